This design comes from an exercise in tuning for small area and a short achievable clock period on the open sky130 flow, not from production work. RTL that was checked went through simulation tests only; none was proved equivalent to the original. Order is by start time. A run may have started before the one above it ended, and the first run may already hold edits. Not every run is shown, and edits may drop behaviour that the tests do not exercise. No functional check of the RTL was part of runs 5 to 9, 16, 19, 24, 26 to 28 and 42. Power figures rest on the tool's default switching activity, not on a simulated workload.

**run.sh**
```bash
#!/bin/bash
# synth_recipe.tcl (not shown) runs the flow's synth.tcl, then flattens the netlist and writes it again
# the make line also repeats each setting of config.mk as NAME=value (left out here)
make -C /OpenROAD-flow-scripts/flow DESIGN_CONFIG=/design/flow/config.mk WORK_HOME=/design/flow/orfs CLKGATE_MAP_FILE= SYNTH_SCRIPT=/design/flow/synth_recipe.tcl finish
```
**config.mk**
```make
export PLATFORM = sky130hd
export DESIGN_NAME = sigmoid
export DESIGN_NICKNAME = sigmoid
export VERILOG_FILES = /design/flow/design.v
export SDC_FILE = /design/flow/constraint.sdc
export NUM_CORES = 4
export LEC_CHECK = 0
export CAP_MARGIN = 20
export CORE_MARGIN = 2
export CORE_UTILIZATION = 40
export SLEW_MARGIN = 20
```
**constraint.sdc**
```tcl
create_clock -name core_clock -period 14.0 [get_ports {clk}]
set_input_delay 2.8000 -clock core_clock [delete_from_list [all_inputs] [get_ports {clk}]]
set_output_delay 2.8000 -clock core_clock [all_outputs]
set_load 0.01 [all_outputs]
```
**design.v**
```verilog
module sigmoid_ROM(
    input [2:0] addr,
    output reg [17:0]  dout1,
    output reg [17:0]  dout2
    );
	always @* begin
		case(addr)
		4'h0: begin 
				dout1<=18'b0_0000_0100000000000; 
				dout2<=18'b0_0000_1000000000000; 
				end
		4'h1: begin 
				dout1<=18'b0_0000_0010000010101; 
				dout2<=18'b0_0000_1001100101011; 
				end
		4'h2: begin 
				dout1<=18'b0_0000_0000100010111; 
				dout2<=18'b0_0000_1101100001100; 
				end
		4'h3: begin 
				dout1<=18'b0_0000_0000000101000; 
				dout2<=18'b0_0000_1111011001101; 
				end
		4'h4: begin 
				dout1<=18'b0_0000_0000000000000; 
				dout2<=18'b0_0001_0000000000000; 
				end
		default:begin
				dout1<=18'd0;
				dout2<=18'd0;
				end
		endcase
	end
endmodule
module sigmoid_combinational(
    input wire [17:0] x1,
    output reg signed [15:0] fixed_op
    );
	wire [17:0]  dout1,dout2;
	reg [17:0] n1,n2,n3,n4,n5;
	reg [2:0] addr;
	reg pos,sign;
	reg signed [47:0] temp1;
	reg [17:0] x_abs;
	reg signed [47:0] temp2;
	sigmoid_ROM my_rom(
		.addr(addr),
		.dout1(dout1),
		.dout2(dout2)	
	);
	always @* begin
		x_abs={1'b0,x1[16:0]}; 
		n1=18'b0_0000_1100010110111;   	 
		n2=18'b0_0010_1010010100011;   	 
		n3=18'b0_0100_0000000000000;   	 
		n4=18'b0_1000_0000000000000;	 
		if(x1[17]==0) begin
			pos=1; 
		end else begin
			pos=0;
		end
		if(x_abs[16:0]< n1[16:0]) begin
			addr=3'b000;
		end
		else if((x_abs[16:0]>=n1[16:0]) && (x_abs[16:0]<n2[16:0])) begin
			addr=3'b001;
		end
		else if((x_abs[16:0]>=n2[16:0]) && (x_abs[16:0]<n3[16:0])) begin
			addr=3'b010;
		end
		else if((x_abs[16:0]>=n3[16:0]) && (x_abs[16:0]<n4[16:0])) begin
			addr=3'b011;
		end 
		else if(x_abs[16:0]>=n4[16:0]) begin
			addr=3'b100;
		end
		else begin
			addr=3'b100;
		end
		temp1=(x_abs*dout1)>>13; 
		temp2=(temp1+dout2);	
		if(temp2 >8192) begin
			temp2=8192;
		end
		if(pos==1) begin
			fixed_op=temp2;
		end else begin
			fixed_op=18'b0_0001_0000000000000-temp2;
		end	
	end 
endmodule
module sigmoid(
	input wire clk,
	input wire reset,
	input wire enable,
	input wire [17:0] x1,
	output reg [15:0] fixed_op
	);
	wire [15:0] fixed_op_next;
	sigmoid_combinational sigmoid_combinational_instance1(
		.x1(x1),
		.fixed_op(fixed_op_next)
	);
	always @(posedge(clk),posedge(reset)) begin
		if(reset) begin
			fixed_op <= 567;
		end else begin
			if(enable) begin
				fixed_op <= fixed_op_next;
			end else begin
				fixed_op <= fixed_op;
			end
		end
	end
endmodule
```
==> metrics.md, run 1 <==
| Metric | Value |
|---|---|
| Result of the run | timing/DRC/antenna clean |
| Final Net Count | 1119 |
| TritonCTS clock tree | done |
| Data arrival time of the critical path | 13.50 ns |
| Non-Filler Instances | approximately 1100 |
| Summed negative setup slack over all endpoints | 0 ns |
| Post-synth EDFFs | 0 |
| Initial antenna violation count | 0 |
| Diode count | 0 |
| Peak per-stage delay on the critical path | 0.67 ns |
| Final critical delay including setup and external delays | 13.33 ns |
| Latest clock arrival within the worst-skew pair | 0.24 ns |
| Port-buffer cells | 36 |
| Height of the die | 137 um |
| Clock slew seen by the registers of the worst setup and hold paths | 0.05 ns |
| Fraction of synthesized cell area taken by the top area cell type | 0.274 |
| Top Ports | 37 |
| Top cell types by occurrence after synthesis | sky130_fd_sc_hd__inv_1 (184), sky130_fd_sc_hd__ha_1 (109), sky130_fd_sc_hd__fa_1 (97), sky130_fd_sc_hd__nand2_1 (59), sky130_fd_sc_hd__and2_1 (47) |
| Core Rows | 48 |
| Overall Global Routing Usage | 0.196 |
| Root buffer selected by CTS | sky130_fd_sc_hd__clkbuf_16 |
| Number of vias in the routed layout | 5859 |
| TritonCTS buffer count | 3 |
| Die X-Extent | 137 um |
| Final setup margin | 0.668 ns |
| Via count of the first global-routing pass | 5809 |
| Standard cell with the maximum stage delay on the critical path | sky130_fd_sc_hd__or4b_2 |
| Number of distinct library cells after synthesis | 76 |
| Residual antenna-violating net count after detailed routing | 0 |
| Area enclosed by the die boundary | 18800 um^2 |
| Number of DRC markers in iteration 0 | 300 |
| Maximum ir drop on the vdd rail | 0.000110 V |
| Syn_area_per_cell | 8.45 um^2 |
| Global-route wire length before repair | 29300 um |
| Worst flop-to-flop path startpoint | fixed_op[12]$_DFFE_PP0P_ |
| Post-synthesis cell area | ~7100 um^2 |
| Sink count of the clock tree | 16 |
| Worst min path class | reg -> reg |
| Average wire per standard cell | 15.6 um |
| Layout Skew | 0 ns |
| Register bit count reported by yosys | 16 |
| Worst slew margin relative to its limit | 0.480 |
| Largest net degree at the start of global routing | 23 |
| Final wirelength | 17400 um |
| Reg-to-reg critical path endpoint | fixed_op[12]$_DFFE_PP0P_ |
| Top cells by area, synth | sky130_fd_sc_hd__fa_1 (27%), sky130_fd_sc_hd__ha_1 (19%), sky130_fd_sc_hd__inv_1 (9.7%), sky130_fd_sc_hd__and2_1 (4.1%), sky130_fd_sc_hd__dfrtp_1 (3.5%) |
| Placed insts | 1110 |
| Worst Hold End | fixed_op[5]$_DFFE_PP1P_ |
| Final Wtd Congestion | 0.896 |
| Data required time at the worst endpoint | 14.16 ns |
| Core ar. | 17300 um^2 |
| CTS HTree Levels | 1 |
| Max-slew violation count | 0 |
| Reg2reg setup slack | 12.95 ns |
| Share of synthesized registers carrying an async set or reset | 1.00 |
| Max Clock Freq | 75.0 MHz |
| Pre-CTS worst setup slack | 0.223 ns |
| Worst-Margin Slew | 0.760 ns |
| Share of the yosys chip area belonging to registers | 0.0575 |
| Drc violations | 0 |
| Worst Hold Path Cells | 1 |
| Synth warn | 3 |
| Critical setup path kind | in -> reg |
| Cells on worst reg2reg path | 2 |
| Final Setup Violations | 0 |
| Vias per Instance | around 5.3 |
| Post-Syn Instances | about 840 |
| Max reg flops | 16 |
| Largest registers ranked by flip-flop count | fixed_op (16) |
| Biggest register | fixed_op |
| Cell type with the highest aggregate area in the netlist | sky130_fd_sc_hd__fa_1 |
| Type of origin of the critical path | input port |
| Highest net fanout along the worst path | 21 |
| Synthesis-to-finish area growth | 11.9% |
| Leakage power summed over all cells | 4.16 nW |
| Hold Path Origin | fixed_op[5]$_DFFE_PP1P_ |
| Number of detailed-routing iterations run before antenna repair | 5 |
| Areal power density over the cells | 160 nW/um^2 |
| Post-detail-place hpwl | 15200 um |
| Remaining Overflow, GRT | 0 |
| Final hold viol count | 0 |
| Number of violations of the max-capacitance limit | 0 |
| Element type at the critical path end | flop |
| Number of filler cells placed in the layout | 1782 |
| Most frequent cell on the critical path | sky130_fd_sc_hd__a21oi_1 |
| Share of cells above drive strength 1 | 0.0561 |
| Period utilisation layout | 0.952 |
| Setup repair after global routing missed its margin | false |
| Starting Density | 0.410 |
| Number of buffers between clock root and the deepest sink | 2 |
| Ys flop type | sky130_fd_sc_hd__dfrtp_1 |
| Dominant cell by count in the synthesized netlist | sky130_fd_sc_hd__inv_1 |
==> logic make-up (layout without fill, tap and decap cells) <==
kind of cell / count (synthesis) / count (layout) / synth area share
adder cells (fa/ha/maj): 206 / 206 / 0.466
flip-flops: 16 / 16 / 0.0575
AO/OA/AOI/OAI: 159 / 159 / 0.158
AND/OR/NAND/NOR: 219 / 219 / 0.164
buffers and inverters: 204 / 240 / 0.110
multiplexers: 2 / 2 / 0.00335
XOR/XNOR: 31 / 31 / 0.0394
other: 2 / 18 / 0.00106
==> through the flow <==
stage	area, um^2	utilization	power (mW)	hold WS, ns
final	7940	0.459	1.27	0.474
after global routing	7940	0.459	1.41	0.497
after CTS	7900	0.457	1.25	0.477
after detailed placement	7810	0.452	1.17	0.469
after global placement	7810	0.452	1.18	0.466
after floorplan	7150	-	0.920	0.474
==> per-layer routing <==
metal | share of wire | track usage | vias to the layer above
met5 | 0 | 0 | -
met1 | 0.48 | 0.282 | 2810
met2 | 0.46 | 0.328 | 148
met4 | 0.015 | 0.0321 | 0
li1 | - | - | 2875
met3 | 0.043 | 0.0137 | 26
==> worst max-delay path by stage <==
stage,from,slack [ns],endpoint,cells past startpoint
floorplan,x1[11],1.60,fixed_op[10]$_DFFE_PP0P_,43
global placement,x1[9],0.33,fixed_op[10]$_DFFE_PP0P_,43
detailed placement,x1[9],0.22,fixed_op[10]$_DFFE_PP0P_,43
CTS,x1[9],0.44,fixed_op[10]$_DFFE_PP0P_,43
global route,x1[16],0.02,fixed_op[10]$_DFFE_PP0P_,45
finish,x1[9],0.67,fixed_op[10]$_DFFE_PP0P_,44
==> worst max-delay path, delay by kind of cell <==
family	cells	cell delay, ns
buf+inv	7	1.35
compound gates	18	3.51
fa+ha+maj	8	3.35
xor+xnor	1	0.13
simple gates	10	2.32
==> what timing repair did <==
item / CTS / global route
resized for setup: 0 / 6
setup endpoints to repair: 0 / 6
hold buffers: 0 / 0
setup buffers: 0 / 2
==> area by class of cell <==
type / count / area, um^2 / share of cell area
Clock buffer: 4 / 88.8 / 0.0112
Inverter: 184 / 691 / 0.0870
Multi-Input combinational cell: 635 / 5990 / 0.754
Sequential cell: 16 / 408 / 0.0514
Tap cell: 225 / 282 / 0.0355
Timing Repair Buffer: 52 / 480 / 0.0605
==> layout by cell type (no fill, tap or decap), types with 3 or more instances in the layout <==
cell type	instances
sky130_fd_sc_hd__nand2b_1	5
sky130_fd_sc_hd__conb_1	18
sky130_fd_sc_hd__o21bai_1	3
sky130_fd_sc_hd__nor2b_1	8
sky130_fd_sc_hd__nand2_1	58
sky130_fd_sc_hd__o21ai_1	3
sky130_fd_sc_hd__a211oi_1	7
sky130_fd_sc_hd__o2111ai_1	3
sky130_fd_sc_hd__a21oi_1	40
sky130_fd_sc_hd__and2_1	47
sky130_fd_sc_hd__clkbuf_16	3
sky130_fd_sc_hd__ha_1	109
sky130_fd_sc_hd__nand4_1	11
sky130_fd_sc_hd__a21o_1	12
sky130_fd_sc_hd__nor2_1	33
sky130_fd_sc_hd__nor3_1	9
sky130_fd_sc_hd__nand3_1	14
sky130_fd_sc_hd__inv_1	184
sky130_fd_sc_hd__dfstp_2	6
sky130_fd_sc_hd__dfrtp_1	10
sky130_fd_sc_hd__xor2_1	11
sky130_fd_sc_hd__fa_1	97
sky130_fd_sc_hd__o211ai_1	6
sky130_fd_sc_hd__o21a_1	7
sky130_fd_sc_hd__buf_4	16
sky130_fd_sc_hd__o21ai_0	19
sky130_fd_sc_hd__clkdlybuf4s50_1	36
sky130_fd_sc_hd__o211a_1	4
sky130_fd_sc_hd__or3_1	3
sky130_fd_sc_hd__xnor2_1	19
sky130_fd_sc_hd__nand2_2	3
sky130_fd_sc_hd__o31ai_1	6
sky130_fd_sc_hd__a211o_1	4
sky130_fd_sc_hd__and4_1	4
sky130_fd_sc_hd__and3_1	11
sky130_fd_sc_hd__a31oi_1	12
==> where the power goes <==
part / switching (mW) / internal, mW / total [mW]
sequential: 0.00828 / 0.0678 / 0.0761
clock: 0.0170 / 0.0433 / 0.0604
combinational: 0.679 / 0.455 / 1.13
==> run 2, diff against run 1 <==
==> design.v (replaced) <==
module sigmoid_combinational(
    input  wire [17:0] x1,
    output wire [15:0] fixed_op
    );
	wire [16:0] m   = x1[16:0];
	wire        neg = x1[17];
	wire r0  = m < 17'h018B7;
	wire r1  = m < 17'h054A3;
	wire r2  = ~m[16] & ~m[15];
	wire sat = m >= 17'd62874;	 
	wire [25:0] p1 = m[14:0] * 11'd1045;
	wire [24:0] p2 = m[14:0] * 9'd279;
	wire [19:0] p3 = m[15:0] * 3'd5;
	wire [11:0] q = r0 ? {1'b0, m[12:2]} :
	                r1 ? p1[24:13] :
	                r2 ? p2[24:13] :
	                     {2'b0, p3[19:10]};
	wire [12:0] k = r0 ? (neg ? 13'd1    : 13'd4096) :
	                r1 ? (neg ? 13'd7382 : 13'd4907) :
	                r2 ? (neg ? 13'd5365 : 13'd6924) :
	                     (neg ? 13'd4404 : 13'd7885);
	wire [12:0] g = k + {1'b0, q ^ {12{neg}}};
	assign fixed_op = sat ? {2'b00, ~neg, 13'd0} : {3'b000, g};
endmodule
module sigmoid(
	input wire clk,
	input wire reset,
	input wire enable,
	input wire [17:0] x1,
	output reg [15:0] fixed_op
	);
	wire [15:0] fixed_op_next;
	sigmoid_combinational sigmoid_combinational_instance1(
		.x1(x1),
		.fixed_op(fixed_op_next)
	);
	always @(posedge clk, posedge reset) begin
		if (reset)
			fixed_op <= 567;
		else if (enable)
			fixed_op <= fixed_op_next;
	end
endmodule
==> run 2 against run 1 <==
- largest power group unchanged
- synthesized cell count decreased by 13%
- total power decreased by 34%
- sequential cell count decreased by 2
- count of clock-buffer cells in the layout unchanged
- final cell count decreased by 13%
- critical path type unchanged
- utilization decreased by 0.93 points
- wire length decreased by 17%
==> metrics.md, run 2 <==
| Metric | Value |
|---|---|
| Result of the run | timing/DRC/antenna clean |
| Area enclosed by the die boundary | 17300 um^2 (-8.1%) |
| Buffering stage count on the worst path with inverters included | 3 (-4) |
| Worst-Margin Slew | 0.858 ns (+0.0978 ns) |
| Die X-Extent | 131 um (-4.2%) |
| Non-Filler Instances | 975 (-13%) |
| Global-route wire length before repair | 24700 um (-16%) |
| Max reg flops | 14 (-2) |
| Number of vias in the routed layout | 4909 (-16%) |
| Placed cell areas | 7050 um^2 (-9.8%) |
| Final critical delay including setup and external delays | 9.74 ns (-3.59 ns) |
| # Post-CTS Setup Buffers | 0 (unchanged) |
| Post-synthesis cell area | 6500 um^2 (-8.4%) |
| Areal power density over the cells | 117 nW/um^2 (-27%) |
| Post-Syn Instances | 729 (-13%) |
| Diode count | 0 (unchanged) |
| TritonCTS buffer count | 3 (unchanged) |
| Share of cells above drive strength 1 | 0.0540 (-0.00210) |
| Sink count of the clock tree | 14 (-2) |
| Area occupied by multi-input gates | 5440 um^2 (-9.2%) |
| Fraction of synthesized cell area taken by the top area cell type | 0.347 (+0.0728) |
| Final hold viol count | 0 (unchanged) |
| Top Ports | 37 (unchanged) |
| Part of the total power dissipated in the clock network | 0.071 (+0.023) |
| Post-detail-place hpwl | 11900 um (-22%) |
| Max-slew violation count | 0 (unchanged) |
| Number of filler cells placed in the layout | 1637 (-8.1%) |
| Dominant cell by count in the synthesized netlist | sky130_fd_sc_hd__ha_1 |
| Initial antenna violation count | 0 (unchanged) |
| Leakage power summed over all cells | 3.74 nW (-10%) |
| Type of origin of the critical path | input port |
| TritonCTS clock tree | done |
| Share of the yosys chip area belonging to registers | 0.0551 (-0.00244) |
| Vias per Instance | 5.03 (-4.1%) |
| Overall Global Routing Usage | 0.173 (-0.0228) |
| Worst slew margin relative to its limit | 0.426 (-0.0539) |
| Maximum ir drop on the vdd rail | 0.0000750 V (-32%) |
| Final Wtd Congestion | 0.840 (-6.2%) |
| Element type at the critical path end | flop |
| Switching power of the nets | 0.410 mW (-42%) |
| Residual antenna-violating net count after detailed routing | 0 (unchanged) |
| Critical setup path kind | in -> reg |
| Placed insts | 971 (-13%) |
| Highest net fanout along the worst path | 11 (-48%) |
| Largest registers ranked by flip-flop count | fixed_op (14) |
| Number of distinct library cells after synthesis | 75 (-1.3%) |
| Cells resized by post-CTS repair | 0 (unchanged) |
| Drc violations | 0 (unchanged) |
| Hold buffer count at cts | 0 (unchanged) |
| Port-buffer cells | 34 (-5.6%) |
| Post-synth EDFFs | 0 (unchanged) |
| Commonest non-fill, non-tap cells in the layout | sky130_fd_sc_hd__ha_1 (180), sky130_fd_sc_hd__inv_1 (157), sky130_fd_sc_hd__fa_1 (53) |
| Biggest register | fixed_op |
| Register bit count reported by yosys | 14 (-2) |
| Kind of cell adding the most delay to the critical path | adder cells |
| Portion of total power attributed to combinational logic | 0.846 (-0.047) |
| Peak per-stage delay on the critical path | 0.91 ns (+0.24 ns) |
| Core ar. | 15900 um^2 (-8.2%) |
| Most frequent standard cell in the layout excluding fill and tap cells | sky130_fd_sc_hd__ha_1 |
| Cell type with the highest aggregate area in the netlist | sky130_fd_sc_hd__ha_1 |
| Height of the die | 131 um (-4.2%) |
| Average wire per standard cell | 14.8 um (-5.4%) |
| Layout Skew | 0 ns (unchanged) |
| Number of buffers between clock root and the deepest sink | 2 (unchanged) |
| CTS HTree Levels | 1 (unchanged) |
| Max Clock Freq | 103 MHz (+37%) |
| Top cells by area, synth | sky130_fd_sc_hd__ha_1 (35%), sky130_fd_sc_hd__fa_1 (16%), sky130_fd_sc_hd__inv_1 (9.1%), sky130_fd_sc_hd__xnor2_1 (4.7%), sky130_fd_sc_hd__dfrtp_1 (3.1%) |
| Data required time at the worst endpoint | 14.15 ns (about the same) |
| Final Setup Violations | 0 (unchanged) |
| Largest net degree at the start of global routing | 24 (+4.3%) |
| Standard cell with the maximum stage delay on the critical path | sky130_fd_sc_hd__clkdlybuf4s50_1 |
| Data arrival time of the critical path | 9.89 ns (-3.61 ns) |
| Synthesis-to-finish area growth | 9.92% |
| Summed negative setup slack over all endpoints | 0 ns (unchanged) |
| Number of detailed-routing iterations run before antenna repair | 4 (-1) |
| Remaining Overflow, GRT | 0 (unchanged) |
| Setup repair after global routing missed its margin | false |
| Area occupied by registers | 358 um^2 (-12%) |
| Share of total power in sequential cells | 0.084 (+0.024) |
| Ys flop type | sky130_fd_sc_hd__dfrtp_1 |
| Starting Density | 0.409 (-0.000992) |
| Via count of the first global-routing pass | 5012 (-14%) |
| Root buffer selected by CTS | sky130_fd_sc_hd__clkbuf_16 |
| Top cell types by occurrence after synthesis | sky130_fd_sc_hd__ha_1 (180), sky130_fd_sc_hd__inv_1 (157), sky130_fd_sc_hd__fa_1 (53), sky130_fd_sc_hd__xnor2_1 (35), sky130_fd_sc_hd__nand2_1 (30) |
| Number of violations of the max-capacitance limit | 0 (unchanged) |
| Number of DRC markers in iteration 0 | 218 (-27%) |
| Latest clock arrival within the worst-skew pair | 0.24 ns (about the same) |
| Share of synthesized registers carrying an async set or reset | 1.00 (unchanged) |
| Final wirelength | 14400 um (-17%) |
| Non-Filler Cell Area, Final | 7140 um^2 (-10%) |
| Final Net Count | 1014 (-9.4%) |
| Clock slew seen by the registers of the worst setup and hold paths | 0.05 ns (about the same) |
| Syn_area_per_cell | 8.91 um^2 (+5.4%) |
| Internal power | 0.422 mW (-25%) |
| Core Rows | 46 (-4.2%) |
| Synth warn | 1 (-2) |
| Worst min path class | reg -> reg |
| Share of total power consumed by net switching | 0.493 (-0.0615) |
| Period utilisation layout | 0.696 (-0.256) |
run 2: worst paths after layout:
check / start / to / slack, ns / cells past startpoint
max in group asynchronous: reset / fixed_op[2]$_DFFE_PP1P_ / 10.76 / 2
worst min register to register: fixed_op[1]$_DFFE_PP1P_ / fixed_op[1]$_DFFE_PP1P_ / 0.47 / 2
worst min-delay path: fixed_op[1]$_DFFE_PP1P_ / fixed_op[1]$_DFFE_PP1P_ / 0.47 / 2
worst max register to register: fixed_op[8]$_DFFE_PP0P_ / fixed_op[8]$_DFFE_PP0P_ / 13.17 / 2
worst max-delay path: x1[9] / fixed_op[12]$_DFFE_PP0P_ / 4.26 / 28
min in group asynchronous: reset / fixed_op[8]$_DFFE_PP0P_ / 2.89 / 2
run 2: area by class of cell:
cell class / instances / share of cell area
inverter: 159 / 0.0860
sequential: 14 / 0.0501
timing repair buffer: 38 / 0.0519
multi-input combinational: 544 / 0.762
tap: 216 / 0.0378
clock buffer: 4 / 0.0124
run 2: power groups by stage:
stage / logic (mW) / clock network, mW / registers [mW]
after floorplan: 0.524 / 0 / 0.0778
after global placement: 0.699 / 0 / 0.0698
after detailed placement: 0.705 / 0 / 0.0704
after CTS: 0.710 / 0.0600 / 0.0702
after global routing: 0.806 / 0.0612 / 0.0725
final: 0.704 / 0.0588 / 0.0697
run 2: per-stage QoR:
stage | hold slack [ns] | util | setup slack [ns] | power (mW)
CTS | 0.470 | 0.450 | 4.22 | 0.841
detailed placement | 0.462 | 0.444 | 4.00 | 0.775
global placement | 0.464 | 0.444 | 4.09 | 0.769
floorplan | 0.474 | - | 5.56 | 0.602
finish | 0.466 | 0.450 | 4.26 | 0.832
global route | 0.489 | 0.450 | 3.75 | 0.940
run 2: cells by family (layout without fill, tap and decap cells):
kind of cell | Yosys count | count (layout) | synth area share
adders and majority gates | 233 | 233 | 0.510
other | 1 | 2 | 0.000577
DFF | 14 | 14 | 0.0551
xor gates and xnor gates | 46 | 46 | 0.0620
muxes | 3 | 3 | 0.00558
and+or+nand+nor | 115 | 115 | 0.0886
buffers and inverters | 172 | 201 | 0.108
AOI/OAI and AO/OA | 145 | 145 | 0.170
run 2: metal layers:
metal,vias up,share of wire,track usage
met3,10,0.021,0.00424
met4,0,0.0099,0.0236
met1,2321,0.47,0.237
met2,55,0.49,0.312
li1,2523,-,-
met5,-,0,0
run 2: tightest hold or removal path: stages, from the launching register on:
cell and delay, ns:
sky130_fd_sc_hd__dfstp_2 0.36, sky130_fd_sc_hd__inv_1 0.04, sky130_fd_sc_hd__o21ai_0 0.06
==> run 3, diff against run 2 <==
==> design.v (replaced) <==
module sigmoid_combinational(
    input  wire [17:0] x1,
    output wire [15:0] fixed_op
    );
	wire [16:0] m   = x1[16:0];
	wire        neg = x1[17];
	wire r0  = m < 17'h018B7;
	wire r1  = ~r0 & (m < 17'h054A3);
	wire r2  = ~r0 & ~r1 & ~m[16] & ~m[15];
	wire r3  = ~r0 & ~r1 & ~r2;
	wire sat = m >= 17'd62874;	 
	wire [12:0] n13 = m[12:0] ^ {13{neg}};
	wire [14:0] n15 = m[14:0] ^ {15{neg}};
	wire [15:0] n16 = m[15:0] ^ {16{neg}};
	wire [25:0] a = ({26{r0}} & ({13'd0, n13} << 11))
	              | ({26{r1}} & ({11'd0, n15} << 10))
	              | ({26{r2}} & ({11'd0, n15} << 8))
	              | ({26{r3}} & ({10'd0, n16} << 5));
	wire [25:0] b = ({26{r1 | r2}} & ({11'd0, n15} << 4))
	              | ({26{r3}}      & ({10'd0, n16} << 3));
	wire [25:0] c = ({26{r1 | r2}} & ({11'd0, n15} << 2));
	wire [25:0] d = ({26{r1}} & {11'd0, n15})
	              | ({26{r2}} & ({11'd0, n15} << 1));
	wire [25:0] e = ({26{r2}} & {11'd0, n15});
	wire [25:0] k = r0 ? (neg ? 26'h10027ff : 26'h2000000) :
	                r1 ? (neg ? 26'h3904414 : 26'h2656000) :
	                r2 ? (neg ? 26'h0132116 : 26'h3618000) :
	                     (neg ? 26'h3fe8027 : 26'h3d9a000);
	wire [25:0] g = k + a + b + c + d + e;
	assign fixed_op = sat ? {2'b00, ~neg, 13'd0} : {3'b000, g[25:13]};
endmodule
module sigmoid(
	input wire clk,
	input wire reset,
	input wire enable,
	input wire [17:0] x1,
	output reg [15:0] fixed_op
	);
	wire [15:0] fixed_op_next;
	sigmoid_combinational sigmoid_combinational_instance1(
		.x1(x1),
		.fixed_op(fixed_op_next)
	);
	always @(posedge clk, posedge reset) begin
		if (reset)
			fixed_op <= 567;
		else if (enable)
			fixed_op <= fixed_op_next;
	end
endmodule
==> run 3 against run 2 <==
- sequential cell count unchanged
- fmax is 11% lower
- cell area shrank 21%
- utilization shrank 0.45 points
- via count down 1.2%
- first-iteration DRC count up 130%
- combinational power down 4.5%
- count of clock-buffer cells in the layout stayed put
- critical path depth shrank 5
- sequential share of layout area grew 1.3 points
==> metrics.md, run 3 <==
| Metric | Value |
|---|---|
| Summed negative setup slack over all endpoints | 0 ns (unchanged) |
| Final hold viol count | 0 (unchanged) |
| Fraction of synthesized cell area taken by the top area cell type | 0.208 (-0.139) |
| Share of cells above drive strength 1 | 0.0559 (+0.00189) |
| Worst-Margin Slew | 1.12 ns (+0.260 ns) |
| Sink count of the clock tree | 14 (unchanged) |
| Hold buffer count at cts | 0 (unchanged) |
| Data required time at the worst endpoint | 14.13 ns (-0.02 ns) |
| Number of vias in the routed layout | 4848 (-1.2%) |
| Result of the run | timing/DRC/antenna clean |
| Port-buffer cells | 34 (unchanged) |
| Biggest register | fixed_op |
| Final critical delay including setup and external delays | 10.92 ns (+1.18 ns) |
| Data arrival time of the critical path | 11.05 ns (+1.16 ns) |
| Share of synthesized registers carrying an async set or reset | 1.00 (unchanged) |
| Core Rows | 41 (-11%) |
| Area share of and/or/nand/nor cells after synthesis | 0.121 (+0.0325) |
| Starting Density | 0.410 (+0.00124) |
| Layout Skew | 0 ns (unchanged) |
| Core ar. | 12700 um^2 (-20%) |
| Non-Filler Cell Area, Final | 5640 um^2 (-21%) |
| Placed cell areas | 5560 um^2 (-21%) |
| Top cells by area, synth | sky130_fd_sc_hd__fa_1 (21%), sky130_fd_sc_hd__ha_1 (13%), sky130_fd_sc_hd__inv_1 (6.9%), sky130_fd_sc_hd__a221oi_1 (6.1%), sky130_fd_sc_hd__xnor2_1 (4.2%) |
| Critical Path Sink | fixed_op[6]$_DFFE_PP0P_ |
| Area share of xor/xnor cells in the synthesized design | 0.0506 (-0.0115) |
| Element type at the critical path end | flop |
| Worst slew margin relative to its limit | 0.254 (-0.172) |
| Die X-Extent | 118 um (-10%) |
| Vias per Instance | 6.08 (+21%) |
| Worst min path class | reg -> reg |
| Area occupied by multi-input gates | 4240 um^2 (-22%) |
| Highest net fanout along the worst path | 32 (+21) |
| Number of violations of the max-capacitance limit | 0 (unchanged) |
| Share of the synthesized area in compound gates (AO/OA/AOI/OAI) | 0.302 (+0.132) |
| Leakage power summed over all cells | 2.54 nW (-32%) |
| Final setup margin | 3.08 ns (-1.18 ns) |
| Via count of the first global-routing pass | 4828 (-3.7%) |
| Worst flop-to-flop path startpoint | fixed_op[9]$_DFFE_PP1P_ |
| Ys flop type | sky130_fd_sc_hd__dfrtp_1 |
| Dominant combinational cell family by area after synthesis | adder cells |
| Number of DRC markers in iteration 0 | 499 (+130%) |
| Root buffer selected by CTS | sky130_fd_sc_hd__clkbuf_16 |
| Height of the die | 118 um (-10%) |
| CTS HTree Levels | 1 (unchanged) |
| Dominant cell by count in the synthesized netlist | sky130_fd_sc_hd__inv_1 |
| Post-synth EDFFs | 0 (unchanged) |
| Register bit count reported by yosys | 14 (unchanged) |
| Number of distinct library cells after synthesis | 72 (-4.0%) |
| Share of cell area taken by muxes after synthesis | 0 (-0.00559) |
| Maximum ir drop on the vdd rail | 0.000108 V (+44%) |
| Most frequent standard cell in the layout excluding fill and tap cells | sky130_fd_sc_hd__inv_1 |
| Worst hold-check slack | 0.479 ns (+0.0137 ns) |
| Largest net degree at the start of global routing | 88 (+270%) |
| Syn_area_per_cell | 8.21 um^2 (-7.9%) |
| Reg-to-reg critical path endpoint | fixed_op[9]$_DFFE_PP1P_ |
| Number of buffers between clock root and the deepest sink | 2 (unchanged) |
| Top Ports | 37 (unchanged) |
| Post-detail-place hpwl | 11000 um (-8.1%) |
| Post-Syn Instances | 633 (-13%) |
| Final wirelength | 14300 um (-0.59%) |
| Final Wtd Congestion | 0.879 (+4.6%) |
| Drc violations | 0 (unchanged) |
| Average wire per standard cell | 17.9 um (+21%) |
| Residual antenna-violating net count after detailed routing | 0 (unchanged) |
| Share of the yosys chip area belonging to registers | 0.0688 (+0.0138) |
| Cells on worst reg2reg path | 2 (unchanged) |
| Critical setup path kind | in -> reg |
| Reg2reg setup slack | 13.09 ns (-0.08 ns) |
| Area enclosed by the die boundary | 13900 um^2 (-19%) |
| Latest clock arrival within the worst-skew pair | 0.24 ns (about the same) |
| Max Clock Freq | 91.5 MHz (-11%) |
| Cells resized by post-CTS repair | 0 (unchanged) |
| Setup repair after global routing missed its margin | false |
| Number of filler cells placed in the layout | 1325 (-19%) |
| Clock slew seen by the registers of the worst setup and hold paths | 0.05 ns (about the same) |
| TritonCTS buffer count | 3 (unchanged) |
| Final Setup Violations | 0 (unchanged) |
| Global-route wire length before repair | 24300 um (-1.9%) |
| Synthesis-to-finish area growth | 8.50% |
| Diode count | 0 (unchanged) |
| Top cell types by occurrence after synthesis | sky130_fd_sc_hd__inv_1 (95), sky130_fd_sc_hd__ha_1 (55), sky130_fd_sc_hd__fa_1 (54), sky130_fd_sc_hd__a21oi_1 (43), sky130_fd_sc_hd__nor2_1 (42) |
| Pre-CTS worst setup slack | 2.97 ns (-1.03 ns) |
| Post-synthesis cell area | 5200 um^2 (-20%) |
| First element of the critical path | x1[11] |
| # Post-CTS Setup Buffers | 0 (unchanged) |
| Synth warn | 1 (unchanged) |
| Remaining Overflow, GRT | 0 (unchanged) |
| Largest registers ranked by flip-flop count | fixed_op (14) |
| Area occupied by registers | 358 um^2 (unchanged) |
| Max-slew violation count | 0 (unchanged) |
| Final Net Count | 757 (-25%) |
| Areal power density over the cells | 141 nW/um^2 (+21%) |
| Cell type with the highest aggregate area in the netlist | sky130_fd_sc_hd__fa_1 |
| Number of detailed-routing iterations run before antenna repair | 6 (+2) |
| Period utilisation layout | 0.780 (+0.0842) |
| Commonest non-fill, non-tap cells in the layout | sky130_fd_sc_hd__inv_1 (95), sky130_fd_sc_hd__ha_1 (55), sky130_fd_sc_hd__fa_1 (54) |
| Overall Global Routing Usage | 0.210 (+0.0368) |
| Max reg flops | 14 (unchanged) |
| Arithmetic-cell share of the synthesized area counting full adders, half adders and majority gates | 0.340 (-0.170) |
| Initial antenna violation count | 0 (unchanged) |
| Type of origin of the critical path | input port |
| TritonCTS clock tree | done |
-- run 3: changes by cell type in the layout (fill, tap and decap cells not counted), sizes merged, moves of 6 or more --
cell and delta:
a221o +6, inv -61, a221oi +33, nand3 -7, o22a +18, ha -125, nor2 +19, xnor2 -10
o21ai -17, xor2 -6, a21oi +13, a22o +11
-- run 3: logic make-up after synthesis --
kind of cell | after synthesis
compound gates | 203
xor+xnor | 30
fa+ha+maj | 109
buf+inv | 149
flops | 14
other cells | 1
simple gates | 127
-- run 3: per-layer routing --
metal,up-vias,share of wire,routed length [um],GRT usage
li1,2251,-,-,-
met1,2411,0.43,6230,0.280
met2,170,0.51,7290,0.376
met3,16,0.040,578,0.0131
met4,0,0.015,218,0.0392
met5,-,0,0,0
-- run 3: worst min path at each step --
stage,startpoint,end,slack [ns],cells past startpoint
global placement,fixed_op[4]$_DFFE_PP1P_,fixed_op[4]$_DFFE_PP1P_,0.47,2
global route,fixed_op[4]$_DFFE_PP1P_,fixed_op[4]$_DFFE_PP1P_,0.49,2
detailed placement,fixed_op[4]$_DFFE_PP1P_,fixed_op[4]$_DFFE_PP1P_,0.47,2
floorplan,fixed_op[4]$_DFFE_PP1P_,fixed_op[4]$_DFFE_PP1P_,0.47,2
finish,fixed_op[4]$_DFFE_PP1P_,fixed_op[4]$_DFFE_PP1P_,0.48,2
CTS,fixed_op[4]$_DFFE_PP1P_,fixed_op[4]$_DFFE_PP1P_,0.48,2
-- run 3: final cells by class --
class                           instances  share of cell area
Clock buffer                            4              0.0140
Inverter                               97              0.0646
Multi-Input combinational cell        471               0.752
Sequential cell                        14              0.0635
Tap cell                              172              0.0382
Timing Repair Buffer                   40              0.0679
-- run 3: per-stage QoR --
stage	power, mW	cells	util
global route	0.895	798	0.445
finish	0.795	798	0.445
detailed placement	0.739	794	0.439
CTS	0.798	798	0.445
floorplan	0.562	634	-
global placement	0.724	794	0.439
-- run 3: power by group --
| group | switching [mW] | total [mW] | internal [mW] |
|---|---|---|---|
| registers | 0.00854 | 0.0689 | 0.0603 |
| logic | 0.395 | 0.672 | 0.277 |
| clock network | 0.0163 | 0.0548 | 0.0385 |
-- run 3: critical path: stages --
cell	delay (ns)
sky130_fd_sc_hd__clkdlybuf4s50_1	0.80
sky130_fd_sc_hd__a21oi_1	0.37
sky130_fd_sc_hd__o211ai_1	0.16
sky130_fd_sc_hd__a21o_2	0.31
sky130_fd_sc_hd__nand2_1	0.10
sky130_fd_sc_hd__buf_4	0.34
sky130_fd_sc_hd__inv_1	0.45
sky130_fd_sc_hd__nor2_2	0.99
sky130_fd_sc_hd__o22a_1	0.27
sky130_fd_sc_hd__a21oi_1	0.08
sky130_fd_sc_hd__fa_1	0.52
sky130_fd_sc_hd__fa_1	0.49
sky130_fd_sc_hd__inv_1	0.05
sky130_fd_sc_hd__fa_1	0.52
sky130_fd_sc_hd__inv_1	0.04
sky130_fd_sc_hd__ha_1	0.35
sky130_fd_sc_hd__and2_1	0.19
sky130_fd_sc_hd__a221o_1	0.32
sky130_fd_sc_hd__a31oi_1	0.45
sky130_fd_sc_hd__a21boi_0	0.62
sky130_fd_sc_hd__a211o_1	0.34
sky130_fd_sc_hd__o21ai_0	0.14
sky130_fd_sc_hd__a221o_1	0.30
==> run 4, diff against run 3 <==
--- a/config.mk
+++ b/config.mk
@@ -6,6 +6,8 @@
 export NUM_CORES = 4
 export LEC_CHECK = 0
+export ABC_CLOCK_PERIOD_IN_PS = 3000
 export CAP_MARGIN = 20
 export CORE_MARGIN = 2
 export CORE_UTILIZATION = 40
+export SETUP_SLACK_MARGIN = 5
 export SLEW_MARGIN = 20
==> run 4 against run 3 <==
- largest power group unchanged
- still clean
- non-clock buffer count up 20
- clock skew unchanged
- setup slack better by 2.1 ns
- hold slack about the same
- global-route usage up 1.3 points
- critical path depth up 1
- die area unchanged
- critical endpoint is now fixed_op[11]$_DFFE_PP0P_
- utilization up 3.3 points
- synthesized cell count unchanged
==> metrics.md, run 4 <==
| Metric | Value |
|---|---|
| TritonCTS clock tree | done |
| Share of the yosys chip area belonging to registers | 0.0688 (unchanged) |
| Setup repair after global routing missed its margin | false |
| Cell type with the highest aggregate area in the netlist | sky130_fd_sc_hd__fa_1 |
| Post-synthesis cell area | 5200 um^2 (unchanged) |
| Height of the die | 118 um (unchanged) |
| Type of origin of the critical path | input port |
| Remaining Overflow, GRT | 0 (unchanged) |
| Commonest non-fill, non-tap cells in the layout | sky130_fd_sc_hd__inv_1 (93), sky130_fd_sc_hd__fa_1 (54), sky130_fd_sc_hd__ha_1 (54) |
| Most frequent cell on the critical path | sky130_fd_sc_hd__fa_1 |
| Post-Syn Instances | 633 (unchanged) |
| Final wirelength | 15600 um (+8.9%) |
| Average wire per standard cell | 18.9 um (+5.6%) |
| Areal power density over the cells | 148 nW/um^2 (+4.7%) |
| Share of cells above drive strength 1 | 0.149 (+0.0931) |
| Post-synth EDFFs | 0 (unchanged) |
| Drc violations | 0 (unchanged) |
| Most frequent standard cell in the layout excluding fill and tap cells | sky130_fd_sc_hd__inv_1 |
| Fraction of synthesized cell area taken by the top area cell type | 0.208 (unchanged) |
| Data arrival time of the critical path | 8.97 ns (-2.08 ns) |
| Maximum ir drop on the vdd rail | 0.000116 V (+7.1%) |
| Result of the run | timing/DRC/antenna clean |
| Worst slew margin relative to its limit | 0.331 (+0.0767) |
| Root buffer selected by CTS | sky130_fd_sc_hd__clkbuf_16 |
| Dominant cell by count in the synthesized netlist | sky130_fd_sc_hd__inv_1 |
| Largest registers ranked by flip-flop count | fixed_op (14) |
| Summed negative setup slack over all endpoints | 0 ns (unchanged) |
| Sink count of the clock tree | 14 (unchanged) |
| Syn_area_per_cell | 8.21 um^2 (unchanged) |
| Biggest register | fixed_op |
| Residual antenna-violating net count after detailed routing | 0 (unchanged) |
| Number of filler cells placed in the layout | 1299 (-2.0%) |
| Number of buffers between clock root and the deepest sink | 2 (unchanged) |
| Number of violations of the max-capacitance limit | 0 (unchanged) |
| Peak per-stage delay on the critical path | 0.53 ns (-0.46 ns) |
| Final critical delay including setup and external delays | 8.80 ns (-2.13 ns) |
| Standard cell with the maximum stage delay on the critical path | sky130_fd_sc_hd__fa_1 |
| Leakage power summed over all cells | 2.72 nW (+7.2%) |
| CTS HTree Levels | 1 (unchanged) |
| CP Cell Sequence | dlygate4sd2_1 -> or3_4 -> nor4_4 -> a21o_2 -> nand2_2 -> buf_12 -> clkinvlp_4 -> buf_4 -> nor2_4 -> buf_4 -> o221a_2 -> a31oi_2 -> fa_1 -> fa_1 -> inv_1 -> fa_1 -> inv_1 -> ha_1 -> nand4_1 -> a211oi_4 -> a21boi_4 -> a211o_4 -> or4_1 -> nand4_1 |
| Overall Global Routing Usage | 0.222 (+0.0126) |
| Clock slew seen by the registers of the worst setup and hold paths | 0.05 ns (about the same) |
| Initial antenna violation count | 0 (unchanged) |
| Global-route wire length before repair | 25500 um (+5.2%) |
| Via count of the first global-routing pass | 5018 (+3.9%) |
| Top cell types by occurrence after synthesis | sky130_fd_sc_hd__inv_1 (95), sky130_fd_sc_hd__ha_1 (55), sky130_fd_sc_hd__fa_1 (54), sky130_fd_sc_hd__a21oi_1 (43), sky130_fd_sc_hd__nor2_1 (42) |
| Period utilisation layout | 0.628 (-0.152) |
| Worst-Margin Slew | 1.00 ns (-0.114 ns) |
| Latest clock arrival within the worst-skew pair | 0.24 ns (about the same) |
| TritonCTS buffer count | 3 (unchanged) |
| Highest net fanout along the worst path | 17 (-47%) |
| Final Net Count | 782 (+3.3%) |
| Worst min path class | reg -> reg |
| Synth warn | 1 (unchanged) |
| Port-buffer cells | 34 (unchanged) |
| Number of distinct library cells after synthesis | 72 (unchanged) |
| Final Wtd Congestion | 0.879 (unchanged) |
| Element type at the critical path end | flop |
| Area enclosed by the die boundary | 13900 um^2 (unchanged) |
| Diode count | 0 (unchanged) |
| Core ar. | 12700 um^2 (unchanged) |
| Layout Skew | 0 ns (unchanged) |
| Final hold viol count | 0 (unchanged) |
| Ys flop type | sky130_fd_sc_hd__dfrtp_1 |
| Area occupied by registers | 358 um^2 (unchanged) |
| Max Clock Freq | 114 MHz (+24%) |
| Starting Density | 0.410 (unchanged) |
| Core Rows | 41 (unchanged) |
| Number of detailed-routing iterations run before antenna repair | 6 (unchanged) |
| Max reg flops | 14 (unchanged) |
| Top cells by area, synth | sky130_fd_sc_hd__fa_1 (21%), sky130_fd_sc_hd__ha_1 (13%), sky130_fd_sc_hd__inv_1 (6.9%), sky130_fd_sc_hd__a221oi_1 (6.1%), sky130_fd_sc_hd__xnor2_1 (4.2%) |
| Synthesis-to-finish area growth | 16.5% |
| Number of vias in the routed layout | 5082 (+4.8%) |
| Post-detail-place hpwl | 11000 um (unchanged) |
| Die X-Extent | 118 um (unchanged) |
| Kind of cell adding the most delay to the critical path | adder cells |
| Critical setup path kind | in -> reg |
| Final Setup Violations | 0 (unchanged) |
| Data required time at the worst endpoint | 14.18 ns (+0.05 ns) |
| Register bit count reported by yosys | 14 (unchanged) |
| Vias per Instance | 6.17 (+1.6%) |
| Buffering stage count on the worst path with inverters included | 7 (+2) |
| Number of DRC markers in iteration 0 | 405 (-19%) |
| Share of synthesized registers carrying an async set or reset | 1.00 (unchanged) |
| Power consumption | 0.894 mW (+12%) |
| Area occupied by multi-input gates | 4460 um^2 (+5.1%) |
| Max-slew violation count | 0 (unchanged) |
| Top Ports | 37 (unchanged) |
| Largest net degree at the start of global routing | 88 (unchanged) |
-- run 4: changes by cell type in the layout (fill, tap and decap cells not counted), sizes merged --
cell and change:
clkbuf +8, clkdlybuf4s15 +2, nor2 +1, clkinvlp +6
dlymetal6s2s +2, inv -2, buf +19, dlygate4sd2 +6
clkdlybuf4s50 -17
-- run 4: final cells by class --
class                      count  area share
multi-input combinational    472       0.736
tap                          172      0.0355
clock buffer                   4      0.0130
inverter                      97      0.0614
timing repair inverter         4     0.00454
timing repair buffer          60      0.0907
sequential                    14      0.0591
-- run 4: final timing paths --
kind | endpoint | cells past startpoint | start | slack, ns
max | fixed_op[11]$_DFFE_PP0P_ | 24 | x1[13] | 5.20
min | fixed_op[4]$_DFFE_PP1P_ | 2 | fixed_op[4]$_DFFE_PP1P_ | 0.48
max reg2reg | fixed_op[9]$_DFFE_PP1P_ | 2 | fixed_op[9]$_DFFE_PP1P_ | 13.08
min reg2reg | fixed_op[4]$_DFFE_PP1P_ | 2 | fixed_op[4]$_DFFE_PP1P_ | 0.48
max in group asynchronous | fixed_op[4]$_DFFE_PP1P_ | 2 | reset | 10.72
min in group asynchronous | fixed_op[6]$_DFFE_PP0P_ | 2 | reset | 2.91
-- run 4: routing by layer --
| metal | global-route usage | up-vias | part of all wire |
|---|---|---|---|
| met3 | 0.0237 | 35 | 0.055 |
| li1 | - | 2301 | - |
| met1 | 0.289 | 2550 | 0.42 |
| met5 | 0 | - | 0 |
| met2 | 0.401 | 196 | 0.50 |
| met4 | 0.0407 | 0 | 0.027 |
-- run 4: timing repair --
item                                    CTS  global route
gates cloned                              6             1
pin swaps                                 3             7
setup buffers                            12             6
hold buffers                              0             0
resized for setup                        55            33
endpoints found under the setup margin   13            13
-- run 4: where the power goes --
part / switching [mW] / leakage, nW / internal, mW
clock network: 0.0162 / 0.0382 / 0.0385
logic: 0.446 / 2.52 / 0.324
registers: 0.00871 / 0.165 / 0.0604
-- run 4: cell families (layout without fill, tap and decap cells) --
logic type                 after synthesis  after routing  share of synthesized area
AOI/OAI and AO/OA                      203            203                      0.302
buffers and inverters                  149            165                      0.116
and+or+nand+nor                        127            128                      0.121
adders and majority gates              109            109                      0.340
xor gates and xnor gates                30             30                     0.0506
DFF                                     14             14                     0.0688
other                                    1              2                   0.000722
-- run 4: through the flow --
stage          cell area, um^2   util  worst slack (ns)  hold WS, ns  std cells
6_report                  6060  0.478              5.20        0.479        823
5_1_grt                   6060  0.478              5.01        0.491        823
4_1_cts                   5920  0.467              5.02        0.480        816
3_5_place_dp              5560  0.439              2.97        0.470        794
3_3_place_gp              5560  0.439              3.27        0.470        794
2_1_floorplan             5200      -              5.09        0.473        634
-- run 4: tightest hold or removal path, delay by kind of cell (launching register included) --
| kind | cells | cell delay, ns |
|---|---|---|
| buffers and inverters | 1 | 0.05 |
| DFF | 1 | 0.36 |
| AOI/OAI and AO/OA | 1 | 0.06 |
==> run 5, diff against run 4 <==
==> design.v (replaced) <==
module sigmoid_combinational(
    input  wire [17:0] x1,
    output wire [15:0] fixed_op
    );
	wire [16:0] m   = x1[16:0];
	wire        neg = x1[17];
	wire lt0 = m < 17'h018B7;
	wire lt1 = m < 17'h054A3;
	wire r0  = lt0;
	wire r1  = ~lt0 & lt1;
	wire r2  = ~lt1 & ~m[16] & ~m[15];
	wire r3  = ~m[16] & m[15];
	wire sat = m >= 17'd62874;	 
	wire [14:0] n  = m[14:0] ^ {15{neg}};
	wire [14:0] ni = ~n;
	wire p0_5 = (r3 & n[0]);
	wire p0_6 = (r3 & n[1]);
	wire p0_7 = (r3 & n[2]);
	wire p0_8 = (r2 & n[0]) | (r3 & n[3]);
	wire p0_9 = (r2 & n[1]) | (r3 & n[4]);
	wire p0_10 = (r1 & n[0]) | (r2 & n[2]) | (r3 & n[5]);
	wire p0_11 = (r0 & n[0]) | (r1 & n[1]) | (r2 & n[3]) | (r3 & n[6]);
	wire p0_12 = (r0 & n[1]) | (r1 & n[2]) | (r2 & n[4]) | (r3 & n[7]);
	wire p0_13 = (r0 & n[2]) | (r1 & n[3]) | (r2 & n[5]) | (r3 & n[8]);
	wire p0_14 = (r0 & n[3]) | (r1 & n[4]) | (r2 & n[6]) | (r3 & n[9]);
	wire p0_15 = (r0 & n[4]) | (r1 & n[5]) | (r2 & n[7]) | (r3 & n[10]);
	wire p0_16 = (r0 & n[5]) | (r1 & n[6]) | (r2 & n[8]) | (r3 & n[11]);
	wire p0_17 = (r0 & n[6]) | (r1 & n[7]) | (r2 & n[9]) | (r3 & n[12]);
	wire p0_18 = (r0 & n[7]) | (r1 & n[8]) | (r2 & n[10]) | (r3 & n[13]);
	wire p0_19 = (r0 & n[8]) | (r1 & n[9]) | (r2 & n[11]) | (r3 & n[14]);
	wire p0_20 = (r0 & n[9]) | (r1 & n[10]) | (r2 & n[12]);
	wire p0_21 = (r0 & n[10]) | (r1 & n[11]) | (r2 & n[13]);
	wire p0_22 = (r0 & n[11]) | (r1 & n[12]) | (r2 & n[14]);
	wire p0_23 = (r0 & n[12]) | (r1 & n[13]);
	wire p0_24 = (r0 & n[13]) | (r1 & n[14]);
	wire p0_25 = (r0 & n[14]);
	wire p1_3 = (r3 & n[0]);
	wire p1_4 = (r1 & n[0]) | (r3 & n[1]);
	wire p1_5 = (r1 & n[1]) | (r2 & n[0]) | (r3 & n[2]);
	wire p1_6 = (r1 & n[2]) | (r2 & n[1]) | (r3 & n[3]);
	wire p1_7 = (r1 & n[3]) | (r2 & n[2]) | (r3 & n[4]);
	wire p1_8 = (r1 & n[4]) | (r2 & n[3]) | (r3 & n[5]);
	wire p1_9 = (r1 & n[5]) | (r2 & n[4]) | (r3 & n[6]);
	wire p1_10 = (r1 & n[6]) | (r2 & n[5]) | (r3 & n[7]);
	wire p1_11 = (r1 & n[7]) | (r2 & n[6]) | (r3 & n[8]);
	wire p1_12 = (r1 & n[8]) | (r2 & n[7]) | (r3 & n[9]);
	wire p1_13 = (r1 & n[9]) | (r2 & n[8]) | (r3 & n[10]);
	wire p1_14 = (r1 & n[10]) | (r2 & n[9]) | (r3 & n[11]);
	wire p1_15 = (r1 & n[11]) | (r2 & n[10]) | (r3 & n[12]);
	wire p1_16 = (r1 & n[12]) | (r2 & n[11]) | (r3 & n[13]);
	wire p1_17 = (r1 & n[13]) | (r2 & n[12]) | (r3 & n[14]);
	wire p1_18 = (r1 & n[14]) | (r2 & n[13]);
	wire p1_19 = (r2 & n[14]);
	wire p2_2 = (r1 & n[0]);
	wire p2_3 = (r1 & n[1]) | (r2 & ni[0]);
	wire p2_4 = (r1 & n[2]) | (r2 & ni[1]);
	wire p2_5 = (r1 & n[3]) | (r2 & ni[2]);
	wire p2_6 = (r1 & n[4]) | (r2 & ni[3]);
	wire p2_7 = (r1 & n[5]) | (r2 & ni[4]);
	wire p2_8 = (r1 & n[6]) | (r2 & ni[5]);
	wire p2_9 = (r1 & n[7]) | (r2 & ni[6]);
	wire p2_10 = (r1 & n[8]) | (r2 & ni[7]);
	wire p2_11 = (r1 & n[9]) | (r2 & ni[8]);
	wire p2_12 = (r1 & n[10]) | (r2 & ni[9]);
	wire p2_13 = (r1 & n[11]) | (r2 & ni[10]);
	wire p2_14 = (r1 & n[12]) | (r2 & ni[11]);
	wire p2_15 = (r1 & n[13]) | (r2 & ni[12]);
	wire p2_16 = (r1 & n[14]) | (r2 & ni[13]);
	wire p2_17 = (r2 & ni[14]);
	wire p3_0 = (r1 & n[0]) | (r2 & ni[0]);
	wire p3_1 = (r1 & n[1]) | (r2 & ni[1]);
	wire p3_2 = (r1 & n[2]) | (r2 & ni[2]);
	wire p3_3 = (r1 & n[3]) | (r2 & ni[3]);
	wire p3_4 = (r1 & n[4]) | (r2 & ni[4]);
	wire p3_5 = (r1 & n[5]) | (r2 & ni[5]);
	wire p3_6 = (r1 & n[6]) | (r2 & ni[6]);
	wire p3_7 = (r1 & n[7]) | (r2 & ni[7]);
	wire p3_8 = (r1 & n[8]) | (r2 & ni[8]);
	wire p3_9 = (r1 & n[9]) | (r2 & ni[9]);
	wire p3_10 = (r1 & n[10]) | (r2 & ni[10]);
	wire p3_11 = (r1 & n[11]) | (r2 & ni[11]);
	wire p3_12 = (r1 & n[12]) | (r2 & ni[12]);
	wire p3_13 = (r1 & n[13]) | (r2 & ni[13]);
	wire p3_14 = (r1 & n[14]) | (r2 & ni[14]);
	wire k_0 = (r0 & neg) | r2 | (r3 & neg);
	wire k_1 = (r0 & neg) | (r2 & neg) | (r3 & neg);
	wire k_2 = (r0 & neg) | (r1 & neg) | (r2 & neg) | (r3 & neg);
	wire k_3 = (r0 & neg) | r2;
	wire k_4 = (r0 & neg) | (r1 & neg) | (r2 & neg);
	wire k_5 = (r0 & neg) | (r3 & neg);
	wire k_6 = (r0 & neg);
	wire k_7 = (r0 & neg);
	wire k_8 = (r0 & neg) | (r2 & neg);
	wire k_9 = (r0 & neg);
	wire k_10 = (r0 & neg) | (r1 & neg);
	wire k_13 = (r0 & neg) | (r1 & ~neg) | (r2 & neg) | (r3 & ~neg);
	wire k_14 = r1;
	wire k_15 = (r2 & neg) | r3;
	wire k_16 = (r1 & ~neg) | (r2 & ~neg) | (r3 & ~neg);
	wire k_17 = (r2 & neg) | (r3 & neg);
	wire k_18 = (r1 & ~neg) | r2 | r3;
	wire k_19 = r2 | r3;
	wire k_20 = (r1 & neg) | (r2 & ~neg) | (r3 & neg);
	wire k_21 = (r1 & ~neg) | r3;
	wire k_22 = (r1 & ~neg) | (r2 & ~neg) | r3;
	wire k_23 = (r1 & neg) | r3;
	wire k_24 = (r1 & neg) | (r2 & ~neg) | r3;
	wire k_25 = r0 | r1 | (r2 & ~neg) | r3;
	wire s0 = p0_5 ^ p1_5;
	wire c0 = p0_5 & p1_5;
	wire s1 = p0_6 ^ p1_6 ^ p2_6;
	wire c1 = (p0_6 & p1_6) | (p0_6 & p2_6) | (p1_6 & p2_6);
	wire s2 = p0_7 ^ p1_7 ^ p2_7;
	wire c2 = (p0_7 & p1_7) | (p0_7 & p2_7) | (p1_7 & p2_7);
	wire s3 = p0_8 ^ p1_8 ^ p2_8;
	wire c3 = (p0_8 & p1_8) | (p0_8 & p2_8) | (p1_8 & p2_8);
	wire s4 = p0_9 ^ p1_9 ^ p2_9;
	wire c4 = (p0_9 & p1_9) | (p0_9 & p2_9) | (p1_9 & p2_9);
	wire s5 = p0_10 ^ p1_10 ^ p2_10;
	wire c5 = (p0_10 & p1_10) | (p0_10 & p2_10) | (p1_10 & p2_10);
	wire s6 = p0_11 ^ p1_11;
	wire c6 = p0_11 & p1_11;
	wire s7 = p0_12 ^ p1_12;
	wire c7 = p0_12 & p1_12;
	wire s8 = p0_13 ^ p1_13 ^ p2_13;
	wire c8 = (p0_13 & p1_13) | (p0_13 & p2_13) | (p1_13 & p2_13);
	wire s9 = p0_14 ^ p1_14 ^ p2_14;
	wire c9 = (p0_14 & p1_14) | (p0_14 & p2_14) | (p1_14 & p2_14);
	wire s10 = p0_15 ^ p1_15;
	wire c10 = p0_15 & p1_15;
	wire s11 = p0_16 ^ p1_16;
	wire c11 = p0_16 & p1_16;
	wire s12 = p0_17 ^ p1_17;
	wire c12 = p0_17 & p1_17;
	wire s13 = p1_3 ^ p2_3;
	wire c13 = p1_3 & p2_3;
	wire s14 = p1_4 ^ p2_4 ^ p3_4;
	wire c14 = (p1_4 & p2_4) | (p1_4 & p3_4) | (p2_4 & p3_4);
	wire s15 = p2_5 ^ p3_5 ^ k_5;
	wire c15 = (p2_5 & p3_5) | (p2_5 & k_5) | (p3_5 & k_5);
	wire s16 = p3_6 ^ k_6 ^ c0;
	wire c16 = (p3_6 & k_6) | (p3_6 & c0) | (k_6 & c0);
	wire s17 = p3_7 ^ k_7 ^ c1;
	wire c17 = (p3_7 & k_7) | (p3_7 & c1) | (k_7 & c1);
	wire s18 = p3_8 ^ k_8 ^ c2;
	wire c18 = (p3_8 & k_8) | (p3_8 & c2) | (k_8 & c2);
	wire s19 = p3_9 ^ k_9 ^ c3;
	wire c19 = (p3_9 & k_9) | (p3_9 & c3) | (k_9 & c3);
	wire s20 = p3_10 ^ k_10 ^ c4;
	wire c20 = (p3_10 & k_10) | (p3_10 & c4) | (k_10 & c4);
	wire s21 = p2_11 ^ p3_11 ^ c5;
	wire c21 = (p2_11 & p3_11) | (p2_11 & c5) | (p3_11 & c5);
	wire s22 = p2_12 ^ p3_12 ^ c6;
	wire c22 = (p2_12 & p3_12) | (p2_12 & c6) | (p3_12 & c6);
	wire s23 = p3_13 ^ k_13 ^ c7;
	wire c23 = (p3_13 & k_13) | (p3_13 & c7) | (k_13 & c7);
	wire s24 = p3_14 ^ k_14 ^ c8;
	wire c24 = (p3_14 & k_14) | (p3_14 & c8) | (k_14 & c8);
	wire s25 = p2_15 ^ k_15 ^ c9;
	wire c25 = (p2_15 & k_15) | (p2_15 & c9) | (k_15 & c9);
	wire s26 = p2_16 ^ k_16 ^ c10;
	wire c26 = (p2_16 & k_16) | (p2_16 & c10) | (k_16 & c10);
	wire s27 = p2_17 ^ k_17 ^ c11;
	wire c27 = (p2_17 & k_17) | (p2_17 & c11) | (k_17 & c11);
	wire s28 = p0_18 ^ p1_18 ^ k_18;
	wire c28 = (p0_18 & p1_18) | (p0_18 & k_18) | (p1_18 & k_18);
	wire s29 = p0_19 ^ p1_19;
	wire c29 = p0_19 & p1_19;
	wire s30 = p2_2 ^ p3_2;
	wire c30 = p2_2 & p3_2;
	wire s31 = p3_3 ^ k_3 ^ s13;
	wire c31 = (p3_3 & k_3) | (p3_3 & s13) | (k_3 & s13);
	wire s32 = k_4 ^ c13 ^ s14;
	wire c32 = (k_4 & c13) | (k_4 & s14) | (c13 & s14);
	wire s33 = s0 ^ c14 ^ s15;
	wire c33 = (s0 & c14) | (s0 & s15) | (c14 & s15);
	wire s34 = s1 ^ c15 ^ s16;
	wire c34 = (s1 & c15) | (s1 & s16) | (c15 & s16);
	wire s35 = s2 ^ c16 ^ s17;
	wire c35 = (s2 & c16) | (s2 & s17) | (c16 & s17);
	wire s36 = s3 ^ c17 ^ s18;
	wire c36 = (s3 & c17) | (s3 & s18) | (c17 & s18);
	wire s37 = s4 ^ c18 ^ s19;
	wire c37 = (s4 & c18) | (s4 & s19) | (c18 & s19);
	wire s38 = s5 ^ c19 ^ s20;
	wire c38 = (s5 & c19) | (s5 & s20) | (c19 & s20);
	wire s39 = s6 ^ c20 ^ s21;
	wire c39 = (s6 & c20) | (s6 & s21) | (c20 & s21);
	wire s40 = s7 ^ c21 ^ s22;
	wire c40 = (s7 & c21) | (s7 & s22) | (c21 & s22);
	wire s41 = s8 ^ c22 ^ s23;
	wire c41 = (s8 & c22) | (s8 & s23) | (c22 & s23);
	wire s42 = s9 ^ c23 ^ s24;
	wire c42 = (s9 & c23) | (s9 & s24) | (c23 & s24);
	wire s43 = s10 ^ c24 ^ s25;
	wire c43 = (s10 & c24) | (s10 & s25) | (c24 & s25);
	wire s44 = s11 ^ c25 ^ s26;
	wire c44 = (s11 & c25) | (s11 & s26) | (c25 & s26);
	wire s45 = s12 ^ c26 ^ s27;
	wire c45 = (s12 & c26) | (s12 & s27) | (c26 & s27);
	wire s46 = c12 ^ c27 ^ s28;
	wire c46 = (c12 & c27) | (c12 & s28) | (c27 & s28);
	wire s47 = k_19 ^ c28 ^ s29;
	wire c47 = (k_19 & c28) | (k_19 & s29) | (c28 & s29);
	wire s48 = p0_20 ^ k_20 ^ c29;
	wire c48 = (p0_20 & k_20) | (p0_20 & c29) | (k_20 & c29);
	wire s49 = p0_21 ^ k_21;
	wire c49 = p0_21 & k_21;
	wire s50 = p0_22 ^ k_22;
	wire c50 = p0_22 & k_22;
	wire s51 = p0_23 ^ k_23;
	wire c51 = p0_23 & k_23;
	wire s52 = p0_24 ^ k_24;
	wire c52 = p0_24 & k_24;
	wire s53 = p0_25 ^ k_25;
	wire c53 = p0_25 & k_25;
	wire [25:0] ra = {c52, c51, c50, c49, c48, c47, c46, c45, c44, c43, c42, c41, c40, c39, c38, c37, c36, c35, c34, c33, c32, c31, c30, k_2, p3_1, p3_0};
	wire [25:0] rb = {s53, s52, s51, s50, s49, s48, s47, s46, s45, s44, s43, s42, s41, s40, s39, s38, s37, s36, s35, s34, s33, s32, s31, s30, k_1, k_0};
	wire [25:0] pg = ra ^ rb;
	wire [25:0] gg = ra & rb;
	wire G1_0 = gg[1] | (pg[1] & gg[0]);
	wire G3_2 = gg[3] | (pg[3] & gg[2]);
	wire P3_2 = pg[3] & pg[2];
	wire G5_4 = gg[5] | (pg[5] & gg[4]);
	wire P5_4 = pg[5] & pg[4];
	wire G7_6 = gg[7] | (pg[7] & gg[6]);
	wire P7_6 = pg[7] & pg[6];
	wire G9_8 = gg[9] | (pg[9] & gg[8]);
	wire P9_8 = pg[9] & pg[8];
	wire G11_10 = gg[11] | (pg[11] & gg[10]);
	wire P11_10 = pg[11] & pg[10];
	wire G13_12 = gg[13] | (pg[13] & gg[12]);
	wire P13_12 = pg[13] & pg[12];
	wire G15_14 = gg[15] | (pg[15] & gg[14]);
	wire P15_14 = pg[15] & pg[14];
	wire G17_16 = gg[17] | (pg[17] & gg[16]);
	wire P17_16 = pg[17] & pg[16];
	wire G19_18 = gg[19] | (pg[19] & gg[18]);
	wire P19_18 = pg[19] & pg[18];
	wire G21_20 = gg[21] | (pg[21] & gg[20]);
	wire P21_20 = pg[21] & pg[20];
	wire G23_22 = gg[23] | (pg[23] & gg[22]);
	wire P23_22 = pg[23] & pg[22];
	wire G25_24 = gg[25] | (pg[25] & gg[24]);
	wire P25_24 = pg[25] & pg[24];
	wire G3_0 = G3_2 | (P3_2 & G1_0);
	wire G7_4 = G7_6 | (P7_6 & G5_4);
	wire P7_4 = P7_6 & P5_4;
	wire G11_8 = G11_10 | (P11_10 & G9_8);
	wire P11_8 = P11_10 & P9_8;
	wire G15_12 = G15_14 | (P15_14 & G13_12);
	wire P15_12 = P15_14 & P13_12;
	wire G19_16 = G19_18 | (P19_18 & G17_16);
	wire P19_16 = P19_18 & P17_16;
	wire G23_20 = G23_22 | (P23_22 & G21_20);
	wire P23_20 = P23_22 & P21_20;
	wire G7_0 = G7_4 | (P7_4 & G3_0);
	wire G15_8 = G15_12 | (P15_12 & G11_8);
	wire P15_8 = P15_12 & P11_8;
	wire G23_16 = G23_20 | (P23_20 & G19_16);
	wire P23_16 = P23_20 & P19_16;
	wire G15_0 = G15_8 | (P15_8 & G7_0);
	wire G23_0 = G23_16 | (P23_16 & G15_0);
	wire G11_0 = G11_8 | (P11_8 & G7_0);
	wire G19_0 = G19_16 | (P19_16 & G15_0);
	wire G5_0 = G5_4 | (P5_4 & G3_0);
	wire G9_0 = G9_8 | (P9_8 & G7_0);
	wire G13_0 = G13_12 | (P13_12 & G11_0);
	wire G17_0 = G17_16 | (P17_16 & G15_0);
	wire G21_0 = G21_20 | (P21_20 & G19_0);
	wire G25_0 = G25_24 | (P25_24 & G23_0);
	wire G2_0 = gg[2] | (pg[2] & G1_0);
	wire G4_0 = gg[4] | (pg[4] & G3_0);
	wire G6_0 = gg[6] | (pg[6] & G5_0);
	wire G8_0 = gg[8] | (pg[8] & G7_0);
	wire G10_0 = gg[10] | (pg[10] & G9_0);
	wire G12_0 = gg[12] | (pg[12] & G11_0);
	wire G14_0 = gg[14] | (pg[14] & G13_0);
	wire G16_0 = gg[16] | (pg[16] & G15_0);
	wire G18_0 = gg[18] | (pg[18] & G17_0);
	wire G20_0 = gg[20] | (pg[20] & G19_0);
	wire G22_0 = gg[22] | (pg[22] & G21_0);
	wire G24_0 = gg[24] | (pg[24] & G23_0);
	wire G0_0 = gg[0];
	wire [25:0] g = pg ^ {G24_0, G23_0, G22_0, G21_0, G20_0, G19_0, G18_0, G17_0, G16_0, G15_0, G14_0, G13_0, G12_0, G11_0, G10_0, G9_0, G8_0, G7_0, G6_0, G5_0, G4_0, G3_0, G2_0, G1_0, G0_0, 1'b0};
	assign fixed_op = sat ? {2'b00, ~neg, 13'd0} : {3'b000, g[25:13]};
endmodule
module sigmoid(
	input wire clk,
	input wire reset,
	input wire enable,
	input wire [17:0] x1,
	output reg [15:0] fixed_op
	);
	wire [15:0] fixed_op_next;
	sigmoid_combinational sigmoid_combinational_instance1(
		.x1(x1),
		.fixed_op(fixed_op_next)
	);
	always @(posedge clk, posedge reset) begin
		if (reset)
			fixed_op <= 567;
		else if (enable)
			fixed_op <= fixed_op_next;
	end
endmodule
--- a/config.mk
+++ b/config.mk
@@ -6,8 +6,7 @@
 export NUM_CORES = 4
 export LEC_CHECK = 0
-export ABC_CLOCK_PERIOD_IN_PS = 3000
+export ABC_AREA = 1
 export CAP_MARGIN = 20
 export CORE_MARGIN = 2
 export CORE_UTILIZATION = 40
-export SETUP_SLACK_MARGIN = 5
 export SLEW_MARGIN = 20
==> run 5 against run 4 <==
- still clean
- clock power shrank 29%
- fmax grew 7.6%
- cell area shrank 32%
- clock skew is the same
- critical path depth shrank 3
- utilization shrank 0.74 points
- die area shrank 28%
- sequential share of layout area grew 2.7 points
- synthesized cell count shrank 19%
- sequential power shrank 8.7%
- largest cell class unchanged
==> metrics.md, run 5 <==
| Metric | Value |
|---|---|
| Cell type with the highest aggregate area in the netlist | sky130_fd_sc_hd__fa_1 |
| CP Cell Sequence | clkdlybuf4s50_1 -> xnor2_1 -> nor2_1 -> nor3_1 -> fa_1 -> inv_1 -> fa_1 -> fa_1 -> ha_1 -> nand2_1 -> inv_1 -> a221oi_1 -> o211a_1 -> nand2_1 -> nand2_1 -> nand2_1 -> a21oi_1 -> fa_1 -> xor2_1 -> xor2_1 -> a22o_1 |
| Port-buffer cells | 34 (unchanged) |
| Areal power density over the cells | 95.5 nW/um^2 (-35%) |
| Standard cell with the maximum stage delay on the critical path | sky130_fd_sc_hd__clkdlybuf4s50_1 |
| Die X-Extent | 99.9 um (-15%) |
| Share of synthesized registers carrying an async set or reset | 1.00 (unchanged) |
| Clock slew seen by the registers of the worst setup and hold paths | 0.06 ns (about the same) |
| Dominant cell by count in the synthesized netlist | sky130_fd_sc_hd__nand2_1 |
| Summed negative setup slack over all endpoints | 0 ns (unchanged) |
| Global-route wire length before repair | 16300 um (-36%) |
| Number of buffers between clock root and the deepest sink | 2 (unchanged) |
| Top cell types by occurrence after synthesis | sky130_fd_sc_hd__nand2_1 (127), sky130_fd_sc_hd__inv_1 (92), sky130_fd_sc_hd__fa_1 (46), sky130_fd_sc_hd__nor2_1 (40), sky130_fd_sc_hd__ha_1 (36) |
| Critical setup path kind | in -> reg |
| Final Net Count | 643 (-18%) |
| Initial antenna violation count | 0 (unchanged) |
| Drc violations | 0 (unchanged) |
| Pre-CTS worst setup slack | 5.57 ns (+2.60 ns) |
| Remaining Overflow, GRT | 0 (unchanged) |
| Result of the run | timing/DRC/antenna clean |
| Latest clock arrival within the worst-skew pair | 0.24 ns (about the same) |
| Leakage power summed over all cells | 2.28 nW (-16%) |
| Largest net degree at the start of global routing | 25 (-72%) |
| Placed insts | 643 (-19%) |
| Max Clock Freq | 122 MHz (+7.6%) |
| Non-Filler Instances | 647 (-21%) |
| Maximum ir drop on the vdd rail | 0.0000630 V (-46%) |
| Via count of the first global-routing pass | 3539 (-29%) |
| Post-layout util | 0.471 (-0.00744) |
| Core ar. | 8810 um^2 (-31%) |
| Starting Density | 0.418 (+0.00754) |
| Number of DRC markers in iteration 0 | 281 (-31%) |
| TritonCTS clock tree | done |
| Largest registers ranked by flip-flop count | fixed_op (14) |
| Worst hold-check slack | 0.469 ns (-0.0106 ns) |
| Sink count of the clock tree | 14 (unchanged) |
| Number of detailed-routing iterations run before antenna repair | 5 (-1) |
| Max reg flops | 14 (unchanged) |
| # Post-CTS Setup Buffers | 0 (-12) |
| Post-detail-place hpwl | 8090 um (-26%) |
| Overall Global Routing Usage | 0.202 (-0.0208) |
| Data arrival time of the critical path | 8.31 ns (-0.66 ns) |
| Top cells by area, synth | sky130_fd_sc_hd__fa_1 (25%), sky130_fd_sc_hd__nand2_1 (13%), sky130_fd_sc_hd__ha_1 (12%), sky130_fd_sc_hd__inv_1 (9.4%), sky130_fd_sc_hd__dfrtp_1 (5.4%) |
| Post-Syn Instances | 511 (-19%) |
| Number of vias in the routed layout | 3365 (-34%) |
| Power consumption | 0.396 mW (-56%) |
| Worst min path class | reg -> reg |
| Share of cells above drive strength 1 | 0.0668 (-0.0822) |
| Placed cell areas | 4090 um^2 (-26%) |
| CTS HTree Levels | 1 (unchanged) |
| Post-synthesis cell area | 3680 um^2 (-29%) |
| Layout Skew | 0 ns (unchanged) |
| Core Rows | 34 (-17%) |
| Element type at the critical path end | flop |
| Share of the yosys chip area belonging to registers | 0.0973 (+0.0284) |
| Height of the die | 99.9 um (-15%) |
| Diode count | 0 (unchanged) |
| TritonCTS buffer count | 3 (unchanged) |
| Average wire per standard cell | 14.8 um (-22%) |
| Setup repair after global routing missed its margin | false |
| Worst-Margin Slew | 0.967 ns (-0.0375 ns) |
| Worst slew margin relative to its limit | 0.354 (+0.0230) |
| Period utilisation layout | 0.584 (-0.0446) |
| Final Setup Violations | 0 (unchanged) |
| Non-Filler Cell Area, Final | 4140 um^2 (-32%) |
| Top Ports | 37 (unchanged) |
| Highest net fanout along the worst path | 20 (+3) |
| Syn_area_per_cell | 7.20 um^2 (-12%) |
| Most frequent standard cell in the layout excluding fill and tap cells | sky130_fd_sc_hd__nand2_1 |
| Data required time at the worst endpoint | 14.14 ns (-0.04 ns) |
| Cells resized by post-CTS repair | 0 (-100%) |
| Vias per Instance | 5.20 (-16%) |
| Fraction of synthesized cell area taken by the top area cell type | 0.250 (+0.0423) |
| Biggest register | fixed_op |
| Final wirelength | 9600 um (-38%) |
| Residual antenna-violating net count after detailed routing | 0 (unchanged) |
| Peak per-stage delay on the critical path | 0.91 ns (+0.38 ns) |
| Number of distinct library cells after synthesis | 45 (-38%) |
| Final Wtd Congestion | 0.979 (+11%) |
| Hold buffer count at cts | 0 (unchanged) |
| Commonest non-fill, non-tap cells in the layout | sky130_fd_sc_hd__nand2_1 (127), sky130_fd_sc_hd__inv_1 (92), sky130_fd_sc_hd__fa_1 (46) |
| Final critical delay including setup and external delays | 8.17 ns (-0.624 ns) |
| Max-slew violation count | 0 (unchanged) |
| Synthesis-to-finish area growth | 12.7% |
| Root buffer selected by CTS | sky130_fd_sc_hd__clkbuf_8 |
| Final setup margin | 5.83 ns (+0.624 ns) |
| Final hold viol count | 0 (unchanged) |
| Register bit count reported by yosys | 14 (unchanged) |
| Type of origin of the critical path | input port |
| Number of violations of the max-capacitance limit | 0 (unchanged) |
| Area enclosed by the die boundary | 9980 um^2 (-28%) |
| Ys flop type | sky130_fd_sc_hd__dfrtp_1 |
| Synth warn | 1 (unchanged) |
| Post-synth EDFFs | 0 (unchanged) |
## run 5: cell families (layout without fill, tap and decap cells)
logic type | after synthesis | in the layout | synth area share
xor+xnor | 22 | 22 | 0.0524
fa+ha+maj | 82 | 82 | 0.373
buf+inv | 117 | 144 | 0.129
simple gates | 223 | 223 | 0.259
flops | 14 | 14 | 0.0973
compound gates | 52 | 52 | 0.0884
other cells | 1 | 2 | 0.00102
## run 5: path summary, 6_finish.rpt
kind                       cells after the start  slack (ns)                     from                       end
max in group asynchronous                      2       10.75                    reset   fixed_op[5]$_DFFE_PP1P_
hold reg to reg                                2        0.47  fixed_op[0]$_DFFE_PP1P_   fixed_op[0]$_DFFE_PP1P_
setup reg to reg                               2       13.25  fixed_op[4]$_DFFE_PP1P_   fixed_op[4]$_DFFE_PP1P_
setup / recovery                              21        5.83                   x1[17]  fixed_op[12]$_DFFE_PP0P_
hold / removal                                 2        0.47  fixed_op[0]$_DFFE_PP1P_   fixed_op[0]$_DFFE_PP1P_
min in group asynchronous                      2        2.89                    reset  fixed_op[11]$_DFFE_PP0P_
## run 5: area by class of cell
type	count	area (um^2)
fillers	906	4660
multi-input cells	381	2850
inverters	105	399
flip-flops and latches	14	358
repair buffers	35	348
well taps	108	135
clock buffers	4	55.1
## run 5: power breakdown
| group | internal, mW | total, mW | switching (mW) |
|---|---|---|---|
| registers | 0.0568 | 0.0631 | 0.00635 |
| logic | 0.126 | 0.294 | 0.168 |
| clock network | 0.0249 | 0.0391 | 0.0142 |
## run 5: per-layer routing
metal / vias up / GRT usage / part of all wire
li1: 1641 / - / -
met1: 1616 / 0.274 / 0.45
met2: 102 / 0.356 / 0.50
met3: 6 / 0.0237 / 0.049
met4: 0 / 0.0285 / 0.0058
met5: - / 0 / 0
## run 5: critical path: cells and delay by family
kind	cells	cell delay, ns
compound gates	4	0.90
xor+xnor	3	1.07
fa+ha+maj	5	1.69
buf+inv	3	1.00
simple gates	6	0.84
==> run 6, diff against run 5 <==
--- a/config.mk
+++ b/config.mk
@@ -10,3 +10,4 @@
 export CORE_MARGIN = 2
 export CORE_UTILIZATION = 40
+export SETUP_SLACK_MARGIN = 5
 export SLEW_MARGIN = 20
==> run 6 against run 5 <==
- still clean
- synthesized cell count unchanged
- critical endpoint unchanged
- total power unchanged
- via count unchanged
- clock skew unchanged
- global-route usage unchanged
- hold slack unchanged
- first-iteration DRC count unchanged
- combinational power about the same
- non-clock buffer count unchanged
- critical path depth unchanged
- clock power about the same
- sequential share of layout area unchanged
- highest routed layer unchanged
==> metrics.md, run 6 <==
| Metric | Value |
|---|---|
| Worst min path class | reg -> reg |
| Biggest register | fixed_op |
| Data required time at the worst endpoint | 14.14 ns (about the same) |
| Most frequent standard cell in the layout excluding fill and tap cells | sky130_fd_sc_hd__nand2_1 |
| Synthesis-to-finish area growth | 12.7% (unchanged) |
| Max Clock Freq | 122 MHz (unchanged) |
| Worst-Margin Slew | 0.967 ns (unchanged) |
| Setup repair after global routing missed its margin | false |
| Share of cell area taken by muxes after synthesis | 0 (unchanged) |
| Number of filler cells placed in the layout | 906 (unchanged) |
| Max reg flops | 14 (unchanged) |
| Most heavily used metal layer in global routing | met2 |
| Data arrival time of the critical path | 8.31 ns (about the same) |
| Number of detailed-routing iterations run before antenna repair | 5 (unchanged) |
| Fraction of synthesized cell area taken by the top area cell type | 0.250 (unchanged) |
| Element type at the critical path end | flop |
| Share of synthesized registers carrying an async set or reset | 1.00 (unchanged) |
| Final Net Count | 643 (unchanged) |
| Max-slew violation count | 0 (unchanged) |
| Final Setup Violations | 0 (unchanged) |
| Pre-CTS worst setup slack | 5.57 ns (unchanged) |
| Power consumption | 0.396 mW (unchanged) |
| Number of vias in the routed layout | 3365 (unchanged) |
| Cells resized by post-CTS repair | 0 (unchanged) |
| Cell type with the highest aggregate area in the netlist | sky130_fd_sc_hd__fa_1 |
| Post-synthesis cell area | 3680 um^2 (unchanged) |
| Leakage power summed over all cells | 2.28 nW (unchanged) |
| Latest clock arrival within the worst-skew pair | 0.24 ns (about the same) |
| Share of the synthesized area in compound gates (AO/OA/AOI/OAI) | 0.0884 (unchanged) |
| Number of distinct library cells after synthesis | 45 (unchanged) |
| Type of origin of the critical path | input port |
| Starting Density | 0.418 (unchanged) |
| Die X-Extent | 99.9 um (unchanged) |
| Final setup margin | 5.83 ns (unchanged) |
| Area occupied by registers | 358 um^2 (unchanged) |
| Period utilisation layout | 0.584 (unchanged) |
| Post-detail-place hpwl | 8090 um (unchanged) |
| GRT met1 Usage | 0.274 (unchanged) |
| Root buffer selected by CTS | sky130_fd_sc_hd__clkbuf_8 |
| Initial antenna violation count | 0 (unchanged) |
| Maximum ir drop on the vdd rail | 0.0000630 V (unchanged) |
| Commonest non-fill, non-tap cells in the layout | sky130_fd_sc_hd__nand2_1 (127), sky130_fd_sc_hd__inv_1 (92), sky130_fd_sc_hd__fa_1 (46) |
| Number of DRC markers in iteration 0 | 281 (unchanged) |
| Vias per Instance | 5.20 (unchanged) |
| Final wirelength | 9600 um (unchanged) |
| Overall Global Routing Usage | 0.202 (unchanged) |
| Dominant combinational cell family by area after synthesis | adder cells |
| Area share of and/or/nand/nor cells after synthesis | 0.259 (unchanged) |
| Summed negative setup slack over all endpoints | 0 ns (unchanged) |
| Global-route wire length before repair | 16300 um (unchanged) |
| Final hold viol count | 0 (unchanged) |
| Drc violations | 0 (unchanged) |
| Via count of the first global-routing pass | 3539 (unchanged) |
| CP Cell Sequence | clkdlybuf4s50_1 -> xnor2_1 -> nor2_1 -> nor3_1 -> fa_1 -> inv_1 -> fa_1 -> fa_1 -> ha_1 -> nand2_1 -> inv_1 -> a221oi_1 -> o211a_1 -> nand2_1 -> nand2_1 -> nand2_1 -> a21oi_1 -> fa_1 -> xor2_1 -> xor2_1 -> a22o_1 |
| Top Ports | 37 (unchanged) |
| Area occupied by multi-input gates | 2850 um^2 (unchanged) |
| Core Rows | 34 (unchanged) |
| Top cell types by occurrence after synthesis | sky130_fd_sc_hd__nand2_1 (127), sky130_fd_sc_hd__inv_1 (92), sky130_fd_sc_hd__fa_1 (46), sky130_fd_sc_hd__nor2_1 (40), sky130_fd_sc_hd__ha_1 (36) |
| Final critical delay including setup and external delays | 8.17 ns (unchanged) |
| Ys flop type | sky130_fd_sc_hd__dfrtp_1 |
| Remaining Overflow, GRT | 0 (unchanged) |
| Share of cells above drive strength 1 | 0.0668 (unchanged) |
| Height of the die | 99.9 um (unchanged) |
| Port-buffer cells | 34 (unchanged) |
| Synth warn | 1 (unchanged) |
| CTS HTree Levels | 1 (unchanged) |
| Clock slew seen by the registers of the worst setup and hold paths | 0.06 ns (about the same) |
| Register bit count reported by yosys | 14 (unchanged) |
| Largest net degree at the start of global routing | 25 (unchanged) |
| Final Wtd Congestion | 0.979 (unchanged) |
| Routing usage on met3 | 0.0237 (unchanged) |
| Residual antenna-violating net count after detailed routing | 0 (unchanged) |
| Post-synth EDFFs | 0 (unchanged) |
| Syn_area_per_cell | 7.20 um^2 (unchanged) |
| Highest net fanout along the worst path | 20 (unchanged) |
| Standard cell with the maximum stage delay on the critical path | sky130_fd_sc_hd__clkdlybuf4s50_1 |
| Sink count of the clock tree | 14 (unchanged) |
| Core ar. | 8810 um^2 (unchanged) |
| TritonCTS clock tree | done |
| Met2 track demand over resource | 0.356 (unchanged) |
| Number of buffers between clock root and the deepest sink | 2 (unchanged) |
| Top cells by area, synth | sky130_fd_sc_hd__fa_1 (25%), sky130_fd_sc_hd__nand2_1 (13%), sky130_fd_sc_hd__ha_1 (12%), sky130_fd_sc_hd__inv_1 (9.4%), sky130_fd_sc_hd__dfrtp_1 (5.4%) |
| Hold buffer count at cts | 0 (unchanged) |
| Average wire per standard cell | 14.8 um (unchanged) |
| Worst slew margin relative to its limit | 0.354 (unchanged) |
| Peak per-stage delay on the critical path | 0.91 ns (about the same) |
| Dominant cell by count in the synthesized netlist | sky130_fd_sc_hd__nand2_1 |
| Share of the yosys chip area belonging to registers | 0.0973 (unchanged) |
| Diode count | 0 (unchanged) |
| Area enclosed by the die boundary | 9980 um^2 (unchanged) |
| Areal power density over the cells | 95.5 nW/um^2 (unchanged) |
| Buffering stage count on the worst path with inverters included | 3 (unchanged) |
| Layout Skew | 0 ns (unchanged) |
| Number of violations of the max-capacitance limit | 0 (unchanged) |
| Post-Syn Instances | 511 (unchanged) |
| Result of the run | timing/DRC/antenna clean |
| Area share of xor/xnor cells in the synthesized design | 0.0524 (unchanged) |
| Kind of cell adding the most delay to the critical path | adder cells |
| # Post-CTS Setup Buffers | 0 (unchanged) |
| TritonCTS buffer count | 3 (unchanged) |
| Largest registers ranked by flip-flop count | fixed_op (14) |
| Critical setup path kind | in -> reg |
| Arithmetic-cell share of the synthesized area counting full adders, half adders and majority gates | 0.373 (unchanged) |
run 6: path summary, 6_finish.rpt:
| path | depth (start not counted) | endpoint | slack [ns] | start |
|---|---|---|---|---|
| worst max-delay path | 21 | fixed_op[12]$_DFFE_PP0P_ | 5.83 | x1[17] |
| max in group asynchronous | 2 | fixed_op[5]$_DFFE_PP1P_ | 10.75 | reset |
| worst max register to register | 2 | fixed_op[4]$_DFFE_PP1P_ | 13.25 | fixed_op[4]$_DFFE_PP1P_ |
| worst min register to register | 2 | fixed_op[0]$_DFFE_PP1P_ | 0.47 | fixed_op[0]$_DFFE_PP1P_ |
| worst min-delay path | 2 | fixed_op[0]$_DFFE_PP1P_ | 0.47 | fixed_op[0]$_DFFE_PP1P_ |
| min in group asynchronous | 2 | fixed_op[11]$_DFFE_PP0P_ | 2.89 | reset |
run 6: cell families (layout without fill, tap and decap cells):
logic type               Yosys count  after routing
AO/OA/AOI/OAI                     52             52
AND/OR/NAND/NOR                  223            223
buffers and inverters            117            144
XOR/XNOR                          22             22
adder cells (fa/ha/maj)           82             82
flip-flops                        14             14
other                              1              2
run 6: final cells by class:
type                            instances  area share
Clock buffer                            4      0.0133
Inverter                              105      0.0963
Sequential cell                        14      0.0864
Timing Repair Buffer                   35      0.0839
Multi-Input combinational cell        381       0.688
Tap cell                              108      0.0326
run 6: worst reg2reg max path, stage by stage, from the launching register on:
cell	delay, ns
sky130_fd_sc_hd__dfstp_2	0.53
sky130_fd_sc_hd__nand2_1	0.05
sky130_fd_sc_hd__o21ai_0	0.09
run 6: stage by stage:
step                area (um^2)  utilization  instances  hold WS [ns]
floorplan                  3680            -        512         0.474
global placement           4090        0.464        643         0.463
detailed placement         4090        0.464        643         0.463
CTS                        4140        0.471        647         0.472
global route               4140        0.471        647         0.512
finish                     4140        0.471        647         0.469
run 6: metal layers:
layer  up-vias  routed length [um]  share of wire
met5         -                   0              0
met4         0                  56         0.0058
met3         6                 466          0.049
met2       102                4760           0.50
met1      1616                4320           0.45
li1       1641                   -              -
run 6: power by group:
part	internal (mW)	leakage [nW]	switching (mW)
clock network	0.0249	0.0288	0.0142
registers	0.0568	0.168	0.00635
logic	0.126	2.08	0.168
==> run 7, diff against run 6 <==
==> flow/run.sh (new file) <==
#!/bin/bash
# The standard layout, with timing repair aiming for extra setup slack.
set -euo pipefail
bash standard.sh SETUP_SLACK_MARGIN=8 finish > standard.log 2>&1
==> standard.sh (new file) <==
#!/bin/bash
# synth_recipe.tcl (not shown) runs the flow's synth.tcl, then flattens the netlist and writes it again
# the make line also repeats each setting of config.mk as NAME=value (left out here)
make -C /OpenROAD-flow-scripts/flow DESIGN_CONFIG=/design/flow/config.mk WORK_HOME=/design/flow/orfs CLKGATE_MAP_FILE= SYNTH_SCRIPT=/design/flow/synth_recipe.tcl "${@:-finish}"
--- a/config.mk
+++ b/config.mk
@@ -10,4 +10,3 @@
 export CORE_MARGIN = 2
 export CORE_UTILIZATION = 40
-export SETUP_SLACK_MARGIN = 5
 export SLEW_MARGIN = 20
removed: run.sh
==> run 7 against run 6 <==
- hold slack improved by 0.0029 ns
- critical path type unchanged
- clock skew unchanged
- total power rose by 30%
- clock power shrank 13%
- sequential cell count is the same
- setup slack improved by 0.82 ns
- final cell count rose by 12%
- wire length rose by 29%
- die area unchanged
- critical path depth grew 6
- combinational power rose by 43%
- still clean on timing, DRC and antenna
- global-route usage up 3.8 points
==> metrics.md, run 7 <==
| Metric | Value |
|---|---|
| Dominant combinational cell family by area after synthesis | adder cells |
| Post-synth EDFFs | 0 (unchanged) |
| Top cells by area, synth | sky130_fd_sc_hd__fa_1 (25%), sky130_fd_sc_hd__nand2_1 (13%), sky130_fd_sc_hd__ha_1 (12%), sky130_fd_sc_hd__inv_1 (9.4%), sky130_fd_sc_hd__dfrtp_1 (5.4%) |
| Number of vias in the routed layout | 3814 (+13%) |
| Remaining Overflow, GRT | 0 (unchanged) |
| Max reg flops | 14 (unchanged) |
| Port-buffer cells | 34 (unchanged) |
| Number of detailed-routing iterations run before antenna repair | 5 (unchanged) |
| Non-Filler Instances | 724 (+12%) |
| Worst slew margin relative to its limit | 0.537 (+0.184) |
| Max Clock Freq | 136 MHz (+11%) |
| Max-slew violation count | 0 (unchanged) |
| Period utilisation layout | 0.525 (-0.0589) |
| Final hold viol count | 0 (unchanged) |
| Post-Syn Instances | 511 (unchanged) |
| Share of total power consumed by net switching | 0.472 (-0.00379) |
| Height of the die | 99.9 um (unchanged) |
| Worst Hold Path Cells | 2 (unchanged) |
| Area share of xor/xnor cells in the synthesized design | 0.0524 (unchanged) |
| Top Ports | 37 (unchanged) |
| Number of violations of the max-capacitance limit | 0 (unchanged) |
| Ys flop type | sky130_fd_sc_hd__dfrtp_1 |
| Metal3 WL | 544 um (+17%) |
| Worst-Margin Slew | 0.689 ns (-0.278 ns) |
| Fraction of synthesized cell area taken by the top area cell type | 0.250 (unchanged) |
| Portion of total power attributed to combinational logic | 0.812 (+0.070) |
| Switching power of the nets | 0.243 mW (+29%) |
| Data required time at the worst endpoint | 14.14 ns (about the same) |
| Largest net degree at the start of global routing | 25 (unchanged) |
| Overall Global Routing Usage | 0.240 (+0.0381) |
| Areal power density over the cells | 94.3 nW/um^2 (-1.3%) |
| Wire length on met1 | 5360 um (+24%) |
| Highest Signal Layer | met4 |
| Global-route wire length before repair | 19200 um (+17%) |
| Post-detail-place hpwl | 8500 um (+5.0%) |
| Standard cell with the maximum stage delay on the critical path | sky130_fd_sc_hd__fa_1 |
| Number of DRC markers in iteration 0 | 339 (+21%) |
| Core ar. | 8810 um^2 (unchanged) |
| CTS HTree Levels | 1 (unchanged) |
| Final critical delay including setup and external delays | 7.35 ns (-0.824 ns) |
| Worst min path class | reg -> reg |
| Residual antenna-violating net count after detailed routing | 0 (unchanged) |
| TritonCTS buffer count | 3 (unchanged) |
| Element type at the critical path end | flop |
| Final Setup Violations | 0 (unchanged) |
| Synth warn | 1 (unchanged) |
| Most frequent standard cell in the layout excluding fill and tap cells | sky130_fd_sc_hd__nand2_1 |
| Core Rows | 34 (unchanged) |
| Hold buffer count at cts | 0 (unchanged) |
| Peak per-stage delay on the critical path | 0.55 ns (-0.36 ns) |
| Register bit count reported by yosys | 14 (unchanged) |
| Largest registers ranked by flip-flop count | fixed_op (14) |
| Top cell types by occurrence after synthesis | sky130_fd_sc_hd__nand2_1 (127), sky130_fd_sc_hd__inv_1 (92), sky130_fd_sc_hd__fa_1 (46), sky130_fd_sc_hd__nor2_1 (40), sky130_fd_sc_hd__ha_1 (36) |
| Initial antenna violation count | 0 (unchanged) |
| Commonest non-fill, non-tap cells in the layout | sky130_fd_sc_hd__nand2_1 (101), sky130_fd_sc_hd__inv_1 (75), sky130_fd_sc_hd__buf_4 (42) |
| Share of synthesized registers carrying an async set or reset | 1.00 (unchanged) |
| First element of the critical path | x1[15] |
| Worst flop-to-flop path startpoint | fixed_op[4]$_DFFE_PP1P_ |
| Area enclosed by the die boundary | 9980 um^2 (unchanged) |
| Final Net Count | 720 (+12%) |
| Diode count | 0 (unchanged) |
| Kind of cell adding the most delay to the critical path | adder cells |
| Number of distinct library cells after synthesis | 45 (unchanged) |
| Layout Skew | 0 ns (unchanged) |
| Synthesis-to-finish area growth | 48.7% |
| Cell type with the highest aggregate area in the netlist | sky130_fd_sc_hd__fa_1 |
| Vias per Instance | 5.27 (+1.3%) |
| Share of cells above drive strength 1 | 0.407 (+0.341) |
| Share of the synthesized area in compound gates (AO/OA/AOI/OAI) | 0.0884 (unchanged) |
| Reg2reg setup slack | 13.26 ns (about the same) |
| Critical Path Sink | fixed_op[12]$_DFFE_PP0P_ |
| Setup repair after global routing missed its margin | true |
| Via count of the first global-routing pass | 3877 (+9.6%) |
| Final setup margin | 6.65 ns (+0.824 ns) |
| Summed negative setup slack over all endpoints | 0 ns (unchanged) |
| Maximum ir drop on the vdd rail | 0.0000569 V (-9.7%) |
| Critical setup path kind | in -> reg |
| Syn_area_per_cell | 7.20 um^2 (unchanged) |
| Final wirelength | 12400 um (+29%) |
| Starting Density | 0.418 (unchanged) |
| Leakage power summed over all cells | 2.81 nW (+24%) |
| Share of total power in sequential cells | 0.122 (-0.037) |
| TritonCTS clock tree | done |
| Buffering stage count on the worst path with inverters included | 5 (+2) |
| Die X-Extent | 99.9 um (unchanged) |
| Final Wtd Congestion | 0.930 (-5.1%) |
| Share of the yosys chip area belonging to registers | 0.0973 (unchanged) |
| Root buffer selected by CTS | sky130_fd_sc_hd__clkbuf_8 |
| Levels on crit path | 27 (+29%) |
| Internal power | 0.272 mW (+31%) |
| Area share of and/or/nand/nor cells after synthesis | 0.259 (unchanged) |
| Data arrival time of the critical path | 7.48 ns (-0.83 ns) |
| Sink count of the clock tree | 14 (unchanged) |
| Average wire per standard cell | 17.1 um (+15%) |
| Biggest register | fixed_op |
| Post-synthesis cell area | 3680 um^2 (unchanged) |
| Sum of met2 wire segment lengths after detailed routing | 6160 um (+29%) |
| Highest net fanout along the worst path | 7 (-65%) |
| Dominant cell by count in the synthesized netlist | sky130_fd_sc_hd__nand2_1 |
| Clock slew seen by the registers of the worst setup and hold paths | 0.06 ns (about the same) |
| Drc violations | 0 (unchanged) |
| Pre-CTS worst setup slack | 5.26 ns (-0.312 ns) |
| Post-layout util | 0.621 (+0.150) |
| Most frequent cell on the critical path | sky130_fd_sc_hd__nand2_4 |
| Power consumption | 0.516 mW (+30%) |
| Placed insts | 642 (-0.16%) |
| Part of the total power dissipated in the clock network | 0.066 (-0.033) |
| Arithmetic-cell share of the synthesized area counting full adders, half adders and majority gates | 0.373 (unchanged) |
| Result of the run | timing/DRC/antenna clean |
| Number of buffers between clock root and the deepest sink | 2 (unchanged) |
| Reg-to-reg critical path endpoint | fixed_op[4]$_DFFE_PP1P_ |
| Latest clock arrival within the worst-skew pair | 0.24 ns (about the same) |
| Cells on worst reg2reg path | 2 (unchanged) |
| Type of origin of the critical path | input port |
| Share of cell area taken by muxes after synthesis | 0 (unchanged) |
[run 7: cell types whose count changed in the layout (fill, tap and decap cells not counted), sizes merged]
cell / delta
nand2: +1
nor2: +1
clkdlybuf4s50: -18
clkinv: +1
clkinvlp: +1
inv: -1
buf: +92
[run 7: how the worst min path moves through the flow]
stage,from,to,slack (ns)
final,fixed_op[0]$_DFFE_PP1P_,fixed_op[0]$_DFFE_PP1P_,0.47
after global routing,fixed_op[0]$_DFFE_PP1P_,fixed_op[0]$_DFFE_PP1P_,0.50
after CTS,fixed_op[0]$_DFFE_PP1P_,fixed_op[0]$_DFFE_PP1P_,0.48
after detailed placement,fixed_op[0]$_DFFE_PP1P_,fixed_op[0]$_DFFE_PP1P_,0.47
after global placement,fixed_op[0]$_DFFE_PP1P_,fixed_op[0]$_DFFE_PP1P_,0.46
after floorplan,fixed_op[0]$_DFFE_PP1P_,fixed_op[0]$_DFFE_PP1P_,0.47
[run 7: metal layers]
metal | up-vias | GRT usage
li1 | 1806 | -
met1 | 1856 | 0.337
met2 | 124 | 0.402
met3 | 28 | 0.0230
met4 | 0 | 0.0558
met5 | - | 0
[run 7: stage by stage]
step | hold slack (ns) | area (um^2)
after global routing | 0.495 | 5470
after CTS | 0.477 | 5050
final | 0.472 | 5470
after detailed placement | 0.468 | 4200
after floorplan | 0.474 | 3820
after global placement | 0.463 | 4200
[run 7: power by group through the flow]
stage | Sequential, mW | Combinational [mW] | Clock [mW]
finish | 0.0629 | 0.419 | 0.0342
global route | 0.0645 | 0.469 | 0.0380
CTS | 0.0630 | 0.368 | 0.0344
detailed placement | 0.0634 | 0.314 | 0
global placement | 0.0634 | 0.307 | 0
floorplan | 0.0692 | 0.219 | 0
[run 7: logic make-up (layout without fill, tap and decap cells)]
group / Yosys count / count (layout)
and+or+nand+nor: 223 / 225
buffers and inverters: 117 / 219
adders and majority gates: 82 / 82
AOI/OAI and AO/OA: 52 / 52
xor gates and xnor gates: 22 / 22
DFF: 14 / 14
other: 1 / 2
[run 7: cell type report]
class	instances	area (um^2)
multi-input cells	383	3460
fillers	776	3340
repair buffers	109	1030
inverters	105	430
flip-flops and latches	14	358
well taps	108	135
clock buffers	4	45.0
repair inverters	1	7.51
[run 7: worst register-to-register path, cell delays in order (launching register included)]
cell                      delay [ns]
sky130_fd_sc_hd__dfstp_2        0.53
sky130_fd_sc_hd__nand2_1        0.05
sky130_fd_sc_hd__o21ai_1        0.10
[run 7: what timing repair did]
| item | CTS | global route |
|---|---|---|
| cloned | 3 | 0 |
| setup endpoints to repair | 13 | 14 |
| gates resized for setup | 172 | 94 |
| buffers inserted | 64 | 11 |
| pin swaps | 56 | 65 |
==> run 8, diff against run 7 <==
==> design.v (replaced) <==
module sigmoid_combinational(
    input  wire [17:0] x1,
    output wire [15:0] fixed_op
    );
	wire [16:0] m   = x1[16:0];
	wire        neg = x1[17];
	wire lt0 = m < 17'h018B7;
	wire lt1 = m < 17'h054A3;
	wire r0  = lt0;
	wire r1  = ~lt0 & lt1;
	wire r2  = ~lt1 & ~m[16] & ~m[15];
	wire r3  = ~m[16] & m[15];
	wire sat = m >= 17'd62874;	 
	wire [14:0] n  = m[14:0] ^ {15{neg}};
	wire [14:0] ni = ~n;
	wire p0_0 = r2 | (r3 & neg);
	wire p0_1 = (r2 & neg) | (r3 & neg);
	wire p0_2 = (r1 & neg) | (r2 & neg) | (r3 & neg);
	wire p0_4 = (r1 & neg) | (r2 & neg);
	wire p0_5 = (r0 & neg) | (r3 & n[0]);
	wire p0_6 = (r0 & neg) | (r3 & n[1]);
	wire p0_7 = (r0 & neg) | (r3 & n[2]);
	wire p0_8 = (r0 & neg) | (r2 & n[0]) | (r3 & n[3]);
	wire p0_9 = (r0 & neg) | (r2 & n[1]) | (r3 & n[4]);
	wire p0_10 = (r0 & neg) | (r1 & n[0]) | (r2 & n[2]) | (r3 & n[5]);
	wire p0_11 = (r0 & n[0]) | (r1 & n[1]) | (r2 & n[3]) | (r3 & n[6]);
	wire p0_12 = (r0 & n[1]) | (r1 & n[2]) | (r2 & n[4]) | (r3 & n[7]);
	wire p0_13 = (r0 & n[2]) | (r1 & n[3]) | (r2 & n[5]) | (r3 & n[8]);
	wire p0_14 = (r0 & n[3]) | (r1 & n[4]) | (r2 & n[6]) | (r3 & n[9]);
	wire p0_15 = (r0 & n[4]) | (r1 & n[5]) | (r2 & n[7]) | (r3 & n[10]);
	wire p0_16 = (r0 & n[5]) | (r1 & n[6]) | (r2 & n[8]) | (r3 & n[11]);
	wire p0_17 = (r0 & n[6]) | (r1 & n[7]) | (r2 & n[9]) | (r3 & n[12]);
	wire p0_18 = (r0 & n[7]) | (r1 & n[8]) | (r2 & n[10]) | (r3 & n[13]);
	wire p0_19 = (r0 & n[8]) | (r1 & n[9]) | (r2 & n[11]) | (r3 & n[14]);
	wire p0_20 = (r0 & n[9]) | (r1 & n[10]) | (r2 & n[12]) | (r3 & neg);
	wire p0_21 = (r0 & n[10]) | (r1 & n[11]) | (r2 & n[13]) | r3;
	wire p0_22 = (r0 & n[11]) | (r1 & n[12]) | r3;
	wire p0_23 = (r0 & n[12]) | (r1 & n[13]) | (r2 & ~neg) | r3;
	wire p0_24 = (r0 & neg) | (r1 & n[14]) | (r2 & ~neg) | r3;
	wire p0_25 = (r0 & ~neg) | r1 | (r2 & ~neg) | r3;
	wire p1_3 = (r0 & neg) | r2 | (r3 & n[0]);
	wire p1_4 = (r0 & neg) | (r1 & n[0]) | (r3 & n[1]);
	wire p1_5 = (r1 & n[1]) | (r2 & n[0]) | (r3 & n[2]);
	wire p1_6 = (r1 & n[2]) | (r2 & n[1]) | (r3 & n[3]);
	wire p1_7 = (r1 & n[3]) | (r2 & n[2]) | (r3 & n[4]);
	wire p1_8 = (r1 & n[4]) | (r2 & n[3]) | (r3 & n[5]);
	wire p1_9 = (r1 & n[5]) | (r2 & n[4]) | (r3 & n[6]);
	wire p1_10 = (r1 & n[6]) | (r2 & n[5]) | (r3 & n[7]);
	wire p1_11 = (r1 & n[7]) | (r2 & n[6]) | (r3 & n[8]);
	wire p1_12 = (r1 & n[8]) | (r2 & n[7]) | (r3 & n[9]);
	wire p1_13 = (r0 & neg) | (r1 & n[9]) | (r2 & n[8]) | (r3 & n[10]);
	wire p1_14 = (r1 & n[10]) | (r2 & n[9]) | (r3 & n[11]);
	wire p1_15 = (r1 & n[11]) | (r2 & n[10]) | (r3 & n[12]);
	wire p1_16 = (r1 & n[12]) | (r2 & n[11]) | (r3 & n[13]);
	wire p1_17 = (r1 & n[13]) | (r2 & n[12]) | (r3 & n[14]);
	wire p1_18 = (r1 & n[14]) | (r2 & n[13]) | r3;
	wire p1_19 = r3;
	wire p1_20 = (r1 & neg) | (r2 & neg);
	wire p1_21 = (r1 & ~neg) | (r2 & ~neg);
	wire p1_22 = (r1 & ~neg);
	wire p1_23 = (r1 & neg);
	wire p1_24 = (r1 & neg);
	wire p2_2 = (r0 & neg) | (r1 & n[0]);
	wire p2_3 = (r1 & n[1]) | (r2 & ni[0]);
	wire p2_4 = (r1 & n[2]) | (r2 & ni[1]);
	wire p2_5 = (r1 & n[3]) | (r2 & ni[2]) | (r3 & neg);
	wire p2_6 = (r1 & n[4]) | (r2 & ni[3]);
	wire p2_7 = (r1 & n[5]) | (r2 & ni[4]);
	wire p2_8 = (r1 & n[6]) | (r2 & ni[5]);
	wire p2_9 = (r1 & n[7]) | (r2 & ni[6]);
	wire p2_10 = (r1 & n[8]) | (r2 & ni[7]);
	wire p2_11 = (r1 & n[9]) | (r2 & ni[8]);
	wire p2_12 = (r1 & n[10]) | (r2 & ni[9]);
	wire p2_13 = (r1 & n[11]) | (r2 & ni[10]) | (r3 & ~neg);
	wire p2_14 = (r1 & n[12]) | (r2 & ni[11]);
	wire p2_15 = (r1 & n[13]) | (r2 & ni[12]) | r3;
	wire p2_16 = (r1 & n[14]) | (r2 & ni[13]) | (r3 & ~neg);
	wire p2_17 = (r3 & neg);
	wire p2_18 = (r1 & ~neg) | (r2 & ~neg);
	wire p3_0 = (r0 & neg) | (r1 & n[0]) | (r2 & ni[0]);
	wire p3_1 = (r0 & neg) | (r1 & n[1]) | (r2 & ni[1]);
	wire p3_2 = (r1 & n[2]) | (r2 & ni[2]);
	wire p3_3 = (r1 & n[3]) | (r2 & ni[3]);
	wire p3_4 = (r1 & n[4]) | (r2 & ni[4]);
	wire p3_5 = (r1 & n[5]) | (r2 & ni[5]);
	wire p3_6 = (r1 & n[6]) | (r2 & ni[6]);
	wire p3_7 = (r1 & n[7]) | (r2 & ni[7]);
	wire p3_8 = (r1 & n[8]) | (r2 & ni[8]);
	wire p3_9 = (r1 & n[9]) | (r2 & ni[9]);
	wire p3_10 = (r1 & n[10]) | (r2 & ni[10]);
	wire p3_11 = (r1 & n[11]) | (r2 & ni[11]);
	wire p3_12 = (r1 & n[12]) | (r2 & ni[12]);
	wire p3_13 = (r1 & n[13]) | (r2 & ni[13]);
	wire p3_14 = (r1 & n[14]) | (r2 & neg);
	wire p3_15 = (r2 & neg);
	wire p3_16 = (r1 & ~neg) | (r2 & ~neg);
	wire p4_8 = (r2 & neg);
	wire p4_10 = (r1 & neg);
	wire p4_13 = (r1 & ~neg) | (r2 & neg);
	wire p4_14 = r1;
	wire s0 = p0_8 ^ p1_8;
	wire c0 = p0_8 & p1_8;
	wire s1 = p0_9 ^ p1_9;
	wire c1 = p0_9 & p1_9;
	wire s2 = p0_10 ^ p1_10 ^ p2_10;
	wire c2 = (p0_10 & p1_10) | (p0_10 & p2_10) | (p1_10 & p2_10);
	wire s3 = p0_11 ^ p1_11;
	wire c3 = p0_11 & p1_11;
	wire s4 = p0_12 ^ p1_12;
	wire c4 = p0_12 & p1_12;
	wire s5 = p0_13 ^ p1_13 ^ p2_13;
	wire c5 = (p0_13 & p1_13) | (p0_13 & p2_13) | (p1_13 & p2_13);
	wire s6 = p0_14 ^ p1_14 ^ p2_14;
	wire c6 = (p0_14 & p1_14) | (p0_14 & p2_14) | (p1_14 & p2_14);
	wire s7 = p0_15 ^ p1_15;
	wire c7 = p0_15 & p1_15;
	wire s8 = p0_16 ^ p1_16;
	wire c8 = p0_16 & p1_16;
	wire s9 = p0_4 ^ p1_4;
	wire c9 = p0_4 & p1_4;
	wire s10 = p0_5 ^ p1_5 ^ p2_5;
	wire c10 = (p0_5 & p1_5) | (p0_5 & p2_5) | (p1_5 & p2_5);
	wire s11 = p0_6 ^ p1_6 ^ p2_6;
	wire c11 = (p0_6 & p1_6) | (p0_6 & p2_6) | (p1_6 & p2_6);
	wire s12 = p0_7 ^ p1_7 ^ p2_7;
	wire c12 = (p0_7 & p1_7) | (p0_7 & p2_7) | (p1_7 & p2_7);
	wire s13 = p2_8 ^ p3_8 ^ p4_8;
	wire c13 = (p2_8 & p3_8) | (p2_8 & p4_8) | (p3_8 & p4_8);
	wire s14 = p2_9 ^ p3_9 ^ c0;
	wire c14 = (p2_9 & p3_9) | (p2_9 & c0) | (p3_9 & c0);
	wire s15 = p3_10 ^ p4_10 ^ c1;
	wire c15 = (p3_10 & p4_10) | (p3_10 & c1) | (p4_10 & c1);
	wire s16 = p2_11 ^ p3_11 ^ c2;
	wire c16 = (p2_11 & p3_11) | (p2_11 & c2) | (p3_11 & c2);
	wire s17 = p2_12 ^ p3_12 ^ c3;
	wire c17 = (p2_12 & p3_12) | (p2_12 & c3) | (p3_12 & c3);
	wire s18 = p3_13 ^ p4_13 ^ c4;
	wire c18 = (p3_13 & p4_13) | (p3_13 & c4) | (p4_13 & c4);
	wire s19 = p3_14 ^ p4_14 ^ c5;
	wire c19 = (p3_14 & p4_14) | (p3_14 & c5) | (p4_14 & c5);
	wire s20 = p2_15 ^ p3_15 ^ c6;
	wire c20 = (p2_15 & p3_15) | (p2_15 & c6) | (p3_15 & c6);
	wire s21 = p2_16 ^ p3_16 ^ c7;
	wire c21 = (p2_16 & p3_16) | (p2_16 & c7) | (p3_16 & c7);
	wire s22 = p0_17 ^ p1_17 ^ p2_17;
	wire c22 = (p0_17 & p1_17) | (p0_17 & p2_17) | (p1_17 & p2_17);
	wire s23 = p0_18 ^ p1_18;
	wire c23 = p0_18 & p1_18;
	wire s24 = p0_2 ^ p2_2;
	wire c24 = p0_2 & p2_2;
	wire s25 = p1_3 ^ p2_3 ^ p3_3;
	wire c25 = (p1_3 & p2_3) | (p1_3 & p3_3) | (p2_3 & p3_3);
	wire s26 = p2_4 ^ p3_4 ^ s9;
	wire c26 = (p2_4 & p3_4) | (p2_4 & s9) | (p3_4 & s9);
	wire s27 = p3_5 ^ c9 ^ s10;
	wire c27 = (p3_5 & c9) | (p3_5 & s10) | (c9 & s10);
	wire s28 = p3_6 ^ c10 ^ s11;
	wire c28 = (p3_6 & c10) | (p3_6 & s11) | (c10 & s11);
	wire s29 = p3_7 ^ c11 ^ s12;
	wire c29 = (p3_7 & c11) | (p3_7 & s12) | (c11 & s12);
	wire s30 = s0 ^ c12 ^ s13;
	wire c30 = (s0 & c12) | (s0 & s13) | (c12 & s13);
	wire s31 = s1 ^ c13 ^ s14;
	wire c31 = (s1 & c13) | (s1 & s14) | (c13 & s14);
	wire s32 = s2 ^ c14 ^ s15;
	wire c32 = (s2 & c14) | (s2 & s15) | (c14 & s15);
	wire s33 = s3 ^ c15 ^ s16;
	wire c33 = (s3 & c15) | (s3 & s16) | (c15 & s16);
	wire s34 = s4 ^ c16 ^ s17;
	wire c34 = (s4 & c16) | (s4 & s17) | (c16 & s17);
	wire s35 = s5 ^ c17 ^ s18;
	wire c35 = (s5 & c17) | (s5 & s18) | (c17 & s18);
	wire s36 = s6 ^ c18 ^ s19;
	wire c36 = (s6 & c18) | (s6 & s19) | (c18 & s19);
	wire s37 = s7 ^ c19 ^ s20;
	wire c37 = (s7 & c19) | (s7 & s20) | (c19 & s20);
	wire s38 = s8 ^ c20 ^ s21;
	wire c38 = (s8 & c20) | (s8 & s21) | (c20 & s21);
	wire s39 = c8 ^ c21 ^ s22;
	wire c39 = (c8 & c21) | (c8 & s22) | (c21 & s22);
	wire s40 = p2_18 ^ c22 ^ s23;
	wire c40 = (p2_18 & c22) | (p2_18 & s23) | (c22 & s23);
	wire s41 = p0_19 ^ p1_19 ^ c23;
	wire c41 = (p0_19 & p1_19) | (p0_19 & c23) | (p1_19 & c23);
	wire s42 = p0_20 ^ p1_20;
	wire c42 = p0_20 & p1_20;
	wire s43 = p0_21 ^ p1_21;
	wire c43 = p0_21 & p1_21;
	wire s44 = p0_22 ^ p1_22;
	wire c44 = p0_22 & p1_22;
	wire s45 = p0_23 ^ p1_23;
	wire c45 = p0_23 & p1_23;
	wire s46 = p0_24 ^ p1_24;
	wire c46 = p0_24 & p1_24;
	wire [25:0] ra = {p0_25, c45, c44, c43, c42, c41, c40, c39, c38, c37, c36, c35, c34, c33, c32, c31, c30, c29, c28, c27, c26, c25, c24, p3_2, p0_1, p0_0};
	wire [25:0] rb = {c46, s46, s45, s44, s43, s42, s41, s40, s39, s38, s37, s36, s35, s34, s33, s32, s31, s30, s29, s28, s27, s26, s25, s24, p3_1, p3_0};
	wire [25:0] pg = ra ^ rb;
	wire [25:0] gg = ra & rb;
	wire G1_0 = gg[1] | (pg[1] & gg[0]);
	wire G3_2 = gg[3] | (pg[3] & gg[2]);
	wire P3_2 = pg[3] & pg[2];
	wire G5_4 = gg[5] | (pg[5] & gg[4]);
	wire P5_4 = pg[5] & pg[4];
	wire G7_6 = gg[7] | (pg[7] & gg[6]);
	wire P7_6 = pg[7] & pg[6];
	wire G9_8 = gg[9] | (pg[9] & gg[8]);
	wire P9_8 = pg[9] & pg[8];
	wire G11_10 = gg[11] | (pg[11] & gg[10]);
	wire P11_10 = pg[11] & pg[10];
	wire G13_12 = gg[13] | (pg[13] & gg[12]);
	wire P13_12 = pg[13] & pg[12];
	wire G15_14 = gg[15] | (pg[15] & gg[14]);
	wire P15_14 = pg[15] & pg[14];
	wire G17_16 = gg[17] | (pg[17] & gg[16]);
	wire P17_16 = pg[17] & pg[16];
	wire G19_18 = gg[19] | (pg[19] & gg[18]);
	wire P19_18 = pg[19] & pg[18];
	wire G21_20 = gg[21] | (pg[21] & gg[20]);
	wire P21_20 = pg[21] & pg[20];
	wire G23_22 = gg[23] | (pg[23] & gg[22]);
	wire P23_22 = pg[23] & pg[22];
	wire G25_24 = gg[25] | (pg[25] & gg[24]);
	wire P25_24 = pg[25] & pg[24];
	wire G3_0 = G3_2 | (P3_2 & G1_0);
	wire G7_4 = G7_6 | (P7_6 & G5_4);
	wire P7_4 = P7_6 & P5_4;
	wire G11_8 = G11_10 | (P11_10 & G9_8);
	wire P11_8 = P11_10 & P9_8;
	wire G15_12 = G15_14 | (P15_14 & G13_12);
	wire P15_12 = P15_14 & P13_12;
	wire G19_16 = G19_18 | (P19_18 & G17_16);
	wire P19_16 = P19_18 & P17_16;
	wire G23_20 = G23_22 | (P23_22 & G21_20);
	wire P23_20 = P23_22 & P21_20;
	wire G7_0 = G7_4 | (P7_4 & G3_0);
	wire G15_8 = G15_12 | (P15_12 & G11_8);
	wire P15_8 = P15_12 & P11_8;
	wire G23_16 = G23_20 | (P23_20 & G19_16);
	wire P23_16 = P23_20 & P19_16;
	wire G15_0 = G15_8 | (P15_8 & G7_0);
	wire G23_0 = G23_16 | (P23_16 & G15_0);
	wire G11_0 = G11_8 | (P11_8 & G7_0);
	wire G19_0 = G19_16 | (P19_16 & G15_0);
	wire G5_0 = G5_4 | (P5_4 & G3_0);
	wire G9_0 = G9_8 | (P9_8 & G7_0);
	wire G13_0 = G13_12 | (P13_12 & G11_0);
	wire G17_0 = G17_16 | (P17_16 & G15_0);
	wire G21_0 = G21_20 | (P21_20 & G19_0);
	wire G25_0 = G25_24 | (P25_24 & G23_0);
	wire G2_0 = gg[2] | (pg[2] & G1_0);
	wire G4_0 = gg[4] | (pg[4] & G3_0);
	wire G6_0 = gg[6] | (pg[6] & G5_0);
	wire G8_0 = gg[8] | (pg[8] & G7_0);
	wire G10_0 = gg[10] | (pg[10] & G9_0);
	wire G12_0 = gg[12] | (pg[12] & G11_0);
	wire G14_0 = gg[14] | (pg[14] & G13_0);
	wire G16_0 = gg[16] | (pg[16] & G15_0);
	wire G18_0 = gg[18] | (pg[18] & G17_0);
	wire G20_0 = gg[20] | (pg[20] & G19_0);
	wire G22_0 = gg[22] | (pg[22] & G21_0);
	wire G24_0 = gg[24] | (pg[24] & G23_0);
	wire G0_0 = gg[0];
	wire [25:0] g = pg ^ {G24_0, G23_0, G22_0, G21_0, G20_0, G19_0, G18_0, G17_0, G16_0, G15_0, G14_0, G13_0, G12_0, G11_0, G10_0, G9_0, G8_0, G7_0, G6_0, G5_0, G4_0, G3_0, G2_0, G1_0, G0_0, 1'b0};
	assign fixed_op = sat ? {2'b00, ~neg, 13'd0} : {3'b000, g[25:13]};
endmodule
module sigmoid(
	input wire clk,
	input wire reset,
	input wire enable,
	input wire [17:0] x1,
	output reg [15:0] fixed_op
	);
	wire [15:0] fixed_op_next;
	sigmoid_combinational sigmoid_combinational_instance1(
		.x1(x1),
		.fixed_op(fixed_op_next)
	);
	always @(posedge clk, posedge reset) begin
		if (reset)
			fixed_op <= 567;
		else if (enable)
			fixed_op <= fixed_op_next;
	end
endmodule
==> flow/run.sh (replaced) <==
#!/bin/bash
# The standard layout, with plain buffers on the ports and timing repair
# aiming for extra setup slack.
set -euo pipefail
bash standard.sh BUFFER_PORTS_ARGS="-buffer_cell sky130_fd_sc_hd__buf_1" SETUP_SLACK_MARGIN=0 finish > standard.log 2>&1
==> run 8 against run 7 <==
- count of clock-buffer cells in the layout stayed put
- synthesized cell count is 3.1% lower
- register-to-register slack hardly changed
- critical path depth is 2 higher
- setup slack worse by 0.83 ns
- clock skew stayed put
- final cell count is 13% lower
- hold slack hardly changed
- highest routed layer unchanged
- non-clock buffer count is 74 lower
- die area is 3.1% lower
- critical path type unchanged
==> metrics.md, run 8 <==
| Metric | Value |
|---|---|
| Result of the run | timing/DRC/antenna clean |
| Standard cell with the maximum stage delay on the critical path | sky130_fd_sc_hd__inv_1 |
| Final critical delay including setup and external delays | 8.18 ns (+0.828 ns) |
| Kind of cell adding the most delay to the critical path | adder cells |
| Post-Syn Instances | 495 (-3.1%) |
| Via count of the first global-routing pass | 3310 (-15%) |
| Post-synth EDFFs | 0 (unchanged) |
| Maximum ir drop on the vdd rail | 0.0000355 V (-38%) |
| Post-detail-place hpwl | 8050 um (-5.3%) |
| Core ar. | 8680 um^2 (-1.4%) |
| Area enclosed by the die boundary | 9670 um^2 (-3.1%) |
| Worst flop-to-flop path startpoint | fixed_op[1]$_DFFE_PP1P_ |
| Reg2reg setup slack | 13.25 ns (about the same) |
| Summed negative setup slack over all endpoints | 0 ns (unchanged) |
| Most frequent cell on the critical path | sky130_fd_sc_hd__nand2_1 |
| Remaining Overflow, GRT | 0 (unchanged) |
| Port-buffer cells | 34 (unchanged) |
| Synthesis-to-finish area growth | 7.34% |
| Vias per Instance | 5.20 (-1.3%) |
| Period utilisation layout | 0.584 (+0.0592) |
| Hold buffer count at cts | 0 (unchanged) |
| Root buffer selected by CTS | sky130_fd_sc_hd__clkbuf_8 |
| Diode count | 0 (unchanged) |
| Drc violations | 0 (unchanged) |
| Max-slew violation count | 0 (unchanged) |
| Most heavily used metal layer in global routing | met2 |
| Hold Path Origin | fixed_op[5]$_DFFE_PP1P_ |
| Top cell types by occurrence after synthesis | sky130_fd_sc_hd__nand2_1 (125), sky130_fd_sc_hd__inv_1 (94), sky130_fd_sc_hd__fa_1 (39), sky130_fd_sc_hd__ha_1 (37), sky130_fd_sc_hd__nor2_1 (36) |
| Most frequent standard cell in the layout excluding fill and tap cells | sky130_fd_sc_hd__nand2_1 |
| TritonCTS buffer count | 3 (unchanged) |
| Synth warn | 1 (unchanged) |
| Ys flop type | sky130_fd_sc_hd__dfrtp_1 |
| Cells resized by post-CTS repair | 0 (-100%) |
| Starting Density | 0.410 (-0.00741) |
| Top Ports | 37 (unchanged) |
| Final Wtd Congestion | 0.968 (+4.1%) |
| Routing usage on met3 | 0.0143 (-0.00866) |
| Met2 track demand over resource | 0.320 (-0.0826) |
| Initial antenna violation count | 0 (unchanged) |
| Final Net Count | 621 (-14%) |
| Largest net degree at the start of global routing | 25 (unchanged) |
| Die X-Extent | 98.4 um (-1.5%) |
| First element of the critical path | x1[7] |
| Max Clock Freq | 122 MHz (-10%) |
| Top cells by area, synth | sky130_fd_sc_hd__fa_1 (22%), sky130_fd_sc_hd__nand2_1 (13%), sky130_fd_sc_hd__ha_1 (13%), sky130_fd_sc_hd__inv_1 (9.9%), sky130_fd_sc_hd__dfrtp_1 (5.6%) |
| Worst slew margin relative to its limit | 0.382 (-0.155) |
| Layout Skew | 0 ns (unchanged) |
| Final hold viol count | 0 (unchanged) |
| Syn_area_per_cell | 7.19 um^2 (about the same) |
| Number of detailed-routing iterations run before antenna repair | 5 (unchanged) |
| Final Setup Violations | 0 (unchanged) |
| Worst min path class | reg -> reg |
| Number of distinct library cells after synthesis | 43 (-4.4%) |
| Global-route wire length before repair | 15600 um (-19%) |
| Sink count of the clock tree | 14 (unchanged) |
| Max reg flops | 14 (unchanged) |
| Buffering stage count on the worst path with inverters included | 3 (-2) |
| Share of cells above drive strength 1 | 0.0707 (-0.337) |
| Data arrival time of the critical path | 8.31 ns (+0.83 ns) |
| Average wire per standard cell | 14.7 um (-14%) |
| Core Rows | 34 (unchanged) |
| CTS HTree Levels | 1 (unchanged) |
| Highest net fanout along the worst path | 14 (+7) |
| Critical setup path kind | in -> reg |
| Leakage power summed over all cells | 2.07 nW (-26%) |
| Share of synthesized registers carrying an async set or reset | 1.00 (unchanged) |
| Worst-Margin Slew | 0.915 ns (+0.226 ns) |
| Areal power density over the cells | 92.1 nW/um^2 (-2.3%) |
| Latest clock arrival within the worst-skew pair | 0.24 ns (about the same) |
| Number of DRC markers in iteration 0 | 209 (-38%) |
| # Post-CTS Setup Buffers | 0 (-100%) |
| Largest registers ranked by flip-flop count | fixed_op (14) |
| Number of filler cells placed in the layout | 930 (+20%) |
| Element type at the critical path end | flop |
| Register bit count reported by yosys | 14 (unchanged) |
| Overall Global Routing Usage | 0.195 (-0.0450) |
| Type of origin of the critical path | input port |
| Fraction of synthesized cell area taken by the top area cell type | 0.219 (-0.0311) |
| Cell type with the highest aggregate area in the netlist | sky130_fd_sc_hd__fa_1 |
| Dominant cell by count in the synthesized netlist | sky130_fd_sc_hd__nand2_1 |
| Peak per-stage delay on the critical path | 0.46 ns (-0.09 ns) |
| Setup repair after global routing missed its margin | false |
| Data required time at the worst endpoint | 14.13 ns (about the same) |
| Number of vias in the routed layout | 3281 (-14%) |
| Biggest register | fixed_op |
| Post-synthesis cell area | 3560 um^2 (-3.2%) |
| Number of violations of the max-capacitance limit | 0 (unchanged) |
| TritonCTS clock tree | done |
| Final wirelength | 9310 um (-25%) |
| Share of the yosys chip area belonging to registers | 0.100 (+0.00321) |
| Commonest non-fill, non-tap cells in the layout | sky130_fd_sc_hd__nand2_1 (125), sky130_fd_sc_hd__inv_1 (94), sky130_fd_sc_hd__fa_1 (39) |
| GRT met1 Usage | 0.275 (-0.0620) |
| Number of buffers between clock root and the deepest sink | 2 (unchanged) |
| Worst hold-check slack | 0.472 ns (+0.000489 ns) |
| Clock slew seen by the registers of the worst setup and hold paths | 0.06 ns (about the same) |
| Height of the die | 98.4 um (-1.5%) |
| Residual antenna-violating net count after detailed routing | 0 (unchanged) |
==> run 8: worst paths after layout <==
check | depth (start not counted) | endpoint
setup / recovery | 29 | fixed_op[12]$_DFFE_PP0P_
setup reg to reg | 2 | fixed_op[1]$_DFFE_PP1P_
hold reg to reg | 2 | fixed_op[5]$_DFFE_PP1P_
min in group asynchronous | 2 | fixed_op[11]$_DFFE_PP0P_
max in group asynchronous | 2 | fixed_op[4]$_DFFE_PP1P_
hold / removal | 2 | fixed_op[5]$_DFFE_PP1P_
==> run 8: worst register-to-register path, stage by stage (launching register included) <==
cell and delay, ns:
sky130_fd_sc_hd__dfstp_2 0.53, sky130_fd_sc_hd__nand2_1 0.05, sky130_fd_sc_hd__o21ai_1 0.10
==> run 8: cell families (layout without fill, tap and decap cells) <==
kind of cell	Yosys count	in the layout	synth area share
and+or+nand+nor	219	219	0.274
buffers and inverters	110	137	0.122
other	1	2	0.00105
adders and majority gates	76	76	0.349
DFF	14	14	0.100
AOI/OAI and AO/OA	53	53	0.0987
xor gates and xnor gates	22	22	0.0541
==> run 8: routing by layer <==
layer / up-vias / share of wire
li1: 1610 / -
met4: 0 / 0.022
met5: - / 0
met1: 1530 / 0.46
met3: 18 / 0.060
met2: 123 / 0.46
==> run 8: area by class of cell <==
| cell class | count | area [um^2] | area share |
|---|---|---|---|
| clock buffers | 4 | 55.1 | 0.0144 |
| inverters | 98 | 368 | 0.0962 |
| multi-input cells | 372 | 2770 | 0.725 |
| flip-flops and latches | 14 | 358 | 0.0936 |
| well taps | 108 | 135 | 0.0354 |
| repair buffers | 35 | 135 | 0.0354 |
==> run 8: metrics by stage <==
step	cell area, um^2	setup WS [ns]	cells	total power, mW	utilization
2_1_floorplan	3560	7.00	496	0.250	-
3_3_place_gp	3770	5.88	627	0.307	0.434
3_5_place_dp	3770	5.67	627	0.314	0.434
4_1_cts	3820	5.92	631	0.354	0.440
5_1_grt	3820	5.47	631	0.395	0.440
6_report	3820	5.82	631	0.352	0.440
==> run 8: power breakdown <==
group	switching [mW]	internal [mW]
Sequential	0.00598	0.0571
Combinational	0.154	0.0973
Clock	0.0134	0.0249
==> run 9, diff against run 8 <==
==> flow/run.sh (replaced) <==
#!/bin/bash
# The standard layout, with plain buffers on the ports and timing repair
# aiming for extra setup slack.
set -euo pipefail
bash standard.sh BUFFER_PORTS_ARGS="-buffer_cell sky130_fd_sc_hd__buf_1" SETUP_SLACK_MARGIN=7 finish > standard.log 2>&1
==> run 9 against run 8 <==
- sequential share of layout area fell by 1.7 points
- largest power group unchanged
- clock skew did not move
- final cell count rose by 5.2%
- total power rose by 25%
- sequential cell count did not move
- synthesized cell count did not move
==> metrics.md, run 9 <==
| Metric | Value |
|---|---|
| Post-Syn Instances | 495 (unchanged) |
| Max-slew violation count | 0 (unchanged) |
| Global-route wire length before repair | 16900 um (+8.4%) |
| Port-buffer cells | 34 (unchanged) |
| Data arrival time of the critical path | 7.35 ns (-0.96 ns) |
| Biggest register | fixed_op |
| Core ar. | 8680 um^2 (unchanged) |
| Power consumption | 0.442 mW (+25%) |
| Share of the yosys chip area belonging to registers | 0.100 (unchanged) |
| Hold buffer count at cts | 0 (unchanged) |
| Vias per Instance | 5.28 (+1.5%) |
| Layout Skew | 0 ns (unchanged) |
| Number of detailed-routing iterations run before antenna repair | 4 (-1) |
| Share of total power consumed by net switching | 0.484 (-0.00685) |
| Largest registers ranked by flip-flop count | fixed_op (14) |
| Synth warn | 1 (unchanged) |
| Standard cell with the maximum stage delay on the critical path | sky130_fd_sc_hd__fa_1 |
| TritonCTS clock tree | done |
| Share of cells above drive strength 1 | 0.308 (+0.237) |
| Area enclosed by the die boundary | 9670 um^2 (unchanged) |
| Portion of total power attributed to combinational logic | 0.771 (+0.059) |
| Number of distinct library cells after synthesis | 43 (unchanged) |
| Type of origin of the critical path | input port |
| Leakage power summed over all cells | 2.44 nW (+17%) |
| Residual antenna-violating net count after detailed routing | 0 (unchanged) |
| Highest net fanout along the worst path | 3 (-11) |
| TritonCTS buffer count | 3 (unchanged) |
| Element type at the critical path end | flop |
| Final hold viol count | 0 (unchanged) |
| Post-detail-place hpwl | 8050 um (unchanged) |
| Buffering stage count on the worst path with inverters included | 6 (+3) |
| Peak per-stage delay on the critical path | 0.55 ns (+0.09 ns) |
| Kind of cell adding the most delay to the critical path | adder cells |
| Die X-Extent | 98.4 um (unchanged) |
| Cell type with the highest aggregate area in the netlist | sky130_fd_sc_hd__fa_1 |
| Diode count | 0 (unchanged) |
| Worst min path class | reg -> reg |
| Number of buffers between clock root and the deepest sink | 2 (unchanged) |
| Final Wtd Congestion | 0.968 (unchanged) |
| Internal power | 0.228 mW (+27%) |
| Remaining Overflow, GRT | 0 (unchanged) |
| Data required time at the worst endpoint | 14.13 ns (about the same) |
| Summed negative setup slack over all endpoints | 0 ns (unchanged) |
| CTS HTree Levels | 1 (unchanged) |
| Ys flop type | sky130_fd_sc_hd__dfrtp_1 |
| Part of the total power dissipated in the clock network | 0.087 (-0.022) |
| Register bit count reported by yosys | 14 (unchanged) |
| Number of vias in the routed layout | 3504 (+6.8%) |
| Worst slew margin relative to its limit | 0.380 (-0.00180) |
| Final critical delay including setup and external delays | 7.22 ns (-0.956 ns) |
| Setup repair after global routing missed its margin | true |
| Number of DRC markers in iteration 0 | 249 (+19%) |
| Overall Global Routing Usage | 0.211 (+0.0161) |
| Height of the die | 98.4 um (unchanged) |
| Drc violations | 0 (unchanged) |
| Root buffer selected by CTS | sky130_fd_sc_hd__clkbuf_8 |
| Fraction of synthesized cell area taken by the top area cell type | 0.219 (unchanged) |
| Areal power density over the cells | 94.7 nW/um^2 (+2.8%) |
| Result of the run | timing/DRC/antenna clean |
| Top Ports | 37 (unchanged) |
| Largest net degree at the start of global routing | 25 (unchanged) |
| Share of synthesized registers carrying an async set or reset | 1.00 (unchanged) |
| Worst-Margin Slew | 0.918 ns (+0.00267 ns) |
| Post-synthesis cell area | 3560 um^2 (unchanged) |
| Final Net Count | 654 (+5.3%) |
| Maximum ir drop on the vdd rail | 0.0000415 V (+17%) |
| Most frequent standard cell in the layout excluding fill and tap cells | sky130_fd_sc_hd__nand2_1 |
| Syn_area_per_cell | 7.19 um^2 (unchanged) |
| Core Rows | 34 (unchanged) |
| Most frequent cell on the critical path | sky130_fd_sc_hd__nand2_2 |
| Max reg flops | 14 (unchanged) |
| Number of filler cells placed in the layout | 820 (-12%) |
| Share of total power in sequential cells | 0.143 (-0.036) |
| Average wire per standard cell | 16.0 um (+8.5%) |
| Number of violations of the max-capacitance limit | 0 (unchanged) |
| Final Setup Violations | 0 (unchanged) |
| Synthesis-to-finish area growth | 31.1% |
| Period utilisation layout | 0.516 (-0.0683) |
| Dominant cell by count in the synthesized netlist | sky130_fd_sc_hd__nand2_1 |
| Commonest non-fill, non-tap cells in the layout | sky130_fd_sc_hd__nand2_1 (103), sky130_fd_sc_hd__inv_1 (83), sky130_fd_sc_hd__ha_1 (31) |
| Clock slew seen by the registers of the worst setup and hold paths | 0.06 ns (about the same) |
| Final wirelength | 10600 um (+14%) |
| Max Clock Freq | 138 MHz (+13%) |
| Sink count of the clock tree | 14 (unchanged) |
| Initial antenna violation count | 0 (unchanged) |
| Via count of the first global-routing pass | 3555 (+7.4%) |
| Latest clock arrival within the worst-skew pair | 0.24 ns (about the same) |
| Top cells by area, synth | sky130_fd_sc_hd__fa_1 (22%), sky130_fd_sc_hd__nand2_1 (13%), sky130_fd_sc_hd__ha_1 (13%), sky130_fd_sc_hd__inv_1 (9.9%), sky130_fd_sc_hd__dfrtp_1 (5.6%) |
| Starting Density | 0.410 (unchanged) |
| Critical setup path kind | in -> reg |
| Switching power of the nets | 0.214 mW (+24%) |
| Post-synth EDFFs | 0 (unchanged) |
| Top cell types by occurrence after synthesis | sky130_fd_sc_hd__nand2_1 (125), sky130_fd_sc_hd__inv_1 (94), sky130_fd_sc_hd__fa_1 (39), sky130_fd_sc_hd__ha_1 (37), sky130_fd_sc_hd__nor2_1 (36) |
[run 9: cell counts after synthesis]
No cell type changed its count.
[run 9: per-layer routing]
| metal | track usage | vias to the layer above | wire length (um) |
|---|---|---|---|
| met3 | 0.0179 | 28 | 477 |
| met4 | 0.0706 | 0 | 289 |
| met5 | 0 | - | 0 |
| li1 | - | 1677 | - |
| met1 | 0.287 | 1665 | 4640 |
| met2 | 0.355 | 134 | 5230 |
[run 9: final timing paths]
check	start	endpoint	slack, ns	depth (start not counted)
min in group asynchronous	reset	fixed_op[11]$_DFFE_PP0P_	2.56	2
worst max register to register	fixed_op[2]$_DFFE_PP1P_	fixed_op[2]$_DFFE_PP1P_	13.25	2
worst min register to register	fixed_op[5]$_DFFE_PP1P_	fixed_op[5]$_DFFE_PP1P_	0.47	2
worst min-delay path	fixed_op[5]$_DFFE_PP1P_	fixed_op[5]$_DFFE_PP1P_	0.47	2
max in group asynchronous	reset	fixed_op[4]$_DFFE_PP1P_	11.08	2
worst max-delay path	x1[1]	fixed_op[12]$_DFFE_PP0P_	6.78	28
[run 9: cell type report]
class	instances	area (um^2)	area share
multi-input cells	372	3210	0.689
repair buffers	68	495	0.106
inverters	98	410	0.0879
flip-flops and latches	14	358	0.0767
well taps	108	135	0.0289
clock buffers	4	55.1	0.0118
[run 9: per-stage QoR]
step | cell area (um^2) | cells | setup slack [ns] | util | hold slack, ns
floorplan | 3560 | 496 | 7.00 | - | 0.473
global placement | 3770 | 627 | 5.88 | 0.434 | 0.463
detailed placement | 3770 | 627 | 5.67 | 0.434 | 0.463
CTS | 4210 | 652 | 6.89 | 0.485 | 0.473
global route | 4670 | 664 | 6.65 | 0.538 | 0.488
finish | 4670 | 664 | 6.78 | 0.538 | 0.471
[run 9: tightest hold or removal path: stages, from the launching register on]
cell	delay, ns
sky130_fd_sc_hd__dfstp_2	0.36
sky130_fd_sc_hd__nand2_1	0.05
sky130_fd_sc_hd__o21ai_1	0.05
[run 9: cells by family after synthesis]
| logic type | after synthesis | share of synthesized area |
|---|---|---|
| AND/OR/NAND/NOR | 219 | 0.274 |
| XOR/XNOR | 22 | 0.0541 |
| adder cells (fa/ha/maj) | 76 | 0.349 |
| flip-flops | 14 | 0.100 |
| other | 1 | 0.00105 |
| buffers and inverters | 110 | 0.122 |
| AO/OA/AOI/OAI | 53 | 0.0987 |
[run 9: timing repair]
action,CTS,global route
buffers inserted,21,12
pin swaps,29,63
resized for setup,73,96
setup endpoints to repair,13,12
[run 9: power groups by stage]
stage	registers [mW]	logic (mW)	clock network, mW
2_1_floorplan	0.0696	0.181	0
3_3_place_gp	0.0633	0.244	0
3_5_place_dp	0.0637	0.250	0
4_1_cts	0.0632	0.283	0.0390
5_1_grt	0.0649	0.380	0.0415
6_report	0.0630	0.341	0.0383
==> run 10, diff against run 9 <==
--- a/design.v
+++ b/design.v
@@ -99,98 +99,98 @@
 	wire p4_13 = (r1 & ~neg) | (r2 & neg);
 	wire p4_14 = r1;
-	wire s0 = p0_8 ^ p1_8;
-	wire c0 = p0_8 & p1_8;
-	wire s1 = p0_9 ^ p1_9;
-	wire c1 = p0_9 & p1_9;
-	wire s2 = p0_10 ^ p1_10 ^ p2_10;
-	wire c2 = (p0_10 & p1_10) | (p0_10 & p2_10) | (p1_10 & p2_10);
-	wire s3 = p0_11 ^ p1_11;
-	wire c3 = p0_11 & p1_11;
-	wire s4 = p0_12 ^ p1_12;
-	wire c4 = p0_12 & p1_12;
-	wire s5 = p0_13 ^ p1_13 ^ p2_13;
-	wire c5 = (p0_13 & p1_13) | (p0_13 & p2_13) | (p1_13 & p2_13);
-	wire s6 = p0_14 ^ p1_14 ^ p2_14;
-	wire c6 = (p0_14 & p1_14) | (p0_14 & p2_14) | (p1_14 & p2_14);
-	wire s7 = p0_15 ^ p1_15;
-	wire c7 = p0_15 & p1_15;
-	wire s8 = p0_16 ^ p1_16;
-	wire c8 = p0_16 & p1_16;
-	wire s9 = p0_4 ^ p1_4;
-	wire c9 = p0_4 & p1_4;
-	wire s10 = p0_5 ^ p1_5 ^ p2_5;
-	wire c10 = (p0_5 & p1_5) | (p0_5 & p2_5) | (p1_5 & p2_5);
-	wire s11 = p0_6 ^ p1_6 ^ p2_6;
-	wire c11 = (p0_6 & p1_6) | (p0_6 & p2_6) | (p1_6 & p2_6);
-	wire s12 = p0_7 ^ p1_7 ^ p2_7;
-	wire c12 = (p0_7 & p1_7) | (p0_7 & p2_7) | (p1_7 & p2_7);
-	wire s13 = p2_8 ^ p3_8 ^ p4_8;
-	wire c13 = (p2_8 & p3_8) | (p2_8 & p4_8) | (p3_8 & p4_8);
-	wire s14 = p2_9 ^ p3_9 ^ c0;
-	wire c14 = (p2_9 & p3_9) | (p2_9 & c0) | (p3_9 & c0);
-	wire s15 = p3_10 ^ p4_10 ^ c1;
-	wire c15 = (p3_10 & p4_10) | (p3_10 & c1) | (p4_10 & c1);
-	wire s16 = p2_11 ^ p3_11 ^ c2;
-	wire c16 = (p2_11 & p3_11) | (p2_11 & c2) | (p3_11 & c2);
-	wire s17 = p2_12 ^ p3_12 ^ c3;
-	wire c17 = (p2_12 & p3_12) | (p2_12 & c3) | (p3_12 & c3);
-	wire s18 = p3_13 ^ p4_13 ^ c4;
-	wire c18 = (p3_13 & p4_13) | (p3_13 & c4) | (p4_13 & c4);
-	wire s19 = p3_14 ^ p4_14 ^ c5;
-	wire c19 = (p3_14 & p4_14) | (p3_14 & c5) | (p4_14 & c5);
-	wire s20 = p2_15 ^ p3_15 ^ c6;
-	wire c20 = (p2_15 & p3_15) | (p2_15 & c6) | (p3_15 & c6);
-	wire s21 = p2_16 ^ p3_16 ^ c7;
-	wire c21 = (p2_16 & p3_16) | (p2_16 & c7) | (p3_16 & c7);
-	wire s22 = p0_17 ^ p1_17 ^ p2_17;
-	wire c22 = (p0_17 & p1_17) | (p0_17 & p2_17) | (p1_17 & p2_17);
-	wire s23 = p0_18 ^ p1_18;
-	wire c23 = p0_18 & p1_18;
-	wire s24 = p0_2 ^ p2_2;
-	wire c24 = p0_2 & p2_2;
-	wire s25 = p1_3 ^ p2_3 ^ p3_3;
-	wire c25 = (p1_3 & p2_3) | (p1_3 & p3_3) | (p2_3 & p3_3);
-	wire s26 = p2_4 ^ p3_4 ^ s9;
-	wire c26 = (p2_4 & p3_4) | (p2_4 & s9) | (p3_4 & s9);
-	wire s27 = p3_5 ^ c9 ^ s10;
-	wire c27 = (p3_5 & c9) | (p3_5 & s10) | (c9 & s10);
-	wire s28 = p3_6 ^ c10 ^ s11;
-	wire c28 = (p3_6 & c10) | (p3_6 & s11) | (c10 & s11);
-	wire s29 = p3_7 ^ c11 ^ s12;
-	wire c29 = (p3_7 & c11) | (p3_7 & s12) | (c11 & s12);
-	wire s30 = s0 ^ c12 ^ s13;
-	wire c30 = (s0 & c12) | (s0 & s13) | (c12 & s13);
-	wire s31 = s1 ^ c13 ^ s14;
-	wire c31 = (s1 & c13) | (s1 & s14) | (c13 & s14);
-	wire s32 = s2 ^ c14 ^ s15;
-	wire c32 = (s2 & c14) | (s2 & s15) | (c14 & s15);
-	wire s33 = s3 ^ c15 ^ s16;
-	wire c33 = (s3 & c15) | (s3 & s16) | (c15 & s16);
-	wire s34 = s4 ^ c16 ^ s17;
-	wire c34 = (s4 & c16) | (s4 & s17) | (c16 & s17);
-	wire s35 = s5 ^ c17 ^ s18;
-	wire c35 = (s5 & c17) | (s5 & s18) | (c17 & s18);
-	wire s36 = s6 ^ c18 ^ s19;
-	wire c36 = (s6 & c18) | (s6 & s19) | (c18 & s19);
-	wire s37 = s7 ^ c19 ^ s20;
-	wire c37 = (s7 & c19) | (s7 & s20) | (c19 & s20);
-	wire s38 = s8 ^ c20 ^ s21;
-	wire c38 = (s8 & c20) | (s8 & s21) | (c20 & s21);
-	wire s39 = c8 ^ c21 ^ s22;
-	wire c39 = (c8 & c21) | (c8 & s22) | (c21 & s22);
-	wire s40 = p2_18 ^ c22 ^ s23;
-	wire c40 = (p2_18 & c22) | (p2_18 & s23) | (c22 & s23);
-	wire s41 = p0_19 ^ p1_19 ^ c23;
-	wire c41 = (p0_19 & p1_19) | (p0_19 & c23) | (p1_19 & c23);
-	wire s42 = p0_20 ^ p1_20;
-	wire c42 = p0_20 & p1_20;
-	wire s43 = p0_21 ^ p1_21;
-	wire c43 = p0_21 & p1_21;
-	wire s44 = p0_22 ^ p1_22;
-	wire c44 = p0_22 & p1_22;
-	wire s45 = p0_23 ^ p1_23;
-	wire c45 = p0_23 & p1_23;
-	wire s46 = p0_24 ^ p1_24;
-	wire c46 = p0_24 & p1_24;
+	wire s0, c0;
+	sigmoid_ha ha0 (.a(p0_8), .b(p1_8), .s(s0), .co(c0));
+	wire s1, c1;
+	sigmoid_ha ha1 (.a(p0_9), .b(p1_9), .s(s1), .co(c1));
+	wire s2, c2;
+	sigmoid_fa fa2 (.a(p0_10), .b(p1_10), .c(p2_10), .s(s2), .co(c2));
+	wire s3, c3;
+	sigmoid_ha ha3 (.a(p0_11), .b(p1_11), .s(s3), .co(c3));
+	wire s4, c4;
+	sigmoid_ha ha4 (.a(p0_12), .b(p1_12), .s(s4), .co(c4));
+	wire s5, c5;
+	sigmoid_fa fa5 (.a(p0_13), .b(p1_13), .c(p2_13), .s(s5), .co(c5));
+	wire s6, c6;
+	sigmoid_fa fa6 (.a(p0_14), .b(p1_14), .c(p2_14), .s(s6), .co(c6));
+	wire s7, c7;
+	sigmoid_ha ha7 (.a(p0_15), .b(p1_15), .s(s7), .co(c7));
+	wire s8, c8;
+	sigmoid_ha ha8 (.a(p0_16), .b(p1_16), .s(s8), .co(c8));
+	wire s9, c9;
+	sigmoid_ha ha9 (.a(p0_4), .b(p1_4), .s(s9), .co(c9));
+	wire s10, c10;
+	sigmoid_fa fa10 (.a(p0_5), .b(p1_5), .c(p2_5), .s(s10), .co(c10));
+	wire s11, c11;
+	sigmoid_fa fa11 (.a(p0_6), .b(p1_6), .c(p2_6), .s(s11), .co(c11));
+	wire s12, c12;
+	sigmoid_fa fa12 (.a(p0_7), .b(p1_7), .c(p2_7), .s(s12), .co(c12));
+	wire s13, c13;
+	sigmoid_fa fa13 (.a(p2_8), .b(p3_8), .c(p4_8), .s(s13), .co(c13));
+	wire s14, c14;
+	sigmoid_fa fa14 (.a(p2_9), .b(p3_9), .c(c0), .s(s14), .co(c14));
+	wire s15, c15;
+	sigmoid_fa fa15 (.a(p3_10), .b(p4_10), .c(c1), .s(s15), .co(c15));
+	wire s16, c16;
+	sigmoid_fa fa16 (.a(p2_11), .b(p3_11), .c(c2), .s(s16), .co(c16));
+	wire s17, c17;
+	sigmoid_fa fa17 (.a(p2_12), .b(p3_12), .c(c3), .s(s17), .co(c17));
+	wire s18, c18;
+	sigmoid_fa fa18 (.a(p3_13), .b(p4_13), .c(c4), .s(s18), .co(c18));
+	wire s19, c19;
+	sigmoid_fa fa19 (.a(p3_14), .b(p4_14), .c(c5), .s(s19), .co(c19));
+	wire s20, c20;
+	sigmoid_fa fa20 (.a(p2_15), .b(p3_15), .c(c6), .s(s20), .co(c20));
+	wire s21, c21;
+	sigmoid_fa fa21 (.a(p2_16), .b(p3_16), .c(c7), .s(s21), .co(c21));
+	wire s22, c22;
+	sigmoid_fa fa22 (.a(p0_17), .b(p1_17), .c(p2_17), .s(s22), .co(c22));
+	wire s23, c23;
+	sigmoid_ha ha23 (.a(p0_18), .b(p1_18), .s(s23), .co(c23));
+	wire s24, c24;
+	sigmoid_ha ha24 (.a(p0_2), .b(p2_2), .s(s24), .co(c24));
+	wire s25, c25;
+	sigmoid_fa fa25 (.a(p1_3), .b(p2_3), .c(p3_3), .s(s25), .co(c25));
+	wire s26, c26;
+	sigmoid_fa fa26 (.a(p2_4), .b(p3_4), .c(s9), .s(s26), .co(c26));
+	wire s27, c27;
+	sigmoid_fa fa27 (.a(p3_5), .b(c9), .c(s10), .s(s27), .co(c27));
+	wire s28, c28;
+	sigmoid_fa fa28 (.a(p3_6), .b(c10), .c(s11), .s(s28), .co(c28));
+	wire s29, c29;
+	sigmoid_fa fa29 (.a(p3_7), .b(c11), .c(s12), .s(s29), .co(c29));
+	wire s30, c30;
+	sigmoid_fa fa30 (.a(s0), .b(c12), .c(s13), .s(s30), .co(c30));
+	wire s31, c31;
+	sigmoid_fa fa31 (.a(s1), .b(c13), .c(s14), .s(s31), .co(c31));
+	wire s32, c32;
+	sigmoid_fa fa32 (.a(s2), .b(c14), .c(s15), .s(s32), .co(c32));
+	wire s33, c33;
+	sigmoid_fa fa33 (.a(s3), .b(c15), .c(s16), .s(s33), .co(c33));
+	wire s34, c34;
+	sigmoid_fa fa34 (.a(s4), .b(c16), .c(s17), .s(s34), .co(c34));
+	wire s35, c35;
+	sigmoid_fa fa35 (.a(s5), .b(c17), .c(s18), .s(s35), .co(c35));
+	wire s36, c36;
+	sigmoid_fa fa36 (.a(s6), .b(c18), .c(s19), .s(s36), .co(c36));
+	wire s37, c37;
+	sigmoid_fa fa37 (.a(s7), .b(c19), .c(s20), .s(s37), .co(c37));
+	wire s38, c38;
+	sigmoid_fa fa38 (.a(s8), .b(c20), .c(s21), .s(s38), .co(c38));
+	wire s39, c39;
+	sigmoid_fa fa39 (.a(c8), .b(c21), .c(s22), .s(s39), .co(c39));
+	wire s40, c40;
+	sigmoid_fa fa40 (.a(p2_18), .b(c22), .c(s23), .s(s40), .co(c40));
+	wire s41, c41;
+	sigmoid_fa fa41 (.a(p0_19), .b(p1_19), .c(c23), .s(s41), .co(c41));
+	wire s42, c42;
+	sigmoid_ha ha42 (.a(p0_20), .b(p1_20), .s(s42), .co(c42));
+	wire s43, c43;
+	sigmoid_ha ha43 (.a(p0_21), .b(p1_21), .s(s43), .co(c43));
+	wire s44, c44;
+	sigmoid_ha ha44 (.a(p0_22), .b(p1_22), .s(s44), .co(c44));
+	wire s45, c45;
+	sigmoid_ha ha45 (.a(p0_23), .b(p1_23), .s(s45), .co(c45));
+	wire s46, c46;
+	sigmoid_ha ha46 (.a(p0_24), .b(p1_24), .s(s46), .co(c46));
 	wire [25:0] ra = {p0_25, c45, c44, c43, c42, c41, c40, c39, c38, c37, c36, c35, c34, c33, c32, c31, c30, c29, c28, c27, c26, c25, c24, p3_2, p0_1, p0_0};
 	wire [25:0] rb = {c46, s46, s45, s44, s43, s42, s41, s40, s39, s38, s37, s36, s35, s34, s33, s32, s31, s30, s29, s28, s27, s26, s25, s24, p3_1, p3_0};
@@ -264,4 +264,12 @@
 	assign fixed_op = sat ? {2'b00, ~neg, 13'd0} : {3'b000, g[25:13]};
 endmodule
+module sigmoid_fa(input wire a, input wire b, input wire c, output wire s, output wire co);
+	assign s  = a ^ b ^ c;
+	assign co = (a & b) | (a & c) | (b & c);
+endmodule
+module sigmoid_ha(input wire a, input wire b, output wire s, output wire co);
+	assign s  = a ^ b;
+	assign co = a & b;
+endmodule
 module sigmoid(
 	input wire clk,
==> flow/run.sh (replaced) <==
#!/bin/bash
# The standard layout, with plain buffers on the ports and timing repair
# aiming for extra setup slack.
set -euo pipefail
bash standard.sh BUFFER_PORTS_ARGS="-buffer_cell sky130_fd_sc_hd__buf_1" SETUP_SLACK_MARGIN=0 finish > standard.log 2>&1
--- a/config.mk
+++ b/config.mk
@@ -11,2 +11,3 @@
 export CORE_UTILIZATION = 40
 export SLEW_MARGIN = 20
+export SYNTH_HIERARCHICAL = 1
==> run 10 against run 9 <==
- non-clock buffer count decreased by 28
- synthesized cell count decreased by 3.8%
- fmax decreased by 9.7%
- utilization decreased by 10 points
- area after synthesis decreased by 1.9%
- total power decreased by 15%
- critical path depth increased by 3
- final cell count decreased by 7.4%
- largest power group unchanged
==> metrics.md, run 10 <==
| Metric | Value |
|---|---|
| Result of the run | timing/DRC/antenna clean |
| Port-buffer cells | 36 (+5.9%) |
| Number of vias in the routed layout | 3202 (-8.6%) |
| Residual antenna-violating net count after detailed routing | 0 (unchanged) |
| Maximum ir drop on the vdd rail | 0.0000396 V (-4.7%) |
| Worst-Margin Slew | 0.814 ns (-0.103 ns) |
| Register bit count reported by yosys | 16 (+2) |
| Reg2reg setup slack | 13.30 ns (+0.05 ns) |
| Summed negative setup slack over all endpoints | 0 ns (unchanged) |
| Drc violations | 0 (unchanged) |
| # Post-CTS Setup Buffers | 0 (-100%) |
| Top cells by area, synth | sky130_fd_sc_hd__fa_1 (22%), sky130_fd_sc_hd__nand2_1 (18%), sky130_fd_sc_hd__ha_1 (13%), sky130_fd_sc_hd__dfrtp_1 (7.2%), sky130_fd_sc_hd__inv_1 (5.3%) |
| Non-Filler Instances | 615 (-7.4%) |
| Post-detail-place hpwl | 7460 um (-7.4%) |
| Worst slew margin relative to its limit | 0.457 (+0.0770) |
| Vias per Instance | 5.21 (-1.3%) |
| Post-synth EDFFs | 0 (unchanged) |
| Worst Hold End | fixed_op[2]$_DFFE_PP1P_ |
| Post-layout util | 0.435 (-0.103) |
| Reg-to-reg critical path endpoint | fixed_op[0]$_DFFE_PP1P_ |
| Diode count | 0 (unchanged) |
| Core Rows | 34 (unchanged) |
| Number of DRC markers in iteration 0 | 271 (+8.8%) |
| Height of the die | 97.5 um (-0.89%) |
| TritonCTS clock tree | done |
| Leakage power summed over all cells | 2.06 nW (-15%) |
| Placed cell areas | 3690 um^2 (-1.9%) |
| Final Setup Violations | 0 (unchanged) |
| Type of origin of the critical path | input port |
| CTS HTree Levels | 1 (unchanged) |
| Average wire per standard cell | 14.1 um (-12%) |
| Standard cell with the maximum stage delay on the critical path | sky130_fd_sc_hd__fa_1 |
| Final setup margin | 6.00 ns (-0.776 ns) |
| Worst min path class | reg -> reg |
| Highest net fanout along the worst path | 16 (+13) |
| Final wirelength | 8680 um (-18%) |
| Most frequent cell on the critical path | sky130_fd_sc_hd__nand2_1 |
| Critical setup path kind | in -> reg |
| Areal power density over the cells | 100 nW/um^2 (+6.0%) |
| Root buffer selected by CTS | sky130_fd_sc_hd__clkbuf_8 |
| Clock slew seen by the registers of the worst setup and hold paths | 0.07 ns (about the same) |
| Element type at the critical path end | flop |
| Number of detailed-routing iterations run before antenna repair | 5 (+1) |
| Number of buffers between clock root and the deepest sink | 2 (unchanged) |
| Dominant cell by count in the synthesized netlist | sky130_fd_sc_hd__nand2_1 |
| Setup repair after global routing missed its margin | false |
| Top Ports | 37 (unchanged) |
| Most frequent standard cell in the layout excluding fill and tap cells | sky130_fd_sc_hd__nand2_1 |
| Remaining Overflow, GRT | 0 (unchanged) |
| Starting Density | 0.407 (-0.00365) |
| Share of the yosys chip area belonging to registers | 0.117 (+0.0162) |
| Worst flop-to-flop path startpoint | fixed_op[0]$_DFFE_PP1P_ |
| Data required time at the worst endpoint | 14.19 ns (+0.06 ns) |
| Syn_area_per_cell | 7.34 um^2 (+2.1%) |
| Max reg flops | 16 (+2) |
| Final critical delay including setup and external delays | 8.00 ns (+0.776 ns) |
| Number of distinct library cells after synthesis | 39 (-9.3%) |
| Area enclosed by the die boundary | 9500 um^2 (-1.8%) |
| Period utilisation layout | 0.571 (+0.0554) |
| Final Net Count | 605 (-7.5%) |
| Biggest register | fixed_op |
| Top cell types by occurrence after synthesis | sky130_fd_sc_hd__nand2_1 (163), sky130_fd_sc_hd__inv_1 (49), sky130_fd_sc_hd__fa_1 (39), sky130_fd_sc_hd__ha_1 (37), sky130_fd_sc_hd__nor2_1 (36) |
| Via count of the first global-routing pass | 3190 (-10%) |
| Peak per-stage delay on the critical path | 0.52 ns (-0.03 ns) |
| Cells resized by post-CTS repair | 0 (-100%) |
| Cell type with the highest aggregate area in the netlist | sky130_fd_sc_hd__fa_1 |
| Post-synthesis cell area | 3490 um^2 (-1.9%) |
| Cells on worst reg2reg path | 2 (unchanged) |
| Die X-Extent | 97.5 um (-0.89%) |
| Area occupied by multi-input gates | 2790 um^2 (-13%) |
| Share of cells above drive strength 1 | 0.0671 (-0.240) |
| Layout Skew | 0 ns (unchanged) |
| Core ar. | 8590 um^2 (-0.98%) |
| Number of violations of the max-capacitance limit | 0 (unchanged) |
| Synthesis-to-finish area growth | 7.02% |
| Largest net degree at the start of global routing | 30 (+20%) |
| Max-slew violation count | 0 (unchanged) |
| Largest registers ranked by flip-flop count | fixed_op (16) |
| Data arrival time of the critical path | 8.19 ns (+0.84 ns) |
| Fraction of synthesized cell area taken by the top area cell type | 0.223 (+0.00416) |
| Post-Syn Instances | 476 (-3.8%) |
| Final hold viol count | 0 (unchanged) |
| Commonest non-fill, non-tap cells in the layout | sky130_fd_sc_hd__nand2_1 (163), sky130_fd_sc_hd__inv_1 (49), sky130_fd_sc_hd__fa_1 (39) |
| Power consumption | 0.375 mW (-15%) |
| Hold Path Origin | fixed_op[2]$_DFFE_PP1P_ |
| Worst hold-check slack | 0.461 ns (-0.0109 ns) |
| Synth warn | 7 (+6) |
| Hold buffer count at cts | 0 (unchanged) |
| Placed insts | 611 (-2.6%) |
| Initial antenna violation count | 0 (unchanged) |
| TritonCTS buffer count | 3 (unchanged) |
| Non-Filler Cell Area, Final | 3740 um^2 (-20%) |
| Number of filler cells placed in the layout | 917 (+12%) |
| Worst Hold Path Cells | 2 (unchanged) |
| Global-route wire length before repair | 15000 um (-11%) |
| Latest clock arrival within the worst-skew pair | 0.25 ns (about the same) |
| Share of synthesized registers carrying an async set or reset | 1.00 (unchanged) |
| Area occupied by registers | 408 um^2 (+14%) |
| Overall Global Routing Usage | 0.190 (-0.0212) |
| Pre-CTS worst setup slack | 5.78 ns (+0.100 ns) |
| Ys flop type | sky130_fd_sc_hd__dfrtp_1 |
| Max Clock Freq | 125 MHz (-9.7%) |
| Sink count of the clock tree | 16 (+2) |
| Final Wtd Congestion | 0.952 (-1.7%) |
run 10: cell types whose count changed after synthesis, moves of 3 or more:
cell / before / now
sky130_fd_sc_hd__o21ai_1: 10 / 2
sky130_fd_sc_hd__o21ai_0: 8 / 5
sky130_fd_sc_hd__o2111ai_1: 9 / 13
sky130_fd_sc_hd__nand3b_1: 6 / 0
sky130_fd_sc_hd__nor3_1: 5 / 0
sky130_fd_sc_hd__nand2_1: 125 / 163
sky130_fd_sc_hd__nor2_2: 3 / 0
sky130_fd_sc_hd__nand3_2: 3 / 0
sky130_fd_sc_hd__nand2_2: 8 / 15
sky130_fd_sc_hd__inv_1: 94 / 49
sky130_fd_sc_hd__buf_6: 0 / 3
sky130_fd_sc_hd__nand3_1: 21 / 32
run 10: per-layer routing:
layer | wire length, um | GRT usage | vias to the layer above | share of wire
met1 | 4030 | 0.264 | 1475 | 0.46
met4 | 74 | 0.0214 | 0 | 0.0085
met5 | 0 | 0 | - | 0
met3 | 520 | 0.0353 | 14 | 0.060
met2 | 4050 | 0.319 | 119 | 0.47
li1 | - | - | 1594 | -
run 10: area by class of cell:
class	count	area share
well taps	108	0.0361
inverters	51	0.0525
clock buffers	4	0.0120
flip-flops and latches	16	0.109
multi-input cells	396	0.746
repair buffers	40	0.0442
run 10: worst max path at each step:
stage | start | endpoint | slack, ns | cells past startpoint
6_report | x1[14] | fixed_op[12]$_DFFE_PP0P_ | 6.00 | 31
5_1_grt | x1[16] | fixed_op[12]$_DFFE_PP0P_ | 5.51 | 31
4_1_cts | x1[14] | fixed_op[12]$_DFFE_PP0P_ | 6.03 | 31
3_5_place_dp | x1[16] | fixed_op[12]$_DFFE_PP0P_ | 5.78 | 31
3_3_place_gp | x1[16] | fixed_op[12]$_DFFE_PP0P_ | 5.86 | 31
2_1_floorplan | x1[16] | fixed_op[12]$_DFFE_PP0P_ | 6.64 | 30
run 10: power breakdown:
group	internal (mW)	switching (mW)	leakage [nW]
combinational	0.110	0.159	1.85
sequential	0.0637	0.00684	0.192
clock	0.0202	0.0164	0.0228
run 10: kinds of logic after synthesis:
group                    synth area share
AO/OA/AOI/OAI                      0.0784
AND/OR/NAND/NOR                     0.309
adder cells (fa/ha/maj)             0.356
other                             0.00107
buffers and inverters              0.0859
XOR/XNOR                           0.0526
flip-flops                          0.117
run 10: worst max-delay path: cells and delay by family:
kind                     cells  cell delay [ns]
AO/OA/AOI/OAI                5             0.71
buffers and inverters        4             0.48
XOR/XNOR                     1             0.20
AND/OR/NAND/NOR             16             1.89
adder cells (fa/ha/maj)      5             2.10
run 10: modules after synthesis (local to each module, per instance):
module / area, um^2 / copies in the design / cells inside / flops+latches
sigmoid: 656 / 1 / 69 / 16
sigmoid_ha: 12.5 / 14 / 1 / 0
sigmoid_combinational: 2000 / 1 / 360 / 0
sigmoid_fa: 20.0 / 33 / 1 / 0
==> run 11, diff against run 10 <==
==> flow/run.sh (replaced) <==
#!/bin/bash
# The standard layout, with plain buffers (buf_1) on the ports instead of the
# default delay-cell buffers.  The make output goes to standard.log; ORFS keeps
# each step's log under orfs/logs/.
set -euo pipefail
bash standard.sh BUFFER_PORTS_ARGS="-buffer_cell sky130_fd_sc_hd__buf_1" finish > standard.log 2>&1
==> run 11 against run 10 <==
- die area unchanged
- count of clock-buffer cells in the layout unchanged
- still clean on timing, DRC and antenna
- wire length unchanged
- via count unchanged
- non-clock buffer count unchanged
- final cell count unchanged
- global-route usage unchanged
- cell area unchanged
- synthesized cell count unchanged
- fmax unchanged
- clock skew unchanged
==> metrics.md, run 11 <==
| Metric | Value |
|---|---|
| Result of the run | timing/DRC/antenna clean |
| Biggest register | fixed_op |
| Number of vias in the routed layout | 3202 (unchanged) |
| Port-buffer cells | 36 (unchanged) |
| Core ar. | 8590 um^2 (unchanged) |
| Die X-Extent | 97.5 um (unchanged) |
| Setup repair after global routing missed its margin | false |
| Maximum ir drop on the vdd rail | 0.0000396 V (unchanged) |
| Element type at the critical path end | flop |
| Placed cell areas | 3690 um^2 (unchanged) |
| Starting Density | 0.407 (unchanged) |
| Buffering stage count on the worst path with inverters included | 4 (unchanged) |
| Type of origin of the critical path | input port |
| Number of DRC markers in iteration 0 | 271 (unchanged) |
| Commonest non-fill, non-tap cells in the layout | sky130_fd_sc_hd__nand2_1 (163), sky130_fd_sc_hd__inv_1 (49), sky130_fd_sc_hd__fa_1 (39) |
| Final critical delay including setup and external delays | 8.00 ns (unchanged) |
| Post-Syn Instances | 476 (unchanged) |
| Residual antenna-violating net count after detailed routing | 0 (unchanged) |
| Synth warn | 7 (unchanged) |
| Via count of the first global-routing pass | 3190 (unchanged) |
| TritonCTS clock tree | done |
| Summed negative setup slack over all endpoints | 0 ns (unchanged) |
| Post-detail-place hpwl | 7460 um (unchanged) |
| Worst-Margin Slew | 0.814 ns (unchanged) |
| Synthesis-to-finish area growth | 7.02% (unchanged) |
| Largest registers ranked by flip-flop count | fixed_op (16) |
| Number of distinct library cells after synthesis | 39 (unchanged) |
| TritonCTS buffer count | 3 (unchanged) |
| Data arrival time of the critical path | 8.19 ns (about the same) |
| Cell type with the highest aggregate area in the netlist | sky130_fd_sc_hd__fa_1 |
| Drc violations | 0 (unchanged) |
| Non-Filler Cell Area, Final | 3740 um^2 (unchanged) |
| Top cells by area, synth | sky130_fd_sc_hd__fa_1 (22%), sky130_fd_sc_hd__nand2_1 (18%), sky130_fd_sc_hd__ha_1 (13%), sky130_fd_sc_hd__dfrtp_1 (7.2%), sky130_fd_sc_hd__inv_1 (5.3%) |
| Non-Filler Instances | 615 (unchanged) |
| Worst min path class | reg -> reg |
| Syn_area_per_cell | 7.34 um^2 (unchanged) |
| Share of the yosys chip area belonging to registers | 0.117 (unchanged) |
| Cells resized by post-CTS repair | 0 (unchanged) |
| Most frequent cell on the critical path | sky130_fd_sc_hd__nand2_1 |
| Overall Global Routing Usage | 0.190 (unchanged) |
| Critical setup path kind | in -> reg |
| Post-synthesis cell area | 3490 um^2 (unchanged) |
| Number of detailed-routing iterations run before antenna repair | 5 (unchanged) |
| Power consumption | 0.375 mW (unchanged) |
| Initial antenna violation count | 0 (unchanged) |
| Post-synth EDFFs | 0 (unchanged) |
| Max-slew violation count | 0 (unchanged) |
| Dominant cell by count in the synthesized netlist | sky130_fd_sc_hd__nand2_1 |
| Final wirelength | 8680 um (unchanged) |
| Final hold viol count | 0 (unchanged) |
| Latest clock arrival within the worst-skew pair | 0.25 ns (about the same) |
| Leakage power summed over all cells | 2.06 nW (unchanged) |
| Highest net fanout along the worst path | 16 (unchanged) |
| Max reg flops | 16 (unchanged) |
| Vias per Instance | 5.21 (unchanged) |
| Final Net Count | 605 (unchanged) |
| Placed insts | 611 (unchanged) |
| Top cell types by occurrence after synthesis | sky130_fd_sc_hd__nand2_1 (163), sky130_fd_sc_hd__inv_1 (49), sky130_fd_sc_hd__fa_1 (39), sky130_fd_sc_hd__ha_1 (37), sky130_fd_sc_hd__nor2_1 (36) |
| Kind of cell adding the most delay to the critical path | adder cells |
| Root buffer selected by CTS | sky130_fd_sc_hd__clkbuf_8 |
| Most frequent standard cell in the layout excluding fill and tap cells | sky130_fd_sc_hd__nand2_1 |
| Height of the die | 97.5 um (unchanged) |
| Layout Skew | 0 ns (unchanged) |
| Remaining Overflow, GRT | 0 (unchanged) |
| Sink count of the clock tree | 16 (unchanged) |
| Area enclosed by the die boundary | 9500 um^2 (unchanged) |
| Share of cells above drive strength 1 | 0.0671 (unchanged) |
| Period utilisation layout | 0.571 (unchanged) |
| Number of violations of the max-capacitance limit | 0 (unchanged) |
| Fraction of synthesized cell area taken by the top area cell type | 0.223 (unchanged) |
| Number of filler cells placed in the layout | 917 (unchanged) |
| # Post-CTS Setup Buffers | 0 (unchanged) |
| Hold buffer count at cts | 0 (unchanged) |
| Max Clock Freq | 125 MHz (unchanged) |
| Areal power density over the cells | 100 nW/um^2 (unchanged) |
| Peak per-stage delay on the critical path | 0.52 ns (about the same) |
| Data required time at the worst endpoint | 14.19 ns (about the same) |
| Ys flop type | sky130_fd_sc_hd__dfrtp_1 |
| Global-route wire length before repair | 15000 um (unchanged) |
| Core Rows | 34 (unchanged) |
| Final Wtd Congestion | 0.952 (unchanged) |
| Final Setup Violations | 0 (unchanged) |
| Standard cell with the maximum stage delay on the critical path | sky130_fd_sc_hd__fa_1 |
| Clock slew seen by the registers of the worst setup and hold paths | 0.07 ns (about the same) |
| Register bit count reported by yosys | 16 (unchanged) |
| Share of synthesized registers carrying an async set or reset | 1.00 (unchanged) |
| Worst slew margin relative to its limit | 0.457 (unchanged) |
| Top Ports | 37 (unchanged) |
| Largest net degree at the start of global routing | 30 (unchanged) |
| Average wire per standard cell | 14.1 um (unchanged) |
| Diode count | 0 (unchanged) |
| CTS HTree Levels | 1 (unchanged) |
| Number of buffers between clock root and the deepest sink | 2 (unchanged) |
-- run 11: cell counts after synthesis --
Identical to the previous run, type by type.
-- run 11: stage by stage --
step,setup slack [ns],hold WS [ns],utilization
detailed placement,5.78,0.453,0.430
global placement,5.86,0.454,0.430
finish,6.00,0.461,0.435
global route,5.51,0.483,0.435
CTS,6.03,0.463,0.435
floorplan,6.64,0.466,-
-- run 11: metal layers --
metal / global-route usage / wire length, um
met1: 0.264 / 4030
met5: 0 / 0
met3: 0.0353 / 520
met2: 0.319 / 4050
met4: 0.0214 / 74
-- run 11: modules after synthesis, one instance, submodules excluded --
module	area, um^2	flip-flops and latches	cells
sigmoid_combinational	2000	0	360
sigmoid	656	16	69
sigmoid_fa	20.0	0	1
sigmoid_ha	12.5	0	1
-- run 11: worst reg2reg max path, stage by stage (launching register included) --
cell	delay (ns)
sky130_fd_sc_hd__dfstp_2	0.53
sky130_fd_sc_hd__nand2_1	0.05
sky130_fd_sc_hd__nand2_1	0.06
-- run 11: cell type report --
type / count / area (um^2) / area share
inverter: 51 / 196 / 0.0525
clock buffer: 4 / 45.0 / 0.0120
timing repair buffer: 40 / 165 / 0.0442
multi-input combinational: 396 / 2790 / 0.746
sequential: 16 / 408 / 0.109
tap: 108 / 135 / 0.0361
-- run 11: final timing paths --
kind | startpoint | endpoint | slack (ns) | depth (start not counted)
hold / removal | fixed_op[2]$_DFFE_PP1P_ | fixed_op[2]$_DFFE_PP1P_ | 0.46 | 2
min in group asynchronous | reset | fixed_op[6]$_DFFE_PP0P_ | 2.60 | 2
setup / recovery | x1[14] | fixed_op[12]$_DFFE_PP0P_ | 6.00 | 31
max in group asynchronous | reset | fixed_op[11]$_DFFE_PP0P_ | 11.00 | 2
hold reg to reg | fixed_op[2]$_DFFE_PP1P_ | fixed_op[2]$_DFFE_PP1P_ | 0.46 | 2
setup reg to reg | fixed_op[0]$_DFFE_PP1P_ | fixed_op[0]$_DFFE_PP1P_ | 13.30 | 2
-- run 11: cells by family (layout without fill, tap and decap cells) --
group | after synthesis | count (layout) | synth area share
AND/OR/NAND/NOR | 257 | 257 | 0.309
adder cells (fa/ha/maj) | 76 | 76 | 0.356
buffers and inverters | 65 | 95 | 0.0859
AO/OA/AOI/OAI | 40 | 40 | 0.0784
XOR/XNOR | 21 | 21 | 0.0526
flip-flops | 16 | 16 | 0.117
other | 1 | 2 | 0.00107
-- run 11: power by group --
group	total, mW	internal (mW)	switching [mW]	leakage (nW)
clock network	0.0366	0.0202	0.0164	0.0228
registers	0.0706	0.0637	0.00684	0.192
logic	0.268	0.110	0.159	1.85
total	0.375	0.193	0.182	2.06
==> run 12, diff against run 11 <==
--- a/design.v
+++ b/design.v
@@ -1,6 +1,17 @@
-module sigmoid_combinational(
-    input  wire [17:0] x1,
-    output wire [15:0] fixed_op
-    );
+module sigmoid_fa(input wire a, input wire b, input wire c, output wire s, output wire co);
+	assign s  = a ^ b ^ c;
+	assign co = (a & b) | (a & c) | (b & c);
+endmodule
+module sigmoid_ha(input wire a, input wire b, output wire s, output wire co);
+	assign s  = a ^ b;
+	assign co = a & b;
+endmodule
+module sigmoid(
+	input wire clk,
+	input wire reset,
+	input wire enable,
+	input wire [17:0] x1,
+	output reg [15:0] fixed_op
+	);
 	wire [16:0] m   = x1[16:0];
 	wire        neg = x1[17];
@@ -262,26 +273,5 @@
 	wire G0_0 = gg[0];
 	wire [25:0] g = pg ^ {G24_0, G23_0, G22_0, G21_0, G20_0, G19_0, G18_0, G17_0, G16_0, G15_0, G14_0, G13_0, G12_0, G11_0, G10_0, G9_0, G8_0, G7_0, G6_0, G5_0, G4_0, G3_0, G2_0, G1_0, G0_0, 1'b0};
-	assign fixed_op = sat ? {2'b00, ~neg, 13'd0} : {3'b000, g[25:13]};
-endmodule
-module sigmoid_fa(input wire a, input wire b, input wire c, output wire s, output wire co);
-	assign s  = a ^ b ^ c;
-	assign co = (a & b) | (a & c) | (b & c);
-endmodule
-module sigmoid_ha(input wire a, input wire b, output wire s, output wire co);
-	assign s  = a ^ b;
-	assign co = a & b;
-endmodule
-module sigmoid(
-	input wire clk,
-	input wire reset,
-	input wire enable,
-	input wire [17:0] x1,
-	output reg [15:0] fixed_op
-	);
-	wire [15:0] fixed_op_next;
-	sigmoid_combinational sigmoid_combinational_instance1(
-		.x1(x1),
-		.fixed_op(fixed_op_next)
-	);
+	wire [15:0] fixed_op_next = sat ? {2'b00, ~neg, 13'd0} : {3'b000, g[25:13]};
 	always @(posedge clk, posedge reset) begin
 		if (reset)
==> run 12 against run 11 <==
- hold slack improved by 0.015 ns
- still clean on timing, DRC and antenna
- first-iteration DRC count increased by 13%
- final cell count decreased by 6.0%
- wire length decreased by 0.30%
- setup slack improved by 0.39 ns
- via count decreased by 3.4%
- total power decreased by 10%
- utilization increased by 0.35 points
- sequential cell count decreased by 2
==> metrics.md, run 12 <==
| Metric | Value |
|---|---|
| Number of vias in the routed layout | 3093 (-3.4%) |
| Number of DRC markers in iteration 0 | 305 (+13%) |
| Sink count of the clock tree | 14 (-2) |
| Ys flop type | sky130_fd_sc_hd__dfrtp_1 |
| Remaining Overflow, GRT | 0 (unchanged) |
| Post-Syn Instances | 444 (-6.7%) |
| Largest registers ranked by flip-flop count | fixed_op (14) |
| Average wire per standard cell | 15.0 um (+6.1%) |
| Synth warn | 7 (unchanged) |
| Worst Hold End | fixed_op[0]$_DFFE_PP1P_ |
| Worst min path class | reg -> reg |
| Worst flop-to-flop path startpoint | fixed_op[4]$_DFFE_PP1P_ |
| Dominant cell by count in the synthesized netlist | sky130_fd_sc_hd__nand2_1 |
| Number of distinct library cells after synthesis | 37 (-5.1%) |
| Final Wtd Congestion | 0.965 (+1.3%) |
| Syn_area_per_cell | 7.47 um^2 (+1.7%) |
| Non-Filler Cell Area, Final | 3570 um^2 (-4.6%) |
| Hold buffer count at cts | 0 (unchanged) |
| Element type at the critical path end | flop |
| Final critical delay including setup and external delays | 7.60 ns (-0.392 ns) |
| Final wirelength | 8650 um (-0.30%) |
| Register bit count reported by yosys | 14 (-2) |
| Placed cell areas | 3520 um^2 (-4.6%) |
| Cells resized by post-CTS repair | 0 (unchanged) |
| Vias per Instance | 5.35 (+2.8%) |
| Max reg flops | 14 (-2) |
| Type of origin of the critical path | input port |
| Reg-to-reg critical path endpoint | fixed_op[4]$_DFFE_PP1P_ |
| Area occupied by multi-input gates | 2700 um^2 (-3.1%) |
| Diode count | 0 (unchanged) |
| Top Ports | 37 (unchanged) |
| Die X-Extent | 95.0 um (-2.5%) |
| Cells on worst reg2reg path | 2 (unchanged) |
| Fraction of synthesized cell area taken by the top area cell type | 0.235 (+0.0121) |
| Share of synthesized registers carrying an async set or reset | 1.00 (unchanged) |
| Core ar. | 8130 um^2 (-5.3%) |
| Areal power density over the cells | 94.3 nW/um^2 (-6.1%) |
| Core Rows | 33 (-2.9%) |
| Area enclosed by the die boundary | 9030 um^2 (-4.9%) |
| Pre-CTS worst setup slack | 6.14 ns (+0.364 ns) |
| Biggest register | fixed_op |
| Global-route wire length before repair | 14300 um (-5.0%) |
| Worst slew margin relative to its limit | 0.435 (-0.0219) |
| Final hold viol count | 0 (unchanged) |
| Clock slew seen by the registers of the worst setup and hold paths | 0.06 ns (about the same) |
| Number of violations of the max-capacitance limit | 0 (unchanged) |
| Worst-Margin Slew | 0.846 ns (+0.0320 ns) |
| Latest clock arrival within the worst-skew pair | 0.24 ns (about the same) |
| Cell type with the highest aggregate area in the netlist | sky130_fd_sc_hd__fa_1 |
| Top cells by area, synth | sky130_fd_sc_hd__fa_1 (24%), sky130_fd_sc_hd__nand2_1 (16%), sky130_fd_sc_hd__ha_1 (14%), sky130_fd_sc_hd__dfrtp_1 (6.0%), sky130_fd_sc_hd__inv_1 (5.4%) |
| Share of the yosys chip area belonging to registers | 0.108 (-0.00880) |
| Root buffer selected by CTS | sky130_fd_sc_hd__clkbuf_8 |
| Reg2reg setup slack | 13.22 ns (-0.08 ns) |
| Via count of the first global-routing pass | 3018 (-5.4%) |
| Post-synth EDFFs | 0 (unchanged) |
| Post-synthesis cell area | 3320 um^2 (-5.1%) |
| Starting Density | 0.408 (+0.000961) |
| Setup repair after global routing missed its margin | false |
| Result of the run | timing/DRC/antenna clean |
| Hold Path Origin | fixed_op[0]$_DFFE_PP1P_ |
| Initial antenna violation count | 0 (unchanged) |
| Share of cells above drive strength 1 | 0.0592 (-0.00786) |
| Highest net fanout along the worst path | 18 (+2) |
| Layout Skew | 0 ns (unchanged) |
| Max-slew violation count | 0 (unchanged) |
| Residual antenna-violating net count after detailed routing | 0 (unchanged) |
| Largest net degree at the start of global routing | 28 (-6.7%) |
| Post-layout util | 0.439 (+0.00349) |
| TritonCTS clock tree | done |
| Data required time at the worst endpoint | 14.13 ns (-0.06 ns) |
| # Post-CTS Setup Buffers | 0 (unchanged) |
| Post-detail-place hpwl | 7510 um (+0.67%) |
| Summed negative setup slack over all endpoints | 0 ns (unchanged) |
| Height of the die | 95.0 um (-2.5%) |
| Number of buffers between clock root and the deepest sink | 2 (unchanged) |
| Most frequent standard cell in the layout excluding fill and tap cells | sky130_fd_sc_hd__nand2_1 |
| Area occupied by registers | 358 um^2 (-12%) |
| Drc violations | 0 (unchanged) |
| Final Setup Violations | 0 (unchanged) |
| Final Net Count | 571 (-5.6%) |
| Data arrival time of the critical path | 7.74 ns (-0.45 ns) |
| Port-buffer cells | 34 (-5.6%) |
| Max Clock Freq | 132 MHz (+5.1%) |
| Maximum ir drop on the vdd rail | 0.0000606 V (+53%) |
| Overall Global Routing Usage | 0.200 (+0.0100) |
| Number of detailed-routing iterations run before antenna repair | 8 (+3) |
| Synthesis-to-finish area growth | 7.62% |
| Critical setup path kind | in -> reg |
| Number of filler cells placed in the layout | 815 (-11%) |
| Period utilisation layout | 0.543 (-0.0280) |
| TritonCTS buffer count | 3 (unchanged) |
| CTS HTree Levels | 1 (unchanged) |
| Power consumption | 0.336 mW (-10%) |
| Worst Hold Path Cells | 2 (unchanged) |
| Leakage power summed over all cells | 1.91 nW (-7.3%) |
| Final setup margin | 6.40 ns (+0.392 ns) |
| Top cell types by occurrence after synthesis | sky130_fd_sc_hd__nand2_1 (141), sky130_fd_sc_hd__inv_1 (48), sky130_fd_sc_hd__fa_1 (39), sky130_fd_sc_hd__ha_1 (37), sky130_fd_sc_hd__nand3_1 (30) |
| Commonest non-fill, non-tap cells in the layout | sky130_fd_sc_hd__nand2_1 (141), sky130_fd_sc_hd__inv_1 (48), sky130_fd_sc_hd__fa_1 (39) |
[run 12: cells by family (layout without fill, tap and decap cells)]
logic type,Yosys count,count (layout),synth area share
AND/OR/NAND/NOR,218,218,0.281
AO/OA/AOI/OAI,50,50,0.0989
adder cells (fa/ha/maj),76,76,0.375
XOR/XNOR,22,22,0.0581
other,1,2,0.00113
flip-flops,14,14,0.108
buffers and inverters,63,91,0.0777
[run 12: metal layers]
| layer | wire (um) | share of wire | global-route usage | vias up |
|---|---|---|---|---|
| met5 | 0 | 0 | 0 | - |
| met4 | 177 | 0.020 | 0.0423 | 0 |
| met3 | 577 | 0.067 | 0.0387 | 22 |
| met2 | 4010 | 0.46 | 0.324 | 135 |
| met1 | 3890 | 0.45 | 0.278 | 1428 |
| li1 | - | - | - | 1508 |
[run 12: worst max-delay path: stages]
cell,delay (ns)
sky130_fd_sc_hd__buf_1,0.18
sky130_fd_sc_hd__inv_1,0.06
sky130_fd_sc_hd__nand2_1,0.07
sky130_fd_sc_hd__inv_1,0.04
sky130_fd_sc_hd__nand2_1,0.09
sky130_fd_sc_hd__o211ai_1,0.10
sky130_fd_sc_hd__nand2_1,0.08
sky130_fd_sc_hd__nand3_2,0.27
sky130_fd_sc_hd__inv_1,0.22
sky130_fd_sc_hd__nor2_4,0.12
sky130_fd_sc_hd__nand2_1,0.20
sky130_fd_sc_hd__o2111ai_1,0.19
sky130_fd_sc_hd__fa_1,0.47
sky130_fd_sc_hd__fa_1,0.50
sky130_fd_sc_hd__fa_1,0.41
sky130_fd_sc_hd__ha_1,0.34
sky130_fd_sc_hd__inv_1,0.07
sky130_fd_sc_hd__nor3_1,0.26
sky130_fd_sc_hd__nand3_1,0.13
sky130_fd_sc_hd__nand2_2,0.12
sky130_fd_sc_hd__nand2_2,0.06
sky130_fd_sc_hd__nand2_2,0.09
sky130_fd_sc_hd__a21oi_1,0.09
sky130_fd_sc_hd__fa_1,0.38
sky130_fd_sc_hd__xor2_1,0.16
sky130_fd_sc_hd__xnor2_1,0.15
sky130_fd_sc_hd__o21ai_1,0.07
[run 12: cell type report]
| type | count | share of cell area |
|---|---|---|
| inverter | 52 | 0.0547 |
| timing repair buffer | 35 | 0.0379 |
| clock buffer | 4 | 0.0126 |
| multi-input combinational | 368 | 0.758 |
| sequential | 14 | 0.100 |
| tap | 105 | 0.0368 |
[run 12: metrics by stage]
stage,hold slack (ns),cells
after global placement,0.461,574
after global routing,0.507,578
after CTS,0.477,578
final,0.475,578
after detailed placement,0.468,574
after floorplan,0.474,445
[run 12: per-module statistics from Yosys (local to each module, per instance)]
module	flip-flops and latches	cells
sigmoid_fa	0	1
sigmoid_ha	0	1
sigmoid	14	397
[run 12: how the worst max path moves through the flow]
stage          startpoint                       end  cells past startpoint
6_report            x1[8]  fixed_op[12]$_DFFE_PP0P_                     27
5_1_grt             x1[7]  fixed_op[12]$_DFFE_PP0P_                     23
4_1_cts             x1[7]  fixed_op[12]$_DFFE_PP0P_                     23
3_5_place_dp        x1[7]  fixed_op[12]$_DFFE_PP0P_                     23
3_3_place_gp       x1[16]  fixed_op[12]$_DFFE_PP0P_                     22
2_1_floorplan      x1[15]  fixed_op[12]$_DFFE_PP0P_                     22
[run 12: power by group]
group          switching, mW  total (mW)  leakage (nW)  internal, mW
clock network         0.0145      0.0346        0.0228        0.0201
logic                  0.143       0.239          1.72        0.0959
registers            0.00610      0.0632         0.167        0.0571
total                  0.163       0.336          1.91         0.173
==> run 13, diff against run 12 <==
==> flow/run.sh (replaced) <==
#!/bin/bash
set -euo pipefail
bash standard.sh BUFFER_PORTS_ARGS="-buffer_cell sky130_fd_sc_hd__buf_1" SETUP_SLACK_MARGIN=7 finish > standard.log 2>&1
--- a/config.mk
+++ b/config.mk
@@ -12,2 +12,3 @@
 export SLEW_MARGIN = 20
 export SYNTH_HIERARCHICAL = 1
+export TNS_END_PERCENT = 0
==> run 13 against run 12 <==
- critical endpoint unchanged
- critical path type unchanged
- synthesized cell count stayed put
- hold slack worse by 0.0073 ns
- clock power is 4% lower
- critical path depth is 6 lower
- total power is 22% higher
- largest cell class unchanged
==> metrics.md, run 13 <==
| Metric | Value |
|---|---|
| Height of the die | 95.0 um (unchanged) |
| Max-slew violation count | 0 (unchanged) |
| Core Rows | 33 (unchanged) |
| Commonest non-fill, non-tap cells in the layout | sky130_fd_sc_hd__nand2_1 (117), sky130_fd_sc_hd__inv_1 (37), sky130_fd_sc_hd__fa_1 (31), sky130_fd_sc_hd__ha_1 (31), sky130_fd_sc_hd__buf_4 (25) |
| TritonCTS clock tree | done |
| Most frequent standard cell in the layout excluding fill and tap cells | sky130_fd_sc_hd__nand2_1 |
| Worst flop-to-flop path startpoint | fixed_op[4]$_DFFE_PP1P_ |
| Number of distinct library cells after synthesis | 37 (unchanged) |
| Die X-Extent | 95.0 um (unchanged) |
| Top Ports | 37 (unchanged) |
| Worst slew margin relative to its limit | 0.486 (+0.0505) |
| Largest net degree at the start of global routing | 28 (unchanged) |
| Top cells by area, synth | sky130_fd_sc_hd__fa_1 (24%), sky130_fd_sc_hd__nand2_1 (16%), sky130_fd_sc_hd__ha_1 (14%), sky130_fd_sc_hd__dfrtp_1 (6.0%), sky130_fd_sc_hd__inv_1 (5.4%) |
| Type of origin of the critical path | input port |
| Max reg flops | 14 (unchanged) |
| Final wirelength | 9310 um (+7.7%) |
| Final critical delay including setup and external delays | 6.96 ns (-0.646 ns) |
| Leakage power summed over all cells | 2.18 nW (+14%) |
| Setup repair after global routing missed its margin | true |
| Sink count of the clock tree | 14 (unchanged) |
| Max Clock Freq | 144 MHz (+9.3%) |
| Port-buffer cells | 34 (unchanged) |
| Areal power density over the cells | 96.7 nW/um^2 (+2.6%) |
| Pre-CTS worst setup slack | 6.23 ns (+0.0903 ns) |
| Summed negative setup slack over all endpoints | 0 ns (unchanged) |
| Overall Global Routing Usage | 0.210 (+0.0108) |
| Maximum ir drop on the vdd rail | 0.0000699 V (+15%) |
| Cell type with the highest aggregate area in the netlist | sky130_fd_sc_hd__fa_1 |
| Dominant combinational cell family by area after synthesis | adder cells |
| Clock slew seen by the registers of the worst setup and hold paths | 0.05 ns (about the same) |
| Biggest register | fixed_op |
| Reg2reg setup slack | 13.25 ns (+0.03 ns) |
| Fraction of synthesized cell area taken by the top area cell type | 0.235 (unchanged) |
| Starting Density | 0.408 (unchanged) |
| Final Setup Violations | 0 (unchanged) |
| CTS HTree Levels | 1 (unchanged) |
| Synth warn | 7 (unchanged) |
| Share of cell area taken by muxes after synthesis | 0 (unchanged) |
| Share of the synthesized area in compound gates (AO/OA/AOI/OAI) | 0.0989 (unchanged) |
| Root buffer selected by CTS | sky130_fd_sc_hd__clkbuf_8 |
| Largest registers ranked by flip-flop count | fixed_op (14) |
| Final hold viol count | 0 (unchanged) |
| Worst Hold End | fixed_op[0]$_DFFE_PP1P_ |
| Ys flop type | sky130_fd_sc_hd__dfrtp_1 |
| Average wire per standard cell | 15.5 um (+3.7%) |
| Element type at the critical path end | flop |
| Number of vias in the routed layout | 3237 (+4.7%) |
| Syn_area_per_cell | 7.47 um^2 (unchanged) |
| Final Net Count | 593 (+3.9%) |
| Residual antenna-violating net count after detailed routing | 0 (unchanged) |
| Hold Path Origin | fixed_op[0]$_DFFE_PP1P_ |
| Core ar. | 8130 um^2 (unchanged) |
| Layout Skew | 0 ns (unchanged) |
| Post-synthesis cell area | 3320 um^2 (unchanged) |
| Synthesis-to-finish area growth | 28.3% |
| Global-route wire length before repair | 15100 um (+5.6%) |
| Reg-to-reg critical path endpoint | fixed_op[4]$_DFFE_PP1P_ |
| Share of cells above drive strength 1 | 0.287 (+0.228) |
| Top cell types by occurrence after synthesis | sky130_fd_sc_hd__nand2_1 (141), sky130_fd_sc_hd__inv_1 (48), sky130_fd_sc_hd__fa_1 (39), sky130_fd_sc_hd__ha_1 (37), sky130_fd_sc_hd__nand3_1 (30) |
| Worst-Margin Slew | 0.761 ns (-0.0848 ns) |
| Data arrival time of the critical path | 7.09 ns (-0.65 ns) |
| Diode count | 0 (unchanged) |
| Drc violations | 0 (unchanged) |
| Post-Syn Instances | 444 (unchanged) |
| Period utilisation layout | 0.497 (-0.0461) |
| Dominant cell by count in the synthesized netlist | sky130_fd_sc_hd__nand2_1 |
| Number of detailed-routing iterations run before antenna repair | 6 (-2) |
| Post-layout util | 0.523 (+0.0844) |
| Cells on worst reg2reg path | 2 (unchanged) |
| Vias per Instance | 5.40 (+0.82%) |
| Number of filler cells placed in the layout | 768 (-5.8%) |
| Result of the run | timing/DRC/antenna clean |
| Arithmetic-cell share of the synthesized area counting full adders, half adders and majority gates | 0.375 (unchanged) |
| Critical setup path kind | in -> reg |
| Data required time at the worst endpoint | 14.13 ns (about the same) |
| Initial antenna violation count | 0 (unchanged) |
| Worst min path class | reg -> reg |
| Area enclosed by the die boundary | 9030 um^2 (unchanged) |
| Number of buffers between clock root and the deepest sink | 2 (unchanged) |
| Worst Hold Path Cells | 2 (unchanged) |
| Latest clock arrival within the worst-skew pair | 0.24 ns (about the same) |
| Worst hold-check slack | 0.468 ns (-0.00733 ns) |
| Number of violations of the max-capacitance limit | 0 (unchanged) |
| Area share of xor/xnor cells in the synthesized design | 0.0581 (unchanged) |
| Area share of and/or/nand/nor cells after synthesis | 0.281 (unchanged) |
| Highest net fanout along the worst path | 22 (+4) |
| Final setup margin | 7.04 ns (+0.646 ns) |
| Remaining Overflow, GRT | 0 (unchanged) |
| Share of synthesized registers carrying an async set or reset | 1.00 (unchanged) |
| Share of the yosys chip area belonging to registers | 0.108 (unchanged) |
| Post-synth EDFFs | 0 (unchanged) |
| Number of DRC markers in iteration 0 | 335 (+9.8%) |
| Final Wtd Congestion | 1.01 (+4.3%) |
| Register bit count reported by yosys | 14 (unchanged) |
| TritonCTS buffer count | 3 (unchanged) |
| Via count of the first global-routing pass | 3059 (+1.4%) |
| Post-detail-place hpwl | 7400 um (-1.5%) |
==> run 13: cell counts after synthesis <==
Identical to the previous run, type by type.
==> run 13: how the worst max path moves through the flow <==
stage           start                       end  slack, ns
3_5_place_dp    x1[8]  fixed_op[12]$_DFFE_PP0P_       6.23
5_1_grt        x1[10]  fixed_op[12]$_DFFE_PP0P_       6.89
2_1_floorplan   x1[6]  fixed_op[12]$_DFFE_PP0P_       7.02
3_3_place_gp   x1[16]  fixed_op[12]$_DFFE_PP0P_       6.26
4_1_cts         x1[6]  fixed_op[12]$_DFFE_PP0P_       7.01
6_report       x1[17]  fixed_op[12]$_DFFE_PP0P_       7.04
==> run 13: worst max-delay path: stages <==
cell,delay (ns)
sky130_fd_sc_hd__buf_1,0.07
sky130_fd_sc_hd__buf_4,0.23
sky130_fd_sc_hd__xnor2_1,0.38
sky130_fd_sc_hd__inv_1,0.13
sky130_fd_sc_hd__nand2_1,0.22
sky130_fd_sc_hd__o2111ai_2,0.16
sky130_fd_sc_hd__fa_2,0.37
sky130_fd_sc_hd__fa_1,0.50
sky130_fd_sc_hd__fa_2,0.47
sky130_fd_sc_hd__ha_4,0.30
sky130_fd_sc_hd__inv_2,0.06
sky130_fd_sc_hd__nor3_4,0.21
sky130_fd_sc_hd__nand3_2,0.12
sky130_fd_sc_hd__nand2_4,0.10
sky130_fd_sc_hd__nand2_4,0.05
sky130_fd_sc_hd__nand2_4,0.09
sky130_fd_sc_hd__a21oi_4,0.06
sky130_fd_sc_hd__fa_2,0.35
sky130_fd_sc_hd__xor2_2,0.15
sky130_fd_sc_hd__xnor2_1,0.17
sky130_fd_sc_hd__o21ai_1,0.09
==> run 13: cells by family (layout without fill, tap and decap cells) <==
| group | count (synthesis) | count (layout) |
|---|---|---|
| fa+ha+maj | 76 | 76 |
| simple gates | 218 | 219 |
| xor+xnor | 22 | 22 |
| buf+inv | 63 | 112 |
| flops | 14 | 14 |
| other cells | 1 | 2 |
| compound gates | 50 | 50 |
==> run 13: modules after synthesis, one instance, submodules excluded <==
module      cells  flops+latches  times used
sigmoid_ha      1              0          14
sigmoid       397             14           1
sigmoid_fa      1              0          33
==> run 13: stage by stage <==
step / total power, mW / cells / instance area [um^2]
6_report: 0.412 / 600 / 4260
4_1_cts: 0.369 / 587 / 3890
5_1_grt: 0.458 / 600 / 4260
3_5_place_dp: 0.305 / 574 / 3530
3_3_place_gp: 0.303 / 574 / 3530
2_1_floorplan: 0.249 / 445 / 3330
==> run 13: per-layer routing <==
metal | wire length [um] | vias to the layer above | track usage
met4 | 208 | 0 | 0.0471
met2 | 4450 | 130 | 0.344
met1 | 4160 | 1524 | 0.300
met5 | 0 | - | 0
met3 | 493 | 26 | 0.0253
li1 | - | 1557 | -
==> run 13: timing repair <==
item	in CTS	in global routing
pin swaps	30	44
gates resized for setup	66	83
cloned	1	2
setup endpoints to repair	12	11
hold buffers	0	0
setup buffers	8	11
==> run 13: final cells by class <==
cell class / count / area (um^2) / area share
Sequential cell: 14 / 358 / 0.0841
Timing Repair Buffer: 54 / 369 / 0.0867
Clock buffer: 4 / 45.0 / 0.0106
Tap cell: 105 / 131 / 0.0309
Inverter: 52 / 215 / 0.0506
Multi-Input combinational cell: 369 / 3120 / 0.733
Timing Repair inverter: 2 / 17.5 / 0.00412
==> run 13: power by group <==
group / internal [mW] / switching [mW]
Clock: 0.0201 / 0.0131
Combinational: 0.139 / 0.177
Sequential: 0.0571 / 0.00595
Total: 0.216 / 0.196
==> run 14, diff against run 13 <==
==> flow/run.sh (replaced) <==
#!/bin/bash
# The standard layout, with plain buffers (buf_1) on the ports instead of the
# default delay-cell buffers.  The make output goes to standard.log; ORFS keeps
# each step's log under orfs/logs/.
set -euo pipefail
bash standard.sh BUFFER_PORTS_ARGS="-buffer_cell sky130_fd_sc_hd__buf_1" finish > standard.log 2>&1
--- a/config.mk
+++ b/config.mk
@@ -9,6 +9,5 @@
 export CAP_MARGIN = 20
 export CORE_MARGIN = 2
-export CORE_UTILIZATION = 40
+export CORE_UTILIZATION = 70
 export SLEW_MARGIN = 20
 export SYNTH_HIERARCHICAL = 1
-export TNS_END_PERCENT = 0
==> run 14 against run 13 <==
- still clean on timing, DRC and antenna
- non-clock buffer count is 20 lower
- area after synthesis stayed put
- count of clock-buffer cells in the layout stayed put
- wire length is 5.6% lower
- total power is 15% lower
- sequential power hardly changed
- hold slack better by 0.0022 ns
- die area is 41% lower
- cell area is 18% lower
- critical path type unchanged
- critical endpoint unchanged
- highest routed layer unchanged
==> metrics.md, run 14 <==
| Metric | Value |
|---|---|
| Residual antenna-violating net count after detailed routing | 0 (unchanged) |
| Number of buffers between clock root and the deepest sink | 2 (unchanged) |
| Areal power density over the cells | 99.9 nW/um^2 (+3.3%) |
| Core ar. | 4630 um^2 (-43%) |
| TritonCTS buffer count | 3 (unchanged) |
| Hold Path Origin | fixed_op[0]$_DFFE_PP1P_ |
| Die X-Extent | 72.8 um (-23%) |
| Data arrival time of the critical path | 7.94 ns (+0.85 ns) |
| Worst flop-to-flop path startpoint | fixed_op[9]$_DFFE_PP1P_ |
| Vias per Instance | 6.23 (+15%) |
| Max reg flops | 14 (unchanged) |
| Critical setup path kind | in -> reg |
| Share of total power consumed by net switching | 0.495 (+0.0193) |
| Core Rows | 25 (-24%) |
| Peak per-stage delay on the critical path | 0.53 ns (+0.03 ns) |
| Commonest non-fill, non-tap cells in the layout | sky130_fd_sc_hd__nand2_1 (141), sky130_fd_sc_hd__inv_1 (48), sky130_fd_sc_hd__fa_1 (39) |
| Leakage power summed over all cells | 1.91 nW (-12%) |
| Result of the run | timing/DRC/antenna clean |
| Diode count | 0 (unchanged) |
| Port-buffer cells | 34 (unchanged) |
| Register bit count reported by yosys | 14 (unchanged) |
| Share of cells above drive strength 1 | 0.0593 (-0.228) |
| Share of the yosys chip area belonging to registers | 0.108 (unchanged) |
| Average wire per standard cell | 16.7 um (+7.6%) |
| Number of vias in the routed layout | 3275 (+1.2%) |
| Final Net Count | 570 (-3.9%) |
| Part of the total power dissipated in the clock network | 0.101 (+0.020) |
| Switching power of the nets | 0.173 mW (-12%) |
| TritonCTS clock tree | done |
| Post-Syn Instances | 444 (unchanged) |
| Dominant cell by count in the synthesized netlist | sky130_fd_sc_hd__nand2_1 |
| Metal3 WL | 804 um (+63%) |
| Via count of the first global-routing pass | 3173 (+3.7%) |
| Data required time at the worst endpoint | 14.14 ns (about the same) |
| Final Wtd Congestion | 1.01 (+0.60%) |
| Post-layout util | 0.756 (+0.233) |
| Post-synthesis cell area | 3320 um^2 (unchanged) |
| Worst-Margin Slew | 0.778 ns (+0.0162 ns) |
| Final critical delay including setup and external delays | 7.80 ns (+0.842 ns) |
| Drc violations | 0 (unchanged) |
| Post-detail-place hpwl | 7340 um (-0.77%) |
| Sink count of the clock tree | 14 (unchanged) |
| Maximum ir drop on the vdd rail | 0.0000812 V (+16%) |
| Hold buffer count at cts | 0 (unchanged) |
| Number of detailed-routing iterations run before antenna repair | 6 (unchanged) |
| Worst slew margin relative to its limit | 0.481 (-0.00469) |
| Top Ports | 37 (unchanged) |
| Overall Global Routing Usage | 0.347 (+0.137) |
| Biggest register | fixed_op |
| Share of synthesized registers carrying an async set or reset | 1.00 (unchanged) |
| Largest registers ranked by flip-flop count | fixed_op (14) |
| Final wirelength | 8790 um (-5.6%) |
| # Post-CTS Setup Buffers | 0 (-8) |
| CTS HTree Levels | 1 (unchanged) |
| Ys flop type | sky130_fd_sc_hd__dfrtp_1 |
| Kind of cell adding the most delay to the critical path | adder cells |
| Layout Skew | 0 ns (unchanged) |
| Worst min path class | reg -> reg |
| Number of violations of the max-capacitance limit | 0 (unchanged) |
| First element of the critical path | x1[8] |
| Element type at the critical path end | flop |
| Max Clock Freq | 128 MHz (-11%) |
| Most frequent standard cell in the layout excluding fill and tap cells | sky130_fd_sc_hd__nand2_1 |
| Starting Density | 0.716 (+0.309) |
| Synth warn | 7 (unchanged) |
| Largest net degree at the start of global routing | 28 (unchanged) |
| Latest clock arrival within the worst-skew pair | 0.24 ns (about the same) |
| Share of total power in sequential cells | 0.180 (+0.027) |
| Summed negative setup slack over all endpoints | 0 ns (unchanged) |
| Max-slew violation count | 0 (unchanged) |
| Top cells by area, synth | sky130_fd_sc_hd__fa_1 (24%), sky130_fd_sc_hd__nand2_1 (16%), sky130_fd_sc_hd__ha_1 (14%), sky130_fd_sc_hd__dfrtp_1 (6.0%), sky130_fd_sc_hd__inv_1 (5.4%) |
| Cells resized by post-CTS repair | 0 (-100%) |
| Initial antenna violation count | 0 (unchanged) |
| Top cell types by occurrence after synthesis | sky130_fd_sc_hd__nand2_1 (141), sky130_fd_sc_hd__inv_1 (48), sky130_fd_sc_hd__fa_1 (39), sky130_fd_sc_hd__ha_1 (37), sky130_fd_sc_hd__nand3_1 (30) |
| Synthesis-to-finish area growth | 5.51% |
| Setup repair after global routing missed its margin | false |
| Sum of met2 wire segment lengths after detailed routing | 4160 um (-6.5%) |
| Root buffer selected by CTS | sky130_fd_sc_hd__clkbuf_8 |
| Area enclosed by the die boundary | 5300 um^2 (-41%) |
| Buffering stage count on the worst path with inverters included | 5 (+1) |
| Post-synth EDFFs | 0 (unchanged) |
| Number of DRC markers in iteration 0 | 435 (+30%) |
| Remaining Overflow, GRT | 0 (unchanged) |
| Period utilisation layout | 0.557 (+0.0601) |
| Internal power | 0.177 mW (-18%) |
| Highest net fanout along the worst path | 18 (-18%) |
| Clock slew seen by the registers of the worst setup and hold paths | 0.06 ns (about the same) |
| Global-route wire length before repair | 14300 um (-4.9%) |
| Wire length on met1 | 3550 um (-15%) |
| Height of the die | 72.8 um (-23%) |
| Syn_area_per_cell | 7.47 um^2 (unchanged) |
| Fraction of synthesized cell area taken by the top area cell type | 0.235 (unchanged) |
| Cell type with the highest aggregate area in the netlist | sky130_fd_sc_hd__fa_1 |
| Final Setup Violations | 0 (unchanged) |
| Portion of total power attributed to combinational logic | 0.719 (-0.047) |
| Type of origin of the critical path | input port |
| Number of distinct library cells after synthesis | 37 (unchanged) |
| Standard cell with the maximum stage delay on the critical path | sky130_fd_sc_hd__fa_1 |
| Final hold viol count | 0 (unchanged) |
| Highest Signal Layer | met4 |
==> run 14: cell counts after synthesis <==
No cell type changed its count.
==> run 14: metrics by stage <==
stage / area (um^2) / worst slack, ns / std cells / hold WS (ns) / power [mW]
2_1_floorplan: 3320 / 6.95 / 445 / 0.474 / 0.247
3_3_place_gp: 3450 / 6.07 / 522 / 0.456 / 0.294
3_5_place_dp: 3450 / 6.03 / 522 / 0.458 / 0.309
4_1_cts: 3500 / 6.29 / 526 / 0.468 / 0.348
5_1_grt: 3500 / 5.80 / 526 / 0.494 / 0.384
6_report: 3500 / 6.20 / 526 / 0.470 / 0.350
==> run 14: metal layers <==
layer	GRT usage	up-vias
met1	0.465	1493
met2	0.586	235
li1	-	1505
met3	0.0566	42
met5	0	-
met4	0.0947	0
==> run 14: power groups by stage <==
stage                     clock network [mW]  registers, mW  logic (mW)
after CTS                             0.0345         0.0630       0.251
after global placement                     0         0.0631       0.231
after detailed placement                   0         0.0634       0.246
final                                 0.0354         0.0630       0.251
after global routing                  0.0367         0.0650       0.282
after floorplan                            0         0.0696       0.177
==> run 14: final cells by class <==
type / count / area [um^2]
Inverter: 52 / 195
Tap cell: 54 / 67.6
Fill cell: 367 / 1130
Clock buffer: 4 / 45.0
Sequential cell: 14 / 358
Timing Repair Buffer: 34 / 129
Multi-Input combinational cell: 368 / 2700
==> run 14: modules after synthesis (local to each module, per instance) <==
module      cells  cell area [um^2]  flip-flops and latches
sigmoid       397              2480                      14
sigmoid_fa      1              20.0                       0
sigmoid_ha      1              12.5                       0
==> run 14: path summary, 6_finish.rpt <==
kind | depth (start not counted) | slack, ns | endpoint
worst max-delay path | 27 | 6.20 | fixed_op[12]$_DFFE_PP0P_
worst min-delay path | 2 | 0.47 | fixed_op[0]$_DFFE_PP1P_
worst max register to register | 2 | 13.24 | fixed_op[9]$_DFFE_PP1P_
worst min register to register | 2 | 0.47 | fixed_op[0]$_DFFE_PP1P_
max in group asynchronous | 2 | 11.08 | fixed_op[4]$_DFFE_PP1P_
min in group asynchronous | 2 | 2.55 | fixed_op[7]$_DFFE_PP0P_
==> run 14: cell families after synthesis <==
kind of cell / after synthesis / synth area share
simple gates: 218 / 0.281
fa+ha+maj: 76 / 0.375
buf+inv: 63 / 0.0777
compound gates: 50 / 0.0989
xor+xnor: 22 / 0.0581
flops: 14 / 0.108
other cells: 1 / 0.00113
==> run 14: worst min-delay path, cell delays in order (launching register included) <==
cell and delay [ns]:
sky130_fd_sc_hd__dfstp_2 0.36, sky130_fd_sc_hd__nand2_1 0.05, sky130_fd_sc_hd__nand2_1 0.05
==> run 15, diff against run 14 <==
--- a/config.mk
+++ b/config.mk
@@ -10,4 +10,5 @@
 export CORE_MARGIN = 2
 export CORE_UTILIZATION = 70
+export CTS_BUF_LIST = sky130_fd_sc_hd__clkbuf_2 sky130_fd_sc_hd__clkbuf_4
 export SLEW_MARGIN = 20
 export SYNTH_HIERARCHICAL = 1
==> run 15 against run 14 <==
- sequential cell count unchanged
- cell area decreased by 0.43%
- largest power group unchanged
- utilization decreased by 0.32 points
- still clean
- sequential share of layout area about the same
- final cell count unchanged
- global-route usage decreased by 0.27 points
==> metrics.md, run 15 <==
| Metric | Value |
|---|---|
| Top cells by area, synth | sky130_fd_sc_hd__fa_1 (24%), sky130_fd_sc_hd__nand2_1 (16%), sky130_fd_sc_hd__ha_1 (14%), sky130_fd_sc_hd__dfrtp_1 (6.0%), sky130_fd_sc_hd__inv_1 (5.4%) |
| Number of violations of the max-capacitance limit | 0 (unchanged) |
| Core Rows | 25 (unchanged) |
| Die X-Extent | 72.8 um (unchanged) |
| Result of the run | timing/DRC/antenna clean |
| Data required time at the worst endpoint | 14.18 ns (+0.04 ns) |
| Power consumption | 0.337 mW (-3.6%) |
| Hold Path Origin | fixed_op[0]$_DFFE_PP1P_ |
| Worst hold-check slack | 0.472 ns (+0.00229 ns) |
| Post-synth EDFFs | 0 (unchanged) |
| # Post-CTS Setup Buffers | 0 (unchanged) |
| Post-synthesis cell area | 3320 um^2 (unchanged) |
| Final hold viol count | 0 (unchanged) |
| Overall Global Routing Usage | 0.344 (-0.00273) |
| Element type at the critical path end | flop |
| Kind of cell adding the most delay to the critical path | adder cells |
| Clock slew seen by the registers of the worst setup and hold paths | 0.09 ns (+0.03 ns) |
| Hold buffer count at cts | 0 (unchanged) |
| Residual antenna-violating net count after detailed routing | 0 (unchanged) |
| Final critical delay including setup and external delays | 7.75 ns (-0.0543 ns) |
| Standard cell with the maximum stage delay on the critical path | sky130_fd_sc_hd__fa_1 |
| Latest clock arrival within the worst-skew pair | 0.28 ns (+0.04 ns) |
| Syn_area_per_cell | 7.47 um^2 (unchanged) |
| Final Wtd Congestion | 1.01 (unchanged) |
| Commonest non-fill, non-tap cells in the layout | sky130_fd_sc_hd__nand2_1 (141), sky130_fd_sc_hd__inv_1 (48), sky130_fd_sc_hd__fa_1 (39) |
| Final Net Count | 570 (unchanged) |
| Diode count | 0 (unchanged) |
| Critical setup path kind | in -> reg |
| Summed negative setup slack over all endpoints | 0 ns (unchanged) |
| Worst-Margin Slew | 0.778 ns (+0.000622 ns) |
| Maximum ir drop on the vdd rail | 0.000107 V (+32%) |
| Dominant cell by count in the synthesized netlist | sky130_fd_sc_hd__nand2_1 |
| Highest net fanout along the worst path | 18 (unchanged) |
| Share of cells above drive strength 1 | 0.0614 (+0.00212) |
| CTS HTree Levels | 1 (unchanged) |
| Peak per-stage delay on the critical path | 0.47 ns (-0.06 ns) |
| Synth warn | 7 (unchanged) |
| Area enclosed by the die boundary | 5300 um^2 (unchanged) |
| Max reg flops | 14 (unchanged) |
| Post-Syn Instances | 444 (unchanged) |
| Number of detailed-routing iterations run before antenna repair | 6 (unchanged) |
| Max-slew violation count | 0 (unchanged) |
| Share of the synthesized area in compound gates (AO/OA/AOI/OAI) | 0.0989 (unchanged) |
| Average wire per standard cell | 16.3 um (-2.5%) |
| Leakage power summed over all cells | 1.91 nW (-0.23%) |
| Register bit count reported by yosys | 14 (unchanged) |
| Layout Skew | 0 ns (unchanged) |
| Largest registers ranked by flip-flop count | fixed_op (14) |
| Final Setup Violations | 0 (unchanged) |
| Port-buffer cells | 34 (unchanged) |
| Top Ports | 37 (unchanged) |
| Arithmetic-cell share of the synthesized area counting full adders, half adders and majority gates | 0.375 (unchanged) |
| Final wirelength | 8560 um (-2.5%) |
| First element of the critical path | x1[7] |
| Top cell types by occurrence after synthesis | sky130_fd_sc_hd__nand2_1 (141), sky130_fd_sc_hd__inv_1 (48), sky130_fd_sc_hd__fa_1 (39), sky130_fd_sc_hd__ha_1 (37), sky130_fd_sc_hd__nand3_1 (30) |
| Number of distinct library cells after synthesis | 37 (unchanged) |
| Via count of the first global-routing pass | 3158 (-0.47%) |
| Number of buffers between clock root and the deepest sink | 2 (unchanged) |
| Cell type with the highest aggregate area in the netlist | sky130_fd_sc_hd__fa_1 |
| Initial antenna violation count | 0 (unchanged) |
| Dominant combinational cell family by area after synthesis | adder cells |
| Ys flop type | sky130_fd_sc_hd__dfrtp_1 |
| Synthesis-to-finish area growth | 5.06% |
| Area share of xor/xnor cells in the synthesized design | 0.0581 (unchanged) |
| Core ar. | 4630 um^2 (unchanged) |
| Remaining Overflow, GRT | 0 (unchanged) |
| Worst slew margin relative to its limit | 0.481 (about the same) |
| Setup repair after global routing missed its margin | false |
| TritonCTS clock tree | done |
| Share of synthesized registers carrying an async set or reset | 1.00 (unchanged) |
| Share of the yosys chip area belonging to registers | 0.108 (unchanged) |
| Cells resized by post-CTS repair | 0 (unchanged) |
| Worst flop-to-flop path startpoint | fixed_op[9]$_DFFE_PP1P_ |
| Drc violations | 0 (unchanged) |
| Areal power density over the cells | 96.8 nW/um^2 (-3.1%) |
| Biggest register | fixed_op |
| Starting Density | 0.716 (unchanged) |
| Buffering stage count on the worst path with inverters included | 4 (-1) |
| Global-route wire length before repair | 14100 um (-1.3%) |
| Area share of and/or/nand/nor cells after synthesis | 0.281 (unchanged) |
| Max Clock Freq | 129 MHz (+0.70%) |
| Height of the die | 72.8 um (unchanged) |
| Period utilisation layout | 0.553 (-0.00388) |
| Number of DRC markers in iteration 0 | 400 (-8.0%) |
| Vias per Instance | 6.11 (-1.9%) |
| Type of origin of the critical path | input port |
| Data arrival time of the critical path | 7.93 ns (about the same) |
| Sink count of the clock tree | 14 (unchanged) |
| Post-detail-place hpwl | 7340 um (unchanged) |
| Share of cell area taken by muxes after synthesis | 0 (unchanged) |
| Most frequent standard cell in the layout excluding fill and tap cells | sky130_fd_sc_hd__nand2_1 |
| Fraction of synthesized cell area taken by the top area cell type | 0.235 (unchanged) |
| TritonCTS buffer count | 3 (unchanged) |
| Largest net degree at the start of global routing | 28 (unchanged) |
| Root buffer selected by CTS | sky130_fd_sc_hd__clkbuf_4 |
| Worst min path class | reg -> reg |
| Number of vias in the routed layout | 3212 (-1.9%) |
[run 15: logic make-up after synthesis]
group / count (synthesis)
compound gates: 50
xor+xnor: 22
fa+ha+maj: 76
buf+inv: 63
flops: 14
other cells: 1
simple gates: 218
[run 15: cell type report]
type,count,area [um^2]
multi-input cells,368,2700
well taps,54,67.6
fillers,375,1150
repair buffers,34,129
inverters,52,195
clock buffers,4,30.0
flip-flops and latches,14,358
[run 15: metal layers]
| layer | share of wire | GRT usage | wire length, um |
|---|---|---|---|
| met5 | 0 | 0 | 0 |
| met4 | 0.027 | 0.0988 | 229 |
| met3 | 0.093 | 0.0580 | 799 |
| met2 | 0.47 | 0.570 | 3990 |
| met1 | 0.41 | 0.469 | 3550 |
[run 15: Yosys stat by module, one instance, submodules excluded]
module	flip-flops and latches	copies in the design
sigmoid_ha	0	14
sigmoid_fa	0	33
sigmoid	14	1
[run 15: worst reg2reg max path, cell delays in order (launching register included)]
cell and delay, ns:
sky130_fd_sc_hd__dfstp_2 0.54, sky130_fd_sc_hd__nand2_1 0.05, sky130_fd_sc_hd__o21ai_0 0.09
[run 15: where the power goes]
group          total [mW]  leakage [nW]  switching [mW]  internal [mW]
registers          0.0630         0.167         0.00605         0.0569
logic               0.247          1.72           0.149         0.0983
clock network      0.0271        0.0184          0.0141         0.0130
total               0.337          1.91           0.169          0.168
[run 15: per-stage QoR]
step | cell area (um^2) | utilization | setup WS, ns | instances
after global placement | 3450 | 0.746 | 6.07 | 522
after floorplan | 3320 | - | 6.95 | 445
after CTS | 3480 | 0.752 | 6.35 | 526
final | 3480 | 0.752 | 6.25 | 526
after global routing | 3480 | 0.752 | 5.85 | 526
after detailed placement | 3450 | 0.746 | 6.03 | 522
[run 15: final timing paths]
check                                                 to  slack, ns  depth (start not counted)
worst min register to register   fixed_op[0]$_DFFE_PP1P_       0.47                          2
min in group asynchronous        fixed_op[7]$_DFFE_PP0P_       2.51                          2
worst max-delay path            fixed_op[12]$_DFFE_PP0P_       6.25                         26
worst min-delay path             fixed_op[0]$_DFFE_PP1P_       0.47                          2
worst max register to register   fixed_op[9]$_DFFE_PP1P_      13.24                          2
max in group asynchronous        fixed_op[4]$_DFFE_PP1P_      11.12                          2
==> run 16, diff against run 15 <==
--- a/design.v
+++ b/design.v
@@ -25,4 +25,6 @@
 	wire [14:0] n  = m[14:0] ^ {15{neg}};
 	wire [14:0] ni = ~n;
+	wire [15:0] v1_3 = neg ? ({1'd0, n[14:0]} + 16'd17408) : ({1'd0, n[14:0]} + 16'd24576);
+	wire [16:0] v2_3 = neg ? ({3'd0, ni[13:0]} + 17'd57600) : ({3'd0, ni[13:0]} + 17'd0);
 	wire p0_0 = r2 | (r3 & neg);
 	wire p0_1 = (r2 & neg) | (r3 & neg);
@@ -89,122 +91,104 @@
 	wire p2_17 = (r3 & neg);
 	wire p2_18 = (r1 & ~neg) | (r2 & ~neg);
-	wire p3_0 = (r0 & neg) | (r1 & n[0]) | (r2 & ni[0]);
-	wire p3_1 = (r0 & neg) | (r1 & n[1]) | (r2 & ni[1]);
-	wire p3_2 = (r1 & n[2]) | (r2 & ni[2]);
-	wire p3_3 = (r1 & n[3]) | (r2 & ni[3]);
-	wire p3_4 = (r1 & n[4]) | (r2 & ni[4]);
-	wire p3_5 = (r1 & n[5]) | (r2 & ni[5]);
-	wire p3_6 = (r1 & n[6]) | (r2 & ni[6]);
-	wire p3_7 = (r1 & n[7]) | (r2 & ni[7]);
-	wire p3_8 = (r1 & n[8]) | (r2 & ni[8]);
-	wire p3_9 = (r1 & n[9]) | (r2 & ni[9]);
-	wire p3_10 = (r1 & n[10]) | (r2 & ni[10]);
-	wire p3_11 = (r1 & n[11]) | (r2 & ni[11]);
-	wire p3_12 = (r1 & n[12]) | (r2 & ni[12]);
-	wire p3_13 = (r1 & n[13]) | (r2 & ni[13]);
-	wire p3_14 = (r1 & n[14]) | (r2 & neg);
-	wire p3_15 = (r2 & neg);
-	wire p3_16 = (r1 & ~neg) | (r2 & ~neg);
-	wire p4_8 = (r2 & neg);
-	wire p4_10 = (r1 & neg);
-	wire p4_13 = (r1 & ~neg) | (r2 & neg);
-	wire p4_14 = r1;
+	wire p3_0 = (r0 & neg) | (r1 & v1_3[0]) | (r2 & v2_3[0]);
+	wire p3_1 = (r0 & neg) | (r1 & v1_3[1]) | (r2 & v2_3[1]);
+	wire p3_2 = (r1 & v1_3[2]) | (r2 & v2_3[2]);
+	wire p3_3 = (r1 & v1_3[3]) | (r2 & v2_3[3]);
+	wire p3_4 = (r1 & v1_3[4]) | (r2 & v2_3[4]);
+	wire p3_5 = (r1 & v1_3[5]) | (r2 & v2_3[5]);
+	wire p3_6 = (r1 & v1_3[6]) | (r2 & v2_3[6]);
+	wire p3_7 = (r1 & v1_3[7]) | (r2 & v2_3[7]);
+	wire p3_8 = (r1 & v1_3[8]) | (r2 & v2_3[8]);
+	wire p3_9 = (r1 & v1_3[9]) | (r2 & v2_3[9]);
+	wire p3_10 = (r1 & v1_3[10]) | (r2 & v2_3[10]);
+	wire p3_11 = (r1 & v1_3[11]) | (r2 & v2_3[11]);
+	wire p3_12 = (r1 & v1_3[12]) | (r2 & v2_3[12]);
+	wire p3_13 = (r1 & v1_3[13]) | (r2 & v2_3[13]);
+	wire p3_14 = (r1 & v1_3[14]) | (r2 & v2_3[14]);
+	wire p3_15 = (r1 & v1_3[15]) | (r2 & v2_3[15]);
+	wire p3_16 = (r1 & ~neg) | (r2 & v2_3[16]);
+	wire p4_16 = (r2 & ~neg);
 	wire s0, c0;
-	sigmoid_ha ha0 (.a(p0_8), .b(p1_8), .s(s0), .co(c0));
+	sigmoid_ha ha0 (.a(p0_16), .b(p1_16), .s(s0), .co(c0));
 	wire s1, c1;
-	sigmoid_ha ha1 (.a(p0_9), .b(p1_9), .s(s1), .co(c1));
+	sigmoid_ha ha1 (.a(p0_4), .b(p1_4), .s(s1), .co(c1));
 	wire s2, c2;
-	sigmoid_fa fa2 (.a(p0_10), .b(p1_10), .c(p2_10), .s(s2), .co(c2));
+	sigmoid_fa fa2 (.a(p0_5), .b(p1_5), .c(p2_5), .s(s2), .co(c2));
 	wire s3, c3;
-	sigmoid_ha ha3 (.a(p0_11), .b(p1_11), .s(s3), .co(c3));
+	sigmoid_fa fa3 (.a(p0_6), .b(p1_6), .c(p2_6), .s(s3), .co(c3));
 	wire s4, c4;
-	sigmoid_ha ha4 (.a(p0_12), .b(p1_12), .s(s4), .co(c4));
+	sigmoid_fa fa4 (.a(p0_7), .b(p1_7), .c(p2_7), .s(s4), .co(c4));
 	wire s5, c5;
-	sigmoid_fa fa5 (.a(p0_13), .b(p1_13), .c(p2_13), .s(s5), .co(c5));
+	sigmoid_fa fa5 (.a(p0_8), .b(p1_8), .c(p2_8), .s(s5), .co(c5));
 	wire s6, c6;
-	sigmoid_fa fa6 (.a(p0_14), .b(p1_14), .c(p2_14), .s(s6), .co(c6));
+	sigmoid_fa fa6 (.a(p0_9), .b(p1_9), .c(p2_9), .s(s6), .co(c6));
 	wire s7, c7;
-	sigmoid_ha ha7 (.a(p0_15), .b(p1_15), .s(s7), .co(c7));
+	sigmoid_fa fa7 (.a(p0_10), .b(p1_10), .c(p2_10), .s(s7), .co(c7));
 	wire s8, c8;
-	sigmoid_ha ha8 (.a(p0_16), .b(p1_16), .s(s8), .co(c8));
+	sigmoid_fa fa8 (.a(p0_11), .b(p1_11), .c(p2_11), .s(s8), .co(c8));
 	wire s9, c9;
-	sigmoid_ha ha9 (.a(p0_4), .b(p1_4), .s(s9), .co(c9));
+	sigmoid_fa fa9 (.a(p0_12), .b(p1_12), .c(p2_12), .s(s9), .co(c9));
 	wire s10, c10;
-	sigmoid_fa fa10 (.a(p0_5), .b(p1_5), .c(p2_5), .s(s10), .co(c10));
+	sigmoid_fa fa10 (.a(p0_13), .b(p1_13), .c(p2_13), .s(s10), .co(c10));
 	wire s11, c11;
-	sigmoid_fa fa11 (.a(p0_6), .b(p1_6), .c(p2_6), .s(s11), .co(c11));
+	sigmoid_fa fa11 (.a(p0_14), .b(p1_14), .c(p2_14), .s(s11), .co(c11));
 	wire s12, c12;
-	sigmoid_fa fa12 (.a(p0_7), .b(p1_7), .c(p2_7), .s(s12), .co(c12));
+	sigmoid_fa fa12 (.a(p0_15), .b(p1_15), .c(p2_15), .s(s12), .co(c12));
 	wire s13, c13;
-	sigmoid_fa fa13 (.a(p2_8), .b(p3_8), .c(p4_8), .s(s13), .co(c13));
+	sigmoid_fa fa13 (.a(p2_16), .b(p3_16), .c(p4_16), .s(s13), .co(c13));
 	wire s14, c14;
-	sigmoid_fa fa14 (.a(p2_9), .b(p3_9), .c(c0), .s(s14), .co(c14));
+	sigmoid_fa fa14 (.a(p0_17), .b(p1_17), .c(p2_17), .s(s14), .co(c14));
 	wire s15, c15;
-	sigmoid_fa fa15 (.a(p3_10), .b(p4_10), .c(c1), .s(s15), .co(c15));
+	sigmoid_ha ha15 (.a(p0_18), .b(p1_18), .s(s15), .co(c15));
 	wire s16, c16;
-	sigmoid_fa fa16 (.a(p2_11), .b(p3_11), .c(c2), .s(s16), .co(c16));
+	sigmoid_ha ha16 (.a(p0_2), .b(p2_2), .s(s16), .co(c16));
 	wire s17, c17;
-	sigmoid_fa fa17 (.a(p2_12), .b(p3_12), .c(c3), .s(s17), .co(c17));
+	sigmoid_fa fa17 (.a(p1_3), .b(p2_3), .c(p3_3), .s(s17), .co(c17));
 	wire s18, c18;
-	sigmoid_fa fa18 (.a(p3_13), .b(p4_13), .c(c4), .s(s18), .co(c18));
+	sigmoid_fa fa18 (.a(p2_4), .b(p3_4), .c(s1), .s(s18), .co(c18));
 	wire s19, c19;
-	sigmoid_fa fa19 (.a(p3_14), .b(p4_14), .c(c5), .s(s19), .co(c19));
+	sigmoid_fa fa19 (.a(p3_5), .b(c1), .c(s2), .s(s19), .co(c19));
 	wire s20, c20;
-	sigmoid_fa fa20 (.a(p2_15), .b(p3_15), .c(c6), .s(s20), .co(c20));
+	sigmoid_fa fa20 (.a(p3_6), .b(c2), .c(s3), .s(s20), .co(c20));
 	wire s21, c21;
-	sigmoid_fa fa21 (.a(p2_16), .b(p3_16), .c(c7), .s(s21), .co(c21));
+	sigmoid_fa fa21 (.a(p3_7), .b(c3), .c(s4), .s(s21), .co(c21));
 	wire s22, c22;
-	sigmoid_fa fa22 (.a(p0_17), .b(p1_17), .c(p2_17), .s(s22), .co(c22));
+	sigmoid_fa fa22 (.a(p3_8), .b(c4), .c(s5), .s(s22), .co(c22));
 	wire s23, c23;
-	sigmoid_ha ha23 (.a(p0_18), .b(p1_18), .s(s23), .co(c23));
+	sigmoid_fa fa23 (.a(p3_9), .b(c5), .c(s6), .s(s23), .co(c23));
 	wire s24, c24;
-	sigmoid_ha ha24 (.a(p0_2), .b(p2_2), .s(s24), .co(c24));
+	sigmoid_fa fa24 (.a(p3_10), .b(c6), .c(s7), .s(s24), .co(c24));
 	wire s25, c25;
-	sigmoid_fa fa25 (.a(p1_3), .b(p2_3), .c(p3_3), .s(s25), .co(c25));
+	sigmoid_fa fa25 (.a(p3_11), .b(c7), .c(s8), .s(s25), .co(c25));
 	wire s26, c26;
-	sigmoid_fa fa26 (.a(p2_4), .b(p3_4), .c(s9), .s(s26), .co(c26));
+	sigmoid_fa fa26 (.a(p3_12), .b(c8), .c(s9), .s(s26), .co(c26));
 	wire s27, c27;
-	sigmoid_fa fa27 (.a(p3_5), .b(c9), .c(s10), .s(s27), .co(c27));
+	sigmoid_fa fa27 (.a(p3_13), .b(c9), .c(s10), .s(s27), .co(c27));
 	wire s28, c28;
-	sigmoid_fa fa28 (.a(p3_6), .b(c10), .c(s11), .s(s28), .co(c28));
+	sigmoid_fa fa28 (.a(p3_14), .b(c10), .c(s11), .s(s28), .co(c28));
 	wire s29, c29;
-	sigmoid_fa fa29 (.a(p3_7), .b(c11), .c(s12), .s(s29), .co(c29));
+	sigmoid_fa fa29 (.a(p3_15), .b(c11), .c(s12), .s(s29), .co(c29));
 	wire s30, c30;
 	sigmoid_fa fa30 (.a(s0), .b(c12), .c(s13), .s(s30), .co(c30));
 	wire s31, c31;
-	sigmoid_fa fa31 (.a(s1), .b(c13), .c(s14), .s(s31), .co(c31));
+	sigmoid_fa fa31 (.a(c0), .b(c13), .c(s14), .s(s31), .co(c31));
 	wire s32, c32;
-	sigmoid_fa fa32 (.a(s2), .b(c14), .c(s15), .s(s32), .co(c32));
+	sigmoid_fa fa32 (.a(p2_18), .b(c14), .c(s15), .s(s32), .co(c32));
 	wire s33, c33;
-	sigmoid_fa fa33 (.a(s3), .b(c15), .c(s16), .s(s33), .co(c33));
+	sigmoid_fa fa33 (.a(p0_19), .b(p1_19), .c(c15), .s(s33), .co(c33));
 	wire s34, c34;
-	sigmoid_fa fa34 (.a(s4), .b(c16), .c(s17), .s(s34), .co(c34));
+	sigmoid_ha ha34 (.a(p0_20), .b(p1_20), .s(s34), .co(c34));
 	wire s35, c35;
-	sigmoid_fa fa35 (.a(s5), .b(c17), .c(s18), .s(s35), .co(c35));
+	sigmoid_ha ha35 (.a(p0_21), .b(p1_21), .s(s35), .co(c35));
 	wire s36, c36;
-	sigmoid_fa fa36 (.a(s6), .b(c18), .c(s19), .s(s36), .co(c36));
+	sigmoid_ha ha36 (.a(p0_22), .b(p1_22), .s(s36), .co(c36));
 	wire s37, c37;
-	sigmoid_fa fa37 (.a(s7), .b(c19), .c(s20), .s(s37), .co(c37));
+	sigmoid_ha ha37 (.a(p0_23), .b(p1_23), .s(s37), .co(c37));
 	wire s38, c38;
-	sigmoid_fa fa38 (.a(s8), .b(c20), .c(s21), .s(s38), .co(c38));
-	wire s39, c39;
-	sigmoid_fa fa39 (.a(c8), .b(c21), .c(s22), .s(s39), .co(c39));
-	wire s40, c40;
-	sigmoid_fa fa40 (.a(p2_18), .b(c22), .c(s23), .s(s40), .co(c40));
-	wire s41, c41;
-	sigmoid_fa fa41 (.a(p0_19), .b(p1_19), .c(c23), .s(s41), .co(c41));
-	wire s42, c42;
-	sigmoid_ha ha42 (.a(p0_20), .b(p1_20), .s(s42), .co(c42));
-	wire s43, c43;
-	sigmoid_ha ha43 (.a(p0_21), .b(p1_21), .s(s43), .co(c43));
-	wire s44, c44;
-	sigmoid_ha ha44 (.a(p0_22), .b(p1_22), .s(s44), .co(c44));
-	wire s45, c45;
-	sigmoid_ha ha45 (.a(p0_23), .b(p1_23), .s(s45), .co(c45));
-	wire s46, c46;
-	sigmoid_ha ha46 (.a(p0_24), .b(p1_24), .s(s46), .co(c46));
-	wire [25:0] ra = {p0_25, c45, c44, c43, c42, c41, c40, c39, c38, c37, c36, c35, c34, c33, c32, c31, c30, c29, c28, c27, c26, c25, c24, p3_2, p0_1, p0_0};
-	wire [25:0] rb = {c46, s46, s45, s44, s43, s42, s41, s40, s39, s38, s37, s36, s35, s34, s33, s32, s31, s30, s29, s28, s27, s26, s25, s24, p3_1, p3_0};
+	sigmoid_ha ha38 (.a(p0_24), .b(p1_24), .s(s38), .co(c38));
+	wire [25:0] ra = {p0_25, c37, c36, c35, c34, c33, c32, c31, c30, c29, c28, c27, c26, c25, c24, c23, c22, c21, c20, c19, c18, c17, c16, p3_2, p0_1, p0_0};
+	wire [25:0] rb = {c38, s38, s37, s36, s35, s34, s33, s32, s31, s30, s29, s28, s27, s26, s25, s24, s23, s22, s21, s20, s19, s18, s17, s16, p3_1, p3_0};
 	wire [25:0] pg = ra ^ rb;
+	wire [25:0] tg = ra | rb;
 	wire [25:0] gg = ra & rb;
 	wire G1_0 = gg[1] | (pg[1] & gg[0]);
--- a/config.mk
+++ b/config.mk
@@ -9,6 +9,5 @@
 export CAP_MARGIN = 20
 export CORE_MARGIN = 2
-export CORE_UTILIZATION = 70
-export CTS_BUF_LIST = sky130_fd_sc_hd__clkbuf_2 sky130_fd_sc_hd__clkbuf_4
+export CORE_UTILIZATION = 40
 export SLEW_MARGIN = 20
 export SYNTH_HIERARCHICAL = 1
==> run 16 against run 15 <==
- fmax shrank 5.7%
- count of clock-buffer cells in the layout is the same
- clock power up 24%
- clock skew is the same
- hold slack got worse by 0.0060 ns
- via count rose by 9.3%
- wire length grew 11%
- utilization is 31 points lower
- critical path type unchanged
- largest power group unchanged
==> metrics.md, run 16 <==
| Metric | Value |
|---|---|
| Worst min path class | reg -> reg |
| Leakage power summed over all cells | 1.95 nW (+2.4%) |
| Most frequent standard cell in the layout excluding fill and tap cells | sky130_fd_sc_hd__nand2_1 |
| Clock slew seen by the registers of the worst setup and hold paths | 0.06 ns (-0.03 ns) |
| Layout Skew | 0 ns (unchanged) |
| Setup repair after global routing missed its margin | false |
| Top cells by area, synth | sky130_fd_sc_hd__fa_1 (20%), sky130_fd_sc_hd__nand2_1 (16%), sky130_fd_sc_hd__ha_1 (14%), sky130_fd_sc_hd__dfrtp_1 (5.6%), sky130_fd_sc_hd__inv_1 (5.3%) |
| Fraction of synthesized cell area taken by the top area cell type | 0.203 (-0.0322) |
| Maximum ir drop on the vdd rail | 0.0000325 V (-70%) |
| Latest clock arrival within the worst-skew pair | 0.24 ns (-0.04 ns) |
| Worst slew margin relative to its limit | 0.534 (+0.0530) |
| Max Clock Freq | 122 MHz (-5.7%) |
| Average wire per standard cell | 15.0 um (-8.1%) |
| Final critical delay including setup and external delays | 8.22 ns (+0.470 ns) |
| Reg2reg setup slack | 13.26 ns (+0.02 ns) |
| Post-synthesis cell area | 3540 um^2 (+6.9%) |
| Area enclosed by the die boundary | 9630 um^2 (+82%) |
| Number of buffers between clock root and the deepest sink | 2 (unchanged) |
| Initial antenna violation count | 0 (unchanged) |
| Starting Density | 0.410 (-0.306) |
| Global-route wire length before repair | 16600 um (+18%) |
| Top cell types by occurrence after synthesis | sky130_fd_sc_hd__nand2_1 (150), sky130_fd_sc_hd__inv_1 (50), sky130_fd_sc_hd__ha_1 (39), sky130_fd_sc_hd__nand3_1 (37) |
| Area occupied by multi-input gates | 2900 um^2 (+7.2%) |
| Max-slew violation count | 0 (unchanged) |
| Post-detail-place hpwl | 7870 um (+7.2%) |
| Data arrival time of the critical path | 8.38 ns (+0.45 ns) |
| Critical setup path kind | in -> reg |
| Port-buffer cells | 34 (unchanged) |
| Post-Syn Instances | 502 (+13%) |
| Final hold viol count | 0 (unchanged) |
| Worst flop-to-flop path startpoint | fixed_op[9]$_DFFE_PP1P_ |
| Via count of the first global-routing pass | 3491 (+11%) |
| Vias per Instance | 5.53 (-9.4%) |
| Share of cells above drive strength 1 | 0.0607 (-0.000720) |
| Hold buffer count at cts | 0 (unchanged) |
| Number of filler cells placed in the layout | 900 (+140%) |
| Ys flop type | sky130_fd_sc_hd__dfrtp_1 |
| Diode count | 0 (unchanged) |
| Reg-to-reg critical path endpoint | fixed_op[9]$_DFFE_PP1P_ |
| Drc violations | 0 (unchanged) |
| Number of violations of the max-capacitance limit | 0 (unchanged) |
| Residual antenna-violating net count after detailed routing | 0 (unchanged) |
| Sink count of the clock tree | 14 (unchanged) |
| Syn_area_per_cell | 7.06 um^2 (-5.4%) |
| Share of synthesized registers carrying an async set or reset | 1.00 (unchanged) |
| Dominant cell by count in the synthesized netlist | sky130_fd_sc_hd__nand2_1 |
| Worst Hold Path Cells | 2 (unchanged) |
| Data required time at the worst endpoint | 14.16 ns (-0.02 ns) |
| Period utilisation layout | 0.587 (+0.0336) |
| Number of DRC markers in iteration 0 | 345 (-14%) |
| Worst-Margin Slew | 0.695 ns (-0.0830 ns) |
| Summed negative setup slack over all endpoints | 0 ns (unchanged) |
| Cells resized by post-CTS repair | 0 (unchanged) |
| Height of the die | 98.1 um (+35%) |
| Worst Hold End | fixed_op[0]$_DFFE_PP1P_ |
| Synthesis-to-finish area growth | 6.99% |
| Final Net Count | 624 (+9.5%) |
| Register bit count reported by yosys | 14 (unchanged) |
| Root buffer selected by CTS | sky130_fd_sc_hd__clkbuf_8 |
| Cells on worst reg2reg path | 2 (unchanged) |
| CTS HTree Levels | 1 (unchanged) |
| Largest net degree at the start of global routing | 29 (+3.6%) |
| Post-layout util | 0.439 (-0.313) |
| TritonCTS clock tree | done |
| Areal power density over the cells | 85.5 nW/um^2 (-12%) |
| Final Wtd Congestion | 1.00 (-1.1%) |
| Remaining Overflow, GRT | 0 (unchanged) |
| Type of origin of the critical path | input port |
| Core ar. | 8640 um^2 (+87%) |
| Largest registers ranked by flip-flop count | fixed_op (14) |
| Number of distinct library cells after synthesis | 37 (unchanged) |
| Element type at the critical path end | flop |
| Max reg flops | 14 (unchanged) |
| Cell type with the highest aggregate area in the netlist | sky130_fd_sc_hd__fa_1 |
| TritonCTS buffer count | 3 (unchanged) |
| Final Setup Violations | 0 (unchanged) |
| Result of the run | timing/DRC/antenna clean |
| Top Ports | 37 (unchanged) |
| Overall Global Routing Usage | 0.206 (-0.138) |
| # Post-CTS Setup Buffers | 0 (unchanged) |
| Area occupied by registers | 358 um^2 (unchanged) |
| Die X-Extent | 98.1 um (+35%) |
| Hold Path Origin | fixed_op[0]$_DFFE_PP1P_ |
| Highest net fanout along the worst path | 16 (-2) |
| Share of the yosys chip area belonging to registers | 0.101 (-0.00697) |
| Number of detailed-routing iterations run before antenna repair | 5 (-1) |
| Biggest register | fixed_op |
| Synth warn | 7 (unchanged) |
| Post-synth EDFFs | 0 (unchanged) |
| Number of vias in the routed layout | 3512 (+9.3%) |
| Commonest non-fill, non-tap cells in the layout | sky130_fd_sc_hd__nand2_1 (150), sky130_fd_sc_hd__inv_1 (50), sky130_fd_sc_hd__ha_1 (39) |
| Core Rows | 34 (+36%) |
| Final wirelength | 9500 um (+11%) |
==> run 16: cell count changes in the layout (fill, tap and decap cells not counted), moves of 4 or more <==
cell / delta
sky130_fd_sc_hd__clkbuf_4: -4
sky130_fd_sc_hd__xnor2_1: -6
sky130_fd_sc_hd__nand3_1: +7
sky130_fd_sc_hd__nor2_1: +13
sky130_fd_sc_hd__nand2_1: +9
sky130_fd_sc_hd__o21ai_0: +12
sky130_fd_sc_hd__inv_2: +4
==> run 16: cell families (layout without fill, tap and decap cells) <==
group | Yosys count | count (layout) | share of synthesized area
other cells | 1 | 2 | 0.00106
fa+ha+maj | 75 | 75 | 0.341
flops | 14 | 14 | 0.101
xor+xnor | 18 | 18 | 0.0445
compound gates | 74 | 74 | 0.135
simple gates | 246 | 246 | 0.295
buf+inv | 74 | 98 | 0.0826
==> run 16: metrics by stage <==
step / instance area (um^2) / hold slack [ns] / power (mW) / cells / setup WS, ns
after floorplan: 3550 / 0.474 / 0.234 / 503 / 6.93
after global placement: 3750 / 0.464 / 0.287 / 631 / 5.75
after detailed placement: 3750 / 0.461 / 0.291 / 631 / 5.62
after CTS: 3790 / 0.471 / 0.327 / 635 / 5.85
after global routing: 3790 / 0.511 / 0.369 / 635 / 5.32
final: 3790 / 0.466 / 0.324 / 635 / 5.78
==> run 16: worst max-delay path, cell delays in order <==
cell and delay, ns:
sky130_fd_sc_hd__buf_1 0.13, sky130_fd_sc_hd__clkinv_1 0.27, sky130_fd_sc_hd__ha_1 0.30, sky130_fd_sc_hd__nand3_1 0.10, sky130_fd_sc_hd__nor2_1 0.05, sky130_fd_sc_hd__nor2_1 0.15
sky130_fd_sc_hd__nand3_2 0.34, sky130_fd_sc_hd__nand2_1 0.44, sky130_fd_sc_hd__inv_1 0.36, sky130_fd_sc_hd__nand2_1 0.27, sky130_fd_sc_hd__o2111ai_1 0.19, sky130_fd_sc_hd__fa_1 0.59
sky130_fd_sc_hd__fa_1 0.41, sky130_fd_sc_hd__ha_1 0.36, sky130_fd_sc_hd__nand2_1 0.07, sky130_fd_sc_hd__nor3_1 0.21, sky130_fd_sc_hd__nand3_1 0.15, sky130_fd_sc_hd__nand2_2 0.11
sky130_fd_sc_hd__nand2_1 0.07, sky130_fd_sc_hd__nand2_2 0.11, sky130_fd_sc_hd__a21oi_2 0.07, sky130_fd_sc_hd__fa_1 0.37, sky130_fd_sc_hd__xor2_1 0.16, sky130_fd_sc_hd__xor2_1 0.16
sky130_fd_sc_hd__o21ai_0 0.15
==> run 16: Yosys stat by module (local to each module, per instance) <==
module,cell area [um^2],cells inside,copies in the design
sigmoid,2830,463,1
sigmoid_fa,20.0,1,30
sigmoid_ha,12.5,1,9
==> run 16: worst max path at each step <==
stage / startpoint / end / cells after the start / slack (ns)
after floorplan: x1[13] / fixed_op[12]$_DFFE_PP0P_ / 25 / 6.93
after global placement: x1[13] / fixed_op[12]$_DFFE_PP0P_ / 25 / 5.75
after detailed placement: x1[13] / fixed_op[12]$_DFFE_PP0P_ / 25 / 5.62
after CTS: x1[13] / fixed_op[12]$_DFFE_PP0P_ / 25 / 5.85
after global routing: x1[13] / fixed_op[12]$_DFFE_PP0P_ / 25 / 5.32
final: x1[13] / fixed_op[12]$_DFFE_PP0P_ / 25 / 5.78
==> run 16: report_power, final <==
part,switching [mW],internal (mW),leakage [nW],total [mW]
Sequential,0.00612,0.0578,0.168,0.0639
Clock,0.0134,0.0201,0.0228,0.0335
Combinational,0.139,0.0884,1.76,0.227
Total,0.158,0.166,1.95,0.324
==> run 16: cell type report <==
| type | instances | area share |
|---|---|---|
| Sequential cell | 14 | 0.0944 |
| Multi-Input combinational cell | 415 | 0.764 |
| Timing Repair Buffer | 35 | 0.0356 |
| Clock buffer | 4 | 0.0119 |
| Inverter | 59 | 0.0584 |
| Tap cell | 108 | 0.0356 |
==> run 16: layer usage <==
layer	wire length [um]	part of all wire	track usage	vias to the layer above
met1	4400	0.46	0.294	1651
met2	4350	0.46	0.344	132
met5	0	0	0	-
li1	-	-	-	1706
met4	191	0.020	0.0400	0
met3	558	0.059	0.0200	23
==> run 17, diff against run 16 <==
==> design.v: back to that of run 12 <==
==> flow/run.sh (replaced) <==
#!/bin/bash
set -euo pipefail
bash standard.sh BUFFER_PORTS_ARGS="-buffer_cell sky130_fd_sc_hd__buf_1" ADDER_MAP_FILE= finish > standard.log 2>&1
--- a/config.mk
+++ b/config.mk
@@ -11,3 +11,2 @@
 export CORE_UTILIZATION = 40
 export SLEW_MARGIN = 20
-export SYNTH_HIERARCHICAL = 1
==> run 17 against run 16 <==
- still clean
- global-route usage rose by 0.98 points
- largest power group unchanged
- fmax rose by 21%
- critical path depth rose by 2
- first-iteration DRC count fell by 3.8%
- largest cell class unchanged
==> metrics.md, run 17 <==
| Metric | Value |
|---|---|
| Result of the run | timing/DRC/antenna clean |
| Largest registers ranked by flip-flop count | fixed_op (14) |
| Final hold viol count | 0 (unchanged) |
| Power consumption | 0.348 mW (+7.4%) |
| Share of the yosys chip area belonging to registers | 0.0810 (-0.0200) |
| Height of the die | 109 um (+11%) |
| Number of buffers between clock root and the deepest sink | 2 (unchanged) |
| Worst Hold Path Cells | 2 (unchanged) |
| Final Net Count | 944 (+51%) |
| Most frequent standard cell in the layout excluding fill and tap cells | sky130_fd_sc_hd__nand2_1 |
| Latest clock arrival within the worst-skew pair | 0.23 ns (about the same) |
| Drc violations | 0 (unchanged) |
| Max reg flops | 14 (unchanged) |
| Synth warn | 1 (-6) |
| Post-synth EDFFs | 0 (unchanged) |
| Share of synthesized registers carrying an async set or reset | 1.00 (unchanged) |
| Global-route wire length before repair | 21200 um (+28%) |
| Element type at the critical path end | flop |
| Top cell types by occurrence after synthesis | sky130_fd_sc_hd__nand2_1 (382), sky130_fd_sc_hd__inv_1 (125), sky130_fd_sc_hd__nand3_1 (123), sky130_fd_sc_hd__nor2_1 (78), sky130_fd_sc_hd__nand4_1 (23) |
| Ys flop type | sky130_fd_sc_hd__dfrtp_1 |
| Core Rows | 38 (+12%) |
| Worst-Margin Slew | 0.943 ns (+0.248 ns) |
| Data required time at the worst endpoint | 14.13 ns (-0.03 ns) |
| Residual antenna-violating net count after detailed routing | 0 (unchanged) |
| Standard cell with the maximum stage delay on the critical path | sky130_fd_sc_hd__nor2_4 |
| Post-Syn Instances | 900 (+79%) |
| Internal power | 0.159 mW (-4.2%) |
| Summed negative setup slack over all endpoints | 0 ns (unchanged) |
| Final Setup Violations | 0 (unchanged) |
| Die X-Extent | 109 um (+11%) |
| Levels on crit path | 27 (+8.0%) |
| Dominant cell by count in the synthesized netlist | sky130_fd_sc_hd__nand2_1 |
| Number of detailed-routing iterations run before antenna repair | 5 (unchanged) |
| Via count of the first global-routing pass | 4851 (+39%) |
| Areal power density over the cells | 74.8 nW/um^2 (-13%) |
| Type of origin of the critical path | input port |
| Overall Global Routing Usage | 0.216 (+0.00981) |
| Average wire per standard cell | 11.3 um (-24%) |
| Layout Skew | 0 ns (unchanged) |
| Area enclosed by the die boundary | 11900 um^2 (+24%) |
| Maximum ir drop on the vdd rail | 0.0000513 V (+58%) |
| Fraction of synthesized cell area taken by the top area cell type | 0.324 (+0.121) |
| Share of total power consumed by net switching | 0.543 (+0.0553) |
| Clock slew seen by the registers of the worst setup and hold paths | 0.05 ns (about the same) |
| Root buffer selected by CTS | sky130_fd_sc_hd__clkbuf_8 |
| # Post-CTS Setup Buffers | 0 (unchanged) |
| Final Wtd Congestion | 0.938 (-6.3%) |
| Commonest non-fill, non-tap cells in the layout | sky130_fd_sc_hd__nand2_1 (382), sky130_fd_sc_hd__inv_1 (125), sky130_fd_sc_hd__nand3_1 (123) |
| Top Ports | 37 (unchanged) |
| Final wirelength | 12000 um (+27%) |
| Number of filler cells placed in the layout | 1253 (+39%) |
| Max-slew violation count | 0 (unchanged) |
| Leakage power summed over all cells | 2.91 nW (+49%) |
| Buffering stage count on the worst path with inverters included | 1 (-2) |
| Kind of cell adding the most delay to the critical path | simple AND/OR/NAND/NOR gates |
| Worst slew margin relative to its limit | 0.369 (-0.164) |
| Critical setup path kind | in -> reg |
| Part of the total power dissipated in the clock network | 0.093 (-0.010) |
| Synthesis-to-finish area growth | 5.41% |
| Port-buffer cells | 34 (unchanged) |
| Share of total power in sequential cells | 0.168 (-0.029) |
| Remaining Overflow, GRT | 0 (unchanged) |
| Cell type with the highest aggregate area in the netlist | sky130_fd_sc_hd__nand2_1 |
| Number of DRC markers in iteration 0 | 332 (-3.8%) |
| Most frequent cell on the critical path | sky130_fd_sc_hd__nand2_1 |
| Starting Density | 0.410 (-0.000885) |
| Diode count | 0 (unchanged) |
| Portion of total power attributed to combinational logic | 0.739 (+0.039) |
| Max Clock Freq | 148 MHz (+21%) |
| Syn_area_per_cell | 4.91 um^2 (-30%) |
| Biggest register | fixed_op |
| Register bit count reported by yosys | 14 (unchanged) |
| Share of cells above drive strength 1 | 0.0586 (-0.00215) |
| Core ar. | 10800 um^2 (+25%) |
| Cells resized by post-CTS repair | 0 (unchanged) |
| Worst min path class | reg -> reg |
| Cells on worst reg2reg path | 2 (unchanged) |
| Number of vias in the routed layout | 5223 (+49%) |
| Hold buffer count at cts | 0 (unchanged) |
| CTS HTree Levels | 1 (unchanged) |
| Post-synthesis cell area | 4420 um^2 (+25%) |
| Switching power of the nets | 0.189 mW (+20%) |
| TritonCTS clock tree | done |
| Sink count of the clock tree | 14 (unchanged) |
| Setup repair after global routing missed its margin | false |
| Data arrival time of the critical path | 6.90 ns (-1.48 ns) |
| Vias per Instance | 4.92 (-11%) |
| Largest net degree at the start of global routing | 27 (-6.9%) |
| Initial antenna violation count | 0 (unchanged) |
| Final critical delay including setup and external delays | 6.78 ns (-1.44 ns) |
| Number of distinct library cells after synthesis | 43 (+16%) |
| Number of violations of the max-capacitance limit | 0 (unchanged) |
| Peak per-stage delay on the critical path | 0.54 ns (-0.05 ns) |
| Post-detail-place hpwl | 10100 um (+28%) |
| TritonCTS buffer count | 3 (unchanged) |
| Top cells by area, synth | sky130_fd_sc_hd__nand2_1 (32%), sky130_fd_sc_hd__nand3_1 (14%), sky130_fd_sc_hd__inv_1 (11%), sky130_fd_sc_hd__nor2_1 (6.6%), sky130_fd_sc_hd__dfrtp_1 (4.5%) |
| Highest net fanout along the worst path | 26 (+10) |
| Period utilisation layout | 0.484 (-0.103) |
[run 17: cell types whose count changed after synthesis, sizes merged, moves of 5 or more]
cell / change
nor2: +41
ha: -39
fa: -36
a21oi: -5
nand4: +18
xnor2: +5
inv: +76
buf: +5
nand2: +236
nor3: +5
nand3b: +5
xor2: +6
nand3: +100
o2111ai: -12
[run 17: cells by family after synthesis]
logic type | count (synthesis) | share of synthesized area
other cells | 1 | 0.000848
buf+inv | 151 | 0.140
flops | 14 | 0.0810
xor+xnor | 29 | 0.0575
simple gates | 653 | 0.649
compound gates | 52 | 0.0713
[run 17: per-stage QoR]
step | instance area [um^2] | util | setup slack (ns) | hold slack, ns | std cells
final | 4660 | 0.432 | 7.22 | 0.469 | 1062
after global routing | 4660 | 0.432 | 6.58 | 0.489 | 1062
after detailed placement | 4610 | 0.428 | 7.02 | 0.465 | 1058
after CTS | 4660 | 0.432 | 7.26 | 0.473 | 1062
after floorplan | 4420 | - | 8.51 | 0.477 | 901
after global placement | 4610 | 0.428 | 7.04 | 0.462 | 1058
[run 17: power by group through the flow]
| stage | Clock [mW] | Combinational, mW | Sequential, mW |
|---|---|---|---|
| 6_report | 0.0324 | 0.258 | 0.0584 |
| 5_1_grt | 0.0360 | 0.303 | 0.0599 |
| 4_1_cts | 0.0336 | 0.258 | 0.0586 |
| 3_5_place_dp | 0 | 0.257 | 0.0591 |
| 3_3_place_gp | 0 | 0.256 | 0.0585 |
| 2_1_floorplan | 0 | 0.201 | 0.0639 |
[run 17: cell type report]
class / count / area [um^2] / area share
multi-input combinational: 736 / 3450 / 0.740
inverter: 133 / 499 / 0.107
sequential: 14 / 358 / 0.0768
tap: 140 / 175 / 0.0376
timing repair buffer: 35 / 135 / 0.0290
clock buffer: 4 / 45.0 / 0.00967
[run 17: per-layer routing]
metal / track usage / up-vias / part of all wire
met1: 0.278 / 2212 / 0.48
met3: 0.00717 / 20 / 0.040
li1: - / 2875 / -
met5: 0 / - / 0
met2: 0.391 / 116 / 0.46
met4: 0.0586 / 0 / 0.022
[run 17: path summary, 6_finish.rpt]
check	startpoint	to	slack, ns
setup / recovery	x1[16]	fixed_op[10]$_DFFE_PP0P_	7.22
hold / removal	fixed_op[9]$_DFFE_PP1P_	fixed_op[9]$_DFFE_PP1P_	0.47
setup reg to reg	fixed_op[2]$_DFFE_PP1P_	fixed_op[2]$_DFFE_PP1P_	13.25
hold reg to reg	fixed_op[9]$_DFFE_PP1P_	fixed_op[9]$_DFFE_PP1P_	0.47
max in group asynchronous	reset	fixed_op[1]$_DFFE_PP1P_	11.08
min in group asynchronous	reset	fixed_op[6]$_DFFE_PP0P_	2.55
[run 17: worst reg2reg max path, delay by kind of cell, from the launching register on]
kind,cells,cell delay [ns]
flip-flops,1,0.52
AO/OA/AOI/OAI,1,0.10
AND/OR/NAND/NOR,1,0.05
==> run 18, diff against run 17 <==
--- a/design.v
+++ b/design.v
@@ -50,20 +50,19 @@
 	wire p0_24 = (r0 & neg) | (r1 & n[14]) | (r2 & ~neg) | r3;
 	wire p0_25 = (r0 & ~neg) | r1 | (r2 & ~neg) | r3;
-	wire p1_3 = (r0 & neg) | r2 | (r3 & n[0]);
-	wire p1_4 = (r0 & neg) | (r1 & n[0]) | (r3 & n[1]);
-	wire p1_5 = (r1 & n[1]) | (r2 & n[0]) | (r3 & n[2]);
-	wire p1_6 = (r1 & n[2]) | (r2 & n[1]) | (r3 & n[3]);
-	wire p1_7 = (r1 & n[3]) | (r2 & n[2]) | (r3 & n[4]);
-	wire p1_8 = (r1 & n[4]) | (r2 & n[3]) | (r3 & n[5]);
-	wire p1_9 = (r1 & n[5]) | (r2 & n[4]) | (r3 & n[6]);
-	wire p1_10 = (r1 & n[6]) | (r2 & n[5]) | (r3 & n[7]);
-	wire p1_11 = (r1 & n[7]) | (r2 & n[6]) | (r3 & n[8]);
-	wire p1_12 = (r1 & n[8]) | (r2 & n[7]) | (r3 & n[9]);
-	wire p1_13 = (r0 & neg) | (r1 & n[9]) | (r2 & n[8]) | (r3 & n[10]);
-	wire p1_14 = (r1 & n[10]) | (r2 & n[9]) | (r3 & n[11]);
-	wire p1_15 = (r1 & n[11]) | (r2 & n[10]) | (r3 & n[12]);
-	wire p1_16 = (r1 & n[12]) | (r2 & n[11]) | (r3 & n[13]);
-	wire p1_17 = (r1 & n[13]) | (r2 & n[12]) | (r3 & n[14]);
-	wire p1_18 = (r1 & n[14]) | (r2 & n[13]) | r3;
+	wire p1_4 = (r0 & neg) | (r1 & n[0]) | (r2 & n[0]);
+	wire p1_5 = (r1 & n[1]) | (r2 & n[1]) | (r3 & neg);
+	wire p1_6 = (r1 & n[2]) | (r2 & n[2]);
+	wire p1_7 = (r1 & n[3]) | (r2 & n[3]);
+	wire p1_8 = (r1 & n[4]) | (r2 & n[4]);
+	wire p1_9 = (r1 & n[5]) | (r2 & n[5]);
+	wire p1_10 = (r1 & n[6]) | (r2 & n[6]);
+	wire p1_11 = (r1 & n[7]) | (r2 & n[7]);
+	wire p1_12 = (r1 & n[8]) | (r2 & n[8]);
+	wire p1_13 = (r0 & neg) | (r1 & n[9]) | (r2 & n[9]) | (r3 & ~neg);
+	wire p1_14 = (r1 & n[10]) | (r2 & n[10]);
+	wire p1_15 = (r1 & n[11]) | (r2 & n[11]) | r3;
+	wire p1_16 = (r1 & n[12]) | (r2 & n[12]) | (r3 & ~neg);
+	wire p1_17 = (r1 & n[13]) | (r2 & n[13]) | (r3 & neg);
+	wire p1_18 = (r1 & n[14]) | (r2 & ~neg) | r3;
 	wire p1_19 = r3;
 	wire p1_20 = (r1 & neg) | (r2 & neg);
@@ -73,20 +72,20 @@
 	wire p1_24 = (r1 & neg);
 	wire p2_2 = (r0 & neg) | (r1 & n[0]);
-	wire p2_3 = (r1 & n[1]) | (r2 & ni[0]);
-	wire p2_4 = (r1 & n[2]) | (r2 & ni[1]);
-	wire p2_5 = (r1 & n[3]) | (r2 & ni[2]) | (r3 & neg);
-	wire p2_6 = (r1 & n[4]) | (r2 & ni[3]);
-	wire p2_7 = (r1 & n[5]) | (r2 & ni[4]);
-	wire p2_8 = (r1 & n[6]) | (r2 & ni[5]);
-	wire p2_9 = (r1 & n[7]) | (r2 & ni[6]);
-	wire p2_10 = (r1 & n[8]) | (r2 & ni[7]);
-	wire p2_11 = (r1 & n[9]) | (r2 & ni[8]);
-	wire p2_12 = (r1 & n[10]) | (r2 & ni[9]);
-	wire p2_13 = (r1 & n[11]) | (r2 & ni[10]) | (r3 & ~neg);
-	wire p2_14 = (r1 & n[12]) | (r2 & ni[11]);
-	wire p2_15 = (r1 & n[13]) | (r2 & ni[12]) | r3;
-	wire p2_16 = (r1 & n[14]) | (r2 & ni[13]) | (r3 & ~neg);
-	wire p2_17 = (r3 & neg);
-	wire p2_18 = (r1 & ~neg) | (r2 & ~neg);
+	wire p2_3 = (r0 & neg) | (r1 & n[1]) | (r2 & n[0]) | (r3 & n[0]);
+	wire p2_4 = (r1 & n[2]) | (r2 & n[1]) | (r3 & n[1]);
+	wire p2_5 = (r1 & n[3]) | (r2 & n[2]) | (r3 & n[2]);
+	wire p2_6 = (r1 & n[4]) | (r2 & n[3]) | (r3 & n[3]);
+	wire p2_7 = (r1 & n[5]) | (r2 & n[4]) | (r3 & n[4]);
+	wire p2_8 = (r1 & n[6]) | (r2 & n[5]) | (r3 & n[5]);
+	wire p2_9 = (r1 & n[7]) | (r2 & n[6]) | (r3 & n[6]);
+	wire p2_10 = (r1 & n[8]) | (r2 & n[7]) | (r3 & n[7]);
+	wire p2_11 = (r1 & n[9]) | (r2 & n[8]) | (r3 & n[8]);
+	wire p2_12 = (r1 & n[10]) | (r2 & n[9]) | (r3 & n[9]);
+	wire p2_13 = (r1 & n[11]) | (r2 & n[10]) | (r3 & n[10]);
+	wire p2_14 = (r1 & n[12]) | (r2 & n[11]) | (r3 & n[11]);
+	wire p2_15 = (r1 & n[13]) | (r2 & n[12]) | (r3 & n[12]);
+	wire p2_16 = (r1 & n[14]) | (r2 & n[13]) | (r3 & n[13]);
+	wire p2_17 = r2 | (r3 & n[14]);
+	wire p2_18 = (r1 & ~neg);
 	wire p3_0 = (r0 & neg) | (r1 & n[0]) | (r2 & ni[0]);
 	wire p3_1 = (r0 & neg) | (r1 & n[1]) | (r2 & ni[1]);
@@ -161,5 +160,5 @@
 	sigmoid_ha ha24 (.a(p0_2), .b(p2_2), .s(s24), .co(c24));
 	wire s25, c25;
-	sigmoid_fa fa25 (.a(p1_3), .b(p2_3), .c(p3_3), .s(s25), .co(c25));
+	sigmoid_ha ha25 (.a(p2_3), .b(p3_3), .s(s25), .co(c25));
 	wire s26, c26;
 	sigmoid_fa fa26 (.a(p2_4), .b(p3_4), .c(s9), .s(s26), .co(c26));
@@ -207,4 +206,5 @@
 	wire [25:0] rb = {c46, s46, s45, s44, s43, s42, s41, s40, s39, s38, s37, s36, s35, s34, s33, s32, s31, s30, s29, s28, s27, s26, s25, s24, p3_1, p3_0};
 	wire [25:0] pg = ra ^ rb;
+	wire [25:0] tg = ra | rb;
 	wire [25:0] gg = ra & rb;
 	wire G1_0 = gg[1] | (pg[1] & gg[0]);
==> flow/run.sh (replaced) <==
#!/bin/bash
# The standard layout, with plain buffers (buf_1) on the ports instead of the
# default delay-cell buffers.  The make output goes to standard.log; ORFS keeps
# each step's log under orfs/logs/.
set -euo pipefail
bash standard.sh BUFFER_PORTS_ARGS="-buffer_cell sky130_fd_sc_hd__buf_1" finish > standard.log 2>&1
--- a/config.mk
+++ b/config.mk
@@ -10,3 +10,5 @@
 export CORE_MARGIN = 2
 export CORE_UTILIZATION = 40
+export GPL_TIMING_DRIVEN = 1
 export SLEW_MARGIN = 20
+export SYNTH_HIERARCHICAL = 1
==> run 18 against run 17 <==
- wire length is 31% lower
- clock power is 2% higher
- non-clock buffer count stayed put
- final cell count is 48% lower
- sequential power is 7.7% higher
- area after synthesis is 26% lower
- total power is 4.7% lower
- clock skew stayed put
- register-to-register slack hardly changed
- largest power group unchanged
- highest routed layer unchanged
==> metrics.md, run 18 <==
| Metric | Value |
|---|---|
| Area occupied by registers | 358 um^2 (unchanged) |
| Via count of the first global-routing pass | 3039 (-37%) |
| Max reg flops | 14 (unchanged) |
| Setup repair after global routing missed its margin | false |
| Worst Hold End | fixed_op[0]$_DFFE_PP1P_ |
| Max Clock Freq | 133 MHz (-10%) |
| Hold Path Origin | fixed_op[0]$_DFFE_PP1P_ |
| Number of detailed-routing iterations run before antenna repair | 4 (-1) |
| TritonCTS clock tree | done |
| TritonCTS buffer count | 3 (unchanged) |
| Latest clock arrival within the worst-skew pair | 0.24 ns (about the same) |
| Register bit count reported by yosys | 14 (unchanged) |
| Post-detail-place hpwl | 7230 um (-28%) |
| Post-synth EDFFs | 0 (unchanged) |
| Power consumption | 0.332 mW (-4.7%) |
| Number of violations of the max-capacitance limit | 0 (unchanged) |
| Clock slew seen by the registers of the worst setup and hold paths | 0.06 ns (about the same) |
| Post-synthesis cell area | 3270 um^2 (-26%) |
| Number of DRC markers in iteration 0 | 326 (-1.8%) |
| # Post-CTS Setup Buffers | 0 (unchanged) |
| Diode count | 0 (unchanged) |
| Drc violations | 0 (unchanged) |
| Global-route wire length before repair | 14200 um (-33%) |
| Cells resized by post-CTS repair | 0 (unchanged) |
| Largest registers ranked by flip-flop count | fixed_op (14) |
| Worst flop-to-flop path startpoint | fixed_op[2]$_DFFE_PP1P_ |
| Area enclosed by the die boundary | 8920 um^2 (-25%) |
| Final Net Count | 551 (-42%) |
| Worst slew margin relative to its limit | 0.610 (+0.241) |
| Commonest non-fill, non-tap cells in the layout | sky130_fd_sc_hd__nand2_1 (119), sky130_fd_sc_hd__fa_1 (38), sky130_fd_sc_hd__ha_1 (38) |
| Layout Skew | 0 ns (unchanged) |
| Core Rows | 32 (-16%) |
| Highest Signal Layer | met4 |
| CTS HTree Levels | 1 (unchanged) |
| Area occupied by multi-input gates | 2720 um^2 (-21%) |
| Max-slew violation count | 0 (unchanged) |
| Metal3 WL | 407 um (-16%) |
| Top Ports | 37 (unchanged) |
| Data arrival time of the critical path | 7.66 ns (+0.76 ns) |
| Height of the die | 94.5 um (-13%) |
| Standard cell with the maximum stage delay on the critical path | sky130_fd_sc_hd__fa_1 |
| Most frequent standard cell in the layout excluding fill and tap cells | sky130_fd_sc_hd__nand2_1 |
| Ys flop type | sky130_fd_sc_hd__dfrtp_1 |
| Cell type with the highest aggregate area in the netlist | sky130_fd_sc_hd__fa_1 |
| Summed negative setup slack over all endpoints | 0 ns (unchanged) |
| Root buffer selected by CTS | sky130_fd_sc_hd__clkbuf_8 |
| Initial antenna violation count | 0 (unchanged) |
| Sink count of the clock tree | 14 (unchanged) |
| Average wire per standard cell | 15.0 um (+33%) |
| Leakage power summed over all cells | 1.83 nW (-37%) |
| Synth warn | 7 (+6) |
| Biggest register | fixed_op |
| Number of vias in the routed layout | 2954 (-43%) |
| Share of synthesized registers carrying an async set or reset | 1.00 (unchanged) |
| Most frequent cell on the critical path | sky130_fd_sc_hd__fa_1 |
| Wire length on met1 | 4020 um (-30%) |
| Share of the yosys chip area belonging to registers | 0.109 (+0.0284) |
| Final critical delay including setup and external delays | 7.54 ns (+0.759 ns) |
| Remaining Overflow, GRT | 0 (unchanged) |
| Cells on worst reg2reg path | 2 (unchanged) |
| Synthesis-to-finish area growth | 7.61% |
| Highest net fanout along the worst path | 16 (-38%) |
| Core ar. | 7850 um^2 (-27%) |
| Hold buffer count at cts | 0 (unchanged) |
| Reg-to-reg critical path endpoint | fixed_op[2]$_DFFE_PP1P_ |
| Largest net degree at the start of global routing | 23 (-15%) |
| Worst min path class | reg -> reg |
| Data required time at the worst endpoint | 14.13 ns (about the same) |
| Final Setup Violations | 0 (unchanged) |
| Worst Hold Path Cells | 2 (unchanged) |
| Areal power density over the cells | 94.3 nW/um^2 (+26%) |
| Port-buffer cells | 34 (unchanged) |
| Dominant cell by count in the synthesized netlist | sky130_fd_sc_hd__nand2_1 |
| Period utilisation layout | 0.538 (+0.0542) |
| Kind of cell adding the most delay to the critical path | adder cells |
| Top cells by area, synth | sky130_fd_sc_hd__fa_1 (23%), sky130_fd_sc_hd__ha_1 (15%), sky130_fd_sc_hd__nand2_1 (14%), sky130_fd_sc_hd__dfrtp_1 (6.1%), sky130_fd_sc_hd__dfstp_2 (4.8%) |
| Fraction of synthesized cell area taken by the top area cell type | 0.232 (-0.0920) |
| Overall Global Routing Usage | 0.199 (-0.0173) |
| Result of the run | timing/DRC/antenna clean |
| Worst-Margin Slew | 0.578 ns (-0.365 ns) |
| Type of origin of the critical path | input port |
| Element type at the critical path end | flop |
| Post-layout util | 0.449 (+0.0171) |
| Reg2reg setup slack | 13.26 ns (about the same) |
| Top cell types by occurrence after synthesis | sky130_fd_sc_hd__nand2_1 (119), sky130_fd_sc_hd__fa_1 (38), sky130_fd_sc_hd__ha_1 (38), sky130_fd_sc_hd__inv_1 (32), sky130_fd_sc_hd__nand3_1 (30) |
| Post-Syn Instances | 424 (-53%) |
| Maximum ir drop on the vdd rail | 0.0000675 V (+32%) |
| Number of buffers between clock root and the deepest sink | 2 (unchanged) |
| Critical setup path kind | in -> reg |
| Number of distinct library cells after synthesis | 40 (-7.0%) |
| Starting Density | 0.417 (+0.00752) |
| Syn_area_per_cell | 7.72 um^2 (+57%) |
| Residual antenna-violating net count after detailed routing | 0 (unchanged) |
| Buffering stage count on the worst path with inverters included | 4 (+3) |
| Final wirelength | 8330 um (-31%) |
| Final Wtd Congestion | 0.906 (-3.5%) |
| Peak per-stage delay on the critical path | 0.51 ns (-0.03 ns) |
| Final hold viol count | 0 (unchanged) |
| Vias per Instance | 5.32 (+8.2%) |
| Die X-Extent | 94.5 um (-13%) |
| Sum of met2 wire segment lengths after detailed routing | 3810 um (-31%) |
| Share of cells above drive strength 1 | 0.0905 (+0.0319) |
| Number of filler cells placed in the layout | 842 (-33%) |
-- run 18: changes by cell type after synthesis, sizes merged, moves of 5 or more --
cell,previous run,this run
nand2,390,133
nand3,139,31
inv,133,36
nor2,82,27
fa,0,38
ha,0,38
xnor2,17,5
nand4,23,14
nor3,9,2
buf,14,8
nand3b,5,0
xor2,12,17
-- run 18: logic make-up (layout without fill, tap and decap cells) --
| family | count (synthesis) | count (layout) | synth area share |
|---|---|---|---|
| AO/OA/AOI/OAI | 53 | 53 | 0.0982 |
| XOR/XNOR | 22 | 22 | 0.0589 |
| adder cells (fa/ha/maj) | 76 | 76 | 0.378 |
| buffers and inverters | 48 | 76 | 0.0619 |
| flip-flops | 14 | 14 | 0.109 |
| other | 1 | 2 | 0.00115 |
| AND/OR/NAND/NOR | 210 | 210 | 0.293 |
-- run 18: modules after synthesis (local to each module, per instance) --
| module | times used | flops+latches |
|---|---|---|
| sigmoid_ha | 15 | 0 |
| sigmoid_fa | 32 | 0 |
| sigmoid | 1 | 14 |
-- run 18: through the flow --
stage / area [um^2] / cells / setup slack [ns] / hold WS, ns
after floorplan: 3280 / 425 / 6.92 / 0.474
after CTS: 3520 / 555 / 6.46 / 0.478
after detailed placement: 3480 / 551 / 6.21 / 0.466
after global placement: 3480 / 551 / 6.37 / 0.464
after global routing: 3520 / 555 / 6.01 / 0.499
final: 3520 / 555 / 6.46 / 0.471
-- run 18: final cells by class --
class                   count  share of cell area
repair buffers             35              0.0384
clock buffers               4              0.0128
multi-input cells         363               0.771
inverters                  37              0.0398
well taps                 102              0.0362
flip-flops and latches     14               0.102
-- run 18: metal layers --
| metal | track usage | up-vias |
|---|---|---|
| li1 | - | 1459 |
| met1 | 0.286 | 1399 |
| met2 | 0.335 | 84 |
| met3 | 0.0200 | 12 |
| met4 | 0.0205 | 0 |
| met5 | 0 | - |
-- run 18: worst max path at each step --
stage | startpoint | to | slack, ns | cells past startpoint
6_report | x1[16] | fixed_op[12]$_DFFE_PP0P_ | 6.46 | 25
5_1_grt | x1[14] | fixed_op[12]$_DFFE_PP0P_ | 6.01 | 28
4_1_cts | x1[16] | fixed_op[12]$_DFFE_PP0P_ | 6.46 | 25
3_5_place_dp | x1[16] | fixed_op[12]$_DFFE_PP0P_ | 6.21 | 25
3_3_place_gp | x1[16] | fixed_op[12]$_DFFE_PP0P_ | 6.37 | 25
2_1_floorplan | x1[15] | fixed_op[12]$_DFFE_PP0P_ | 6.92 | 25
-- run 18: report_power, final --
group	leakage [nW]	switching [mW]	internal, mW	total, mW
Sequential	0.167	0.00572	0.0572	0.0629
Clock	0.0228	0.0128	0.0201	0.0329
Combinational	1.64	0.141	0.0952	0.236
-- run 18: worst reg2reg max path: stages (launching register included) --
cell,delay (ns)
sky130_fd_sc_hd__dfstp_2,0.52
sky130_fd_sc_hd__nand2_1,0.04
sky130_fd_sc_hd__o21ai_0,0.10
==> run 19, diff against run 18 <==
--- a/design.v
+++ b/design.v
@@ -16,10 +16,10 @@
 	wire [16:0] m   = x1[16:0];
 	wire        neg = x1[17];
-	wire lt0 = m < 17'h018B7;
-	wire lt1 = m < 17'h054A3;
+	wire lt0 = m[15:0] < 16'h18B7;
+	wire lt1 = m[15:0] < 16'h54A3;
 	wire r0  = lt0;
 	wire r1  = ~lt0 & lt1;
-	wire r2  = ~lt1 & ~m[16] & ~m[15];
-	wire r3  = ~m[16] & m[15];
+	wire r2  = ~lt1 & ~m[15];
+	wire r3  = m[15];
 	wire sat = m >= 17'd62874;	 
 	wire [14:0] n  = m[14:0] ^ {15{neg}};
--- a/config.mk
+++ b/config.mk
@@ -10,5 +10,4 @@
 export CORE_MARGIN = 2
 export CORE_UTILIZATION = 40
-export GPL_TIMING_DRIVEN = 1
 export SLEW_MARGIN = 20
 export SYNTH_HIERARCHICAL = 1
==> run 19 against run 18 <==
- sequential share of layout area is 0.14 points higher
- final cell count shrank 0.54%
- wire length up 0.65%
- synthesized cell count down 0.94%
- combinational power up 57%
- count of clock-buffer cells in the layout unchanged
- first-iteration DRC count decreased by 35%
- global-route usage rose by 0.97 points
- die area shrank 2.2%
- critical path type unchanged
==> metrics.md, run 19 <==
| Metric | Value |
|---|---|
| Result of the run | timing/DRC/antenna clean |
| Final critical delay including setup and external delays | 7.83 ns (+0.290 ns) |
| Syn_area_per_cell | 7.61 um^2 (-1.4%) |
| Max-slew violation count | 0 (unchanged) |
| Height of the die | 93.4 um (-1.1%) |
| Area occupied by multi-input gates | 2650 um^2 (-2.6%) |
| Share of cells above drive strength 1 | 0.0733 (-0.0172) |
| Share of total power in sequential cells | 0.136 (-0.053) |
| Most frequent standard cell in the layout excluding fill and tap cells | sky130_fd_sc_hd__nand2_1 |
| Largest net degree at the start of global routing | 23 (unchanged) |
| Diode count | 0 (unchanged) |
| TritonCTS buffer count | 3 (unchanged) |
| Leakage power summed over all cells | 1.74 nW (-5.2%) |
| Type of origin of the critical path | input port |
| Portion of total power attributed to combinational logic | 0.780 (+0.068) |
| Largest registers ranked by flip-flop count | fixed_op (14) |
| Final wirelength | 8390 um (+0.65%) |
| Synthesis-to-finish area growth | 8.61% |
| Number of distinct library cells after synthesis | 37 (-7.5%) |
| Vias per Instance | 5.39 (+1.3%) |
| Hold buffer count at cts | 0 (unchanged) |
| TritonCTS clock tree | done |
| Biggest register | fixed_op |
| Post-synth EDFFs | 0 (unchanged) |
| Root buffer selected by CTS | sky130_fd_sc_hd__clkbuf_8 |
| Synth warn | 7 (unchanged) |
| Element type at the critical path end | flop |
| Share of cell area taken by muxes after synthesis | 0 (unchanged) |
| Die X-Extent | 93.4 um (-1.1%) |
| Number of vias in the routed layout | 2976 (+0.74%) |
| Area enclosed by the die boundary | 8730 um^2 (-2.2%) |
| Number of detailed-routing iterations run before antenna repair | 4 (unchanged) |
| Max reg flops | 14 (unchanged) |
| Overall Global Routing Usage | 0.208 (+0.00966) |
| Top Ports | 37 (unchanged) |
| Post-Syn Instances | 420 (-0.94%) |
| Share of total power consumed by net switching | 0.501 (+0.0200) |
| Worst slew margin relative to its limit | 0.586 (-0.0247) |
| Final hold viol count | 0 (unchanged) |
| Maximum ir drop on the vdd rail | 0.0000558 V (-17%) |
| Worst-Margin Slew | 0.615 ns (+0.0367 ns) |
| Non-Filler Cell Area, Final | 3470 um^2 (-1.4%) |
| Top cells by area, synth | sky130_fd_sc_hd__fa_1 (24%), sky130_fd_sc_hd__ha_1 (15%), sky130_fd_sc_hd__nand2_1 (14%), sky130_fd_sc_hd__dfrtp_1 (6.3%), sky130_fd_sc_hd__nand3_1 (5.5%) |
| Register bit count reported by yosys | 14 (unchanged) |
| Layout Skew | 0 ns (unchanged) |
| Number of buffers between clock root and the deepest sink | 2 (unchanged) |
| Drc violations | 0 (unchanged) |
| Share of the synthesized area in compound gates (AO/OA/AOI/OAI) | 0.104 (+0.00583) |
| Final Wtd Congestion | 0.967 (+6.8%) |
| Global-route wire length before repair | 14600 um (+3.5%) |
| Arithmetic-cell share of the synthesized area counting full adders, half adders and majority gates | 0.387 (+0.00887) |
| Period utilisation layout | 0.559 (+0.0207) |
| Dominant combinational cell family by area after synthesis | adder cells |
| Ys flop type | sky130_fd_sc_hd__dfrtp_1 |
| Initial antenna violation count | 0 (unchanged) |
| Data required time at the worst endpoint | 14.14 ns (about the same) |
| Max Clock Freq | 128 MHz (-3.7%) |
| Number of filler cells placed in the layout | 812 (-3.6%) |
| Fraction of synthesized cell area taken by the top area cell type | 0.238 (+0.00546) |
| Top cell types by occurrence after synthesis | sky130_fd_sc_hd__nand2_1 (121), sky130_fd_sc_hd__fa_1 (38), sky130_fd_sc_hd__ha_1 (38), sky130_fd_sc_hd__nand3_1 (35), sky130_fd_sc_hd__inv_1 (32) |
| Post-synthesis cell area | 3200 um^2 (-2.3%) |
| Internal power | 0.237 mW (+37%) |
| Post-detail-place hpwl | 7220 um (-0.13%) |
| Starting Density | 0.414 (-0.00323) |
| CTS HTree Levels | 1 (unchanged) |
| Post-layout util | 0.449 (+0.000662) |
| Remaining Overflow, GRT | 0 (unchanged) |
| Cell type with the highest aggregate area in the netlist | sky130_fd_sc_hd__fa_1 |
| Port-buffer cells | 34 (unchanged) |
| Summed negative setup slack over all endpoints | 0 ns (unchanged) |
| Dominant cell by count in the synthesized netlist | sky130_fd_sc_hd__nand2_1 |
| Latest clock arrival within the worst-skew pair | 0.24 ns (about the same) |
| Final Net Count | 548 (-0.54%) |
| Data arrival time of the critical path | 7.96 ns (+0.30 ns) |
| Via count of the first global-routing pass | 2994 (-1.5%) |
| Setup repair after global routing missed its margin | false |
| Core Rows | 32 (unchanged) |
| Sink count of the clock tree | 14 (unchanged) |
| Highest net fanout along the worst path | 22 (+6) |
| Final Setup Violations | 0 (unchanged) |
| # Post-CTS Setup Buffers | 0 (unchanged) |
| Areal power density over the cells | 136 nW/um^2 (+45%) |
| Switching power of the nets | 0.237 mW (+49%) |
| Area occupied by registers | 358 um^2 (unchanged) |
| Commonest non-fill, non-tap cells in the layout | sky130_fd_sc_hd__nand2_1 (121), sky130_fd_sc_hd__fa_1 (38), sky130_fd_sc_hd__ha_1 (38) |
| Worst min path class | reg -> reg |
| Average wire per standard cell | 15.2 um (+1.2%) |
| Part of the total power dissipated in the clock network | 0.084 (-0.015) |
| Clock slew seen by the registers of the worst setup and hold paths | 0.06 ns (about the same) |
| Residual antenna-violating net count after detailed routing | 0 (unchanged) |
| Critical setup path kind | in -> reg |
| Area share of xor/xnor cells in the synthesized design | 0.0603 (+0.00138) |
| Share of synthesized registers carrying an async set or reset | 1.00 (unchanged) |
| Number of DRC markers in iteration 0 | 211 (-35%) |
| Area share of and/or/nand/nor cells after synthesis | 0.274 (-0.0186) |
| Cells resized by post-CTS repair | 0 (unchanged) |
| Share of the yosys chip area belonging to registers | 0.112 (+0.00257) |
| Placed cell areas | 3420 um^2 (-1.7%) |
| Core ar. | 7730 um^2 (-1.5%) |
| Number of violations of the max-capacitance limit | 0 (unchanged) |
run 19: path summary, 6_finish.rpt:
kind,from,endpoint,slack [ns],depth (start not counted)
setup / recovery,x1[15],fixed_op[12]$_DFFE_PP0P_,6.17,26
hold / removal,fixed_op[0]$_DFFE_PP1P_,fixed_op[0]$_DFFE_PP1P_,0.48,2
setup reg to reg,fixed_op[9]$_DFFE_PP1P_,fixed_op[9]$_DFFE_PP1P_,13.26,2
hold reg to reg,fixed_op[0]$_DFFE_PP1P_,fixed_op[0]$_DFFE_PP1P_,0.48,2
max in group asynchronous,reset,fixed_op[5]$_DFFE_PP1P_,11.06,2
min in group asynchronous,reset,fixed_op[13]$_DFFE_PP0P_,2.57,2
run 19: cell families after synthesis:
kind of cell / after synthesis
other: 1
flip-flops: 14
adder cells (fa/ha/maj): 76
AO/OA/AOI/OAI: 56
AND/OR/NAND/NOR: 202
XOR/XNOR: 22
buffers and inverters: 49
run 19: per-layer routing:
metal | up-vias | part of all wire | global-route usage
li1 | 1456 | - | -
met1 | 1409 | 0.48 | 0.298
met2 | 98 | 0.46 | 0.344
met3 | 13 | 0.048 | 0.0274
met4 | 0 | 0.014 | 0.0294
met5 | - | 0 | 0
run 19: layout make-up:
type                            count  share of cell area
Timing Repair Buffer               36              0.0411
Multi-Input combinational cell    358               0.762
Tap cell                          102              0.0367
Inverter                           38              0.0414
Clock buffer                        4              0.0159
Sequential cell                    14               0.103
run 19: through the flow:
step                      std cells  total power, mW  hold WS (ns)  setup WS [ns]
after floorplan                 421            0.356         0.474           6.89
after global placement          548            0.436         0.460           5.91
after detailed placement        548            0.441         0.466           5.95
after CTS                       552            0.482         0.482           6.20
after global routing            552            0.548         0.507           5.90
final                           552            0.474         0.476           6.17
run 19: worst max-delay path, stage by stage:
cell	delay (ns)
sky130_fd_sc_hd__buf_1	0.07
sky130_fd_sc_hd__buf_4	0.27
sky130_fd_sc_hd__inv_2	0.14
sky130_fd_sc_hd__nand4_1	0.11
sky130_fd_sc_hd__nor2_2	0.04
sky130_fd_sc_hd__nand2_1	0.07
sky130_fd_sc_hd__nand2_2	0.09
sky130_fd_sc_hd__nand2_1	0.45
sky130_fd_sc_hd__inv_2	0.25
sky130_fd_sc_hd__nand2_1	0.17
sky130_fd_sc_hd__nand4_1	0.17
sky130_fd_sc_hd__fa_1	0.46
sky130_fd_sc_hd__fa_1	0.50
sky130_fd_sc_hd__fa_1	0.41
sky130_fd_sc_hd__ha_1	0.34
sky130_fd_sc_hd__inv_1	0.07
sky130_fd_sc_hd__nor3_1	0.25
sky130_fd_sc_hd__nand3_1	0.13
sky130_fd_sc_hd__nand2_2	0.11
sky130_fd_sc_hd__nand2_2	0.07
sky130_fd_sc_hd__nand2_4	0.08
sky130_fd_sc_hd__a21oi_2	0.06
sky130_fd_sc_hd__fa_1	0.37
sky130_fd_sc_hd__xnor2_1	0.14
sky130_fd_sc_hd__xor2_1	0.16
sky130_fd_sc_hd__a22o_1	0.18
run 19: modules after synthesis, one instance, submodules excluded:
module | flip-flops and latches | cell area, um^2 | cells | times used
sigmoid | 14 | 2370 | 373 | 1
sigmoid_fa | 0 | 20.0 | 1 | 32
sigmoid_ha | 0 | 12.5 | 1 | 15
run 19: power groups by stage:
stage | combinational, mW | clock [mW] | sequential (mW)
5_1_grt | 0.438 | 0.0428 | 0.0669
4_1_cts | 0.377 | 0.0405 | 0.0649
3_3_place_gp | 0.371 | 0 | 0.0652
6_report | 0.370 | 0.0397 | 0.0646
2_1_floorplan | 0.284 | 0 | 0.0716
3_5_place_dp | 0.375 | 0 | 0.0655
==> run 20, diff against run 19 <==
--- a/design.v
+++ b/design.v
@@ -16,10 +16,10 @@
 	wire [16:0] m   = x1[16:0];
 	wire        neg = x1[17];
-	wire lt0 = m[15:0] < 16'h18B7;
-	wire lt1 = m[15:0] < 16'h54A3;
+	wire lt0 = m < 17'h018B7;
+	wire lt1 = m < 17'h054A3;
 	wire r0  = lt0;
 	wire r1  = ~lt0 & lt1;
-	wire r2  = ~lt1 & ~m[15];
-	wire r3  = m[15];
+	wire r2  = ~lt1 & ~m[16] & ~m[15];
+	wire r3  = ~m[16] & m[15];
 	wire sat = m >= 17'd62874;	 
 	wire [14:0] n  = m[14:0] ^ {15{neg}};
==> run 20 against run 19 <==
- largest power group unchanged
- non-clock buffer count down 1
- cell area up 1.4%
- register-to-register slack about the same
==> metrics.md, run 20 <==
| Metric | Value |
|---|---|
| Result of the run | timing/DRC/antenna clean |
| Share of cells above drive strength 1 | 0.0905 (+0.0172) |
| Post-detail-place hpwl | 7230 um (+0.13%) |
| Synth warn | 7 (unchanged) |
| Worst slew margin relative to its limit | 0.610 (+0.0247) |
| Worst-Margin Slew | 0.578 ns (-0.0367 ns) |
| Peak per-stage delay on the critical path | 0.51 ns (about the same) |
| Post-synthesis cell area | 3270 um^2 (+2.3%) |
| Worst Hold End | fixed_op[0]$_DFFE_PP1P_ |
| Number of distinct library cells after synthesis | 40 (+8.1%) |
| Top cells by area, synth | sky130_fd_sc_hd__fa_1 (23%), sky130_fd_sc_hd__ha_1 (15%), sky130_fd_sc_hd__nand2_1 (14%), sky130_fd_sc_hd__dfrtp_1 (6.1%), sky130_fd_sc_hd__dfstp_2 (4.8%) |
| Setup repair after global routing missed its margin | false |
| TritonCTS clock tree | done |
| Residual antenna-violating net count after detailed routing | 0 (unchanged) |
| Final hold viol count | 0 (unchanged) |
| Highest net fanout along the worst path | 16 (-27%) |
| Number of violations of the max-capacitance limit | 0 (unchanged) |
| Cell type with the highest aggregate area in the netlist | sky130_fd_sc_hd__fa_1 |
| Most frequent cell on the critical path | sky130_fd_sc_hd__fa_1 |
| Final Setup Violations | 0 (unchanged) |
| Synthesis-to-finish area growth | 7.61% |
| Top Ports | 37 (unchanged) |
| Overall Global Routing Usage | 0.199 (-0.00966) |
| Cells resized by post-CTS repair | 0 (unchanged) |
| Initial antenna violation count | 0 (unchanged) |
| Starting Density | 0.417 (+0.00323) |
| Hold buffer count at cts | 0 (unchanged) |
| Drc violations | 0 (unchanged) |
| Sink count of the clock tree | 14 (unchanged) |
| Power consumption | 0.332 mW (-30%) |
| Type of origin of the critical path | input port |
| Worst flop-to-flop path startpoint | fixed_op[2]$_DFFE_PP1P_ |
| Number of DRC markers in iteration 0 | 326 (+55%) |
| Area enclosed by the die boundary | 8920 um^2 (+2.2%) |
| Via count of the first global-routing pass | 3039 (+1.5%) |
| Share of synthesized registers carrying an async set or reset | 1.00 (unchanged) |
| Syn_area_per_cell | 7.72 um^2 (+1.4%) |
| Final Net Count | 551 (+0.55%) |
| Reg-to-reg critical path endpoint | fixed_op[2]$_DFFE_PP1P_ |
| Die X-Extent | 94.5 um (+1.1%) |
| Number of detailed-routing iterations run before antenna repair | 4 (unchanged) |
| CTS HTree Levels | 1 (unchanged) |
| TritonCTS buffer count | 3 (unchanged) |
| Height of the die | 94.5 um (+1.1%) |
| Global-route wire length before repair | 14200 um (-3.3%) |
| Max-slew violation count | 0 (unchanged) |
| Critical setup path kind | in -> reg |
| Number of vias in the routed layout | 2954 (-0.74%) |
| Core ar. | 7850 um^2 (+1.6%) |
| Worst Hold Path Cells | 2 (unchanged) |
| Data required time at the worst endpoint | 14.13 ns (about the same) |
| Summed negative setup slack over all endpoints | 0 ns (unchanged) |
| Worst min path class | reg -> reg |
| Clock slew seen by the registers of the worst setup and hold paths | 0.06 ns (about the same) |
| Reg2reg setup slack | 13.26 ns (about the same) |
| Layout Skew | 0 ns (unchanged) |
| Post-synth EDFFs | 0 (unchanged) |
| Port-buffer cells | 34 (unchanged) |
| Standard cell with the maximum stage delay on the critical path | sky130_fd_sc_hd__fa_1 |
| # Post-CTS Setup Buffers | 0 (unchanged) |
| Top cell types by occurrence after synthesis | sky130_fd_sc_hd__nand2_1 (119), sky130_fd_sc_hd__fa_1 (38), sky130_fd_sc_hd__ha_1 (38), sky130_fd_sc_hd__inv_1 (32), sky130_fd_sc_hd__nand3_1 (30) |
| Areal power density over the cells | 94.3 nW/um^2 (-31%) |
| Max reg flops | 14 (unchanged) |
| Dominant cell by count in the synthesized netlist | sky130_fd_sc_hd__nand2_1 |
| Final wirelength | 8330 um (-0.64%) |
| Most frequent standard cell in the layout excluding fill and tap cells | sky130_fd_sc_hd__nand2_1 |
| Commonest non-fill, non-tap cells in the layout | sky130_fd_sc_hd__nand2_1 (119), sky130_fd_sc_hd__fa_1 (38), sky130_fd_sc_hd__ha_1 (38) |
| Final Wtd Congestion | 0.906 (-6.4%) |
| Maximum ir drop on the vdd rail | 0.0000675 V (+21%) |
| Largest registers ranked by flip-flop count | fixed_op (14) |
| Ys flop type | sky130_fd_sc_hd__dfrtp_1 |
| Average wire per standard cell | 15.0 um (-1.2%) |
| Core Rows | 32 (unchanged) |
| Element type at the critical path end | flop |
| Latest clock arrival within the worst-skew pair | 0.24 ns (about the same) |
| Largest net degree at the start of global routing | 23 (unchanged) |
| Fraction of synthesized cell area taken by the top area cell type | 0.232 (-0.00546) |
| Biggest register | fixed_op |
| Number of buffers between clock root and the deepest sink | 2 (unchanged) |
| Buffering stage count on the worst path with inverters included | 4 (-1) |
| Kind of cell adding the most delay to the critical path | adder cells |
| Post-Syn Instances | 424 (+0.95%) |
| Share of the yosys chip area belonging to registers | 0.109 (-0.00257) |
| Diode count | 0 (unchanged) |
| Remaining Overflow, GRT | 0 (unchanged) |
| Hold Path Origin | fixed_op[0]$_DFFE_PP1P_ |
| Number of filler cells placed in the layout | 842 (+3.7%) |
| Final critical delay including setup and external delays | 7.54 ns (-0.290 ns) |
| Period utilisation layout | 0.538 (-0.0207) |
| Root buffer selected by CTS | sky130_fd_sc_hd__clkbuf_8 |
| Data arrival time of the critical path | 7.66 ns (-0.30 ns) |
| Max Clock Freq | 133 MHz (+3.8%) |
| Leakage power summed over all cells | 1.83 nW (+5.4%) |
| Cells on worst reg2reg path | 2 (unchanged) |
| Register bit count reported by yosys | 14 (unchanged) |
| Vias per Instance | 5.32 (-1.3%) |
[run 20: stage by stage]
stage / instance area (um^2) / utilization / worst slack, ns / std cells / hold WS, ns
after floorplan: 3280 / - / 6.92 / 425 / 0.474
after global placement: 3480 / 0.443 / 6.37 / 551 / 0.464
after detailed placement: 3480 / 0.443 / 6.21 / 551 / 0.466
after CTS: 3520 / 0.449 / 6.46 / 555 / 0.478
after global routing: 3520 / 0.449 / 6.01 / 555 / 0.499
final: 3520 / 0.449 / 6.46 / 555 / 0.471
[run 20: final cells by class]
type                       count  area (um^2)  share of cell area
multi-input combinational    363         2720               0.771
clock buffer                   4         45.0              0.0128
timing repair buffer          35          135              0.0384
inverter                      37          140              0.0398
tap                          102          128              0.0362
sequential                    14          358               0.102
[run 20: how the worst max path moves through the flow]
stage                       from                       end  slack, ns  depth (start not counted)
after floorplan           x1[15]  fixed_op[12]$_DFFE_PP0P_       6.92                         25
after global placement    x1[16]  fixed_op[12]$_DFFE_PP0P_       6.37                         25
after detailed placement  x1[16]  fixed_op[12]$_DFFE_PP0P_       6.21                         25
after CTS                 x1[16]  fixed_op[12]$_DFFE_PP0P_       6.46                         25
after global routing      x1[14]  fixed_op[12]$_DFFE_PP0P_       6.01                         28
final                     x1[16]  fixed_op[12]$_DFFE_PP0P_       6.46                         25
[run 20: worst register-to-register path, cell delays in order (launching register included)]
cell and delay (ns):
sky130_fd_sc_hd__dfstp_2 0.52, sky130_fd_sc_hd__nand2_1 0.04, sky130_fd_sc_hd__o21ai_0 0.10
[run 20: per-module statistics from Yosys (local to each module, per instance)]
module,cell area [um^2],times used
sigmoid,2440,1
sigmoid_ha,12.5,15
sigmoid_fa,20.0,32
[run 20: cells by family (layout without fill, tap and decap cells)]
family          Yosys count  count (layout)  synth area share
compound gates           53              53            0.0982
xor+xnor                 22              22            0.0589
fa+ha+maj                76              76             0.378
buf+inv                  48              76            0.0619
flops                    14              14             0.109
other cells               1               2           0.00115
simple gates            210             210             0.293
[run 20: layer usage]
metal  share of wire  GRT usage
met5               0          0
met4           0.011     0.0205
met3           0.049     0.0200
met2            0.46      0.335
met1            0.48      0.286
[run 20: power by group]
group / internal, mW / leakage [nW] / switching, mW
sequential: 0.0572 / 0.167 / 0.00572
combinational: 0.0952 / 1.64 / 0.141
clock: 0.0201 / 0.0228 / 0.0128
total: 0.173 / 1.83 / 0.160
==> run 21, diff against run 20 <==
==> flow/run.sh (replaced) <==
#!/bin/bash
set -euo pipefail
bash standard.sh BUFFER_PORTS_ARGS="-buffer_cell sky130_fd_sc_hd__buf_1" SETUP_SLACK_MARGIN=6.8 TNS_END_PERCENT=0 finish > standard.log 2>&1
--- a/config.mk
+++ b/config.mk
@@ -9,5 +9,6 @@
 export CAP_MARGIN = 20
 export CORE_MARGIN = 2
-export CORE_UTILIZATION = 40
+export CORE_UTILIZATION = 60
+export CTS_BUF_LIST = sky130_fd_sc_hd__clkbuf_4
 export SLEW_MARGIN = 20
 export SYNTH_HIERARCHICAL = 1
==> run 21 against run 20 <==
- register-to-register slack lost 0.04 ns
- via count up 9.1%
- hold slack gained 0.0040 ns
- highest routed layer unchanged
- sequential cell count did not move
- synthesized cell count is the same
- sequential share of layout area shrank 0.62 points
- still clean
- largest cell class unchanged
- critical path depth is 1 higher
- clock skew unchanged
- largest power group unchanged
- die area down 32%
- count of clock-buffer cells in the layout is 1 lower
- sequential power rose by 0.6%
==> metrics.md, run 21 <==
| Metric | Value |
|---|---|
| Maximum ir drop on the vdd rail | 0.0000675 V (about the same) |
| Worst Hold Path Cells | 2 (unchanged) |
| Post-detail-place hpwl | 7220 um (-0.11%) |
| Number of violations of the max-capacitance limit | 0 (unchanged) |
| Summed negative setup slack over all endpoints | 0 ns (unchanged) |
| Height of the die | 77.9 um (-18%) |
| Area share of xor/xnor cells in the synthesized design | 0.0589 (unchanged) |
| Diode count | 0 (unchanged) |
| Latest clock arrival within the worst-skew pair | 0.30 ns (+0.06 ns) |
| Global-route wire length before repair | 14900 um (+5.5%) |
| Largest net degree at the start of global routing | 23 (unchanged) |
| Data arrival time of the critical path | 7.28 ns (-0.38 ns) |
| Starting Density | 0.633 (+0.216) |
| Type of origin of the critical path | input port |
| Register bit count reported by yosys | 14 (unchanged) |
| Core ar. | 5170 um^2 (-34%) |
| Share of the yosys chip area belonging to registers | 0.109 (unchanged) |
| Number of detailed-routing iterations run before antenna repair | 6 (+2) |
| Critical setup path kind | in -> reg |
| Worst min path class | reg -> reg |
| Final critical delay including setup and external delays | 7.10 ns (-0.433 ns) |
| Post-Syn Instances | 424 (unchanged) |
| Met2 track demand over resource | 0.517 (+0.182) |
| Area enclosed by the die boundary | 6060 um^2 (-32%) |
| Port-buffer cells | 34 (unchanged) |
| Sink count of the clock tree | 14 (unchanged) |
| Number of distinct library cells after synthesis | 40 (unchanged) |
| Via count of the first global-routing pass | 3222 (+6.0%) |
| Worst-Margin Slew | 0.585 ns (+0.00661 ns) |
| Routing usage on met3 | 0.0581 (+0.0382) |
| Non-Filler Instances | 535 (-3.6%) |
| Overall Global Routing Usage | 0.307 (+0.109) |
| Biggest register | fixed_op |
| Share of cells above drive strength 1 | 0.189 (+0.0987) |
| TritonCTS buffer count | 3 (unchanged) |
| Share of the synthesized area in compound gates (AO/OA/AOI/OAI) | 0.0982 (unchanged) |
| Drc violations | 0 (unchanged) |
| Worst Hold End | fixed_op[0]$_DFFE_PP1P_ |
| Most frequent standard cell in the layout excluding fill and tap cells | sky130_fd_sc_hd__nand2_1 |
| Reg-to-reg critical path endpoint | fixed_op[2]$_DFFE_PP1P_ |
| Top cells by area, synth | sky130_fd_sc_hd__fa_1 (23%), sky130_fd_sc_hd__ha_1 (15%), sky130_fd_sc_hd__nand2_1 (14%), sky130_fd_sc_hd__dfrtp_1 (6.1%), sky130_fd_sc_hd__dfstp_2 (4.8%) |
| Core Rows | 26 (-19%) |
| Post-synthesis cell area | 3270 um^2 (unchanged) |
| Syn_area_per_cell | 7.72 um^2 (unchanged) |
| Most heavily used metal layer in global routing | met2 |
| Hold buffer count at cts | 0 (unchanged) |
| TritonCTS clock tree | done |
| Number of vias in the routed layout | 3223 (+9.1%) |
| Worst flop-to-flop path startpoint | fixed_op[2]$_DFFE_PP1P_ |
| Final wirelength | 8980 um (+7.8%) |
| Number of buffers between clock root and the deepest sink | 2 (unchanged) |
| Post-synth EDFFs | 0 (unchanged) |
| Initial antenna violation count | 0 (unchanged) |
| Layout Skew | 0 ns (unchanged) |
| Commonest non-fill, non-tap cells in the layout | sky130_fd_sc_hd__nand2_1 (114), sky130_fd_sc_hd__ha_1 (36), sky130_fd_sc_hd__fa_1 (34) |
| Result of the run | timing/DRC/antenna clean |
| Setup repair after global routing missed its margin | true |
| Root buffer selected by CTS | sky130_fd_sc_hd__clkbuf_4 |
| Dominant combinational cell family by area after synthesis | adder cells |
| Period utilisation layout | 0.507 (-0.0309) |
| Arithmetic-cell share of the synthesized area counting full adders, half adders and majority gates | 0.378 (unchanged) |
| Number of DRC markers in iteration 0 | 400 (+23%) |
| Average wire per standard cell | 16.8 um (+12%) |
| Hold Path Origin | fixed_op[0]$_DFFE_PP1P_ |
| Part of the total power dissipated in the clock network | 0.071 (-0.028) |
| Remaining Overflow, GRT | 0 (unchanged) |
| Cell type with the highest aggregate area in the netlist | sky130_fd_sc_hd__fa_1 |
| GRT met1 Usage | 0.422 (+0.136) |
| Element type at the critical path end | flop |
| Max-slew violation count | 0 (unchanged) |
| Share of synthesized registers carrying an async set or reset | 1.00 (unchanged) |
| Power consumption | 0.361 mW (+8.8%) |
| Number of filler cells placed in the layout | 439 (-48%) |
| Synthesis-to-finish area growth | 14.6% |
| Final Wtd Congestion | 0.954 (+5.3%) |
| Residual antenna-violating net count after detailed routing | 0 (unchanged) |
| Leakage power summed over all cells | 1.94 nW (+6.1%) |
| Placed insts | 518 (-6.0%) |
| Clock slew seen by the registers of the worst setup and hold paths | 0.10 ns (+0.04 ns) |
| Worst slew margin relative to its limit | 0.606 (-0.00445) |
| Portion of total power attributed to combinational logic | 0.754 (+0.042) |
| Vias per Instance | 6.02 (+13%) |
| Share of cell area taken by muxes after synthesis | 0 (unchanged) |
| Area share of and/or/nand/nor cells after synthesis | 0.293 (unchanged) |
| Cells on worst reg2reg path | 2 (unchanged) |
| Data required time at the worst endpoint | 14.18 ns (+0.05 ns) |
| Share of total power in sequential cells | 0.175 (-0.014) |
| Dominant cell by count in the synthesized netlist | sky130_fd_sc_hd__nand2_1 |
| Die X-Extent | 77.9 um (-18%) |
| Areal power density over the cells | 96.4 nW/um^2 (+2.2%) |
| Top Ports | 37 (unchanged) |
| Switching power of the nets | 0.179 mW (+12%) |
| Max reg flops | 14 (unchanged) |
| Share of total power consumed by net switching | 0.496 (+0.0152) |
| Synth warn | 7 (unchanged) |
| Final Net Count | 563 (+2.2%) |
| Final Setup Violations | 0 (unchanged) |
| Highest net fanout along the worst path | 8 (-8) |
| Ys flop type | sky130_fd_sc_hd__dfrtp_1 |
| CTS HTree Levels | 1 (unchanged) |
| Top cell types by occurrence after synthesis | sky130_fd_sc_hd__nand2_1 (119), sky130_fd_sc_hd__fa_1 (38), sky130_fd_sc_hd__ha_1 (38), sky130_fd_sc_hd__inv_1 (32), sky130_fd_sc_hd__nand3_1 (30) |
| Max Clock Freq | 141 MHz (+6.1%) |
| Internal power | 0.182 mW (+5.6%) |
| Largest registers ranked by flip-flop count | fixed_op (14) |
| Final hold viol count | 0 (unchanged) |
| Reg2reg setup slack | 13.22 ns (-0.04 ns) |
| Fraction of synthesized cell area taken by the top area cell type | 0.232 (unchanged) |
run 21: cell counts after synthesis:
No cell type changed its count.
run 21: power groups by stage:
| stage | logic, mW | registers, mW | clock network, mW |
|---|---|---|---|
| finish | 0.273 | 0.0633 | 0.0255 |
| detailed placement | 0.242 | 0.0638 | 0 |
| global route | 0.309 | 0.0651 | 0.0275 |
| floorplan | 0.175 | 0.0698 | 0 |
| CTS | 0.249 | 0.0631 | 0.0262 |
| global placement | 0.231 | 0.0631 | 0 |
run 21: worst max-delay path by stage:
| stage | start | endpoint | slack, ns | cells past startpoint |
|---|---|---|---|---|
| after floorplan | x1[15] | fixed_op[12]$_DFFE_PP0P_ | 6.92 | 25 |
| after global placement | x1[17] | fixed_op[12]$_DFFE_PP0P_ | 6.20 | 18 |
| after detailed placement | x1[17] | fixed_op[12]$_DFFE_PP0P_ | 6.14 | 18 |
| after CTS | x1[8] | fixed_op[12]$_DFFE_PP0P_ | 6.80 | 26 |
| after global routing | x1[7] | fixed_op[12]$_DFFE_PP0P_ | 6.68 | 25 |
| final | x1[6] | fixed_op[12]$_DFFE_PP0P_ | 6.90 | 26 |
run 21: Yosys stat by module (local to each module, per instance):
module      cells  times used  flops+latches  area [um^2]
sigmoid       377           1             14         2440
sigmoid_fa      1          32              0         20.0
sigmoid_ha      1          15              0         12.5
run 21: layout make-up:
type	count	area, um^2	area share
clock inverter	1	3.75	0.00100
tap	70	87.6	0.0234
clock buffer	3	22.5	0.00601
sequential	14	358	0.0954
timing repair buffer	47	268	0.0714
inverter	37	158	0.0420
multi-input combinational	363	2850	0.761
run 21: per-layer routing:
layer | share of wire | routed length [um] | up-vias
met2 | 0.47 | 4180 | 190
met1 | 0.43 | 3890 | 1514
li1 | - | - | 1487
met5 | 0 | 0 | -
met3 | 0.077 | 692 | 32
met4 | 0.024 | 218 | 0
run 21: logic make-up (layout without fill, tap and decap cells):
logic type | count (synthesis) | count (layout)
buffers and inverters | 48 | 88
xor gates and xnor gates | 22 | 22
and+or+nand+nor | 210 | 210
adders and majority gates | 76 | 76
other | 1 | 2
DFF | 14 | 14
AOI/OAI and AO/OA | 53 | 53
run 21: what timing repair did:
action,CTS,global route
setup endpoints to repair,8,8
setup buffers,6,7
resized for setup,8,50
pin swaps,2,22
run 21: worst max-delay path, cell delays in order:
cell                         delay (ns)
sky130_fd_sc_hd__buf_8             0.11
sky130_fd_sc_hd__inv_4             0.05
sky130_fd_sc_hd__nand2_4           0.04
sky130_fd_sc_hd__nor2_4            0.11
sky130_fd_sc_hd__inv_1             0.05
sky130_fd_sc_hd__o211ai_1          0.16
sky130_fd_sc_hd__nand2_1           0.11
sky130_fd_sc_hd__nand3_4           0.13
sky130_fd_sc_hd__clkinvlp_4        0.16
sky130_fd_sc_hd__buf_12            0.16
sky130_fd_sc_hd__nand2_2           0.05
sky130_fd_sc_hd__nand4_1           0.15
sky130_fd_sc_hd__fa_2              0.40
sky130_fd_sc_hd__fa_1              0.53
sky130_fd_sc_hd__fa_1              0.56
sky130_fd_sc_hd__ha_4              0.32
sky130_fd_sc_hd__nand3_2           0.08
sky130_fd_sc_hd__o211a_1           0.22
sky130_fd_sc_hd__nand2_2           0.09
sky130_fd_sc_hd__nand2_2           0.07
sky130_fd_sc_hd__nand2_4           0.09
sky130_fd_sc_hd__a21oi_4           0.07
sky130_fd_sc_hd__fa_2              0.37
sky130_fd_sc_hd__xor2_1            0.16
sky130_fd_sc_hd__xnor2_1           0.14
sky130_fd_sc_hd__o21ai_1           0.09
run 21: stage by stage:
step	utilization	area, um^2	setup WS, ns	hold slack [ns]
floorplan	-	3280	6.92	0.474
global placement	0.663	3430	6.20	0.458
CTS	0.688	3560	6.80	0.477
global route	0.725	3750	6.68	0.507
finish	0.725	3750	6.90	0.475
detailed placement	0.663	3430	6.14	0.462
==> run 22, diff against run 21 <==
==> flow/run.sh (replaced) <==
#!/bin/bash
set -euo pipefail
bash standard.sh BUFFER_PORTS_ARGS="-buffer_cell sky130_fd_sc_hd__buf_1" SETUP_SLACK_MARGIN=7.2 TNS_END_PERCENT=0 finish > standard.log 2>&1
==> run 22 against run 21 <==
- hold slack better by 0.0081 ns
- still clean
- non-clock buffer count increased by 24
- via count rose by 4.5%
- sequential power about the same
- register-to-register slack gained 0.02 ns
- first-iteration DRC count fell by 3.0%
- wire length grew 3.9%
==> metrics.md, run 22 <==
| Metric | Value |
|---|---|
| Worst-Margin Slew | 0.603 ns (+0.0178 ns) |
| Share of cells above drive strength 1 | 0.280 (+0.0903) |
| Hold Path Origin | fixed_op[0]$_DFFE_PP1P_ |
| Final wirelength | 9330 um (+3.9%) |
| Post-detail-place hpwl | 6940 um (-3.9%) |
| Largest registers ranked by flip-flop count | fixed_op (14) |
| Vias per Instance | 6.01 (-0.20%) |
| Max reg flops | 14 (unchanged) |
| Top Ports | 37 (unchanged) |
| Share of synthesized registers carrying an async set or reset | 1.00 (unchanged) |
| Final critical delay including setup and external delays | 7.00 ns (-0.0985 ns) |
| Most heavily used metal layer in global routing | met2 |
| Ys flop type | sky130_fd_sc_hd__dfrtp_1 |
| Leakage power summed over all cells | 2.12 nW (+9.2%) |
| First element of the critical path | x1[5] |
| Overall Global Routing Usage | 0.324 (+0.0172) |
| Diode count | 0 (unchanged) |
| Commonest non-fill, non-tap cells in the layout | sky130_fd_sc_hd__nand2_1 (103), sky130_fd_sc_hd__buf_4 (35), sky130_fd_sc_hd__fa_1 (33) |
| Largest net degree at the start of global routing | 20 (-13%) |
| Final hold viol count | 0 (unchanged) |
| Remaining Overflow, GRT | 0 (unchanged) |
| Top cells by area, synth | sky130_fd_sc_hd__fa_1 (23%), sky130_fd_sc_hd__ha_1 (15%), sky130_fd_sc_hd__nand2_1 (14%), sky130_fd_sc_hd__dfrtp_1 (6.1%), sky130_fd_sc_hd__dfstp_2 (4.8%) |
| Areal power density over the cells | 94.8 nW/um^2 (-1.6%) |
| Element type at the critical path end | flop |
| Summed negative setup slack over all endpoints | 0 ns (unchanged) |
| Worst slew margin relative to its limit | 0.597 (-0.00908) |
| Result of the run | timing/DRC/antenna clean |
| Number of vias in the routed layout | 3367 (+4.5%) |
| Global-route wire length before repair | 15800 um (+5.7%) |
| Data arrival time of the critical path | 7.18 ns (-0.10 ns) |
| Non-Filler Instances | 560 (+4.7%) |
| Average wire per standard cell | 16.7 um (-0.73%) |
| Placed cell areas | 3480 um^2 (+1.5%) |
| Synth warn | 7 (unchanged) |
| Fraction of synthesized cell area taken by the top area cell type | 0.232 (unchanged) |
| Final Setup Violations | 0 (unchanged) |
| Post-synthesis cell area | 3270 um^2 (unchanged) |
| Data required time at the worst endpoint | 14.18 ns (about the same) |
| Core Rows | 26 (unchanged) |
| Final Wtd Congestion | 1.05 (+10%) |
| Worst flop-to-flop path startpoint | fixed_op[4]$_DFFE_PP1P_ |
| Placed insts | 519 (+0.19%) |
| TritonCTS buffer count | 3 (unchanged) |
| Setup repair after global routing missed its margin | true |
| Drc violations | 0 (unchanged) |
| Number of detailed-routing iterations run before antenna repair | 6 (unchanged) |
| Reg2reg setup slack | 13.24 ns (+0.02 ns) |
| Cell type with the highest aggregate area in the netlist | sky130_fd_sc_hd__fa_1 |
| Cells on worst reg2reg path | 2 (unchanged) |
| Syn_area_per_cell | 7.72 um^2 (unchanged) |
| Core ar. | 5170 um^2 (unchanged) |
| Max-slew violation count | 0 (unchanged) |
| Final Net Count | 588 (+4.4%) |
| Maximum ir drop on the vdd rail | 0.0000660 V (-2.2%) |
| Non-Filler Cell Area, Final | 4110 um^2 (+9.7%) |
| Height of the die | 77.9 um (unchanged) |
| Biggest register | fixed_op |
| Dominant cell by count in the synthesized netlist | sky130_fd_sc_hd__nand2_1 |
| Share of the yosys chip area belonging to registers | 0.109 (unchanged) |
| CTS HTree Levels | 1 (unchanged) |
| Pre-CTS worst setup slack | 6.42 ns (+0.285 ns) |
| Post-synth EDFFs | 0 (unchanged) |
| Worst min path class | reg -> reg |
| Die X-Extent | 77.9 um (unchanged) |
| Number of DRC markers in iteration 0 | 388 (-3.0%) |
| Synthesis-to-finish area growth | 25.6% |
| Sink count of the clock tree | 14 (unchanged) |
| Via count of the first global-routing pass | 3421 (+6.2%) |
| Reg-to-reg critical path endpoint | fixed_op[4]$_DFFE_PP1P_ |
| Clock slew seen by the registers of the worst setup and hold paths | 0.10 ns (about the same) |
| Number of buffers between clock root and the deepest sink | 2 (unchanged) |
| Most frequent standard cell in the layout excluding fill and tap cells | sky130_fd_sc_hd__nand2_1 |
| Hold buffer count at cts | 0 (unchanged) |
| Max Clock Freq | 143 MHz (+1.4%) |
| Residual antenna-violating net count after detailed routing | 0 (unchanged) |
| Register bit count reported by yosys | 14 (unchanged) |
| Number of distinct library cells after synthesis | 40 (unchanged) |
| Routing usage on met3 | 0.0500 (-0.00814) |
| Number of violations of the max-capacitance limit | 0 (unchanged) |
| Initial antenna violation count | 0 (unchanged) |
| Top cell types by occurrence after synthesis | sky130_fd_sc_hd__nand2_1 (119), sky130_fd_sc_hd__fa_1 (38), sky130_fd_sc_hd__ha_1 (38), sky130_fd_sc_hd__inv_1 (32), sky130_fd_sc_hd__nand3_1 (30) |
| Type of origin of the critical path | input port |
| Starting Density | 0.633 (unchanged) |
| Latest clock arrival within the worst-skew pair | 0.29 ns (about the same) |
| Root buffer selected by CTS | sky130_fd_sc_hd__clkbuf_4 |
| TritonCTS clock tree | done |
| Layout Skew | 0 ns (unchanged) |
| Area enclosed by the die boundary | 6060 um^2 (unchanged) |
| Highest net fanout along the worst path | 7 (-1) |
| Period utilisation layout | 0.500 (-0.00703) |
| Port-buffer cells | 34 (unchanged) |
| Final setup margin | 7.00 ns (+0.0985 ns) |
| Critical Path Sink | fixed_op[12]$_DFFE_PP0P_ |
| Met2 track demand over resource | 0.555 (+0.0379) |
| GRT met1 Usage | 0.428 (+0.00549) |
| Critical setup path kind | in -> reg |
| Post-Syn Instances | 424 (unchanged) |
==> run 22: repair_timing <==
action / CTS / global route
resized for setup: 72 / 19
setup endpoints to repair: 12 / 12
pin swaps: 36 / 30
cloned: 1 / 0
setup buffers: 29 / 7
==> run 22: cell type report <==
class	count	area, um^2
Inverter	37	166
Timing Repair inverter	1	8.76
Fill cell	372	1060
Multi-Input combinational cell	363	2990
Sequential cell	14	358
Timing Repair Buffer	71	479
Tap cell	70	87.6
Clock buffer	3	22.5
Clock inverter	1	3.75
==> run 22: cell families after synthesis <==
| kind of cell | synth area share |
|---|---|
| AOI/OAI and AO/OA | 0.0982 |
| xor gates and xnor gates | 0.0589 |
| adders and majority gates | 0.378 |
| buffers and inverters | 0.0619 |
| DFF | 0.109 |
| other | 0.00115 |
| and+or+nand+nor | 0.293 |
==> run 22: Yosys stat by module (local to each module, per instance) <==
module	copies in the design	area [um^2]
sigmoid_ha	15	12.5
sigmoid_fa	32	20.0
sigmoid	1	2440
==> run 22: per-stage QoR <==
stage,power [mW],hold WS [ns],util
floorplan,0.251,0.474,-
global placement,0.298,0.458,0.670
detailed placement,0.310,0.471,0.673
CTS,0.367,0.488,0.771
global route,0.431,0.524,0.795
finish,0.390,0.483,0.795
==> run 22: metal layers <==
metal	up-vias	wire, um
li1	1539	-
met2	202	4430
met3	46	802
met5	-	0
met4	0	322
met1	1580	3780
==> run 22: worst min-delay path by stage <==
stage | depth (start not counted) | end
CTS | 2 | fixed_op[0]$_DFFE_PP1P_
floorplan | 2 | fixed_op[0]$_DFFE_PP1P_
finish | 2 | fixed_op[0]$_DFFE_PP1P_
detailed placement | 2 | fixed_op[0]$_DFFE_PP1P_
global route | 2 | fixed_op[13]$_DFFE_PP0P_
global placement | 2 | fixed_op[0]$_DFFE_PP1P_
==> run 22: critical path, stage by stage <==
cell and delay, ns:
sky130_fd_sc_hd__buf_2 0.13, sky130_fd_sc_hd__nand2_2 0.07, sky130_fd_sc_hd__nor2_4 0.12, sky130_fd_sc_hd__inv_1 0.05
sky130_fd_sc_hd__o211ai_1 0.18, sky130_fd_sc_hd__nand2_1 0.13, sky130_fd_sc_hd__nand3_4 0.18, sky130_fd_sc_hd__inv_8 0.06
sky130_fd_sc_hd__nand2_8 0.07, sky130_fd_sc_hd__nand4_1 0.16, sky130_fd_sc_hd__fa_2 0.41, sky130_fd_sc_hd__fa_1 0.48
sky130_fd_sc_hd__fa_1 0.54, sky130_fd_sc_hd__ha_4 0.31, sky130_fd_sc_hd__nand2_4 0.05, sky130_fd_sc_hd__o21ai_2 0.14
sky130_fd_sc_hd__inv_2 0.06, sky130_fd_sc_hd__o211a_1 0.21, sky130_fd_sc_hd__nand2_2 0.08, sky130_fd_sc_hd__nand2_2 0.06
sky130_fd_sc_hd__nand2_4 0.08, sky130_fd_sc_hd__a21oi_4 0.06, sky130_fd_sc_hd__fa_2 0.36, sky130_fd_sc_hd__xor2_2 0.16
sky130_fd_sc_hd__xnor2_1 0.14, sky130_fd_sc_hd__o21ai_1 0.07
==> run 22: report_power, final <==
part / switching, mW / internal (mW)
clock network: 0.0148 / 0.0104
logic: 0.169 / 0.133
registers: 0.00594 / 0.0571
total: 0.189 / 0.201
==> run 23, diff against run 22 <==
==> flow/run.sh (replaced) <==
#!/bin/bash
# The standard layout, with plain buffers (buf_1) on the ports instead of the
# default delay-cell buffers.  The make output goes to standard.log; ORFS keeps
# each step's log under orfs/logs/.
set -euo pipefail
bash standard.sh BUFFER_PORTS_ARGS="-buffer_cell sky130_fd_sc_hd__buf_1" finish > standard.log 2>&1
--- a/config.mk
+++ b/config.mk
@@ -9,5 +9,5 @@
 export CAP_MARGIN = 20
 export CORE_MARGIN = 2
-export CORE_UTILIZATION = 60
+export CORE_UTILIZATION = 80
 export CTS_BUF_LIST = sky130_fd_sc_hd__clkbuf_4
 export SLEW_MARGIN = 20
==> run 23 against run 22 <==
- still clean on timing, DRC and antenna
- sequential cell count stayed put
- cell area is 17% lower
- clock skew stayed put
- sequential share of layout area is 1.7 points higher
- area after synthesis stayed put
- global-route usage is 15 points higher
- wire length is 0.60% higher
- critical path depth stayed put
- combinational power is 12% lower
- largest power group unchanged
==> metrics.md, run 23 <==
| Metric | Value |
|---|---|
| Maximum ir drop on the vdd rail | 0.0000565 V (-14%) |
| Placed insts | 498 (-4.0%) |
| Remaining Overflow, GRT | 0 (unchanged) |
| Syn_area_per_cell | 7.72 um^2 (unchanged) |
| Power consumption | 0.356 mW (-8.6%) |
| Area enclosed by the die boundary | 4620 um^2 (-24%) |
| Layout Skew | 0 ns (unchanged) |
| Area occupied by registers | 358 um^2 (unchanged) |
| Commonest non-fill, non-tap cells in the layout | sky130_fd_sc_hd__nand2_1 (119), sky130_fd_sc_hd__fa_1 (38), sky130_fd_sc_hd__ha_1 (38) |
| Average wire per standard cell | 18.7 um (+12%) |
| Worst hold-check slack | 0.481 ns (-0.00279 ns) |
| Root buffer selected by CTS | sky130_fd_sc_hd__clkbuf_4 |
| Post-synthesis cell area | 3270 um^2 (unchanged) |
| Data required time at the worst endpoint | 14.18 ns (about the same) |
| Final Net Count | 550 (-6.5%) |
| Core ar. | 3970 um^2 (-23%) |
| Hold buffer count at cts | 0 (unchanged) |
| Data arrival time of the critical path | 7.76 ns (+0.58 ns) |
| Register bit count reported by yosys | 14 (unchanged) |
| Area occupied by multi-input gates | 2720 um^2 (-9.0%) |
| Dominant cell by count in the synthesized netlist | sky130_fd_sc_hd__nand2_1 |
| Areal power density over the cells | 104 nW/um^2 (+9.5%) |
| Critical setup path kind | in -> reg |
| Cells resized by post-CTS repair | 0 (-100%) |
| Type of origin of the critical path | input port |
| Period utilisation layout | 0.541 (+0.0410) |
| Final hold viol count | 0 (unchanged) |
| Worst min path class | reg -> reg |
| Post-Syn Instances | 424 (unchanged) |
| Switching power of the nets | 0.186 mW (-1.5%) |
| Biggest register | fixed_op |
| Placed cell areas | 3400 um^2 (-2.2%) |
| Number of detailed-routing iterations run before antenna repair | 8 (+2) |
| Latest clock arrival within the worst-skew pair | 0.30 ns (about the same) |
| Diode count | 0 (unchanged) |
| Number of buffers between clock root and the deepest sink | 2 (unchanged) |
| Via count of the first global-routing pass | 3472 (+1.5%) |
| Part of the total power dissipated in the clock network | 0.073 (+0.009) |
| Residual antenna-violating net count after detailed routing | 0 (unchanged) |
| Top cells by area, synth | sky130_fd_sc_hd__fa_1 (23%), sky130_fd_sc_hd__ha_1 (15%), sky130_fd_sc_hd__nand2_1 (14%), sky130_fd_sc_hd__dfrtp_1 (6.1%), sky130_fd_sc_hd__dfstp_2 (4.8%) |
| Share of the yosys chip area belonging to registers | 0.109 (unchanged) |
| Standard cell with the maximum stage delay on the critical path | sky130_fd_sc_hd__fa_1 |
| Max-slew violation count | 0 (unchanged) |
| Final critical delay including setup and external delays | 7.58 ns (+0.574 ns) |
| Max Clock Freq | 132 MHz (-7.6%) |
| Share of cells above drive strength 1 | 0.0907 (-0.189) |
| Synthesis-to-finish area growth | 4.85% |
| Cell type with the highest aggregate area in the netlist | sky130_fd_sc_hd__fa_1 |
| Non-Filler Cell Area, Final | 3430 um^2 (-17%) |
| Most frequent cell on the critical path | sky130_fd_sc_hd__fa_1 |
| Element type at the critical path end | flop |
| Vias per Instance | 6.54 (+8.7%) |
| Setup repair after global routing missed its margin | false |
| Final Setup Violations | 0 (unchanged) |
| Highest net fanout along the worst path | 13 (+6) |
| Worst-Margin Slew | 0.590 ns (-0.0128 ns) |
| Peak per-stage delay on the critical path | 0.51 ns (-0.03 ns) |
| Number of vias in the routed layout | 3282 (-2.5%) |
| Worst slew margin relative to its limit | 0.606 (+0.00946) |
| Post-synth EDFFs | 0 (unchanged) |
| Global-route wire length before repair | 16000 um (+1.5%) |
| Fraction of synthesized cell area taken by the top area cell type | 0.232 (unchanged) |
| Result of the run | timing/DRC/antenna clean |
| Largest registers ranked by flip-flop count | fixed_op (14) |
| Starting Density | 0.824 (+0.191) |
| Die X-Extent | 68.0 um (-13%) |
| Post-detail-place hpwl | 7670 um (+11%) |
| Number of DRC markers in iteration 0 | 427 (+10%) |
| Ys flop type | sky130_fd_sc_hd__dfrtp_1 |
| Top Ports | 37 (unchanged) |
| Largest net degree at the start of global routing | 23 (+15%) |
| Sink count of the clock tree | 14 (unchanged) |
| # Post-CTS Setup Buffers | 0 (-100%) |
| Final wirelength | 9390 um (+0.60%) |
| TritonCTS clock tree | done |
| Summed negative setup slack over all endpoints | 0 ns (unchanged) |
| Internal power | 0.170 mW (-15%) |
| Number of filler cells placed in the layout | 237 (-36%) |
| Clock slew seen by the registers of the worst setup and hold paths | 0.10 ns (about the same) |
| Portion of total power attributed to combinational logic | 0.749 (-0.025) |
| Share of total power in sequential cells | 0.178 (+0.016) |
| Initial antenna violation count | 0 (unchanged) |
| Synth warn | 7 (unchanged) |
| Number of distinct library cells after synthesis | 40 (unchanged) |
| Share of synthesized registers carrying an async set or reset | 1.00 (unchanged) |
| Max reg flops | 14 (unchanged) |
| Drc violations | 0 (unchanged) |
| Port-buffer cells | 34 (unchanged) |
| Most frequent standard cell in the layout excluding fill and tap cells | sky130_fd_sc_hd__nand2_1 |
| Non-Filler Instances | 502 (-10%) |
| Leakage power summed over all cells | 1.82 nW (-14%) |
| CTS HTree Levels | 1 (unchanged) |
| Height of the die | 68.0 um (-13%) |
| Overall Global Routing Usage | 0.473 (+0.149) |
| Number of violations of the max-capacitance limit | 0 (unchanged) |
| Final Wtd Congestion | 1.06 (+1.4%) |
| TritonCTS buffer count | 3 (unchanged) |
| Top cell types by occurrence after synthesis | sky130_fd_sc_hd__nand2_1 (119), sky130_fd_sc_hd__fa_1 (38), sky130_fd_sc_hd__ha_1 (38), sky130_fd_sc_hd__inv_1 (32), sky130_fd_sc_hd__nand3_1 (30) |
| Share of total power consumed by net switching | 0.523 (+0.0380) |
| Core Rows | 23 (-12%) |
-- run 23: logic make-up (layout without fill, tap and decap cells) --
| kind of cell | count (synthesis) | after routing | share of synthesized area |
|---|---|---|---|
| buf+inv | 48 | 75 | 0.0619 |
| flops | 14 | 14 | 0.109 |
| simple gates | 210 | 210 | 0.293 |
| other cells | 1 | 2 | 0.00115 |
| fa+ha+maj | 76 | 76 | 0.378 |
| xor+xnor | 22 | 22 | 0.0589 |
| compound gates | 53 | 53 | 0.0982 |
-- run 23: power groups by stage --
stage / Combinational (mW) / Clock (mW) / Sequential (mW)
floorplan: 0.175 / 0 / 0.0698
global placement: 0.226 / 0 / 0.0631
detailed placement: 0.256 / 0 / 0.0641
CTS: 0.258 / 0.0260 / 0.0634
global route: 0.302 / 0.0277 / 0.0657
finish: 0.267 / 0.0261 / 0.0634
-- run 23: metal layers --
metal  up-vias  share of wire  global-route usage
li1       1458              -                   -
met1      1515           0.37               0.543
met2       239           0.48               0.737
met3        70           0.10               0.207
met4         0          0.050               0.263
met5         -              0              0.0125
-- run 23: path summary, 6_finish.rpt --
kind | startpoint | endpoint | slack [ns] | cells past startpoint
min in group asynchronous | reset | fixed_op[3]$_DFFE_PP0P_ | 2.51 | 2
min reg2reg | fixed_op[0]$_DFFE_PP1P_ | fixed_op[0]$_DFFE_PP1P_ | 0.48 | 2
max in group asynchronous | reset | fixed_op[11]$_DFFE_PP0P_ | 11.09 | 2
max reg2reg | fixed_op[4]$_DFFE_PP1P_ | fixed_op[4]$_DFFE_PP1P_ | 13.17 | 2
min | fixed_op[0]$_DFFE_PP1P_ | fixed_op[0]$_DFFE_PP1P_ | 0.48 | 2
max | x1[7] | fixed_op[12]$_DFFE_PP0P_ | 6.42 | 26
-- run 23: metrics by stage --
stage / utilization / setup WS (ns)
2_1_floorplan: - / 6.92
3_3_place_gp: 0.857 / 6.32
3_5_place_dp: 0.857 / 6.13
4_1_cts: 0.864 / 6.45
5_1_grt: 0.864 / 6.04
6_report: 0.864 / 6.42
-- run 23: worst max-delay path: cells and delay by family --
kind	cells	cell delay, ns
AO/OA/AOI/OAI	5	0.70
XOR/XNOR	2	0.36
adder cells (fa/ha/maj)	5	2.10
buffers and inverters	4	0.56
AND/OR/NAND/NOR	10	1.23
-- run 23: area by class of cell --
type | count | area share
multi-input combinational | 363 | 0.791
sequential | 14 | 0.104
inverter | 37 | 0.0408
timing repair buffer | 34 | 0.0376
tap | 50 | 0.0182
clock buffer | 3 | 0.00656
clock inverter | 1 | 0.00109
-- run 23: modules after synthesis, one instance, submodules excluded --
module      flops+latches  cells  times used
sigmoid                14    377           1
sigmoid_fa              0      1          32
sigmoid_ha              0      1          15
==> run 24, diff against run 23 <==
--- a/design.v
+++ b/design.v
@@ -25,14 +25,14 @@
 	wire [14:0] n  = m[14:0] ^ {15{neg}};
 	wire [14:0] ni = ~n;
-	wire p0_0 = r2 | (r3 & neg);
-	wire p0_1 = (r2 & neg) | (r3 & neg);
-	wire p0_2 = (r1 & neg) | (r2 & neg) | (r3 & neg);
+	wire p0_0 = r2;
+	wire p0_1 = (r2 & neg);
+	wire p0_2 = (r1 & neg) | (r2 & neg);
 	wire p0_4 = (r1 & neg) | (r2 & neg);
-	wire p0_5 = (r0 & neg) | (r3 & n[0]);
-	wire p0_6 = (r0 & neg) | (r3 & n[1]);
-	wire p0_7 = (r0 & neg) | (r3 & n[2]);
-	wire p0_8 = (r0 & neg) | (r2 & n[0]) | (r3 & n[3]);
-	wire p0_9 = (r0 & neg) | (r2 & n[1]) | (r3 & n[4]);
-	wire p0_10 = (r0 & neg) | (r1 & n[0]) | (r2 & n[2]) | (r3 & n[5]);
+	wire p0_5 = (r3 & n[0]);
+	wire p0_6 = (r3 & n[1]);
+	wire p0_7 = (r3 & n[2]);
+	wire p0_8 = (r2 & n[0]) | (r3 & n[3]);
+	wire p0_9 = (r2 & n[1]) | (r3 & n[4]);
+	wire p0_10 = (r1 & n[0]) | (r2 & n[2]) | (r3 & n[5]);
 	wire p0_11 = (r0 & n[0]) | (r1 & n[1]) | (r2 & n[3]) | (r3 & n[6]);
 	wire p0_12 = (r0 & n[1]) | (r1 & n[2]) | (r2 & n[4]) | (r3 & n[7]);
@@ -50,5 +50,5 @@
 	wire p0_24 = (r0 & neg) | (r1 & n[14]) | (r2 & ~neg) | r3;
 	wire p0_25 = (r0 & ~neg) | r1 | (r2 & ~neg) | r3;
-	wire p1_4 = (r0 & neg) | (r1 & n[0]) | (r2 & n[0]);
+	wire p1_4 = (r1 & n[0]) | (r2 & n[0]);
 	wire p1_5 = (r1 & n[1]) | (r2 & n[1]) | (r3 & neg);
 	wire p1_6 = (r1 & n[2]) | (r2 & n[2]);
@@ -71,6 +71,6 @@
 	wire p1_23 = (r1 & neg);
 	wire p1_24 = (r1 & neg);
-	wire p2_2 = (r0 & neg) | (r1 & n[0]);
-	wire p2_3 = (r0 & neg) | (r1 & n[1]) | (r2 & n[0]) | (r3 & n[0]);
+	wire p2_2 = (r1 & n[0]);
+	wire p2_3 = (r1 & n[1]) | (r2 & n[0]) | (r3 & n[0]);
 	wire p2_4 = (r1 & n[2]) | (r2 & n[1]) | (r3 & n[1]);
 	wire p2_5 = (r1 & n[3]) | (r2 & n[2]) | (r3 & n[2]);
@@ -88,6 +88,6 @@
 	wire p2_17 = r2 | (r3 & n[14]);
 	wire p2_18 = (r1 & ~neg);
-	wire p3_0 = (r0 & neg) | (r1 & n[0]) | (r2 & ni[0]);
-	wire p3_1 = (r0 & neg) | (r1 & n[1]) | (r2 & ni[1]);
+	wire p3_0 = (r1 & n[0]) | (r2 & ni[0]);
+	wire p3_1 = (r1 & n[1]) | (r2 & ni[1]);
 	wire p3_2 = (r1 & n[2]) | (r2 & ni[2]);
 	wire p3_3 = (r1 & n[3]) | (r2 & ni[3]);
--- a/config.mk
+++ b/config.mk
@@ -9,5 +9,5 @@
 export CAP_MARGIN = 20
 export CORE_MARGIN = 2
-export CORE_UTILIZATION = 80
+export CORE_UTILIZATION = 60
 export CTS_BUF_LIST = sky130_fd_sc_hd__clkbuf_4
 export SLEW_MARGIN = 20
==> run 24 against run 23 <==
- sequential cell count did not move
- largest cell class unchanged
- global-route usage fell by 18 points
- critical path type unchanged
- fmax rose by 1.2%
- highest routed layer unchanged
- sequential share of layout area fell by 0.16 points
==> metrics.md, run 24 <==
| Metric | Value |
|---|---|
| Standard cell with the maximum stage delay on the critical path | sky130_fd_sc_hd__fa_1 |
| Max-slew violation count | 0 (unchanged) |
| Final critical delay including setup and external delays | 7.49 ns (-0.0889 ns) |
| Worst min path class | reg -> reg |
| TritonCTS clock tree | done |
| Number of violations of the max-capacitance limit | 0 (unchanged) |
| Register bit count reported by yosys | 14 (unchanged) |
| Share of total power consumed by net switching | 0.502 (-0.0216) |
| Period utilisation layout | 0.535 (-0.00635) |
| Vias per Instance | 5.79 (-11%) |
| Share of synthesized registers carrying an async set or reset | 1.00 (unchanged) |
| Max reg flops | 14 (unchanged) |
| Maximum ir drop on the vdd rail | 0.0000789 V (+40%) |
| Dominant cell by count in the synthesized netlist | sky130_fd_sc_hd__nand2_1 |
| Element type at the critical path end | flop |
| Number of DRC markers in iteration 0 | 426 (-0.23%) |
| Diode count | 0 (unchanged) |
| Final Wtd Congestion | 1.05 (-1.3%) |
| Number of filler cells placed in the layout | 482 (+100%) |
| Max Clock Freq | 134 MHz (+1.2%) |
| Share of cells above drive strength 1 | 0.0940 (+0.00325) |
| Type of origin of the critical path | input port |
| Area enclosed by the die boundary | 6100 um^2 (+32%) |
| Most frequent cell on the critical path | sky130_fd_sc_hd__nand2_1 |
| Height of the die | 78.1 um (+15%) |
| Hold buffer count at cts | 0 (unchanged) |
| Sink count of the clock tree | 14 (unchanged) |
| Cell type with the highest aggregate area in the netlist | sky130_fd_sc_hd__fa_1 |
| Drc violations | 0 (unchanged) |
| Residual antenna-violating net count after detailed routing | 0 (unchanged) |
| Clock slew seen by the registers of the worst setup and hold paths | 0.09 ns (about the same) |
| Number of distinct library cells after synthesis | 42 (+5.0%) |
| Largest net degree at the start of global routing | 23 (unchanged) |
| Ys flop type | sky130_fd_sc_hd__dfrtp_1 |
| Die X-Extent | 78.1 um (+15%) |
| Average wire per standard cell | 16.2 um (-13%) |
| Remaining Overflow, GRT | 0 (unchanged) |
| Top cell types by occurrence after synthesis | sky130_fd_sc_hd__nand2_1 (110), sky130_fd_sc_hd__fa_1 (38), sky130_fd_sc_hd__ha_1 (38), sky130_fd_sc_hd__inv_1 (33), sky130_fd_sc_hd__nor2_1 (28) |
| Area occupied by multi-input gates | 2730 um^2 (+0.55%) |
| Core Rows | 26 (+13%) |
| Number of buffers between clock root and the deepest sink | 2 (unchanged) |
| Synthesis-to-finish area growth | 5.81% |
| Cells resized by post-CTS repair | 0 (unchanged) |
| Post-synth EDFFs | 0 (unchanged) |
| Root buffer selected by CTS | sky130_fd_sc_hd__clkbuf_4 |
| Post-Syn Instances | 417 (-1.7%) |
| Core ar. | 5200 um^2 (+31%) |
| Number of detailed-routing iterations run before antenna repair | 5 (-3) |
| Non-Filler Cell Area, Final | 3490 um^2 (+1.6%) |
| Final Net Count | 545 (-0.91%) |
| Final Setup Violations | 0 (unchanged) |
| Critical setup path kind | in -> reg |
| Final wirelength | 8390 um (-11%) |
| Final hold viol count | 0 (unchanged) |
| Cells on worst reg2reg path | 2 (unchanged) |
| Highest net fanout along the worst path | 15 (+2) |
| Top cells by area, synth | sky130_fd_sc_hd__fa_1 (23%), sky130_fd_sc_hd__ha_1 (14%), sky130_fd_sc_hd__nand2_1 (13%), sky130_fd_sc_hd__dfrtp_1 (6.1%), sky130_fd_sc_hd__dfstp_2 (4.8%) |
| CTS HTree Levels | 1 (unchanged) |
| Share of total power in sequential cells | 0.190 (+0.012) |
| Part of the total power dissipated in the clock network | 0.073 (about the same) |
| Most frequent standard cell in the layout excluding fill and tap cells | sky130_fd_sc_hd__nand2_1 |
| Starting Density | 0.633 (-0.191) |
| Leakage power summed over all cells | 1.88 nW (+3.1%) |
| Largest registers ranked by flip-flop count | fixed_op (14) |
| TritonCTS buffer count | 3 (unchanged) |
| Switching power of the nets | 0.166 mW (-11%) |
| Data required time at the worst endpoint | 14.17 ns (about the same) |
| Worst slew margin relative to its limit | 0.466 (-0.140) |
| Worst Hold Path Cells | 2 (unchanged) |
| # Post-CTS Setup Buffers | 0 (unchanged) |
| Area occupied by registers | 358 um^2 (unchanged) |
| Fraction of synthesized cell area taken by the top area cell type | 0.231 (-0.00150) |
| Biggest register | fixed_op |
| Placed cell areas | 3460 um^2 (+1.6%) |
| Internal power | 0.165 mW (-3.0%) |
| Commonest non-fill, non-tap cells in the layout | sky130_fd_sc_hd__nand2_1 (110), sky130_fd_sc_hd__fa_1 (38), sky130_fd_sc_hd__ha_1 (38) |
| Top Ports | 37 (unchanged) |
| Port-buffer cells | 34 (unchanged) |
| Layout Skew | 0 ns (unchanged) |
| Result of the run | timing/DRC/antenna clean |
| Syn_area_per_cell | 7.90 um^2 (+2.3%) |
| Number of vias in the routed layout | 2994 (-8.8%) |
| Via count of the first global-routing pass | 3034 (-13%) |
| Initial antenna violation count | 0 (unchanged) |
| Post-detail-place hpwl | 7160 um (-6.6%) |
| Worst-Margin Slew | 0.792 ns (+0.203 ns) |
| Share of the yosys chip area belonging to registers | 0.109 (-0.000706) |
| Setup repair after global routing missed its margin | false |
| Peak per-stage delay on the critical path | 0.44 ns (-0.07 ns) |
| Summed negative setup slack over all endpoints | 0 ns (unchanged) |
| Global-route wire length before repair | 14300 um (-10%) |
| Post-synthesis cell area | 3290 um^2 (+0.65%) |
| Portion of total power attributed to combinational logic | 0.737 (-0.012) |
| Latest clock arrival within the worst-skew pair | 0.29 ns (about the same) |
| Synth warn | 7 (unchanged) |
| Data arrival time of the critical path | 7.66 ns (-0.10 ns) |
| Overall Global Routing Usage | 0.297 (-0.176) |
| Areal power density over the cells | 94.8 nW/um^2 (-8.7%) |
run 24: changes by cell type in the layout (fill, tap and decap cells not counted), sizes merged, moves of 2 or more:
cell,delta
nand2,-7
nand3,-5
nor2,+5
nand3b,+4
nand4,-4
buf,+2
inv,+2
o2111ai,+2
or2,-2
run 24: worst paths after layout:
path	startpoint	end	slack, ns
min in group asynchronous	reset	fixed_op[3]$_DFFE_PP0P_	2.51
max reg2reg	fixed_op[4]$_DFFE_PP1P_	fixed_op[4]$_DFFE_PP1P_	13.25
max in group asynchronous	reset	fixed_op[9]$_DFFE_PP1P_	11.12
min	fixed_op[0]$_DFFE_PP1P_	fixed_op[0]$_DFFE_PP1P_	0.48
min reg2reg	fixed_op[0]$_DFFE_PP1P_	fixed_op[0]$_DFFE_PP1P_	0.48
max	x1[6]	fixed_op[12]$_DFFE_PP0P_	6.51
run 24: cell type report:
| class | instances | share of cell area |
|---|---|---|
| timing repair buffer | 35 | 0.0388 |
| multi-input combinational | 355 | 0.784 |
| sequential | 14 | 0.103 |
| tap | 70 | 0.0251 |
| clock buffer | 3 | 0.00646 |
| clock inverter | 1 | 0.00108 |
| inverter | 39 | 0.0424 |
run 24: cells by family (layout without fill, tap and decap cells):
group,Yosys count,after routing,synth area share
flops,14,14,0.109
other cells,1,2,0.00114
simple gates,200,200,0.289
xor+xnor,21,21,0.0558
fa+ha+maj,76,76,0.375
buf+inv,49,78,0.0634
compound gates,56,56,0.106
run 24: stage by stage:
stage / total power, mW / utilization / cells / setup slack [ns] / hold WS (ns)
3_5_place_dp: 0.306 / 0.665 / 513 / 6.18 / 0.466
5_1_grt: 0.370 / 0.670 / 517 / 6.10 / 0.511
3_3_place_gp: 0.295 / 0.665 / 513 / 6.25 / 0.457
2_1_floorplan: 0.246 / - / 418 / 7.01 / 0.474
4_1_cts: 0.332 / 0.670 / 517 / 6.48 / 0.479
6_report: 0.330 / 0.670 / 517 / 6.51 / 0.483
run 24: critical path: cells and delay by family:
kind,cells,cell delay [ns]
and+or+nand+nor,14,1.36
xor gates and xnor gates,1,0.17
adders and majority gates,5,1.76
buffers and inverters,4,0.75
AOI/OAI and AO/OA,5,0.79
run 24: modules after synthesis, one instance, submodules excluded:
module      flops+latches  times used
sigmoid                14           1
sigmoid_fa              0          32
sigmoid_ha              0          15
run 24: power groups by stage:
stage	sequential (mW)	clock [mW]	combinational [mW]
finish	0.0629	0.0240	0.243
global route	0.0647	0.0270	0.278
CTS	0.0629	0.0245	0.244
detailed placement	0.0635	0	0.243
global placement	0.0632	0	0.231
floorplan	0.0697	0	0.176
run 24: per-layer routing:
metal / GRT usage / vias up / part of all wire
met3: 0.0460 / 13 / 0.074
li1: - / 1444 / -
met5: 0 / - / 0
met1: 0.430 / 1401 / 0.46
met4: 0.0404 / 0 / 0.014
met2: 0.487 / 136 / 0.45
==> run 25, diff against run 24 <==
--- a/design.v
+++ b/design.v
@@ -25,14 +25,14 @@
 	wire [14:0] n  = m[14:0] ^ {15{neg}};
 	wire [14:0] ni = ~n;
-	wire p0_0 = r2;
-	wire p0_1 = (r2 & neg);
-	wire p0_2 = (r1 & neg) | (r2 & neg);
+	wire p0_0 = r2 | (r3 & neg);
+	wire p0_1 = (r2 & neg) | (r3 & neg);
+	wire p0_2 = (r1 & neg) | (r2 & neg) | (r3 & neg);
 	wire p0_4 = (r1 & neg) | (r2 & neg);
-	wire p0_5 = (r3 & n[0]);
-	wire p0_6 = (r3 & n[1]);
-	wire p0_7 = (r3 & n[2]);
-	wire p0_8 = (r2 & n[0]) | (r3 & n[3]);
-	wire p0_9 = (r2 & n[1]) | (r3 & n[4]);
-	wire p0_10 = (r1 & n[0]) | (r2 & n[2]) | (r3 & n[5]);
+	wire p0_5 = (r0 & neg) | (r3 & n[0]);
+	wire p0_6 = (r0 & neg) | (r3 & n[1]);
+	wire p0_7 = (r0 & neg) | (r3 & n[2]);
+	wire p0_8 = (r0 & neg) | (r2 & n[0]) | (r3 & n[3]);
+	wire p0_9 = (r0 & neg) | (r2 & n[1]) | (r3 & n[4]);
+	wire p0_10 = (r0 & neg) | (r1 & n[0]) | (r2 & n[2]) | (r3 & n[5]);
 	wire p0_11 = (r0 & n[0]) | (r1 & n[1]) | (r2 & n[3]) | (r3 & n[6]);
 	wire p0_12 = (r0 & n[1]) | (r1 & n[2]) | (r2 & n[4]) | (r3 & n[7]);
@@ -50,5 +50,5 @@
 	wire p0_24 = (r0 & neg) | (r1 & n[14]) | (r2 & ~neg) | r3;
 	wire p0_25 = (r0 & ~neg) | r1 | (r2 & ~neg) | r3;
-	wire p1_4 = (r1 & n[0]) | (r2 & n[0]);
+	wire p1_4 = (r0 & neg) | (r1 & n[0]) | (r2 & n[0]);
 	wire p1_5 = (r1 & n[1]) | (r2 & n[1]) | (r3 & neg);
 	wire p1_6 = (r1 & n[2]) | (r2 & n[2]);
@@ -71,6 +71,6 @@
 	wire p1_23 = (r1 & neg);
 	wire p1_24 = (r1 & neg);
-	wire p2_2 = (r1 & n[0]);
-	wire p2_3 = (r1 & n[1]) | (r2 & n[0]) | (r3 & n[0]);
+	wire p2_2 = (r0 & neg) | (r1 & n[0]);
+	wire p2_3 = (r0 & neg) | (r1 & n[1]) | (r2 & n[0]) | (r3 & n[0]);
 	wire p2_4 = (r1 & n[2]) | (r2 & n[1]) | (r3 & n[1]);
 	wire p2_5 = (r1 & n[3]) | (r2 & n[2]) | (r3 & n[2]);
@@ -88,6 +88,6 @@
 	wire p2_17 = r2 | (r3 & n[14]);
 	wire p2_18 = (r1 & ~neg);
-	wire p3_0 = (r1 & n[0]) | (r2 & ni[0]);
-	wire p3_1 = (r1 & n[1]) | (r2 & ni[1]);
+	wire p3_0 = (r0 & neg) | (r1 & n[0]) | (r2 & ni[0]);
+	wire p3_1 = (r0 & neg) | (r1 & n[1]) | (r2 & ni[1]);
 	wire p3_2 = (r1 & n[2]) | (r2 & ni[2]);
 	wire p3_3 = (r1 & n[3]) | (r2 & ni[3]);
==> run 25 against run 24 <==
- cell area shrank 0.83%
- via count grew 3.4%
- synthesized cell count grew 1.7%
- die area shrank 0.61%
- register-to-register slack lost 0.04 ns
- first-iteration DRC count shrank 24%
- largest cell class unchanged
==> metrics.md, run 25 <==
| Metric | Value |
|---|---|
| Type of origin of the critical path | input port |
| Final Net Count | 550 (+0.92%) |
| Layout Skew | 0 ns (unchanged) |
| Data arrival time of the critical path | 7.59 ns (-0.07 ns) |
| Number of vias in the routed layout | 3097 (+3.4%) |
| Worst min path class | reg -> reg |
| Setup repair after global routing missed its margin | false |
| Share of synthesized registers carrying an async set or reset | 1.00 (unchanged) |
| Largest registers ranked by flip-flop count | fixed_op (14) |
| Data required time at the worst endpoint | 14.18 ns (about the same) |
| Post-detail-place hpwl | 7220 um (+0.83%) |
| Starting Density | 0.633 (about the same) |
| First element of the critical path | x1[14] |
| Overall Global Routing Usage | 0.304 (+0.00677) |
| Result of the run | timing/DRC/antenna clean |
| Register bit count reported by yosys | 14 (unchanged) |
| Reg2reg setup slack | 13.21 ns (-0.04 ns) |
| Height of the die | 77.9 um (-0.31%) |
| # Post-CTS Setup Buffers | 0 (unchanged) |
| Hold Path Origin | fixed_op[0]$_DFFE_PP1P_ |
| Latest clock arrival within the worst-skew pair | 0.30 ns (about the same) |
| Worst slew margin relative to its limit | 0.628 (+0.162) |
| Final Setup Violations | 0 (unchanged) |
| Max reg flops | 14 (unchanged) |
| Sink count of the clock tree | 14 (unchanged) |
| Share of cells above drive strength 1 | 0.0907 (-0.00325) |
| Number of violations of the max-capacitance limit | 0 (unchanged) |
| Final critical delay including setup and external delays | 7.41 ns (-0.0833 ns) |
| Diode count | 0 (unchanged) |
| Final setup margin | 6.59 ns (+0.0833 ns) |
| Port-buffer cells | 34 (unchanged) |
| Vias per Instance | 5.93 (+2.4%) |
| Highest net fanout along the worst path | 16 (+1) |
| Number of distinct library cells after synthesis | 40 (-4.8%) |
| Drc violations | 0 (unchanged) |
| Post-synthesis cell area | 3270 um^2 (-0.65%) |
| Syn_area_per_cell | 7.72 um^2 (-2.3%) |
| Cell type with the highest aggregate area in the netlist | sky130_fd_sc_hd__fa_1 |
| Biggest register | fixed_op |
| Reg-to-reg critical path endpoint | fixed_op[2]$_DFFE_PP1P_ |
| Max-slew violation count | 0 (unchanged) |
| Commonest non-fill, non-tap cells in the layout | sky130_fd_sc_hd__nand2_1 (119), sky130_fd_sc_hd__fa_1 (38), sky130_fd_sc_hd__ha_1 (38) |
| Number of buffers between clock root and the deepest sink | 2 (unchanged) |
| Final wirelength | 8520 um (+1.6%) |
| Initial antenna violation count | 0 (unchanged) |
| Clock slew seen by the registers of the worst setup and hold paths | 0.10 ns (about the same) |
| Hold buffer count at cts | 0 (unchanged) |
| Global-route wire length before repair | 14800 um (+3.1%) |
| Core Rows | 26 (unchanged) |
| Largest net degree at the start of global routing | 23 (unchanged) |
| Element type at the critical path end | flop |
| Top Ports | 37 (unchanged) |
| Share of the yosys chip area belonging to registers | 0.109 (+0.000706) |
| Synth warn | 7 (unchanged) |
| TritonCTS clock tree | done |
| Post-Syn Instances | 424 (+1.7%) |
| Final hold viol count | 0 (unchanged) |
| Number of DRC markers in iteration 0 | 322 (-24%) |
| Maximum ir drop on the vdd rail | 0.0000652 V (-17%) |
| Fraction of synthesized cell area taken by the top area cell type | 0.232 (+0.00150) |
| Top cell types by occurrence after synthesis | sky130_fd_sc_hd__nand2_1 (119), sky130_fd_sc_hd__fa_1 (38), sky130_fd_sc_hd__ha_1 (38), sky130_fd_sc_hd__inv_1 (32), sky130_fd_sc_hd__nand3_1 (30) |
| Synthesis-to-finish area growth | 5.62% |
| Via count of the first global-routing pass | 3178 (+4.7%) |
| Pre-CTS worst setup slack | 6.14 ns (-0.0463 ns) |
| Root buffer selected by CTS | sky130_fd_sc_hd__clkbuf_4 |
| Cells resized by post-CTS repair | 0 (unchanged) |
| Area enclosed by the die boundary | 6060 um^2 (-0.61%) |
| Summed negative setup slack over all endpoints | 0 ns (unchanged) |
| TritonCTS buffer count | 3 (unchanged) |
| Core ar. | 5170 um^2 (-0.62%) |
| Final Wtd Congestion | 0.954 (-9.1%) |
| Period utilisation layout | 0.529 (-0.00595) |
| Residual antenna-violating net count after detailed routing | 0 (unchanged) |
| Cells on worst reg2reg path | 2 (unchanged) |
| Top cells by area, synth | sky130_fd_sc_hd__fa_1 (23%), sky130_fd_sc_hd__ha_1 (15%), sky130_fd_sc_hd__nand2_1 (14%), sky130_fd_sc_hd__dfrtp_1 (6.1%), sky130_fd_sc_hd__dfstp_2 (4.8%) |
| Worst flop-to-flop path startpoint | fixed_op[2]$_DFFE_PP1P_ |
| Dominant cell by count in the synthesized netlist | sky130_fd_sc_hd__nand2_1 |
| Worst-Margin Slew | 0.557 ns (-0.236 ns) |
| Most frequent standard cell in the layout excluding fill and tap cells | sky130_fd_sc_hd__nand2_1 |
| Areal power density over the cells | 96.1 nW/um^2 (+1.4%) |
| Die X-Extent | 77.9 um (-0.31%) |
| Post-synth EDFFs | 0 (unchanged) |
| Leakage power summed over all cells | 1.82 nW (-3.0%) |
| Remaining Overflow, GRT | 0 (unchanged) |
| Average wire per standard cell | 16.3 um (+0.64%) |
| Number of detailed-routing iterations run before antenna repair | 6 (+1) |
| CTS HTree Levels | 1 (unchanged) |
| Max Clock Freq | 135 MHz (+1.1%) |
| Critical Path Sink | fixed_op[12]$_DFFE_PP0P_ |
| Critical setup path kind | in -> reg |
| Ys flop type | sky130_fd_sc_hd__dfrtp_1 |
run 25: cell count changes in the layout (fill, tap and decap cells not counted), sizes merged, moves of 4 or more:
cell / previous run / this run
nand2: 126 / 133
nand4: 10 / 14
nand3: 26 / 31
nand3b: 4 / 0
nor2: 32 / 27
run 25: kinds of logic (layout without fill, tap and decap cells):
logic type               Yosys count  count (layout)  synth area share
other                              1               2           0.00115
XOR/XNOR                          22              22            0.0589
buffers and inverters             48              75            0.0619
flip-flops                        14              14             0.109
adder cells (fa/ha/maj)           76              76             0.378
AO/OA/AOI/OAI                     53              53            0.0982
AND/OR/NAND/NOR                  210             210             0.293
run 25: worst min-delay path by stage:
stage	end	slack (ns)	cells past startpoint
2_1_floorplan	fixed_op[0]$_DFFE_PP1P_	0.47	2
3_3_place_gp	fixed_op[0]$_DFFE_PP1P_	0.46	2
3_5_place_dp	fixed_op[0]$_DFFE_PP1P_	0.46	2
4_1_cts	fixed_op[0]$_DFFE_PP1P_	0.48	2
5_1_grt	fixed_op[0]$_DFFE_PP1P_	0.51	2
6_report	fixed_op[0]$_DFFE_PP1P_	0.48	2
run 25: Yosys stat by module, one instance, submodules excluded:
module,copies in the design,cells,flip-flops and latches,area [um^2]
sigmoid,1,377,14,2440
sigmoid_ha,15,1,0,12.5
sigmoid_fa,32,1,0,20.0
run 25: report_power, final:
group	internal (mW)	leakage [nW]	switching (mW)
combinational	0.0969	1.64	0.146
clock	0.0104	0.0154	0.0154
sequential	0.0571	0.167	0.00610
total	0.164	1.82	0.168
run 25: layer usage:
| layer | GRT usage | share of wire |
|---|---|---|
| met1 | 0.417 | 0.44 |
| met2 | 0.514 | 0.47 |
| met3 | 0.0558 | 0.079 |
| met4 | 0.0411 | 0.013 |
| met5 | 0 | 0 |
run 25: through the flow:
stage	total power [mW]	instances	utilization	cell area (um^2)	hold WS [ns]
after CTS	0.332	522	0.668	3460	0.477
after detailed placement	0.306	518	0.663	3430	0.462
after global routing	0.373	522	0.668	3460	0.507
final	0.332	522	0.668	3460	0.479
after global placement	0.294	518	0.663	3430	0.458
after floorplan	0.245	425	-	3280	0.474
run 25: layout make-up:
class                           count  area (um^2)
Clock buffer                        3         22.5
Fill cell                         472         1720
Timing Repair Buffer               34          129
Clock inverter                      1         3.75
Tap cell                           70         87.6
Multi-Input combinational cell    363         2720
Inverter                           37          140
Sequential cell                    14          358
run 25: critical path, stage by stage:
cell	delay (ns)
sky130_fd_sc_hd__buf_1	0.21
sky130_fd_sc_hd__inv_2	0.04
sky130_fd_sc_hd__nor2_1	0.08
sky130_fd_sc_hd__nand2_1	0.07
sky130_fd_sc_hd__nor2_1	0.11
sky130_fd_sc_hd__nand2_1	0.06
sky130_fd_sc_hd__nand2_1	0.09
sky130_fd_sc_hd__inv_2	0.07
sky130_fd_sc_hd__nand2_4	0.10
sky130_fd_sc_hd__clkinv_2	0.26
sky130_fd_sc_hd__nand2_1	0.22
sky130_fd_sc_hd__nand4_1	0.15
sky130_fd_sc_hd__fa_1	0.48
sky130_fd_sc_hd__fa_1	0.51
sky130_fd_sc_hd__fa_1	0.42
sky130_fd_sc_hd__ha_1	0.31
sky130_fd_sc_hd__nand2_1	0.07
sky130_fd_sc_hd__o21ai_0	0.16
sky130_fd_sc_hd__inv_1	0.10
sky130_fd_sc_hd__o211a_1	0.22
sky130_fd_sc_hd__nand2_2	0.10
sky130_fd_sc_hd__nand2_2	0.07
sky130_fd_sc_hd__nand2_4	0.08
sky130_fd_sc_hd__a21oi_2	0.06
sky130_fd_sc_hd__fa_1	0.38
sky130_fd_sc_hd__xor2_1	0.16
sky130_fd_sc_hd__xnor2_1	0.16
sky130_fd_sc_hd__o21ai_1	0.07
==> run 26, diff against run 25 <==
--- a/design.v
+++ b/design.v
@@ -233,42 +233,68 @@
 	wire G25_24 = gg[25] | (pg[25] & gg[24]);
 	wire P25_24 = pg[25] & pg[24];
+	wire G2_0 = gg[2] | (pg[2] & G1_0);
 	wire G3_0 = G3_2 | (P3_2 & G1_0);
+	wire G6_4 = gg[6] | (pg[6] & G5_4);
+	wire P6_4 = pg[6] & P5_4;
 	wire G7_4 = G7_6 | (P7_6 & G5_4);
 	wire P7_4 = P7_6 & P5_4;
+	wire G10_8 = gg[10] | (pg[10] & G9_8);
+	wire P10_8 = pg[10] & P9_8;
 	wire G11_8 = G11_10 | (P11_10 & G9_8);
 	wire P11_8 = P11_10 & P9_8;
+	wire G14_12 = gg[14] | (pg[14] & G13_12);
+	wire P14_12 = pg[14] & P13_12;
 	wire G15_12 = G15_14 | (P15_14 & G13_12);
 	wire P15_12 = P15_14 & P13_12;
+	wire G18_16 = gg[18] | (pg[18] & G17_16);
+	wire P18_16 = pg[18] & P17_16;
 	wire G19_16 = G19_18 | (P19_18 & G17_16);
 	wire P19_16 = P19_18 & P17_16;
+	wire G22_20 = gg[22] | (pg[22] & G21_20);
+	wire P22_20 = pg[22] & P21_20;
 	wire G23_20 = G23_22 | (P23_22 & G21_20);
 	wire P23_20 = P23_22 & P21_20;
+	wire G4_0 = gg[4] | (pg[4] & G3_0);
+	wire G5_0 = G5_4 | (P5_4 & G3_0);
+	wire G6_0 = G6_4 | (P6_4 & G3_0);
 	wire G7_0 = G7_4 | (P7_4 & G3_0);
+	wire G12_8 = gg[12] | (pg[12] & G11_8);
+	wire P12_8 = pg[12] & P11_8;
+	wire G13_8 = G13_12 | (P13_12 & G11_8);
+	wire P13_8 = P13_12 & P11_8;
+	wire G14_8 = G14_12 | (P14_12 & G11_8);
+	wire P14_8 = P14_12 & P11_8;
 	wire G15_8 = G15_12 | (P15_12 & G11_8);
 	wire P15_8 = P15_12 & P11_8;
+	wire G20_16 = gg[20] | (pg[20] & G19_16);
+	wire P20_16 = pg[20] & P19_16;
+	wire G21_16 = G21_20 | (P21_20 & G19_16);
+	wire P21_16 = P21_20 & P19_16;
+	wire G22_16 = G22_20 | (P22_20 & G19_16);
+	wire P22_16 = P22_20 & P19_16;
 	wire G23_16 = G23_20 | (P23_20 & G19_16);
 	wire P23_16 = P23_20 & P19_16;
+	wire G8_0 = gg[8] | (pg[8] & G7_0);
+	wire G9_0 = G9_8 | (P9_8 & G7_0);
+	wire G10_0 = G10_8 | (P10_8 & G7_0);
+	wire G11_0 = G11_8 | (P11_8 & G7_0);
+	wire G12_0 = G12_8 | (P12_8 & G7_0);
+	wire G13_0 = G13_8 | (P13_8 & G7_0);
+	wire G14_0 = G14_8 | (P14_8 & G7_0);
 	wire G15_0 = G15_8 | (P15_8 & G7_0);
+	wire G24_16 = gg[24] | (pg[24] & G23_16);
+	wire P24_16 = pg[24] & P23_16;
+	wire G25_16 = G25_24 | (P25_24 & G23_16);
+	wire P25_16 = P25_24 & P23_16;
+	wire G16_0 = gg[16] | (pg[16] & G15_0);
+	wire G17_0 = G17_16 | (P17_16 & G15_0);
+	wire G18_0 = G18_16 | (P18_16 & G15_0);
+	wire G19_0 = G19_16 | (P19_16 & G15_0);
+	wire G20_0 = G20_16 | (P20_16 & G15_0);
+	wire G21_0 = G21_16 | (P21_16 & G15_0);
+	wire G22_0 = G22_16 | (P22_16 & G15_0);
 	wire G23_0 = G23_16 | (P23_16 & G15_0);
-	wire G11_0 = G11_8 | (P11_8 & G7_0);
-	wire G19_0 = G19_16 | (P19_16 & G15_0);
-	wire G5_0 = G5_4 | (P5_4 & G3_0);
-	wire G9_0 = G9_8 | (P9_8 & G7_0);
-	wire G13_0 = G13_12 | (P13_12 & G11_0);
-	wire G17_0 = G17_16 | (P17_16 & G15_0);
-	wire G21_0 = G21_20 | (P21_20 & G19_0);
-	wire G25_0 = G25_24 | (P25_24 & G23_0);
-	wire G2_0 = gg[2] | (pg[2] & G1_0);
-	wire G4_0 = gg[4] | (pg[4] & G3_0);
-	wire G6_0 = gg[6] | (pg[6] & G5_0);
-	wire G8_0 = gg[8] | (pg[8] & G7_0);
-	wire G10_0 = gg[10] | (pg[10] & G9_0);
-	wire G12_0 = gg[12] | (pg[12] & G11_0);
-	wire G14_0 = gg[14] | (pg[14] & G13_0);
-	wire G16_0 = gg[16] | (pg[16] & G15_0);
-	wire G18_0 = gg[18] | (pg[18] & G17_0);
-	wire G20_0 = gg[20] | (pg[20] & G19_0);
-	wire G22_0 = gg[22] | (pg[22] & G21_0);
-	wire G24_0 = gg[24] | (pg[24] & G23_0);
+	wire G24_0 = G24_16 | (P24_16 & G15_0);
+	wire G25_0 = G25_16 | (P25_16 & G15_0);
 	wire G0_0 = gg[0];
 	wire [25:0] g = pg ^ {G24_0, G23_0, G22_0, G21_0, G20_0, G19_0, G18_0, G17_0, G16_0, G15_0, G14_0, G13_0, G12_0, G11_0, G10_0, G9_0, G8_0, G7_0, G6_0, G5_0, G4_0, G3_0, G2_0, G1_0, G0_0, 1'b0};
==> run 26 against run 25 <==
- hold slack lost 0.0092 ns
- register-to-register slack gained 0.05 ns
- wire length grew 3.0%
- area after synthesis grew 2.3%
- critical path type unchanged
==> metrics.md, run 26 <==
| Metric | Value |
|---|---|
| Result of the run | timing/DRC/antenna clean |
| Die X-Extent | 78.7 um (+1.1%) |
| Number of violations of the max-capacitance limit | 0 (unchanged) |
| Worst-Margin Slew | 0.547 ns (-0.00921 ns) |
| Cell type with the highest aggregate area in the netlist | sky130_fd_sc_hd__fa_1 |
| Hold Path Origin | fixed_op[5]$_DFFE_PP1P_ |
| Data arrival time of the critical path | 7.93 ns (+0.34 ns) |
| Cells resized by post-CTS repair | 0 (unchanged) |
| Biggest register | fixed_op |
| Final Wtd Congestion | 1.04 (+9.1%) |
| Data required time at the worst endpoint | 14.18 ns (about the same) |
| Commonest non-fill, non-tap cells in the layout | sky130_fd_sc_hd__nand2_1 (161), sky130_fd_sc_hd__nand3_1 (41), sky130_fd_sc_hd__ha_1 (39) |
| Sink count of the clock tree | 14 (unchanged) |
| Post-synth EDFFs | 0 (unchanged) |
| Core ar. | 5440 um^2 (+5.2%) |
| Initial antenna violation count | 0 (unchanged) |
| First element of the critical path | x1[7] |
| Post-layout util | 0.654 (-0.0146) |
| Number of vias in the routed layout | 3333 (+7.6%) |
| Ys flop type | sky130_fd_sc_hd__dfrtp_1 |
| Clock slew seen by the registers of the worst setup and hold paths | 0.08 ns (-0.02 ns) |
| Critical setup path kind | in -> reg |
| Post-detail-place hpwl | 7400 um (+2.4%) |
| Final setup margin | 6.25 ns (-0.344 ns) |
| Number of detailed-routing iterations run before antenna repair | 5 (-1) |
| Fraction of synthesized cell area taken by the top area cell type | 0.197 (-0.0351) |
| Number of buffers between clock root and the deepest sink | 2 (unchanged) |
| Diode count | 0 (unchanged) |
| Final Setup Violations | 0 (unchanged) |
| Arithmetic-cell share of the synthesized area counting full adders, half adders and majority gates | 0.343 (-0.0346) |
| TritonCTS buffer count | 3 (unchanged) |
| Layout Skew | 0 ns (unchanged) |
| CTS HTree Levels | 1 (unchanged) |
| Top cell types by occurrence after synthesis | sky130_fd_sc_hd__nand2_1 (161), sky130_fd_sc_hd__nand3_1 (41), sky130_fd_sc_hd__ha_1 (39), sky130_fd_sc_hd__inv_1 (38), sky130_fd_sc_hd__fa_1 (33) |
| # Post-CTS Setup Buffers | 0 (unchanged) |
| Cells on worst reg2reg path | 2 (unchanged) |
| Non-Filler Instances | 577 (+11%) |
| Share of the synthesized area in compound gates (AO/OA/AOI/OAI) | 0.0800 (-0.0183) |
| Drc violations | 0 (unchanged) |
| Highest net fanout along the worst path | 13 (-3) |
| Overall Global Routing Usage | 0.306 (+0.00198) |
| Number of DRC markers in iteration 0 | 456 (+42%) |
| Vias per Instance | 5.78 (-2.6%) |
| Largest net degree at the start of global routing | 23 (unchanged) |
| Worst flop-to-flop path startpoint | fixed_op[4]$_DFFE_PP1P_ |
| Worst slew margin relative to its limit | 0.631 (+0.00269) |
| Hold buffer count at cts | 0 (unchanged) |
| Register bit count reported by yosys | 14 (unchanged) |
| Placed insts | 573 (+11%) |
| Maximum ir drop on the vdd rail | 0.0000746 V (+14%) |
| Type of origin of the critical path | input port |
| Starting Density | 0.616 (-0.0172) |
| Met2 track demand over resource | 0.510 (-0.00354) |
| Root buffer selected by CTS | sky130_fd_sc_hd__clkbuf_4 |
| TritonCTS clock tree | done |
| Max reg flops | 14 (unchanged) |
| Dominant cell by count in the synthesized netlist | sky130_fd_sc_hd__nand2_1 |
| Post-synthesis cell area | 3350 um^2 (+2.3%) |
| Remaining Overflow, GRT | 0 (unchanged) |
| Critical Path Sink | fixed_op[3]$_DFFE_PP0P_ |
| Average wire per standard cell | 15.2 um (-6.8%) |
| Most heavily used metal layer in global routing | met2 |
| Share of synthesized registers carrying an async set or reset | 1.00 (unchanged) |
| Element type at the critical path end | flop |
| Worst min path class | reg -> reg |
| Power consumption | 0.342 mW (+2.9%) |
| Final hold viol count | 0 (unchanged) |
| Post-Syn Instances | 475 (+12%) |
| Top cells by area, synth | sky130_fd_sc_hd__fa_1 (20%), sky130_fd_sc_hd__nand2_1 (18%), sky130_fd_sc_hd__ha_1 (15%), sky130_fd_sc_hd__nand3_1 (6.1%), sky130_fd_sc_hd__dfrtp_1 (6.0%) |
| Reg2reg setup slack | 13.26 ns (+0.05 ns) |
| Most frequent standard cell in the layout excluding fill and tap cells | sky130_fd_sc_hd__nand2_1 |
| Global-route wire length before repair | 15000 um (+1.7%) |
| Largest registers ranked by flip-flop count | fixed_op (14) |
| Synthesis-to-finish area growth | 6.20% |
| Port-buffer cells | 34 (unchanged) |
| Reg-to-reg critical path endpoint | fixed_op[4]$_DFFE_PP1P_ |
| Core Rows | 27 (+3.8%) |
| Period utilisation layout | 0.554 (+0.0246) |
| Leakage power summed over all cells | 1.98 nW (+8.8%) |
| Max-slew violation count | 0 (unchanged) |
| Final Net Count | 599 (+8.9%) |
| Latest clock arrival within the worst-skew pair | 0.28 ns (-0.02 ns) |
| Dominant combinational cell family by area after synthesis | simple AND/OR/NAND/NOR gates |
| Routing usage on met3 | 0.0466 (-0.00922) |
| Pre-CTS worst setup slack | 5.91 ns (-0.233 ns) |
| Top Ports | 37 (unchanged) |
| Number of distinct library cells after synthesis | 36 (-10%) |
| Area enclosed by the die boundary | 6190 um^2 (+2.2%) |
| Max Clock Freq | 129 MHz (-4.4%) |
| Via count of the first global-routing pass | 3212 (+1.1%) |
| GRT met1 Usage | 0.435 (+0.0174) |
| Share of cells above drive strength 1 | 0.0713 (-0.0194) |
| Placed cell areas | 3520 um^2 (+2.8%) |
| Share of the yosys chip area belonging to registers | 0.107 (-0.00245) |
| Non-Filler Cell Area, Final | 3560 um^2 (+2.9%) |
| Number of filler cells placed in the layout | 480 (+1.7%) |
| Area share of and/or/nand/nor cells after synthesis | 0.364 (+0.0715) |
| Summed negative setup slack over all endpoints | 0 ns (unchanged) |
| Residual antenna-violating net count after detailed routing | 0 (unchanged) |
| Final critical delay including setup and external delays | 7.75 ns (+0.344 ns) |
| Areal power density over the cells | 96.1 nW/um^2 (about the same) |
| Share of cell area taken by muxes after synthesis | 0 (unchanged) |
| Syn_area_per_cell | 7.05 um^2 (-8.7%) |
| Worst hold-check slack | 0.470 ns (-0.00919 ns) |
| Final wirelength | 8780 um (+3.0%) |
| Height of the die | 78.7 um (+1.1%) |
| Setup repair after global routing missed its margin | false |
| Synth warn | 7 (unchanged) |
| Area share of xor/xnor cells in the synthesized design | 0.0419 (-0.0170) |
## run 26: cell types whose count changed after synthesis, moves of 3 or more
cell	previous run	this run
sky130_fd_sc_hd__nand2_2	12	6
sky130_fd_sc_hd__nand3_2	1	5
sky130_fd_sc_hd__a21oi_1	10	14
sky130_fd_sc_hd__xnor2_1	5	2
sky130_fd_sc_hd__xor2_1	17	14
sky130_fd_sc_hd__nand3_1	30	41
sky130_fd_sc_hd__o21ai_0	23	20
sky130_fd_sc_hd__nand2_1	119	161
sky130_fd_sc_hd__fa_1	38	33
sky130_fd_sc_hd__nand4_1	14	19
sky130_fd_sc_hd__o21ai_1	5	2
sky130_fd_sc_hd__inv_1	32	38
sky130_fd_sc_hd__nor2_1	21	29
## run 26: cell type report
cell class | instances | area, um^2 | area share
multi-input cells | 410 | 2780 | 0.783
well taps | 72 | 90.1 | 0.0253
repair buffers | 35 | 136 | 0.0384
clock buffers | 4 | 30.0 | 0.00844
inverters | 42 | 158 | 0.0443
flip-flops and latches | 14 | 358 | 0.101
## run 26: critical path, cell delays in order
cell                       delay (ns)
sky130_fd_sc_hd__buf_1           0.16
sky130_fd_sc_hd__inv_1           0.09
sky130_fd_sc_hd__nor2_2          0.10
sky130_fd_sc_hd__nand2_2         0.07
sky130_fd_sc_hd__o211ai_1        0.16
sky130_fd_sc_hd__nand2_1         0.09
sky130_fd_sc_hd__nand3_2         0.11
sky130_fd_sc_hd__inv_1           0.18
sky130_fd_sc_hd__nand2_1         0.37
sky130_fd_sc_hd__nand4_1         0.24
sky130_fd_sc_hd__fa_1            0.48
sky130_fd_sc_hd__fa_1            0.54
sky130_fd_sc_hd__fa_1            0.43
sky130_fd_sc_hd__ha_1            0.30
sky130_fd_sc_hd__a21oi_1         0.15
sky130_fd_sc_hd__o21ai_1         0.08
sky130_fd_sc_hd__a21o_1          0.18
sky130_fd_sc_hd__a21oi_1         0.23
sky130_fd_sc_hd__o21bai_1        0.14
sky130_fd_sc_hd__a21oi_2         0.26
sky130_fd_sc_hd__nand2_8         0.12
sky130_fd_sc_hd__fa_1            0.44
sky130_fd_sc_hd__a22o_1          0.20
## run 26: modules after synthesis (local to each module, per instance)
module | copies in the design | flip-flops and latches | cells | cell area (um^2)
sigmoid | 1 | 14 | 428 | 2520
sigmoid_fa | 32 | 0 | 1 | 20.0
sigmoid_ha | 15 | 0 | 1 | 12.5
## run 26: how the worst min path moves through the flow
stage	end	slack [ns]	cells after the start
after floorplan	fixed_op[0]$_DFFE_PP1P_	0.47	2
after global placement	fixed_op[0]$_DFFE_PP1P_	0.46	2
after detailed placement	fixed_op[5]$_DFFE_PP1P_	0.46	2
after CTS	fixed_op[5]$_DFFE_PP1P_	0.47	2
after global routing	fixed_op[5]$_DFFE_PP1P_	0.48	2
final	fixed_op[5]$_DFFE_PP1P_	0.47	2
## run 26: kinds of logic after synthesis
family | count (synthesis)
xor+xnor | 16
compound gates | 47
buf+inv | 52
simple gates | 273
flops | 14
other cells | 1
fa+ha+maj | 72
## run 26: per-layer routing
| layer | routed length, um | part of all wire |
|---|---|---|
| met1 | 4070 | 0.46 |
| met2 | 3920 | 0.45 |
| met3 | 713 | 0.081 |
| met4 | 74 | 0.0084 |
| met5 | 0 | 0 |
## run 26: where the power goes
group	internal, mW	total [mW]	leakage [nW]	switching (mW)
clock	0.0130	0.0267	0.0184	0.0137
combinational	0.0956	0.252	1.80	0.156
sequential	0.0574	0.0635	0.167	0.00603
total	0.166	0.342	1.98	0.176
==> run 27, diff against run 26 <==
==> design.v (replaced) <==
module sigmoid_fa(input wire a, input wire b, input wire c, output wire s, output wire co);
	assign s  = a ^ b ^ c;
	assign co = (a & b) | (a & c) | (b & c);
endmodule
module sigmoid_ha(input wire a, input wire b, output wire s, output wire co);
	assign s  = a ^ b;
	assign co = a & b;
endmodule
module sigmoid(
	input wire clk,
	input wire reset,
	input wire enable,
	input wire [17:0] x1,
	output reg [15:0] fixed_op
	);
	wire [16:0] m   = x1[16:0];
	wire        neg = x1[17];
	wire lt0 = m[15:0] < 16'h18B7;
	wire lt1 = m[15:0] < 16'h54A3;
	wire r0  = lt0;
	wire r1  = ~lt0 & lt1;
	wire r2  = ~lt1 & ~m[15];
	wire r3  = m[15];
	wire sat = m >= 17'd62874;	 
	wire [14:0] n  = m[14:0];
	wire [14:0] ni = ~n;
	wire p0_0 = r2;
	wire p0_5 = (r3 & n[0]);
	wire p0_6 = (r3 & n[1]);
	wire p0_7 = (r3 & n[2]);
	wire p0_8 = (r2 & n[0]) | (r3 & n[3]);
	wire p0_9 = (r2 & n[1]) | (r3 & n[4]);
	wire p0_10 = (r1 & n[0]) | (r2 & n[2]) | (r3 & n[5]);
	wire p0_11 = (r0 & n[0]) | (r1 & n[1]) | (r2 & n[3]) | (r3 & n[6]);
	wire p0_12 = (r0 & n[1]) | (r1 & n[2]) | (r2 & n[4]) | (r3 & n[7]);
	wire p0_13 = (r0 & n[2]) | (r1 & n[3]) | (r2 & n[5]) | (r3 & n[8]);
	wire p0_14 = (r0 & n[3]) | (r1 & n[4]) | (r2 & n[6]) | (r3 & n[9]);
	wire p0_15 = (r0 & n[4]) | (r1 & n[5]) | (r2 & n[7]) | (r3 & n[10]);
	wire p0_16 = (r0 & n[5]) | (r1 & n[6]) | (r2 & n[8]) | (r3 & n[11]);
	wire p0_17 = (r0 & n[6]) | (r1 & n[7]) | (r2 & n[9]) | (r3 & n[12]);
	wire p0_18 = (r0 & n[7]) | (r1 & n[8]) | (r2 & n[10]) | (r3 & n[13]);
	wire p0_19 = (r0 & n[8]) | (r1 & n[9]) | (r2 & n[11]) | (r3 & n[14]);
	wire p0_20 = (r0 & n[9]) | (r1 & n[10]) | (r2 & n[12]);
	wire p0_21 = (r0 & n[10]) | (r1 & n[11]) | (r2 & n[13]) | r3;
	wire p0_22 = (r0 & n[11]) | (r1 & n[12]) | r3;
	wire p0_23 = (r0 & n[12]) | (r1 & n[13]) | r2 | r3;
	wire p0_24 = (r0 & neg) | (r1 & n[14]) | r2 | r3;
	wire p0_25 = (r0 & ~neg) | r1 | r2 | r3;
	wire p1_4 = (r1 & n[0]) | (r2 & n[0]);
	wire p1_5 = (r1 & n[1]) | (r2 & n[1]);
	wire p1_6 = (r1 & n[2]) | (r2 & n[2]);
	wire p1_7 = (r1 & n[3]) | (r2 & n[3]);
	wire p1_8 = (r1 & n[4]) | (r2 & n[4]);
	wire p1_9 = (r1 & n[5]) | (r2 & n[5]);
	wire p1_10 = (r1 & n[6]) | (r2 & n[6]);
	wire p1_11 = (r1 & n[7]) | (r2 & n[7]);
	wire p1_12 = (r1 & n[8]) | (r2 & n[8]);
	wire p1_13 = (r0 & neg) | (r1 & n[9]) | (r2 & n[9]) | (r3 & ~neg);
	wire p1_14 = (r0 & neg) | (r1 & n[10]) | (r2 & n[10]);
	wire p1_15 = (r0 & neg) | (r1 & n[11]) | (r2 & n[11]) | r3;
	wire p1_16 = (r0 & neg) | (r1 & n[12]) | (r2 & n[12]) | r3;
	wire p1_17 = (r0 & neg) | (r1 & n[13]) | (r2 & n[13]);
	wire p1_18 = (r0 & neg) | (r1 & n[14]) | r2 | r3;
	wire p1_19 = (r0 & neg) | r3;
	wire p1_20 = (r0 & neg);
	wire p1_21 = (r0 & neg) | r1 | r2;
	wire p1_22 = (r0 & neg) | r1;
	wire p1_23 = (r0 & neg);
	wire p2_2 = (r1 & n[0]);
	wire p2_3 = (r1 & n[1]) | (r2 & n[0]) | (r3 & n[0]);
	wire p2_4 = (r1 & n[2]) | (r2 & n[1]) | (r3 & n[1]);
	wire p2_5 = (r1 & n[3]) | (r2 & n[2]) | (r3 & n[2]);
	wire p2_6 = (r1 & n[4]) | (r2 & n[3]) | (r3 & n[3]);
	wire p2_7 = (r1 & n[5]) | (r2 & n[4]) | (r3 & n[4]);
	wire p2_8 = (r1 & n[6]) | (r2 & n[5]) | (r3 & n[5]);
	wire p2_9 = (r1 & n[7]) | (r2 & n[6]) | (r3 & n[6]);
	wire p2_10 = (r1 & n[8]) | (r2 & n[7]) | (r3 & n[7]);
	wire p2_11 = (r1 & n[9]) | (r2 & n[8]) | (r3 & n[8]);
	wire p2_12 = (r1 & n[10]) | (r2 & n[9]) | (r3 & n[9]);
	wire p2_13 = (r1 & n[11]) | (r2 & n[10]) | (r3 & n[10]);
	wire p2_14 = (r1 & n[12]) | (r2 & n[11]) | (r3 & n[11]);
	wire p2_15 = (r1 & n[13]) | (r2 & n[12]) | (r3 & n[12]);
	wire p2_16 = (r1 & n[14]) | (r2 & n[13]) | (r3 & n[13]);
	wire p2_17 = r2 | (r3 & n[14]);
	wire p2_18 = r1;
	wire p3_0 = (r1 & n[0]) | (r2 & ni[0]);
	wire p3_1 = (r1 & n[1]) | (r2 & ni[1]);
	wire p3_2 = (r1 & n[2]) | (r2 & ni[2]);
	wire p3_3 = (r1 & n[3]) | (r2 & ni[3]);
	wire p3_4 = (r1 & n[4]) | (r2 & ni[4]);
	wire p3_5 = (r1 & n[5]) | (r2 & ni[5]);
	wire p3_6 = (r1 & n[6]) | (r2 & ni[6]);
	wire p3_7 = (r1 & n[7]) | (r2 & ni[7]);
	wire p3_8 = (r1 & n[8]) | (r2 & ni[8]);
	wire p3_9 = (r1 & n[9]) | (r2 & ni[9]);
	wire p3_10 = (r1 & n[10]) | (r2 & ni[10]);
	wire p3_11 = (r1 & n[11]) | (r2 & ni[11]);
	wire p3_12 = (r1 & n[12]) | (r2 & ni[12]);
	wire p3_13 = (r1 & n[13]) | (r2 & ni[13]);
	wire p3_14 = (r1 & n[14]) | (r2 & neg);
	wire p3_15 = (r2 & neg);
	wire p3_16 = r1 | (r2 & ~neg);
	wire p4_13 = (r1 & ~neg) | (r2 & neg);
	wire p4_14 = r1;
	wire s0, c0;
	sigmoid_ha ha0 (.a(p0_13), .b(p1_13), .s(s0), .co(c0));
	wire s1, c1;
	sigmoid_fa fa1 (.a(p0_14), .b(p1_14), .c(p2_14), .s(s1), .co(c1));
	wire s2, c2;
	sigmoid_ha ha2 (.a(p0_15), .b(p1_15), .s(s2), .co(c2));
	wire s3, c3;
	sigmoid_ha ha3 (.a(p0_16), .b(p1_16), .s(s3), .co(c3));
	wire s4, c4;
	sigmoid_ha ha4 (.a(p0_5), .b(p1_5), .s(s4), .co(c4));
	wire s5, c5;
	sigmoid_fa fa5 (.a(p0_6), .b(p1_6), .c(p2_6), .s(s5), .co(c5));
	wire s6, c6;
	sigmoid_fa fa6 (.a(p0_7), .b(p1_7), .c(p2_7), .s(s6), .co(c6));
	wire s7, c7;
	sigmoid_fa fa7 (.a(p0_8), .b(p1_8), .c(p2_8), .s(s7), .co(c7));
	wire s8, c8;
	sigmoid_fa fa8 (.a(p0_9), .b(p1_9), .c(p2_9), .s(s8), .co(c8));
	wire s9, c9;
	sigmoid_fa fa9 (.a(p0_10), .b(p1_10), .c(p2_10), .s(s9), .co(c9));
	wire s10, c10;
	sigmoid_fa fa10 (.a(p0_11), .b(p1_11), .c(p2_11), .s(s10), .co(c10));
	wire s11, c11;
	sigmoid_fa fa11 (.a(p0_12), .b(p1_12), .c(p2_12), .s(s11), .co(c11));
	wire s12, c12;
	sigmoid_fa fa12 (.a(p2_13), .b(p3_13), .c(p4_13), .s(s12), .co(c12));
	wire s13, c13;
	sigmoid_fa fa13 (.a(p3_14), .b(p4_14), .c(c0), .s(s13), .co(c13));
	wire s14, c14;
	sigmoid_fa fa14 (.a(p2_15), .b(p3_15), .c(c1), .s(s14), .co(c14));
	wire s15, c15;
	sigmoid_fa fa15 (.a(p2_16), .b(p3_16), .c(c2), .s(s15), .co(c15));
	wire s16, c16;
	sigmoid_fa fa16 (.a(p0_17), .b(p1_17), .c(p2_17), .s(s16), .co(c16));
	wire s17, c17;
	sigmoid_ha ha17 (.a(p0_18), .b(p1_18), .s(s17), .co(c17));
	wire s18, c18;
	sigmoid_ha ha18 (.a(p1_4), .b(p2_4), .s(s18), .co(c18));
	wire s19, c19;
	sigmoid_fa fa19 (.a(p2_5), .b(p3_5), .c(s4), .s(s19), .co(c19));
	wire s20, c20;
	sigmoid_fa fa20 (.a(p3_6), .b(c4), .c(s5), .s(s20), .co(c20));
	wire s21, c21;
	sigmoid_fa fa21 (.a(p3_7), .b(c5), .c(s6), .s(s21), .co(c21));
	wire s22, c22;
	sigmoid_fa fa22 (.a(p3_8), .b(c6), .c(s7), .s(s22), .co(c22));
	wire s23, c23;
	sigmoid_fa fa23 (.a(p3_9), .b(c7), .c(s8), .s(s23), .co(c23));
	wire s24, c24;
	sigmoid_fa fa24 (.a(p3_10), .b(c8), .c(s9), .s(s24), .co(c24));
	wire s25, c25;
	sigmoid_fa fa25 (.a(p3_11), .b(c9), .c(s10), .s(s25), .co(c25));
	wire s26, c26;
	sigmoid_fa fa26 (.a(p3_12), .b(c10), .c(s11), .s(s26), .co(c26));
	wire s27, c27;
	sigmoid_fa fa27 (.a(s0), .b(c11), .c(s12), .s(s27), .co(c27));
	wire s28, c28;
	sigmoid_fa fa28 (.a(s1), .b(c12), .c(s13), .s(s28), .co(c28));
	wire s29, c29;
	sigmoid_fa fa29 (.a(s2), .b(c13), .c(s14), .s(s29), .co(c29));
	wire s30, c30;
	sigmoid_fa fa30 (.a(s3), .b(c14), .c(s15), .s(s30), .co(c30));
	wire s31, c31;
	sigmoid_fa fa31 (.a(c3), .b(c15), .c(s16), .s(s31), .co(c31));
	wire s32, c32;
	sigmoid_fa fa32 (.a(p2_18), .b(c16), .c(s17), .s(s32), .co(c32));
	wire s33, c33;
	sigmoid_fa fa33 (.a(p0_19), .b(p1_19), .c(c17), .s(s33), .co(c33));
	wire s34, c34;
	sigmoid_ha ha34 (.a(p0_20), .b(p1_20), .s(s34), .co(c34));
	wire s35, c35;
	sigmoid_ha ha35 (.a(p0_21), .b(p1_21), .s(s35), .co(c35));
	wire s36, c36;
	sigmoid_ha ha36 (.a(p0_22), .b(p1_22), .s(s36), .co(c36));
	wire s37, c37;
	sigmoid_ha ha37 (.a(p0_23), .b(p1_23), .s(s37), .co(c37));
	wire [25:0] ra = {p0_25, p0_24, c36, c35, c34, c33, c32, c31, c30, c29, c28, c27, c26, c25, c24, c23, c22, c21, c20, c19, c18, p3_4, p2_3, p2_2, p3_1, p0_0};
	wire [25:0] rb = {1'b0, c37, s37, s36, s35, s34, s33, s32, s31, s30, s29, s28, s27, s26, s25, s24, s23, s22, s21, s20, s19, s18, p3_3, p3_2, 1'b0, p3_0};
	wire [25:0] pg = ra ^ rb;
	wire [25:0] tg = ra | rb;
	wire [25:0] gg = ra & rb;
	wire G1_0 = gg[1] | (pg[1] & gg[0]);
	wire G3_2 = gg[3] | (pg[3] & gg[2]);
	wire P3_2 = pg[3] & pg[2];
	wire G5_4 = gg[5] | (pg[5] & gg[4]);
	wire P5_4 = pg[5] & pg[4];
	wire G7_6 = gg[7] | (pg[7] & gg[6]);
	wire P7_6 = pg[7] & pg[6];
	wire G9_8 = gg[9] | (pg[9] & gg[8]);
	wire P9_8 = pg[9] & pg[8];
	wire G11_10 = gg[11] | (pg[11] & gg[10]);
	wire P11_10 = pg[11] & pg[10];
	wire G13_12 = gg[13] | (pg[13] & gg[12]);
	wire P13_12 = pg[13] & pg[12];
	wire G15_14 = gg[15] | (pg[15] & gg[14]);
	wire P15_14 = pg[15] & pg[14];
	wire G17_16 = gg[17] | (pg[17] & gg[16]);
	wire P17_16 = pg[17] & pg[16];
	wire G19_18 = gg[19] | (pg[19] & gg[18]);
	wire P19_18 = pg[19] & pg[18];
	wire G21_20 = gg[21] | (pg[21] & gg[20]);
	wire P21_20 = pg[21] & pg[20];
	wire G23_22 = gg[23] | (pg[23] & gg[22]);
	wire P23_22 = pg[23] & pg[22];
	wire G25_24 = gg[25] | (pg[25] & gg[24]);
	wire P25_24 = pg[25] & pg[24];
	wire G3_0 = G3_2 | (P3_2 & G1_0);
	wire G7_4 = G7_6 | (P7_6 & G5_4);
	wire P7_4 = P7_6 & P5_4;
	wire G11_8 = G11_10 | (P11_10 & G9_8);
	wire P11_8 = P11_10 & P9_8;
	wire G15_12 = G15_14 | (P15_14 & G13_12);
	wire P15_12 = P15_14 & P13_12;
	wire G19_16 = G19_18 | (P19_18 & G17_16);
	wire P19_16 = P19_18 & P17_16;
	wire G23_20 = G23_22 | (P23_22 & G21_20);
	wire P23_20 = P23_22 & P21_20;
	wire G7_0 = G7_4 | (P7_4 & G3_0);
	wire G15_8 = G15_12 | (P15_12 & G11_8);
	wire P15_8 = P15_12 & P11_8;
	wire G23_16 = G23_20 | (P23_20 & G19_16);
	wire P23_16 = P23_20 & P19_16;
	wire G15_0 = G15_8 | (P15_8 & G7_0);
	wire G23_0 = G23_16 | (P23_16 & G15_0);
	wire G11_0 = G11_8 | (P11_8 & G7_0);
	wire G19_0 = G19_16 | (P19_16 & G15_0);
	wire G5_0 = G5_4 | (P5_4 & G3_0);
	wire G9_0 = G9_8 | (P9_8 & G7_0);
	wire G13_0 = G13_12 | (P13_12 & G11_0);
	wire G17_0 = G17_16 | (P17_16 & G15_0);
	wire G21_0 = G21_20 | (P21_20 & G19_0);
	wire G25_0 = G25_24 | (P25_24 & G23_0);
	wire G2_0 = gg[2] | (pg[2] & G1_0);
	wire G4_0 = gg[4] | (pg[4] & G3_0);
	wire G6_0 = gg[6] | (pg[6] & G5_0);
	wire G8_0 = gg[8] | (pg[8] & G7_0);
	wire G10_0 = gg[10] | (pg[10] & G9_0);
	wire G12_0 = gg[12] | (pg[12] & G11_0);
	wire G14_0 = gg[14] | (pg[14] & G13_0);
	wire G16_0 = gg[16] | (pg[16] & G15_0);
	wire G18_0 = gg[18] | (pg[18] & G17_0);
	wire G20_0 = gg[20] | (pg[20] & G19_0);
	wire G22_0 = gg[22] | (pg[22] & G21_0);
	wire G24_0 = gg[24] | (pg[24] & G23_0);
	wire G0_0 = gg[0];
	wire [25:0] g = pg ^ {G24_0, G23_0, G22_0, G21_0, G20_0, G19_0, G18_0, G17_0, G16_0, G15_0, G14_0, G13_0, G12_0, G11_0, G10_0, G9_0, G8_0, G7_0, G6_0, G5_0, G4_0, G3_0, G2_0, G1_0, G0_0, 1'b0};
	wire [15:0] fixed_op_next = sat ? {2'b00, ~neg, 13'd0} : {3'b000, g[25:13] ^ {13{neg}}};
	always @(posedge clk, posedge reset) begin
		if (reset)
			fixed_op <= 567;
		else if (enable)
			fixed_op <= fixed_op_next;
	end
endmodule
==> run 27 against run 26 <==
- still clean
- sequential power is 2% higher
- first-iteration DRC count is 38% lower
- area after synthesis is 11% lower
- critical path depth is 2 higher
- utilization is 0.67 points higher
- total power is 12% higher
- non-clock buffer count is 1 lower
- critical endpoint is now fixed_op[11]$_DFFE_PP0P_
- highest routed layer unchanged
==> metrics.md, run 27 <==
| Metric | Value |
|---|---|
| Result of the run | timing/DRC/antenna clean |
| Cells resized by post-CTS repair | 0 (unchanged) |
| Period utilisation layout | 0.561 (+0.00770) |
| Die X-Extent | 74.3 um (-5.6%) |
| Highest net fanout along the worst path | 25 (+12) |
| TritonCTS buffer count | 3 (unchanged) |
| Number of DRC markers in iteration 0 | 284 (-38%) |
| Worst flop-to-flop path startpoint | fixed_op[9]$_DFFE_PP1P_ |
| Core ar. | 4750 um^2 (-13%) |
| Diode count | 0 (unchanged) |
| Final critical delay including setup and external delays | 7.86 ns (+0.108 ns) |
| Syn_area_per_cell | 7.63 um^2 (+8.2%) |
| Fraction of synthesized cell area taken by the top area cell type | 0.229 (+0.0321) |
| Hold buffer count at cts | 0 (unchanged) |
| Vias per Instance | 5.93 (+2.6%) |
| Number of detailed-routing iterations run before antenna repair | 5 (unchanged) |
| Setup repair after global routing missed its margin | false |
| Global-route wire length before repair | 13000 um (-13%) |
| Synthesis-to-finish area growth | 5.86% |
| Root buffer selected by CTS | sky130_fd_sc_hd__clkbuf_4 |
| Number of buffers between clock root and the deepest sink | 2 (unchanged) |
| Largest net degree at the start of global routing | 26 (+13%) |
| Post-detail-place hpwl | 6470 um (-12%) |
| Average wire per standard cell | 16.3 um (+7.5%) |
| Sink count of the clock tree | 14 (unchanged) |
| Latest clock arrival within the worst-skew pair | 0.29 ns (about the same) |
| Initial antenna violation count | 0 (unchanged) |
| Summed negative setup slack over all endpoints | 0 ns (unchanged) |
| Final wirelength | 7860 um (-10%) |
| Post-Syn Instances | 389 (-18%) |
| First element of the critical path | x1[15] |
| Post-layout util | 0.661 (+0.00674) |
| Number of violations of the max-capacitance limit | 0 (unchanged) |
| TritonCTS clock tree | done |
| Area enclosed by the die boundary | 5520 um^2 (-11%) |
| Max reg flops | 14 (unchanged) |
| Max Clock Freq | 127 MHz (-1.4%) |
| Clock slew seen by the registers of the worst setup and hold paths | 0.09 ns (about the same) |
| Drc violations | 0 (unchanged) |
| Hold Path Origin | fixed_op[0]$_DFFE_PP1P_ |
| Worst min path class | reg -> reg |
| Core Rows | 25 (-7.4%) |
| Commonest non-fill, non-tap cells in the layout | sky130_fd_sc_hd__nand2_1 (105), sky130_fd_sc_hd__o21ai_0 (43), sky130_fd_sc_hd__fa_1 (34), sky130_fd_sc_hd__buf_1 (34) |
| Number of vias in the routed layout | 2850 (-14%) |
| Worst slew margin relative to its limit | 0.385 (-0.246) |
| Final Net Count | 502 (-16%) |
| Top Ports | 37 (unchanged) |
| Number of distinct library cells after synthesis | 36 (unchanged) |
| Element type at the critical path end | flop |
| Overall Global Routing Usage | 0.308 (+0.00212) |
| Cells on worst reg2reg path | 2 (unchanged) |
| Share of the yosys chip area belonging to registers | 0.121 (+0.0137) |
| Share of synthesized registers carrying an async set or reset | 1.00 (unchanged) |
| Biggest register | fixed_op |
| Post-synth EDFFs | 0 (unchanged) |
| Largest registers ranked by flip-flop count | fixed_op (14) |
| # Post-CTS Setup Buffers | 0 (unchanged) |
| Reg-to-reg critical path endpoint | fixed_op[9]$_DFFE_PP1P_ |
| Power consumption | 0.383 mW (+12%) |
| Worst-Margin Slew | 0.922 ns (+0.375 ns) |
| Leakage power summed over all cells | 1.52 nW (-23%) |
| Via count of the first global-routing pass | 2732 (-15%) |
| Critical Path Sink | fixed_op[11]$_DFFE_PP0P_ |
| Synth warn | 7 (unchanged) |
| CTS HTree Levels | 1 (unchanged) |
| Areal power density over the cells | 122 nW/um^2 (+27%) |
| Maximum ir drop on the vdd rail | 0.0000662 V (-11%) |
| Register bit count reported by yosys | 14 (unchanged) |
| Data arrival time of the critical path | 8.07 ns (+0.14 ns) |
| Max-slew violation count | 0 (unchanged) |
| Ys flop type | sky130_fd_sc_hd__dfrtp_1 |
| Most frequent standard cell in the layout excluding fill and tap cells | sky130_fd_sc_hd__nand2_1 |
| Final Setup Violations | 0 (unchanged) |
| Cell type with the highest aggregate area in the netlist | sky130_fd_sc_hd__fa_1 |
| Layout Skew | 0 ns (unchanged) |
| Top cell types by occurrence after synthesis | sky130_fd_sc_hd__nand2_1 (105), sky130_fd_sc_hd__o21ai_0 (43), sky130_fd_sc_hd__fa_1 (34), sky130_fd_sc_hd__ha_1 (32), sky130_fd_sc_hd__inv_1 (32) |
| Starting Density | 0.624 (+0.00835) |
| Residual antenna-violating net count after detailed routing | 0 (unchanged) |
| Data required time at the worst endpoint | 14.21 ns (+0.03 ns) |
| Final Wtd Congestion | 1.04 (-0.38%) |
| Number of filler cells placed in the layout | 450 (-6.3%) |
| Post-synthesis cell area | 2970 um^2 (-11%) |
| Port-buffer cells | 34 (unchanged) |
| Share of cells above drive strength 1 | 0.0652 (-0.00607) |
| Final hold viol count | 0 (unchanged) |
| Dominant cell by count in the synthesized netlist | sky130_fd_sc_hd__nand2_1 |
| Reg2reg setup slack | 13.25 ns (about the same) |
| Critical setup path kind | in -> reg |
| Type of origin of the critical path | input port |
| Top cells by area, synth | sky130_fd_sc_hd__fa_1 (23%), sky130_fd_sc_hd__ha_1 (13%), sky130_fd_sc_hd__nand2_1 (13%), sky130_fd_sc_hd__o21ai_0 (7.3%), sky130_fd_sc_hd__dfrtp_1 (6.7%) |
| Remaining Overflow, GRT | 0 (unchanged) |
| Height of the die | 74.3 um (-5.6%) |
[run 27: worst min path at each step]
stage,endpoint,slack [ns],cells past startpoint
after floorplan,fixed_op[0]$_DFFE_PP1P_,0.47,2
after global placement,fixed_op[0]$_DFFE_PP1P_,0.46,2
after detailed placement,fixed_op[0]$_DFFE_PP1P_,0.46,2
after CTS,fixed_op[0]$_DFFE_PP1P_,0.48,2
after global routing,fixed_op[0]$_DFFE_PP1P_,0.49,2
final,fixed_op[0]$_DFFE_PP1P_,0.48,2
[run 27: where the power goes]
group	total [mW]	leakage (nW)	internal, mW	switching, mW
Clock	0.0246	0.0154	0.0104	0.0143
Combinational	0.294	1.34	0.125	0.168
Sequential	0.0647	0.167	0.0578	0.00686
[run 27: per-module statistics from Yosys, one instance, submodules excluded]
module / cell area (um^2) / flip-flops and latches / cells inside
sigmoid_fa: 20.0 / 0 / 1
sigmoid: 2280 / 14 / 351
sigmoid_ha: 12.5 / 0 / 1
[run 27: cell families (layout without fill, tap and decap cells)]
group,after synthesis,in the layout,share of synthesized area
xor+xnor,17,17,0.0502
simple gates,156,156,0.223
flops,14,14,0.121
other cells,1,2,0.00126
fa+ha+maj,66,66,0.364
compound gates,83,83,0.170
buf+inv,52,76,0.0709
[run 27: worst max-delay path, cell delays in order]
cell,delay (ns)
sky130_fd_sc_hd__buf_1,0.53
sky130_fd_sc_hd__inv_2,0.27
sky130_fd_sc_hd__nand4_1,0.14
sky130_fd_sc_hd__nor2_1,0.06
sky130_fd_sc_hd__nand2_2,0.09
sky130_fd_sc_hd__nand2_2,0.08
sky130_fd_sc_hd__nand2_4,0.22
sky130_fd_sc_hd__clkinv_1,0.28
sky130_fd_sc_hd__nand2_1,0.15
sky130_fd_sc_hd__o2111ai_1,0.15
sky130_fd_sc_hd__fa_1,0.47
sky130_fd_sc_hd__fa_1,0.51
sky130_fd_sc_hd__fa_1,0.41
sky130_fd_sc_hd__ha_1,0.33
sky130_fd_sc_hd__a21oi_1,0.14
sky130_fd_sc_hd__o21ai_0,0.09
sky130_fd_sc_hd__a21oi_1,0.15
sky130_fd_sc_hd__nand2_2,0.10
sky130_fd_sc_hd__nand2_1,0.08
sky130_fd_sc_hd__nand2_2,0.07
sky130_fd_sc_hd__nand4_1,0.08
sky130_fd_sc_hd__nand3_1,0.09
sky130_fd_sc_hd__fa_1,0.45
sky130_fd_sc_hd__xnor2_1,0.14
sky130_fd_sc_hd__o21ai_0,0.19
[run 27: per-stage QoR]
| stage | hold slack, ns | cell area [um^2] | std cells | setup slack, ns |
|---|---|---|---|---|
| 2_1_floorplan | 0.474 | 2970 | 390 | 6.95 |
| 3_3_place_gp | 0.457 | 3110 | 477 | 6.10 |
| 3_5_place_dp | 0.462 | 3110 | 477 | 5.94 |
| 4_1_cts | 0.477 | 3140 | 481 | 6.23 |
| 5_1_grt | 0.489 | 3140 | 481 | 5.81 |
| 6_report | 0.476 | 3140 | 481 | 6.14 |
[run 27: per-layer routing]
metal / share of wire / wire, um / up-vias / GRT usage
li1: - / - / 1354 / -
met1: 0.44 / 3490 / 1302 / 0.448
met2: 0.43 / 3380 / 171 / 0.475
met3: 0.11 / 875 / 23 / 0.0894
met4: 0.015 / 116 / 0 / 0.0357
met5: 0 / 0 / - / 0
[run 27: cell type report]
cell class / count / area (um^2) / share of cell area
multi-input cells: 324 / 2400 / 0.765
flip-flops and latches: 14 / 358 / 0.114
inverters: 38 / 143 / 0.0454
repair buffers: 34 / 128 / 0.0406
well taps: 67 / 83.8 / 0.0267
clock buffers: 3 / 22.5 / 0.00717
clock inverters: 1 / 3.75 / 0.00120
==> run 28, diff against run 27 <==
--- a/design.v
+++ b/design.v
@@ -6,4 +6,7 @@
 	assign s  = a ^ b;
 	assign co = a & b;
+endmodule
+module sigmoid_xor(input wire a, input wire b, output wire y);
+	assign y = a ^ b;
 endmodule
 module sigmoid(
@@ -248,6 +251,20 @@
 	wire G24_0 = gg[24] | (pg[24] & G23_0);
 	wire G0_0 = gg[0];
-	wire [25:0] g = pg ^ {G24_0, G23_0, G22_0, G21_0, G20_0, G19_0, G18_0, G17_0, G16_0, G15_0, G14_0, G13_0, G12_0, G11_0, G10_0, G9_0, G8_0, G7_0, G6_0, G5_0, G4_0, G3_0, G2_0, G1_0, G0_0, 1'b0};
-	wire [15:0] fixed_op_next = sat ? {2'b00, ~neg, 13'd0} : {3'b000, g[25:13] ^ {13{neg}}};
+	wire [25:13] pgx;
+	sigmoid_xor x13 (.a(pg[13]), .b(neg), .y(pgx[13]));
+	sigmoid_xor x14 (.a(pg[14]), .b(neg), .y(pgx[14]));
+	sigmoid_xor x15 (.a(pg[15]), .b(neg), .y(pgx[15]));
+	sigmoid_xor x16 (.a(pg[16]), .b(neg), .y(pgx[16]));
+	sigmoid_xor x17 (.a(pg[17]), .b(neg), .y(pgx[17]));
+	sigmoid_xor x18 (.a(pg[18]), .b(neg), .y(pgx[18]));
+	sigmoid_xor x19 (.a(pg[19]), .b(neg), .y(pgx[19]));
+	sigmoid_xor x20 (.a(pg[20]), .b(neg), .y(pgx[20]));
+	sigmoid_xor x21 (.a(pg[21]), .b(neg), .y(pgx[21]));
+	sigmoid_xor x22 (.a(pg[22]), .b(neg), .y(pgx[22]));
+	sigmoid_xor x23 (.a(pg[23]), .b(neg), .y(pgx[23]));
+	sigmoid_xor x24 (.a(pg[24]), .b(neg), .y(pgx[24]));
+	sigmoid_xor x25 (.a(pg[25]), .b(neg), .y(pgx[25]));
+	wire [25:13] gx = pgx ^ {G24_0, G23_0, G22_0, G21_0, G20_0, G19_0, G18_0, G17_0, G16_0, G15_0, G14_0, G13_0, G12_0};
+	wire [15:0] fixed_op_next = sat ? {2'b00, ~neg, 13'd0} : {3'b000, gx[25:13]};
 	always @(posedge clk, posedge reset) begin
 		if (reset)
==> run 28 against run 27 <==
- wire length increased by 2.4%
- sequential share of layout area decreased by 0.73 points
- clock power increased by 6%
- setup slack improved by 0.39 ns
- critical endpoint is now fixed_op[12]$_DFFE_PP0P_
- die area increased by 7.3%
- hold slack improved by 0.0022 ns
- first-iteration DRC count increased by 29%
==> metrics.md, run 28 <==
| Metric | Value |
|---|---|
| Worst flop-to-flop path startpoint | fixed_op[0]$_DFFE_PP1P_ |
| Number of buffers between clock root and the deepest sink | 2 (unchanged) |
| Final critical delay including setup and external delays | 7.47 ns (-0.393 ns) |
| Post-Syn Instances | 483 (+24%) |
| Maximum ir drop on the vdd rail | 0.0000791 V (+19%) |
| Latest clock arrival within the worst-skew pair | 0.28 ns (about the same) |
| Max reg flops | 14 (unchanged) |
| Height of the die | 77.0 um (+3.6%) |
| Setup repair after global routing missed its margin | false |
| Layout Skew | 0 ns (unchanged) |
| Port-buffer cells | 34 (unchanged) |
| Post-detail-place hpwl | 6730 um (+4.0%) |
| Critical setup path kind | in -> reg |
| Number of detailed-routing iterations run before antenna repair | 6 (+1) |
| Residual antenna-violating net count after detailed routing | 0 (unchanged) |
| Die X-Extent | 77.0 um (+3.6%) |
| Share of the yosys chip area belonging to registers | 0.112 (-0.00869) |
| Buffering stage count on the worst path with inverters included | 3 (unchanged) |
| Synthesis-to-finish area growth | 5.01% |
| Initial antenna violation count | 0 (unchanged) |
| Summed negative setup slack over all endpoints | 0 ns (unchanged) |
| Standard cell with the maximum stage delay on the critical path | sky130_fd_sc_hd__buf_1 |
| Fraction of synthesized cell area taken by the top area cell type | 0.214 (-0.0157) |
| Cell type with the highest aggregate area in the netlist | sky130_fd_sc_hd__nand2_1 |
| Cells on worst reg2reg path | 2 (unchanged) |
| Worst min path class | reg -> reg |
| Global-route wire length before repair | 14300 um (+9.9%) |
| Syn_area_per_cell | 6.62 um^2 (-13%) |
| Data arrival time of the critical path | 7.64 ns (-0.43 ns) |
| Leakage power summed over all cells | 1.86 nW (+23%) |
| Top cells by area, synth | sky130_fd_sc_hd__nand2_1 (21%), sky130_fd_sc_hd__fa_1 (18%), sky130_fd_sc_hd__ha_1 (13%), sky130_fd_sc_hd__inv_1 (7.3%), sky130_fd_sc_hd__dfrtp_1 (6.3%) |
| Final Wtd Congestion | 1.04 (+0.57%) |
| Worst Hold Path Cells | 2 (unchanged) |
| Final wirelength | 8050 um (+2.4%) |
| Kind of cell adding the most delay to the critical path | adder cells |
| Core ar. | 5140 um^2 (+8.1%) |
| Biggest register | fixed_op |
| Hold buffer count at cts | 0 (unchanged) |
| Area enclosed by the die boundary | 5930 um^2 (+7.3%) |
| Drc violations | 0 (unchanged) |
| # Post-CTS Setup Buffers | 0 (unchanged) |
| Highest net fanout along the worst path | 18 (-28%) |
| Worst-Margin Slew | 0.958 ns (+0.0353 ns) |
| Area occupied by registers | 358 um^2 (unchanged) |
| Final hold viol count | 0 (unchanged) |
| Max Clock Freq | 134 MHz (+5.3%) |
| Worst Hold End | fixed_op[9]$_DFFE_PP1P_ |
| Reg-to-reg critical path endpoint | fixed_op[0]$_DFFE_PP1P_ |
| Reg2reg setup slack | 13.25 ns (about the same) |
| Register bit count reported by yosys | 14 (unchanged) |
| Sink count of the clock tree | 14 (unchanged) |
| TritonCTS clock tree | done |
| Top cell types by occurrence after synthesis | sky130_fd_sc_hd__nand2_1 (182), sky130_fd_sc_hd__inv_1 (62), sky130_fd_sc_hd__ha_1 (33), sky130_fd_sc_hd__nand3_1 (31), sky130_fd_sc_hd__fa_1 (28) |
| Remaining Overflow, GRT | 0 (unchanged) |
| Final Net Count | 590 (+18%) |
| Number of DRC markers in iteration 0 | 365 (+29%) |
| Hold Path Origin | fixed_op[9]$_DFFE_PP1P_ |
| TritonCTS buffer count | 3 (unchanged) |
| CTS HTree Levels | 1 (unchanged) |
| Largest registers ranked by flip-flop count | fixed_op (14) |
| Via count of the first global-routing pass | 3120 (+14%) |
| Areal power density over the cells | 117 nW/um^2 (-4.4%) |
| Share of cells above drive strength 1 | 0.0671 (+0.00184) |
| Diode count | 0 (unchanged) |
| Power consumption | 0.391 mW (+2.2%) |
| Element type at the critical path end | flop |
| Share of synthesized registers carrying an async set or reset | 1.00 (unchanged) |
| Top Ports | 37 (unchanged) |
| Starting Density | 0.622 (-0.00199) |
| Synth warn | 7 (unchanged) |
| Most frequent standard cell in the layout excluding fill and tap cells | sky130_fd_sc_hd__nand2_1 |
| Number of vias in the routed layout | 3248 (+14%) |
| Clock slew seen by the registers of the worst setup and hold paths | 0.08 ns (about the same) |
| Most frequent cell on the critical path | sky130_fd_sc_hd__nand2_2 |
| Post-synth EDFFs | 0 (unchanged) |
| Core Rows | 26 (+4.0%) |
| Vias per Instance | 5.63 (-5.0%) |
| Number of violations of the max-capacitance limit | 0 (unchanged) |
| Overall Global Routing Usage | 0.292 (-0.0162) |
| Worst slew margin relative to its limit | 0.359 (-0.0259) |
| Number of filler cells placed in the layout | 513 (+14%) |
| Number of distinct library cells after synthesis | 37 (+2.8%) |
| Cells resized by post-CTS repair | 0 (unchanged) |
| Final Setup Violations | 0 (unchanged) |
| Dominant cell by count in the synthesized netlist | sky130_fd_sc_hd__nand2_1 |
| Area occupied by multi-input gates | 2500 um^2 (+4.0%) |
| Period utilisation layout | 0.533 (-0.0281) |
| Largest net degree at the start of global routing | 31 (+19%) |
| Root buffer selected by CTS | sky130_fd_sc_hd__clkbuf_4 |
| Result of the run | timing/DRC/antenna clean |
| Post-synthesis cell area | 3200 um^2 (+7.8%) |
| Ys flop type | sky130_fd_sc_hd__dfrtp_1 |
| Max-slew violation count | 0 (unchanged) |
| Average wire per standard cell | 13.9 um (-15%) |
| Data required time at the worst endpoint | 14.18 ns (-0.03 ns) |
| Commonest non-fill, non-tap cells in the layout | sky130_fd_sc_hd__nand2_1 (182), sky130_fd_sc_hd__inv_1 (62), sky130_fd_sc_hd__buf_1 (34) |
| Type of origin of the critical path | input port |
| Peak per-stage delay on the critical path | 0.55 ns (+0.02 ns) |
==> run 28: cell count changes after synthesis, sizes merged, moves of 3 or more <==
cell     change
inv         +29
buf          +6
nand3       +16
xor2         -7
o2111ai      -3
clkbuf       -4
nor2         +6
nand2       +82
nand4        +3
o21ai       -17
fa           -6
xnor2       -10
==> run 28: power by group <==
part	internal, mW	switching (mW)
Sequential	0.0594	0.00651
Combinational	0.113	0.186
Clock	0.0130	0.0130
Total	0.186	0.205
==> run 28: kinds of logic after synthesis <==
kind of cell	count (synthesis)	share of synthesized area
compound gates	61	0.124
flops	14	0.112
buf+inv	82	0.108
other cells	1	0.00117
fa+ha+maj	61	0.305
simple gates	264	0.351
==> run 28: metal layers <==
layer / vias up / wire, um / track usage
met3: 24 / 736 / 0.0682
met5: - / 0 / 0
li1: 1602 / - / -
met1: 1469 / 3560 / 0.413
met4: 0 / 145 / 0.0321
met2: 153 / 3600 / 0.474
==> run 28: worst reg2reg max path, delay by kind of cell, from the launching register on <==
kind             cells  cell delay [ns]
AND/OR/NAND/NOR      1             0.05
flip-flops           1             0.53
AO/OA/AOI/OAI        1             0.10
==> run 28: worst max-delay path by stage <==
stage / cells past startpoint / start / endpoint
after CTS: 26 / x1[15] / fixed_op[12]$_DFFE_PP0P_
after global placement: 26 / x1[15] / fixed_op[12]$_DFFE_PP0P_
after detailed placement: 26 / x1[15] / fixed_op[12]$_DFFE_PP0P_
final: 26 / x1[15] / fixed_op[12]$_DFFE_PP0P_
after floorplan: 26 / x1[15] / fixed_op[12]$_DFFE_PP0P_
after global routing: 26 / x1[15] / fixed_op[10]$_DFFE_PP0P_
==> run 28: cell type report <==
| type | count | share of cell area |
|---|---|---|
| inverters | 66 | 0.0738 |
| multi-input cells | 388 | 0.744 |
| clock buffers | 4 | 0.00895 |
| repair buffers | 35 | 0.0403 |
| well taps | 70 | 0.0261 |
| flip-flops and latches | 14 | 0.107 |
==> run 28: Yosys stat by module, one instance, submodules excluded <==
module / copies in the design / area, um^2 / cells inside / flops+latches
sigmoid_fa: 28 / 20.0 / 1 / 0
sigmoid_xor: 13 / 18.8 / 5 / 0
sigmoid_ha: 10 / 12.5 / 1 / 0
sigmoid: 1 / 2270 / 380 / 14
==> run 28: per-stage QoR <==
step / cells / cell area [um^2] / util / setup WS [ns] / hold WS (ns)
global placement: 573 / 3330 / 0.647 / 6.43 / 0.463
finish: 577 / 3360 / 0.653 / 6.53 / 0.478
CTS: 577 / 3360 / 0.653 / 6.62 / 0.483
floorplan: 484 / 3200 / - / 7.21 / 0.476
global route: 577 / 3360 / 0.653 / 6.20 / 0.507
detailed placement: 573 / 3330 / 0.647 / 6.33 / 0.470
==> run 29, diff against run 28 <==
--- a/design.v
+++ b/design.v
@@ -19,10 +19,10 @@
 	wire [16:0] m   = x1[16:0];
 	wire        neg = x1[17];
-	wire lt0 = m[15:0] < 16'h18B7;
-	wire lt1 = m[15:0] < 16'h54A3;
+	wire lt0 = m < 17'h018B7;
+	wire lt1 = m < 17'h054A3;
 	wire r0  = lt0;
 	wire r1  = ~lt0 & lt1;
-	wire r2  = ~lt1 & ~m[15];
-	wire r3  = m[15];
+	wire r2  = ~lt1 & ~m[16] & ~m[15];
+	wire r3  = ~m[16] & m[15];
 	wire sat = m >= 17'd62874;	 
 	wire [14:0] n  = m[14:0];
==> run 29 against run 28 <==
- sequential cell count unchanged
- first-iteration DRC count is 15% lower
- register-to-register slack about the same
- largest cell class unchanged
- largest power group unchanged
- highest routed layer unchanged
==> metrics.md, run 29 <==
| Metric | Value |
|---|---|
| Worst slew margin relative to its limit | 0.410 (+0.0507) |
| Average wire per standard cell | 13.8 um (-0.97%) |
| Type of origin of the critical path | input port |
| Final hold viol count | 0 (unchanged) |
| Ys flop type | sky130_fd_sc_hd__dfrtp_1 |
| Final setup margin | 6.51 ns (-0.0232 ns) |
| Max Clock Freq | 134 MHz (-0.31%) |
| Fraction of synthesized cell area taken by the top area cell type | 0.223 (+0.00933) |
| Port-buffer cells | 34 (unchanged) |
| Diode count | 0 (unchanged) |
| Cells resized by post-CTS repair | 0 (unchanged) |
| Share of total power in sequential cells | 0.207 (+0.038) |
| Remaining Overflow, GRT | 0 (unchanged) |
| Switching power of the nets | 0.148 mW (-28%) |
| Final Wtd Congestion | 1.12 (+7.1%) |
| Number of vias in the routed layout | 3278 (+0.92%) |
| Starting Density | 0.614 (-0.00781) |
| Clock slew seen by the registers of the worst setup and hold paths | 0.08 ns (about the same) |
| Initial antenna violation count | 0 (unchanged) |
| Area enclosed by the die boundary | 5750 um^2 (-3.0%) |
| Most frequent standard cell in the layout excluding fill and tap cells | sky130_fd_sc_hd__nand2_1 |
| Max reg flops | 14 (unchanged) |
| Core Rows | 26 (unchanged) |
| Leakage power summed over all cells | 1.86 nW (+0.17%) |
| Final Net Count | 590 (unchanged) |
| Largest registers ranked by flip-flop count | fixed_op (14) |
| Post-Syn Instances | 480 (-0.62%) |
| Root buffer selected by CTS | sky130_fd_sc_hd__clkbuf_4 |
| Global-route wire length before repair | 13200 um (-8.1%) |
| Data arrival time of the critical path | 7.70 ns (+0.06 ns) |
| Final wirelength | 7970 um (-0.97%) |
| Worst min path class | reg -> reg |
| Dominant cell by count in the synthesized netlist | sky130_fd_sc_hd__nand2_1 |
| Core ar. | 5040 um^2 (-1.9%) |
| Post-detail-place hpwl | 6590 um (-2.1%) |
| Worst-Margin Slew | 0.882 ns (-0.0758 ns) |
| Synthesis-to-finish area growth | 6.06% |
| Data required time at the worst endpoint | 14.21 ns (+0.03 ns) |
| Share of total power consumed by net switching | 0.510 (-0.0150) |
| Number of filler cells placed in the layout | 490 (-4.5%) |
| Biggest register | fixed_op |
| Latest clock arrival within the worst-skew pair | 0.28 ns (about the same) |
| TritonCTS clock tree | done |
| Cell type with the highest aggregate area in the netlist | sky130_fd_sc_hd__nand2_1 |
| Highest net fanout along the worst path | 16 (-2) |
| Internal power | 0.142 mW (-24%) |
| Overall Global Routing Usage | 0.296 (+0.00454) |
| Post-synth EDFFs | 0 (unchanged) |
| # Post-CTS Setup Buffers | 0 (unchanged) |
| Share of the yosys chip area belonging to registers | 0.116 (+0.00362) |
| Register bit count reported by yosys | 14 (unchanged) |
| Setup repair after global routing missed its margin | false |
| Hold buffer count at cts | 0 (unchanged) |
| Final critical delay including setup and external delays | 7.49 ns (+0.0232 ns) |
| Share of cells above drive strength 1 | 0.0454 (-0.0217) |
| Top Ports | 37 (unchanged) |
| Top cells by area, synth | sky130_fd_sc_hd__nand2_1 (22%), sky130_fd_sc_hd__fa_1 (18%), sky130_fd_sc_hd__ha_1 (13%), sky130_fd_sc_hd__inv_1 (7.0%), sky130_fd_sc_hd__dfrtp_1 (6.5%) |
| Most frequent cell on the critical path | sky130_fd_sc_hd__nand2_1 |
| Portion of total power attributed to combinational logic | 0.714 (-0.051) |
| Number of buffers between clock root and the deepest sink | 2 (unchanged) |
| Final Setup Violations | 0 (unchanged) |
| Residual antenna-violating net count after detailed routing | 0 (unchanged) |
| Drc violations | 0 (unchanged) |
| Synth warn | 7 (unchanged) |
| Part of the total power dissipated in the clock network | 0.079 (+0.013) |
| Number of violations of the max-capacitance limit | 0 (unchanged) |
| Sink count of the clock tree | 14 (unchanged) |
| Commonest non-fill, non-tap cells in the layout | sky130_fd_sc_hd__nand2_1 (184), sky130_fd_sc_hd__inv_1 (58), sky130_fd_sc_hd__nor2_1 (36) |
| Critical setup path kind | in -> reg |
| Top cell types by occurrence after synthesis | sky130_fd_sc_hd__nand2_1 (184), sky130_fd_sc_hd__inv_1 (58), sky130_fd_sc_hd__nor2_1 (36), sky130_fd_sc_hd__ha_1 (33), sky130_fd_sc_hd__nand3_1 (30) |
| Height of the die | 75.8 um (-1.5%) |
| Share of synthesized registers carrying an async set or reset | 1.00 (unchanged) |
| Maximum ir drop on the vdd rail | 0.0000573 V (-28%) |
| Via count of the first global-routing pass | 3009 (-3.6%) |
| Standard cell with the maximum stage delay on the critical path | sky130_fd_sc_hd__nor2_2 |
| CTS HTree Levels | 1 (unchanged) |
| Number of DRC markers in iteration 0 | 312 (-15%) |
| Die X-Extent | 75.8 um (-1.5%) |
| Largest net degree at the start of global routing | 33 (+6.5%) |
| Post-synthesis cell area | 3100 um^2 (-3.1%) |
| Peak per-stage delay on the critical path | 0.62 ns (+0.07 ns) |
| Number of detailed-routing iterations run before antenna repair | 6 (unchanged) |
| Areal power density over the cells | 88.1 nW/um^2 (-24%) |
| Number of distinct library cells after synthesis | 31 (-16%) |
| Post-layout util | 0.651 (-0.00175) |
| Pre-CTS worst setup slack | 6.31 ns (-0.0114 ns) |
| Syn_area_per_cell | 6.45 um^2 (-2.5%) |
| Period utilisation layout | 0.535 (+0.00166) |
| Max-slew violation count | 0 (unchanged) |
| Layout Skew | 0 ns (unchanged) |
| Summed negative setup slack over all endpoints | 0 ns (unchanged) |
| Element type at the critical path end | flop |
| Vias per Instance | 5.68 (+0.92%) |
| TritonCTS buffer count | 3 (unchanged) |
| Result of the run | timing/DRC/antenna clean |
==> run 29: cell count changes after synthesis, sizes merged, moves of 2 or more <==
cell and change:
nand2 -5, o211ai +2, nor3 +2, a21oi -3, o2111ai -2, nor2 +9, nand3b +3, buf -3
inv -3, o21ai +2
==> run 29: path summary, 6_finish.rpt <==
| check | startpoint | to | slack, ns | depth (start not counted) |
|---|---|---|---|---|
| max | x1[4] | fixed_op[12]$_DFFE_PP0P_ | 6.51 | 27 |
| min reg2reg | fixed_op[0]$_DFFE_PP1P_ | fixed_op[0]$_DFFE_PP1P_ | 0.47 | 2 |
| min in group asynchronous | reset | fixed_op[3]$_DFFE_PP0P_ | 2.52 | 2 |
| min | fixed_op[0]$_DFFE_PP1P_ | fixed_op[0]$_DFFE_PP1P_ | 0.47 | 2 |
| max reg2reg | fixed_op[1]$_DFFE_PP1P_ | fixed_op[1]$_DFFE_PP1P_ | 13.24 | 2 |
| max in group asynchronous | reset | fixed_op[9]$_DFFE_PP1P_ | 11.10 | 2 |
==> run 29: power by group through the flow <==
stage                     registers (mW)  logic, mW  clock network, mW
after floorplan                   0.0661      0.151                  0
after global placement            0.0603      0.199                  0
after detailed placement          0.0605      0.205                  0
after CTS                         0.0598      0.207             0.0232
after global routing              0.0618      0.241             0.0259
final                             0.0598      0.207             0.0230
==> run 29: area by class of cell <==
type	count	area, um^2	share of cell area
inverter	62	233	0.0709
sequential	14	358	0.109
tap	70	87.6	0.0267
clock inverter	1	3.75	0.00114
multi-input combinational	392	2440	0.744
timing repair buffer	35	135	0.0411
clock buffer	3	22.5	0.00686
==> run 29: kinds of logic (layout without fill, tap and decap cells) <==
family,after synthesis,in the layout,synth area share
simple gates,272,272,0.362
flops,14,14,0.116
buf+inv,75,101,0.0962
compound gates,57,57,0.110
fa+ha+maj,61,61,0.314
other cells,1,2,0.00121
==> run 29: routing by layer <==
metal | track usage | up-vias | part of all wire | routed length [um]
met5 | 0 | - | 0 | 0
li1 | - | 1594 | - | -
met2 | 0.485 | 156 | 0.45 | 3570
met4 | 0.0409 | 0 | 0.014 | 109
met1 | 0.409 | 1511 | 0.45 | 3600
met3 | 0.0714 | 17 | 0.088 | 700
==> run 29: worst max-delay path: cells and delay by family <==
family	cells	cell delay (ns)
AND/OR/NAND/NOR	16	1.92
buffers and inverters	4	0.86
adder cells (fa/ha/maj)	3	1.19
AO/OA/AOI/OAI	4	0.93
==> run 29: Yosys stat by module, one instance, submodules excluded <==
module / times used / cells / area (um^2) / flops+latches
sigmoid: 1 / 377 / 2170 / 14
sigmoid_xor: 13 / 5 / 18.8 / 0
sigmoid_ha: 10 / 1 / 12.5 / 0
sigmoid_fa: 28 / 1 / 20.0 / 0
==> run 29: through the flow <==
step / power [mW] / area, um^2 / std cells / hold WS [ns]
4_1_cts: 0.290 / 3280 / 577 / 0.475
3_3_place_gp: 0.259 / 3260 / 573 / 0.463
3_5_place_dp: 0.266 / 3260 / 573 / 0.462
2_1_floorplan: 0.218 / 3100 / 481 / 0.476
6_report: 0.289 / 3280 / 577 / 0.472
5_1_grt: 0.329 / 3280 / 577 / 0.500
==> run 30, diff against run 29 <==
--- a/config.mk
+++ b/config.mk
@@ -11,4 +11,4 @@
 export CORE_UTILIZATION = 60
 export CTS_BUF_LIST = sky130_fd_sc_hd__clkbuf_4
-export SLEW_MARGIN = 20
+export SLEW_MARGIN = 85
 export SYNTH_HIERARCHICAL = 1
==> run 30 against run 29 <==
- area after synthesis did not move
- critical endpoint unchanged
- highest routed layer unchanged
- critical path type unchanged
- hold slack about the same
- clock power is 3% higher
- combinational power is 9% higher
- register-to-register slack gained 0.02 ns
- largest power group unchanged
==> metrics.md, run 30 <==
| Metric | Value |
|---|---|
| Result of the run | timing/DRC/antenna clean |
| Post-synth EDFFs | 0 (unchanged) |
| Max Clock Freq | 117 MHz (-12%) |
| Global-route wire length before repair | 14100 um (+6.6%) |
| Post-layout util | 0.737 (+0.0859) |
| Area occupied by multi-input gates | 2730 um^2 (+12%) |
| Cell type with the highest aggregate area in the netlist | sky130_fd_sc_hd__nand2_1 |
| Critical Path Sink | fixed_op[12]$_DFFE_PP0P_ |
| Highest net fanout along the worst path | 9 (-7) |
| Dominant combinational cell family by area after synthesis | simple AND/OR/NAND/NOR gates |
| Root buffer selected by CTS | sky130_fd_sc_hd__clkbuf_4 |
| Reg-to-reg critical path endpoint | fixed_op[1]$_DFFE_PP1P_ |
| Non-Filler Instances | 593 (+2.8%) |
| Hold buffer count at cts | 0 (unchanged) |
| Overall Global Routing Usage | 0.315 (+0.0184) |
| Top Ports | 37 (unchanged) |
| Leakage power summed over all cells | 2.11 nW (+13%) |
| Port-buffer cells | 34 (unchanged) |
| Average wire per standard cell | 14.5 um (+4.9%) |
| Data arrival time of the critical path | 8.70 ns (+1.00 ns) |
| Max reg flops | 14 (unchanged) |
| Reg2reg setup slack | 13.26 ns (+0.02 ns) |
| Top cell types by occurrence after synthesis | sky130_fd_sc_hd__nand2_1 (184), sky130_fd_sc_hd__inv_1 (58), sky130_fd_sc_hd__nor2_1 (36), sky130_fd_sc_hd__ha_1 (33), sky130_fd_sc_hd__nand3_1 (30) |
| Standard cell with the maximum stage delay on the critical path | sky130_fd_sc_hd__clkdlybuf4s50_1 |
| Ys flop type | sky130_fd_sc_hd__dfrtp_1 |
| Residual antenna-violating net count after detailed routing | 0 (unchanged) |
| Top cells by area, synth | sky130_fd_sc_hd__nand2_1 (22%), sky130_fd_sc_hd__fa_1 (18%), sky130_fd_sc_hd__ha_1 (13%), sky130_fd_sc_hd__inv_1 (7.0%), sky130_fd_sc_hd__dfrtp_1 (6.5%) |
| Final Net Count | 606 (+2.7%) |
| Area enclosed by the die boundary | 5750 um^2 (unchanged) |
| Number of vias in the routed layout | 3387 (+3.3%) |
| Critical setup path kind | in -> reg |
| Most frequent standard cell in the layout excluding fill and tap cells | sky130_fd_sc_hd__nand2_1 |
| Period utilisation layout | 0.608 (+0.0734) |
| Biggest register | fixed_op |
| Share of synthesized registers carrying an async set or reset | 1.00 (unchanged) |
| Sink count of the clock tree | 14 (unchanged) |
| Synth warn | 7 (unchanged) |
| Final wirelength | 8600 um (+7.9%) |
| Latest clock arrival within the worst-skew pair | 0.28 ns (about the same) |
| First element of the critical path | x1[4] |
| Register bit count reported by yosys | 14 (unchanged) |
| TritonCTS clock tree | done |
| Syn_area_per_cell | 6.45 um^2 (unchanged) |
| Final critical delay including setup and external delays | 8.52 ns (+1.03 ns) |
| Cells resized by post-CTS repair | 0 (unchanged) |
| Wire length on met1 | 3680 um (+2.4%) |
| Number of distinct library cells after synthesis | 31 (unchanged) |
| Most frequent cell on the critical path | sky130_fd_sc_hd__nand2_1 |
| Final Wtd Congestion | 1.12 (unchanged) |
| Post-Syn Instances | 480 (unchanged) |
| Highest Signal Layer | met4 |
| Element type at the critical path end | flop |
| Largest net degree at the start of global routing | 33 (unchanged) |
| Commonest non-fill, non-tap cells in the layout | sky130_fd_sc_hd__nand2_1 (168), sky130_fd_sc_hd__inv_1 (52), sky130_fd_sc_hd__ha_1 (33) |
| Initial antenna violation count | 0 (unchanged) |
| Share of cells above drive strength 1 | 0.199 (+0.153) |
| Non-Filler Cell Area, Final | 3720 um^2 (+13%) |
| Cells on worst reg2reg path | 2 (unchanged) |
| Maximum ir drop on the vdd rail | 0.0000593 V (+3.5%) |
| Max-slew violation count | 0 (unchanged) |
| Share of the synthesized area in compound gates (AO/OA/AOI/OAI) | 0.110 (unchanged) |
| Remaining Overflow, GRT | 0 (unchanged) |
| Worst flop-to-flop path startpoint | fixed_op[1]$_DFFE_PP1P_ |
| TritonCTS buffer count | 3 (unchanged) |
| Share of the yosys chip area belonging to registers | 0.116 (unchanged) |
| CTS HTree Levels | 1 (unchanged) |
| Drc violations | 0 (unchanged) |
| Placed cell areas | 3640 um^2 (+12%) |
| Data required time at the worst endpoint | 14.18 ns (-0.03 ns) |
| Starting Density | 0.614 (unchanged) |
| Layout Skew | 0 ns (unchanged) |
| Type of origin of the critical path | input port |
| Fraction of synthesized cell area taken by the top area cell type | 0.223 (unchanged) |
| Largest registers ranked by flip-flop count | fixed_op (14) |
| Die X-Extent | 75.8 um (unchanged) |
| Metal3 WL | 722 um (+3.1%) |
| Pre-CTS worst setup slack | 5.27 ns (-1.05 ns) |
| Arithmetic-cell share of the synthesized area counting full adders, half adders and majority gates | 0.314 (unchanged) |
| Placed insts | 588 (+2.6%) |
| Share of cell area taken by muxes after synthesis | 0 (unchanged) |
| Summed negative setup slack over all endpoints | 0 ns (unchanged) |
| Post-detail-place hpwl | 7240 um (+9.9%) |
| Via count of the first global-routing pass | 3227 (+7.2%) |
| Setup repair after global routing missed its margin | false |
| Final setup margin | 5.48 ns (-1.03 ns) |
| Area share of xor/xnor cells in the synthesized design | 0 (unchanged) |
| Number of detailed-routing iterations run before antenna repair | 5 (-1) |
| Core Rows | 26 (unchanged) |
| Number of buffers between clock root and the deepest sink | 2 (unchanged) |
| Diode count | 0 (unchanged) |
| Areal power density over the cells | 83.0 nW/um^2 (-5.8%) |
| Number of filler cells placed in the layout | 406 (-17%) |
| Area share of and/or/nand/nor cells after synthesis | 0.362 (unchanged) |
| Dominant cell by count in the synthesized netlist | sky130_fd_sc_hd__nand2_1 |
| Synthesis-to-finish area growth | 20.0% |
| Clock slew seen by the registers of the worst setup and hold paths | 0.09 ns (about the same) |
| Peak per-stage delay on the critical path | 0.54 ns (-0.08 ns) |
| Post-synthesis cell area | 3100 um^2 (unchanged) |
| Number of DRC markers in iteration 0 | 301 (-3.5%) |
| Vias per Instance | 5.71 (+0.54%) |
| # Post-CTS Setup Buffers | 0 (unchanged) |
| Worst min path class | reg -> reg |
| Core ar. | 5040 um^2 (unchanged) |
| Sum of met2 wire segment lengths after detailed routing | 4040 um (+13%) |
| Number of violations of the max-capacitance limit | 0 (unchanged) |
| Final hold viol count | 0 (unchanged) |
| Area occupied by registers | 358 um^2 (unchanged) |
| Final Setup Violations | 0 (unchanged) |
| Height of the die | 75.8 um (unchanged) |
run 30: cell count changes in the layout (fill, tap and decap cells not counted), sizes merged:
cell / delta
clkdlybuf4s50: +4
buf: +11
clkbuf: +1
run 30: layout make-up:
cell class                      instances  share of cell area
Clock inverter                          1             0.00101
Clock buffer                            3             0.00606
Multi-Input combinational cell        392               0.734
Timing Repair Buffer                   51              0.0724
Sequential cell                        14              0.0963
Inverter                               62              0.0666
Tap cell                               70              0.0236
run 30: routing by layer:
metal	GRT usage	vias to the layer above
met5	0	-
met4	0.0643	0
met3	0.0714	15
met2	0.540	171
met1	0.406	1570
li1	-	1631
run 30: metrics by stage:
stage,power (mW),hold WS (ns)
after floorplan,0.218,0.476
after global placement,0.259,0.463
after detailed placement,0.282,0.463
after CTS,0.306,0.476
after global routing,0.349,0.505
final,0.308,0.472
run 30: Yosys stat by module, one instance, submodules excluded:
module,flip-flops and latches,area [um^2],cells
sigmoid,14,2170,377
sigmoid_fa,0,20.0,1
sigmoid_ha,0,12.5,1
sigmoid_xor,0,18.8,5
run 30: cells by family after synthesis:
kind of cell,Yosys count
adder cells (fa/ha/maj),61
other,1
AND/OR/NAND/NOR,272
flip-flops,14
buffers and inverters,75
AO/OA/AOI/OAI,57
run 30: worst max-delay path, delay by kind of cell:
family                   cells  cell delay (ns)
AND/OR/NAND/NOR             15             1.39
buffers and inverters       10             2.61
adder cells (fa/ha/maj)      3             1.14
AO/OA/AOI/OAI                4             0.74
run 30: worst min-delay path by stage:
stage,startpoint,to,slack [ns],depth (start not counted)
detailed placement,fixed_op[0]$_DFFE_PP1P_,fixed_op[0]$_DFFE_PP1P_,0.46,2
finish,fixed_op[0]$_DFFE_PP1P_,fixed_op[0]$_DFFE_PP1P_,0.47,2
global route,fixed_op[2]$_DFFE_PP1P_,fixed_op[2]$_DFFE_PP1P_,0.50,2
floorplan,fixed_op[0]$_DFFE_PP1P_,fixed_op[0]$_DFFE_PP1P_,0.48,2
CTS,fixed_op[0]$_DFFE_PP1P_,fixed_op[0]$_DFFE_PP1P_,0.48,2
global placement,fixed_op[0]$_DFFE_PP1P_,fixed_op[0]$_DFFE_PP1P_,0.46,2
run 30: power breakdown:
part / leakage [nW] / internal (mW) / switching, mW / total [mW]
sequential: 0.167 / 0.0548 / 0.00510 / 0.0599
clock: 0.0154 / 0.0104 / 0.0132 / 0.0236
combinational: 1.92 / 0.0854 / 0.139 / 0.225
==> run 31, diff against run 30 <==
--- a/config.mk
+++ b/config.mk
@@ -11,4 +11,4 @@
 export CORE_UTILIZATION = 60
 export CTS_BUF_LIST = sky130_fd_sc_hd__clkbuf_4
-export SLEW_MARGIN = 85
+export SLEW_MARGIN = 50
 export SYNTH_HIERARCHICAL = 1
==> run 31 against run 30 <==
- utilization is 8.3 points lower
- total power is 6.3% lower
- combinational power is 8% lower
- wire length is 8.7% lower
- sequential cell count stayed put
==> metrics.md, run 31 <==
| Metric | Value |
|---|---|
| Internal power | 0.142 mW (-5.8%) |
| Core Rows | 26 (unchanged) |
| Initial antenna violation count | 0 (unchanged) |
| Root buffer selected by CTS | sky130_fd_sc_hd__clkbuf_4 |
| Placed cell areas | 3270 um^2 (-10%) |
| Final critical delay including setup and external delays | 7.17 ns (-1.35 ns) |
| Switching power of the nets | 0.147 mW (-6.8%) |
| Fraction of synthesized cell area taken by the top area cell type | 0.223 (unchanged) |
| Number of buffers between clock root and the deepest sink | 2 (unchanged) |
| Largest registers ranked by flip-flop count | fixed_op (14) |
| Via count of the first global-routing pass | 2975 (-7.8%) |
| Leakage power summed over all cells | 1.87 nW (-11%) |
| Number of distinct library cells after synthesis | 31 (unchanged) |
| Number of detailed-routing iterations run before antenna repair | 5 (unchanged) |
| Post-detail-place hpwl | 6540 um (-9.6%) |
| Hold buffer count at cts | 0 (unchanged) |
| Synthesis-to-finish area growth | 6.46% |
| Starting Density | 0.614 (unchanged) |
| Part of the total power dissipated in the clock network | 0.079 (+0.002) |
| Synth warn | 7 (unchanged) |
| Non-Filler Cell Area, Final | 3300 um^2 (-11%) |
| TritonCTS clock tree | done |
| Die X-Extent | 75.8 um (unchanged) |
| Top cell types by occurrence after synthesis | sky130_fd_sc_hd__nand2_1 (184), sky130_fd_sc_hd__inv_1 (58), sky130_fd_sc_hd__nor2_1 (36), sky130_fd_sc_hd__ha_1 (33), sky130_fd_sc_hd__nand3_1 (30) |
| Share of synthesized registers carrying an async set or reset | 1.00 (unchanged) |
| Largest net degree at the start of global routing | 33 (unchanged) |
| Top Ports | 37 (unchanged) |
| Result of the run | timing/DRC/antenna clean |
| Max Clock Freq | 140 MHz (+19%) |
| Share of total power consumed by net switching | 0.509 (-0.00257) |
| Cells resized by post-CTS repair | 0 (unchanged) |
| Commonest non-fill, non-tap cells in the layout | sky130_fd_sc_hd__nand2_1 (184), sky130_fd_sc_hd__inv_1 (58), sky130_fd_sc_hd__buf_1 (34) |
| Final Setup Violations | 0 (unchanged) |
| Portion of total power attributed to combinational logic | 0.714 (-0.015) |
| CTS HTree Levels | 1 (unchanged) |
| Layout Skew | 0 ns (unchanged) |
| Latest clock arrival within the worst-skew pair | 0.28 ns (about the same) |
| Most frequent standard cell in the layout excluding fill and tap cells | sky130_fd_sc_hd__nand2_1 |
| Most frequent cell on the critical path | sky130_fd_sc_hd__nand2_1 |
| Share of total power in sequential cells | 0.207 (+0.013) |
| Average wire per standard cell | 13.6 um (-6.1%) |
| Overall Global Routing Usage | 0.292 (-0.0224) |
| TritonCTS buffer count | 3 (unchanged) |
| Number of DRC markers in iteration 0 | 357 (+19%) |
| Element type at the critical path end | flop |
| Core ar. | 5040 um^2 (unchanged) |
| Height of the die | 75.8 um (unchanged) |
| Data arrival time of the critical path | 7.34 ns (-1.36 ns) |
| Cell type with the highest aggregate area in the netlist | sky130_fd_sc_hd__nand2_1 |
| Area enclosed by the die boundary | 5750 um^2 (unchanged) |
| Final hold viol count | 0 (unchanged) |
| Share of cells above drive strength 1 | 0.0513 (-0.148) |
| Max reg flops | 14 (unchanged) |
| Standard cell with the maximum stage delay on the critical path | sky130_fd_sc_hd__fa_1 |
| Post-synth EDFFs | 0 (unchanged) |
| Setup repair after global routing missed its margin | false |
| Post-Syn Instances | 480 (unchanged) |
| Type of origin of the critical path | input port |
| Worst min path class | reg -> reg |
| Share of the yosys chip area belonging to registers | 0.116 (unchanged) |
| Number of violations of the max-capacitance limit | 0 (unchanged) |
| Register bit count reported by yosys | 14 (unchanged) |
| Residual antenna-violating net count after detailed routing | 0 (unchanged) |
| Data required time at the worst endpoint | 14.17 ns (about the same) |
| Sink count of the clock tree | 14 (unchanged) |
| Period utilisation layout | 0.512 (-0.0965) |
| Biggest register | fixed_op |
| Worst slew margin relative to its limit | 0.649 |
| Ys flop type | sky130_fd_sc_hd__dfrtp_1 |
| Dominant cell by count in the synthesized netlist | sky130_fd_sc_hd__nand2_1 |
| Final Net Count | 590 (-2.6%) |
| Final Wtd Congestion | 1.12 (unchanged) |
| Clock slew seen by the registers of the worst setup and hold paths | 0.08 ns (about the same) |
| Final wirelength | 7850 um (-8.7%) |
| Kind of cell adding the most delay to the critical path | simple AND/OR/NAND/NOR gates |
| Highest net fanout along the worst path | 16 (+7) |
| Maximum ir drop on the vdd rail | 0.0000575 V (-3.1%) |
| Worst-Margin Slew | between 0.5 and 0.6 ns |
| Max-slew violation count | 0 (unchanged) |
| Buffering stage count on the worst path with inverters included | 4 (-6) |
| Top cells by area, synth | sky130_fd_sc_hd__nand2_1 (22%), sky130_fd_sc_hd__fa_1 (18%), sky130_fd_sc_hd__ha_1 (13%), sky130_fd_sc_hd__inv_1 (7.0%), sky130_fd_sc_hd__dfrtp_1 (6.5%) |
| Critical setup path kind | in -> reg |
| Summed negative setup slack over all endpoints | 0 ns (unchanged) |
| Syn_area_per_cell | 6.45 um^2 (unchanged) |
| Number of vias in the routed layout | 3255 (-3.9%) |
| Areal power density over the cells | 87.6 nW/um^2 (+5.6%) |
| Post-synthesis cell area | 3100 um^2 (unchanged) |
| # Post-CTS Setup Buffers | 0 (unchanged) |
| Peak per-stage delay on the critical path | 0.45 ns (-0.09 ns) |
| Drc violations | 0 (unchanged) |
| Diode count | 0 (unchanged) |
| Post-layout util | 0.654 (-0.0834) |
| Global-route wire length before repair | 13100 um (-7.1%) |
| Remaining Overflow, GRT | 0 (unchanged) |
| Vias per Instance | 5.64 (-1.2%) |
| Port-buffer cells | 34 (unchanged) |
==> run 31: through the flow <==
step | hold slack [ns] | instances | setup WS, ns | power (mW)
after floorplan | 0.476 | 481 | 7.30 | 0.218
after global placement | 0.463 | 573 | 6.23 | 0.259
after detailed placement | 0.463 | 573 | 6.44 | 0.266
after CTS | 0.478 | 577 | 6.71 | 0.290
after global routing | 0.508 | 577 | 6.36 | 0.328
final | 0.477 | 577 | 6.83 | 0.289
==> run 31: path summary, 6_finish.rpt <==
| kind | cells past startpoint | to | slack, ns | startpoint |
|---|---|---|---|---|
| setup / recovery | 26 | fixed_op[10]$_DFFE_PP0P_ | 6.83 | x1[4] |
| max in group asynchronous | 2 | fixed_op[9]$_DFFE_PP1P_ | 11.12 | reset |
| setup reg to reg | 2 | fixed_op[2]$_DFFE_PP1P_ | 13.24 | fixed_op[2]$_DFFE_PP1P_ |
| hold reg to reg | 2 | fixed_op[0]$_DFFE_PP1P_ | 0.48 | fixed_op[0]$_DFFE_PP1P_ |
| min in group asynchronous | 2 | fixed_op[3]$_DFFE_PP0P_ | 2.52 | reset |
| hold / removal | 2 | fixed_op[0]$_DFFE_PP1P_ | 0.48 | fixed_op[0]$_DFFE_PP1P_ |
==> run 31: cell type report <==
cell class                      count  area, um^2
Tap cell                           70        87.6
Sequential cell                    14         358
Clock buffer                        3        22.5
Clock inverter                      1        3.75
Fill cell                         488        1750
Timing Repair Buffer               35         135
Multi-Input combinational cell    392        2460
Inverter                           62         233
==> run 31: worst register-to-register path, cell delays in order (launching register included) <==
cell and delay, ns:
sky130_fd_sc_hd__dfstp_2 0.54, sky130_fd_sc_hd__nand2_1 0.05, sky130_fd_sc_hd__o21ai_1 0.10
==> run 31: cell families after synthesis <==
kind of cell,after synthesis,share of synthesized area
buf+inv,75,0.0962
compound gates,57,0.110
simple gates,272,0.362
fa+ha+maj,61,0.314
flops,14,0.116
other cells,1,0.00121
==> run 31: power groups by stage <==
stage | clock network, mW | registers, mW | logic [mW]
floorplan | 0 | 0.0661 | 0.151
global placement | 0 | 0.0603 | 0.199
detailed placement | 0 | 0.0604 | 0.205
CTS | 0.0232 | 0.0597 | 0.207
global route | 0.0259 | 0.0617 | 0.240
finish | 0.0227 | 0.0598 | 0.206
==> run 31: per-module statistics from Yosys, one instance, submodules excluded <==
module	flops+latches	copies in the design	area, um^2	cells
sigmoid_xor	0	13	18.8	5
sigmoid_ha	0	10	12.5	1
sigmoid_fa	0	28	20.0	1
sigmoid	14	1	2170	377
==> run 31: layer usage <==
metal  vias to the layer above  routed length (um)  track usage
met1                      1472                3490        0.400
met5                         -                   0            0
met3                        21                 793       0.0754
li1                       1597                   -            -
met2                       165                3430        0.475
met4                         0                 136       0.0487
==> run 32, diff against run 31 <==
--- a/config.mk
+++ b/config.mk
@@ -11,4 +11,4 @@
 export CORE_UTILIZATION = 60
 export CTS_BUF_LIST = sky130_fd_sc_hd__clkbuf_4
-export SLEW_MARGIN = 50
+export SLEW_MARGIN = 70
 export SYNTH_HIERARCHICAL = 1
==> run 32 against run 31 <==
- via count up 0.55%
- register-to-register slack about the same
- critical path depth is 1 lower
- synthesized cell count did not move
- non-clock buffer count rose by 1
- global-route usage down 0.14 points
- critical endpoint is now fixed_op[12]$_DFFE_PP0P_
==> metrics.md, run 32 <==
| Metric | Value |
|---|---|
| Number of distinct library cells after synthesis | 31 (unchanged) |
| Largest net degree at the start of global routing | 33 (unchanged) |
| Most frequent standard cell in the layout excluding fill and tap cells | sky130_fd_sc_hd__nand2_1 |
| Pre-CTS worst setup slack | 6.67 ns (+0.228 ns) |
| Area occupied by registers | 358 um^2 (unchanged) |
| Setup repair after global routing missed its margin | false |
| Maximum ir drop on the vdd rail | 0.0000592 V (+3.0%) |
| Register bit count reported by yosys | 14 (unchanged) |
| Top cell types by occurrence after synthesis | sky130_fd_sc_hd__nand2_1 (184), sky130_fd_sc_hd__inv_1 (58), sky130_fd_sc_hd__nor2_1 (36), sky130_fd_sc_hd__ha_1 (33), sky130_fd_sc_hd__nand3_1 (30) |
| Type of origin of the critical path | input port |
| Area enclosed by the die boundary | 5750 um^2 (unchanged) |
| Number of vias in the routed layout | 3273 (+0.55%) |
| Peak per-stage delay on the critical path | 0.46 ns (about the same) |
| Share of total power in sequential cells | 0.205 (-0.002) |
| Commonest non-fill, non-tap cells in the layout | sky130_fd_sc_hd__nand2_1 (184), sky130_fd_sc_hd__inv_1 (55), sky130_fd_sc_hd__buf_1 (34) |
| Fraction of synthesized cell area taken by the top area cell type | 0.223 (unchanged) |
| Max-slew violation count | 0 (unchanged) |
| Final wirelength | 7970 um (+1.5%) |
| Number of detailed-routing iterations run before antenna repair | 9 (+4) |
| Port-buffer cells | 34 (unchanged) |
| Remaining Overflow, GRT | 0 (unchanged) |
| Cell type with the highest aggregate area in the netlist | sky130_fd_sc_hd__nand2_1 |
| Reg2reg setup slack | 13.25 ns (about the same) |
| Placed cell areas | 3300 um^2 (+0.88%) |
| Element type at the critical path end | flop |
| # Post-CTS Setup Buffers | 0 (unchanged) |
| Final critical delay including setup and external delays | 7.11 ns (-0.0548 ns) |
| Critical Path Sink | fixed_op[12]$_DFFE_PP0P_ |
| Hold buffer count at cts | 0 (unchanged) |
| Period utilisation layout | 0.508 (-0.00391) |
| Standard cell with the maximum stage delay on the critical path | sky130_fd_sc_hd__fa_1 |
| Height of the die | 75.8 um (unchanged) |
| Number of filler cells placed in the layout | 476 (-2.5%) |
| Starting Density | 0.614 (unchanged) |
| Biggest register | fixed_op |
| Initial antenna violation count | 0 (unchanged) |
| Summed negative setup slack over all endpoints | 0 ns (unchanged) |
| TritonCTS buffer count | 3 (unchanged) |
| Latest clock arrival within the worst-skew pair | 0.28 ns (about the same) |
| Leakage power summed over all cells | 1.87 nW (+0.32%) |
| Worst flop-to-flop path startpoint | fixed_op[1]$_DFFE_PP1P_ |
| Syn_area_per_cell | 6.45 um^2 (unchanged) |
| Vias per Instance | 5.66 (+0.38%) |
| Highest net fanout along the worst path | 9 (-7) |
| Sink count of the clock tree | 14 (unchanged) |
| First element of the critical path | x1[1] |
| Via count of the first global-routing pass | 2935 (-1.3%) |
| Share of cells above drive strength 1 | 0.0591 (+0.00777) |
| Core ar. | 5040 um^2 (unchanged) |
| Top Ports | 37 (unchanged) |
| Core Rows | 26 (unchanged) |
| Areal power density over the cells | 87.6 nW/um^2 (about the same) |
| Final setup margin | 6.89 ns (+0.0548 ns) |
| Share of synthesized registers carrying an async set or reset | 1.00 (unchanged) |
| Number of violations of the max-capacitance limit | 0 (unchanged) |
| Number of buffers between clock root and the deepest sink | 2 (unchanged) |
| Area occupied by multi-input gates | 2470 um^2 (+0.61%) |
| Result of the run | timing/DRC/antenna clean |
| Critical setup path kind | in -> reg |
| Root buffer selected by CTS | sky130_fd_sc_hd__clkbuf_4 |
| Cells on worst reg2reg path | 2 (unchanged) |
| Synth warn | 7 (unchanged) |
| Clock slew seen by the registers of the worst setup and hold paths | 0.08 ns (about the same) |
| Internal power | 0.143 mW (+0.55%) |
| Post-synthesis cell area | 3100 um^2 (unchanged) |
| Share of the yosys chip area belonging to registers | 0.116 (unchanged) |
| Part of the total power dissipated in the clock network | 0.079 (about the same) |
| Global-route wire length before repair | 13000 um (-0.31%) |
| Post-layout util | 0.659 (+0.00521) |
| Data required time at the worst endpoint | 14.17 ns (about the same) |
| Residual antenna-violating net count after detailed routing | 0 (unchanged) |
| Portion of total power attributed to combinational logic | 0.716 (+0.002) |
| CTS HTree Levels | 1 (unchanged) |
| Die X-Extent | 75.8 um (unchanged) |
| Final Setup Violations | 0 (unchanged) |
| Max reg flops | 14 (unchanged) |
| Non-Filler Cell Area, Final | 3320 um^2 (+0.80%) |
| Layout Skew | 0 ns (unchanged) |
| Power consumption | 0.291 mW (+0.78%) |
| Cells resized by post-CTS repair | 0 (unchanged) |
| Number of DRC markers in iteration 0 | 337 (-5.6%) |
| Top cells by area, synth | sky130_fd_sc_hd__nand2_1 (22%), sky130_fd_sc_hd__fa_1 (18%), sky130_fd_sc_hd__ha_1 (13%), sky130_fd_sc_hd__inv_1 (7.0%), sky130_fd_sc_hd__dfrtp_1 (6.5%) |
| Overall Global Routing Usage | 0.291 (-0.00138) |
| Post-synth EDFFs | 0 (unchanged) |
| Largest registers ranked by flip-flop count | fixed_op (14) |
| Share of total power consumed by net switching | 0.510 (+0.00112) |
| Reg-to-reg critical path endpoint | fixed_op[1]$_DFFE_PP1P_ |
| Post-detail-place hpwl | 6680 um (+2.1%) |
| Data arrival time of the critical path | 7.28 ns (-0.06 ns) |
| Worst min path class | reg -> reg |
| Synthesis-to-finish area growth | 7.31% |
| Ys flop type | sky130_fd_sc_hd__dfrtp_1 |
| Average wire per standard cell | 13.8 um (+1.3%) |
| Drc violations | 0 (unchanged) |
| Final Net Count | 591 (+0.17%) |
| Max Clock Freq | 141 MHz (+0.77%) |
| Final hold viol count | 0 (unchanged) |
| Dominant cell by count in the synthesized netlist | sky130_fd_sc_hd__nand2_1 |
| Final Wtd Congestion | 1.12 (unchanged) |
| Post-Syn Instances | 480 (unchanged) |
| TritonCTS clock tree | done |
| Diode count | 0 (unchanged) |
| Switching power of the nets | 0.149 mW (+1.0%) |
==> run 32: layout make-up <==
class,count,share of cell area
Clock inverter,1,0.00113
Sequential cell,14,0.108
Multi-Input combinational cell,392,0.744
Timing Repair Buffer,36,0.0441
Inverter,62,0.0700
Clock buffer,3,0.00678
Tap cell,70,0.0264
==> run 32: worst max-delay path, delay by kind of cell <==
kind | cells | cell delay, ns
compound gates | 5 | 1.00
fa+ha+maj | 3 | 1.28
buf+inv | 4 | 0.77
simple gates | 13 | 1.44
==> run 32: worst min path at each step <==
stage                             start                       end  slack, ns  depth (start not counted)
3_3_place_gp    fixed_op[0]$_DFFE_PP1P_   fixed_op[0]$_DFFE_PP1P_       0.46                          2
3_5_place_dp   fixed_op[10]$_DFFE_PP0P_  fixed_op[10]$_DFFE_PP0P_       0.46                          2
6_report        fixed_op[0]$_DFFE_PP1P_   fixed_op[0]$_DFFE_PP1P_       0.47                          2
5_1_grt         fixed_op[9]$_DFFE_PP1P_   fixed_op[9]$_DFFE_PP1P_       0.51                          2
2_1_floorplan   fixed_op[0]$_DFFE_PP1P_   fixed_op[0]$_DFFE_PP1P_       0.48                          2
4_1_cts         fixed_op[0]$_DFFE_PP1P_   fixed_op[0]$_DFFE_PP1P_       0.48                          2
==> run 32: cells by family after synthesis <==
group | Yosys count | synth area share
simple gates | 272 | 0.362
fa+ha+maj | 61 | 0.314
flops | 14 | 0.116
buf+inv | 75 | 0.0962
compound gates | 57 | 0.110
other cells | 1 | 0.00121
==> run 32: layer usage <==
| metal | GRT usage | vias to the layer above | wire length [um] |
|---|---|---|---|
| met5 | 0 | - | 0 |
| met2 | 0.479 | 165 | 3560 |
| met1 | 0.405 | 1492 | 3520 |
| met4 | 0.0370 | 0 | 111 |
| li1 | - | 1602 | - |
| met3 | 0.0635 | 14 | 775 |
==> run 32: Yosys stat by module (local to each module, per instance) <==
module       cells  times used
sigmoid_ha       1          10
sigmoid_xor      5          13
sigmoid_fa       1          28
sigmoid        377           1
==> run 32: power by group through the flow <==
stage | registers, mW | logic [mW] | clock network (mW)
global route | 0.0618 | 0.243 | 0.0255
floorplan | 0.0661 | 0.151 | 0
detailed placement | 0.0605 | 0.207 | 0
CTS | 0.0598 | 0.209 | 0.0234
finish | 0.0598 | 0.208 | 0.0230
global placement | 0.0603 | 0.199 | 0
==> run 32: through the flow <==
| step | std cells | hold WS (ns) |
|---|---|---|
| finish | 578 | 0.475 |
| global route | 578 | 0.510 |
| CTS | 578 | 0.480 |
| detailed placement | 574 | 0.464 |
| global placement | 573 | 0.463 |
| floorplan | 481 | 0.476 |
==> run 33, diff against run 32 <==
--- a/config.mk
+++ b/config.mk
@@ -11,4 +11,4 @@
 export CORE_UTILIZATION = 60
 export CTS_BUF_LIST = sky130_fd_sc_hd__clkbuf_4
-export SLEW_MARGIN = 70
+export SLEW_MARGIN = 60
 export SYNTH_HIERARCHICAL = 1
==> run 33 against run 32 <==
- wire length decreased by 0.94%
- sequential share of layout area grew 0.086 points
- non-clock buffer count decreased by 1
- clock skew stayed put
- critical endpoint unchanged
- largest cell class unchanged
==> metrics.md, run 33 <==
| Metric | Value |
|---|---|
| Cells resized by post-CTS repair | 0 (unchanged) |
| Cell type with the highest aggregate area in the netlist | sky130_fd_sc_hd__nand2_1 |
| Share of the yosys chip area belonging to registers | 0.116 (unchanged) |
| Number of buffers between clock root and the deepest sink | 2 (unchanged) |
| Met2 track demand over resource | 0.470 (-0.00862) |
| Leakage power summed over all cells | 1.86 nW (-0.52%) |
| Post-synthesis cell area | 3100 um^2 (unchanged) |
| Kind of cell adding the most delay to the critical path | simple AND/OR/NAND/NOR gates |
| Synth warn | 7 (unchanged) |
| Share of synthesized registers carrying an async set or reset | 1.00 (unchanged) |
| Ys flop type | sky130_fd_sc_hd__dfrtp_1 |
| Post-detail-place hpwl | 6570 um (-1.7%) |
| Number of vias in the routed layout | 3287 (+0.43%) |
| Core ar. | 5040 um^2 (unchanged) |
| Commonest non-fill, non-tap cells in the layout | sky130_fd_sc_hd__nand2_1 (184), sky130_fd_sc_hd__inv_1 (57), sky130_fd_sc_hd__buf_1 (34) |
| Data arrival time of the critical path | 7.31 ns (+0.03 ns) |
| Drc violations | 0 (unchanged) |
| Maximum ir drop on the vdd rail | 0.0000570 V (-3.8%) |
| Worst slew margin relative to its limit | 0.642 |
| Dominant combinational cell family by area after synthesis | simple AND/OR/NAND/NOR gates |
| Area share of and/or/nand/nor cells after synthesis | 0.362 (unchanged) |
| Top Ports | 37 (unchanged) |
| Final wirelength | 7890 um (-0.94%) |
| Number of distinct library cells after synthesis | 31 (unchanged) |
| Synthesis-to-finish area growth | 6.46% |
| Result of the run | timing/DRC/antenna clean |
| Via count of the first global-routing pass | 2983 (+1.6%) |
| Share of cells above drive strength 1 | 0.0513 (-0.00777) |
| CTS HTree Levels | 1 (unchanged) |
| Starting Density | 0.614 (unchanged) |
| Share of the synthesized area in compound gates (AO/OA/AOI/OAI) | 0.110 (unchanged) |
| Area share of xor/xnor cells in the synthesized design | 0 (unchanged) |
| Number of detailed-routing iterations run before antenna repair | 6 (-3) |
| GRT met1 Usage | 0.419 (+0.0145) |
| Top cell types by occurrence after synthesis | sky130_fd_sc_hd__nand2_1 (184), sky130_fd_sc_hd__inv_1 (58), sky130_fd_sc_hd__nor2_1 (36), sky130_fd_sc_hd__ha_1 (33), sky130_fd_sc_hd__nand3_1 (30) |
| Final hold viol count | 0 (unchanged) |
| Sink count of the clock tree | 14 (unchanged) |
| Residual antenna-violating net count after detailed routing | 0 (unchanged) |
| Layout Skew | 0 ns (unchanged) |
| Max-slew violation count | 0 (unchanged) |
| Largest net degree at the start of global routing | 33 (unchanged) |
| Post-Syn Instances | 480 (unchanged) |
| Placed cell areas | 3270 um^2 (-0.80%) |
| Overall Global Routing Usage | 0.299 (+0.00790) |
| Number of violations of the max-capacitance limit | 0 (unchanged) |
| Standard cell with the maximum stage delay on the critical path | sky130_fd_sc_hd__fa_1 |
| Element type at the critical path end | flop |
| Clock slew seen by the registers of the worst setup and hold paths | 0.08 ns (about the same) |
| Height of the die | 75.8 um (unchanged) |
| Global-route wire length before repair | 13300 um (+2.5%) |
| Core Rows | 26 (unchanged) |
| Largest registers ranked by flip-flop count | fixed_op (14) |
| Share of cell area taken by muxes after synthesis | 0 (unchanged) |
| Power consumption | 0.289 mW (-0.77%) |
| TritonCTS buffer count | 3 (unchanged) |
| Max reg flops | 14 (unchanged) |
| Syn_area_per_cell | 6.45 um^2 (unchanged) |
| # Post-CTS Setup Buffers | 0 (unchanged) |
| Non-Filler Cell Area, Final | 3300 um^2 (-0.79%) |
| Critical setup path kind | in -> reg |
| Register bit count reported by yosys | 14 (unchanged) |
| Period utilisation layout | 0.510 (+0.00242) |
| Latest clock arrival within the worst-skew pair | 0.28 ns (about the same) |
| Final Net Count | 590 (-0.17%) |
| Fraction of synthesized cell area taken by the top area cell type | 0.223 (unchanged) |
| Worst-Margin Slew | approximately 0.54 ns |
| Initial antenna violation count | 0 (unchanged) |
| Hold buffer count at cts | 0 (unchanged) |
| Die X-Extent | 75.8 um (unchanged) |
| Peak per-stage delay on the critical path | 0.44 ns (-0.02 ns) |
| Biggest register | fixed_op |
| Post-synth EDFFs | 0 (unchanged) |
| Max Clock Freq | 140 MHz (-0.47%) |
| Arithmetic-cell share of the synthesized area counting full adders, half adders and majority gates | 0.314 (unchanged) |
| Worst min path class | reg -> reg |
| Routing usage on met3 | 0.0807 (+0.0172) |
| Vias per Instance | 5.70 (+0.60%) |
| Dominant cell by count in the synthesized netlist | sky130_fd_sc_hd__nand2_1 |
| Areal power density over the cells | 87.6 nW/um^2 (about the same) |
| Most frequent cell on the critical path | sky130_fd_sc_hd__nand2_1 |
| Highest net fanout along the worst path | 16 (+7) |
| Summed negative setup slack over all endpoints | 0 ns (unchanged) |
| Top cells by area, synth | sky130_fd_sc_hd__nand2_1 (22%), sky130_fd_sc_hd__fa_1 (18%), sky130_fd_sc_hd__ha_1 (13%), sky130_fd_sc_hd__inv_1 (7.0%), sky130_fd_sc_hd__dfrtp_1 (6.5%) |
| Diode count | 0 (unchanged) |
| Most frequent standard cell in the layout excluding fill and tap cells | sky130_fd_sc_hd__nand2_1 |
| Root buffer selected by CTS | sky130_fd_sc_hd__clkbuf_4 |
| Final critical delay including setup and external delays | 7.15 ns (+0.0339 ns) |
| Final Setup Violations | 0 (unchanged) |
| Port-buffer cells | 34 (unchanged) |
| Setup repair after global routing missed its margin | false |
| Data required time at the worst endpoint | 14.17 ns (about the same) |
| Non-Filler Instances | 577 (-0.17%) |
| Most heavily used metal layer in global routing | met2 |
| Buffering stage count on the worst path with inverters included | 3 (-1) |
| TritonCTS clock tree | done |
| Final Wtd Congestion | 1.12 (unchanged) |
| Number of DRC markers in iteration 0 | 491 (+46%) |
| Type of origin of the critical path | input port |
| Area enclosed by the die boundary | 5750 um^2 (unchanged) |
| Placed insts | 573 (-0.17%) |
| Remaining Overflow, GRT | 0 (unchanged) |
| Average wire per standard cell | 13.7 um (-0.77%) |
==> run 33: cell counts after synthesis <==
No cell type changed its count.
==> run 33: worst min-delay path: stages, from the launching register on <==
cell and delay [ns]:
sky130_fd_sc_hd__dfstp_2 0.37, sky130_fd_sc_hd__nand2_1 0.05, sky130_fd_sc_hd__o21ai_1 0.05
==> run 33: path summary, 6_finish.rpt <==
| path | start | slack, ns | cells past startpoint | endpoint |
|---|---|---|---|---|
| max | x1[7] | 6.85 | 26 | fixed_op[12]$_DFFE_PP0P_ |
| min | fixed_op[0]$_DFFE_PP1P_ | 0.47 | 2 | fixed_op[0]$_DFFE_PP1P_ |
| max reg2reg | fixed_op[2]$_DFFE_PP1P_ | 13.24 | 2 | fixed_op[2]$_DFFE_PP1P_ |
| min reg2reg | fixed_op[0]$_DFFE_PP1P_ | 0.47 | 2 | fixed_op[0]$_DFFE_PP1P_ |
| max in group asynchronous | reset | 11.25 | 2 | fixed_op[9]$_DFFE_PP1P_ |
| min in group asynchronous | reset | 2.44 | 2 | fixed_op[3]$_DFFE_PP0P_ |
==> run 33: cell type report <==
class	count	area, um^2
Inverter	62	233
Timing Repair Buffer	35	135
Tap cell	70	87.6
Clock inverter	1	3.75
Sequential cell	14	358
Fill cell	500	1750
Clock buffer	3	22.5
Multi-Input combinational cell	392	2460
==> run 33: kinds of logic after synthesis <==
family,after synthesis
AO/OA/AOI/OAI,57
adder cells (fa/ha/maj),61
buffers and inverters,75
flip-flops,14
other,1
AND/OR/NAND/NOR,272
==> run 33: report_power, final <==
group          switching (mW)  internal [mW]
Combinational           0.130         0.0767
Sequential            0.00486         0.0548
Clock                  0.0123         0.0103
==> run 33: stage by stage <==
| step | util | hold WS (ns) | setup slack (ns) |
|---|---|---|---|
| 3_5_place_dp | 0.649 | 0.461 | 6.61 |
| 2_1_floorplan | - | 0.476 | 7.30 |
| 5_1_grt | 0.654 | 0.509 | 6.30 |
| 4_1_cts | 0.654 | 0.474 | 6.90 |
| 3_3_place_gp | 0.646 | 0.463 | 6.23 |
| 6_report | 0.654 | 0.470 | 6.85 |
==> run 33: per-layer routing <==
layer | share of wire | vias to the layer above
met2 | 0.44 | 176
li1 | - | 1599
met1 | 0.44 | 1485
met5 | 0 | -
met3 | 0.11 | 27
met4 | 0.021 | 0
==> run 33: per-module statistics from Yosys (local to each module, per instance) <==
module / copies in the design / flip-flops and latches
sigmoid_ha: 10 / 0
sigmoid_fa: 28 / 0
sigmoid_xor: 13 / 0
sigmoid: 1 / 14
==> run 34, diff against run 33 <==
==> flow/run.sh (replaced) <==
#!/bin/bash
set -euo pipefail
bash standard.sh BUFFER_PORTS_ARGS="-buffer_cell sky130_fd_sc_hd__buf_1" SETUP_SLACK_MARGIN=7 TNS_END_PERCENT=0 SETUP_MOVE_SEQUENCE=sizeup,swap finish > standard.log 2>&1
==> run 34 against run 33 <==
- combinational power increased by about 10%
- clock skew did not move
- hold slack about the same
- count of clock-buffer cells in the layout unchanged
- sequential cell count did not move
- sequential power about the same
- via count up 2.4%
- clock power is essentially flat
- fmax is 3.3% higher
- first-iteration DRC count down 16%
- wire length increased by 5.5%
==> metrics.md, run 34 <==
| Metric | Value |
|---|---|
| Result of the run | timing/DRC/antenna clean |
| Peak per-stage delay on the critical path | 0.52 ns (+0.08 ns) |
| Non-Filler Cell Area, Final | 3510 um^2 (+6.6%) |
| Synthesis-to-finish area growth | 13.5% |
| Type of origin of the critical path | input port |
| Final wirelength | 8330 um (+5.5%) |
| Initial antenna violation count | 0 (unchanged) |
| Highest net fanout along the worst path | 16 (unchanged) |
| Number of vias in the routed layout | 3365 (+2.4%) |
| Leakage power summed over all cells | 1.94 nW (+4.4%) |
| Number of distinct library cells after synthesis | 31 (unchanged) |
| Register bit count reported by yosys | 14 (unchanged) |
| Number of DRC markers in iteration 0 | 411 (-16%) |
| Diode count | 0 (unchanged) |
| Data required time at the worst endpoint | 14.17 ns (about the same) |
| TritonCTS buffer count | 3 (unchanged) |
| Commonest non-fill, non-tap cells in the layout | sky130_fd_sc_hd__nand2_1 (166), sky130_fd_sc_hd__inv_1 (54), sky130_fd_sc_hd__nor2_1 (32) |
| Post-detail-place hpwl | 6570 um (unchanged) |
| Maximum ir drop on the vdd rail | 0.0000570 V (about the same) |
| Element type at the critical path end | flop |
| Ys flop type | sky130_fd_sc_hd__dfrtp_1 |
| Final critical delay including setup and external delays | 6.92 ns (-0.226 ns) |
| Via count of the first global-routing pass | 2990 (+0.23%) |
| Die X-Extent | 75.8 um (unchanged) |
| Worst-Margin Slew | 0.654 ns (+0.117 ns) |
| Core ar. | 5040 um^2 (unchanged) |
| Root buffer selected by CTS | sky130_fd_sc_hd__clkbuf_4 |
| Vias per Instance | 5.83 (+2.4%) |
| Port-buffer cells | 34 (unchanged) |
| Layout Skew | 0 ns (unchanged) |
| Sink count of the clock tree | 14 (unchanged) |
| TritonCTS clock tree | done |
| Latest clock arrival within the worst-skew pair | 0.28 ns (about the same) |
| Number of detailed-routing iterations run before antenna repair | 6 (unchanged) |
| Final Wtd Congestion | 1.12 (unchanged) |
| Share of the yosys chip area belonging to registers | 0.116 (unchanged) |
| Average wire per standard cell | 14.4 um (+5.5%) |
| Post-synth EDFFs | 0 (unchanged) |
| Height of the die | 75.8 um (unchanged) |
| Setup repair after global routing missed its margin | true |
| Final hold viol count | 0 (unchanged) |
| Area enclosed by the die boundary | 5750 um^2 (unchanged) |
| Placed cell areas | 3270 um^2 (unchanged) |
| Standard cell with the maximum stage delay on the critical path | sky130_fd_sc_hd__nor2_4 |
| Post-synthesis cell area | 3100 um^2 (unchanged) |
| Residual antenna-violating net count after detailed routing | 0 (unchanged) |
| Most frequent standard cell in the layout excluding fill and tap cells | sky130_fd_sc_hd__nand2_1 |
| Cell type with the highest aggregate area in the netlist | sky130_fd_sc_hd__nand2_1 |
| Remaining Overflow, GRT | 0 (unchanged) |
| Starting Density | 0.614 (unchanged) |
| Top cell types by occurrence after synthesis | sky130_fd_sc_hd__nand2_1 (184), sky130_fd_sc_hd__inv_1 (58), sky130_fd_sc_hd__nor2_1 (36), sky130_fd_sc_hd__ha_1 (33), sky130_fd_sc_hd__nand3_1 (30) |
| Final Net Count | 590 (unchanged) |
| Worst min path class | reg -> reg |
| Post-Syn Instances | 480 (unchanged) |
| Syn_area_per_cell | 6.45 um^2 (unchanged) |
| Data arrival time of the critical path | 7.09 ns (-0.22 ns) |
| Max-slew violation count | 0 (unchanged) |
| Areal power density over the cells | 88.4 nW/um^2 (+0.85%) |
| Summed negative setup slack over all endpoints | 0 ns (unchanged) |
| Fraction of synthesized cell area taken by the top area cell type | 0.223 (unchanged) |
| Max Clock Freq | 145 MHz (+3.3%) |
| Number of buffers between clock root and the deepest sink | 2 (unchanged) |
| Max reg flops | 14 (unchanged) |
| Number of violations of the max-capacitance limit | 0 (unchanged) |
| Global-route wire length before repair | 13300 um (about the same) |
| Share of synthesized registers carrying an async set or reset | 1.00 (unchanged) |
| Dominant cell by count in the synthesized netlist | sky130_fd_sc_hd__nand2_1 |
| Power consumption | 0.311 mW (+7.5%) |
| Synth warn | 7 (unchanged) |
| Final Setup Violations | 0 (unchanged) |
| Critical setup path kind | in -> reg |
| Largest net degree at the start of global routing | 33 (unchanged) |
| Drc violations | 0 (unchanged) |
| Top Ports | 37 (unchanged) |
| Top cells by area, synth | sky130_fd_sc_hd__nand2_1 (22%), sky130_fd_sc_hd__fa_1 (18%), sky130_fd_sc_hd__ha_1 (13%), sky130_fd_sc_hd__inv_1 (7.0%), sky130_fd_sc_hd__dfrtp_1 (6.5%) |
| Largest registers ranked by flip-flop count | fixed_op (14) |
| Most frequent cell on the critical path | sky130_fd_sc_hd__nand2_2 |
| Period utilisation layout | 0.494 (-0.0161) |
| CTS HTree Levels | 1 (unchanged) |
| Clock slew seen by the registers of the worst setup and hold paths | 0.08 ns (about the same) |
| Number of filler cells placed in the layout | 479 (-4.2%) |
| Overall Global Routing Usage | 0.299 (unchanged) |
| Worst slew margin relative to its limit | 0.563 (-0.0788) |
| Share of cells above drive strength 1 | 0.140 (+0.0888) |
| Core Rows | 26 (unchanged) |
| Biggest register | fixed_op |
==> run 34: cell counts after synthesis <==
No cell type changed its count.
==> run 34: stage by stage <==
| step | worst slack (ns) | utilization | std cells | hold slack (ns) |
|---|---|---|---|---|
| final | 7.08 | 0.697 | 577 | 0.470 |
| after global routing | 6.75 | 0.697 | 577 | 0.509 |
| after CTS | 7.01 | 0.655 | 577 | 0.474 |
| after detailed placement | 6.61 | 0.649 | 573 | 0.461 |
| after global placement | 6.23 | 0.646 | 573 | 0.463 |
| after floorplan | 7.30 | - | 481 | 0.476 |
==> run 34: worst paths after layout <==
path / startpoint / to / slack (ns) / depth (start not counted)
worst max-delay path: x1[4] / fixed_op[12]$_DFFE_PP0P_ / 7.08 / 26
worst min-delay path: fixed_op[0]$_DFFE_PP1P_ / fixed_op[0]$_DFFE_PP1P_ / 0.47 / 2
worst max register to register: fixed_op[2]$_DFFE_PP1P_ / fixed_op[2]$_DFFE_PP1P_ / 13.24 / 2
worst min register to register: fixed_op[0]$_DFFE_PP1P_ / fixed_op[0]$_DFFE_PP1P_ / 0.47 / 2
max in group asynchronous: reset / fixed_op[9]$_DFFE_PP1P_ / 11.25 / 2
min in group asynchronous: reset / fixed_op[3]$_DFFE_PP0P_ / 2.44 / 2
==> run 34: final cells by class <==
class	count	area, um^2	share of cell area
Multi-Input combinational cell	392	2590	0.736
Sequential cell	14	358	0.102
Inverter	62	244	0.0694
Timing Repair Buffer	35	210	0.0598
Tap cell	70	87.6	0.0249
Clock buffer	3	22.5	0.00641
Clock inverter	1	3.75	0.00107
==> run 34: Yosys stat by module, one instance, submodules excluded <==
module       cells  area [um^2]
sigmoid_xor      5         18.8
sigmoid_ha       1         12.5
sigmoid        377         2170
sigmoid_fa       1         20.0
==> run 34: where the power goes <==
group	leakage, nW	internal [mW]	total, mW	switching, mW
Clock	0.0154	0.0103	0.0228	0.0125
Combinational	1.76	0.0890	0.228	0.139
Sequential	0.167	0.0548	0.0597	0.00489
==> run 34: cells by family (layout without fill, tap and decap cells) <==
family          Yosys count  after routing  synth area share
fa+ha+maj                61             61             0.314
buf+inv                  75            101            0.0962
flops                    14             14             0.116
compound gates           57             57             0.110
other cells               1              2           0.00121
simple gates            272            272             0.362
==> run 34: metal layers <==
| metal | GRT usage | wire length, um | up-vias |
|---|---|---|---|
| li1 | - | - | 1599 |
| met1 | 0.417 | 3570 | 1541 |
| met2 | 0.470 | 3660 | 180 |
| met5 | 0 | 0 | - |
| met3 | 0.0833 | 826 | 45 |
| met4 | 0.0507 | 265 | 0 |
==> run 34: timing repair <==
item | CTS | global route
resized for setup | 6 | 75
setup buffers | 0 | 0
pin swaps | 1 | 25
hold buffers | 0 | 0
endpoints found under the setup margin | 5 | 13
==> run 34: worst max-delay path, delay by kind of cell <==
family                     cells  cell delay, ns
buffers and inverters          2            0.24
AOI/OAI and AO/OA              2            0.38
adders and majority gates      4            1.47
and+or+nand+nor               18            2.17
==> run 35, diff against run 34 <==
==> flow/run.sh (replaced) <==
#!/bin/bash
set -euo pipefail
F=$(pwd)/flow
bash standard.sh SYNTH_SCRIPT=$F/synth.tcl MY_ABC_SCRIPT=$F/area.abc \
  BUFFER_PORTS_ARGS="-buffer_cell sky130_fd_sc_hd__buf_1" finish > standard.log 2>&1
==> flow/area.abc (new file) <==
strash
dch
map -a
==> flow/synth.tcl (new file) <==
proc synth {args} { yosys synth -nofsm -noshare {*}$args }
proc abc {args} {
  if {[info exists ::env(MY_ABC_SCRIPT)]} {
    set i [lsearch -exact $args -script]
    if {$i >= 0} { lset args [expr {$i + 1}] $::env(MY_ABC_SCRIPT) }
  }
  yosys abc {*}$args
}
source $::env(SCRIPTS_DIR)/synth.tcl
# left out here: clear keep_hierarchy, flatten, clean up, hide names made inside functions, write 1_2_yosys.v
==> run 35 against run 34 <==
- still clean on timing, DRC and antenna
- non-clock buffer count is 1 higher
- sequential cell count is the same
- first-iteration DRC count fell by 27%
- hold slack gained 0.012 ns
- utilization is 0.96 points lower
- sequential share of layout area is 1.5 points higher
- critical path type unchanged
- critical endpoint is now fixed_op[10]$_DFFE_PP0P_
- largest power group unchanged
==> metrics.md, run 35 <==
| Metric | Value |
|---|---|
| Cells resized by post-CTS repair | 0 (-6) |
| Number of filler cells placed in the layout | 406 (-15%) |
| Synthesis-to-finish area growth | 8.44% |
| Dominant cell by count in the synthesized netlist | sky130_fd_sc_hd__nand2_1 |
| Area occupied by multi-input gates | 2320 um^2 (-10%) |
| Most frequent cell on the critical path | sky130_fd_sc_hd__clkinv_1 |
| Share of cells above drive strength 1 | 0.0444 (-0.0956) |
| Reg-to-reg critical path endpoint | fixed_op[4]$_DFFE_PP1P_ |
| Max-slew violation count | 0 (unchanged) |
| Via count of the first global-routing pass | 2738 (-8.4%) |
| Diode count | 0 (unchanged) |
| Fraction of synthesized cell area taken by the top area cell type | 0.199 (-0.0240) |
| Sink count of the clock tree | 14 (unchanged) |
| Highest net fanout along the worst path | 14 (-2) |
| Post-synth EDFFs | 0 (unchanged) |
| Layout Skew | 0 ns (unchanged) |
| Port-buffer cells | 34 (unchanged) |
| Worst Hold End | fixed_op[2]$_DFFE_PP1P_ |
| Initial antenna violation count | 0 (unchanged) |
| Largest registers ranked by flip-flop count | fixed_op (14) |
| Worst flop-to-flop path startpoint | fixed_op[4]$_DFFE_PP1P_ |
| Ys flop type | sky130_fd_sc_hd__dfrtp_1 |
| Most frequent standard cell in the layout excluding fill and tap cells | sky130_fd_sc_hd__nand2_1 |
| Number of detailed-routing iterations run before antenna repair | 5 (-1) |
| TritonCTS buffer count | 3 (unchanged) |
| Largest net degree at the start of global routing | 26 (-21%) |
| # Post-CTS Setup Buffers | 0 (unchanged) |
| Element type at the critical path end | flop |
| Setup repair after global routing missed its margin | false |
| Worst Hold Path Cells | 2 (unchanged) |
| Max reg flops | 14 (unchanged) |
| Hold buffer count at cts | 0 (unchanged) |
| Register bit count reported by yosys | 14 (unchanged) |
| Vias per Instance | 6.13 (+5.2%) |
| Data arrival time of the critical path | 8.85 ns (+1.76 ns) |
| Final Wtd Congestion | 1.09 (-2.0%) |
| Period utilisation layout | 0.619 (+0.125) |
| Starting Density | 0.634 (+0.0196) |
| Commonest non-fill, non-tap cells in the layout | sky130_fd_sc_hd__nand2_1 (81), sky130_fd_sc_hd__clkinv_1 (38), sky130_fd_sc_hd__buf_1 (34) |
| Pre-CTS worst setup slack | 4.95 ns (-1.66 ns) |
| Share of the yosys chip area belonging to registers | 0.127 (+0.0115) |
| Number of vias in the routed layout | 2803 (-17%) |
| Drc violations | 0 (unchanged) |
| Areal power density over the cells | 92.0 nW/um^2 (+4.1%) |
| Final critical delay including setup and external delays | 8.66 ns (+1.74 ns) |
| Latest clock arrival within the worst-skew pair | 0.29 ns (about the same) |
| Data required time at the worst endpoint | 14.19 ns (+0.02 ns) |
| Final setup margin | 5.34 ns (-1.74 ns) |
| Biggest register | fixed_op |
| Global-route wire length before repair | 12600 um (-5.6%) |
| Standard cell with the maximum stage delay on the critical path | sky130_fd_sc_hd__fa_1 |
| Area occupied by registers | 358 um^2 (unchanged) |
| Final Setup Violations | 0 (unchanged) |
| Number of DRC markers in iteration 0 | 298 (-27%) |
| Final hold viol count | 0 (unchanged) |
| Reg2reg setup slack | 13.25 ns (about the same) |
| Core Rows | 24 (-7.7%) |
| Leakage power summed over all cells | 1.42 nW (-27%) |
| Top cell types by occurrence after synthesis | sky130_fd_sc_hd__nand2_1 (81), sky130_fd_sc_hd__clkinv_1 (39), sky130_fd_sc_hd__ha_1 (33), sky130_fd_sc_hd__fa_1 (28), sky130_fd_sc_hd__o21ai_0 (26) |
| Area enclosed by the die boundary | 5260 um^2 (-8.6%) |
| Root buffer selected by CTS | sky130_fd_sc_hd__clkbuf_4 |
| Peak per-stage delay on the critical path | 0.48 ns (-0.04 ns) |
| Clock slew seen by the registers of the worst setup and hold paths | 0.09 ns (about the same) |
| Average wire per standard cell | 15.9 um (+10%) |
| CTS HTree Levels | 1 (unchanged) |
| Post-Syn Instances | 366 (-24%) |
| Number of violations of the max-capacitance limit | 0 (unchanged) |
| Top Ports | 37 (unchanged) |
| Max Clock Freq | 115 MHz (-20%) |
| Share of synthesized registers carrying an async set or reset | 1.00 (unchanged) |
| Synth warn | 7 (unchanged) |
| Syn_area_per_cell | 7.70 um^2 (+19%) |
| Remaining Overflow, GRT | 0 (unchanged) |
| Type of origin of the critical path | input port |
| Worst min path class | reg -> reg |
| Height of the die | 72.5 um (-4.4%) |
| Core ar. | 4440 um^2 (-12%) |
| Top cells by area, synth | sky130_fd_sc_hd__fa_1 (20%), sky130_fd_sc_hd__ha_1 (15%), sky130_fd_sc_hd__nand2_1 (11%), sky130_fd_sc_hd__xor2_1 (7.5%), sky130_fd_sc_hd__dfrtp_1 (7.1%) |
| Die X-Extent | 72.5 um (-4.4%) |
| Overall Global Routing Usage | 0.302 (+0.00356) |
| Post-detail-place hpwl | 6020 um (-8.4%) |
| Cells on worst reg2reg path | 2 (unchanged) |
| Final wirelength | 7270 um (-13%) |
| Number of distinct library cells after synthesis | 26 (-16%) |
| Summed negative setup slack over all endpoints | 0 ns (unchanged) |
| Number of buffers between clock root and the deepest sink | 2 (unchanged) |
| Final Net Count | 488 (-17%) |
| Residual antenna-violating net count after detailed routing | 0 (unchanged) |
| Cell type with the highest aggregate area in the netlist | sky130_fd_sc_hd__fa_1 |
| Post-synthesis cell area | 2820 um^2 (-9.1%) |
| Maximum ir drop on the vdd rail | 0.0000530 V (-7.0%) |
| Critical setup path kind | in -> reg |
| TritonCTS clock tree | done |
| Hold Path Origin | fixed_op[2]$_DFFE_PP1P_ |
| Result of the run | timing/DRC/antenna clean |
run 35: worst max path at each step:
stage          startpoint                       end  cells past startpoint
3_3_place_gp        x1[0]  fixed_op[10]$_DFFE_PP0P_                     29
4_1_cts             x1[0]  fixed_op[10]$_DFFE_PP0P_                     29
5_1_grt             x1[1]  fixed_op[10]$_DFFE_PP0P_                     29
3_5_place_dp        x1[0]  fixed_op[10]$_DFFE_PP0P_                     29
6_report            x1[0]  fixed_op[10]$_DFFE_PP0P_                     29
2_1_floorplan       x1[0]  fixed_op[10]$_DFFE_PP0P_                     28
run 35: cell type report:
type,count,share of cell area
repair buffers,36,0.0467
well taps,52,0.0213
flip-flops and latches,14,0.117
inverters,39,0.0479
multi-input cells,312,0.758
clock inverters,1,0.00123
clock buffers,3,0.00737
run 35: logic make-up (layout without fill, tap and decap cells):
kind of cell,count (synthesis),after routing,share of synthesized area
AOI/OAI and AO/OA,84,84,0.184
xor gates and xnor gates,24,24,0.0746
adders and majority gates,61,61,0.346
buffers and inverters,41,79,0.0573
DFF,14,14,0.127
other,1,2,0.00133
and+or+nand+nor,141,141,0.210
run 35: power by group:
group | total (mW) | switching (mW) | internal, mW
Sequential | 0.0636 | 0.00604 | 0.0576
Clock | 0.0242 | 0.0138 | 0.0104
Combinational | 0.193 | 0.117 | 0.0765
Total | 0.281 | 0.137 | 0.144
run 35: critical path: cells and delay by family:
kind                     cells  cell delay (ns)
XOR/XNOR                     1             0.08
buffers and inverters        8             1.53
AO/OA/AOI/OAI               10             1.75
AND/OR/NAND/NOR              7             1.51
adder cells (fa/ha/maj)      3             1.19
run 35: Yosys stat by module (local to each module, per instance):
module / flops+latches / copies in the design / cell area [um^2]
sigmoid_ha: 0 / 10 / 12.5
sigmoid_fa: 0 / 28 / 20.0
sigmoid: 14 / 1 / 2020
sigmoid_xor: 0 / 13 / 8.76
run 35: through the flow:
step	total power, mW	area [um^2]	utilization	hold slack, ns	instances
2_1_floorplan	0.209	2820	-	0.486	367
3_3_place_gp	0.252	3010	0.678	0.464	453
3_5_place_dp	0.256	3020	0.680	0.467	453
4_1_cts	0.283	3050	0.686	0.484	457
5_1_grt	0.315	3050	0.687	0.501	457
6_report	0.281	3050	0.687	0.482	457
run 35: metal layers:
metal	part of all wire	up-vias	GRT usage	routed length, um
li1	-	1365	-	-
met3	0.10	27	0.0806	747
met1	0.44	1251	0.438	3190
met4	0.031	0	0.101	225
met2	0.43	160	0.440	3110
met5	0	-	0	0
==> run 36, diff against run 35 <==
==> flow/run.sh (replaced) <==
#!/bin/bash
# The standard layout, with two changes:
#  - plain buffers (buf_1) on the ports instead of the default delay-cell buffers;
#  - synthesis runs flow/synth.tcl: synth_recipe.tcl unchanged except that the
#    two-input XOR cells (module sigmoid_xor) are mapped by ABC with an
#    area-only script (flow/xor_area.abc), so they become xor2 cells.
# The make output goes to standard.log; ORFS keeps each step's log under orfs/logs/.
set -euo pipefail
F=$(pwd)/flow
bash standard.sh SYNTH_SCRIPT=$F/synth.tcl MY_XOR_ABC_SCRIPT=$F/xor_area.abc \
  BUFFER_PORTS_ARGS="-buffer_cell sky130_fd_sc_hd__buf_1" finish > standard.log 2>&1
==> flow/synth.tcl (replaced) <==
proc synth {args} { yosys synth -nofsm -noshare {*}$args }
# synth_recipe.tcl, except that ABC maps the XOR cells (module sigmoid_xor)
# with an area-only script and everything else with the flow's own script.
proc abc {args} {
  set mod_args $args
  set i [lsearch -exact $mod_args -script]
  lset mod_args [expr {$i + 1}] $::env(MY_XOR_ABC_SCRIPT)
  yosys select sigmoid_xor
  yosys abc {*}$mod_args
  yosys select * sigmoid_xor %d
  yosys abc {*}$args
  yosys select -clear
}
source $::env(SCRIPTS_DIR)/synth.tcl
# left out here: clear keep_hierarchy, flatten, clean up, hide names made inside functions, write 1_2_yosys.v
==> flow/xor_area.abc (new file) <==
strash
map -a
removed: flow/area.abc
==> run 36 against run 35 <==
- via count grew 7.7%
- still clean on timing, DRC and antenna
- clock skew did not move
- cell area increased by 3.7%
- highest routed layer unchanged
- critical endpoint is now fixed_op[12]$_DFFE_PP0P_
- utilization fell by 2.1 points
- wire length grew 3.8%
- largest cell class unchanged
- sequential power fell by 1%
- count of clock-buffer cells in the layout is the same
- area after synthesis grew 5.3%
- synthesized cell count up 17%
- final cell count rose by 14%
==> metrics.md, run 36 <==
| Metric | Value |
|---|---|
| Result of the run | timing/DRC/antenna clean |
| Worst Hold Path Cells | 2 (unchanged) |
| Residual antenna-violating net count after detailed routing | 0 (unchanged) |
| Most frequent cell on the critical path | sky130_fd_sc_hd__nand2_1 |
| Die X-Extent | 74.3 um (+2.5%) |
| Number of filler cells placed in the layout | 465 (+15%) |
| Starting Density | 0.624 (-0.00978) |
| Type of origin of the critical path | input port |
| Initial antenna violation count | 0 (unchanged) |
| Most frequent standard cell in the layout excluding fill and tap cells | sky130_fd_sc_hd__nand2_1 |
| Highest net fanout along the worst path | 16 (+2) |
| Hold Path Origin | fixed_op[2]$_DFFE_PP1P_ |
| Number of buffers between clock root and the deepest sink | 2 (unchanged) |
| Number of distinct library cells after synthesis | 32 (+23%) |
| Levels on crit path | 26 (-10%) |
| Diode count | 0 (unchanged) |
| Via count of the first global-routing pass | 2925 (+6.8%) |
| CTS HTree Levels | 1 (unchanged) |
| Overall Global Routing Usage | 0.303 (+0.000859) |
| Summed negative setup slack over all endpoints | 0 ns (unchanged) |
| Ys flop type | sky130_fd_sc_hd__dfrtp_1 |
| Number of violations of the max-capacitance limit | 0 (unchanged) |
| Worst-Margin Slew | 0.527 ns |
| Synthesis-to-finish area growth | 6.79% |
| Max Clock Freq | 139 MHz (+20%) |
| Buffering stage count on the worst path with inverters included | 2 (-6) |
| Post-Syn Instances | 428 (+17%) |
| Period utilisation layout | 0.514 (-0.105) |
| Maximum ir drop on the vdd rail | 0.0000525 V (-1.0%) |
| Kind of cell adding the most delay to the critical path | simple AND/OR/NAND/NOR gates |
| Core ar. | 4750 um^2 (+7.0%) |
| Max-slew violation count | 0 (unchanged) |
| Final Wtd Congestion | 1.03 (-5.9%) |
| Pre-CTS worst setup slack | 6.59 ns (+1.64 ns) |
| Worst min path class | reg -> reg |
| Post-synth EDFFs | 0 (unchanged) |
| Drc violations | 0 (unchanged) |
| Core Rows | 25 (+4.2%) |
| Critical setup path kind | in -> reg |
| Layout Skew | 0 ns (unchanged) |
| Root buffer selected by CTS | sky130_fd_sc_hd__clkbuf_4 |
| Remaining Overflow, GRT | 0 (unchanged) |
| Post-detail-place hpwl | 6270 um (+4.2%) |
| Hold buffer count at cts | 0 (unchanged) |
| Final wirelength | 7550 um (+3.8%) |
| Cells on worst reg2reg path | 2 (unchanged) |
| Vias per Instance | 5.78 (-5.7%) |
| Dominant cell by count in the synthesized netlist | sky130_fd_sc_hd__nand2_1 |
| Setup repair after global routing missed its margin | false |
| Latest clock arrival within the worst-skew pair | 0.28 ns (about the same) |
| Final Net Count | 538 (+10%) |
| Max reg flops | 14 (unchanged) |
| Average wire per standard cell | 14.5 um (-9.1%) |
| Top cell types by occurrence after synthesis | sky130_fd_sc_hd__nand2_1 (145), sky130_fd_sc_hd__nor2_1 (36), sky130_fd_sc_hd__ha_1 (33), sky130_fd_sc_hd__inv_1 (32), sky130_fd_sc_hd__nand3_1 (30) |
| Number of detailed-routing iterations run before antenna repair | 6 (+1) |
| Area enclosed by the die boundary | 5520 um^2 (+5.0%) |
| Synth warn | 7 (unchanged) |
| Final setup margin | 6.80 ns (+1.47 ns) |
| Leakage power summed over all cells | 1.67 nW (+18%) |
| Cells resized by post-CTS repair | 0 (unchanged) |
| Cell type with the highest aggregate area in the netlist | sky130_fd_sc_hd__fa_1 |
| Peak per-stage delay on the critical path | 0.46 ns (-0.02 ns) |
| Clock slew seen by the registers of the worst setup and hold paths | 0.09 ns (about the same) |
| Number of DRC markers in iteration 0 | 319 (+7.0%) |
| Share of the yosys chip area belonging to registers | 0.121 (-0.00643) |
| Share of cells above drive strength 1 | 0.0571 (+0.0127) |
| First element of the critical path | x1[3] |
| Syn_area_per_cell | 6.93 um^2 (-9.9%) |
| # Post-CTS Setup Buffers | 0 (unchanged) |
| Worst flop-to-flop path startpoint | fixed_op[4]$_DFFE_PP1P_ |
| Global-route wire length before repair | 13100 um (+4.1%) |
| Register bit count reported by yosys | 14 (unchanged) |
| Height of the die | 74.3 um (+2.5%) |
| Biggest register | fixed_op |
| Element type at the critical path end | flop |
| TritonCTS buffer count | 3 (unchanged) |
| Data arrival time of the critical path | 7.37 ns (-1.48 ns) |
| Sink count of the clock tree | 14 (unchanged) |
| Standard cell with the maximum stage delay on the critical path | sky130_fd_sc_hd__fa_1 |
| Final Setup Violations | 0 (unchanged) |
| Worst slew margin relative to its limit | 0.648 |
| Areal power density over the cells | 91.7 nW/um^2 (-0.33%) |
| Commonest non-fill, non-tap cells in the layout | sky130_fd_sc_hd__nand2_1 (145), sky130_fd_sc_hd__buf_1 (34), sky130_fd_sc_hd__nor2_1 (33), sky130_fd_sc_hd__ha_1 (33), sky130_fd_sc_hd__inv_1 (31) |
| Final hold viol count | 0 (unchanged) |
| Post-layout util | 0.666 (-0.0209) |
| Share of synthesized registers carrying an async set or reset | 1.00 (unchanged) |
| Port-buffer cells | 34 (unchanged) |
| TritonCTS clock tree | done |
| Fraction of synthesized cell area taken by the top area cell type | 0.189 (-0.0101) |
| Largest registers ranked by flip-flop count | fixed_op (14) |
| Data required time at the worst endpoint | 14.17 ns (-0.02 ns) |
| Top cells by area, synth | sky130_fd_sc_hd__fa_1 (19%), sky130_fd_sc_hd__nand2_1 (18%), sky130_fd_sc_hd__ha_1 (14%), sky130_fd_sc_hd__dfrtp_1 (6.7%), sky130_fd_sc_hd__dfstp_2 (5.3%) |
| Final critical delay including setup and external delays | 7.20 ns (-1.47 ns) |
| Top Ports | 37 (unchanged) |
| Number of vias in the routed layout | 3019 (+7.7%) |
| Post-synthesis cell area | 2970 um^2 (+5.3%) |
| Largest net degree at the start of global routing | 20 (-23%) |
run 36: worst reg2reg max path, delay by kind of cell, from the launching register on:
kind | cells | cell delay, ns
simple gates | 1 | 0.06
compound gates | 1 | 0.11
flops | 1 | 0.54
run 36: Yosys stat by module (local to each module, per instance):
module	area (um^2)	flip-flops and latches	cells inside	copies in the design
sigmoid_fa	20.0	0	1	28
sigmoid_ha	12.5	0	1	10
sigmoid_xor	8.76	0	1	13
sigmoid	2170	14	377	1
run 36: final timing paths:
path | endpoint | slack (ns)
worst min-delay path | fixed_op[2]$_DFFE_PP1P_ | 0.48
worst max-delay path | fixed_op[12]$_DFFE_PP0P_ | 6.80
max in group asynchronous | fixed_op[9]$_DFFE_PP1P_ | 11.25
worst max register to register | fixed_op[4]$_DFFE_PP1P_ | 13.22
worst min register to register | fixed_op[2]$_DFFE_PP1P_ | 0.48
min in group asynchronous | fixed_op[13]$_DFFE_PP0P_ | 2.44
run 36: cell families (layout without fill, tap and decap cells):
logic type / after synthesis / after routing / share of synthesized area
XOR/XNOR: 13 / 13 / 0.0384
buffers and inverters: 49 / 75 / 0.0675
other: 1 / 2 / 0.00126
flip-flops: 14 / 14 / 0.121
AO/OA/AOI/OAI: 57 / 57 / 0.115
AND/OR/NAND/NOR: 233 / 233 / 0.329
adder cells (fa/ha/maj): 61 / 61 / 0.328
run 36: power breakdown:
part           internal [mW]  leakage [nW]  switching [mW]
Sequential            0.0569         0.167         0.00601
Clock                 0.0103        0.0154          0.0132
Combinational         0.0775          1.49           0.127
Total                  0.145          1.67           0.146
run 36: per-layer routing:
layer | global-route usage | share of wire | up-vias
met2 | 0.496 | 0.44 | 150
met1 | 0.436 | 0.45 | 1384
met3 | 0.0650 | 0.096 | 17
met4 | 0.0258 | 0.013 | 0
li1 | - | - | 1468
met5 | 0 | 0 | -
run 36: final cells by class:
cell class,count,area [um^2],area share
multi-input cells,366,2430,0.767
clock inverters,1,3.75,0.00118
inverters,36,135,0.0427
flip-flops and latches,14,358,0.113
repair buffers,35,135,0.0427
well taps,67,83.8,0.0265
clock buffers,3,22.5,0.00711
run 36: stage by stage:
| stage | hold slack, ns | instance area (um^2) | std cells | total power, mW |
|---|---|---|---|---|
| final | 0.478 | 3170 | 522 | 0.291 |
| after global routing | 0.503 | 3170 | 522 | 0.326 |
| after CTS | 0.481 | 3160 | 522 | 0.291 |
| after detailed placement | 0.467 | 3140 | 518 | 0.266 |
| after global placement | 0.464 | 3120 | 518 | 0.258 |
| after floorplan | 0.476 | 2970 | 429 | 0.217 |
==> run 37, diff against run 36 <==
--- a/flow/run.sh
+++ b/flow/run.sh
@@ -8,4 +8,4 @@
 set -euo pipefail
 F=$(pwd)/flow
-bash standard.sh SYNTH_SCRIPT=$F/synth.tcl MY_XOR_ABC_SCRIPT=$F/xor_area.abc \
+bash standard.sh SYNTH_SCRIPT=$F/synth.tcl MY_XOR_ABC_SCRIPT=$F/xor_area.abc MY_TOP_ABC_SCRIPT=$F/top.abc \
   BUFFER_PORTS_ARGS="-buffer_cell sky130_fd_sc_hd__buf_1" finish > standard.log 2>&1
--- a/flow/synth.tcl
+++ b/flow/synth.tcl
@@ -1,5 +1,5 @@
 proc synth {args} { yosys synth -nofsm -noshare {*}$args }
-# synth_recipe.tcl, except that ABC maps the XOR cells (module sigmoid_xor)
-# with an area-only script and everything else with the flow's own script.
+# Map the XOR cells' module with an area-only ABC script; everything else
+# with the flow's own ABC script.
 proc abc {args} {
   set mod_args $args
@@ -9,5 +9,7 @@
   yosys abc {*}$mod_args
   yosys select * sigmoid_xor %d
-  yosys abc {*}$args
+  set top_args $args
+  if {[info exists ::env(MY_TOP_ABC_SCRIPT)]} { lset top_args [expr {$i + 1}] $::env(MY_TOP_ABC_SCRIPT) }
+  yosys abc {*}$top_args
   yosys select -clear
 }
==> flow/top.abc (new file) <==
strash
dch
map -B 0.9
topo
stime -c
upsize -c
dnsize -c
==> run 37 against run 36 <==
- wire length up 0.61%
- total power up 2.8%
- area after synthesis unchanged
- hold slack worse by 0.00053 ns
- cell area up 1.2%
- setup slack better by 0.10 ns
- first-iteration DRC count down 8.5%
- clock power up 8.9%
- register-to-register slack better by 0.04 ns
- combinational power up 3%
- sequential power down 1%
- global-route usage down 0.48 points
==> metrics.md, run 37 <==
| Metric | Value |
|---|---|
| Result of the run | timing/DRC/antenna clean |
| Portion of total power attributed to combinational logic | 0.706 (+0.003) |
| Height of the die | 74.3 um (unchanged) |
| Worst Hold Path Cells | 2 (unchanged) |
| Largest net degree at the start of global routing | 20 (unchanged) |
| Residual antenna-violating net count after detailed routing | 0 (unchanged) |
| Number of vias in the routed layout | 3023 (+0.13%) |
| Part of the total power dissipated in the clock network | 0.086 (+0.005) |
| Peak per-stage delay on the critical path | 0.44 ns (-0.02 ns) |
| Element type at the critical path end | flop |
| Switching power of the nets | 0.150 mW (+2.5%) |
| Max reg flops | 14 (unchanged) |
| Final critical delay including setup and external delays | 7.09 ns (-0.102 ns) |
| Hold buffer count at cts | 0 (unchanged) |
| Routing usage on met3 | 0.0542 (-0.0108) |
| Setup repair after global routing missed its margin | false |
| Leakage power summed over all cells | 1.60 nW (-4.2%) |
| Cell type with the highest aggregate area in the netlist | sky130_fd_sc_hd__fa_1 |
| Top Ports | 37 (unchanged) |
| Number of buffers between clock root and the deepest sink | 2 (unchanged) |
| Via count of the first global-routing pass | 2855 (-2.4%) |
| Summed negative setup slack over all endpoints | 0 ns (unchanged) |
| # Post-CTS Setup Buffers | 0 (unchanged) |
| Diode count | 0 (unchanged) |
| Layout Skew | 0 ns (unchanged) |
| Latest clock arrival within the worst-skew pair | 0.28 ns (about the same) |
| Port-buffer cells | 34 (unchanged) |
| Area share of xor/xnor cells in the synthesized design | 0.0384 (unchanged) |
| Initial antenna violation count | 0 (unchanged) |
| Reg-to-reg critical path endpoint | fixed_op[1]$_DFFE_PP1P_ |
| Final hold viol count | 0 (unchanged) |
| Internal power | 0.149 mW (+3.1%) |
| Overall Global Routing Usage | 0.299 (-0.00479) |
| Post-detail-place hpwl | 6370 um (+1.7%) |
| Synth warn | 7 (unchanged) |
| GRT met1 Usage | 0.424 (-0.0116) |
| Critical setup path kind | in -> reg |
| Share of the synthesized area in compound gates (AO/OA/AOI/OAI) | 0.115 (unchanged) |
| Starting Density | 0.624 (unchanged) |
| TritonCTS clock tree | done |
| Worst flop-to-flop path startpoint | fixed_op[1]$_DFFE_PP1P_ |
| Areal power density over the cells | 93.2 nW/um^2 (+1.6%) |
| Vias per Instance | 5.79 (+0.13%) |
| Biggest register | fixed_op |
| Global-route wire length before repair | 13000 um (-1.1%) |
| Syn_area_per_cell | 7.11 um^2 (+2.6%) |
| Fraction of synthesized cell area taken by the top area cell type | 0.189 (unchanged) |
| Period utilisation layout | 0.507 (-0.00729) |
| Worst Hold End | fixed_op[2]$_DFFE_PP1P_ |
| Core ar. | 4750 um^2 (unchanged) |
| Number of DRC markers in iteration 0 | 292 (-8.5%) |
| Top cells by area, synth | sky130_fd_sc_hd__fa_1 (19%), sky130_fd_sc_hd__nand2_1 (18%), sky130_fd_sc_hd__ha_1 (14%), sky130_fd_sc_hd__dfrtp_1 (6.7%), sky130_fd_sc_hd__dfstp_2 (5.3%) |
| Data required time at the worst endpoint | 14.18 ns (about the same) |
| Final wirelength | 7600 um (+0.61%) |
| Reg2reg setup slack | 13.26 ns (+0.04 ns) |
| Number of distinct library cells after synthesis | 31 (-3.1%) |
| Post-Syn Instances | 417 (-2.6%) |
| Final Wtd Congestion | 1.09 (+5.7%) |
| Standard cell with the maximum stage delay on the critical path | sky130_fd_sc_hd__fa_1 |
| Maximum ir drop on the vdd rail | 0.0000607 V (+16%) |
| Share of cells above drive strength 1 | 0.0901 (+0.0330) |
| CTS HTree Levels | 1 (unchanged) |
| Worst min path class | reg -> reg |
| Ys flop type | sky130_fd_sc_hd__dfrtp_1 |
| Share of the yosys chip area belonging to registers | 0.121 (unchanged) |
| Dominant cell by count in the synthesized netlist | sky130_fd_sc_hd__nand2_1 |
| Average wire per standard cell | 14.6 um (+0.61%) |
| Clock slew seen by the registers of the worst setup and hold paths | 0.08 ns (about the same) |
| Met2 track demand over resource | 0.490 (-0.00595) |
| Number of detailed-routing iterations run before antenna repair | 5 (-1) |
| Cells resized by post-CTS repair | 0 (unchanged) |
| Share of total power in sequential cells | 0.208 (-0.008) |
| Drc violations | 0 (unchanged) |
| Remaining Overflow, GRT | 0 (unchanged) |
| Core Rows | 25 (unchanged) |
| Synthesis-to-finish area growth | 8.10% |
| Final Net Count | 538 (unchanged) |
| Data arrival time of the critical path | 7.27 ns (-0.10 ns) |
| Dominant combinational cell family by area after synthesis | simple AND/OR/NAND/NOR gates |
| Sink count of the clock tree | 14 (unchanged) |
| Post-synthesis cell area | 2970 um^2 (unchanged) |
| Cells on worst reg2reg path | 2 (unchanged) |
| Top cell types by occurrence after synthesis | sky130_fd_sc_hd__nand2_1 (140), sky130_fd_sc_hd__ha_1 (33), sky130_fd_sc_hd__nor2_1 (33), sky130_fd_sc_hd__nand3_1 (30), sky130_fd_sc_hd__fa_1 (28) |
| Share of cell area taken by muxes after synthesis | 0 (unchanged) |
| Hold Path Origin | fixed_op[2]$_DFFE_PP1P_ |
| Commonest non-fill, non-tap cells in the layout | sky130_fd_sc_hd__nand2_1 (140), sky130_fd_sc_hd__buf_1 (34), sky130_fd_sc_hd__ha_1 (33) |
| TritonCTS buffer count | 3 (unchanged) |
| Register bit count reported by yosys | 14 (unchanged) |
| Most heavily used metal layer in global routing | met2 |
| Area share of and/or/nand/nor cells after synthesis | 0.346 (+0.0169) |
| Power consumption | 0.299 mW (+2.8%) |
| Type of origin of the critical path | input port |
| Final Setup Violations | 0 (unchanged) |
| Number of violations of the max-capacitance limit | 0 (unchanged) |
| Share of synthesized registers carrying an async set or reset | 1.00 (unchanged) |
| Largest registers ranked by flip-flop count | fixed_op (14) |
| Max Clock Freq | 141 MHz (+1.4%) |
| Root buffer selected by CTS | sky130_fd_sc_hd__clkbuf_4 |
| Max-slew violation count | 0 (unchanged) |
| Die X-Extent | 74.3 um (unchanged) |
| Share of total power consumed by net switching | 0.501 (-0.00147) |
| Post-synth EDFFs | 0 (unchanged) |
| Arithmetic-cell share of the synthesized area counting full adders, half adders and majority gates | 0.328 (unchanged) |
| Highest net fanout along the worst path | 16 (unchanged) |
| Area enclosed by the die boundary | 5520 um^2 (unchanged) |
| Most frequent standard cell in the layout excluding fill and tap cells | sky130_fd_sc_hd__nand2_1 |
## run 37: worst max path at each step
| stage | from | end | slack, ns | cells past startpoint |
|---|---|---|---|---|
| 2_1_floorplan | x1[16] | fixed_op[10]$_DFFE_PP0P_ | 7.44 | 24 |
| 3_3_place_gp | x1[1] | fixed_op[12]$_DFFE_PP0P_ | 6.84 | 25 |
| 3_5_place_dp | x1[1] | fixed_op[12]$_DFFE_PP0P_ | 6.71 | 25 |
| 4_1_cts | x1[1] | fixed_op[12]$_DFFE_PP0P_ | 7.01 | 25 |
| 5_1_grt | x1[4] | fixed_op[10]$_DFFE_PP0P_ | 6.57 | 26 |
| 6_report | x1[4] | fixed_op[10]$_DFFE_PP0P_ | 6.91 | 25 |
## run 37: per-stage QoR
stage / setup slack (ns) / cell area, um^2 / utilization / std cells / hold slack [ns]
5_1_grt: 6.57 / 3210 / 0.674 / 522 / 0.494
3_5_place_dp: 6.71 / 3180 / 0.668 / 518 / 0.465
2_1_floorplan: 7.44 / 2970 / - / 418 / 0.477
4_1_cts: 7.01 / 3210 / 0.674 / 522 / 0.480
6_report: 6.91 / 3210 / 0.674 / 522 / 0.477
3_3_place_gp: 6.84 / 3170 / 0.668 / 518 / 0.462
## run 37: kinds of logic (layout without fill, tap and decap cells)
family	after synthesis	in the layout
other cells	1	2
fa+ha+maj	61	61
buf+inv	38	75
xor+xnor	13	13
simple gates	233	233
compound gates	57	57
flops	14	14
## run 37: cell type report
cell class / count / area (um^2)
inverters: 36 / 135
well taps: 67 / 83.8
fillers: 437 / 1550
repair buffers: 35 / 135
multi-input cells: 366 / 2460
clock buffers: 4 / 30.0
flip-flops and latches: 14 / 358
## run 37: worst max-delay path: cells and delay by family
family | cells | cell delay [ns]
AOI/OAI and AO/OA | 4 | 0.68
adders and majority gates | 4 | 1.46
and+or+nand+nor | 15 | 1.87
buffers and inverters | 2 | 0.43
## run 37: modules after synthesis (local to each module, per instance)
module	area, um^2	cells inside
sigmoid	2170	366
sigmoid_fa	20.0	1
sigmoid_ha	12.5	1
sigmoid_xor	8.76	1
## run 37: layer usage
metal / up-vias / wire [um]
met5: - / 0
met4: 0 / 143
met2: 153 / 3310
met3: 20 / 711
met1: 1373 / 3430
li1: 1477 / -
## run 37: power groups by stage
stage                     Sequential, mW  Clock [mW]  Combinational, mW
after global routing              0.0639      0.0281              0.245
after global placement            0.0630           0              0.203
after floorplan                   0.0696           0              0.151
after CTS                         0.0623      0.0264              0.210
final                             0.0623      0.0257              0.211
after detailed placement          0.0631           0              0.209
==> run 38, diff against run 37 <==
==> flow/run.sh (replaced) <==
#!/bin/bash
# The standard layout, with two changes:
#  - plain buffers (buf_2) on the ports instead of the default delay-cell buffers;
#  - synthesis runs flow/synth.tcl: synth_recipe.tcl unchanged except that the
#    two-input XOR cells (module sigmoid_xor) are mapped by ABC with an
#    area-only script (flow/xor_area.abc), so they become xor2 cells.
# The make output goes to standard.log; ORFS keeps each step's log under orfs/logs/.
set -euo pipefail
F=$(pwd)/flow
bash standard.sh SYNTH_SCRIPT=$F/synth.tcl MY_XOR_ABC_SCRIPT=$F/xor_area.abc \
  BUFFER_PORTS_ARGS="-buffer_cell sky130_fd_sc_hd__buf_2" finish > standard.log 2>&1
==> flow/synth.tcl (replaced) <==
proc synth {args} { yosys synth -nofsm -noshare {*}$args }
# synth_recipe.tcl, except that ABC maps the XOR cells (module sigmoid_xor)
# with an area-only script and everything else with the flow's own script.
proc abc {args} {
  set mod_args $args
  set i [lsearch -exact $mod_args -script]
  lset mod_args [expr {$i + 1}] $::env(MY_XOR_ABC_SCRIPT)
  yosys select sigmoid_xor
  yosys abc {*}$mod_args
  yosys select * sigmoid_xor %d
  yosys abc {*}$args
  yosys select -clear
}
source $::env(SCRIPTS_DIR)/synth.tcl
# left out here: clear keep_hierarchy, flatten, clean up, hide names made inside functions, write 1_2_yosys.v
removed: flow/top.abc
==> run 38 against run 37 <==
- still clean
- setup slack better by 0.0059 ns
- largest power group unchanged
- non-clock buffer count down 1
- fmax hardly changed
- synthesized cell count up 2.6%
- sequential share of layout area hardly changed
- clock power decreased by 9.7%
- critical endpoint unchanged
- total power shrank 2.4%
- register-to-register slack lost 0.04 ns
==> metrics.md, run 38 <==
| Metric | Value |
|---|---|
| Starting Density | 0.624 (unchanged) |
| Fraction of synthesized cell area taken by the top area cell type | 0.189 (unchanged) |
| Areal power density over the cells | 91.1 nW/um^2 (-2.3%) |
| Standard cell with the maximum stage delay on the critical path | sky130_fd_sc_hd__fa_1 |
| Clock slew seen by the registers of the worst setup and hold paths | 0.08 ns (about the same) |
| Hold buffer count at cts | 0 (unchanged) |
| Residual antenna-violating net count after detailed routing | 0 (unchanged) |
| Number of vias in the routed layout | 3050 (+0.89%) |
| Commonest non-fill, non-tap cells in the layout | sky130_fd_sc_hd__nand2_1 (145), sky130_fd_sc_hd__buf_2 (34), sky130_fd_sc_hd__nor2_1 (33), sky130_fd_sc_hd__ha_1 (33), sky130_fd_sc_hd__inv_1 (31) |
| Layout Skew | 0 ns (unchanged) |
| Port-buffer cells | 34 (unchanged) |
| Share of total power consumed by net switching | 0.494 (-0.00698) |
| Final critical delay including setup and external delays | 7.09 ns (-0.00591 ns) |
| Data arrival time of the critical path | 7.26 ns (about the same) |
| Number of detailed-routing iterations run before antenna repair | 5 (unchanged) |
| Post-synth EDFFs | 0 (unchanged) |
| Share of synthesized registers carrying an async set or reset | 1.00 (unchanged) |
| Summed negative setup slack over all endpoints | 0 ns (unchanged) |
| Maximum ir drop on the vdd rail | 0.0000520 V (-14%) |
| Final wirelength | 7400 um (-2.6%) |
| Drc violations | 0 (unchanged) |
| Peak per-stage delay on the critical path | 0.47 ns (+0.03 ns) |
| Latest clock arrival within the worst-skew pair | 0.28 ns (about the same) |
| Largest registers ranked by flip-flop count | fixed_op (14) |
| Register bit count reported by yosys | 14 (unchanged) |
| Portion of total power attributed to combinational logic | 0.706 (about the same) |
| Overall Global Routing Usage | 0.302 (+0.00334) |
| Root buffer selected by CTS | sky130_fd_sc_hd__clkbuf_4 |
| Worst-Margin Slew | approximately 0.57 ns |
| Post-synthesis cell area | 2970 um^2 (unchanged) |
| Global-route wire length before repair | 13100 um (+1.3%) |
| Data required time at the worst endpoint | 14.18 ns (about the same) |
| Share of cells above drive strength 1 | 0.132 (+0.0420) |
| Number of violations of the max-capacitance limit | 0 (unchanged) |
| Max reg flops | 14 (unchanged) |
| Share of the yosys chip area belonging to registers | 0.121 (unchanged) |
| Average wire per standard cell | 14.2 um (-2.4%) |
| Final hold viol count | 0 (unchanged) |
| TritonCTS buffer count | 3 (unchanged) |
| Number of DRC markers in iteration 0 | 255 (-13%) |
| First element of the critical path | x1[16] |
| CTS HTree Levels | 1 (unchanged) |
| Number of buffers between clock root and the deepest sink | 2 (unchanged) |
| Via count of the first global-routing pass | 2974 (+4.2%) |
| Area enclosed by the die boundary | 5520 um^2 (unchanged) |
| Result of the run | timing/DRC/antenna clean |
| Cell type with the highest aggregate area in the netlist | sky130_fd_sc_hd__fa_1 |
| Top cell types by occurrence after synthesis | sky130_fd_sc_hd__nand2_1 (145), sky130_fd_sc_hd__nor2_1 (36), sky130_fd_sc_hd__ha_1 (33), sky130_fd_sc_hd__inv_1 (32), sky130_fd_sc_hd__nand3_1 (30) |
| Internal power | 0.148 mW (-1.0%) |
| Biggest register | fixed_op |
| Synthesis-to-finish area growth | 7.97% |
| Highest net fanout along the worst path | 16 (unchanged) |
| Sink count of the clock tree | 14 (unchanged) |
| Max-slew violation count | 0 (unchanged) |
| Height of the die | 74.3 um (unchanged) |
| Period utilisation layout | 0.506 (about the same) |
| Core Rows | 25 (unchanged) |
| Element type at the critical path end | flop |
| Type of origin of the critical path | input port |
| Buffering stage count on the worst path with inverters included | 4 (+2) |
| Kind of cell adding the most delay to the critical path | simple AND/OR/NAND/NOR gates |
| Ys flop type | sky130_fd_sc_hd__dfrtp_1 |
| Worst flop-to-flop path startpoint | fixed_op[2]$_DFFE_PP1P_ |
| Worst min path class | reg -> reg |
| Syn_area_per_cell | 6.93 um^2 (-2.6%) |
| Most frequent cell on the critical path | sky130_fd_sc_hd__nand2_1 |
| Setup repair after global routing missed its margin | false |
| Post-Syn Instances | 428 (+2.6%) |
| Number of distinct library cells after synthesis | 32 (+3.2%) |
| Power consumption | 0.292 mW (-2.4%) |
| Final Net Count | 537 (-0.19%) |
| Cells resized by post-CTS repair | 0 (unchanged) |
| Top cells by area, synth | sky130_fd_sc_hd__fa_1 (19%), sky130_fd_sc_hd__nand2_1 (18%), sky130_fd_sc_hd__ha_1 (14%), sky130_fd_sc_hd__dfrtp_1 (6.7%), sky130_fd_sc_hd__dfstp_2 (5.3%) |
| Core ar. | 4750 um^2 (unchanged) |
| Share of total power in sequential cells | 0.215 (+0.007) |
| Vias per Instance | 5.85 (+1.1%) |
| Diode count | 0 (unchanged) |
| Leakage power summed over all cells | 1.78 nW (+11%) |
| Die X-Extent | 74.3 um (unchanged) |
| Top Ports | 37 (unchanged) |
| Switching power of the nets | 0.144 mW (-3.8%) |
| Final Setup Violations | 0 (unchanged) |
| Dominant cell by count in the synthesized netlist | sky130_fd_sc_hd__nand2_1 |
| TritonCTS clock tree | done |
| Hold Path Origin | fixed_op[9]$_DFFE_PP1P_ |
| Critical setup path kind | in -> reg |
| # Post-CTS Setup Buffers | 0 (unchanged) |
| Final Wtd Congestion | 1.07 (-1.5%) |
| Post-detail-place hpwl | 6150 um (-3.5%) |
| Largest net degree at the start of global routing | 20 (unchanged) |
| Worst slew margin relative to its limit | 0.622 |
| Part of the total power dissipated in the clock network | 0.080 (-0.006) |
| Max Clock Freq | 141 MHz (about the same) |
| Synth warn | 7 (unchanged) |
| Most frequent standard cell in the layout excluding fill and tap cells | sky130_fd_sc_hd__nand2_1 |
| Remaining Overflow, GRT | 0 (unchanged) |
| Initial antenna violation count | 0 (unchanged) |
-- run 38: cell types whose count changed after synthesis, sizes merged --
| cell | delta |
|---|---|
| clkinv | -25 |
| clkbuf | +4 |
| inv | +25 |
| buf | +7 |
-- run 38: logic make-up (layout without fill, tap and decap cells) --
| group | Yosys count | in the layout | share of synthesized area |
|---|---|---|---|
| xor gates and xnor gates | 13 | 13 | 0.0384 |
| and+or+nand+nor | 233 | 233 | 0.329 |
| buffers and inverters | 49 | 74 | 0.0675 |
| AOI/OAI and AO/OA | 57 | 57 | 0.115 |
| other | 1 | 2 | 0.00126 |
| DFF | 14 | 14 | 0.121 |
| adders and majority gates | 61 | 61 | 0.328 |
-- run 38: Yosys stat by module (local to each module, per instance) --
module	flip-flops and latches	cells
sigmoid_ha	0	1
sigmoid_fa	0	1
sigmoid_xor	0	1
sigmoid	14	377
-- run 38: worst register-to-register path: stages, from the launching register on --
cell	delay, ns
sky130_fd_sc_hd__dfstp_2	0.54
sky130_fd_sc_hd__nand2_1	0.05
sky130_fd_sc_hd__o21ai_1	0.12
-- run 38: power groups by stage --
stage	Combinational, mW	Sequential (mW)	Clock (mW)
6_report	0.206	0.0627	0.0232
3_3_place_gp	0.199	0.0626	0
5_1_grt	0.240	0.0642	0.0262
4_1_cts	0.206	0.0626	0.0241
2_1_floorplan	0.147	0.0696	0
3_5_place_dp	0.205	0.0632	0
-- run 38: routing by layer --
metal | share of wire | vias up | routed length, um | GRT usage
met3 | 0.10 | 24 | 751 | 0.0854
met4 | 0.021 | 0 | 155 | 0.0456
met1 | 0.45 | 1369 | 3350 | 0.425
met2 | 0.42 | 186 | 3140 | 0.479
met5 | 0 | - | 0 | 0
li1 | - | 1471 | - | -
-- run 38: path summary, 6_finish.rpt --
path / end / slack (ns) / cells after the start
setup / recovery: fixed_op[10]$_DFFE_PP0P_ / 6.91 / 27
hold / removal: fixed_op[9]$_DFFE_PP1P_ / 0.47 / 2
setup reg to reg: fixed_op[2]$_DFFE_PP1P_ / 13.22 / 2
hold reg to reg: fixed_op[9]$_DFFE_PP1P_ / 0.47 / 2
max in group asynchronous: fixed_op[9]$_DFFE_PP1P_ / 11.26 / 2
min in group asynchronous: fixed_op[13]$_DFFE_PP0P_ / 2.46 / 2
-- run 38: layout make-up --
type / count / area (um^2)
Tap cell: 67 / 83.8
Clock inverter: 1 / 3.75
Sequential cell: 14 / 358
Multi-Input combinational cell: 366 / 2430
Clock buffer: 3 / 22.5
Inverter: 36 / 135
Timing Repair Buffer: 34 / 170
Fill cell: 450 / 1550
-- run 38: per-stage QoR --
step	hold WS (ns)	setup slack, ns	instances	cell area (um^2)	util
global route	0.499	6.48	521	3200	0.674
CTS	0.475	6.99	521	3200	0.673
floorplan	0.476	7.30	429	2970	-
detailed placement	0.460	6.70	517	3170	0.667
global placement	0.462	6.42	517	3160	0.664
finish	0.471	6.91	521	3200	0.674
==> run 39, diff against run 38 <==
==> flow/run.sh (replaced) <==
#!/bin/bash
# The standard layout, with two changes:
#  - plain buffers (buf_1) on the ports instead of the default delay-cell buffers;
#  - synthesis runs flow/synth.tcl: synth_recipe.tcl unchanged except that the
#    two-input XOR cells (module sigmoid_xor) are mapped by ABC with an
#    area-only script (flow/xor_area.abc), so they become xor2 cells.
# The make output goes to standard.log; ORFS keeps each step's log under orfs/logs/.
set -euo pipefail
F=$(pwd)/flow
bash standard.sh SYNTH_SCRIPT=$F/synth.tcl MY_XOR_ABC_SCRIPT=$F/xor_area.abc \
  BUFFER_PORTS_ARGS="-buffer_cell sky130_fd_sc_hd__buf_1" finish > standard.log 2>&1
--- a/config.mk
+++ b/config.mk
@@ -7,5 +7,5 @@
 export LEC_CHECK = 0
 export ABC_AREA = 1
-export CAP_MARGIN = 20
+export CAP_MARGIN = 60
 export CORE_MARGIN = 2
 export CORE_UTILIZATION = 60
==> run 39 against run 38 <==
- count of clock-buffer cells in the layout did not move
- register-to-register slack about the same
- sequential cell count unchanged
- final cell count grew 0.19%
- global-route usage is 0.14 points higher
- setup slack worse by 0.11 ns
- wire length increased by 2.0%
- via count decreased by 1.0%
- largest cell class unchanged
- highest routed layer unchanged
==> metrics.md, run 39 <==
| Metric | Value |
|---|---|
| Maximum ir drop on the vdd rail | 0.0000525 V (+0.90%) |
| Worst min path class | reg -> reg |
| Share of the yosys chip area belonging to registers | 0.121 (unchanged) |
| Post-synth EDFFs | 0 (unchanged) |
| CTS HTree Levels | 1 (unchanged) |
| Sink count of the clock tree | 14 (unchanged) |
| Via count of the first global-routing pass | 2925 (-1.6%) |
| Largest net degree at the start of global routing | 20 (unchanged) |
| Final setup margin | 6.80 ns (-0.108 ns) |
| # Post-CTS Setup Buffers | 0 (unchanged) |
| Post-layout util | 0.666 (-0.00737) |
| Core ar. | 4750 um^2 (unchanged) |
| Number of detailed-routing iterations run before antenna repair | 6 (+1) |
| Top cells by area, synth | sky130_fd_sc_hd__fa_1 (19%), sky130_fd_sc_hd__nand2_1 (18%), sky130_fd_sc_hd__ha_1 (14%), sky130_fd_sc_hd__dfrtp_1 (6.7%), sky130_fd_sc_hd__dfstp_2 (5.3%) |
| Final Setup Violations | 0 (unchanged) |
| Most frequent cell on the critical path | sky130_fd_sc_hd__nand2_1 |
| Buffering stage count on the worst path with inverters included | 2 (-2) |
| Max Clock Freq | 139 MHz (-1.5%) |
| Highest net fanout along the worst path | 16 (unchanged) |
| Residual antenna-violating net count after detailed routing | 0 (unchanged) |
| Clock slew seen by the registers of the worst setup and hold paths | 0.09 ns (about the same) |
| Starting Density | 0.624 (unchanged) |
| Remaining Overflow, GRT | 0 (unchanged) |
| Commonest non-fill, non-tap cells in the layout | sky130_fd_sc_hd__nand2_1 (145), sky130_fd_sc_hd__buf_1 (34), sky130_fd_sc_hd__nor2_1 (33), sky130_fd_sc_hd__ha_1 (33), sky130_fd_sc_hd__inv_1 (31) |
| Placed insts | 518 (+0.19%) |
| Max-slew violation count | 0 (unchanged) |
| Root buffer selected by CTS | sky130_fd_sc_hd__clkbuf_4 |
| Summed negative setup slack over all endpoints | 0 ns (unchanged) |
| Overall Global Routing Usage | 0.303 (+0.00145) |
| Peak per-stage delay on the critical path | 0.46 ns (about the same) |
| Synth warn | 7 (unchanged) |
| Power consumption | 0.291 mW (-0.36%) |
| Worst-Margin Slew | 0.527 ns (-0.0389 ns) |
| Average wire per standard cell | 14.5 um (+1.8%) |
| Port-buffer cells | 34 (unchanged) |
| Number of distinct library cells after synthesis | 32 (unchanged) |
| Areal power density over the cells | 91.7 nW/um^2 (+0.74%) |
| Setup repair after global routing missed its margin | false |
| Layout Skew | 0 ns (unchanged) |
| Initial antenna violation count | 0 (unchanged) |
| Drc violations | 0 (unchanged) |
| Ys flop type | sky130_fd_sc_hd__dfrtp_1 |
| Area enclosed by the die boundary | 5520 um^2 (unchanged) |
| Number of violations of the max-capacitance limit | 0 (unchanged) |
| Leakage power summed over all cells | 1.67 nW (-5.9%) |
| Final Wtd Congestion | 1.03 (-4.0%) |
| Register bit count reported by yosys | 14 (unchanged) |
| Non-Filler Instances | 522 (+0.19%) |
| Post-Syn Instances | 428 (unchanged) |
| Latest clock arrival within the worst-skew pair | 0.28 ns (about the same) |
| Data arrival time of the critical path | 7.37 ns (+0.11 ns) |
| Number of buffers between clock root and the deepest sink | 2 (unchanged) |
| Final critical delay including setup and external delays | 7.20 ns (+0.108 ns) |
| Top cell types by occurrence after synthesis | sky130_fd_sc_hd__nand2_1 (145), sky130_fd_sc_hd__nor2_1 (36), sky130_fd_sc_hd__ha_1 (33), sky130_fd_sc_hd__inv_1 (32), sky130_fd_sc_hd__nand3_1 (30) |
| Fraction of synthesized cell area taken by the top area cell type | 0.189 (unchanged) |
| Post-synthesis cell area | 2970 um^2 (unchanged) |
| Number of DRC markers in iteration 0 | 319 (+25%) |
| Dominant cell by count in the synthesized netlist | sky130_fd_sc_hd__nand2_1 |
| Share of synthesized registers carrying an async set or reset | 1.00 (unchanged) |
| Largest registers ranked by flip-flop count | fixed_op (14) |
| Result of the run | timing/DRC/antenna clean |
| Most frequent standard cell in the layout excluding fill and tap cells | sky130_fd_sc_hd__nand2_1 |
| Cells resized by post-CTS repair | 0 (unchanged) |
| Vias per Instance | 5.78 (-1.2%) |
| Share of cells above drive strength 1 | 0.0571 (-0.0750) |
| Biggest register | fixed_op |
| Final wirelength | 7550 um (+2.0%) |
| Standard cell with the maximum stage delay on the critical path | sky130_fd_sc_hd__fa_1 |
| Synthesis-to-finish area growth | 6.79% |
| Syn_area_per_cell | 6.93 um^2 (unchanged) |
| Data required time at the worst endpoint | 14.17 ns (about the same) |
| Final Net Count | 538 (+0.19%) |
| Diode count | 0 (unchanged) |
| Die X-Extent | 74.3 um (unchanged) |
| Pre-CTS worst setup slack | 6.59 ns (-0.117 ns) |
| Critical setup path kind | in -> reg |
| Core Rows | 25 (unchanged) |
| Max reg flops | 14 (unchanged) |
| TritonCTS clock tree | done |
| Type of origin of the critical path | input port |
| Hold buffer count at cts | 0 (unchanged) |
| Final hold viol count | 0 (unchanged) |
| Period utilisation layout | 0.514 (+0.00771) |
| Cell type with the highest aggregate area in the netlist | sky130_fd_sc_hd__fa_1 |
| Global-route wire length before repair | 13100 um (-0.26%) |
| Height of the die | 74.3 um (unchanged) |
| Kind of cell adding the most delay to the critical path | simple AND/OR/NAND/NOR gates |
| Number of vias in the routed layout | 3019 (-1.0%) |
| Worst slew margin relative to its limit | 0.648 (+0.0260) |
| TritonCTS buffer count | 3 (unchanged) |
| Post-detail-place hpwl | 6270 um (+1.9%) |
| Top Ports | 37 (unchanged) |
| Number of filler cells placed in the layout | 465 (+3.3%) |
| Element type at the critical path end | flop |
## run 39: cell counts after synthesis
No cell type changed its count.
## run 39: layer usage
metal,routed length [um],track usage
met5,0,0
met4,97,0.0258
met3,726,0.0650
met2,3330,0.496
met1,3400,0.436
## run 39: where the power goes
group,internal [mW],total [mW],switching [mW]
clock network,0.0103,0.0236,0.0132
logic,0.0775,0.204,0.127
registers,0.0569,0.0629,0.00601
total,0.145,0.291,0.146
## run 39: cell families (layout without fill, tap and decap cells)
| logic type | Yosys count | in the layout | share of synthesized area |
|---|---|---|---|
| simple gates | 233 | 233 | 0.329 |
| fa+ha+maj | 61 | 61 | 0.328 |
| compound gates | 57 | 57 | 0.115 |
| buf+inv | 49 | 75 | 0.0675 |
| flops | 14 | 14 | 0.121 |
| xor+xnor | 13 | 13 | 0.0384 |
| other cells | 1 | 2 | 0.00126 |
## run 39: worst paths after layout
check	start	endpoint	slack [ns]	cells past startpoint
worst max-delay path	x1[3]	fixed_op[12]$_DFFE_PP0P_	6.80	26
worst min-delay path	fixed_op[2]$_DFFE_PP1P_	fixed_op[2]$_DFFE_PP1P_	0.48	2
worst max register to register	fixed_op[4]$_DFFE_PP1P_	fixed_op[4]$_DFFE_PP1P_	13.22	2
worst min register to register	fixed_op[2]$_DFFE_PP1P_	fixed_op[2]$_DFFE_PP1P_	0.48	2
max in group asynchronous	reset	fixed_op[9]$_DFFE_PP1P_	11.25	2
min in group asynchronous	reset	fixed_op[13]$_DFFE_PP0P_	2.44	2
## run 39: worst register-to-register path: cells and delay by family (launching register included)
family          cells  cell delay, ns
compound gates      1            0.11
flops               1            0.54
simple gates        1            0.06
## run 39: area by class of cell
type                       count  area [um^2]  area share
multi-input combinational    366         2430       0.767
sequential                    14          358       0.113
timing repair buffer          35          135      0.0427
inverter                      36          135      0.0427
tap                           67         83.8      0.0265
clock buffer                   3         22.5     0.00711
clock inverter                 1         3.75     0.00118
## run 39: Yosys stat by module (local to each module, per instance)
| module | copies in the design | area, um^2 | cells |
|---|---|---|---|
| sigmoid_xor | 13 | 8.76 | 1 |
| sigmoid_fa | 28 | 20.0 | 1 |
| sigmoid_ha | 10 | 12.5 | 1 |
| sigmoid | 1 | 2170 | 377 |
## run 39: through the flow
stage               hold slack, ns  cell area (um^2)
floorplan                    0.476              2970
global placement             0.464              3120
detailed placement           0.467              3140
CTS                          0.481              3160
global route                 0.503              3170
finish                       0.478              3170
==> run 40, diff against run 39 <==
--- a/config.mk
+++ b/config.mk
@@ -7,8 +7,8 @@
 export LEC_CHECK = 0
 export ABC_AREA = 1
-export CAP_MARGIN = 60
+export CAP_MARGIN = 20
 export CORE_MARGIN = 2
 export CORE_UTILIZATION = 60
 export CTS_BUF_LIST = sky130_fd_sc_hd__clkbuf_4
-export SLEW_MARGIN = 60
+export SLEW_MARGIN = 75
 export SYNTH_HIERARCHICAL = 1
==> run 40 against run 39 <==
- setup slack improved by 0.087 ns
- count of clock-buffer cells in the layout unchanged
- synthesized cell count unchanged
- clock power grew 4%
- cell area up 0.99%
- clock skew stayed put
- via count increased by 1.2%
- critical path type unchanged
- largest power group unchanged
==> metrics.md, run 40 <==
| Metric | Value |
|---|---|
| Final Net Count | 540 (+0.37%) |
| Via count of the first global-routing pass | 2950 (+0.85%) |
| Share of synthesized registers carrying an async set or reset | 1.00 (unchanged) |
| Dominant cell by count in the synthesized netlist | sky130_fd_sc_hd__nand2_1 |
| Drc violations | 0 (unchanged) |
| Period utilisation layout | 0.508 (-0.00620) |
| TritonCTS clock tree | done |
| Worst min path class | reg -> reg |
| Share of cell area taken by muxes after synthesis | 0 (unchanged) |
| Max-slew violation count | 0 (unchanged) |
| Starting Density | 0.624 (unchanged) |
| Initial antenna violation count | 0 (unchanged) |
| Fraction of synthesized cell area taken by the top area cell type | 0.189 (unchanged) |
| Post-detail-place hpwl | 6290 um (+0.36%) |
| Root buffer selected by CTS | sky130_fd_sc_hd__clkbuf_4 |
| Height of the die | 74.3 um (unchanged) |
| Share of the yosys chip area belonging to registers | 0.121 (unchanged) |
| CTS HTree Levels | 1 (unchanged) |
| Highest net fanout along the worst path | 9 (-7) |
| Max reg flops | 14 (unchanged) |
| Worst Hold End | fixed_op[2]$_DFFE_PP1P_ |
| Max Clock Freq | 141 MHz (+1.2%) |
| Final Wtd Congestion | 1.03 (unchanged) |
| Result of the run | timing/DRC/antenna clean |
| Post-synth EDFFs | 0 (unchanged) |
| Largest registers ranked by flip-flop count | fixed_op (14) |
| Diode count | 0 (unchanged) |
| Number of DRC markers in iteration 0 | 290 (-9.1%) |
| Leakage power summed over all cells | 1.69 nW (+1.2%) |
| Area occupied by registers | 358 um^2 (unchanged) |
| Top cell types by occurrence after synthesis | sky130_fd_sc_hd__nand2_1 (145), sky130_fd_sc_hd__nor2_1 (36), sky130_fd_sc_hd__ha_1 (33), sky130_fd_sc_hd__inv_1 (32), sky130_fd_sc_hd__nand3_1 (30) |
| Residual antenna-violating net count after detailed routing | 0 (unchanged) |
| Average wire per standard cell | 14.6 um (+1.2%) |
| Cells resized by post-CTS repair | 0 (unchanged) |
| Standard cell with the maximum stage delay on the critical path | sky130_fd_sc_hd__fa_1 |
| Hold buffer count at cts | 0 (unchanged) |
| Final wirelength | 7670 um (+1.5%) |
| TritonCTS buffer count | 3 (unchanged) |
| Number of vias in the routed layout | 3055 (+1.2%) |
| Area enclosed by the die boundary | 5520 um^2 (unchanged) |
| Layout Skew | 0 ns (unchanged) |
| Reg-to-reg critical path endpoint | fixed_op[4]$_DFFE_PP1P_ |
| Final Setup Violations | 0 (unchanged) |
| Share of the synthesized area in compound gates (AO/OA/AOI/OAI) | 0.115 (unchanged) |
| Reg2reg setup slack | 13.24 ns (+0.02 ns) |
| Number of detailed-routing iterations run before antenna repair | 5 (-1) |
| Final hold viol count | 0 (unchanged) |
| Core Rows | 25 (unchanged) |
| Post-synthesis cell area | 2970 um^2 (unchanged) |
| Element type at the critical path end | flop |
| Biggest register | fixed_op |
| Maximum ir drop on the vdd rail | 0.0000490 V (-6.7%) |
| Remaining Overflow, GRT | 0 (unchanged) |
| Number of filler cells placed in the layout | 454 (-2.4%) |
| Largest net degree at the start of global routing | 20 (unchanged) |
| Port-buffer cells | 34 (unchanged) |
| Post-Syn Instances | 428 (unchanged) |
| Core ar. | 4750 um^2 (unchanged) |
| Most frequent cell on the critical path | sky130_fd_sc_hd__nand2_1 |
| Area occupied by multi-input gates | 2440 um^2 (+0.41%) |
| Data required time at the worst endpoint | 14.19 ns (+0.02 ns) |
| Register bit count reported by yosys | 14 (unchanged) |
| Number of distinct library cells after synthesis | 32 (unchanged) |
| Sink count of the clock tree | 14 (unchanged) |
| Type of origin of the critical path | input port |
| Area share of and/or/nand/nor cells after synthesis | 0.329 (unchanged) |
| Latest clock arrival within the worst-skew pair | 0.29 ns (about the same) |
| Share of cells above drive strength 1 | 0.0722 (+0.0151) |
| Global-route wire length before repair | 13000 um (-0.63%) |
| Vias per Instance | 5.83 (+0.81%) |
| Number of violations of the max-capacitance limit | 0 (unchanged) |
| Die X-Extent | 74.3 um (unchanged) |
| Setup repair after global routing missed its margin | false |
| Worst Hold Path Cells | 2 (unchanged) |
| Final critical delay including setup and external delays | 7.11 ns (-0.0868 ns) |
| Synth warn | 7 (unchanged) |
| Top Ports | 37 (unchanged) |
| Summed negative setup slack over all endpoints | 0 ns (unchanged) |
| Area share of xor/xnor cells in the synthesized design | 0.0384 (unchanged) |
| Ys flop type | sky130_fd_sc_hd__dfrtp_1 |
| Number of buffers between clock root and the deepest sink | 2 (unchanged) |
| Worst hold-check slack | 0.479 ns (+0.00126 ns) |
| Most frequent standard cell in the layout excluding fill and tap cells | sky130_fd_sc_hd__nand2_1 |
| Arithmetic-cell share of the synthesized area counting full adders, half adders and majority gates | 0.328 (unchanged) |
| Cells on worst reg2reg path | 2 (unchanged) |
| Dominant combinational cell family by area after synthesis | simple AND/OR/NAND/NOR gates |
| Peak per-stage delay on the critical path | 0.46 ns (about the same) |
| Critical setup path kind | in -> reg |
| Hold Path Origin | fixed_op[2]$_DFFE_PP1P_ |
| Clock slew seen by the registers of the worst setup and hold paths | 0.09 ns (about the same) |
| Areal power density over the cells | 91.9 nW/um^2 (+0.16%) |
| Top cells by area, synth | sky130_fd_sc_hd__fa_1 (19%), sky130_fd_sc_hd__nand2_1 (18%), sky130_fd_sc_hd__ha_1 (14%), sky130_fd_sc_hd__dfrtp_1 (6.7%), sky130_fd_sc_hd__dfstp_2 (5.3%) |
| # Post-CTS Setup Buffers | 0 (unchanged) |
| Commonest non-fill, non-tap cells in the layout | sky130_fd_sc_hd__nand2_1 (145), sky130_fd_sc_hd__nor2_1 (33), sky130_fd_sc_hd__ha_1 (33) |
| Syn_area_per_cell | 6.93 um^2 (unchanged) |
| Data arrival time of the critical path | 7.29 ns (-0.08 ns) |
| Worst flop-to-flop path startpoint | fixed_op[4]$_DFFE_PP1P_ |
| Cell type with the highest aggregate area in the netlist | sky130_fd_sc_hd__fa_1 |
| Overall Global Routing Usage | 0.303 (about the same) |
| Synthesis-to-finish area growth | 7.84% |
-- run 40: report_power, final --
group          switching (mW)  internal, mW
logic                   0.128        0.0786
clock network          0.0141        0.0104
registers             0.00601        0.0569
total                   0.148         0.146
-- run 40: final cells by class --
class | count | share of cell area
inverter | 36 | 0.0422
multi-input combinational | 366 | 0.763
tap | 67 | 0.0262
timing repair buffer | 37 | 0.0489
sequential | 14 | 0.112
clock buffer | 3 | 0.00704
clock inverter | 1 | 0.00117
-- run 40: how the worst max path moves through the flow --
stage,depth (start not counted),start,slack [ns],end
after floorplan,26,x1[1],7.30,fixed_op[10]$_DFFE_PP0P_
after global placement,26,x1[4],6.29,fixed_op[10]$_DFFE_PP0P_
after detailed placement,27,x1[4],6.67,fixed_op[12]$_DFFE_PP0P_
after CTS,27,x1[4],6.97,fixed_op[12]$_DFFE_PP0P_
after global routing,27,x1[7],6.51,fixed_op[10]$_DFFE_PP0P_
final,27,x1[7],6.89,fixed_op[12]$_DFFE_PP0P_
-- run 40: logic make-up after synthesis --
kind of cell | after synthesis
AO/OA/AOI/OAI | 57
other | 1
buffers and inverters | 49
flip-flops | 14
XOR/XNOR | 13
AND/OR/NAND/NOR | 233
adder cells (fa/ha/maj) | 61
-- run 40: Yosys stat by module (local to each module, per instance) --
| module | flip-flops and latches | cell area (um^2) | cells inside | times used |
|---|---|---|---|---|
| sigmoid_fa | 0 | 20.0 | 1 | 28 |
| sigmoid | 14 | 2170 | 377 | 1 |
| sigmoid_ha | 0 | 12.5 | 1 | 10 |
| sigmoid_xor | 0 | 8.76 | 1 | 13 |
-- run 40: routing by layer --
| metal | part of all wire | up-vias | GRT usage | wire, um |
|---|---|---|---|---|
| met2 | 0.43 | 174 | 0.473 | 3330 |
| met3 | 0.10 | 26 | 0.0894 | 796 |
| met1 | 0.44 | 1390 | 0.415 | 3390 |
| met5 | 0 | - | 0 | 0 |
| li1 | - | 1465 | - | - |
| met4 | 0.020 | 0 | 0.0833 | 156 |
-- run 40: per-stage QoR --
step                      utilization  instance area [um^2]  power [mW]  instances  worst slack [ns]
after floorplan                     -                  2970       0.217        429              7.30
after global placement          0.657                  3120       0.258        518              6.29
after detailed placement        0.665                  3160       0.267        519              6.67
after CTS                       0.671                  3190       0.293        523              6.97
after global routing            0.673                  3200       0.328        524              6.51
final                           0.673                  3200       0.294        524              6.89
-- run 40: critical path: cells and delay by family --
| family | cells | cell delay [ns] |
|---|---|---|
| compound gates | 3 | 0.59 |
| fa+ha+maj | 4 | 1.49 |
| buf+inv | 4 | 0.76 |
| simple gates | 16 | 1.66 |
==> run 41, diff against run 40 <==
--- a/flow/run.sh
+++ b/flow/run.sh
@@ -8,4 +8,4 @@
 set -euo pipefail
 F=$(pwd)/flow
-bash standard.sh SYNTH_SCRIPT=$F/synth.tcl MY_XOR_ABC_SCRIPT=$F/xor_area.abc \
+bash standard.sh SYNTH_SCRIPT=$F/synth.tcl MY_XOR_ABC_SCRIPT=$F/xor_area.abc MY_TOP_ABC_SCRIPT=$F/top.abc \
   BUFFER_PORTS_ARGS="-buffer_cell sky130_fd_sc_hd__buf_1" finish > standard.log 2>&1
--- a/flow/synth.tcl
+++ b/flow/synth.tcl
@@ -1,5 +1,5 @@
 proc synth {args} { yosys synth -nofsm -noshare {*}$args }
-# synth_recipe.tcl, except that ABC maps the XOR cells (module sigmoid_xor)
-# with an area-only script and everything else with the flow's own script.
+# Map the XOR cells' module with an area-only ABC script; everything else
+# with the flow's own ABC script.
 proc abc {args} {
   set mod_args $args
@@ -9,5 +9,7 @@
   yosys abc {*}$mod_args
   yosys select * sigmoid_xor %d
-  yosys abc {*}$args
+  set top_args $args
+  if {[info exists ::env(MY_TOP_ABC_SCRIPT)]} { lset top_args [expr {$i + 1}] $::env(MY_TOP_ABC_SCRIPT) }
+  yosys abc {*}$top_args
   yosys select -clear
 }
==> flow/top.abc (new file) <==
strash
dch
map -B 0.8
topo
stime -c
buffer -c
upsize -c
dnsize -c
--- a/config.mk
+++ b/config.mk
@@ -11,4 +11,4 @@
 export CORE_UTILIZATION = 60
 export CTS_BUF_LIST = sky130_fd_sc_hd__clkbuf_4
-export SLEW_MARGIN = 75
+export SLEW_MARGIN = 60
 export SYNTH_HIERARCHICAL = 1
==> run 41 against run 40 <==
- still clean
- total power down 6.8%
- via count down 1.7%
- clock power down 3%
- critical path type unchanged
- highest routed layer unchanged
==> metrics.md, run 41 <==
| Metric | Value |
|---|---|
| Hold Path Origin | fixed_op[5]$_DFFE_PP1P_ |
| # Post-CTS Setup Buffers | 0 (unchanged) |
| Number of vias in the routed layout | 3002 (-1.7%) |
| Synthesis-to-finish area growth | 6.71% |
| Max Clock Freq | 135 MHz (-4.1%) |
| Period utilisation layout | 0.530 (+0.0218) |
| Worst Hold End | fixed_op[5]$_DFFE_PP1P_ |
| Number of filler cells placed in the layout | 471 (+3.7%) |
| Placed cell areas | 3170 um^2 (about the same) |
| Worst flop-to-flop path startpoint | fixed_op[0]$_DFFE_PP1P_ |
| Share of cells above drive strength 1 | 0.0776 (+0.00540) |
| TritonCTS buffer count | 3 (unchanged) |
| Non-Filler Instances | 518 (-1.1%) |
| Final hold viol count | 0 (unchanged) |
| Number of buffers between clock root and the deepest sink | 2 (unchanged) |
| Final Wtd Congestion | 0.992 (-3.7%) |
| Height of the die | 74.7 um (+0.54%) |
| Remaining Overflow, GRT | 0 (unchanged) |
| CTS HTree Levels | 1 (unchanged) |
| Fraction of synthesized cell area taken by the top area cell type | 0.187 (-0.00213) |
| Maximum ir drop on the vdd rail | 0.0000528 V (+7.9%) |
| Via count of the first global-routing pass | 2944 (-0.20%) |
| Root buffer selected by CTS | sky130_fd_sc_hd__clkbuf_4 |
| Kind of cell adding the most delay to the critical path | simple AND/OR/NAND/NOR gates |
| Setup repair after global routing missed its margin | false |
| Sink count of the clock tree | 14 (unchanged) |
| Area occupied by registers | 358 um^2 (unchanged) |
| Number of DRC markers in iteration 0 | 298 (+2.8%) |
| Number of detailed-routing iterations run before antenna repair | 6 (+1) |
| Number of distinct library cells after synthesis | 33 (+3.1%) |
| Port-buffer cells | 34 (unchanged) |
| Area enclosed by the die boundary | 5580 um^2 (+1.1%) |
| Cells resized by post-CTS repair | 0 (unchanged) |
| Core ar. | 4790 um^2 (+0.66%) |
| Post-Syn Instances | 423 (-1.2%) |
| Initial antenna violation count | 0 (unchanged) |
| Post-synth EDFFs | 0 (unchanged) |
| Placed insts | 514 (-0.96%) |
| Post-detail-place hpwl | 6420 um (+2.0%) |
| Wire length on met1 | 3440 um (+1.4%) |
| Synth warn | 7 (unchanged) |
| Largest net degree at the start of global routing | 21 (+5.0%) |
| Final setup margin | 6.59 ns (-0.305 ns) |
| Latest clock arrival within the worst-skew pair | 0.29 ns (about the same) |
| Reg-to-reg critical path endpoint | fixed_op[0]$_DFFE_PP1P_ |
| Data arrival time of the critical path | 7.59 ns (+0.30 ns) |
| Reg2reg setup slack | 13.27 ns (+0.03 ns) |
| Final Net Count | 534 (-1.1%) |
| Final critical delay including setup and external delays | 7.41 ns (+0.305 ns) |
| Max reg flops | 14 (unchanged) |
| Final Setup Violations | 0 (unchanged) |
| Starting Density | 0.627 (+0.00298) |
| Worst Hold Path Cells | 2 (unchanged) |
| Metal3 WL | 675 um (-15%) |
| Power consumption | 0.274 mW (-6.8%) |
| Top cell types by occurrence after synthesis | sky130_fd_sc_hd__nand2_1 (130), sky130_fd_sc_hd__inv_1 (37), sky130_fd_sc_hd__ha_1 (33), sky130_fd_sc_hd__nand3_1 (33), sky130_fd_sc_hd__fa_1 (28) |
| Post-layout util | 0.669 (-0.00388) |
| Buffering stage count on the worst path with inverters included | 3 (-1) |
| Residual antenna-violating net count after detailed routing | 0 (unchanged) |
| Number of violations of the max-capacitance limit | 0 (unchanged) |
| Dominant cell by count in the synthesized netlist | sky130_fd_sc_hd__nand2_1 |
| Cell type with the highest aggregate area in the netlist | sky130_fd_sc_hd__fa_1 |
| Die X-Extent | 74.7 um (+0.54%) |
| Cells on worst reg2reg path | 2 (unchanged) |
| Global-route wire length before repair | 13000 um (-0.42%) |
| Ys flop type | sky130_fd_sc_hd__dfrtp_1 |
| Average wire per standard cell | 14.6 um (-0.13%) |
| Overall Global Routing Usage | 0.296 (-0.00714) |
| Areal power density over the cells | 85.6 nW/um^2 (-6.8%) |
| Pre-CTS worst setup slack | 6.37 ns (-0.301 ns) |
| Top Ports | 37 (unchanged) |
| Result of the run | timing/DRC/antenna clean |
| Vias per Instance | 5.80 (-0.60%) |
| Highest net fanout along the worst path | 16 (+7) |
| Post-synthesis cell area | 3000 um^2 (+1.1%) |
| Syn_area_per_cell | 7.09 um^2 (+2.3%) |
| Largest registers ranked by flip-flop count | fixed_op (14) |
| Sum of met2 wire segment lengths after detailed routing | 3390 um (+2.0%) |
| CP Cell Sequence | buf_1 -> or2_2 -> nor3_1 -> nand4_1 -> nand3_1 -> inv_2 -> nor2_4 -> inv_1 -> o211ai_1 -> fa_1 -> fa_1 -> ha_1 -> a31oi_1 -> a21oi_1 -> nor2_1 -> nand2_4 -> nand2_2 -> nand2_4 -> nand2_2 -> nand2_2 -> nand2_1 -> nand3_1 -> nand3_1 -> nand2_1 |
| Leakage power summed over all cells | 1.74 nW (+2.8%) |
| Type of origin of the critical path | input port |
| Summed negative setup slack over all endpoints | 0 ns (unchanged) |
| Commonest non-fill, non-tap cells in the layout | sky130_fd_sc_hd__nand2_1 (130), sky130_fd_sc_hd__inv_1 (36), sky130_fd_sc_hd__buf_1 (34) |
| Max-slew violation count | 0 (unchanged) |
| Share of synthesized registers carrying an async set or reset | 1.00 (unchanged) |
| Worst-Margin Slew | ~0.51 ns |
| Area occupied by multi-input gates | 2440 um^2 (-0.10%) |
| Layout Skew | 0 ns (unchanged) |
| Diode count | 0 (unchanged) |
| Peak per-stage delay on the critical path | 0.46 ns (about the same) |
| Standard cell with the maximum stage delay on the critical path | sky130_fd_sc_hd__fa_1 |
| Biggest register | fixed_op |
| Share of the yosys chip area belonging to registers | 0.119 (-0.00136) |
| TritonCTS clock tree | done |
| Hold buffer count at cts | 0 (unchanged) |
| Core Rows | 25 (unchanged) |
| Clock slew seen by the registers of the worst setup and hold paths | 0.09 ns (about the same) |
| Drc violations | 0 (unchanged) |
| Critical setup path kind | in -> reg |
| Highest Signal Layer | met4 |
| Worst slew margin relative to its limit | 0.661 |
| Data required time at the worst endpoint | 14.17 ns (-0.02 ns) |
| Most frequent standard cell in the layout excluding fill and tap cells | sky130_fd_sc_hd__nand2_1 |
| Worst min path class | reg -> reg |
| Element type at the critical path end | flop |
| Worst hold-check slack | 0.472 ns (-0.00636 ns) |
| Top cells by area, synth | sky130_fd_sc_hd__fa_1 (19%), sky130_fd_sc_hd__nand2_1 (16%), sky130_fd_sc_hd__ha_1 (14%), sky130_fd_sc_hd__dfrtp_1 (6.7%), sky130_fd_sc_hd__nand3_1 (5.5%) |
| Final wirelength | 7570 um (-1.3%) |
| Non-Filler Cell Area, Final | 3200 um^2 (about the same) |
| Register bit count reported by yosys | 14 (unchanged) |
[run 41: cell count changes in the layout (fill, tap and decap cells not counted), moves of 7 or more]
cell	change
sky130_fd_sc_hd__a21oi_1	+12
sky130_fd_sc_hd__nor2_1	-19
sky130_fd_sc_hd__o21ai_1	-8
sky130_fd_sc_hd__nand2_1	-15
sky130_fd_sc_hd__inv_1	+7
sky130_fd_sc_hd__o21ai_0	+7
[run 41: worst max path at each step]
stage / cells past startpoint / endpoint / from / slack (ns)
3_5_place_dp: 24 / fixed_op[10]$_DFFE_PP0P_ / x1[10] / 6.37
5_1_grt: 26 / fixed_op[12]$_DFFE_PP0P_ / x1[10] / 6.11
2_1_floorplan: 24 / fixed_op[10]$_DFFE_PP0P_ / x1[10] / 7.34
6_report: 24 / fixed_op[10]$_DFFE_PP0P_ / x1[10] / 6.59
4_1_cts: 24 / fixed_op[10]$_DFFE_PP0P_ / x1[10] / 6.66
3_3_place_gp: 24 / fixed_op[10]$_DFFE_PP0P_ / x1[10] / 6.41
[run 41: worst register-to-register path: stages (launching register included)]
cell and delay, ns:
sky130_fd_sc_hd__dfstp_2 0.54, sky130_fd_sc_hd__nand2_1 0.05, sky130_fd_sc_hd__nand2_1 0.09
[run 41: routing by layer]
metal / GRT usage / up-vias
li1: - / 1477
met1: 0.406 / 1374
met2: 0.493 / 143
met3: 0.0736 / 8
met4: 0.0357 / 0
met5: 0 / -
[run 41: report_power, final]
group | leakage, nW | internal, mW | switching, mW
logic | 1.56 | 0.0711 | 0.117
clock network | 0.0154 | 0.0104 | 0.0134
registers | 0.167 | 0.0563 | 0.00577
total | 1.74 | 0.138 | 0.136
[run 41: kinds of logic (layout without fill, tap and decap cells)]
group / count (synthesis) / in the layout / share of synthesized area
DFF: 14 / 14 / 0.119
adders and majority gates: 61 / 61 / 0.324
other: 1 / 2 / 0.00125
AOI/OAI and AO/OA: 69 / 69 / 0.134
buffers and inverters: 55 / 82 / 0.0755
and+or+nand+nor: 210 / 210 / 0.308
xor gates and xnor gates: 13 / 13 / 0.0379
[run 41: final cells by class]
class,count,area share
inverters,43,0.0504
multi-input cells,355,0.761
flip-flops and latches,14,0.112
clock inverters,1,0.00117
clock buffers,3,0.00703
repair buffers,35,0.0422
well taps,67,0.0262
[run 41: Yosys stat by module (local to each module, per instance)]
module,times used,cell area [um^2]
sigmoid_fa,28,20.0
sigmoid_xor,13,8.76
sigmoid_ha,10,12.5
sigmoid,1,2200
==> run 42, diff against run 41 <==
--- a/design.v
+++ b/design.v
@@ -6,4 +6,14 @@
 	assign s  = a ^ b;
 	assign co = a & b;
+endmodule
+module sigmoid_dec(input wire [16:0] m, output wire r0, output wire r1,
+	output wire r2, output wire r3, output wire sat);
+	wire lt0 = m < 17'h018B7;
+	wire lt1 = m < 17'h054A3;
+	assign r0  = lt0;
+	assign r1  = ~lt0 & lt1;
+	assign r2  = ~lt1 & ~m[16] & ~m[15];
+	assign r3  = ~m[16] & m[15];
+	assign sat = m >= 17'd62874;	 
 endmodule
 module sigmoid_xor(input wire a, input wire b, output wire y);
@@ -19,11 +29,6 @@
 	wire [16:0] m   = x1[16:0];
 	wire        neg = x1[17];
-	wire lt0 = m < 17'h018B7;
-	wire lt1 = m < 17'h054A3;
-	wire r0  = lt0;
-	wire r1  = ~lt0 & lt1;
-	wire r2  = ~lt1 & ~m[16] & ~m[15];
-	wire r3  = ~m[16] & m[15];
-	wire sat = m >= 17'd62874;	 
+	wire r0, r1, r2, r3, sat;
+	sigmoid_dec dec (.m(m), .r0(r0), .r1(r1), .r2(r2), .r3(r3), .sat(sat));
 	wire [14:0] n  = m[14:0];
 	wire [14:0] ni = ~n;
==> flow/run.sh (replaced) <==
#!/bin/bash
set -euo pipefail
F=$(pwd)/flow
bash standard.sh SYNTH_SCRIPT=$F/synth.tcl MY_XOR_ABC_SCRIPT=$F/xor_area.abc MY_DEC_ABC_SCRIPT=$F/dec_speed.abc \
  BUFFER_PORTS_ARGS="-buffer_cell sky130_fd_sc_hd__buf_1" finish > standard.log 2>&1
==> flow/dec_speed.abc (new file) <==
&get -n
&st
&dch
&nf
&st
&syn2
&if -g -K 6
&synch2
&nf
&st
&syn2
&if -g -K 6
&synch2
&nf
&st
&syn2
&if -g -K 6
&synch2
&nf
&st
&syn2
&if -g -K 6
&synch2
&nf
&st
&syn2
&if -g -K 6
&synch2
&nf
&put
buffer -c
topo
stime -c
upsize -c
dnsize -c
==> flow/synth.tcl (replaced) <==
proc synth {args} { yosys synth -nofsm -noshare {*}$args }
# synth_recipe.tcl, except that ABC maps the XOR cells (module sigmoid_xor)
# with an area-only script, the region decoder (module sigmoid_dec) with a
# delay-oriented script, and everything else with the flow's own script.
proc abc {args} {
  set i [lsearch -exact $args -script]
  set xor_args $args
  lset xor_args [expr {$i + 1}] $::env(MY_XOR_ABC_SCRIPT)
  set dec_args $args
  lset dec_args [expr {$i + 1}] $::env(MY_DEC_ABC_SCRIPT)
  yosys select sigmoid_xor
  yosys abc {*}$xor_args
  yosys select sigmoid_dec
  yosys abc {*}$dec_args
  yosys select * sigmoid_xor %d sigmoid_dec %d
  yosys abc {*}$args
  yosys select -clear
}
source $::env(SCRIPTS_DIR)/synth.tcl
# left out here: clear keep_hierarchy, flatten, clean up, hide names made inside functions, write 1_2_yosys.v
removed: flow/top.abc
==> run 42 against run 41 <==
- still clean on timing, DRC and antenna
- synthesized cell count decreased by 1.9%
- sequential share of layout area about the same
- global-route usage decreased by 0.87 points
- combinational power decreased by 21%
- final cell count decreased by 0.58%
- sequential cell count unchanged
- total power decreased by 16%
- fmax increased by 2.7%
- cell area decreased by 0.12%
- count of clock-buffer cells in the layout unchanged
- non-clock buffer count increased by 4
- utilization increased by 0.36 points
- critical path type unchanged
==> metrics.md, run 42 <==
| Metric | Value |
|---|---|
| Result of the run | timing/DRC/antenna clean |
| Clock slew seen by the registers of the worst setup and hold paths | 0.09 ns (about the same) |
| Worst-Margin Slew | 0.520 ns (+0.0129 ns) |
| Power consumption | 0.230 mW (-16%) |
| Port-buffer cells | 34 (unchanged) |
| Number of vias in the routed layout | 2914 (-2.9%) |
| Root buffer selected by CTS | sky130_fd_sc_hd__clkbuf_4 |
| Cells on worst reg2reg path | 2 (unchanged) |
| Post-detail-place hpwl | 6320 um (-1.6%) |
| Final wirelength | 7480 um (-1.3%) |
| Post-synthesis cell area | 2970 um^2 (-0.88%) |
| Share of cells above drive strength 1 | 0.0759 (-0.00171) |
| Synth warn | 7 (unchanged) |
| Data arrival time of the critical path | 7.40 ns (-0.19 ns) |
| Cell type with the highest aggregate area in the netlist | sky130_fd_sc_hd__fa_1 |
| Highest net fanout along the worst path | 9 (-7) |
| Maximum ir drop on the vdd rail | 0.0000444 V (-16%) |
| Remaining Overflow, GRT | 0 (unchanged) |
| Share of total power in sequential cells | 0.249 (+0.022) |
| Share of synthesized registers carrying an async set or reset | 1.00 (unchanged) |
| Hold buffer count at cts | 0 (unchanged) |
| TritonCTS clock tree | done |
| Internal power | 0.119 mW (-14%) |
| Average wire per standard cell | 14.5 um (-0.69%) |
| Number of violations of the max-capacitance limit | 0 (unchanged) |
| Commonest non-fill, non-tap cells in the layout | sky130_fd_sc_hd__nand2_1 (134), sky130_fd_sc_hd__nand3_1 (34), sky130_fd_sc_hd__buf_1 (34) |
| Routing usage on met3 | 0.0569 (-0.0167) |
| Diode count | 0 (unchanged) |
| Largest registers ranked by flip-flop count | fixed_op (14) |
| Max reg flops | 14 (unchanged) |
| Pre-CTS worst setup slack | 6.52 ns (+0.147 ns) |
| TritonCTS buffer count | 3 (unchanged) |
| Final hold viol count | 0 (unchanged) |
| Fraction of synthesized cell area taken by the top area cell type | 0.188 (+0.00165) |
| Type of origin of the critical path | input port |
| Area occupied by registers | 358 um^2 (unchanged) |
| Global-route wire length before repair | 12400 um (-4.3%) |
| Met2 track demand over resource | 0.459 (-0.0334) |
| Number of DRC markers in iteration 0 | 249 (-16%) |
| Reg-to-reg critical path endpoint | fixed_op[2]$_DFFE_PP1P_ |
| Largest net degree at the start of global routing | 21 (unchanged) |
| Area enclosed by the die boundary | 5540 um^2 (-0.83%) |
| Final critical delay including setup and external delays | 7.22 ns (-0.194 ns) |
| Worst min path class | reg -> reg |
| Worst Hold Path Cells | 2 (unchanged) |
| Synthesis-to-finish area growth | 7.53% |
| Core Rows | 25 (unchanged) |
| Number of filler cells placed in the layout | 457 (-3.0%) |
| Critical setup path kind | in -> reg |
| Register bit count reported by yosys | 14 (unchanged) |
| Vias per Instance | 5.66 (-2.4%) |
| Most frequent standard cell in the layout excluding fill and tap cells | sky130_fd_sc_hd__nand2_1 |
| Max-slew violation count | 0 (unchanged) |
| Number of buffers between clock root and the deepest sink | 2 (unchanged) |
| Final setup margin | 6.78 ns (+0.194 ns) |
| Max Clock Freq | 139 MHz (+2.7%) |
| Starting Density | 0.626 (-0.00140) |
| Initial antenna violation count | 0 (unchanged) |
| Post-layout util | 0.673 (+0.00361) |
| Number of distinct library cells after synthesis | 35 (+6.1%) |
| Height of the die | 74.4 um (-0.41%) |
| Biggest register | fixed_op |
| Switching power of the nets | 0.111 mW (-19%) |
| Leakage power summed over all cells | 1.80 nW (+3.4%) |
| Core ar. | 4750 um^2 (-0.65%) |
| Worst flop-to-flop path startpoint | fixed_op[2]$_DFFE_PP1P_ |
| Reg2reg setup slack | 13.26 ns (about the same) |
| Latest clock arrival within the worst-skew pair | 0.28 ns (about the same) |
| Non-Filler Instances | 515 (-0.58%) |
| Top Ports | 37 (unchanged) |
| Most heavily used metal layer in global routing | met2 |
## run 42: kinds of logic (layout without fill, tap and decap cells)
group	Yosys count	after routing	synth area share
compound gates	66	66	0.127
xor+xnor	13	13	0.0383
flops	14	14	0.120
other cells	1	2	0.00126
fa+ha+maj	61	61	0.327
simple gates	216	216	0.321
buf+inv	44	76	0.0648
## run 42: metal layers
metal  wire length (um)  part of all wire
met5                  0                 0
met1               3510              0.47
met4                 32            0.0043
met3                587             0.079
met2               3350              0.45
## run 42: how the worst max path moves through the flow
stage,to,cells past startpoint
2_1_floorplan,fixed_op[10]$_DFFE_PP0P_,26
6_report,fixed_op[12]$_DFFE_PP0P_,26
3_5_place_dp,fixed_op[12]$_DFFE_PP0P_,26
4_1_cts,fixed_op[12]$_DFFE_PP0P_,26
5_1_grt,fixed_op[12]$_DFFE_PP0P_,26
3_3_place_gp,fixed_op[12]$_DFFE_PP0P_,24
## run 42: power groups by stage
stage	registers, mW	clock network, mW	logic [mW]
floorplan	0.0628	0	0.103
global placement	0.0578	0	0.143
detailed placement	0.0580	0	0.148
global route	0.0587	0.0267	0.171
finish	0.0573	0.0238	0.149
CTS	0.0573	0.0242	0.149
## run 42: per-module statistics from Yosys, one instance, submodules excluded
| module | cell area, um^2 | times used |
|---|---|---|
| sigmoid | 1980 | 1 |
| sigmoid_dec | 191 | 1 |
| sigmoid_fa | 20.0 | 28 |
| sigmoid_ha | 12.5 | 10 |
| sigmoid_xor | 8.76 | 13 |
## run 42: critical path: stages
cell	delay, ns
sky130_fd_sc_hd__buf_1	0.30
sky130_fd_sc_hd__nand4bb_1	0.19
sky130_fd_sc_hd__nor3_1	0.20
sky130_fd_sc_hd__o211ai_1	0.17
sky130_fd_sc_hd__a2111oi_4	0.50
sky130_fd_sc_hd__buf_2	0.25
sky130_fd_sc_hd__buf_2	0.20
sky130_fd_sc_hd__nand2_1	0.12
sky130_fd_sc_hd__nand4_1	0.14
sky130_fd_sc_hd__fa_1	0.21
sky130_fd_sc_hd__fa_1	0.43
sky130_fd_sc_hd__fa_1	0.44
sky130_fd_sc_hd__ha_1	0.34
sky130_fd_sc_hd__nand2_1	0.11
sky130_fd_sc_hd__nor3_1	0.23
sky130_fd_sc_hd__nand2_2	0.11
sky130_fd_sc_hd__nand2_4	0.08
sky130_fd_sc_hd__nand2_2	0.07
sky130_fd_sc_hd__nand2_4	0.10
sky130_fd_sc_hd__nand2_2	0.06
sky130_fd_sc_hd__nand2_2	0.08
sky130_fd_sc_hd__nand2_2	0.06
sky130_fd_sc_hd__nand2_1	0.05
sky130_fd_sc_hd__nand2_1	0.04
sky130_fd_sc_hd__nand3_1	0.08
sky130_fd_sc_hd__nand2_1	0.05
## run 42: final cells by class
cell class,instances,share of cell area
Clock buffer,3,0.00704
Clock inverter,1,0.00117
Inverter,33,0.0403
Multi-Input combinational cell,358,0.764
Sequential cell,14,0.112
Tap cell,67,0.0262
Timing Repair Buffer,39,0.0493

what the ideal ports hide:
In the flow no input, the clock included, has a driving cell. The finished layouts below were timed again as built, in two steps.
Step 1, drivers: a clkbuf_16 drives clk and a buf_2 each remaining input, both assumed.
Step 2 adds t to the input delays and takes it off the output delays; t is the mean of the earliest and latest rising clock arrival at the registers after step 1. Input paths then give back, and output paths get back, about the clock's delay inside the block.
Three values: ideal ports, drivers, drivers and shift; two values: the first two.
run	shift t [ns]	slack for setup (ns)	worst setup path at the end	slew at the worst register clock pin (ns)	pins driven straight from the clock port
run 1	0.271	0.668 / 0.671 / 0.400	input to register	0.05 / 0.05	1
run 2	0.266	4.256 / 4.256 / 3.991	input to register	0.05 / 0.05	1
run 3	0.270	3.076 / 3.081 / 2.811	input to register	0.05 / 0.05	1
run 4	0.271	5.204 / 5.214 / 4.943	input to register	0.05 / 0.05	1
run 5	0.265	5.828 / 5.825 / 5.560	input to register	0.06 / 0.06	1
run 6	0.265	5.828 / 5.825 / 5.560	input to register	0.06 / 0.06	1
run 7	0.263	6.652 / 6.628 / 6.365	input to register	0.06 / 0.06	1
run 8	0.264	5.824 / 5.824 / 5.560	input to register	0.06 / 0.06	1
run 9	0.265	6.780 / 6.761 / 6.496	input to register	0.06 / 0.06	1
run 10	0.275	6.004 / 6.009 / 5.735	input to register	0.07 / 0.07	1
run 11	0.275	6.004 / 6.009 / 5.735	input to register	0.07 / 0.07	1
run 12	0.267	6.396 / 6.392 / 6.126	input to register	0.06 / 0.06	1
run 13	0.260	7.042 / 7.040 / 6.780	input to register	0.05 / 0.05	1
run 14	0.268	6.200 / 6.202 / 5.934	input to register	0.06 / 0.06	1
run 15	0.303	6.254 / 6.253 / 5.949	input to register	0.09 / 0.09	1
run 16	0.262	5.784 / 5.783 / 5.521	input to register	0.06 / 0.06	1
run 17	0.262	7.224 / 7.230 / 6.968	input to register	0.05 / 0.05	1
run 18	0.259	6.465 / 6.466 / 6.207	input to register	0.06 / 0.06	1
run 19	0.264	6.175 / 6.172 / 5.908	input to register	0.06 / 0.06	1
run 20	0.259	6.465 / 6.466 / 6.207	input to register	0.06 / 0.06	1
run 21	0.310	6.897 / 6.879 / 6.569	input to register	0.10 / 0.10	1
run 22	0.310	6.996 / 6.985 / 6.674	input to register	0.10 / 0.10	1
run 23	0.319	6.422 / 6.423 / 6.104	input to register	0.10 / 0.10	1
run 24	0.303	6.511 / 6.511 / 6.208	input to register	0.09 / 0.09	1
run 25	0.315	6.594 / 6.593 / 6.278	input to register	0.10 / 0.10	1
run 26	0.306	6.250 / 6.250 / 5.943	input to register	0.09 / 0.09	1
run 27	0.312	6.142 / 6.143 / 5.831	input to register	0.09 / 0.09	1
run 28	0.298	6.535 / 6.532 / 6.233	input to register	0.08 / 0.08	1
run 29	0.299	6.512 / 6.512 / 6.212	input to register	0.08 / 0.08	1
run 30	0.301	5.483 / 5.480 / 5.179	input to register	0.09 / 0.09	1
run 31	0.296	6.834 / 6.833 / 6.537	input to register	0.08 / 0.08	1
run 32	0.295	6.889 / 6.882 / 6.587	input to register	0.08 / 0.08	1
run 33	0.296	6.855 / 6.853 / 6.557	input to register	0.08 / 0.08	1
run 34	0.298	7.080 / 7.026 / 6.727	input to register	0.08 / 0.08	1
run 35	0.310	5.337 / 5.338 / 5.028	input to register	0.09 / 0.09	1
run 36	0.296	6.804 / 6.798 / 6.502	input to register	0.09 / 0.09	1
run 37	0.298	6.906 / 6.906 / 6.608	input to register	0.08 / 0.08	1
run 38	0.299	6.912 / 6.916 / 6.616	input to register	0.08 / 0.08	1
run 39	0.296	6.804 / 6.798 / 6.502	input to register	0.09 / 0.09	1
run 40	0.315	6.891 / 6.895 / 6.580	input to register	0.09 / 0.09	1
run 41	0.304	6.586 / 6.589 / 6.285	input to register	0.09 / 0.09	1
run 42	0.302	6.781 / 6.777 / 6.475	input to register	0.09 / 0.09	1
After both steps every run listed still meets setup and hold. For run 34, which loses most, drivers alone change the setup slack by -0.054 ns; drivers and shift together by -0.353 ns.
